This is an optimization exercise on Yosys and OpenROAD, whose aim is small area and a short achievable clock period, not a production implementation.
Where RTL was checked, it was by simulation tests only, not by an equivalence proof against the original.
Order is by start time. A run may have started before the one above it ended, and the first run may already hold edits.
The series may have gaps, and a smaller design here may also do less where the tests do not look.
Only the layout flow was run in runs 2, 4, 5, 7 to 11, 16, 18, 22, 23, 26 to 34, 36, 41 to 43 and 53 to 57; the RTL was not checked for function there.

--- flow/design.v ---
`timescale 1ns / 1ps
module montgomery_kyber(clk,a,b,out);
input clk;
input [11:0] a,b;
output [11:0] out;
wire [23:0] res;
reg [23:0] res_t;
wire [35:0] restd;
wire [11:0] m;
wire [23:0] inter_n;
wire [24:0] resk;
wire [12:0] resu;
wire [12:0] modprime;
wire [11:0] prime;
assign prime=12'd3329;
assign res=a*b;
always@(posedge clk) begin
    res_t<=res;
end
assign restd=res_t*12'd3327;
assign m=restd[11:0];
assign inter_n=m*prime;
assign resk=res_t+inter_n;
assign resu=resk>>12;
assign modprime=resu-prime;
assign out=modprime[12]?resu[11:0]:modprime[11:0];
endmodule
--- flow/run.sh ---
#!/bin/bash
# synth_recipe.tcl (not shown) runs the flow's synth.tcl, then flattens the netlist and writes it again
# the make line also repeats each setting of config.mk as NAME=value (left out here)
make -C /OpenROAD-flow-scripts/flow DESIGN_CONFIG=/design/flow/config.mk WORK_HOME=/design/flow/orfs CLKGATE_MAP_FILE= SYNTH_SCRIPT=/design/flow/synth_recipe.tcl finish
--- flow/config.mk ---
export PLATFORM = sky130hd
export DESIGN_NAME = montgomery_kyber
export DESIGN_NICKNAME = montgomery_kyber
export VERILOG_FILES = /design/flow/design.v
export SDC_FILE = /design/flow/constraint.sdc
export NUM_CORES = 4
export LEC_CHECK = 0
export CAP_MARGIN = 20
export CORE_MARGIN = 2
export CORE_UTILIZATION = 40
export SLEW_MARGIN = 20
--- flow/constraint.sdc ---
create_clock -name core_clock -period 12.0 [get_ports {clk}]
set_input_delay 2.4000 -clock core_clock [delete_from_list [all_inputs] [get_ports {clk}]]
set_output_delay 2.4000 -clock core_clock [all_outputs]
set_load 0.01 [all_outputs]
==> flow_summary.toml, run 1 <==
[hold_path]
hold_start = "a[0]"
min_path_type = "in -> reg"
hold_end = "res_t[0]$_DFF_P_"
hold_depth = 2

[synth]
synth_cells = 1026
ys_ff_latch = 24
avgSynthCellArea_um2 = 8.955
netlist_top_cells_count = "221 x inv_1, 182 x ha_1, 148 x fa_1, 119 x nand2_1, 47 x and2_1"
synth_top_area_frac = 0.3225
synth_edf_count = 0
synth_top_cells_by_area = "fa_1 32%, ha_1 25%, inv_1 9.0%"
synth-main-ff-cell = "dfxtp_1"
synth_most_common_cell = "inv_1"
yosysSeqAreaShare = 0.05229
synthesis.nets = 1381
synth_top_area_cell = "fa_1"
async_reset_ff_frac = 0
synth_cell_types = 56
yosysWarnings = 1
synthesis.area_um2 = 9188

[final_layout]
finalNetCount = 1412
syn_to_final_growth_pct = 10.20
multi_input_area_um2 = 7840
fillers = 2223
top_regs = "res_t (24)"
stdcell_area_um2 = 10120
seq_area_um2 = 485.5
diodes = 0
largest_reg_flops = 24
top_register = "res_t"
drive_above_1_share = 0.04545

[critical_path]
cp_slowest_cell = "fa_1"
path_max_fanout = 6
path_buf_inv = 7
critPathCaptureType = "output port"
worst-endpoint-arrival_ns = 9.09
slowest_delay_ns = 0.57
cp_top_family = "adder cells"
start_kind = "register"
worstSetupPathType = "reg -> out"
crit_required_ns = 9.60

[detailed_routing]
ant_nets = 0
drc = 0
dr_wl_met3_um = 404
met1_length_um = 8984
via_per_inst = 4.903
routed_wl_um = 18300
firstDrtPassIters = 4
vias = 6575
first_iter_violations = 197
wl_met2_um = 8764
top_layer = "met4"
wl_per_cell_um = 13.65

[timing]
setup_tns_ns = 0
min_period_over_period = 0.9571
timing.fmax_ghz = 0.08707
hold_violations = 0
tightest_slew_ns = 0.6167
relSlewSlack = 0.5875
fin_crit_ns = 11.49
rsz0062_at_grt = "false"
slew_violations = 0
setup_viol = 0

[grt]
track_usage = 0.1584
grt_pass1_vias = 6727
grt_pass1_wl_um = 31620
grt_max_degree = 15
grt_antenna_before_repair = 0
overflow = 0

[cts]
root_buffer = "clkbuf_16"
path_clk_slew_ns = 0.06
htreeDepth = 1
numCtsBuffers = 3
cts_buffer_depth = 2
cts_tree = "done"
cts.sinks = 24
cts_hold_buf = 0

[die]
start_util = 0.4070
core_um2 = 22570
die_w_um = 155.6
die_area_um2 = 24200
rows = 55
ios = 37
die_y_um = 155.6

[run]
cap_violations = 0

[placed_design]
gp_congestion = 0.8374
dpl_cell_area_um2 = 9886
dp_hpwl_um = 16210
portBuffers = 36

[outcome]
status = "no timing/DRC/antenna violations"
==> timing repair <==
item,CTS,global route
resized for setup,8,19
endpoints found under the hold margin,0,0
setup endpoints to repair,9,12
pin swaps,4,5
setup buffers,4,2
==> layout by cell type, fill, tap and decap left out, drive strengths merged, types with 6 or more instances in the layout <==
| master | instances |
|---|---|
| buf | 17 |
| nand3 | 11 |
| a21o | 12 |
| nor2 | 31 |
| dfxtp | 24 |
| xor2 | 20 |
| o211ai | 6 |
| fa | 148 |
| a211oi | 6 |
| clkdlybuf4s50 | 25 |
| nor3 | 12 |
| o21a | 9 |
| inv | 221 |
| and2 | 48 |
| o21ai | 26 |
| ha | 182 |
| xnor2 | 43 |
| dlymetal6s2s | 10 |
| nand2 | 120 |
| a21oi | 27 |
==> how the worst max path moves through the flow <==
| stage | cells past startpoint | to | from |
|---|---|---|---|
| finish | 37 | out[3] | res_t[3]$_DFF_P_ |
| global route | 37 | out[3] | res_t[3]$_DFF_P_ |
| CTS | 37 | out[4] | res_t[3]$_DFF_P_ |
| detailed placement | 36 | out[5] | res_t[3]$_DFF_P_ |
| global placement | 37 | out[4] | res_t[3]$_DFF_P_ |
| floorplan | 35 | out[4] | res_t[1]$_DFF_P_ |
==> metal layers <==
layer | GRT usage | vias to the layer above
li1 | - | 3272
met1 | 0.2183 | 3205
met2 | 0.2819 | 89
met3 | 0.006667 | 9
met4 | 0.02534 | 0
met5 | 0 | -
==> stage by stage <==
stage / std cells / worst slack, ns / util / hold slack, ns
2_1_floorplan: 1026 / 0.9138 / - / 2.527
3_3_place_gp: 1331 / 0.2823 / 0.4380 / 3.381
3_5_place_dp: 1331 / 0.04715 / 0.4380 / 3.366
4_1_cts: 1339 / 0.0003784 / 0.4452 / 3.084
5_1_grt: 1341 / 0.09542 / 0.4486 / 3.137
6_report: 1341 / 0.5144 / 0.4486 / 3.077
==> final cells by class <==
type / instances / share of cell area
clock buffer: 3 / 0.007415
clock inverter: 1 / 0.002966
inverter: 221 / 0.08193
multi-input combinational: 754 / 0.7743
sequential: 24 / 0.04795
tap: 285 / 0.03522
timing repair buffer: 53 / 0.05017
==> kinds of logic after synthesis <==
family          synth area share
buf+inv                   0.1013
simple gates              0.1307
mux                     0.002179
fa+ha+maj                 0.5703
compound gates           0.08144
xor+xnor                 0.06169
flops                    0.05229
Power of run 1 is not shown: default switching activity piles up to over one toggle a cycle in this logic, so the estimate is an artifact.
## Run 2: large edit since run 1, in outline
flow/design.v: 27 -> 285 lines; modules unchanged: 0
  montgomery_kyber: edited, 26 -> 285 lines, shown in part
  code outside the modules changed too, not shown
==> module montgomery_kyber, changes in run 2, first 37 of 309 lines <==
@@ -1,26 +1,285 @@
-module montgomery_kyber(clk,a,b,out);
+module montgomery_kyber(clk, a, b, out);
 input clk;
-input [11:0] a,b;
+input [11:0] a, b;
 output [11:0] out;
-wire [23:0] res;
-reg [23:0] res_t;
-wire [35:0] restd;
-wire [11:0] m;
-wire [23:0] inter_n;
-wire [24:0] resk;
-wire [12:0] resu;
-wire [12:0] modprime;
-wire [11:0] prime;
-assign prime=12'd3329;
-assign res=a*b;
-always@(posedge clk) begin
-    res_t<=res;
-end
-assign restd=res_t*12'd3327;
-assign m=restd[11:0];
-assign inter_n=m*prime;
-assign resk=res_t+inter_n;
-assign resu=resk>>12;
-assign modprime=resu-prime;
-assign out=modprime[12]?resu[11:0]:modprime[11:0];
+wire s0 = (a[0] & b[2]) ^ (a[1] & b[1]);
+wire c1 = (a[0] & b[2]) & (a[1] & b[1]);
+wire s2 = (a[0] & b[3]) ^ (a[1] & b[2]) ^ (a[2] & b[1]);
+wire c3 = ((a[0] & b[3]) & (a[1] & b[2])) | ((a[0] & b[3]) & (a[2] & b[1])) | ((a[1] & b[2]) & (a[2] & b[1]));
+wire s4 = (a[3] & b[0]) ^ c1;
+wire c5 = (a[3] & b[0]) & c1;
+wire s6 = (a[0] & b[4]) ^ (a[1] & b[3]) ^ (a[2] & b[2]);
+wire c7 = ((a[0] & b[4]) & (a[1] & b[3])) | ((a[0] & b[4]) & (a[2] & b[2])) | ((a[1] & b[3]) & (a[2] & b[2]));
+wire s8 = (a[3] & b[1]) ^ (a[4] & b[0]) ^ c3;
==> flow_summary.toml, run 2 <==
[outcome]
status = "no timing/DRC/antenna violations"

[detailed_routing]
vias = 4904
firstDrtPassIters = 4
ant_nets = 0
drc = 0
via_per_inst = 5.061
routed_wl_um = 14270
wl_per_cell_um = 14.72
first_iter_violations = 124

[placed_design]
pre_cts_slack_ns = 2.971
dp_cells = 965
dpl_cell_area_um2 = 7077
dp_hpwl_um = 11940
portBuffers = 36
gp_congestion = 0.8564

[timing]
min_period_over_period = 0.7729
fin_crit_ns = 9.275
post-route-worst-setup-slack_ns = 2.725
tightest_slew_ns = 0.7021
relSlewSlack = 0.5284
setup_viol = 0
slew_violations = 0
hold_violations = 0
rsz0062_at_grt = "false"
holdWs_ns = 3.158
timing.fmax_ghz = 0.1078
setup_tns_ns = 0

[synth]
synth_top_area_cell = "fa_1"
async_reset_ff_frac = 0
synthesis.area_um2 = 6536
yosysWarnings = 1
yosysSeqAreaShare = 0.07351
synth_edf_count = 0
synth_cell_types = 51
synth_cells = 737
ys_ff_latch = 24
synth_most_common_cell = "inv_1"
synth-main-ff-cell = "dfxtp_1"
avgSynthCellArea_um2 = 8.869
synth_top_area_frac = 0.3798
synth_top_cells_by_area = "fa_1 38%, ha_1 11%, and2_1 8.4%"
netlist_top_cells_count = "134 x inv_1, 124 x fa_1, 88 x and2_1, 81 x nand2_1, 56 x ha_1"
synthesis.nets = 942

[cts]
cts_tree = "done"
cts_hold_buf = 0
cts-resized-gates = 0
post_cts_buffers = 0
root_buffer = "clkbuf_16"
htreeDepth = 1
numCtsBuffers = 3
cts.sinks = 24
path_clk_slew_ns = 0.05
cts_buffer_depth = 2

[hold_path]
min_path_type = "in -> reg"

[run]
cap_violations = 0

[final_layout]
top_register = "r"
final_cell_mix = "134 x inv_1, 124 x fa_1, 88 x and2_1, 81 x nand2_1, 56 x ha_1"
stdcell_area_um2 = 7166
finalNetCount = 959
final_common_cell = "inv_1"
syn_to_final_growth_pct = 9.629
top_regs = "r (24)"
layout.cells.non_filler = 969
drive_above_1_share = 0.02258
multi_input_area_um2 = 5463
finalCoreUtilization = 0.4495
largest_reg_flops = 24
diodes = 0
seq_area_um2 = 480.5
fillers = 1570

[critical_path]
cp_top_family = "adder cells"
worst-path-stages = 24
start_kind = "register"
cp-startpoint = "r[1]$_DFF_P_"
path_max_fanout = 7
critPathCaptureType = "output port"
slowest_delay_ns = 0.55
path_buf_inv = 5
worstSetupPathType = "reg -> out"
path_cells = "inv_1, fa_1, inv_1, ha_1, fa_1, xor2_1, xor2_1, inv_1, fa_1, fa_1, inv_1, ha_1, o211ai_1, a21o_1, a211oi_2, a21o_1, a31oi_1, xnor2_1, o31a_1, a21oi_2, nor3_4, nand4_1, xnor2_1, clkdlybuf4s50_1"
crit_required_ns = 9.60
worst-endpoint-arrival_ns = 6.88
cp-endpoint = "out[4]"
cp_slowest_cell = "clkdlybuf4s50_1"

[grt]
grt_max_degree = 14
overflow = 0
use_met3 = 0.01230
grt_antenna_before_repair = 0
grtUsageMet2 = 0.3185
grt_pass1_vias = 5455
grtUsageMet1 = 0.2227
grt_pass1_wl_um = 25420
track_usage = 0.1742
busiest_layer = "met2"

[die]
die_w_um = 131.8
die_area_um2 = 17380
ios = 37
rows = 46
core_um2 = 15940
die_y_um = 131.8
start_util = 0.4100
[run 2: changes by cell type in the layout (fill, tap and decap cells not counted), moves of 13 or more]
| cell | previous run | this run |
|---|---|---|
| and2_1 | 47 | 88 |
| buf_4 | 17 | 0 |
| fa_1 | 148 | 124 |
| ha_1 | 180 | 56 |
| inv_1 | 221 | 134 |
| nand2_1 | 119 | 81 |
| nor2_1 | 31 | 18 |
| o21ai_0 | 23 | 10 |
[run 2: worst min-delay path by stage]
stage / cells after the start / slack, ns / start / endpoint
after floorplan: 1 / 2.53 / a[0] / r[0]$_DFF_P_
after global placement: 2 / 3.40 / b[0] / r[0]$_DFF_P_
after detailed placement: 2 / 3.41 / b[0] / r[0]$_DFF_P_
after CTS: 2 / 3.14 / b[0] / r[0]$_DFF_P_
after global routing: 2 / 3.16 / b[0] / r[0]$_DFF_P_
final: 2 / 3.16 / b[0] / r[0]$_DFF_P_
[run 2: per-layer routing]
metal | vias to the layer above | wire length, um
li1 | 2321 | -
met1 | 2445 | 6333
met2 | 118 | 7156
met3 | 20 | 528
met4 | 0 | 248
met5 | - | 0
[run 2: logic make-up (layout without fill, tap and decap cells)]
family | Yosys count | in the layout | synth area share
buf+inv | 158 | 174 | 0.09074
fa+ha+maj | 180 | 180 | 0.4870
flops | 24 | 24 | 0.07351
xor+xnor | 43 | 43 | 0.05877
mux | 3 | 3 | 0.004594
simple gates | 239 | 239 | 0.1926
compound gates | 90 | 90 | 0.09284
[run 2: final cells by class]
cell class,instances,area share
Clock buffer,4,0.01240
Inverter,134,0.07019
Multi-Input combinational cell,555,0.7624
Sequential cell,24,0.06705
Tap cell,216,0.03772
Timing Repair Buffer,36,0.05029
Power of run 2 is left out for the same reason.
==> run 3: changes to the inputs <==
--- a/flow/design.v
+++ b/flow/design.v
@@ -224,10 +224,9 @@
 wire c219 = ((a[10] & b[11]) & (a[11] & b[10])) | ((a[10] & b[11]) & c215) | ((a[11] & b[10]) & c215);
 wire [23:0] p = {1'b0, (a[11] & b[11]), s218, s216, s212, s206, c189, c177, c163, s162, c129, c109, s106, c71, s68, s52, s38, s26, s16, s10, s2, (a[2] & b[0]), (a[0] & b[1]), (a[0] & b[0])} + {1'b0, c219, c217, c213, c207, c199, s198, s188, s176, c147, s146, s128, s108, s88, s70, s54, s40, s28, s18, s8, s4, s0, (a[1] & b[0]), 1'b0};
+wire [3:0] mh1 = p[11:8] + p[3:0] + {p[2:0], 1'b0};
 reg [23:0] r;
-always @(posedge clk) r <= p;
+always @(posedge clk) r <= {p[23:12], mh1, p[7:0]};
 wire [11:0] ph = r[23:12];
-wire [11:0] pl = r[11:0];
-wire [3:0] mh = pl[11:8] + pl[3:0] + {pl[2:0], 1'b0};
-wire [11:0] m = {mh, pl[7:0]};
+wire [11:0] m = r[11:0];
 wire s220 = ~m[0] ^ ~m[10];
 wire c221 = ~m[0] & ~m[10];
==> flow_summary.toml, run 3 <==
[synth]
synth_top_cells_by_area = "fa_1 34%, ha_1 9.3%, inv_1 7.9%"
synth_top_family_by_area = "adder cells"
synth_top_area_frac = 0.3366
netlist_top_cells_count = "156 x inv_1, 124 x fa_1, 88 x and2_1, 85 x nand2_1, 55 x ha_1"
synth_edf_count = 0
synth_xor_xnor_area_share = 0.05462
synth_fa_ha_area_frac = 0.4314
synth_top_area_cell = "fa_1"
synth_most_common_cell = "inv_1"
synthesis.area_um2 = 7376
synth_cell_types = 75
ys_ff_latch = 24
avgSynthCellArea_um2 = 8.577
yosysWarnings = 1
synth_cells = 860
async_reset_ff_frac = 0
synth-compound-area-share = 0.1410
synth_mux_area_frac = 0.002714
synthesis.nets = 1064
yosys.area_share.simple = 0.2017
yosysSeqAreaShare = 0.06514
synth-main-ff-cell = "dfxtp_1"

[run]
cap_violations = 0

[detailed_routing]
vias = 5674
first_iter_violations = 295
firstDrtPassIters = 4
drc = 0
wl_per_cell_um = 14.76
via_per_inst = 5.196
ant_nets = 0
routed_wl_um = 16120

[timing]
setup_viol = 0
fin_crit_ns = 7.809
hold_violations = 0
min_period_over_period = 0.6508
holdWs_ns = 3.189
tightest_slew_ns = 0.7063
slew_violations = 0
timing.fmax_ghz = 0.1281
rsz0062_at_grt = "false"
relSlewSlack = 0.5275
post-route-worst-setup-slack_ns = 4.191
setup_tns_ns = 0

[cts]
post_cts_buffers = 0
root_buffer = "clkbuf_16"
numCtsBuffers = 3
cts_hold_buf = 0
cts.sinks = 24
htreeDepth = 1
path_clk_slew_ns = 0.06
cts_buffer_depth = 2
cts_tree = "done"
cts-resized-gates = 0

[placed_design]
dpl_cell_area_um2 = 7875
gp_congestion = 0.8127
portBuffers = 36
dp_hpwl_um = 13230
pre_cts_slack_ns = 4.088

[grt]
overflow = 0
grt_pass1_wl_um = 28820
grt_pass1_vias = 5913
grt_antenna_before_repair = 0
track_usage = 0.1765
grt_max_degree = 23

[critical_path]
cp_top_family = "compound AO/OA/AOI/OAI gates"
worst-endpoint-arrival_ns = 5.41
crit_required_ns = 9.60
path_max_fanout = 19
start_kind = "register"
crit_top_cell = "inv_1"
worstSetupPathType = "reg -> out"
path_cells = "inv_1, fa_1, inv_1, fa_1, inv_1, ha_1, and3_1, a221oi_2, xnor2_1, nand2_2, nor3_4, a41oi_4, a21oi_4, a2111o_1, nand3_1, a2111oi_1, clkdlybuf4s50_1"
slowest_delay_ns = 0.61
cp_slowest_cell = "clkdlybuf4s50_1"
critPathCaptureType = "output port"
path_buf_inv = 4

[final_layout]
finalNetCount = 1068
multi_input_area_um2 = 6132
top_register = "r"
stdcell_area_um2 = 7980
final_common_cell = "inv_1"
fillers = 1819
diodes = 0
final_cell_mix = "156 x inv_1, 124 x fa_1, 88 x and2_1, 85 x nand2_1, 55 x ha_1"
seq_area_um2 = 480.5
top_regs = "r (24)"
syn_to_final_growth_pct = 8.193
largest_reg_flops = 24
drive_above_1_share = 0.03824

[hold_path]
min_path_type = "in -> reg"

[die]
ios = 37
core_um2 = 18020
die_y_um = 139.8
die_area_um2 = 19540
start_util = 0.4092
die_w_um = 139.8
rows = 49

[outcome]
status = "no timing/DRC/antenna violations"
==> run 3: changes by cell type after synthesis, moves of 5 or more <==
cell and change:
nand3_1 +13, a211oi_1 +9, a21o_1 +6, clkbuf_1 +7, inv_1 +22, nor2_1 +8
a2111oi_0 +5, xnor2_1 -9, a21oi_1 -5, nor3_1 +12, buf_2 +7
==> run 3: area by class of cell <==
class                           instances  share of cell area
Multi-Input combinational cell        639              0.7684
Inverter                              156             0.07338
Sequential cell                        24             0.06021
Timing Repair Buffer                   40             0.04892
Tap cell                              229             0.03590
Clock buffer                            3            0.009407
Clock inverter                          1            0.003763
==> run 3: path summary, 6_finish.rpt <==
kind | slack [ns] | cells after the start | start | end
max | 4.19 | 17 | r[2]$_DFF_P_ | out[7]
min | 3.19 | 2 | a[0] | r[0]$_DFF_P_
==> run 3: kinds of logic (layout without fill, tap and decap cells) <==
family                   Yosys count  in the layout
flip-flops                        24             24
buffers and inverters            197            200
AO/OA/AOI/OAI                    132            132
XOR/XNOR                          40             40
multiplexers                       2              2
AND/OR/NAND/NOR                  285            285
adder cells (fa/ha/maj)          180            180
==> run 3: stage by stage <==
stage                 util  cells
finish              0.4427   1092
global placement    0.4369   1088
CTS                 0.4427   1092
global route        0.4427   1092
detailed placement  0.4369   1088
floorplan                -    860
==> run 3: metal layers <==
metal | wire length [um] | global-route usage | vias up
li1 | - | - | 2779
met5 | 0 | 0 | -
met2 | 7839 | 0.3032 | 70
met3 | 377 | 0.01686 | 10
met4 | 136 | 0.02158 | 0
met1 | 7769 | 0.2497 | 2815
Power of run 3 is left out for the same reason.
==> run 4: too many edits to list; what changed since run 3 <==
flow/design.v: 284 -> 1647 lines; modules unchanged: 0
  montgomery_kyber: edited, 284 -> 1565 lines, not shown
  kfa: new, 6 lines, not shown
  kha: new, 6 lines, not shown
  k_a21bo: new, 5 lines, not shown
  k_a21oi: new, 5 lines, not shown
  k_and2: new, 5 lines
  k_andn2: new, 5 lines, not shown
  k_inv: new, 5 lines
  k_mux2i: new, 5 lines, not shown
  k_nand2: new, 5 lines, not shown
  k_nor2: new, 5 lines, not shown
  k_o21ai: new, 5 lines, not shown
  k_o21bai: new, 5 lines, not shown
  k_or2: new, 5 lines
  k_orn2: new, 5 lines, not shown
  k_xnor2: new, 5 lines, not shown
  k_xor2: new, 5 lines, not shown
==> module k_and2 as of run 4 <==
module k_and2(a, b, y);
input a, b;
output y;
assign y = a & b;
endmodule
==> module k_inv as of run 4 <==
module k_inv(a, y);
input a;
output y;
assign y = ~a;
endmodule
==> module k_or2 as of run 4 <==
module k_or2(a, b, y);
input a, b;
output y;
assign y = a | b;
endmodule
--- a/flow/config.mk
+++ b/flow/config.mk
@@ -10,2 +10,4 @@
 export CORE_UTILIZATION = 40
 export SLEW_MARGIN = 20
+export SYNTH_HIERARCHICAL = 1
+export SYNTH_MINIMUM_KEEP_SIZE = 0
==> flow_summary.toml, run 4 <==
[outcome]
status = "no timing/DRC/antenna violations"

[synth]
synth_edf_count = 0
avgSynthCellArea_um2 = 9.109
synth_top_area_cell = "fa_1"
ys_ff_latch = 24
synth_most_common_cell = "nand2_1"
synthesis.nets = 883
yosysWarnings = 7
synth_cells = 736
synth_top_cells_by_area = "fa_1 36%, xor2_1 15%, nand2_1 9.5%"
async_reset_ff_frac = 0
synth_cell_types = 17
yosysSeqAreaShare = 0.07167
synthesis.area_um2 = 6704
synth-main-ff-cell = "dfxtp_1"
netlist_top_cells_count = "170 x nand2_1, 121 x fa_1, 118 x xor2_1, 58 x inv_1, 53 x a21oi_2"
synth_top_area_frac = 0.3613

[timing]
min_period_over_period = 0.6215
slew_violations = 0
relSlewSlack = 0.5566
setup_viol = 0
hold_violations = 0
setup_tns_ns = 0
rsz0062_at_grt = "false"
tightest_slew_ns = 0.6606
timing.fmax_ghz = 0.1341
fin_crit_ns = 7.458

[grt]
overflow = 0
grt_pass1_vias = 4843
grt_pass1_wl_um = 23560
track_usage = 0.1605
grt_antenna_before_repair = 0
grt_max_degree = 14

[hold_path]
min_path_type = "in -> reg"
hold_start = "a[0]"

[detailed_routing]
via_per_inst = 4.723
wl_per_cell_um = 13.34
drc = 0
first_iter_violations = 198
vias = 4709
ant_nets = 0
firstDrtPassIters = 4
routed_wl_um = 13300

[critical_path]
worst-endpoint-arrival_ns = 7.59
crit_required_ns = 12.13
critPathCaptureType = "register"
path_max_fanout = 12
cp-startpoint = "b[11]"
start_kind = "primary input"
worstSetupPathType = "in -> reg"

[cts]
cts-resized-gates = 0
post_cts_buffers = 0
root_buffer = "clkbuf_16"
cts.sinks = 24
path_clk_slew_ns = 0.06
numCtsBuffers = 3
cts_tree = "done"
htreeDepth = 1
cts_buffer_depth = 2
cts_hold_buf = 0

[die]
core_um2 = 16470
ios = 37
rows = 47
die_w_um = 133.5
die_y_um = 133.5
start_util = 0.4071
die_area_um2 = 17810

[final_layout]
drive_above_1_share = 0.1158
top_regs = "r (24)"
multi_input_area_um2 = 6006
finalNetCount = 925
final_common_cell = "nand2_1"
syn_to_final_growth_pct = 10.92
largest_reg_flops = 24
fillers = 1630
diodes = 0
final_cell_mix = "170 x nand2_1, 121 x fa_1, 118 x xor2_1, 58 x inv_1, 53 x a21oi_2"
top_register = "r"
finalCoreUtilization = 0.4516
seq_area_um2 = 480.5

[placed_design]
gp_congestion = 0.8406
dp_hpwl_um = 11430
portBuffers = 36

[run]
cap_violations = 0
run 4: final timing paths:
check | end | cells after the start
worst max-delay path | r[18]$_DFF_P_ | 15
worst min-delay path | r[1]$_DFF_P_ | 3
run 4: logic make-up (layout without fill, tap and decap cells):
kind of cell	Yosys count	count (layout)	synth area share
simple gates	286	286	0.2228
xor+xnor	141	141	0.1842
fa+ha+maj	122	122	0.3632
compound gates	93	93	0.1077
buf+inv	58	99	0.03247
flops	24	24	0.07167
mux	12	12	0.01792
run 4: layer usage:
| layer | wire length (um) | share of wire | GRT usage | vias to the layer above |
|---|---|---|---|---|
| met4 | 79 | 0.0059 | 0.02837 | 0 |
| li1 | - | - | - | 2356 |
| met3 | 618 | 0.046 | 0.008371 | 4 |
| met1 | 6331 | 0.48 | 0.2344 | 2246 |
| met5 | 0 | 0 | 0 | - |
| met2 | 6266 | 0.47 | 0.2686 | 103 |
run 4: layout make-up:
class,count,area share
Clock buffer,4,0.01195
Inverter,58,0.02928
Multi-Input combinational cell,654,0.8077
Sequential cell,24,0.06461
Tap cell,220,0.03702
Timing Repair Buffer,37,0.04947
run 4: per-stage QoR:
step                      setup WS (ns)  std cells  hold slack (ns)  instance area [um^2]
final                             4.542        997            3.276                  7436
after global routing              4.182        997            3.335                  7436
after CTS                         4.504        997            3.295                  7436
after detailed placement          4.230        993            3.571                  7347
after global placement            4.397        993            3.554                  7347
after floorplan                   5.477        736            2.666                  6704
run 4: Yosys stat by module, one instance, submodules excluded, excerpt:
module	area, um^2	flops+latches	copies in the design	cells
kfa	20.02	0	121	1
k_inv	3.754	0	58	1
kha	12.51	0	1	1
k_xnor2	8.758	0	23	1
k_a21bo	10.01	0	9	1
k_xor2	8.758	0	118	1
k_nor2	3.754	0	44	1
k_a21oi	8.758	0	53	1
run 4: worst max-delay path, cell delays in order:
cell,delay [ns]
clkdlybuf4s50_1,0.79
nand2_1,0.16
fa_1,0.60
fa_1,0.44
fa_1,0.40
fa_1,0.46
fa_1,0.52
xor2_1,0.33
nand2_1,0.24
nor2_1,0.23
nand2_1,0.07
o21ai_1,0.54
inv_1,0.13
o21ai_1,0.19
xnor2_1,0.09
Power of run 4 is left out for the same reason.
--- run 5: outline of the changes from run 4 ---
flow/design.v: 1647 -> 1664 lines; modules unchanged: 15
  montgomery_kyber: edited, 1565 -> 1587 lines, not shown
  removed: k_andn2
--- a/flow/config.mk
+++ b/flow/config.mk
@@ -9,4 +9,5 @@
 export CORE_MARGIN = 2
 export CORE_UTILIZATION = 40
+export SETUP_SLACK_MARGIN = 5
 export SLEW_MARGIN = 20
 export SYNTH_HIERARCHICAL = 1
==> flow_summary.toml, run 5 <==
[cts]
root_buffer = "clkbuf_16"
cts_tree = "done"
numCtsBuffers = 3
htreeDepth = 1
cts_buffer_depth = 2
path_clk_slew_ns = 0.06
cts.sinks = 24

[die]
core_um2 = 15710
die_area_um2 = 16870
start_util = 0.4035
die_w_um = 129.9
die_y_um = 129.9
ios = 37
rows = 46

[detailed_routing]
ant_nets = 0
first_iter_violations = 172
via_per_inst = 4.803
vias = 4721
firstDrtPassIters = 4
drc = 0
routed_wl_um = 13130
wl_per_cell_um = 13.35

[synth]
netlist_top_cells_count = "176 x nand2_1, 121 x fa_1, 82 x xor2_1, 66 x nor2_1, 59 x xnor2_1"
ys_ff_latch = 24
yosysSeqAreaShare = 0.07578
async_reset_ff_frac = 0
yosysWarnings = 7
synth-main-ff-cell = "dfxtp_1"
synth_top_area_cell = "fa_1"
synth_edf_count = 0
avgSynthCellArea_um2 = 8.733
synthesis.area_um2 = 6340
synth_cells = 726
synth_top_cells_by_area = "fa_1 38%, xor2_1 11%, nand2_1 10%"
synthesis.nets = 873
synth_most_common_cell = "nand2_1"
synth_cell_types = 16
synth_top_area_frac = 0.3821

[critical_path]
path_max_fanout = 12
start_kind = "primary input"
path_cells = "clkdlybuf4s15_1, nand2_1, fa_1, fa_1, fa_1, fa_1, fa_1, xor2_1, nand2_1, nor2_1, nand2_1, o21ai_2, inv_1, o21ai_1, xnor2_1"
critPathCaptureType = "register"
cp_slowest_cell = "fa_1"
cp-startpoint = "a[6]"
worst-endpoint-arrival_ns = 6.85
cp_top_family = "adder cells"
crit_required_ns = 12.13
path_buf_inv = 2
cp-endpoint = "r[18]$_DFF_P_"
worstSetupPathType = "in -> reg"
slowest_delay_ns = 0.52
worst-path-stages = 15
crit_top_cell = "fa_1"

[final_layout]
top_regs = "r (24)"
drive_above_1_share = 0.1069
final_common_cell = "nand2_1"
largest_reg_flops = 24
final_cell_mix = "176 x nand2_1, 121 x fa_1, 81 x xor2_1, 66 x nor2_1, 59 x xnor2_1"
top_register = "r"
diodes = 0
finalNetCount = 915
syn_to_final_growth_pct = 10.74
fillers = 1524

[timing]
relSlewSlack = 0.6272
setup_tns_ns = 0
min_period_over_period = 0.5595
rsz0062_at_grt = "true"
slew_violations = 0
timing.fmax_ghz = 0.1489
holdWs_ns = 2.657
hold_violations = 0
tightest_slew_ns = 0.5582
setup_viol = 0
fin_crit_ns = 6.714

[placed_design]
portBuffers = 36
gp_congestion = 0.7900
dp_hpwl_um = 11100

[hold_path]
hold_depth = 2
min_path_type = "in -> reg"

[run]
cap_violations = 0

[outcome]
status = "no timing/DRC/antenna violations"

[grt]
track_usage = 0.1699
grt_max_degree = 15
grt_antenna_before_repair = 0
grt_pass1_vias = 5040
grt_pass1_wl_um = 23230
overflow = 0
-- run 5: routing by layer --
metal	part of all wire	up-vias	global-route usage
li1	-	2327	-
met1	0.42	2299	0.2138
met2	0.53	89	0.3274
met3	0.044	6	0.01640
met4	0.0048	0	0.01392
met5	0	-	0
-- run 5: repair_timing --
item                                    4_1_cts  5_1_grt
resized for setup                            20       44
buffers inserted                              0        0
hold buffers                                  0        0
endpoints found under the setup margin        9       21
hold endpoints to repair                      0        0
-- run 5: worst min-delay path by stage --
| stage | slack [ns] | to | startpoint |
|---|---|---|---|
| 2_1_floorplan | 2.58 | r[0]$_DFF_P_ | b[0] |
| 3_3_place_gp | 3.46 | r[0]$_DFF_P_ | a[0] |
| 3_5_place_dp | 3.46 | r[0]$_DFF_P_ | b[0] |
| 4_1_cts | 2.87 | r[0]$_DFF_P_ | a[0] |
| 5_1_grt | 2.70 | r[0]$_DFF_P_ | a[0] |
| 6_report | 2.66 | r[0]$_DFF_P_ | a[0] |
-- run 5: per-stage QoR --
step,utilization,area (um^2),setup slack [ns],instances
floorplan,-,6340,5.579,726
global placement,0.4441,6978,4.426,979
detailed placement,0.4441,6978,4.369,979
CTS,0.4495,7063,5.039,983
global route,0.4468,7020,4.967,983
finish,0.4468,7020,5.286,983
-- run 5: cell families after synthesis --
family / after synthesis / share of synthesized area
DFF: 24 / 0.07578
adders and majority gates: 122 / 0.3841
muxes: 12 / 0.01895
xor gates and xnor gates: 141 / 0.1948
AOI/OAI and AO/OA: 93 / 0.1113
and+or+nand+nor: 286 / 0.1867
buffers and inverters: 48 / 0.02842
-- run 5: cell type report --
| type | instances | area, um^2 | area share |
|---|---|---|---|
| repair buffers | 37 | 290.3 | 0.04135 |
| multi-input cells | 654 | 5694 | 0.8111 |
| clock buffers | 3 | 75.07 | 0.01069 |
| clock inverters | 1 | 30.03 | 0.004277 |
| well taps | 216 | 270.3 | 0.03850 |
| inverters | 48 | 180.2 | 0.02566 |
| flip-flops and latches | 24 | 480.5 | 0.06844 |
Power of run 5 is left out for the same reason.
==> run 6: changes to the inputs <==
==> flow/design.v: back to that of run 3 <==
--- a/flow/config.mk
+++ b/flow/config.mk
@@ -11,4 +11,2 @@
 export SETUP_SLACK_MARGIN = 5
 export SLEW_MARGIN = 20
-export SYNTH_HIERARCHICAL = 1
-export SYNTH_MINIMUM_KEEP_SIZE = 0
==> flow_summary.toml, run 6 <==
[placed_design]
portBuffers = 36
pre_cts_slack_ns = 4.143
dp_hpwl_um = 13400
dp_cells = 1088
gp_congestion = 0.8315

[synth]
synth_edf_count = 0
synthesis.nets = 1064
synth-main-ff-cell = "dfxtp_1"
synth_top_area_cell = "fa_1"
synth_most_common_cell = "inv_1"
ys_ff_latch = 24
synth_cells = 860
avgSynthCellArea_um2 = 8.577
yosysSeqAreaShare = 0.06514
synth_top_area_frac = 0.3366
yosysWarnings = 1
synth_cell_types = 75
netlist_top_cells_count = "156 x inv_1, 124 x fa_1, 88 x and2_1, 85 x nand2_1, 55 x ha_1"
async_reset_ff_frac = 0
synthesis.area_um2 = 7376
synth_top_cells_by_area = "fa_1 34%, ha_1 9.3%, inv_1 7.9%"

[cts]
cts_buffer_depth = 2
cts_tree = "done"
cts_hold_buf = 0
numCtsBuffers = 3
cts.sinks = 24
htreeDepth = 1
path_clk_slew_ns = 0.06
root_buffer = "clkbuf_16"

[timing]
post-route-worst-setup-slack_ns = 5.086
relSlewSlack = 0.5501
tightest_slew_ns = 0.6726
setup_viol = 0
hold_violations = 0
slew_violations = 0
fin_crit_ns = 6.914
min_period_over_period = 0.5762
setup_tns_ns = 0
timing.fmax_ghz = 0.1446
rsz0062_at_grt = "true"

[final_layout]
top_register = "r"
final_cell_mix = "152 x inv_1, 123 x fa_1, 88 x and2_1, 85 x nand2_1, 45 x ha_1"
finalNetCount = 1104
syn_to_final_growth_pct = 16.32
final_common_cell = "inv_1"
drive_above_1_share = 0.1769
seq_area_um2 = 481.7
largest_reg_flops = 24
diodes = 0
layout.cells.non_filler = 1128
multi_input_area_um2 = 6593
top_regs = "r (24)"
fillers = 1774

[critical_path]
critPathCaptureType = "output port"
crit_required_ns = 9.60
start_kind = "register"
worst-endpoint-arrival_ns = 4.51
worstSetupPathType = "reg -> out"
path_max_fanout = 7

[die]
start_util = 0.4092
die_w_um = 139.8
core_um2 = 18020
die_area_um2 = 19540
rows = 49
ios = 37
die_y_um = 139.8

[grt]
track_usage = 0.1812
grt_pass1_wl_um = 29640
grt_pass1_vias = 6127
overflow = 0
grt_antenna_before_repair = 0
grt_max_degree = 23

[detailed_routing]
first_iter_violations = 258
via_per_inst = 5.287
wl_per_cell_um = 15.85
routed_wl_um = 17870
drc = 0
vias = 5964
firstDrtPassIters = 5
ant_nets = 0

[hold_path]
min_path_type = "in -> reg"

[outcome]
status = "no timing/DRC/antenna violations"

[run]
cap_violations = 0
run 6: cell count changes after synthesis, moves of 54 or more:
cell	change
a21oi_2	-54
nand2_1	-91
inv_1	+108
and2_1	+83
ha_1	+54
xor2_1	-71
run 6: area by class of cell:
cell class | count | share of cell area
clock buffers | 3 | 0.008750
flip-flops and latches | 24 | 0.05615
multi-input cells | 640 | 0.7684
inverters | 156 | 0.06825
clock inverters | 1 | 0.003500
well taps | 229 | 0.03340
repair buffers | 75 | 0.06154
run 6: worst max-delay path, stage by stage (launching register included):
cell	delay, ns
dfxtp_1	0.33
inv_2	0.06
fa_1	0.50
inv_1	0.05
fa_1	0.47
inv_1	0.06
ha_4	0.30
inv_1	0.06
a221o_1	0.31
a211o_2	0.37
nand2_2	0.15
nor3_4	0.07
buf_4	0.15
a41oi_4	0.27
a21oi_4	0.11
buf_4	0.16
buf_4	0.13
a2111o_1	0.38
nand3_1	0.12
a2111oi_2	0.04
buf_2	0.16
run 6: routing by layer:
metal | up-vias | GRT usage | routed length (um)
met3 | 25 | 0.01376 | 605
li1 | 2850 | - | -
met2 | 124 | 0.3212 | 8745
met1 | 2965 | 0.2469 | 8239
met4 | 0 | 0.03000 | 284
met5 | - | 0 | 0
run 6: cells by family after synthesis:
group,after synthesis,share of synthesized area
AO/OA/AOI/OAI,132,0.1410
adder cells (fa/ha/maj),180,0.4314
XOR/XNOR,40,0.05462
flip-flops,24,0.06514
AND/OR/NAND/NOR,285,0.2017
buffers and inverters,197,0.1035
multiplexers,2,0.002714
run 6: timing repair:
action / CTS / global route
endpoints found under the setup margin: 23 / 21
cloned: 0 / 3
resized for setup: 140 / 105
buffers inserted: 15 / 18
pin swaps: 6 / 27
run 6: worst paths after layout:
kind / from / end / cells past startpoint
worst max-delay path: r[2]$_DFF_P_ / out[7] / 20
worst min-delay path: b[0] / r[0]$_DFF_P_ / 2
run 6: through the flow:
stage	hold slack, ns	instance area (um^2)	util
global placement	3.474	7875	0.4369
detailed placement	3.484	7875	0.4369
CTS	2.647	8205	0.4552
floorplan	2.615	7377	-
finish	2.635	8579	0.4760
global route	2.661	8579	0.4760
Power of run 6 is left out for the same reason.
==> run 7: changes to the inputs <==
==> flow/design.v: back to that of run 5 <==
==> flow/flow/run.sh (new file) <==
#!/bin/bash
set -euo pipefail
MARGIN=${MARGIN:-6.5}
bash standard.sh "SETUP_SLACK_MARGIN=$MARGIN" \
  "BUFFER_PORTS_ARGS=-buffer_cell sky130_fd_sc_hd__buf_1" finish > flow_make.log 2>&1
==> flow/standard.sh (new file) <==
#!/bin/bash
# synth_recipe.tcl (not shown) runs the flow's synth.tcl, then flattens the netlist and writes it again
# the make line also repeats each setting of config.mk as NAME=value (left out here)
make -C /OpenROAD-flow-scripts/flow DESIGN_CONFIG=/design/flow/config.mk WORK_HOME=/design/flow/orfs CLKGATE_MAP_FILE= SYNTH_SCRIPT=/design/flow/synth_recipe.tcl "${@:-finish}"
--- a/flow/config.mk
+++ b/flow/config.mk
@@ -11,2 +11,4 @@
 export SETUP_SLACK_MARGIN = 5
 export SLEW_MARGIN = 20
+export SYNTH_HIERARCHICAL = 1
+export SYNTH_MINIMUM_KEEP_SIZE = 0
removed: flow/run.sh
==> flow_summary.toml, run 7 <==
[outcome]
status = "no timing/DRC/antenna violations"

[grt]
overflow = 0
grt_pass1_vias = 5719
grt_max_degree = 15
track_usage = 0.1946
grt_pass1_wl_um = 26510
grt_antenna_before_repair = 0

[detailed_routing]
dr_wl_met3_um = 460
wl_per_cell_um = 14.37
routed_wl_um = 15610
met1_length_um = 6564
via_per_inst = 4.890
first_iter_violations = 194
firstDrtPassIters = 4
wl_met2_um = 8433
drc = 0
vias = 5311
top_layer = "met4"
ant_nets = 0

[die]
die_w_um = 129.9
die_y_um = 129.9
core_um2 = 15710
rows = 46
start_util = 0.4035
ios = 37
die_area_um2 = 16870

[final_layout]
diodes = 0
drive_above_1_share = 0.4034
seq_area_um2 = 499.2
syn_to_final_growth_pct = 39.53
top_register = "r"
final_common_cell = "nand2_1"
multi_input_area_um2 = 6477
final_cell_mix = "147 x nand2_1, 96 x buf_4, 89 x fa_1, 58 x nor2_1, 53 x xor2_1"
fillers = 1349
finalNetCount = 1018
largest_reg_flops = 24
top_regs = "r (24)"

[synth]
synth_cell_types = 16
synthesis.nets = 873
synth_top_cells_by_area = "fa_1 38%, xor2_1 11%, nand2_1 10%"
synth_edf_count = 0
synthesis.area_um2 = 6340
async_reset_ff_frac = 0
synth_most_common_cell = "nand2_1"
synth-main-ff-cell = "dfxtp_1"
synth_cells = 726
ys_ff_latch = 24
yosysWarnings = 7
synth_top_area_frac = 0.3821
avgSynthCellArea_um2 = 8.733
synth_top_area_cell = "fa_1"
netlist_top_cells_count = "176 x nand2_1, 121 x fa_1, 82 x xor2_1, 66 x nor2_1, 59 x xnor2_1"
yosysSeqAreaShare = 0.07578

[critical_path]
cp_slowest_cell = "fa_1"
cp_top_family = "adder cells"
path_buf_inv = 5
critPathCaptureType = "register"
crit_top_cell = "fa_2"
path_cells = "buf_12, buf_8, nand2_4, fa_2, fa_2, fa_1, fa_1, fa_2, xor2_2, buf_4, a21oi_2, o21ai_2, a21oi_2, o21ai_4, buf_4, buf_6, xnor2_2"
path_max_fanout = 7
worstSetupPathType = "in -> reg"
slowest_delay_ns = 0.56
start_kind = "primary input"
crit_required_ns = 12.13
worst-endpoint-arrival_ns = 6.28

[timing]
setup_tns_ns = 0
min_period_over_period = 0.5121
relSlewSlack = 0.6841
fin_crit_ns = 6.145
setup_viol = 0
rsz0062_at_grt = "true"
hold_violations = 0
tightest_slew_ns = 0.4706
slew_violations = 0
timing.fmax_ghz = 0.1627

[cts]
root_buffer = "clkbuf_16"
cts.sinks = 24
cts_tree = "done"
numCtsBuffers = 3
htreeDepth = 1
path_clk_slew_ns = 0.06
cts_buffer_depth = 2

[run]
cap_violations = 0

[placed_design]
dp_hpwl_um = 10980
portBuffers = 36
gp_congestion = 0.7857

[hold_path]
min_path_type = "in -> reg"
-- run 7: changes by cell type after synthesis, moves of 54 or more --
cell     previous run  this run
xor2_1             11        82
inv_1             156        48
a21oi_2             2        56
and2_1             88         5
nand2_1            85       176
ha_1               55         1
-- run 7: kinds of logic after synthesis --
family	after synthesis	synth area share
fa+ha+maj	122	0.3841
buf+inv	48	0.02842
simple gates	286	0.1867
mux	12	0.01895
xor+xnor	141	0.1948
flops	24	0.07578
compound gates	93	0.1113
-- run 7: timing repair --
| item | CTS | global route |
|---|---|---|
| endpoints found under the setup margin | 28 | 27 |
| resized for setup | 201 | 45 |
| cloned | 1 | 0 |
| hold buffers | 0 | 0 |
| setup buffers | 77 | 26 |
| pin swaps | 87 | 58 |
-- run 7: worst paths after layout --
path / depth (start not counted) / from / end / slack [ns]
max: 17 / a[5] / r[16]$_DFF_P_ / 5.86
min: 2 / b[0] / r[0]$_DFF_P_ / 2.55
-- run 7: per-layer routing --
| layer | vias to the layer above | GRT usage |
|---|---|---|
| met5 | - | 0 |
| met1 | 2672 | 0.2458 |
| met4 | 0 | 0.02214 |
| li1 | 2519 | - |
| met3 | 16 | 0.01845 |
| met2 | 104 | 0.3714 |
-- run 7: layout make-up --
type,count,area share
clock buffers,3,0.008487
clock inverters,1,0.003395
inverters,48,0.02037
multi-input cells,654,0.7322
flip-flops and latches,24,0.05644
well taps,216,0.03055
repair buffers,140,0.1485
-- run 7: through the flow --
| step | std cells | util | hold WS, ns | area, um^2 | worst slack (ns) |
|---|---|---|---|---|---|
| 6_report | 1086 | 0.5630 | 2.548 | 8846 | 5.855 |
| 5_1_grt | 1086 | 0.5630 | 2.557 | 8846 | 5.745 |
| 4_1_cts | 1060 | 0.5373 | 2.553 | 8443 | 5.938 |
| 3_5_place_dp | 978 | 0.4481 | 3.080 | 7041 | 4.903 |
| 3_3_place_gp | 978 | 0.4481 | 3.081 | 7041 | 4.972 |
| 2_1_floorplan | 726 | - | 2.575 | 6635 | 5.887 |
Power of run 7 is left out for the same reason.
==> run 8: changes to the inputs <==
==> flow/flow/run.sh (replaced) <==
#!/bin/bash
set -euo pipefail
MARGIN=${MARGIN:-5}
bash standard.sh "SETUP_SLACK_MARGIN=$MARGIN" \
  "BUFFER_PORTS_ARGS=-buffer_cell sky130_fd_sc_hd__buf_1" finish > flow_make.log 2>&1
==> flow_summary.toml, run 8 <==
[critical_path]
worstSetupPathType = "in -> reg"
critPathCaptureType = "register"
path_buf_inv = 2
cp-startpoint = "a[7]"
cp_top_family = "adder cells"
slowest_delay_ns = 0.53
start_kind = "primary input"
cp_slowest_cell = "fa_1"
crit_required_ns = 12.14
path_max_fanout = 12
path_cells = "buf_1, nand2_1, fa_1, fa_1, fa_1, fa_1, fa_1, xor2_1, nand2_1, nor2_1, nand2_1, o21ai_2, inv_1, o21ai_1, xnor2_1"
worst-endpoint-arrival_ns = 6.90
crit_top_cell = "fa_1"

[die]
start_util = 0.4035
ios = 37
rows = 46
die_area_um2 = 16870
die_w_um = 129.9
die_y_um = 129.9
core_um2 = 15710

[synth]
synth-main-ff-cell = "dfxtp_1"
async_reset_ff_frac = 0
yosysWarnings = 7
synth_cell_types = 16
synthesis.nets = 873
synthesis.area_um2 = 6340
synth-compound-area-share = 0.1113
ys_ff_latch = 24
yosysSeqAreaShare = 0.07578
synth_top_family_by_area = "adder cells"
netlist_top_cells_count = "176 x nand2_1, 121 x fa_1, 82 x xor2_1, 66 x nor2_1, 59 x xnor2_1"
synth_xor_xnor_area_share = 0.1948
yosys.area_share.simple = 0.1867
synth_top_area_cell = "fa_1"
synth_top_cells_by_area = "fa_1 38%, xor2_1 11%, nand2_1 10%"
avgSynthCellArea_um2 = 8.733
synth_edf_count = 0
synth_fa_ha_area_frac = 0.3841
synth_most_common_cell = "nand2_1"
synth_top_area_frac = 0.3821
synth_mux_area_frac = 0.01895
synth_cells = 726

[timing]
min_period_over_period = 0.5638
slew_violations = 0
timing.fmax_ghz = 0.1478
hold_violations = 0
rsz0062_at_grt = "false"
setup_viol = 0
setup_tns_ns = 0
fin_crit_ns = 6.766
relSlewSlack = 0.5265
holdWs_ns = 2.668
tightest_slew_ns = 0.7102

[final_layout]
syn_to_final_growth_pct = 8.565
finalNetCount = 915
top_register = "r"
largest_reg_flops = 24
stdcell_area_um2 = 6883
top_regs = "r (24)"
layout.cells.non_filler = 983
drive_above_1_share = 0.1030
final_common_cell = "nand2_1"
diodes = 0
final_cell_mix = "176 x nand2_1, 121 x fa_1, 82 x xor2_1, 66 x nor2_1, 59 x xnor2_1"

[detailed_routing]
drc = 0
first_iter_violations = 167
firstDrtPassIters = 5
wl_per_cell_um = 13.44
routed_wl_um = 13210
ant_nets = 0
via_per_inst = 4.891
vias = 4808

[placed_design]
dp_cells = 979
gp_congestion = 0.8287
dpl_cell_area_um2 = 6753
portBuffers = 36
dp_hpwl_um = 11100

[hold_path]
hold_start = "a[0]"
hold_end = "r[0]$_DFF_P_"
hold_depth = 2
min_path_type = "in -> reg"

[cts]
htreeDepth = 1
path_clk_slew_ns = 0.06
cts_buffer_depth = 2
cts_tree = "done"
cts_hold_buf = 0
cts.sinks = 24
numCtsBuffers = 3
root_buffer = "clkbuf_16"
post_cts_buffers = 0

[run]
cap_violations = 0

[outcome]
status = "no timing/DRC/antenna violations"

[grt]
grt_pass1_vias = 5172
grt_antenna_before_repair = 0
grt_max_degree = 15
grt_pass1_wl_um = 23600
overflow = 0
track_usage = 0.1724
[run 8: final cells by class]
type | count | area (um^2)
inverter | 48 | 180.2
clock buffer | 3 | 75.07
tap | 216 | 270.3
timing repair buffer | 37 | 163.9
clock inverter | 1 | 30.03
sequential | 24 | 480.5
multi-input combinational | 654 | 5683
fill | 1534 | 8830
[run 8: kinds of logic (layout without fill, tap and decap cells)]
| kind of cell | Yosys count | count (layout) |
|---|---|---|
| XOR/XNOR | 141 | 141 |
| buffers and inverters | 48 | 89 |
| adder cells (fa/ha/maj) | 122 | 122 |
| AO/OA/AOI/OAI | 93 | 93 |
| flip-flops | 24 | 24 |
| multiplexers | 12 | 12 |
| AND/OR/NAND/NOR | 286 | 286 |
[run 8: per-stage QoR]
stage	setup slack [ns]	util
floorplan	5.579	-
detailed placement	4.669	0.4298
global placement	4.751	0.4298
CTS	5.104	0.4367
global route	5.002	0.4380
finish	5.234	0.4380
[run 8: what timing repair did]
action	4_1_cts	5_1_grt
resized for setup	1	17
hold endpoints to repair	0	0
setup endpoints to repair	6	8
[run 8: worst max-delay path by stage]
stage                    end  slack (ns)  cells after the start
2_1_floorplan  r[18]$_DFF_P_        5.58                     14
3_3_place_gp   r[21]$_DFF_P_        4.75                     15
3_5_place_dp   r[18]$_DFF_P_        4.67                     15
4_1_cts        r[18]$_DFF_P_        5.10                     15
5_1_grt        r[11]$_DFF_P_        5.00                     15
6_report       r[18]$_DFF_P_        5.23                     15
[run 8: per-layer routing]
metal / global-route usage / up-vias / share of wire
met5: 0 / - / 0
met4: 0.03289 / 0 / 0.018
met3: 0.02132 / 20 / 0.035
met2: 0.3237 / 93 / 0.52
met1: 0.2133 / 2359 / 0.43
li1: - / 2336 / -
[run 8: per-module statistics from Yosys, one instance, submodules excluded, excerpt]
module    times used  area (um^2)
k_mux2i           12        10.01
k_or2             34        6.256
k_orn2             5        6.256
k_and2             5        6.256
k_nor2            66        3.754
k_a21bo            5        10.01
kfa              121        20.02
k_o21ai           30        5.005
k_inv             48        3.754
k_a21oi           56        8.758
k_o21bai           2        7.507
k_nand2          176        3.754
Power of run 8 is left out for the same reason.
==> run 9: changes to the inputs <==
==> flow/flow/run.sh (replaced) <==
#!/bin/bash
set -euo pipefail
MARGIN=${MARGIN:-5.5}
bash standard.sh "SETUP_SLACK_MARGIN=$MARGIN" \
  "BUFFER_PORTS_ARGS=-buffer_cell sky130_fd_sc_hd__buf_1" finish > flow_make.log 2>&1
==> flow_summary.toml, run 9 <==
[final_layout]
fillers = 1502
largest_reg_flops = 24
syn_to_final_growth_pct = 13.03
stdcell_area_um2 = 7166
layout.cells.non_filler = 990
final_common_cell = "nand2_1"
finalNetCount = 922
drive_above_1_share = 0.1499
diodes = 0
final_cell_mix = "174 x nand2_1, 118 x fa_1, 70 x xor2_1, 64 x nor2_1, 59 x xnor2_1"
top_register = "r"
top_regs = "r (24)"

[placed_design]
gp_congestion = 0.8287
portBuffers = 36
dpl_cell_area_um2 = 6753
dp_hpwl_um = 11100
dp_cells = 979

[critical_path]
crit_required_ns = 12.18
critPathCaptureType = "register"
crit_top_cell = "fa_2"
path_cells = "buf_4, nand2_1, fa_2, fa_1, fa_2, fa_2, xor2_4, nand2_2, o21ai_2, xor2_1, fa_1, xor2_2, inv_1, o21ai_2, xor2_1"
start_kind = "primary input"
slowest_delay_ns = 0.66
cp_slowest_cell = "fa_2"
worst-endpoint-arrival_ns = 6.56
worstSetupPathType = "in -> reg"
path_max_fanout = 12

[grt]
grtUsageMet1 = 0.2137
overflow = 0
grt_antenna_before_repair = 0
grt_pass1_vias = 5183
grtUsageMet2 = 0.3252
use_met3 = 0.02132
track_usage = 0.1730
grt_pass1_wl_um = 23670
grt_max_degree = 15
busiest_layer = "met2"

[synth]
ys_ff_latch = 24
synth_top_area_cell = "fa_1"
yosysWarnings = 7
synthesis.area_um2 = 6340
synth_cell_types = 16
netlist_top_cells_count = "176 x nand2_1, 121 x fa_1, 82 x xor2_1, 66 x nor2_1, 59 x xnor2_1"
synthesis.nets = 873
async_reset_ff_frac = 0
yosysSeqAreaShare = 0.07578
synth_most_common_cell = "nand2_1"
synth_edf_count = 0
synth_top_cells_by_area = "fa_1 38%, xor2_1 11%, nand2_1 10%"
synth_top_area_frac = 0.3821
avgSynthCellArea_um2 = 8.733
synth_cells = 726
synth-main-ff-cell = "dfxtp_1"

[die]
die_area_um2 = 16870
die_w_um = 129.9
start_util = 0.4035
core_um2 = 15710
rows = 46
ios = 37
die_y_um = 129.9

[timing]
fin_crit_ns = 6.384
hold_violations = 0
rsz0062_at_grt = "false"
tightest_slew_ns = 0.6042
timing.fmax_ghz = 0.1566
min_period_over_period = 0.5320
slew_violations = 0
relSlewSlack = 0.5972
setup_tns_ns = 0
setup_viol = 0

[hold_path]
min_path_type = "in -> reg"

[detailed_routing]
dr_wl_met3_um = 548
first_iter_violations = 173
ant_nets = 0
firstDrtPassIters = 5
routed_wl_um = 13490
drc = 0
vias = 4841
top_layer = "met4"
met1_length_um = 5651
via_per_inst = 4.890
wl_met2_um = 7064
wl_per_cell_um = 13.63

[run]
cap_violations = 0

[cts]
cts_tree = "done"
htreeDepth = 1
root_buffer = "clkbuf_16"
numCtsBuffers = 3
path_clk_slew_ns = 0.06
cts.sinks = 24
cts_buffer_depth = 2

[outcome]
status = "no timing/DRC/antenna violations"
## run 9: cell counts after synthesis
Identical to the previous run, type by type.
## run 9: final timing paths
path | slack (ns) | cells after the start | to | from
worst max-delay path | 5.62 | 15 | r[11]$_DFF_P_ | a[0]
worst min-delay path | 2.58 | 2 | r[0]$_DFF_P_ | a[0]
## run 9: cell families (layout without fill, tap and decap cells)
kind of cell,after synthesis,in the layout,share of synthesized area
simple gates,286,286,0.1867
xor+xnor,141,141,0.1948
fa+ha+maj,122,122,0.3841
compound gates,93,93,0.1113
buf+inv,48,96,0.02842
flops,24,24,0.07578
mux,12,12,0.01895
## run 9: worst max-delay path, delay by kind of cell
kind	cells	cell delay [ns]
compound gates	2	0.28
buf+inv	2	0.25
xor+xnor	4	0.69
fa+ha+maj	5	2.73
simple gates	2	0.22
## run 9: final cells by class
class	instances	area (um^2)	area share
Clock buffer	3	75.07	0.01048
Clock inverter	1	30.03	0.004191
Inverter	48	180.2	0.02514
Multi-Input combinational cell	654	5856	0.8172
Sequential cell	24	481.7	0.06723
Tap cell	216	270.3	0.03772
Timing Repair Buffer	44	272.8	0.03807
## run 9: stage by stage
stage | hold WS (ns) | utilization | worst slack (ns)
finish | 2.584 | 0.4560 | 5.616
global route | 2.593 | 0.4560 | 5.433
CTS | 2.599 | 0.4400 | 5.503
detailed placement | 3.007 | 0.4298 | 4.669
global placement | 3.026 | 0.4298 | 4.751
floorplan | 2.575 | - | 5.579
## run 9: what timing repair did
item                       4_1_cts  5_1_grt
setup endpoints to repair       12       23
resized for setup               26       55
pin swaps                        0        5
hold buffers                     0        0
buffers inserted                 0        7
## run 9: modules after synthesis, one instance, submodules excluded, excerpt
module,flops+latches,times used,cells,cell area [um^2]
montgomery_kyber,24,1,24,480.5
kha,0,1,1,12.51
k_xor2,0,82,1,8.758
k_mux2i,0,12,1,10.01
kfa,0,121,1,20.02
k_orn2,0,5,1,6.256
k_a21oi,0,56,1,8.758
k_o21bai,0,2,1,7.507
k_and2,0,5,1,6.256
k_nand2,0,176,1,3.754
k_inv,0,48,1,3.754
k_xnor2,0,59,1,8.758
k_o21ai,0,30,1,5.005
Power of run 9 is left out for the same reason.
==> run 10: too many edits to list; what changed since run 9 <==
flow/design.v: 1664 -> 1536 lines; modules unchanged: 14
  montgomery_kyber: edited, 1587 -> 1465 lines, shown in part
  removed: kha
==> module montgomery_kyber, changes in run 10, first 21 of 1566 lines <==
@@ -534,1054 +534,932 @@
 kfa ufs264 (.a(n131), .b(n142), .c(fc243), .s(fs264), .co(fc264));
 wire n265;
-k_nor2 un265 (.a(n1), .b(n12), .y(n265));
+k_xnor2 un265 (.a(n1), .b(n12), .y(n265));
 wire n266;
-k_xor2 un266 (.a(n1), .b(n12), .y(n266));
-wire n267;
-k_nor2 un267 (.a(n24), .b(n244), .y(n267));
-wire n268;
-k_xor2 un268 (.a(n24), .b(n244), .y(n268));
-wire n269;
-k_nor2 un269 (.a(fs246), .b(n245), .y(n269));
-wire n270;
-k_xor2 un270 (.a(fs246), .b(n245), .y(n270));
+k_or2 un266 (.a(n1), .b(n12), .y(n266));
+wire fs267, fc267;
+kfa ufs267 (.a(n24), .b(n244), .c(n266), .s(fs267), .co(fc267));
+wire fs268, fc268;
+kfa ufs268 (.a(fs246), .b(n245), .c(fc267), .s(fs268), .co(fc268));
+wire fs269, fc269;
removed: flow/flow/run.sh
removed: flow/standard.sh
==> flow/run.sh (new file) <==
#!/bin/bash
# synth_recipe.tcl (not shown) runs the flow's synth.tcl, then flattens the netlist and writes it again
# the make line also repeats each setting of config.mk as NAME=value (left out here)
make -C /OpenROAD-flow-scripts/flow DESIGN_CONFIG=/design/flow/config.mk WORK_HOME=/design/flow/orfs CLKGATE_MAP_FILE= SYNTH_SCRIPT=/design/flow/synth_recipe.tcl finish
--- a/flow/config.mk
+++ b/flow/config.mk
@@ -8,5 +8,5 @@
 export CAP_MARGIN = 20
 export CORE_MARGIN = 2
-export CORE_UTILIZATION = 40
+export CORE_UTILIZATION = 65
 export SETUP_SLACK_MARGIN = 5
 export SLEW_MARGIN = 20
==> flow_summary.toml, run 10 <==
[detailed_routing]
routed_wl_um = 12860
firstDrtPassIters = 4
drc = 0
wl_per_cell_um = 14.86
ant_nets = 0
vias = 4707
first_iter_violations = 192
via_per_inst = 5.442

[die]
core_um2 = 9240
die_area_um2 = 10320
die_y_um = 101.6
die_w_um = 101.6
ios = 37
rows = 35
start_util = 0.6699

[synth]
yosysSeqAreaShare = 0.07762
synth_top_area_frac = 0.4043
synth_top_cells_by_area = "fa_1 40%, nand2_1 10%, xor2_1 10%"
synth-compound-area-share = 0.09905
synth_cells = 695
yosysWarnings = 7
ys_ff_latch = 24
synth_most_common_cell = "nand2_1"
synth_fa_ha_area_frac = 0.4043
synthesis.nets = 845
synth_top_family_by_area = "adder cells"
avgSynthCellArea_um2 = 8.906
synth_cell_types = 15
yosys.area_share.simple = 0.1842
synth_edf_count = 0
synthesis.area_um2 = 6190
synth_xor_xnor_area_share = 0.1882
synth_mux_area_frac = 0.01941
synth_top_area_cell = "fa_1"
synth-main-ff-cell = "dfxtp_1"
netlist_top_cells_count = "171 x nand2_1, 125 x fa_1, 71 x xor2_1, 62 x xnor2_1, 61 x nor2_1"
async_reset_ff_frac = 0

[cts]
path_clk_slew_ns = 0.08
root_buffer = "clkbuf_8"
htreeDepth = 1
post_cts_buffers = 0
cts_tree = "done"
cts_buffer_depth = 2
cts_hold_buf = 0
cts.sinks = 24
numCtsBuffers = 3

[final_layout]
fillers = 732
finalNetCount = 887
diodes = 0
layout.cells.non_filler = 865
stdcell_area_um2 = 6804
seq_area_um2 = 480.5
syn_to_final_growth_pct = 9.925
top_regs = "r (24)"
drive_above_1_share = 0.08152
final_cell_mix = "171 x nand2_1, 125 x fa_1, 71 x xor2_1, 62 x xnor2_1, 61 x nor2_1"
top_register = "r"
final_common_cell = "nand2_1"
finalCoreUtilization = 0.7364
largest_reg_flops = 24
multi_input_area_um2 = 5548

[outcome]
status = "no timing/DRC/antenna violations"

[hold_path]
hold_end = "r[0]$_DFF_P_"
hold_start = "a[0]"
min_path_type = "in -> reg"
hold_depth = 3

[critical_path]
crit_top_cell = "fa_1"
crit_required_ns = 12.14
path_cells = "dlygate4sd2_1, nand2_1, fa_1, fa_1, fa_1, fa_1, fa_1, xor2_1, nand2_1, nor2_1, nand2_1, o21ai_1, a21oi_2, xor2_1"
cp-startpoint = "a[5]"
path_max_fanout = 12
worst-endpoint-arrival_ns = 6.96
worstSetupPathType = "in -> reg"
cp-endpoint = "r[22]$_DFF_P_"
start_kind = "primary input"
cp_slowest_cell = "fa_1"
critPathCaptureType = "register"
slowest_delay_ns = 0.59

[grt]
grt_antenna_before_repair = 0
track_usage = 0.2661
grt_pass1_wl_um = 21900
overflow = 0
grt_max_degree = 15
grt_pass1_vias = 5017

[timing]
hold_violations = 0
holdWs_ns = 2.686
setup_tns_ns = 0
relSlewSlack = 0.5812
rsz0062_at_grt = "true"
setup_viol = 0
min_period_over_period = 0.5686
post-route-worst-setup-slack_ns = 5.177
timing.fmax_ghz = 0.1466
tightest_slew_ns = 0.6271
fin_crit_ns = 6.823
slew_violations = 0

[placed_design]
gp_congestion = 0.8775
portBuffers = 36
dp_cells = 861
pre_cts_slack_ns = 4.554
dpl_cell_area_um2 = 6719
dp_hpwl_um = 10830

[run]
cap_violations = 0
-- run 10: changes by cell type after synthesis, moves of 4 or more --
cell      change
nand2b_1      -4
o21ai_1       -4
a21oi_2       -6
nor2_1        -5
xor2_1       -11
fa_1          +4
nand2_1       -5
-- run 10: per-module statistics from Yosys, one instance, submodules excluded --
module / flops+latches / times used
k_a21bo: 0 / 3
k_a21oi: 0 / 50
k_and2: 0 / 7
k_inv: 0 / 45
k_mux2i: 0 / 12
k_nand2: 0 / 171
k_nor2: 0 / 61
k_o21ai: 0 / 26
k_o21bai: 0 / 2
k_or2: 0 / 35
k_orn2: 0 / 1
k_xnor2: 0 / 62
k_xor2: 0 / 71
kfa: 0 / 125
montgomery_kyber: 24 / 1
-- run 10: routing by layer --
layer | part of all wire | track usage | up-vias
li1 | - | - | 2229
met1 | 0.40 | 0.3358 | 2269
met2 | 0.51 | 0.4909 | 190
met3 | 0.074 | 0.02001 | 19
met4 | 0.017 | 0.07484 | 0
met5 | 0 | 0 | -
-- run 10: logic make-up after synthesis --
group                      Yosys count
buffers and inverters               45
adders and majority gates          125
xor gates and xnor gates           133
and+or+nand+nor                    275
AOI/OAI and AO/OA                   81
DFF                                 24
muxes                               12
-- run 10: cell type report --
class | count | area share
sequential | 24 | 0.07061
tap | 129 | 0.02372
clock inverter | 1 | 0.004413
clock buffer | 3 | 0.006068
multi-input combinational | 626 | 0.8154
inverter | 45 | 0.02483
timing repair buffer | 37 | 0.05498
-- run 10: what timing repair did --
item | CTS | global route
endpoints found under the hold margin | 0 | 0
gates resized for setup | 12 | 22
cloned | 0 | 0
endpoints found under the setup margin | 3 | 20
-- run 10: critical path, delay by kind of cell --
kind / cells / cell delay [ns]
simple gates: 4 / 0.75
fa+ha+maj: 5 / 2.41
xor+xnor: 2 / 0.51
compound gates: 2 / 0.36
buf+inv: 1 / 0.53
Power of run 10 is left out for the same reason.
==> run 11: changes to the inputs <==
--- a/flow/config.mk
+++ b/flow/config.mk
@@ -8,5 +8,5 @@
 export CAP_MARGIN = 20
 export CORE_MARGIN = 2
-export CORE_UTILIZATION = 65
+export CORE_UTILIZATION = 40
 export SETUP_SLACK_MARGIN = 5
 export SLEW_MARGIN = 20
==> flow_summary.toml, run 11 <==
[grt]
track_usage = 0.1753
overflow = 0
grt_antenna_before_repair = 0
grtUsageMet2 = 0.3198
use_met3 = 0.009979
busiest_layer = "met2"
grt_pass1_vias = 4969
grtUsageMet1 = 0.2305
grt_max_degree = 15
grt_pass1_wl_um = 23450

[placed_design]
gp_congestion = 0.8423
portBuffers = 36
dp_hpwl_um = 11380
dpl_cell_area_um2 = 6793

[timing]
fin_crit_ns = 6.767
tightest_slew_ns = 0.5939
setup_tns_ns = 0
rsz0062_at_grt = "true"
setup_viol = 0
slew_violations = 0
hold_violations = 0
relSlewSlack = 0.6034
timing.fmax_ghz = 0.1478
min_period_over_period = 0.5639

[detailed_routing]
routed_wl_um = 13380
via_per_inst = 4.908
ant_nets = 0
wl_per_cell_um = 14.48
vias = 4535
drc = 0
firstDrtPassIters = 4
first_iter_violations = 186

[synth]
synth_top_area_frac = 0.4043
synth_top_cells_by_area = "fa_1 40%, nand2_1 10%, xor2_1 10%"
ys_ff_latch = 24
synthesis.area_um2 = 6190
synth_cells = 695
synth-main-ff-cell = "dfxtp_1"
synth_top_area_cell = "fa_1"
avgSynthCellArea_um2 = 8.906
synth_cell_types = 15
yosysSeqAreaShare = 0.07762
async_reset_ff_frac = 0
netlist_top_cells_count = "171 x nand2_1, 125 x fa_1, 71 x xor2_1, 62 x xnor2_1, 61 x nor2_1"
synthesis.nets = 845
yosysWarnings = 7
synth_most_common_cell = "nand2_1"
synth_edf_count = 0

[final_layout]
final_cell_mix = "171 x nand2_1, 125 x fa_1, 71 x xor2_1, 61 x xnor2_1, 61 x nor2_1"
diodes = 0
finalNetCount = 887
stdcell_area_um2 = 6909
top_regs = "r (24)"
largest_reg_flops = 24
drive_above_1_share = 0.09511
final_common_cell = "nand2_1"
syn_to_final_growth_pct = 11.62
top_register = "r"

[die]
die_w_um = 128.4
start_util = 0.4087
ios = 37
die_area_um2 = 16490
die_y_um = 128.4
core_um2 = 15150
rows = 45

[cts]
path_clk_slew_ns = 0.06
htreeDepth = 1
root_buffer = "clkbuf_16"
cts_buffer_depth = 2
cts.sinks = 24
cts_tree = "done"
numCtsBuffers = 3

[critical_path]
worst-endpoint-arrival_ns = 6.91
worstSetupPathType = "in -> reg"
crit_required_ns = 12.14
critPathCaptureType = "register"
start_kind = "primary input"
path_max_fanout = 12

[outcome]
status = "no timing/DRC/antenna violations"

[hold_path]
hold_depth = 3
hold_end = "r[0]$_DFF_P_"
hold_start = "a[0]"
min_path_type = "in -> reg"

[run]
cap_violations = 0
[run 11: cells by family after synthesis]
family | count (synthesis) | synth area share
AOI/OAI and AO/OA | 81 | 0.09905
xor gates and xnor gates | 133 | 0.1882
adders and majority gates | 125 | 0.4043
buffers and inverters | 45 | 0.02729
DFF | 24 | 0.07762
muxes | 12 | 0.01941
and+or+nand+nor | 275 | 0.1842
[run 11: how the worst max path moves through the flow]
stage,start,end,cells past startpoint
after floorplan,a[0],r[11]$_DFF_P_,15
after global placement,a[1],r[11]$_DFF_P_,16
after detailed placement,a[0],r[11]$_DFF_P_,16
after CTS,b[10],r[22]$_DFF_P_,14
after global routing,a[7],r[22]$_DFF_P_,14
final,b[7],r[11]$_DFF_P_,16
[run 11: final cells by class]
| type | instances | area, um^2 |
|---|---|---|
| Multi-Input combinational cell | 626 | 5574 |
| Clock inverter | 1 | 30.03 |
| Tap cell | 188 | 235.2 |
| Fill cell | 1465 | 8237 |
| Timing Repair Buffer | 37 | 344.1 |
| Clock buffer | 3 | 75.07 |
| Sequential cell | 24 | 481.7 |
| Inverter | 45 | 168.9 |
[run 11: repair_timing]
action,CTS,global route
endpoints found under the setup margin,15,23
pin swaps,0,1
buffers inserted,0,1
hold buffers,0,0
resized for setup,17,30
[run 11: metrics by stage]
step	cells	util	hold slack (ns)	setup slack [ns]
floorplan	695	-	2.589	5.692
global placement	919	0.4485	3.454	4.743
detailed placement	919	0.4485	3.519	4.550
CTS	923	0.4552	2.916	5.000
global route	924	0.4562	2.777	4.984
finish	924	0.4562	2.709	5.233
[run 11: worst max-delay path, stage by stage]
cell	delay, ns
clkdlybuf4s15_1	0.44
nand2_1	0.16
fa_1	0.52
fa_1	0.40
fa_1	0.46
fa_1	0.53
xor2_1	0.30
nand2_1	0.11
o21ai_2	0.24
a21oi_2	0.09
xnor2_1	0.17
inv_1	0.07
fa_1	0.52
xor2_1	0.28
a21oi_2	0.10
xnor2_1	0.13
[run 11: layer usage]
layer	vias up	wire length, um
li1	2227	-
met1	2222	6000
met2	82	6852
met3	4	434
met4	0	93
met5	-	0
Power of run 11 is left out for the same reason.
==> run 12: too many edits to list; what changed since run 11 <==
flow/design.v: 1536 -> 1549 lines; modules unchanged: 13
  montgomery_kyber: edited, 1465 -> 1483 lines, shown in part
  removed: k_orn2
==> module montgomery_kyber, changes in run 12, first 37 of 1083 lines <==
@@ -782,684 +782,702 @@
 k_xor2 un388 (.a(n304), .b(n369), .y(n388));
 wire n389;
-k_xnor2 un389 (.a(n0), .b(n265), .y(n389));
+k_nor2 un389 (.a(n265), .b(n0), .y(n389));
 wire n390;
-k_or2 un390 (.a(n0), .b(n265), .y(n390));
+k_xor2 un390 (.a(n265), .b(n0), .y(n390));
 wire n391;
-k_inv un391 (.a(n376), .y(n391));
-wire fs392, fc392;
-kfa ufs392 (.a(n265), .b(fs267), .c(n391), .s(fs392), .co(fc392));
+k_nor2 un391 (.a(fs267), .b(n265), .y(n391));
+wire n392;
+k_xor2 un392 (.a(fs267), .b(n265), .y(n392));
 wire n393;
-k_inv un393 (.a(n377), .y(n393));
-wire fs394, fc394;
-kfa ufs394 (.a(fs267), .b(fs268), .c(n393), .s(fs394), .co(fc394));
+k_nor2 un393 (.a(fs268), .b(fs267), .y(n393));
+wire n394;
+k_xor2 un394 (.a(fs268), .b(fs267), .y(n394));
 wire n395;
-k_inv un395 (.a(n374), .y(n395));
+k_inv un395 (.a(n0), .y(n395));
 wire n396;
-k_nor2 un396 (.a(n395), .b(n0), .y(n396));
+k_nand2 un396 (.a(n390), .b(n395), .y(n396));
 wire n397;
-k_xor2 un397 (.a(n374), .b(n0), .y(n397));
+k_a21oi un397 (.a(n394), .b(n391), .c(n393), .y(n397));
 wire n398;
-k_inv un398 (.a(n375), .y(n398));
+k_nand2 un398 (.a(n394), .b(n392), .y(n398));
 wire n399;
-k_nor2 un399 (.a(n398), .b(n389), .y(n399));
+k_a21oi un399 (.a(n392), .b(n389), .c(n391), .y(n399));
==> flow_summary.toml, run 12 <==
[final_layout]
top_regs = "r (24)"
drive_above_1_share = 0.07984
final_common_cell = "nand2_1"
final_cell_mix = "173 x nand2_1, 127 x fa_1, 75 x xor2_1, 62 x nor2_1, 58 x xnor2_1"
syn_to_final_growth_pct = 12.56
finalCoreUtilization = 0.4617
diodes = 0
layout.cells.non_filler = 927
top_register = "r"
finalNetCount = 892
stdcell_area_um2 = 7019
largest_reg_flops = 24

[timing]
holdWs_ns = 2.811
hold_violations = 0
post-route-worst-setup-slack_ns = 5.185
rsz0062_at_grt = "false"
slew_violations = 0
min_period_over_period = 0.5679
tightest_slew_ns = 0.5886
relSlewSlack = 0.6070
fin_crit_ns = 6.815
timing.fmax_ghz = 0.1467
setup_tns_ns = 0
setup_viol = 0

[placed_design]
portBuffers = 36
dp_cells = 922
pre_cts_slack_ns = 4.681
gp_congestion = 0.8869
dp_hpwl_um = 11520
dpl_cell_area_um2 = 6839

[detailed_routing]
routed_wl_um = 13460
firstDrtPassIters = 5
vias = 4638
via_per_inst = 5.003
drc = 0
wl_per_cell_um = 14.52
first_iter_violations = 191
ant_nets = 0

[cts]
numCtsBuffers = 3
root_buffer = "clkbuf_16"
path_clk_slew_ns = 0.06
cts_hold_buf = 0
htreeDepth = 1
cts.sinks = 24
cts_buffer_depth = 2
cts_tree = "done"

[die]
ios = 37
die_w_um = 128.9
core_um2 = 15200
start_util = 0.4102
die_y_um = 128.9
die_area_um2 = 16600
rows = 45

[synth]
netlist_top_cells_count = "173 x nand2_1, 127 x fa_1, 75 x xor2_1, 62 x nor2_1, 59 x xnor2_1"
yosysWarnings = 7
synth_top_cells_by_area = "fa_1 41%, xor2_1 11%, nand2_1 10%"
synthesis.nets = 850
ys_ff_latch = 24
synth_cells = 698
synth_cell_types = 14
synth_top_area_frac = 0.4077
avgSynthCellArea_um2 = 8.934
synth-main-ff-cell = "dfxtp_1"
async_reset_ff_frac = 0
synth_edf_count = 0
synth_top_area_cell = "fa_1"
synth_most_common_cell = "nand2_1"
synthesis.area_um2 = 6236
yosysSeqAreaShare = 0.07705

[run]
cap_violations = 0

[hold_path]
min_path_type = "in -> reg"
hold_depth = 3

[critical_path]
path_max_fanout = 12
crit_required_ns = 12.13
worstSetupPathType = "in -> reg"
start_kind = "primary input"
worst-endpoint-arrival_ns = 6.94
critPathCaptureType = "register"

[grt]
grt_pass1_wl_um = 23320
overflow = 0
grt_max_degree = 15
grt_pass1_vias = 5050
grt_antenna_before_repair = 0
track_usage = 0.1735

[outcome]
status = "no timing/DRC/antenna violations"
==> run 12: cells by family after synthesis <==
group / after synthesis / share of synthesized area
compound gates: 81 / 0.09831
xor+xnor: 134 / 0.1882
fa+ha+maj: 127 / 0.4077
buf+inv: 43 / 0.02588
flops: 24 / 0.07705
mux: 12 / 0.01926
simple gates: 277 / 0.1836
==> run 12: final timing paths <==
kind | slack [ns] | from | end
max | 5.19 | b[11] | r[22]$_DFF_P_
min | 2.81 | a[0] | r[0]$_DFF_P_
==> run 12: per-module statistics from Yosys (local to each module, per instance), excerpt <==
module	cell area, um^2	cells	flops+latches	copies in the design
k_xnor2	8.758	1	0	59
k_mux2i	10.01	1	0	12
montgomery_kyber	480.5	24	24	1
k_a21oi	8.758	1	0	50
k_a21bo	10.01	1	0	3
k_xor2	8.758	1	0	75
k_o21ai	5.005	1	0	26
k_o21bai	7.507	1	0	2
k_inv	3.754	1	0	43
k_and2	6.256	1	0	7
k_or2	6.256	1	0	35
==> run 12: final cells by class <==
| class | count | area [um^2] |
|---|---|---|
| clock buffer | 3 | 75.07 |
| timing repair buffer | 37 | 412.9 |
| sequential | 24 | 480.5 |
| tap | 188 | 235.2 |
| clock inverter | 1 | 30.03 |
| multi-input combinational | 631 | 5624 |
| inverter | 43 | 161.4 |
| fill | 1465 | 8183 |
==> run 12: per-layer routing <==
layer  track usage  share of wire  up-vias
met4       0.04412          0.018        0
met3       0.01040          0.045       18
met5             0              0        -
li1              -              -     2232
met2        0.3159           0.50      117
met1        0.2258           0.44     2271
==> run 12: critical path: stages <==
cell,delay [ns]
dlygate4sd2_1,0.52
nand2_1,0.15
fa_1,0.47
fa_1,0.47
fa_1,0.54
fa_1,0.43
fa_1,0.52
xor2_1,0.36
nand2_1,0.15
nor2_1,0.29
nand2_1,0.09
o21ai_1,0.28
a21oi_2,0.10
xor2_1,0.16
==> run 12: repair_timing <==
item / 4_1_cts / 5_1_grt
setup endpoints to repair: 13 / 17
setup buffers: 0 / 1
endpoints found under the hold margin: 0 / 0
pin swaps: 1 / 1
gates resized for setup: 5 / 17
Power of run 12 is left out for the same reason.
==> run 13: changes to the inputs <==
==> flow/flow/run.sh (new file) <==
#!/bin/bash
set -euo pipefail
MARGIN=${MARGIN:-6}
bash standard.sh "SETUP_SLACK_MARGIN=$MARGIN" \
  "BUFFER_PORTS_ARGS=-buffer_cell sky130_fd_sc_hd__buf_1" finish > flow_make.log 2>&1
==> flow/standard.sh (new file) <==
#!/bin/bash
# synth_recipe.tcl (not shown) runs the flow's synth.tcl, then flattens the netlist and writes it again
# the make line also repeats each setting of config.mk as NAME=value (left out here)
make -C /OpenROAD-flow-scripts/flow DESIGN_CONFIG=/design/flow/config.mk WORK_HOME=/design/flow/orfs CLKGATE_MAP_FILE= SYNTH_SCRIPT=/design/flow/synth_recipe.tcl "${@:-finish}"
removed: flow/run.sh
==> flow_summary.toml, run 13 <==
[outcome]
status = "no timing/DRC/antenna violations"

[synth]
synth-main-ff-cell = "dfxtp_1"
yosysSeqAreaShare = 0.07705
synth_top_area_frac = 0.4077
ys_ff_latch = 24
yosysWarnings = 7
synthesis.nets = 850
synth_edf_count = 0
netlist_top_cells_count = "173 x nand2_1, 127 x fa_1, 75 x xor2_1, 62 x nor2_1, 59 x xnor2_1"
avgSynthCellArea_um2 = 8.934
async_reset_ff_frac = 0
synth_cells = 698
synth_top_cells_by_area = "fa_1 41%, xor2_1 11%, nand2_1 10%"
synth_most_common_cell = "nand2_1"
synth_top_area_cell = "fa_1"
synthesis.area_um2 = 6236
synth_cell_types = 14

[detailed_routing]
routed_wl_um = 15040
top_layer = "met4"
dr_wl_met3_um = 637
ant_nets = 0
met1_length_um = 6377
first_iter_violations = 211
drc = 0
vias = 4934
wl_per_cell_um = 15.25
via_per_inst = 5.004
firstDrtPassIters = 5
wl_met2_um = 7803

[critical_path]
start_kind = "primary input"
worst-endpoint-arrival_ns = 6.07
path_cells = "buf_8, nand2_2, fa_1, fa_1, fa_2, fa_1, fa_2, xor2_2, nand2_2, o21ai_4, a21oi_4, o21ai_4, a21oi_2, xor2_1"
crit_top_cell = "fa_1"
crit_required_ns = 12.13
cp_slowest_cell = "fa_2"
slowest_delay_ns = 0.67
path_max_fanout = 12
worstSetupPathType = "in -> reg"
critPathCaptureType = "register"

[cts]
numCtsBuffers = 3
cts_tree = "done"
path_clk_slew_ns = 0.06
htreeDepth = 1
root_buffer = "clkbuf_16"
cts.sinks = 24
cts_buffer_depth = 2

[timing]
holdWs_ns = 2.567
timing.fmax_ghz = 0.1682
min_period_over_period = 0.4955
rsz0062_at_grt = "true"
hold_violations = 0
fin_crit_ns = 5.946
slew_violations = 0
setup_tns_ns = 0
setup_viol = 0
relSlewSlack = 0.6706
tightest_slew_ns = 0.4906
post-route-worst-setup-slack_ns = 6.054

[final_layout]
top_register = "r"
diodes = 0
drive_above_1_share = 0.3083
layout.cells.non_filler = 986
seq_area_um2 = 506.7
top_regs = "r (24)"
syn_to_final_growth_pct = 30.50
finalNetCount = 951
finalCoreUtilization = 0.5353
final_common_cell = "nand2_1"
fillers = 1315
multi_input_area_um2 = 6250
final_cell_mix = "157 x nand2_1, 112 x fa_1, 55 x buf_4, 52 x xnor2_1, 52 x nor2_1"
largest_reg_flops = 24
stdcell_area_um2 = 8138

[grt]
track_usage = 0.1771
grt_pass1_vias = 5103
grt_pass1_wl_um = 23920
overflow = 0
grt_max_degree = 15
grt_antenna_before_repair = 0

[placed_design]
gp_congestion = 0.8766
dp_hpwl_um = 11440
pre_cts_slack_ns = 5.218
dp_cells = 922
dpl_cell_area_um2 = 6646
portBuffers = 36

[die]
die_w_um = 128.9
die_y_um = 128.9
rows = 45
ios = 37
die_area_um2 = 16600
start_util = 0.4102
core_um2 = 15200

[hold_path]
min_path_type = "in -> reg"

[run]
cap_violations = 0
## run 13: metal layers
| layer | up-vias | GRT usage |
|---|---|---|
| met5 | - | 0 |
| met1 | 2446 | 0.2359 |
| met2 | 135 | 0.3221 |
| met4 | 0 | 0.03772 |
| met3 | 14 | 0.007484 |
| li1 | 2339 | - |
## run 13: critical path, delay by kind of cell
| kind | cells | cell delay (ns) |
|---|---|---|
| XOR/XNOR | 2 | 0.34 |
| AND/OR/NAND/NOR | 2 | 0.18 |
| adder cells (fa/ha/maj) | 5 | 2.51 |
| AO/OA/AOI/OAI | 4 | 0.51 |
| buffers and inverters | 1 | 0.12 |
## run 13: worst paths after layout
path / from / end / slack (ns) / depth (start not counted)
setup / recovery: a[0] / r[22]$_DFF_P_ / 6.05 / 14
hold / removal: a[0] / r[0]$_DFF_P_ / 2.57 / 3
## run 13: final cells by class
class / instances / area share
Sequential cell: 24 / 0.06227
Tap cell: 188 / 0.02891
Clock buffer: 3 / 0.009225
Clock inverter: 1 / 0.003690
Timing Repair Buffer: 96 / 0.1081
Multi-Input combinational cell: 631 / 0.7680
Inverter: 43 / 0.01983
## run 13: kinds of logic (layout without fill, tap and decap cells)
group | after synthesis | count (layout) | share of synthesized area
XOR/XNOR | 134 | 134 | 0.1882
multiplexers | 12 | 12 | 0.01926
flip-flops | 24 | 24 | 0.07705
AO/OA/AOI/OAI | 81 | 81 | 0.09831
AND/OR/NAND/NOR | 277 | 277 | 0.1836
adder cells (fa/ha/maj) | 127 | 127 | 0.4077
buffers and inverters | 43 | 143 | 0.02588
## run 13: what timing repair did
action | 4_1_cts | 5_1_grt
buffers inserted | 10 | 48
pin swaps | 15 | 56
cloned | 0 | 2
endpoints found under the setup margin | 24 | 24
hold buffers | 0 | 0
gates resized for setup | 86 | 137
## run 13: Yosys stat by module, one instance, submodules excluded, excerpt
module	cell area, um^2	cells inside	flops+latches
k_xor2	8.758	1	0
k_nand2	3.754	1	0
k_o21bai	7.507	1	0
k_xnor2	8.758	1	0
montgomery_kyber	480.5	24	24
k_and2	6.256	1	0
k_o21ai	5.005	1	0
k_mux2i	10.01	1	0
kfa	20.02	1	0
Power of run 13 is left out for the same reason.
==> run 14: changes to the inputs <==
==> flow/flow/run.sh (replaced) <==
#!/bin/bash
set -euo pipefail
MARGIN=${MARGIN:-5.5}
bash standard.sh "SETUP_SLACK_MARGIN=$MARGIN" \
  "BUFFER_PORTS_ARGS=-buffer_cell sky130_fd_sc_hd__buf_1" finish > flow_make.log 2>&1
==> flow_summary.toml, run 14 <==
[synth]
synthesis.nets = 850
synth-main-ff-cell = "dfxtp_1"
ys_ff_latch = 24
synth_top_area_cell = "fa_1"
synth_cell_types = 14
yosys.area_share.simple = 0.1836
synth-compound-area-share = 0.09831
synth_top_area_frac = 0.4077
synth_mux_area_frac = 0.01926
synth_xor_xnor_area_share = 0.1882
synthesis.area_um2 = 6236
synth_fa_ha_area_frac = 0.4077
synth_most_common_cell = "nand2_1"
synth_edf_count = 0
async_reset_ff_frac = 0
netlist_top_cells_count = "173 x nand2_1, 127 x fa_1, 75 x xor2_1, 62 x nor2_1, 59 x xnor2_1"
yosysWarnings = 7
synth_cells = 698
yosysSeqAreaShare = 0.07705
synth_top_family_by_area = "adder cells"
avgSynthCellArea_um2 = 8.934
synth_top_cells_by_area = "fa_1 41%, xor2_1 11%, nand2_1 10%"

[cts]
cts_tree = "done"
path_clk_slew_ns = 0.05
numCtsBuffers = 3
htreeDepth = 1
cts_hold_buf = 0
root_buffer = "clkbuf_16"
cts_buffer_depth = 2
cts.sinks = 24

[grt]
grt_max_degree = 13
grt_pass1_vias = 5044
grt_pass1_wl_um = 23490
grt_antenna_before_repair = 0
overflow = 0
track_usage = 0.1740

[critical_path]
path_max_fanout = 12
critPathCaptureType = "register"
start_kind = "primary input"
cp-startpoint = "b[10]"
cp-endpoint = "r[22]$_DFF_P_"
worstSetupPathType = "in -> reg"
crit_required_ns = 12.13
worst-endpoint-arrival_ns = 6.42

[timing]
timing.fmax_ghz = 0.1588
min_period_over_period = 0.5246
setup_viol = 0
rsz0062_at_grt = "false"
setup_tns_ns = 0
tightest_slew_ns = 0.6605
slew_violations = 0
fin_crit_ns = 6.296
post-route-worst-setup-slack_ns = 5.704
relSlewSlack = 0.5596
hold_violations = 0

[placed_design]
gp_congestion = 0.8574
dp_hpwl_um = 11460
portBuffers = 36
pre_cts_slack_ns = 5.034

[final_layout]
top_regs = "r (24)"
final_cell_mix = "173 x nand2_1, 127 x fa_1, 74 x xor2_1, 61 x nor2_1, 58 x xnor2_1"
syn_to_final_growth_pct = 8.587
diodes = 0
final_common_cell = "nand2_1"
drive_above_1_share = 0.1084
top_register = "r"
finalNetCount = 892
largest_reg_flops = 24

[die]
rows = 45
start_util = 0.4102
core_um2 = 15200
die_w_um = 128.9
die_y_um = 128.9
die_area_um2 = 16600
ios = 37

[detailed_routing]
routed_wl_um = 13440
dr_wl_met3_um = 644
vias = 4644
firstDrtPassIters = 5
ant_nets = 0
drc = 0
met1_length_um = 5847
top_layer = "met4"
first_iter_violations = 216
wl_met2_um = 6725
wl_per_cell_um = 14.51
via_per_inst = 5.015

[run]
cap_violations = 0

[outcome]
status = "no timing/DRC/antenna violations"

[hold_path]
min_path_type = "in -> reg"
[run 14: cell counts after synthesis]
Identical to the previous run, type by type.
[run 14: worst max-delay path, cell delays in order]
cell and delay (ns):
buf_2 0.24, nand2_1 0.12, fa_1 0.56, fa_1 0.44, fa_1 0.41, fa_1 0.48, fa_1 0.59, xor2_1 0.29
nand2_1 0.11, nor2_1 0.14, a21oi_2 0.14, o21ai_2 0.25, a21oi_2 0.08, xor2_1 0.16
[run 14: worst min path at each step]
| stage | end | slack [ns] | cells after the start | start |
|---|---|---|---|---|
| after detailed placement | r[0]$_DFF_P_ | 3.07 | 3 | a[0] |
| after CTS | r[0]$_DFF_P_ | 2.67 | 3 | a[0] |
| final | r[0]$_DFF_P_ | 2.68 | 3 | a[0] |
| after global routing | r[0]$_DFF_P_ | 2.72 | 3 | a[0] |
| after floorplan | r[0]$_DFF_P_ | 2.59 | 2 | b[0] |
| after global placement | r[0]$_DFF_P_ | 3.06 | 3 | b[0] |
[run 14: metrics by stage]
| step | utilization | hold WS [ns] | cell area (um^2) | cells |
|---|---|---|---|---|
| detailed placement | 0.4351 | 3.068 | 6614 | 922 |
| global route | 0.4454 | 2.716 | 6771 | 926 |
| CTS | 0.4437 | 2.667 | 6745 | 926 |
| floorplan | - | 2.594 | 6236 | 698 |
| global placement | 0.4351 | 3.055 | 6614 | 922 |
| finish | 0.4454 | 2.685 | 6771 | 926 |
[run 14: kinds of logic after synthesis]
kind of cell,count (synthesis)
adders and majority gates,127
DFF,24
muxes,12
buffers and inverters,43
and+or+nand+nor,277
AOI/OAI and AO/OA,81
xor gates and xnor gates,134
[run 14: layout make-up]
type,instances,area [um^2]
clock buffers,3,75.07
fillers,1504,8431
inverters,43,161.4
multi-input cells,631,5642
flip-flops and latches,24,481.7
well taps,188,235.2
repair buffers,37,176.4
[run 14: metal layers]
metal  vias to the layer above  GRT usage
met1                      2267     0.2269
li1                       2239          -
met4                         0    0.04604
met2                       126     0.3109
met3                        12    0.01622
met5                         -          0
[run 14: timing repair]
action	CTS	global route
setup buffers	1	0
gates resized for setup	19	7
endpoints found under the setup margin	17	17
pin swaps	1	0
Power of run 14 is left out for the same reason.
==> run 15: changes to the inputs <==
--- a/flow/config.mk
+++ b/flow/config.mk
@@ -8,5 +8,6 @@
 export CAP_MARGIN = 20
 export CORE_MARGIN = 2
-export CORE_UTILIZATION = 40
+export CORE_UTILIZATION = 60
+export PLACE_DENSITY = 0.75
 export SETUP_SLACK_MARGIN = 5
 export SLEW_MARGIN = 20
==> flow_summary.toml, run 15 <==
[outcome]
status = "no timing/DRC/antenna violations"

[final_layout]
top_register = "r"
syn_to_final_growth_pct = 7.404
layout.cells.non_filler = 875
top_regs = "r (24)"
final_cell_mix = "173 x nand2_1, 127 x fa_1, 71 x xor2_1, 61 x nor2_1, 59 x xnor2_1"
seq_area_um2 = 481.7
final_common_cell = "nand2_1"
drive_above_1_share = 0.1110
fillers = 876
largest_reg_flops = 24
finalNetCount = 892
diodes = 0
multi_input_area_um2 = 5649

[die]
die_w_um = 105.9
core_um2 = 10180
die_area_um2 = 11220
ios = 37
start_util = 0.6123
rows = 37
die_y_um = 105.9

[detailed_routing]
drc = 0
top_layer = "met4"
first_iter_violations = 242
dr_wl_met3_um = 836
wl_met2_um = 6981
ant_nets = 0
vias = 4783
firstDrtPassIters = 5
via_per_inst = 5.466
wl_per_cell_um = 15.12
met1_length_um = 5192
routed_wl_um = 13230

[placed_design]
dp_cells = 871
gp_congestion = 0.9314
portBuffers = 36
dp_hpwl_um = 11240

[timing]
rsz0062_at_grt = "true"
setup_tns_ns = 0
setup_viol = 0
timing.fmax_ghz = 0.1592
slew_violations = 0
hold_violations = 0
fin_crit_ns = 6.281
relSlewSlack = 0.5209
min_period_over_period = 0.5234
tightest_slew_ns = 0.7186

[grt]
grt_max_degree = 15
overflow = 0
grt_antenna_before_repair = 0
use_met3 = 0.02820
grt_pass1_vias = 5037
grt_pass1_wl_um = 23030
grtUsageMet1 = 0.3239
track_usage = 0.2553
busiest_layer = "met2"
grtUsageMet2 = 0.4696

[cts]
root_buffer = "clkbuf_8"
path_clk_slew_ns = 0.08
post_cts_buffers = 0
cts_hold_buf = 0
cts_buffer_depth = 2
cts.sinks = 24
numCtsBuffers = 3
htreeDepth = 1
cts_tree = "done"

[critical_path]
critPathCaptureType = "register"
path_max_fanout = 12
crit_required_ns = 12.14
worst-endpoint-arrival_ns = 6.42
worstSetupPathType = "in -> reg"
start_kind = "primary input"
cp-startpoint = "b[11]"

[synth]
synth_most_common_cell = "nand2_1"
synthesis.area_um2 = 6236
yosysWarnings = 7
synth_edf_count = 0
avgSynthCellArea_um2 = 8.934
async_reset_ff_frac = 0
ys_ff_latch = 24
synth_top_area_cell = "fa_1"
synth_cell_types = 14
netlist_top_cells_count = "173 x nand2_1, 127 x fa_1, 75 x xor2_1, 62 x nor2_1, 59 x xnor2_1"
synthesis.nets = 850
synth-main-ff-cell = "dfxtp_1"
synth_cells = 698
synth_top_area_frac = 0.4077
yosysSeqAreaShare = 0.07705
synth_top_cells_by_area = "fa_1 41%, xor2_1 11%, nand2_1 10%"

[hold_path]
hold_depth = 3
min_path_type = "in -> reg"
hold_end = "r[0]$_DFF_P_"
hold_start = "a[0]"

[run]
cap_violations = 0
## run 15: cell counts after synthesis
No cell type changed its count.
## run 15: critical path: stages
cell,delay [ns]
buf_2,0.23
nand2_1,0.13
fa_1,0.44
fa_1,0.46
fa_1,0.55
fa_1,0.43
fa_1,0.57
xor2_2,0.27
nand2_1,0.15
nor2_2,0.23
nand2_1,0.11
o21ai_2,0.21
a21oi_2,0.08
xor2_1,0.16
## run 15: stage by stage
step                hold WS [ns]  worst slack (ns)    util  instance area [um^2]
global route               2.656             5.497  0.6576                  6698
finish                     2.636             5.719  0.6576                  6698
floorplan                  2.594             5.741       -                  6236
CTS                        2.617             5.488  0.6522                  6643
detailed placement         3.043             5.024  0.6430                  6549
global placement           3.054             5.147  0.6430                  6549
## run 15: worst max-delay path by stage
| stage | endpoint | slack [ns] | cells past startpoint |
|---|---|---|---|
| final | r[22]$_DFF_P_ | 5.72 | 14 |
| after global placement | r[22]$_DFF_P_ | 5.15 | 14 |
| after global routing | r[22]$_DFF_P_ | 5.50 | 13 |
| after CTS | r[22]$_DFF_P_ | 5.49 | 14 |
| after detailed placement | r[22]$_DFF_P_ | 5.02 | 14 |
| after floorplan | out[0] | 5.74 | 10 |
## run 15: logic make-up (layout without fill, tap and decap cells)
logic type | after synthesis | in the layout | share of synthesized area
AOI/OAI and AO/OA | 81 | 81 | 0.09831
xor gates and xnor gates | 134 | 134 | 0.1882
adders and majority gates | 127 | 127 | 0.4077
buffers and inverters | 43 | 84 | 0.02588
DFF | 24 | 24 | 0.07705
muxes | 12 | 12 | 0.01926
and+or+nand+nor | 277 | 277 | 0.1836
## run 15: area by class of cell
cell class / count / area share
Multi-Input combinational cell: 631 / 0.8435
Sequential cell: 24 / 0.07192
Clock inverter: 1 / 0.004483
Clock buffer: 3 / 0.006165
Timing Repair Buffer: 37 / 0.02447
Inverter: 43 / 0.02410
Tap cell: 136 / 0.02541
## run 15: timing repair
action,CTS,global route
gates cloned,0,0
gates resized for setup,16,12
endpoints found under the setup margin,6,20
Power of run 15 is left out for the same reason.
==> run 16: too many edits to list; what changed since run 15 <==
flow/design.v: 1549 -> 1493 lines; modules unchanged: 13
  montgomery_kyber: edited, 1483 -> 1427 lines, shown in part
==> module montgomery_kyber, changes in run 16, first 21 of 459 lines <==
@@ -1146,145 +1146,145 @@
 k_nand2 un569 (.a(n567), .b(n555), .y(n569));
 wire n570;
-k_inv un570 (.a(n556), .y(n570));
+k_o21ai un570 (.a(n558), .b(n556), .c(n557), .y(n570));
 wire n571;
-k_a21oi un571 (.a(n535), .b(n570), .c(n534), .y(n571));
+k_o21ai un571 (.a(n562), .b(n559), .c(n561), .y(n571));
 wire n572;
-k_o21ai un572 (.a(n558), .b(n556), .c(n557), .y(n572));
+k_nor2 un572 (.a(n562), .b(n560), .y(n572));
 wire n573;
-k_inv un573 (.a(n559), .y(n573));
+k_o21ai un573 (.a(n566), .b(n563), .c(n565), .y(n573));
 wire n574;
-k_a21oi un574 (.a(n543), .b(n573), .c(n542), .y(n574));
+k_nor2 un574 (.a(n566), .b(n564), .y(n574));
 wire n575;
-k_inv un575 (.a(n543), .y(n575));
+k_a21oi un575 (.a(n572), .b(n570), .c(n571), .y(n575));
 wire n576;
==> flow/flow/run.sh (replaced) <==
#!/bin/bash
set -euo pipefail
MARGIN=${MARGIN:-5.5}
BUF=${BUF:-sky130_fd_sc_hd__buf_1}
bash standard.sh "SETUP_SLACK_MARGIN=$MARGIN" \
  "BUFFER_PORTS_ARGS=-buffer_cell $BUF" finish > flow_make.log 2>&1
--- a/flow/config.mk
+++ b/flow/config.mk
@@ -8,6 +8,5 @@
 export CAP_MARGIN = 20
 export CORE_MARGIN = 2
-export CORE_UTILIZATION = 60
-export PLACE_DENSITY = 0.75
+export CORE_UTILIZATION = 40
 export SETUP_SLACK_MARGIN = 5
 export SLEW_MARGIN = 20
==> flow_summary.toml, run 16 <==
[hold_path]
min_path_type = "in -> reg"

[cts]
cts_tree = "done"
path_clk_slew_ns = 0.05
numCtsBuffers = 3
cts.sinks = 24
root_buffer = "clkbuf_16"
htreeDepth = 1
cts_buffer_depth = 2

[synth]
async_reset_ff_frac = 0
synth_top_family_by_area = "adder cells"
avgSynthCellArea_um2 = 9.055
yosysWarnings = 7
synth_most_common_cell = "nand2_1"
synth_mux_area_frac = 0.01954
netlist_top_cells_count = "172 x nand2_1, 127 x fa_1, 80 x xor2_1, 58 x nor2_1, 54 x xnor2_1"
synth_cell_types = 14
ys_ff_latch = 24
yosysSeqAreaShare = 0.07814
synth-main-ff-cell = "dfxtp_1"
synth_edf_count = 0
synthesis.area_um2 = 6148
synth_top_area_frac = 0.4135
synth_top_area_cell = "fa_1"
synth_xor_xnor_area_share = 0.1909
synthesis.nets = 831
synth_top_cells_by_area = "fa_1 41%, xor2_1 11%, nand2_1 11%"
synth_fa_ha_area_frac = 0.4135
synth_cells = 679
yosys.area_share.simple = 0.1832
synth-compound-area-share = 0.09402

[detailed_routing]
via_per_inst = 4.989
wl_per_cell_um = 14.40
firstDrtPassIters = 6
vias = 4560
routed_wl_um = 13160
drc = 0
ant_nets = 0
first_iter_violations = 221

[placed_design]
portBuffers = 36
gp_congestion = 0.8648
pre_cts_slack_ns = 4.960
dp_hpwl_um = 11160

[critical_path]
path_cells = "buf_2, nand2_1, fa_1, fa_1, fa_1, fa_1, fa_1, xor2_1, nand2_1, nor2_1, a21oi_2, o21ai_2, a21oi_2, xor2_1"
worst-endpoint-arrival_ns = 6.45
cp_top_family = "adder cells"
cp_slowest_cell = "fa_1"
critPathCaptureType = "register"
crit_required_ns = 12.12
path_buf_inv = 1
crit_top_cell = "fa_1"
slowest_delay_ns = 0.58
start_kind = "primary input"
worstSetupPathType = "in -> reg"
path_max_fanout = 12

[final_layout]
fillers = 1479
finalNetCount = 879
drive_above_1_share = 0.1322
multi_input_area_um2 = 5608
final_cell_mix = "172 x nand2_1, 125 x fa_1, 74 x xor2_1, 57 x nor2_1, 54 x xnor2_1"
top_regs = "r (24)"
top_register = "r"
syn_to_final_growth_pct = 9.971
final_common_cell = "nand2_1"
diodes = 0
largest_reg_flops = 24
seq_area_um2 = 486.7

[timing]
setup_tns_ns = 0
min_period_over_period = 0.5269
fin_crit_ns = 6.323
slew_violations = 0
setup_viol = 0
relSlewSlack = 0.5440
tightest_slew_ns = 0.6841
holdWs_ns = 2.678
hold_violations = 0
timing.fmax_ghz = 0.1581
post-route-worst-setup-slack_ns = 5.677
rsz0062_at_grt = "true"

[grt]
grt_antenna_before_repair = 0
overflow = 0
busiest_layer = "met2"
grt_max_degree = 14
grt_pass1_vias = 4938
use_met3 = 0.01169
grtUsageMet2 = 0.3073
track_usage = 0.1717
grtUsageMet1 = 0.2282
grt_pass1_wl_um = 22890

[die]
die_area_um2 = 16380
die_y_um = 128.0
die_w_um = 128.0
ios = 37
rows = 45
core_um2 = 15090
start_util = 0.4075

[run]
cap_violations = 0

[outcome]
status = "no timing/DRC/antenna violations"
[run 16: cells by family after synthesis]
family / after synthesis
AND/OR/NAND/NOR: 272
adder cells (fa/ha/maj): 127
buffers and inverters: 34
AO/OA/AOI/OAI: 76
flip-flops: 24
multiplexers: 12
XOR/XNOR: 134
[run 16: Yosys stat by module (local to each module, per instance)]
module	flip-flops and latches	cells inside	times used	cell area (um^2)
k_nand2	0	1	172	3.754
kfa	0	1	127	20.02
k_o21ai	0	1	23	5.005
k_xor2	0	1	80	8.758
k_inv	0	1	34	3.754
montgomery_kyber	24	24	1	480.5
k_nor2	0	1	58	3.754
k_mux2i	0	1	12	10.01
k_o21bai	0	1	2	7.507
k_a21oi	0	1	50	8.758
k_and2	0	1	7	6.256
k_xnor2	0	1	54	8.758
k_a21bo	0	1	1	10.01
k_or2	0	1	35	6.256
[run 16: timing repair]
action | in CTS | in global routing
endpoints found under the setup margin | 18 | 15
buffers inserted | 1 | 4
hold buffers | 0 | 0
pin swaps | 1 | 6
cloned | 0 | 1
resized for setup | 20 | 18
[run 16: layout make-up]
class	count	share of cell area
sequential	24	0.07198
inverter	34	0.01887
clock buffer	4	0.01314
timing repair buffer	43	0.03183
tap	188	0.03479
multi-input combinational	621	0.8294
[run 16: worst paths after layout]
path	start	end	slack, ns	cells after the start
max	a[0]	r[22]$_DFF_P_	5.68	14
min	a[0]	r[0]$_DFF_P_	2.68	3
[run 16: per-layer routing]
metal  routed length, um  up-vias
met4                 155        0
met5                   0        -
met1                6009     2225
met3                 599       12
met2                6394      129
li1                    -     2194
[run 16: through the flow]
stage | utilization | cells | cell area (um^2)
2_1_floorplan | - | 679 | 6148
3_3_place_gp | 0.4325 | 904 | 6526
3_5_place_dp | 0.4325 | 904 | 6526
4_1_cts | 0.4410 | 909 | 6655
5_1_grt | 0.4481 | 914 | 6761
6_report | 0.4481 | 914 | 6761
Power of run 16 is left out for the same reason.
==> run 17: changes to the inputs <==
==> flow/design.v: back to that of run 12 <==
==> flow/flow/run.sh (replaced) <==
#!/bin/bash
set -euo pipefail
MARGIN=${MARGIN:-5.75}
BUF=${BUF:-sky130_fd_sc_hd__buf_1}
bash standard.sh "SETUP_SLACK_MARGIN=$MARGIN" \
  "BUFFER_PORTS_ARGS=-buffer_cell $BUF" finish > flow_make.log 2>&1
==> flow_summary.toml, run 17 <==
[outcome]
status = "no timing/DRC/antenna violations"

[critical_path]
slowest_delay_ns = 0.58
path_max_fanout = 12
worstSetupPathType = "in -> reg"
critPathCaptureType = "register"
crit_required_ns = 12.13
cp_slowest_cell = "fa_2"
crit_top_cell = "fa_1"
worst-endpoint-arrival_ns = 6.28
path_cells = "clkbuf_4, nand2_1, fa_1, fa_2, fa_1, fa_1, fa_2, xor2_2, nand2_2, nor2_4, nand2_1, o21ai_4, a21oi_2, xor2_1"
start_kind = "primary input"

[final_layout]
top_register = "r"
fillers = 1461
final_common_cell = "nand2_1"
syn_to_final_growth_pct = 16.09
diodes = 0
top_regs = "r (24)"
final_cell_mix = "171 x nand2_1, 116 x fa_1, 60 x nor2_1, 57 x xor2_1, 53 x xnor2_1"
drive_above_1_share = 0.1854
finalNetCount = 908
stdcell_area_um2 = 7239
largest_reg_flops = 24

[hold_path]
min_path_type = "in -> reg"
hold_depth = 3

[placed_design]
dpl_cell_area_um2 = 6614
gp_congestion = 0.8555
portBuffers = 36
dp_hpwl_um = 11410
pre_cts_slack_ns = 5.029

[synth]
synth_top_area_cell = "fa_1"
synth_edf_count = 0
synth_top_area_frac = 0.4077
yosysSeqAreaShare = 0.07705
yosysWarnings = 7
avgSynthCellArea_um2 = 8.934
synth_cell_types = 14
synthesis.nets = 850
ys_ff_latch = 24
async_reset_ff_frac = 0
netlist_top_cells_count = "173 x nand2_1, 127 x fa_1, 75 x xor2_1, 62 x nor2_1, 59 x xnor2_1"
synth_top_cells_by_area = "fa_1 41%, xor2_1 11%, nand2_1 10%"
synth_most_common_cell = "nand2_1"
synthesis.area_um2 = 6236
synth_cells = 698
synth-main-ff-cell = "dfxtp_1"

[detailed_routing]
via_per_inst = 5.015
drc = 0
vias = 4729
first_iter_violations = 221
wl_per_cell_um = 14.66
firstDrtPassIters = 4
routed_wl_um = 13820
ant_nets = 0

[die]
die_w_um = 128.9
start_util = 0.4102
core_um2 = 15200
rows = 45
die_area_um2 = 16600
ios = 37
die_y_um = 128.9

[run]
cap_violations = 0

[grt]
grt_pass1_wl_um = 23800
grt_antenna_before_repair = 0
track_usage = 0.1759
grt_pass1_vias = 5044
grt_max_degree = 14
overflow = 0

[cts]
cts_hold_buf = 0
htreeDepth = 1
cts_tree = "done"
cts_buffer_depth = 2
path_clk_slew_ns = 0.06
root_buffer = "clkbuf_16"
numCtsBuffers = 3
cts.sinks = 24

[timing]
tightest_slew_ns = 0.6218
setup_viol = 0
holdWs_ns = 2.628
hold_violations = 0
min_period_over_period = 0.5124
setup_tns_ns = 0
post-route-worst-setup-slack_ns = 5.851
timing.fmax_ghz = 0.1626
rsz0062_at_grt = "false"
relSlewSlack = 0.5855
slew_violations = 0
fin_crit_ns = 6.149
## run 17: layer usage
| layer | track usage | part of all wire |
|---|---|---|
| met4 | 0.04923 | 0.021 |
| met5 | 0 | 0 |
| met3 | 0.01954 | 0.044 |
| met1 | 0.2334 | 0.44 |
| met2 | 0.3063 | 0.50 |
## run 17: timing repair
item,in CTS,in global routing
resized for setup,29,70
setup endpoints to repair,22,23
setup buffers,1,16
pin swaps,1,16
## run 17: area by class of cell
| type | count | area, um^2 | share of cell area |
|---|---|---|---|
| clock buffers | 4 | 88.84 | 0.01227 |
| inverters | 43 | 161.4 | 0.02230 |
| multi-input cells | 631 | 5937 | 0.8201 |
| flip-flops and latches | 24 | 483.0 | 0.06671 |
| well taps | 188 | 235.2 | 0.03249 |
| repair buffers | 53 | 334.1 | 0.04615 |
## run 17: worst paths after layout
path                  start             to  slack, ns
worst max-delay path   a[3]  r[22]$_DFF_P_       5.85
worst min-delay path   a[0]   r[0]$_DFF_P_       2.63
## run 17: cell families after synthesis
kind of cell / after synthesis / synth area share
and+or+nand+nor: 277 / 0.1836
adders and majority gates: 127 / 0.4077
muxes: 12 / 0.01926
buffers and inverters: 43 / 0.02588
AOI/OAI and AO/OA: 81 / 0.09831
DFF: 24 / 0.07705
xor gates and xnor gates: 134 / 0.1882
## run 17: stage by stage
step | cells | util
after floorplan | 698 | -
after global placement | 922 | 0.4351
after detailed placement | 922 | 0.4351
after CTS | 927 | 0.4482
after global routing | 943 | 0.4762
final | 943 | 0.4762
## run 17: critical path: cells and delay by family
family / cells / cell delay (ns)
compound gates: 2 / 0.28
xor+xnor: 2 / 0.38
fa+ha+maj: 5 / 2.48
buf+inv: 1 / 0.20
simple gates: 4 / 0.53
## run 17: modules after synthesis, one instance, submodules excluded, excerpt
module / copies in the design / cells inside
montgomery_kyber: 1 / 24
kfa: 127 / 1
k_mux2i: 12 / 1
k_a21bo: 3 / 1
k_xnor2: 59 / 1
k_xor2: 75 / 1
k_o21bai: 2 / 1
k_and2: 7 / 1
k_or2: 35 / 1
k_o21ai: 26 / 1
k_nand2: 173 / 1
k_nor2: 62 / 1
Power of run 17 is left out for the same reason.
==> run 18: changes to the inputs <==
--- a/flow/design.v
+++ b/flow/design.v
@@ -1214,271 +1214,181 @@
 k_o21bai un603 (.a(n595), .b(n589), .c(n593), .y(n603));
 wire n604;
-k_xnor2 un604 (.a(n533), .b(n520), .y(n604));
+k_xor2 un604 (.a(n533), .b(n520), .y(n604));
 wire n605;
-k_xor2 un605 (.a(n535), .b(n556), .y(n605));
+k_xnor2 un605 (.a(n535), .b(n556), .y(n605));
 wire n606;
-k_xor2 un606 (.a(n537), .b(n571), .y(n606));
+k_xnor2 un606 (.a(n537), .b(n571), .y(n606));
 wire n607;
-k_xnor2 un607 (.a(n539), .b(n572), .y(n607));
+k_xor2 un607 (.a(n539), .b(n572), .y(n607));
 wire n608;
-k_xor2 un608 (.a(n541), .b(n585), .y(n608));
+k_xnor2 un608 (.a(n541), .b(n585), .y(n608));
 wire n609;
-k_xnor2 un609 (.a(n543), .b(n587), .y(n609));
+k_xor2 un609 (.a(n543), .b(n587), .y(n609));
 wire n610;
-k_xnor2 un610 (.a(n545), .b(n588), .y(n610));
+k_xor2 un610 (.a(n545), .b(n588), .y(n610));
 wire n611;
-k_xor2 un611 (.a(n547), .b(n589), .y(n611));
+k_xnor2 un611 (.a(n547), .b(n589), .y(n611));
 wire n612;
-k_xor2 un612 (.a(n549), .b(n597), .y(n612));
+k_xnor2 un612 (.a(n549), .b(n597), .y(n612));
 wire n613;
-k_xnor2 un613 (.a(n551), .b(n598), .y(n613));
+k_xor2 un613 (.a(n551), .b(n598), .y(n613));
 wire n614;
-k_xnor2 un614 (.a(n553), .b(n600), .y(n614));
+k_xor2 un614 (.a(n553), .b(n600), .y(n614));
 wire n615;
-k_xor2 un615 (.a(n555), .b(n601), .y(n615));
+k_xnor2 un615 (.a(n555), .b(n601), .y(n615));
 wire n616;
 k_xnor2 un616 (.a(n496), .b(n602), .y(n616));
 wire n617;
-k_xor2 un617 (.a(n480), .b(fs481), .y(n617));
+k_nand2 un617 (.a(n604), .b(n616), .y(n617));
 wire n618;
-k_and2 un618 (.a(n480), .b(fs481), .y(n618));
+k_xor2 un618 (.a(n604), .b(n616), .y(n618));
 wire n619;
-k_xnor2 un619 (.a(fc481), .b(fs482), .y(n619));
+k_nand2 un619 (.a(n612), .b(n616), .y(n619));
 wire n620;
-k_or2 un620 (.a(fc481), .b(fs482), .y(n620));
+k_xor2 un620 (.a(n612), .b(n616), .y(n620));
 wire n621;
-k_xnor2 un621 (.a(fc482), .b(fs483), .y(n621));
+k_nand2 un621 (.a(n614), .b(n616), .y(n621));
 wire n622;
-k_or2 un622 (.a(fc482), .b(fs483), .y(n622));
+k_xor2 un622 (.a(n614), .b(n616), .y(n622));
 wire n623;
-k_xnor2 un623 (.a(fc483), .b(fs484), .y(n623));
+k_nand2 un623 (.a(n615), .b(n616), .y(n623));
 wire n624;
-k_or2 un624 (.a(fc483), .b(fs484), .y(n624));
+k_xor2 un624 (.a(n615), .b(n616), .y(n624));
 wire n625;
-k_xnor2 un625 (.a(fc484), .b(fs485), .y(n625));
+k_inv un625 (.a(n605), .y(n625));
 wire n626;
-k_or2 un626 (.a(fc484), .b(fs485), .y(n626));
+k_nor2 un626 (.a(n625), .b(n617), .y(n626));
 wire n627;
-k_xnor2 un627 (.a(fc485), .b(fs486), .y(n627));
+k_nand2 un627 (.a(n605), .b(n618), .y(n627));
 wire n628;
-k_or2 un628 (.a(fc485), .b(fs486), .y(n628));
+k_nand2 un628 (.a(n607), .b(n606), .y(n628));
 wire n629;
-k_xnor2 un629 (.a(fc486), .b(fs487), .y(n629));
+k_nand2 un629 (.a(n609), .b(n608), .y(n629));
 wire n630;
-k_or2 un630 (.a(fc486), .b(fs487), .y(n630));
+k_nand2 un630 (.a(n611), .b(n610), .y(n630));
 wire n631;
-k_xnor2 un631 (.a(fc487), .b(fs488), .y(n631));
+k_inv un631 (.a(n613), .y(n631));
 wire n632;
-k_or2 un632 (.a(fc487), .b(fs488), .y(n632));
+k_nor2 un632 (.a(n631), .b(n619), .y(n632));
 wire n633;
-k_xor2 un633 (.a(n489), .b(fc488), .y(n633));
+k_nand2 un633 (.a(n613), .b(n620), .y(n633));
 wire n634;
-k_and2 un634 (.a(n489), .b(fc488), .y(n634));
+k_inv un634 (.a(n624), .y(n634));
 wire n635;
-k_xnor2 un635 (.a(n490), .b(n491), .y(n635));
+k_o21ai un635 (.a(n634), .b(n621), .c(n623), .y(n635));
 wire n636;
-k_or2 un636 (.a(n490), .b(n491), .y(n636));
+k_nand2 un636 (.a(n624), .b(n622), .y(n636));
 wire n637;
-k_xor2 un637 (.a(n492), .b(fs493), .y(n637));
+k_nand2 un637 (.a(n606), .b(n626), .y(n637));
 wire n638;
-k_and2 un638 (.a(n492), .b(fs493), .y(n638));
+k_inv un638 (.a(n606), .y(n638));
 wire n639;
-k_xor2 un639 (.a(n494), .b(fc493), .y(n639));
+k_nor2 un639 (.a(n638), .b(n627), .y(n639));
 wire n640;
-k_and2 un640 (.a(n494), .b(fc493), .y(n640));
+k_inv un640 (.a(n628), .y(n640));
 wire n641;
-k_nor2 un641 (.a(n619), .b(n618), .y(n641));
+k_nand2 un641 (.a(n640), .b(n626), .y(n641));
 wire n642;
-k_xor2 un642 (.a(n619), .b(n618), .y(n642));
+k_nor2 un642 (.a(n628), .b(n627), .y(n642));
 wire n643;
-k_nor2 un643 (.a(n621), .b(n620), .y(n643));
+k_inv un643 (.a(n610), .y(n643));
 wire n644;
-k_xor2 un644 (.a(n621), .b(n620), .y(n644));
+k_nor2 un644 (.a(n643), .b(n629), .y(n644));
 wire n645;
-k_nor2 un645 (.a(n623), .b(n622), .y(n645));
+k_nor2 un645 (.a(n630), .b(n629), .y(n645));
 wire n646;
-k_xor2 un646 (.a(n623), .b(n622), .y(n646));
+k_a21bo un646 (.a(n622), .b(n632), .c(n621), .y(n646));
 wire n647;
-k_nor2 un647 (.a(n625), .b(n624), .y(n647));
+k_inv un647 (.a(n622), .y(n647));
 wire n648;
-k_xor2 un648 (.a(n625), .b(n624), .y(n648));
+k_nor2 un648 (.a(n647), .b(n633), .y(n648));
 wire n649;
-k_nor2 un649 (.a(n627), .b(n626), .y(n649));
+k_inv un649 (.a(n636), .y(n649));
 wire n650;
-k_xor2 un650 (.a(n627), .b(n626), .y(n650));
+k_a21oi un650 (.a(n649), .b(n632), .c(n635), .y(n650));
 wire n651;
-k_nor2 un651 (.a(n629), .b(n628), .y(n651));
+k_nor2 un651 (.a(n636), .b(n633), .y(n651));
 wire n652;
-k_xor2 un652 (.a(n629), .b(n628), .y(n652));
+k_inv un652 (.a(n608), .y(n652));
 wire n653;
-k_nor2 un653 (.a(n631), .b(n630), .y(n653));
+k_nor2 un653 (.a(n652), .b(n641), .y(n653));
 wire n654;
-k_xor2 un654 (.a(n631), .b(n630), .y(n654));
+k_nand2 un654 (.a(n608), .b(n642), .y(n654));
 wire n655;
-k_nor2 un655 (.a(n633), .b(n632), .y(n655));
+k_nor2 un655 (.a(n629), .b(n641), .y(n655));
 wire n656;
-k_xor2 un656 (.a(n633), .b(n632), .y(n656));
+k_inv un656 (.a(n629), .y(n656));
 wire n657;
-k_nor2 un657 (.a(n635), .b(n634), .y(n657));
+k_nand2 un657 (.a(n656), .b(n642), .y(n657));
 wire n658;
-k_xor2 un658 (.a(n635), .b(n634), .y(n658));
+k_inv un658 (.a(n644), .y(n658));
 wire n659;
-k_nor2 un659 (.a(n637), .b(n636), .y(n659));
+k_nor2 un659 (.a(n658), .b(n641), .y(n659));
 wire n660;
-k_xor2 un660 (.a(n637), .b(n636), .y(n660));
+k_nand2 un660 (.a(n644), .b(n642), .y(n660));
 wire n661;
-k_nor2 un661 (.a(n639), .b(n638), .y(n661));
+k_inv un661 (.a(n645), .y(n661));
 wire n662;
-k_xor2 un662 (.a(n639), .b(n638), .y(n662));
+k_nor2 un662 (.a(n661), .b(n641), .y(n662));
 wire n663;
-k_nor2 un663 (.a(n496), .b(n640), .y(n663));
+k_nand2 un663 (.a(n645), .b(n642), .y(n663));
 wire n664;
-k_xor2 un664 (.a(n496), .b(n640), .y(n664));
+k_a21bo un664 (.a(n620), .b(n662), .c(n619), .y(n664));
 wire n665;
-k_inv un665 (.a(n520), .y(n665));
+k_inv un665 (.a(n620), .y(n665));
 wire n666;
-k_nor2 un666 (.a(n617), .b(n665), .y(n666));
+k_nor2 un666 (.a(n665), .b(n663), .y(n666));
 wire n667;
-k_a21oi un667 (.a(n644), .b(n641), .c(n643), .y(n667));
+k_inv un667 (.a(n633), .y(n667));
 wire n668;
-k_nand2 un668 (.a(n644), .b(n642), .y(n668));
+k_a21oi un668 (.a(n667), .b(n662), .c(n632), .y(n668));
 wire n669;
-k_a21oi un669 (.a(n648), .b(n645), .c(n647), .y(n669));
+k_nor2 un669 (.a(n633), .b(n663), .y(n669));
 wire n670;
-k_nand2 un670 (.a(n648), .b(n646), .y(n670));
+k_a21oi un670 (.a(n648), .b(n662), .c(n646), .y(n670));
 wire n671;
-k_a21oi un671 (.a(n652), .b(n649), .c(n651), .y(n671));
+k_inv un671 (.a(n648), .y(n671));
 wire n672;
-k_nand2 un672 (.a(n652), .b(n650), .y(n672));
+k_nor2 un672 (.a(n671), .b(n663), .y(n672));
 wire n673;
-k_a21oi un673 (.a(n656), .b(n653), .c(n655), .y(n673));
+k_a21bo un673 (.a(n651), .b(n662), .c(n650), .y(n673));
 wire n674;
-k_nand2 un674 (.a(n656), .b(n654), .y(n674));
+k_inv un674 (.a(n651), .y(n674));
 wire n675;
-k_a21oi un675 (.a(n660), .b(n657), .c(n659), .y(n675));
+k_nor2 un675 (.a(n674), .b(n663), .y(n675));
 wire n676;
-k_nand2 un676 (.a(n660), .b(n658), .y(n676));
+k_xnor2 un676 (.a(n605), .b(n617), .y(n676));
 wire n677;
-k_a21oi un677 (.a(n664), .b(n661), .c(n663), .y(n677));
+k_xor2 un677 (.a(n606), .b(n626), .y(n677));
 wire n678;
-k_nand2 un678 (.a(n664), .b(n662), .y(n678));
+k_xnor2 un678 (.a(n607), .b(n637), .y(n678));
 wire n679;
-k_a21oi un679 (.a(n642), .b(n666), .c(n641), .y(n679));
+k_xnor2 un679 (.a(n608), .b(n641), .y(n679));
 wire n680;
-k_inv un680 (.a(n666), .y(n680));
+k_xor2 un680 (.a(n609), .b(n653), .y(n680));
 wire n681;
-k_o21ai un681 (.a(n668), .b(n680), .c(n667), .y(n681));
+k_xor2 un681 (.a(n610), .b(n655), .y(n681));
 wire n682;
-k_inv un682 (.a(n669), .y(n682));
+k_xor2 un682 (.a(n611), .b(n659), .y(n682));
 wire n683;
-k_a21oi un683 (.a(n650), .b(n682), .c(n649), .y(n683));
+k_xor2 un683 (.a(n620), .b(n662), .y(n683));
 wire n684;
-k_inv un684 (.a(n650), .y(n684));
+k_xor2 un684 (.a(n613), .b(n664), .y(n684));
 wire n685;
-k_nor2 un685 (.a(n684), .b(n670), .y(n685));
+k_xnor2 un685 (.a(n622), .b(n668), .y(n685));
 wire n686;
-k_o21ai un686 (.a(n672), .b(n669), .c(n671), .y(n686));
-wire n687;
-k_nor2 un687 (.a(n672), .b(n670), .y(n687));
-wire n688;
-k_inv un688 (.a(n673), .y(n688));
-wire n689;
-k_a21oi un689 (.a(n658), .b(n688), .c(n657), .y(n689));
-wire n690;
-k_inv un690 (.a(n658), .y(n690));
-wire n691;
-k_nor2 un691 (.a(n690), .b(n674), .y(n691));
-wire n692;
-k_o21ai un692 (.a(n676), .b(n673), .c(n675), .y(n692));
-wire n693;
-k_nor2 un693 (.a(n676), .b(n674), .y(n693));
-wire n694;
-k_a21oi un694 (.a(n646), .b(n681), .c(n645), .y(n694));
-wire n695;
-k_inv un695 (.a(n681), .y(n695));
-wire n696;
-k_o21ai un696 (.a(n670), .b(n695), .c(n669), .y(n696));
-wire n697;
-k_a21bo un697 (.a(n685), .b(n681), .c(n683), .y(n697));
-wire n698;
-k_a21oi un698 (.a(n687), .b(n681), .c(n686), .y(n698));
-wire n699;
-k_a21oi un699 (.a(n662), .b(n692), .c(n661), .y(n699));
-wire n700;
-k_nand2 un700 (.a(n662), .b(n693), .y(n700));
-wire n701;
-k_inv un701 (.a(n692), .y(n701));
-wire n702;
-k_o21ai un702 (.a(n678), .b(n701), .c(n677), .y(n702));
-wire n703;
-k_inv un703 (.a(n678), .y(n703));
-wire n704;
-k_nand2 un704 (.a(n703), .b(n693), .y(n704));
-wire n705;
-k_inv un705 (.a(n698), .y(n705));
-wire n706;
-k_a21oi un706 (.a(n654), .b(n705), .c(n653), .y(n706));
-wire n707;
-k_o21ai un707 (.a(n674), .b(n698), .c(n673), .y(n707));
-wire n708;
-k_inv un708 (.a(n691), .y(n708));
-wire n709;
-k_o21ai un709 (.a(n708), .b(n698), .c(n689), .y(n709));
-wire n710;
-k_a21oi un710 (.a(n693), .b(n705), .c(n692), .y(n710));
-wire n711;
-k_o21ai un711 (.a(n700), .b(n698), .c(n699), .y(n711));
-wire n712;
-k_o21bai un712 (.a(n704), .b(n698), .c(n702), .y(n712));
-wire n713;
-k_xor2 un713 (.a(n617), .b(n520), .y(n713));
-wire n714;
-k_xnor2 un714 (.a(n642), .b(n666), .y(n714));
-wire n715;
-k_xor2 un715 (.a(n644), .b(n679), .y(n715));
-wire n716;
-k_xnor2 un716 (.a(n646), .b(n681), .y(n716));
-wire n717;
-k_xor2 un717 (.a(n648), .b(n694), .y(n717));
-wire n718;
-k_xnor2 un718 (.a(n650), .b(n696), .y(n718));
-wire n719;
-k_xnor2 un719 (.a(n652), .b(n697), .y(n719));
-wire n720;
-k_xor2 un720 (.a(n654), .b(n698), .y(n720));
-wire n721;
-k_xor2 un721 (.a(n656), .b(n706), .y(n721));
-wire n722;
-k_xnor2 un722 (.a(n658), .b(n707), .y(n722));
-wire n723;
-k_xnor2 un723 (.a(n660), .b(n709), .y(n723));
-wire n724;
-k_xor2 un724 (.a(n662), .b(n710), .y(n724));
-wire n725;
-k_xnor2 un725 (.a(n664), .b(n711), .y(n725));
-wire o0;
-k_mux2i uo0 (.s(n616), .a(n604), .b(n713), .y(out[0]));
-wire o1;
-k_mux2i uo1 (.s(n616), .a(n605), .b(n714), .y(out[1]));
-wire o2;
-k_mux2i uo2 (.s(n616), .a(n606), .b(n715), .y(out[2]));
-wire o3;
-k_mux2i uo3 (.s(n616), .a(n607), .b(n716), .y(out[3]));
-wire o4;
-k_mux2i uo4 (.s(n616), .a(n608), .b(n717), .y(out[4]));
-wire o5;
-k_mux2i uo5 (.s(n616), .a(n609), .b(n718), .y(out[5]));
-wire o6;
-k_mux2i uo6 (.s(n616), .a(n610), .b(n719), .y(out[6]));
-wire o7;
-k_mux2i uo7 (.s(n616), .a(n611), .b(n720), .y(out[7]));
-wire o8;
-k_mux2i uo8 (.s(n616), .a(n612), .b(n721), .y(out[8]));
-wire o9;
-k_mux2i uo9 (.s(n616), .a(n613), .b(n722), .y(out[9]));
-wire o10;
-k_mux2i uo10 (.s(n616), .a(n614), .b(n723), .y(out[10]));
-wire o11;
-k_mux2i uo11 (.s(n616), .a(n615), .b(n724), .y(out[11]));
+k_xnor2 un686 (.a(n624), .b(n670), .y(n686));
+assign out[0] = n618;
+assign out[1] = n676;
+assign out[2] = n677;
+assign out[3] = n678;
+assign out[4] = n679;
+assign out[5] = n680;
+assign out[6] = n681;
+assign out[7] = n682;
+assign out[8] = n683;
+assign out[9] = n684;
+assign out[10] = n685;
+assign out[11] = n686;
 endmodule
 module kfa(a, b, c, s, co);
@@ -1508,9 +1418,4 @@
 assign y = ~a;
 endmodule
-module k_mux2i(s, a, b, y);
-input s, a, b;
-output y;
-assign y = ~(s ? b : a);
-endmodule
 module k_nand2(a, b, y);
 input a, b;
==> flow/flow/run.sh (replaced) <==
#!/bin/bash
set -euo pipefail
MARGIN=${MARGIN:-5.5}
BUF=${BUF:-sky130_fd_sc_hd__buf_1}
bash standard.sh "SETUP_SLACK_MARGIN=$MARGIN" \
  "BUFFER_PORTS_ARGS=-buffer_cell $BUF" finish > flow_make.log 2>&1
==> flow_summary.toml, run 18 <==
[synth]
synth-main-ff-cell = "dfxtp_1"
netlist_top_cells_count = "177 x nand2_1, 127 x fa_1, 64 x xor2_1, 56 x nor2_1, 50 x xnor2_1"
ys_ff_latch = 24
synth_most_common_cell = "nand2_1"
synth_edf_count = 0
synth_cell_types = 14
yosysWarnings = 7
synth_cells = 650
synth_top_cells_by_area = "fa_1 43%, nand2_1 11%, xor2_1 9.6%"
async_reset_ff_frac = 0
yosysSeqAreaShare = 0.08217
synth_top_area_cell = "fa_1"
avgSynthCellArea_um2 = 8.995
synth_top_area_frac = 0.4348
synthesis.nets = 802
synthesis.area_um2 = 5847

[final_layout]
top_register = "r"
final_common_cell = "nand2_1"
finalCoreUtilization = 0.4555
largest_reg_flops = 24
stdcell_area_um2 = 6570
layout.cells.non_filler = 875
drive_above_1_share = 0.1679
finalNetCount = 845
top_regs = "r (24)"
diodes = 0
syn_to_final_growth_pct = 12.37
final_cell_mix = "175 x nand2_1, 126 x fa_1, 50 x nor2_1, 47 x xnor2_1, 47 x xor2_1"

[detailed_routing]
ant_nets = 0
drc = 0
met1_length_um = 5395
vias = 4236
first_iter_violations = 175
firstDrtPassIters = 4
wl_per_cell_um = 14.49
via_per_inst = 4.841
dr_wl_met3_um = 513
wl_met2_um = 6542
top_layer = "met4"
routed_wl_um = 12680

[timing]
setup_viol = 0
holdWs_ns = 2.682
relSlewSlack = 0.5539
fin_crit_ns = 6.284
rsz0062_at_grt = "false"
slew_violations = 0
post-route-worst-setup-slack_ns = 5.716
tightest_slew_ns = 0.6692
setup_tns_ns = 0
hold_violations = 0
timing.fmax_ghz = 0.1591
min_period_over_period = 0.5236

[run]
cap_violations = 0

[placed_design]
portBuffers = 36
dpl_cell_area_um2 = 6130
gp_congestion = 0.8347
dp_cells = 858
dp_hpwl_um = 10630
pre_cts_slack_ns = 5.027

[grt]
overflow = 0
grt_pass1_wl_um = 21740
grt_pass1_vias = 4685
track_usage = 0.1687
grt_max_degree = 13
grt_antenna_before_repair = 0

[cts]
cts.sinks = 24
numCtsBuffers = 3
cts_tree = "done"
path_clk_slew_ns = 0.05
cts_buffer_depth = 2
root_buffer = "clkbuf_16"
htreeDepth = 1

[hold_path]
hold_start = "a[0]"
min_path_type = "in -> reg"

[die]
die_y_um = 124.9
die_area_um2 = 15600
core_um2 = 14420
ios = 37
start_util = 0.4054
rows = 44
die_w_um = 124.9

[critical_path]
path_max_fanout = 8
critPathCaptureType = "output port"
start_kind = "register"
worst-endpoint-arrival_ns = 3.88
worstSetupPathType = "reg -> out"
crit_required_ns = 9.60
cp-startpoint = "r[11]$_DFF_P_"

[outcome]
status = "no timing/DRC/antenna violations"
## run 18: cell type report
class | instances | area (um^2)
fillers | 1411 | 7854
multi-input cells | 571 | 5348
flip-flops and latches | 24 | 486.7
repair buffers | 50 | 269.0
well taps | 184 | 230.2
inverters | 43 | 161.4
clock buffers | 3 | 75.07
## run 18: critical path, cell delays in order (launching register included)
cell and delay [ns]:
dfxtp_2 0.37, or2_1 0.24, fa_1 0.50, fa_2 0.47, xor2_2 0.20, a21oi_2 0.22
o21ai_4 0.09, a21oi_4 0.22, o21ai_2 0.10, xnor2_2 0.26, buf_6 0.19, xor2_4 0.17
nand2_1 0.10, nor2_2 0.13, a21oi_2 0.07, xnor2_1 0.15, clkbuf_2 0.15
## run 18: kinds of logic (layout without fill, tap and decap cells)
| family | count (synthesis) | in the layout | share of synthesized area |
|---|---|---|---|
| simple gates | 264 | 264 | 0.1828 |
| flops | 24 | 24 | 0.08217 |
| compound gates | 66 | 66 | 0.08645 |
| fa+ha+maj | 127 | 127 | 0.4348 |
| xor+xnor | 114 | 114 | 0.1708 |
| buf+inv | 55 | 96 | 0.04301 |
## run 18: final timing paths
path      endpoint  cells past startpoint
max        out[11]                     16
min   r[0]$_DFF_P_                      3
## run 18: routing by layer
| metal | vias to the layer above | GRT usage |
|---|---|---|
| met5 | - | 0 |
| met4 | 0 | 0.04837 |
| met3 | 17 | 0.01503 |
| met2 | 93 | 0.3044 |
| met1 | 2083 | 0.2173 |
| li1 | 2043 | - |
## run 18: what timing repair did
item / in CTS / in global routing
pin swaps: 3 / 13
gates resized for setup: 33 / 32
hold endpoints to repair: 0 / 0
endpoints found under the setup margin: 15 / 14
buffers inserted: 3 / 11
hold buffers: 0 / 0
## run 18: Yosys stat by module (local to each module, per instance), excerpt
module,cells,times used,area [um^2],flops+latches
k_or2,1,27,6.256,0
k_o21ai,1,20,5.005,0
k_nand2,1,177,3.754,0
k_xor2,1,64,8.758,0
kfa,1,127,20.02,0
k_nor2,1,56,3.754,0
k_xnor2,1,50,8.758,0
Power of run 18 is left out for the same reason.
==> run 19: changes to the inputs <==
==> flow/design.v: back to that of run 12 <==
==> flow/flow/run.sh (replaced) <==
#!/bin/bash
set -euo pipefail
MARGIN=${MARGIN:-5.25}
BUF=${BUF:-sky130_fd_sc_hd__buf_1}
bash standard.sh "SETUP_SLACK_MARGIN=$MARGIN" \
  "BUFFER_PORTS_ARGS=-buffer_cell $BUF" finish > flow_make.log 2>&1
==> flow_summary.toml, run 19 <==
[timing]
hold_violations = 0
slew_violations = 0
fin_crit_ns = 6.484
setup_viol = 0
rsz0062_at_grt = "false"
setup_tns_ns = 0
relSlewSlack = 0.5498
post-route-worst-setup-slack_ns = 5.516
holdWs_ns = 2.723
min_period_over_period = 0.5403
timing.fmax_ghz = 0.1542
tightest_slew_ns = 0.6753

[synth]
yosys.area_share.simple = 0.1836
avgSynthCellArea_um2 = 8.934
yosysSeqAreaShare = 0.07705
synth_edf_count = 0
netlist_top_cells_count = "173 x nand2_1, 127 x fa_1, 75 x xor2_1, 62 x nor2_1, 59 x xnor2_1"
synth_xor_xnor_area_share = 0.1882
synth_top_family_by_area = "adder cells"
synth-main-ff-cell = "dfxtp_1"
ys_ff_latch = 24
synthesis.area_um2 = 6236
synthesis.nets = 850
synth_cell_types = 14
synth_most_common_cell = "nand2_1"
synth_fa_ha_area_frac = 0.4077
synth_cells = 698
synth_top_cells_by_area = "fa_1 41%, xor2_1 11%, nand2_1 10%"
synth_mux_area_frac = 0.01926
yosysWarnings = 7
async_reset_ff_frac = 0
synth_top_area_frac = 0.4077
synth-compound-area-share = 0.09831
synth_top_area_cell = "fa_1"

[final_layout]
syn_to_final_growth_pct = 8.226
diodes = 0
top_regs = "r (24)"
layout.cells.non_filler = 926
final_cell_mix = "173 x nand2_1, 127 x fa_1, 75 x xor2_1, 62 x nor2_1, 58 x xnor2_1"
finalCoreUtilization = 0.4440
finalNetCount = 892
top_register = "r"
final_common_cell = "nand2_1"
drive_above_1_share = 0.1003
stdcell_area_um2 = 6749
largest_reg_flops = 24
fillers = 1509

[critical_path]
cp_top_family = "adder cells"
start_kind = "primary input"
crit_required_ns = 12.13
critPathCaptureType = "register"
worstSetupPathType = "in -> reg"
cp_slowest_cell = "fa_1"
path_max_fanout = 12
slowest_delay_ns = 0.55
path_buf_inv = 1
worst-endpoint-arrival_ns = 6.61
crit_top_cell = "fa_1"
path_cells = "clkbuf_2, nand2_1, fa_1, fa_1, fa_1, fa_1, fa_1, xor2_1, nand2_1, nor2_1, nand2_1, o21ai_1, a21oi_2, xor2_1"

[die]
ios = 37
core_um2 = 15200
die_y_um = 128.9
die_area_um2 = 16600
rows = 45
start_util = 0.4102
die_w_um = 128.9

[cts]
cts.sinks = 24
cts_hold_buf = 0
htreeDepth = 1
cts_buffer_depth = 2
root_buffer = "clkbuf_16"
numCtsBuffers = 3
cts_tree = "done"
path_clk_slew_ns = 0.05

[grt]
grt_antenna_before_repair = 0
grt_max_degree = 13
grt_pass1_vias = 5043
overflow = 0
grt_pass1_wl_um = 23450
track_usage = 0.1736

[hold_path]
min_path_type = "in -> reg"
hold_depth = 3
hold_start = "a[0]"
hold_end = "r[0]$_DFF_P_"

[detailed_routing]
first_iter_violations = 210
via_per_inst = 5.018
routed_wl_um = 13360
wl_per_cell_um = 14.43
firstDrtPassIters = 5
vias = 4647
drc = 0
ant_nets = 0

[placed_design]
dp_hpwl_um = 11460
dpl_cell_area_um2 = 6614
pre_cts_slack_ns = 5.034
gp_congestion = 0.8574
portBuffers = 36
dp_cells = 922

[outcome]
status = "no timing/DRC/antenna violations"

[run]
cap_violations = 0
[run 19: final cells by class]
cell class	count	area, um^2	area share
Clock buffer	3	75.07	0.01112
Inverter	43	161.4	0.02392
Multi-Input combinational cell	631	5620	0.8328
Sequential cell	24	480.5	0.07119
Tap cell	188	235.2	0.03485
Timing Repair Buffer	37	176.4	0.02614
[run 19: what timing repair did]
| action | in CTS | in global routing |
|---|---|---|
| resized for setup | 1 | 19 |
| pin swaps | 0 | 1 |
| buffers inserted | 0 | 1 |
| endpoints found under the hold margin | 0 | 0 |
| setup endpoints to repair | 12 | 17 |
[run 19: worst min-delay path: stages]
cell and delay (ns):
clkbuf_2 0.20, nand2_1 0.26, inv_1 0.06
[run 19: worst max path at each step]
stage,start,slack (ns),depth (start not counted),end
after floorplan,r[11]$_DFF_P_,5.74,10,out[0]
after global placement,b[11],5.13,14,r[22]$_DFF_P_
after detailed placement,b[11],5.03,14,r[22]$_DFF_P_
after CTS,b[11],5.29,14,r[22]$_DFF_P_
after global routing,b[11],5.25,14,r[22]$_DFF_P_
final,a[3],5.52,14,r[22]$_DFF_P_
[run 19: kinds of logic (layout without fill, tap and decap cells)]
kind of cell | Yosys count | count (layout)
AOI/OAI and AO/OA | 81 | 81
xor gates and xnor gates | 134 | 134
adders and majority gates | 127 | 127
buffers and inverters | 43 | 83
DFF | 24 | 24
muxes | 12 | 12
and+or+nand+nor | 277 | 277
[run 19: routing by layer]
metal / up-vias / global-route usage / wire, um
met5: - / 0 / 0
met4: 0 / 0.04540 / 236
met3: 14 / 0.01622 / 637
met2: 116 / 0.3081 / 6665
met1: 2274 / 0.2285 / 5819
li1: 2243 / - / -
[run 19: per-module statistics from Yosys, one instance, submodules excluded, a selection]
module | cells | flip-flops and latches
k_and2 | 1 | 0
k_xnor2 | 1 | 0
k_o21ai | 1 | 0
k_o21bai | 1 | 0
montgomery_kyber | 24 | 24
k_or2 | 1 | 0
k_a21bo | 1 | 0
k_nor2 | 1 | 0
kfa | 1 | 0
Power of run 19 is left out for the same reason.
==> run 20: changes to the inputs <==
==> flow/flow/run.sh (replaced) <==
#!/bin/bash
set -euo pipefail
MARGIN=${MARGIN:-5.5}
BUF=${BUF:-sky130_fd_sc_hd__buf_2}
bash standard.sh "SETUP_SLACK_MARGIN=$MARGIN" \
  "BUFFER_PORTS_ARGS=-buffer_cell $BUF" finish > flow_make.log 2>&1
==> flow_summary.toml, run 20 <==
[timing]
timing.fmax_ghz = 0.1591
rsz0062_at_grt = "false"
hold_violations = 0
min_period_over_period = 0.5238
setup_viol = 0
fin_crit_ns = 6.286
setup_tns_ns = 0
slew_violations = 0
relSlewSlack = 0.6512
tightest_slew_ns = 0.5194

[critical_path]
worst-path-stages = 14
slowest_delay_ns = 0.58
path_max_fanout = 12
cp_slowest_cell = "fa_1"
worst-endpoint-arrival_ns = 6.41
start_kind = "primary input"
path_buf_inv = 1
cp-endpoint = "r[22]$_DFF_P_"
worstSetupPathType = "in -> reg"
crit_top_cell = "fa_1"
critPathCaptureType = "register"
path_cells = "buf_2, nand2_1, fa_1, fa_1, fa_1, fa_1, fa_1, xor2_1, nand2_1, nor2_2, nand2_1, o21ai_2, a21oi_2, xor2_1"
cp-startpoint = "a[1]"
cp_top_family = "adder cells"
crit_required_ns = 12.13

[final_layout]
stdcell_area_um2 = 6815
top_regs = "r (24)"
layout.cells.non_filler = 927
syn_to_final_growth_pct = 9.290
finalNetCount = 892
final_cell_mix = "173 x nand2_1, 127 x fa_1, 73 x xor2_1, 61 x nor2_1, 58 x xnor2_1"
drive_above_1_share = 0.1353
largest_reg_flops = 24
finalCoreUtilization = 0.4483
top_register = "r"
diodes = 0
final_common_cell = "nand2_1"

[die]
rows = 45
die_y_um = 128.9
core_um2 = 15200
die_area_um2 = 16600
die_w_um = 128.9
ios = 37
start_util = 0.4102

[placed_design]
dpl_cell_area_um2 = 6659
dp_hpwl_um = 11050
dp_cells = 922
portBuffers = 36
gp_congestion = 0.8476

[synth]
ys_ff_latch = 24
yosysWarnings = 7
synthesis.area_um2 = 6236
avgSynthCellArea_um2 = 8.934
yosysSeqAreaShare = 0.07705
netlist_top_cells_count = "173 x nand2_1, 127 x fa_1, 75 x xor2_1, 62 x nor2_1, 59 x xnor2_1"
synth_cell_types = 14
synth_top_area_frac = 0.4077
synth-main-ff-cell = "dfxtp_1"
synthesis.nets = 850
async_reset_ff_frac = 0
synth_top_cells_by_area = "fa_1 41%, xor2_1 11%, nand2_1 10%"
synth_cells = 698
synth_edf_count = 0
synth_top_area_cell = "fa_1"
synth_most_common_cell = "nand2_1"

[hold_path]
hold_depth = 3
hold_start = "b[0]"
min_path_type = "in -> reg"

[grt]
grt_antenna_before_repair = 0
grt_pass1_wl_um = 22940
grt_max_degree = 14
grt_pass1_vias = 4949
overflow = 0
track_usage = 0.1690

[detailed_routing]
first_iter_violations = 156
vias = 4608
routed_wl_um = 13060
drc = 0
ant_nets = 0
via_per_inst = 4.971
wl_per_cell_um = 14.08
firstDrtPassIters = 4

[cts]
htreeDepth = 1
cts.sinks = 24
numCtsBuffers = 3
cts_tree = "done"
cts_buffer_depth = 2
path_clk_slew_ns = 0.06
root_buffer = "clkbuf_16"

[outcome]
status = "no timing/DRC/antenna violations"

[run]
cap_violations = 0
run 20: cell counts after synthesis:
No cell type changed its count.
run 20: layout make-up:
class                           instances  area, um^2
Tap cell                              188       235.2
Clock buffer                            4       88.84
Sequential cell                        24       480.5
Timing Repair Buffer                   37       200.2
Multi-Input combinational cell        631        5649
Fill cell                            1483        8387
Inverter                               43       161.4
run 20: per-module statistics from Yosys, one instance, submodules excluded, a selection:
module | flip-flops and latches | cell area [um^2]
montgomery_kyber | 24 | 480.5
k_or2 | 0 | 6.256
k_a21oi | 0 | 8.758
k_mux2i | 0 | 10.01
k_xor2 | 0 | 8.758
k_xnor2 | 0 | 8.758
k_o21bai | 0 | 7.507
run 20: cell families after synthesis:
group	synth area share
and+or+nand+nor	0.1836
xor gates and xnor gates	0.1882
adders and majority gates	0.4077
AOI/OAI and AO/OA	0.09831
buffers and inverters	0.02588
DFF	0.07705
muxes	0.01926
run 20: repair_timing:
item,4_1_cts,5_1_grt
pin swaps,1,1
hold buffers,0,0
endpoints found under the setup margin,12,17
buffers inserted,0,1
gates cloned,0,0
resized for setup,2,7
run 20: routing by layer:
metal	routed length, um	vias up	part of all wire	track usage
met4	125	0	0.0096	0.03389
met2	6650	99	0.51	0.3125
met3	521	10	0.040	0.01247
li1	-	2231	-	-
met1	5758	2268	0.44	0.2182
met5	0	-	0	0
run 20: metrics by stage:
stage                     setup slack, ns  hold slack [ns]
after floorplan                     5.741            2.594
after global placement              5.365            2.921
after detailed placement            5.293            2.929
after CTS                           5.516            2.668
after global routing                5.532            2.709
final                               5.714            2.661
run 20: how the worst min path moves through the flow:
stage / end / slack, ns
CTS: r[0]$_DFF_P_ / 2.67
global route: r[0]$_DFF_P_ / 2.71
finish: r[0]$_DFF_P_ / 2.66
floorplan: r[0]$_DFF_P_ / 2.59
detailed placement: r[0]$_DFF_P_ / 2.93
global placement: r[0]$_DFF_P_ / 2.92
Power of run 20 is left out for the same reason.
==> run 21: changes to the inputs <==
==> flow/flow/run.sh (replaced) <==
#!/bin/bash
set -euo pipefail
MARGIN=${MARGIN:-5.5}
BUF=${BUF:-sky130_fd_sc_hd__buf_1}
RECOVER=${RECOVER:-100}
bash standard.sh "SETUP_SLACK_MARGIN=$MARGIN" \
  "BUFFER_PORTS_ARGS=-buffer_cell $BUF" "RECOVER_POWER=$RECOVER" finish > flow_make.log 2>&1
==> flow_summary.toml, run 21 <==
[final_layout]
largest_reg_flops = 24
syn_to_final_growth_pct = 7.725
drive_above_1_share = 0.09350
diodes = 0
final_cell_mix = "173 x nand2_1, 127 x fa_1, 74 x xor2_1, 61 x nor2_1, 58 x xnor2_1"
finalNetCount = 892
fillers = 1523
top_register = "r"
multi_input_area_um2 = 5604
finalCoreUtilization = 0.4419
final_common_cell = "nand2_1"
top_regs = "r (24)"
seq_area_um2 = 481.7

[critical_path]
cp-endpoint = "out[8]"
cp_top_family = "compound AO/OA/AOI/OAI gates"
slowest_delay_ns = 0.69
cp-startpoint = "r[5]$_DFF_P_"
start_kind = "register"
worstSetupPathType = "reg -> out"
worst-endpoint-arrival_ns = 5.26
cp_slowest_cell = "clkbuf_1"
path_buf_inv = 2
crit_required_ns = 9.60
path_cells = "or2_1, fa_1, fa_1, xor2_1, nand2_1, o21ai_0, a21oi_1, o21ai_0, xnor2_4, clkbuf_1, mux2i_1, buf_1"
worst-path-stages = 12
path_max_fanout = 12
critPathCaptureType = "output port"

[synth]
synth_top_area_cell = "fa_1"
synthesis.area_um2 = 6236
yosysWarnings = 7
yosysSeqAreaShare = 0.07705
async_reset_ff_frac = 0
netlist_top_cells_count = "173 x nand2_1, 127 x fa_1, 75 x xor2_1, 62 x nor2_1, 59 x xnor2_1"
synth_most_common_cell = "nand2_1"
avgSynthCellArea_um2 = 8.934
synth_top_area_frac = 0.4077
synthesis.nets = 850
synth_top_cells_by_area = "fa_1 41%, xor2_1 11%, nand2_1 10%"
synth_edf_count = 0
ys_ff_latch = 24
synth-main-ff-cell = "dfxtp_1"
synth_cell_types = 14
synth_cells = 698

[timing]
slew_violations = 0
fin_crit_ns = 7.655
tightest_slew_ns = 0.8957
post-route-worst-setup-slack_ns = 4.345
setup_tns_ns = 0
rsz0062_at_grt = "false"
timing.fmax_ghz = 0.1306
min_period_over_period = 0.6380
setup_viol = 0
relSlewSlack = 0.4029
hold_violations = 0

[grt]
grt_max_degree = 13
grt_antenna_before_repair = 0
overflow = 0
grt_pass1_wl_um = 23490
track_usage = 0.1740
grt_pass1_vias = 5044

[cts]
cts_tree = "done"
cts_buffer_depth = 2
root_buffer = "clkbuf_16"
htreeDepth = 1
path_clk_slew_ns = 0.05
cts.sinks = 24
numCtsBuffers = 3

[placed_design]
pre_cts_slack_ns = 5.034
portBuffers = 36
gp_congestion = 0.8574
dp_hpwl_um = 11460

[detailed_routing]
vias = 4684
wl_per_cell_um = 14.49
ant_nets = 0
first_iter_violations = 246
via_per_inst = 5.058
routed_wl_um = 13420
drc = 0
firstDrtPassIters = 6

[hold_path]
min_path_type = "in -> reg"
hold_end = "r[0]$_DFF_P_"
hold_start = "a[0]"
hold_depth = 3

[die]
start_util = 0.4102
die_y_um = 128.9
ios = 37
core_um2 = 15200
die_area_um2 = 16600
die_w_um = 128.9
rows = 45

[outcome]
status = "no timing/DRC/antenna violations"

[run]
cap_violations = 0
run 21: cell counts after synthesis:
Identical to the previous run, type by type.
run 21: per-module statistics from Yosys, one instance, submodules excluded, a selection:
module    cells  cell area [um^2]  times used  flip-flops and latches
k_and2        1             6.256           7                       0
k_nor2        1             3.754          62                       0
k_nand2       1             3.754         173                       0
k_o21bai      1             7.507           2                       0
k_xnor2       1             8.758          59                       0
k_o21ai       1             5.005          26                       0
k_inv         1             3.754          43                       0
k_mux2i       1             10.01          12                       0
k_or2         1             6.256          35                       0
run 21: cells by family after synthesis:
group,synth area share
fa+ha+maj,0.4077
flops,0.07705
mux,0.01926
simple gates,0.1836
buf+inv,0.02588
xor+xnor,0.1882
compound gates,0.09831
run 21: per-stage QoR:
| step | instance area, um^2 | cells | hold WS [ns] |
|---|---|---|---|
| 2_1_floorplan | 6236 | 698 | 2.594 |
| 6_report | 6718 | 926 | 2.680 |
| 5_1_grt | 6718 | 926 | 2.716 |
| 3_5_place_dp | 6614 | 922 | 3.068 |
| 4_1_cts | 6745 | 926 | 2.667 |
| 3_3_place_gp | 6614 | 922 | 3.055 |
run 21: repair_timing:
| item | 4_1_cts | 5_1_grt |
|---|---|---|
| gates resized for setup | 19 | 7 |
| pin swaps | 1 | 0 |
| setup buffers | 1 | 0 |
| hold buffers | 0 | 0 |
| endpoints found under the setup margin | 17 | 17 |
run 21: routing by layer:
layer / wire length [um] / vias to the layer above / global-route usage / part of all wire
met2: 6706 / 125 / 0.3109 / 0.50
met3: 575 / 16 / 0.01622 / 0.043
met5: 0 / - / 0 / 0
li1: - / 2237 / - / -
met4: 243 / 0 / 0.04604 / 0.018
met1: 5894 / 2306 / 0.2269 / 0.44
run 21: area by class of cell:
| class | count | area share |
|---|---|---|
| flip-flops and latches | 24 | 0.07171 |
| multi-input cells | 631 | 0.8342 |
| clock buffers | 3 | 0.01118 |
| inverters | 43 | 0.02403 |
| well taps | 188 | 0.03502 |
| repair buffers | 37 | 0.02384 |
Power of run 21 is left out for the same reason.
==> run 22: changes to the inputs <==
==> flow/design.v: back to that of run 18 <==
==> flow/flow/run.sh (replaced) <==
#!/bin/bash
set -euo pipefail
MARGIN=${MARGIN:-5.5}
BUF=${BUF:-sky130_fd_sc_hd__buf_1}
RECOVER=${RECOVER:-0}
bash standard.sh "SETUP_SLACK_MARGIN=$MARGIN" \
  "BUFFER_PORTS_ARGS=-buffer_cell $BUF" "RECOVER_POWER=$RECOVER" finish > flow_make.log 2>&1
==> flow_summary.toml, run 22 <==
[die]
die_w_um = 124.9
core_um2 = 14420
start_util = 0.4054
die_y_um = 124.9
ios = 37
die_area_um2 = 15600
rows = 44

[synth]
ys_ff_latch = 24
synthesis.nets = 802
synth_top_cells_by_area = "fa_1 43%, nand2_1 11%, xor2_1 9.6%"
synth_cell_types = 14
synth_most_common_cell = "nand2_1"
netlist_top_cells_count = "177 x nand2_1, 127 x fa_1, 64 x xor2_1, 56 x nor2_1, 50 x xnor2_1"
yosysWarnings = 7
synth_top_area_cell = "fa_1"
yosysSeqAreaShare = 0.08217
synthesis.area_um2 = 5847
async_reset_ff_frac = 0
synth_top_area_frac = 0.4348
synth_edf_count = 0
avgSynthCellArea_um2 = 8.995
synth_cells = 650
synth-main-ff-cell = "dfxtp_1"

[critical_path]
path_max_fanout = 8
worst-endpoint-arrival_ns = 3.88
crit_required_ns = 9.60
start_kind = "register"
worstSetupPathType = "reg -> out"
critPathCaptureType = "output port"

[timing]
slew_violations = 0
setup_tns_ns = 0
fin_crit_ns = 6.284
rsz0062_at_grt = "false"
relSlewSlack = 0.5539
timing.fmax_ghz = 0.1591
setup_viol = 0
holdWs_ns = 2.682
tightest_slew_ns = 0.6692
min_period_over_period = 0.5236
hold_violations = 0

[cts]
cts.sinks = 24
root_buffer = "clkbuf_16"
htreeDepth = 1
path_clk_slew_ns = 0.05
numCtsBuffers = 3
cts_tree = "done"
cts_buffer_depth = 2

[grt]
overflow = 0
grt_antenna_before_repair = 0
track_usage = 0.1687
grt_pass1_wl_um = 21740
grt_pass1_vias = 4685
grt_max_degree = 13

[placed_design]
dp_hpwl_um = 10630
gp_congestion = 0.8347
portBuffers = 36

[final_layout]
final_cell_mix = "175 x nand2_1, 126 x fa_1, 50 x nor2_1, 47 x xnor2_1, 47 x xor2_1"
diodes = 0
finalNetCount = 845
top_register = "r"
syn_to_final_growth_pct = 12.37
final_common_cell = "nand2_1"
largest_reg_flops = 24
top_regs = "r (24)"
drive_above_1_share = 0.1679

[detailed_routing]
first_iter_violations = 175
ant_nets = 0
wl_met2_um = 6542
drc = 0
via_per_inst = 4.841
top_layer = "met4"
vias = 4236
wl_per_cell_um = 14.49
met1_length_um = 5395
dr_wl_met3_um = 513
routed_wl_um = 12680
firstDrtPassIters = 4

[hold_path]
min_path_type = "in -> reg"

[outcome]
status = "no timing/DRC/antenna violations"

[run]
cap_violations = 0
==> run 22: per-module statistics from Yosys, one instance, submodules excluded, a selection <==
module   times used  cells
k_xnor2          50      1
k_nor2           56      1
kfa             127      1
k_a21oi          40      1
k_nand2         177      1
k_and2            4      1
k_a21bo           4      1
k_or2            27      1
k_inv            43      1
==> run 22: final timing paths <==
kind                       from           end  slack (ns)  cells after the start
setup / recovery  r[11]$_DFF_P_       out[11]        5.72                     16
hold / removal             a[0]  r[0]$_DFF_P_        2.68                      3
==> run 22: layout make-up <==
class,instances,area [um^2]
multi-input combinational,571,5348
fill,1411,7854
tap,184,230.2
sequential,24,486.7
clock buffer,3,75.07
timing repair buffer,50,269.0
inverter,43,161.4
==> run 22: kinds of logic (layout without fill, tap and decap cells) <==
group,Yosys count,after routing,share of synthesized area
buffers and inverters,55,96,0.04301
and+or+nand+nor,264,264,0.1828
AOI/OAI and AO/OA,66,66,0.08645
xor gates and xnor gates,114,114,0.1708
DFF,24,24,0.08217
adders and majority gates,127,127,0.4348
==> run 22: per-layer routing <==
metal / GRT usage / up-vias
met3: 0.01503 / 17
met2: 0.3044 / 93
met1: 0.2173 / 2083
li1: - / 2043
met5: 0 / -
met4: 0.04837 / 0
==> run 22: critical path, cell delays in order (launching register included) <==
cell	delay, ns
dfxtp_2	0.37
or2_1	0.24
fa_1	0.50
fa_2	0.47
xor2_2	0.20
a21oi_2	0.22
o21ai_4	0.09
a21oi_4	0.22
o21ai_2	0.10
xnor2_2	0.26
buf_6	0.19
xor2_4	0.17
nand2_1	0.10
nor2_2	0.13
a21oi_2	0.07
xnor2_1	0.15
clkbuf_2	0.15
==> run 22: repair_timing <==
action	4_1_cts	5_1_grt
gates resized for setup	33	32
buffers inserted	3	11
endpoints found under the hold margin	0	0
hold buffers	0	0
endpoints found under the setup margin	15	14
pin swaps	3	13
==> run 22: through the flow <==
stage	instances	utilization	setup slack, ns	area (um^2)
CTS	864	0.4401	5.487	6347
global placement	858	0.4250	5.107	6130
floorplan	650	-	5.556	5854
global route	875	0.4555	5.467	6570
detailed placement	858	0.4250	5.027	6130
finish	875	0.4555	5.716	6570
Power of run 22 is left out for the same reason.
==> run 23: changes to the inputs <==
==> flow/design.v: back to that of run 16 <==
==> flow_summary.toml, run 23 <==
[cts]
cts_tree = "done"
cts_buffer_depth = 2
cts.sinks = 24
numCtsBuffers = 3
htreeDepth = 1
path_clk_slew_ns = 0.05
root_buffer = "clkbuf_16"

[timing]
slew_violations = 0
setup_tns_ns = 0
hold_violations = 0
setup_viol = 0
min_period_over_period = 0.5269
tightest_slew_ns = 0.6841
fin_crit_ns = 6.323
relSlewSlack = 0.5440
timing.fmax_ghz = 0.1581
rsz0062_at_grt = "true"

[final_layout]
drive_above_1_share = 0.1322
diodes = 0
stdcell_area_um2 = 6761
layout.cells.non_filler = 914
syn_to_final_growth_pct = 9.971
top_regs = "r (24)"
finalNetCount = 879
final_cell_mix = "172 x nand2_1, 125 x fa_1, 74 x xor2_1, 57 x nor2_1, 54 x xnor2_1"
final_common_cell = "nand2_1"
largest_reg_flops = 24
top_register = "r"

[synth]
synth_fa_ha_area_frac = 0.4135
synth_top_cells_by_area = "fa_1 41%, xor2_1 11%, nand2_1 11%"
ys_ff_latch = 24
synth_edf_count = 0
synth_top_area_cell = "fa_1"
yosysSeqAreaShare = 0.07814
synth-main-ff-cell = "dfxtp_1"
synth_top_family_by_area = "adder cells"
synth-compound-area-share = 0.09402
synth_top_area_frac = 0.4135
yosysWarnings = 7
synth_cell_types = 14
yosys.area_share.simple = 0.1832
synth_most_common_cell = "nand2_1"
synthesis.nets = 831
synth_xor_xnor_area_share = 0.1909
synth_mux_area_frac = 0.01954
async_reset_ff_frac = 0
synthesis.area_um2 = 6148
avgSynthCellArea_um2 = 9.055
synth_cells = 679
netlist_top_cells_count = "172 x nand2_1, 127 x fa_1, 80 x xor2_1, 58 x nor2_1, 54 x xnor2_1"

[outcome]
status = "no timing/DRC/antenna violations"

[detailed_routing]
drc = 0
firstDrtPassIters = 6
dr_wl_met3_um = 599
wl_met2_um = 6394
routed_wl_um = 13160
met1_length_um = 6009
ant_nets = 0
top_layer = "met4"
wl_per_cell_um = 14.40
vias = 4560
via_per_inst = 4.989
first_iter_violations = 221

[grt]
overflow = 0
grt_antenna_before_repair = 0
track_usage = 0.1717
grt_max_degree = 14
grt_pass1_vias = 4938
grt_pass1_wl_um = 22890

[die]
core_um2 = 15090
rows = 45
ios = 37
die_y_um = 128.0
start_util = 0.4075
die_area_um2 = 16380
die_w_um = 128.0

[placed_design]
gp_congestion = 0.8648
dp_hpwl_um = 11160
portBuffers = 36
dp_cells = 904
dpl_cell_area_um2 = 6526

[critical_path]
crit_top_cell = "fa_1"
critPathCaptureType = "register"
path_max_fanout = 12
cp_slowest_cell = "fa_1"
worstSetupPathType = "in -> reg"
path_cells = "buf_2, nand2_1, fa_1, fa_1, fa_1, fa_1, fa_1, xor2_1, nand2_1, nor2_1, a21oi_2, o21ai_2, a21oi_2, xor2_1"
slowest_delay_ns = 0.58
path_buf_inv = 1
start_kind = "primary input"
crit_required_ns = 12.12
worst-endpoint-arrival_ns = 6.45
cp_top_family = "adder cells"

[run]
cap_violations = 0

[hold_path]
min_path_type = "in -> reg"
run 23: cell types whose count changed after synthesis, sizes merged:
cell / change
a21bo: -3
a21oi: +10
and2: +3
buf: -12
inv: -9
mux2i: +12
nand2: -5
nor2: +2
o21ai: +3
or2: +8
xnor2: +4
xor2: +16
run 23: per-layer routing:
metal	track usage	up-vias
li1	-	2194
met1	0.2282	2225
met2	0.3073	129
met3	0.01169	12
met4	0.04072	0
met5	0	-
run 23: worst paths after layout:
check,from,endpoint,slack [ns],cells past startpoint
max,a[0],r[22]$_DFF_P_,5.68,14
min,a[0],r[0]$_DFF_P_,2.68,3
run 23: cell families after synthesis:
family          count (synthesis)
simple gates                  272
mux                            12
buf+inv                        34
xor+xnor                      134
compound gates                 76
fa+ha+maj                     127
flops                          24
run 23: modules after synthesis (local to each module, per instance), a selection:
module	area [um^2]	cells
k_and2	6.256	1
montgomery_kyber	480.5	24
k_nand2	3.754	1
k_mux2i	10.01	1
k_a21oi	8.758	1
k_inv	3.754	1
k_o21ai	5.005	1
k_or2	6.256	1
k_a21bo	10.01	1
k_xor2	8.758	1
k_o21bai	7.507	1
run 23: layout make-up:
type,count,area [um^2]
Fill cell,1479,8328
Multi-Input combinational cell,621,5608
Clock buffer,4,88.84
Tap cell,188,235.2
Timing Repair Buffer,43,215.2
Sequential cell,24,486.7
Inverter,34,127.6
run 23: worst min-delay path, stage by stage:
cell     delay [ns]
buf_2          0.19
nand2_1        0.22
inv_1          0.06
run 23: timing repair:
item                       in CTS  in global routing
pin swaps                       1                  6
setup endpoints to repair      18                 15
buffers inserted                1                  4
gates resized for setup        20                 18
hold buffers                    0                  0
gates cloned                    0                  1
run 23: per-stage QoR:
| step | util | hold WS [ns] | worst slack, ns |
|---|---|---|---|
| final | 0.4481 | 2.678 | 5.677 |
| after global routing | 0.4481 | 2.706 | 5.480 |
| after CTS | 0.4410 | 2.669 | 5.521 |
| after detailed placement | 0.4325 | 3.095 | 4.960 |
| after global placement | 0.4325 | 3.083 | 5.081 |
| after floorplan | - | 2.594 | 5.586 |
Power of run 23 is left out for the same reason.
==> run 24: changes to the inputs <==
==> flow/design.v: back to that of run 12 <==
--- a/flow/flow/run.sh
+++ b/flow/flow/run.sh
@@ -1,5 +1,5 @@
 #!/bin/bash
 set -euo pipefail
-MARGIN=${MARGIN:-5.5}
+MARGIN=${MARGIN:-5.25}
 BUF=${BUF:-sky130_fd_sc_hd__buf_1}
 RECOVER=${RECOVER:-0}
==> flow_summary.toml, run 24 <==
[run]
cap_violations = 0

[detailed_routing]
wl_per_cell_um = 14.43
dr_wl_met3_um = 637
first_iter_violations = 210
via_per_inst = 5.018
drc = 0
met1_length_um = 5819
ant_nets = 0
routed_wl_um = 13360
firstDrtPassIters = 5
wl_met2_um = 6665
vias = 4647
top_layer = "met4"

[grt]
busiest_layer = "met2"
track_usage = 0.1736
grtUsageMet2 = 0.3081
grt_pass1_wl_um = 23450
overflow = 0
grt_pass1_vias = 5043
use_met3 = 0.01622
grtUsageMet1 = 0.2285
grt_max_degree = 13
grt_antenna_before_repair = 0

[cts]
htreeDepth = 1
cts_hold_buf = 0
numCtsBuffers = 3
cts_tree = "done"
cts_buffer_depth = 2
cts.sinks = 24
root_buffer = "clkbuf_16"
path_clk_slew_ns = 0.05

[synth]
avgSynthCellArea_um2 = 8.934
synth_most_common_cell = "nand2_1"
yosysWarnings = 7
netlist_top_cells_count = "173 x nand2_1, 127 x fa_1, 75 x xor2_1, 62 x nor2_1, 59 x xnor2_1"
yosysSeqAreaShare = 0.07705
ys_ff_latch = 24
synth_cells = 698
synth_top_area_frac = 0.4077
synth-main-ff-cell = "dfxtp_1"
synthesis.area_um2 = 6236
synth_top_cells_by_area = "fa_1 41%, xor2_1 11%, nand2_1 10%"
synth_edf_count = 0
synth_top_area_cell = "fa_1"
synthesis.nets = 850
async_reset_ff_frac = 0
synth_cell_types = 14

[critical_path]
cp_slowest_cell = "fa_1"
worst-endpoint-arrival_ns = 6.61
path_max_fanout = 12
slowest_delay_ns = 0.55
worstSetupPathType = "in -> reg"
crit_required_ns = 12.13
path_buf_inv = 1
critPathCaptureType = "register"
crit_top_cell = "fa_1"
start_kind = "primary input"
path_cells = "clkbuf_2, nand2_1, fa_1, fa_1, fa_1, fa_1, fa_1, xor2_1, nand2_1, nor2_1, nand2_1, o21ai_1, a21oi_2, xor2_1"
cp_top_family = "adder cells"

[timing]
setup_viol = 0
hold_violations = 0
rsz0062_at_grt = "false"
post-route-worst-setup-slack_ns = 5.516
fin_crit_ns = 6.484
min_period_over_period = 0.5403
slew_violations = 0
relSlewSlack = 0.5498
setup_tns_ns = 0
holdWs_ns = 2.723
timing.fmax_ghz = 0.1542
tightest_slew_ns = 0.6753

[placed_design]
gp_congestion = 0.8574
portBuffers = 36
dpl_cell_area_um2 = 6614
pre_cts_slack_ns = 5.034
dp_hpwl_um = 11460

[final_layout]
largest_reg_flops = 24
top_register = "r"
finalNetCount = 892
fillers = 1509
final_common_cell = "nand2_1"
final_cell_mix = "173 x nand2_1, 127 x fa_1, 75 x xor2_1, 62 x nor2_1, 58 x xnor2_1"
drive_above_1_share = 0.1003
stdcell_area_um2 = 6749
top_regs = "r (24)"
syn_to_final_growth_pct = 8.226
diodes = 0

[die]
rows = 45
die_area_um2 = 16600
core_um2 = 15200
ios = 37
die_w_um = 128.9
start_util = 0.4102
die_y_um = 128.9

[hold_path]
min_path_type = "in -> reg"

[outcome]
status = "no timing/DRC/antenna violations"
==> run 24: worst paths after layout <==
check | from | endpoint | slack [ns] | cells after the start
min | a[0] | r[0]$_DFF_P_ | 2.72 | 3
max | a[3] | r[22]$_DFF_P_ | 5.52 | 14
==> run 24: metrics by stage <==
step | std cells | util
2_1_floorplan | 698 | -
3_3_place_gp | 922 | 0.4351
3_5_place_dp | 922 | 0.4351
4_1_cts | 925 | 0.4407
5_1_grt | 926 | 0.4440
6_report | 926 | 0.4440
==> run 24: layout make-up <==
class	count	area (um^2)	area share
Sequential cell	24	480.5	0.07119
Inverter	43	161.4	0.02392
Tap cell	188	235.2	0.03485
Multi-Input combinational cell	631	5620	0.8328
Timing Repair Buffer	37	176.4	0.02614
Clock buffer	3	75.07	0.01112
==> run 24: Yosys stat by module (local to each module, per instance), a selection <==
| module | copies in the design | cell area (um^2) |
|---|---|---|
| k_a21oi | 50 | 8.758 |
| montgomery_kyber | 1 | 480.5 |
| k_inv | 43 | 3.754 |
| k_o21ai | 26 | 5.005 |
| k_or2 | 35 | 6.256 |
| k_mux2i | 12 | 10.01 |
| k_nand2 | 173 | 3.754 |
| k_xnor2 | 59 | 8.758 |
| k_nor2 | 62 | 3.754 |
| kfa | 127 | 20.02 |
| k_xor2 | 75 | 8.758 |
==> run 24: kinds of logic (layout without fill, tap and decap cells) <==
| group | after synthesis | count (layout) | synth area share |
|---|---|---|---|
| and+or+nand+nor | 277 | 277 | 0.1836 |
| buffers and inverters | 43 | 83 | 0.02588 |
| DFF | 24 | 24 | 0.07705 |
| xor gates and xnor gates | 134 | 134 | 0.1882 |
| muxes | 12 | 12 | 0.01926 |
| AOI/OAI and AO/OA | 81 | 81 | 0.09831 |
| adders and majority gates | 127 | 127 | 0.4077 |
==> run 24: repair_timing <==
item	4_1_cts	5_1_grt
endpoints found under the setup margin	12	17
buffers inserted	0	1
resized for setup	1	19
pin swaps	0	1
Power of run 24 is left out for the same reason.
==> run 25: changes to the inputs <==
==> flow/flow/run.sh (replaced) <==
#!/bin/bash
set -euo pipefail
MARGIN=${MARGIN:-5.5}
BUF=${BUF:-sky130_fd_sc_hd__buf_2}
RECOVER=${RECOVER:-0}
bash standard.sh "SETUP_SLACK_MARGIN=$MARGIN" \
  "BUFFER_PORTS_ARGS=-buffer_cell $BUF" "RECOVER_POWER=$RECOVER" finish > flow_make.log 2>&1
==> flow_summary.toml, run 25 <==
[outcome]
status = "no timing/DRC/antenna violations"

[synth]
synth_edf_count = 0
synth_top_area_cell = "fa_1"
synth-main-ff-cell = "dfxtp_1"
synth_cell_types = 14
synth_top_cells_by_area = "fa_1 41%, xor2_1 11%, nand2_1 10%"
synthesis.nets = 850
synth_cells = 698
yosysSeqAreaShare = 0.07705
synthesis.area_um2 = 6236
synth_most_common_cell = "nand2_1"
synth_top_area_frac = 0.4077
avgSynthCellArea_um2 = 8.934
netlist_top_cells_count = "173 x nand2_1, 127 x fa_1, 75 x xor2_1, 62 x nor2_1, 59 x xnor2_1"
async_reset_ff_frac = 0
ys_ff_latch = 24
yosysWarnings = 7

[timing]
min_period_over_period = 0.5238
relSlewSlack = 0.6512
hold_violations = 0
slew_violations = 0
tightest_slew_ns = 0.5194
holdWs_ns = 2.661
fin_crit_ns = 6.286
post-route-worst-setup-slack_ns = 5.714
timing.fmax_ghz = 0.1591
rsz0062_at_grt = "false"
setup_viol = 0
setup_tns_ns = 0

[hold_path]
min_path_type = "in -> reg"

[final_layout]
top_register = "r"
stdcell_area_um2 = 6815
syn_to_final_growth_pct = 9.290
final_cell_mix = "173 x nand2_1, 127 x fa_1, 73 x xor2_1, 61 x nor2_1, 58 x xnor2_1"
top_regs = "r (24)"
final_common_cell = "nand2_1"
fillers = 1483
drive_above_1_share = 0.1353
finalNetCount = 892
diodes = 0
largest_reg_flops = 24

[critical_path]
cp_slowest_cell = "fa_1"
start_kind = "primary input"
slowest_delay_ns = 0.58
path_buf_inv = 1
worstSetupPathType = "in -> reg"
path_max_fanout = 12
path_cells = "buf_2, nand2_1, fa_1, fa_1, fa_1, fa_1, fa_1, xor2_1, nand2_1, nor2_2, nand2_1, o21ai_2, a21oi_2, xor2_1"
worst-endpoint-arrival_ns = 6.41
critPathCaptureType = "register"
crit_required_ns = 12.13
crit_top_cell = "fa_1"
cp_top_family = "adder cells"

[detailed_routing]
via_per_inst = 4.971
first_iter_violations = 156
routed_wl_um = 13060
wl_per_cell_um = 14.08
drc = 0
vias = 4608
firstDrtPassIters = 4
ant_nets = 0

[cts]
cts_buffer_depth = 2
root_buffer = "clkbuf_16"
numCtsBuffers = 3
cts_tree = "done"
htreeDepth = 1
path_clk_slew_ns = 0.06
cts.sinks = 24

[grt]
grt_max_degree = 14
grt_pass1_wl_um = 22940
grt_antenna_before_repair = 0
overflow = 0
track_usage = 0.1690
grt_pass1_vias = 4949

[die]
die_w_um = 128.9
rows = 45
ios = 37
die_area_um2 = 16600
core_um2 = 15200
die_y_um = 128.9
start_util = 0.4102

[placed_design]
dp_hpwl_um = 11050
pre_cts_slack_ns = 5.293
dpl_cell_area_um2 = 6659
portBuffers = 36
gp_congestion = 0.8476

[run]
cap_violations = 0
[run 25: metal layers]
metal  vias to the layer above  wire (um)  track usage
met2                        99       6650       0.3125
met4                         0        125      0.03389
met5                         -          0            0
li1                       2231          -            -
met1                      2268       5758       0.2182
met3                        10        521      0.01247
[run 25: cells by family after synthesis]
| kind of cell | count (synthesis) | share of synthesized area |
|---|---|---|
| adders and majority gates | 127 | 0.4077 |
| muxes | 12 | 0.01926 |
| buffers and inverters | 43 | 0.02588 |
| and+or+nand+nor | 277 | 0.1836 |
| AOI/OAI and AO/OA | 81 | 0.09831 |
| xor gates and xnor gates | 134 | 0.1882 |
| DFF | 24 | 0.07705 |
[run 25: final timing paths]
path              from       endpoint  slack (ns)  cells past startpoint
hold / removal    b[0]   r[0]$_DFF_P_        2.66                      3
setup / recovery  a[1]  r[22]$_DFF_P_        5.71                     14
[run 25: per-module statistics from Yosys, one instance, submodules excluded, a selection]
module,flops+latches,times used,cells inside,area [um^2]
k_xnor2,0,59,1,8.758
k_o21bai,0,2,1,7.507
montgomery_kyber,24,1,24,480.5
k_mux2i,0,12,1,10.01
k_and2,0,7,1,6.256
k_o21ai,0,26,1,5.005
[run 25: what timing repair did]
item                       in CTS  in global routing
setup buffers                   0                  1
hold buffers                    0                  0
gates resized for setup         2                  7
setup endpoints to repair      12                 17
pin swaps                       1                  1
[run 25: tightest hold or removal path, stage by stage]
cell and delay (ns):
buf_2 0.18, nand2_1 0.20, inv_1 0.07
[run 25: area by class of cell]
| cell class | count | area (um^2) | share of cell area |
|---|---|---|---|
| clock buffer | 4 | 88.84 | 0.01303 |
| inverter | 43 | 161.4 | 0.02368 |
| multi-input combinational | 631 | 5649 | 0.8289 |
| sequential | 24 | 480.5 | 0.07050 |
| tap | 188 | 235.2 | 0.03451 |
| timing repair buffer | 37 | 200.2 | 0.02937 |
[run 25: through the flow]
| step | util | cells |
|---|---|---|
| 2_1_floorplan | - | 698 |
| 3_3_place_gp | 0.4380 | 922 |
| 3_5_place_dp | 0.4380 | 922 |
| 4_1_cts | 0.4449 | 926 |
| 5_1_grt | 0.4483 | 927 |
| 6_report | 0.4483 | 927 |
Power of run 25 is left out for the same reason.
==> run 26: changes to the inputs <==
==> flow/design.v: back to that of run 18 <==
==> flow/flow/run.sh (replaced) <==
#!/bin/bash
set -euo pipefail
MARGIN=${MARGIN:-5.75}
BUF=${BUF:-sky130_fd_sc_hd__buf_1}
RECOVER=${RECOVER:-0}
bash standard.sh "SETUP_SLACK_MARGIN=$MARGIN" \
  "BUFFER_PORTS_ARGS=-buffer_cell $BUF" "RECOVER_POWER=$RECOVER" finish > flow_make.log 2>&1
==> flow_summary.toml, run 26 <==
[die]
die_w_um = 124.9
ios = 37
rows = 44
die_y_um = 124.9
core_um2 = 14420
die_area_um2 = 15600
start_util = 0.4054

[timing]
setup_viol = 0
setup_tns_ns = 0
fin_crit_ns = 6.180
min_period_over_period = 0.5150
hold_violations = 0
timing.fmax_ghz = 0.1618
tightest_slew_ns = 0.5063
slew_violations = 0
relSlewSlack = 0.6600
holdWs_ns = 2.586
rsz0062_at_grt = "true"

[grt]
grt_antenna_before_repair = 0
overflow = 0
track_usage = 0.1730
grt_pass1_wl_um = 22350
grt_pass1_vias = 4745
grt_max_degree = 15

[detailed_routing]
ant_nets = 0
wl_per_cell_um = 14.96
first_iter_violations = 235
drc = 0
firstDrtPassIters = 5
via_per_inst = 4.891
routed_wl_um = 13400
vias = 4382

[synth]
avgSynthCellArea_um2 = 8.995
synth_top_cells_by_area = "fa_1 43%, nand2_1 11%, xor2_1 9.6%"
synth_top_area_cell = "fa_1"
synthesis.area_um2 = 5847
ys_ff_latch = 24
synthesis.nets = 802
synth-main-ff-cell = "dfxtp_1"
synth_cells = 650
async_reset_ff_frac = 0
synth_cell_types = 14
synth_most_common_cell = "nand2_1"
synth_top_area_frac = 0.4348
yosysSeqAreaShare = 0.08217
synth_edf_count = 0
netlist_top_cells_count = "177 x nand2_1, 127 x fa_1, 64 x xor2_1, 56 x nor2_1, 50 x xnor2_1"
yosysWarnings = 7

[cts]
cts_hold_buf = 0
cts_tree = "done"
cts_buffer_depth = 2
numCtsBuffers = 3
path_clk_slew_ns = 0.06
root_buffer = "clkbuf_16"
htreeDepth = 1
cts.sinks = 24

[run]
cap_violations = 0

[critical_path]
cp_slowest_cell = "fa_1"
slowest_delay_ns = 0.58
worst-path-stages = 16
crit_required_ns = 9.60
start_kind = "register"
cp-endpoint = "out[9]"
path_buf_inv = 1
path_max_fanout = 5
cp-startpoint = "r[6]$_DFF_P_"
critPathCaptureType = "output port"
worst-endpoint-arrival_ns = 3.78
path_cells = "or2_1, fa_1, fa_1, xor2_2, nand2_2, nor2_4, a21oi_4, o21ai_2, xnor2_2, nand2_1, nor2_2, nand2_2, nor2_4, a21bo_1, xor2_1, buf_2"
cp_top_family = "simple AND/OR/NAND/NOR gates"
worstSetupPathType = "reg -> out"

[final_layout]
finalCoreUtilization = 0.4801
finalNetCount = 865
syn_to_final_growth_pct = 18.45
layout.cells.non_filler = 896
diodes = 0
final_cell_mix = "170 x nand2_1, 123 x fa_1, 48 x nor2_1, 46 x xnor2_1"
top_register = "r"
top_regs = "r (24)"
largest_reg_flops = 24
seq_area_um2 = 496.7
final_common_cell = "nand2_1"
fillers = 1384
drive_above_1_share = 0.2388
multi_input_area_um2 = 5451

[placed_design]
dp_hpwl_um = 10640
gp_congestion = 0.8644
portBuffers = 36
dp_cells = 858

[hold_path]
min_path_type = "in -> reg"

[outcome]
status = "no timing/DRC/antenna violations"
==> run 26: what timing repair did <==
item	in CTS	in global routing
buffers inserted	17	17
pin swaps	16	34
endpoints found under the setup margin	22	20
gates resized for setup	58	69
==> run 26: cells by family after synthesis <==
family	Yosys count	synth area share
simple gates	264	0.1828
fa+ha+maj	127	0.4348
xor+xnor	114	0.1708
compound gates	66	0.08645
buf+inv	55	0.04301
flops	24	0.08217
==> run 26: metrics by stage <==
step / instance area, um^2 / setup slack, ns
3_3_place_gp: 6141 / 5.086
3_5_place_dp: 6141 / 5.001
2_1_floorplan: 5866 / 5.772
4_1_cts: 6608 / 5.754
6_report: 6925 / 5.820
5_1_grt: 6925 / 5.573
==> run 26: cell type report <==
cell class | count | share of cell area
well taps | 184 | 0.03324
clock inverters | 1 | 0.004336
repair buffers | 70 | 0.06938
multi-input cells | 571 | 0.7872
clock buffers | 3 | 0.01084
flip-flops and latches | 24 | 0.07173
inverters | 43 | 0.02331
==> run 26: how the worst min path moves through the flow <==
| stage | start | endpoint | cells past startpoint |
|---|---|---|---|
| 3_3_place_gp | a[0] | r[0]$_DFF_P_ | 3 |
| 2_1_floorplan | b[0] | r[0]$_DFF_P_ | 2 |
| 4_1_cts | a[0] | r[0]$_DFF_P_ | 3 |
| 3_5_place_dp | b[0] | r[0]$_DFF_P_ | 3 |
| 6_report | a[0] | r[0]$_DFF_P_ | 3 |
| 5_1_grt | a[0] | r[0]$_DFF_P_ | 3 |
==> run 26: metal layers <==
layer	vias to the layer above	part of all wire	track usage
li1	2078	-	-
met1	2178	0.42	0.2282
met2	118	0.53	0.3173
met3	8	0.045	0.008591
met4	0	0.010	0.03725
met5	-	0	0
==> run 26: Yosys stat by module, one instance, submodules excluded <==
module	times used	flip-flops and latches
k_xnor2	50	0
k_and2	4	0
montgomery_kyber	1	24
k_xor2	64	0
k_o21ai	20	0
k_a21bo	4	0
k_nor2	56	0
k_a21oi	40	0
k_nand2	177	0
k_o21bai	2	0
k_or2	27	0
k_inv	43	0
kfa	127	0
Power of run 26 is left out for the same reason.
--- run 27: outline of the changes from run 26 ---
flow/design.v: 1454 -> 1450 lines; modules unchanged: 12
  montgomery_kyber: edited, 1393 -> 1389 lines, shown in part
==> module montgomery_kyber, changes in run 27, first 30 of 553 lines <==
@@ -1028,366 +1028,362 @@
 k_nand2 un510 (.a(n502), .b(n500), .y(n510));
 wire n511;
-k_inv un511 (.a(r[2]), .y(n511));
+k_nand2 un511 (.a(n504), .b(n503), .y(n511));
 wire n512;
-k_nand2 un512 (.a(n511), .b(n503), .y(n512));
+k_nand2 un512 (.a(n506), .b(n505), .y(n512));
 wire n513;
-k_nand2 un513 (.a(n504), .b(n503), .y(n513));
+k_o21ai un513 (.a(n510), .b(n508), .c(n509), .y(n513));
 wire n514;
-k_inv un514 (.a(r[6]), .y(n514));
+k_inv un514 (.a(n498), .y(n514));
 wire n515;
-k_nand2 un515 (.a(n514), .b(n505), .y(n515));
+k_nor2 un515 (.a(n510), .b(n514), .y(n515));
 wire n516;
-k_nand2 un516 (.a(n506), .b(n505), .y(n516));
+k_nor2 un516 (.a(n512), .b(n511), .y(n516));
 wire n517;
-k_inv un517 (.a(n508), .y(n517));
+k_nand2 un517 (.a(n515), .b(n516), .y(n517));
 wire n518;
-k_a21oi un518 (.a(n500), .b(n517), .c(n499), .y(n518));
+k_inv un518 (.a(n505), .y(n518));
 wire n519;
-k_nand2 un519 (.a(n500), .b(n498), .y(n519));
+k_nor2 un519 (.a(n518), .b(n511), .y(n519));
 wire n520;
--- a/flow/flow/run.sh
+++ b/flow/flow/run.sh
@@ -1,5 +1,5 @@
 #!/bin/bash
 set -euo pipefail
-MARGIN=${MARGIN:-5.75}
+MARGIN=${MARGIN:-5.5}
 BUF=${BUF:-sky130_fd_sc_hd__buf_1}
 RECOVER=${RECOVER:-0}
==> flow_summary.toml, run 27 <==
[cts]
root_buffer = "clkbuf_16"
path_clk_slew_ns = 0.06
cts_buffer_depth = 2
numCtsBuffers = 3
htreeDepth = 1
cts.sinks = 24
cts_tree = "done"

[final_layout]
final_cell_mix = "172 x nand2_1, 125 x fa_1, 50 x nor2_1, 50 x xor2_1, 47 x xnor2_1"
finalNetCount = 845
fillers = 1396
syn_to_final_growth_pct = 12.58
largest_reg_flops = 24
top_regs = "r (24)"
diodes = 0
final_common_cell = "nand2_1"
drive_above_1_share = 0.1720
top_register = "r"

[detailed_routing]
wl_per_cell_um = 14.18
drc = 0
firstDrtPassIters = 4
vias = 4274
via_per_inst = 4.879
first_iter_violations = 157
ant_nets = 0
routed_wl_um = 12420

[synth]
synth_edf_count = 0
synth_xor_xnor_area_share = 0.1708
async_reset_ff_frac = 0
synth_cells = 650
synth_cell_types = 14
synth-main-ff-cell = "dfxtp_1"
synth_top_cells_by_area = "fa_1 43%, nand2_1 11%, xor2_1 9.6%"
avgSynthCellArea_um2 = 8.995
synth_top_area_cell = "fa_1"
synth_top_area_frac = 0.4348
synth_top_family_by_area = "adder cells"
synth_most_common_cell = "nand2_1"
synth-compound-area-share = 0.08645
ys_ff_latch = 24
yosysSeqAreaShare = 0.08217
synth_fa_ha_area_frac = 0.4348
synth_mux_area_frac = 0
yosysWarnings = 7
synthesis.nets = 802
netlist_top_cells_count = "177 x nand2_1, 127 x fa_1, 64 x xor2_1, 56 x nor2_1, 50 x xnor2_1"
yosys.area_share.simple = 0.1828
synthesis.area_um2 = 5847

[run]
cap_violations = 0

[die]
die_y_um = 124.9
die_w_um = 124.9
start_util = 0.4054
rows = 44
core_um2 = 14420
ios = 37
die_area_um2 = 15600

[placed_design]
gp_congestion = 0.8418
portBuffers = 36
dp_hpwl_um = 10640

[critical_path]
path_max_fanout = 12
start_kind = "primary input"
slowest_delay_ns = 0.54
critPathCaptureType = "register"
cp_slowest_cell = "fa_1"
crit_required_ns = 12.12
path_cells = "buf_2, nand2_1, fa_1, fa_1, fa_1, fa_1, fa_1, xor2_1, nand2_1, nor2_2, nand2_1, o21ai_2, a21oi_2, xor2_1"
crit_top_cell = "fa_1"
worstSetupPathType = "in -> reg"
worst-endpoint-arrival_ns = 6.42

[timing]
holdWs_ns = 2.669
setup_tns_ns = 0
min_period_over_period = 0.5245
fin_crit_ns = 6.294
hold_violations = 0
slew_violations = 0
timing.fmax_ghz = 0.1589
relSlewSlack = 0.5665
rsz0062_at_grt = "true"
tightest_slew_ns = 0.6503
setup_viol = 0

[grt]
grt_max_degree = 14
grt_pass1_vias = 4501
overflow = 0
track_usage = 0.1656
grt_pass1_wl_um = 21180
grt_antenna_before_repair = 0

[hold_path]
min_path_type = "in -> reg"

[outcome]
status = "no timing/DRC/antenna violations"
==> run 27: final timing paths <==
kind,from,endpoint,slack (ns),cells past startpoint
min,a[0],r[0]$_DFF_P_,2.67,3
max,b[11],r[22]$_DFF_P_,5.71,14
==> run 27: metal layers <==
layer	global-route usage	wire length (um)	vias to the layer above
li1	-	-	2043
met1	0.2098	5220	2098
met3	0.01289	621	18
met2	0.3047	6310	115
met5	0	0	-
met4	0.04641	269	0
==> run 27: logic make-up (layout without fill, tap and decap cells) <==
kind of cell               after synthesis  in the layout
adders and majority gates              127            127
AOI/OAI and AO/OA                       66             66
buffers and inverters                   55             97
DFF                                     24             24
and+or+nand+nor                        264            264
xor gates and xnor gates               114            114
==> run 27: stage by stage <==
step	area [um^2]	cells	setup WS, ns	utilization
after floorplan	5854	650	5.556	-
after global placement	6130	858	5.101	0.4250
after detailed placement	6130	858	4.992	0.4250
after CTS	6375	865	5.501	0.4420
after global routing	6583	876	5.456	0.4564
final	6583	876	5.706	0.4564
==> run 27: critical path, delay by kind of cell <==
kind	cells	cell delay, ns
compound gates	2	0.29
buf+inv	1	0.24
fa+ha+maj	5	2.42
simple gates	4	0.58
xor+xnor	2	0.48
==> run 27: final cells by class <==
class | instances | area, um^2 | area share
clock buffers | 4 | 88.84 | 0.01350
flip-flops and latches | 24 | 491.7 | 0.07470
multi-input cells | 571 | 5343 | 0.8116
inverters | 43 | 161.4 | 0.02452
repair buffers | 50 | 267.8 | 0.04068
well taps | 184 | 230.2 | 0.03497
==> run 27: repair_timing <==
| item | CTS | global route |
|---|---|---|
| resized for setup | 37 | 34 |
| cloned | 0 | 0 |
| hold buffers | 0 | 0 |
| setup endpoints to repair | 15 | 11 |
| pin swaps | 3 | 19 |
| endpoints found under the hold margin | 0 | 0 |
| setup buffers | 3 | 11 |
==> run 27: modules after synthesis, one instance, submodules excluded, excerpt <==
module	times used	cells inside	cell area (um^2)
k_nand2	177	1	3.754
k_a21bo	4	1	10.01
k_or2	27	1	6.256
k_o21bai	2	1	7.507
k_a21oi	40	1	8.758
montgomery_kyber	1	36	570.5
Power of run 27 is left out for the same reason.
## Run 28: large edit since run 27, in outline
flow/design.v: 1450 -> 1416 lines; modules unchanged: 12
  montgomery_kyber: edited, 1389 -> 1355 lines, shown in part
==> module montgomery_kyber, changes in run 28, first 37 of 532 lines <==
@@ -1028,362 +1028,328 @@
 k_nand2 un510 (.a(n502), .b(n500), .y(n510));
 wire n511;
-k_nand2 un511 (.a(n504), .b(n503), .y(n511));
+k_inv un511 (.a(r[2]), .y(n511));
 wire n512;
-k_nand2 un512 (.a(n506), .b(n505), .y(n512));
+k_nand2 un512 (.a(n511), .b(n503), .y(n512));
 wire n513;
-k_o21ai un513 (.a(n510), .b(n508), .c(n509), .y(n513));
+k_nand2 un513 (.a(n504), .b(n503), .y(n513));
 wire n514;
-k_inv un514 (.a(n498), .y(n514));
+k_inv un514 (.a(r[6]), .y(n514));
 wire n515;
-k_nor2 un515 (.a(n510), .b(n514), .y(n515));
+k_nand2 un515 (.a(n514), .b(n505), .y(n515));
 wire n516;
-k_nor2 un516 (.a(n512), .b(n511), .y(n516));
+k_nand2 un516 (.a(n506), .b(n505), .y(n516));
 wire n517;
-k_nand2 un517 (.a(n515), .b(n516), .y(n517));
+k_inv un517 (.a(n508), .y(n517));
 wire n518;
-k_inv un518 (.a(n505), .y(n518));
+k_a21oi un518 (.a(n500), .b(n517), .c(n499), .y(n518));
 wire n519;
-k_nor2 un519 (.a(n518), .b(n511), .y(n519));
+k_nand2 un519 (.a(n500), .b(n498), .y(n519));
 wire n520;
-k_nand2 un520 (.a(n498), .b(n516), .y(n520));
+k_o21ai un520 (.a(n510), .b(n508), .c(n509), .y(n520));
 wire n521;
-k_inv un521 (.a(r[2]), .y(n521));
+k_inv un521 (.a(n498), .y(n521));
 wire n522;
-k_nand2 un522 (.a(n521), .b(n503), .y(n522));
==> flow_summary.toml, run 28 <==
[timing]
holdWs_ns = 2.666
tightest_slew_ns = 0.7159
fin_crit_ns = 6.539
timing.fmax_ghz = 0.1529
post-route-worst-setup-slack_ns = 5.461
relSlewSlack = 0.5227
setup_viol = 0
min_period_over_period = 0.5449
setup_tns_ns = 0
slew_violations = 0
hold_violations = 0
rsz0062_at_grt = "true"

[synth]
netlist_top_cells_count = "177 x nand2_1, 127 x fa_1, 63 x xor2_1, 51 x nor2_1, 51 x xnor2_1"
synth_top_area_cell = "fa_1"
synthesis.nets = 787
synth_top_cells_by_area = "fa_1 44%, nand2_1 12%, xor2_1 9.6%"
synth_top_area_frac = 0.4405
synth_cells = 635
yosysWarnings = 7
ys_ff_latch = 24
yosysSeqAreaShare = 0.08324
avgSynthCellArea_um2 = 9.089
synth_most_common_cell = "nand2_1"
async_reset_ff_frac = 0
synth_edf_count = 0
synth_cell_types = 14
synthesis.area_um2 = 5772
synth-main-ff-cell = "dfxtp_1"

[die]
die_y_um = 124.1
die_area_um2 = 15410
ios = 37
rows = 43
die_w_um = 124.1
core_um2 = 13990
start_util = 0.4126

[grt]
busiest_layer = "met2"
grt_pass1_wl_um = 21870
grt_pass1_vias = 4722
use_met3 = 0.01786
grt_antenna_before_repair = 0
overflow = 0
track_usage = 0.1809
grtUsageMet1 = 0.2342
grtUsageMet2 = 0.3241
grt_max_degree = 14

[cts]
cts.sinks = 24
path_clk_slew_ns = 0.05
htreeDepth = 1
numCtsBuffers = 3
root_buffer = "clkbuf_16"
cts_tree = "done"
cts_buffer_depth = 2

[critical_path]
cp-startpoint = "r[3]$_DFF_P_"
start_kind = "register"
path_cells = "or2_1, fa_1, fa_1, xor2_2, a21oi_2, o21ai_2, a21oi_2, inv_2, a21oi_4, inv_2, a21oi_4, xor2_4, nand2_2, nor2_4, nand2_4, nor2_4, a21oi_2, o21ai_2, xor2_1, buf_2"
worst-path-stages = 20
slowest_delay_ns = 0.52
worstSetupPathType = "reg -> out"
path_max_fanout = 3
worst-endpoint-arrival_ns = 4.14
cp_slowest_cell = "fa_1"
crit_required_ns = 9.60
cp-endpoint = "out[11]"
crit_top_cell = "a21oi_2"
cp_top_family = "compound AO/OA/AOI/OAI gates"
critPathCaptureType = "output port"
path_buf_inv = 3

[final_layout]
finalCoreUtilization = 0.4735
diodes = 0
final_common_cell = "nand2_1"
largest_reg_flops = 24
finalNetCount = 839
syn_to_final_growth_pct = 14.76
top_register = "r"
drive_above_1_share = 0.1924
layout.cells.non_filler = 866
top_regs = "r (24)"
stdcell_area_um2 = 6624
final_cell_mix = "174 x nand2_1, 126 x fa_1, 48 x xnor2_1, 48 x xor2_1, 46 x nor2_1"

[placed_design]
pre_cts_slack_ns = 4.962
portBuffers = 36
dpl_cell_area_um2 = 6058
gp_congestion = 0.8562
dp_cells = 839
dp_hpwl_um = 10700

[detailed_routing]
wl_per_cell_um = 14.94
ant_nets = 0
drc = 0
routed_wl_um = 12940
via_per_inst = 4.948
first_iter_violations = 225
firstDrtPassIters = 4
vias = 4285

[hold_path]
min_path_type = "in -> reg"

[outcome]
status = "no timing/DRC/antenna violations"

[run]
cap_violations = 0
-- run 28: cell count changes after synthesis, sizes merged --
| cell | change |
|---|---|
| inv | -6 |
| nor2 | -5 |
| a21bo | -2 |
| a21oi | -1 |
| o21ai | -1 |
| xnor2 | +1 |
| xor2 | -1 |
-- run 28: layout make-up --
type	count	area [um^2]
clock buffers	4	88.84
fillers	1314	7365
inverters	37	138.9
multi-input cells	562	5318
flip-flops and latches	24	499.2
well taps	180	225.2
repair buffers	59	354.1
-- run 28: worst min-delay path by stage --
stage	from	end	slack [ns]	cells past startpoint
6_report	a[0]	r[0]$_DFF_P_	2.67	3
3_3_place_gp	a[0]	r[0]$_DFF_P_	3.07	3
2_1_floorplan	b[0]	r[0]$_DFF_P_	2.59	2
4_1_cts	a[0]	r[0]$_DFF_P_	2.67	3
3_5_place_dp	a[0]	r[0]$_DFF_P_	3.08	3
5_1_grt	a[0]	r[0]$_DFF_P_	2.71	3
-- run 28: layer usage --
layer / wire length, um / vias to the layer above / part of all wire
li1: - / 2021 / -
met1: 5489 / 2144 / 0.42
met2: 6604 / 104 / 0.51
met3: 649 / 16 / 0.050
met4: 198 / 0 / 0.015
met5: 0 / - / 0
-- run 28: modules after synthesis, one instance, submodules excluded --
module,flip-flops and latches,copies in the design
k_and2,0,4
k_nor2,0,51
k_a21oi,0,39
k_a21bo,0,2
k_o21ai,0,19
k_xor2,0,63
k_inv,0,37
k_or2,0,27
kfa,0,127
k_o21bai,0,2
k_xnor2,0,51
montgomery_kyber,24,1
k_nand2,0,177
-- run 28: timing repair --
item	CTS	global route
hold buffers	0	0
buffers inserted	16	7
setup endpoints to repair	17	13
hold endpoints to repair	0	0
resized for setup	45	42
pin swaps	17	15
-- run 28: logic make-up (layout without fill, tap and decap cells) --
kind of cell	Yosys count	in the layout	synth area share
and+or+nand+nor	259	259	0.1819
adders and majority gates	127	127	0.4405
xor gates and xnor gates	114	114	0.1730
AOI/OAI and AO/OA	62	62	0.08173
buffers and inverters	49	100	0.03967
DFF	24	24	0.08324
-- run 28: worst min-delay path: stages --
cell     delay [ns]
buf_2          0.19
nand2_1        0.22
inv_1          0.06
Power of run 28 is left out for the same reason.
==> run 29: changes to the inputs <==
==> flow/design.v: back to that of run 18 <==
--- a/flow/config.mk
+++ b/flow/config.mk
@@ -9,4 +9,5 @@
 export CORE_MARGIN = 2
 export CORE_UTILIZATION = 40
+export CTS_BUF_LIST = sky130_fd_sc_hd__clkbuf_4 sky130_fd_sc_hd__clkbuf_8
 export SETUP_SLACK_MARGIN = 5
 export SLEW_MARGIN = 20
==> flow_summary.toml, run 29 <==
[detailed_routing]
first_iter_violations = 193
vias = 4237
routed_wl_um = 12580
firstDrtPassIters = 4
wl_per_cell_um = 14.42
via_per_inst = 4.859
drc = 0
ant_nets = 0

[final_layout]
drive_above_1_share = 0.1672
top_register = "r"
seq_area_um2 = 489.2
largest_reg_flops = 24
final_cell_mix = "175 x nand2_1, 126 x fa_1, 50 x nor2_1, 47 x xnor2_1, 47 x xor2_1"
syn_to_final_growth_pct = 11.45
top_regs = "r (24)"
multi_input_area_um2 = 5348
stdcell_area_um2 = 6516
diodes = 0
layout.cells.non_filler = 872
finalCoreUtilization = 0.4518
final_common_cell = "nand2_1"
finalNetCount = 842
fillers = 1419

[cts]
numCtsBuffers = 3
cts_hold_buf = 0
htreeDepth = 1
cts.sinks = 24
cts_buffer_depth = 2
path_clk_slew_ns = 0.07
root_buffer = "clkbuf_8"
cts_tree = "done"

[die]
ios = 37
core_um2 = 14420
rows = 44
die_w_um = 124.9
start_util = 0.4054
die_y_um = 124.9
die_area_um2 = 15600

[synth]
synthesis.area_um2 = 5847
synth_top_area_frac = 0.4348
synth-main-ff-cell = "dfxtp_1"
avgSynthCellArea_um2 = 8.995
synth_top_area_cell = "fa_1"
async_reset_ff_frac = 0
ys_ff_latch = 24
synth_most_common_cell = "nand2_1"
synth_edf_count = 0
netlist_top_cells_count = "177 x nand2_1, 127 x fa_1, 64 x xor2_1, 56 x nor2_1, 50 x xnor2_1"
synthesis.nets = 802
synth_cells = 650
yosysWarnings = 7
yosysSeqAreaShare = 0.08217
synth_cell_types = 14
synth_top_cells_by_area = "fa_1 43%, nand2_1 11%, xor2_1 9.6%"

[critical_path]
worstSetupPathType = "reg -> out"
slowest_delay_ns = 0.50
critPathCaptureType = "output port"
crit_required_ns = 9.60
worst-endpoint-arrival_ns = 3.88
cp-startpoint = "r[11]$_DFF_P_"
path_cells = "or2_1, fa_1, fa_2, xor2_2, a21oi_2, o21ai_4, a21oi_4, o21ai_2, xnor2_2, buf_6, xor2_4, nand2_1, nor2_2, a21oi_2, xnor2_1, clkbuf_2"
cp_slowest_cell = "fa_1"
start_kind = "register"
crit_top_cell = "a21oi_2"
path_max_fanout = 8

[grt]
grt_antenna_before_repair = 0
track_usage = 0.1676
grt_pass1_vias = 4684
grt_pass1_wl_um = 21640
overflow = 0
grt_max_degree = 13

[hold_path]
min_path_type = "in -> reg"
hold_end = "r[0]$_DFF_P_"
hold_depth = 3
hold_start = "a[0]"

[placed_design]
dpl_cell_area_um2 = 6130
portBuffers = 36
pre_cts_slack_ns = 5.027
dp_hpwl_um = 10630
gp_congestion = 0.8347
dp_cells = 858

[timing]
rsz0062_at_grt = "true"
min_period_over_period = 0.5232
setup_tns_ns = 0
timing.fmax_ghz = 0.1593
post-route-worst-setup-slack_ns = 5.722
setup_viol = 0
fin_crit_ns = 6.278
slew_violations = 0
tightest_slew_ns = 0.6660
hold_violations = 0
holdWs_ns = 2.667
relSlewSlack = 0.5560

[run]
cap_violations = 0

[outcome]
status = "no timing/DRC/antenna violations"
## run 29: changes by cell type after synthesis
cell     previous run  this run
o21ai_1            19        20
nor2_1             51        56
xnor2_1            51        50
inv_1              37        43
a21bo_1             2         4
xor2_1             63        64
a21oi_2            39        40
## run 29: worst max-delay path by stage
stage	to	slack (ns)	cells past startpoint
after floorplan	out[9]	5.56	16
after global placement	out[9]	5.11	16
after detailed placement	r[22]$_DFF_P_	5.03	14
after CTS	out[9]	5.51	16
after global routing	out[11]	5.48	16
final	out[11]	5.72	16
## run 29: layout make-up
type	instances	share of cell area
multi-input cells	571	0.8207
well taps	184	0.03533
repair buffers	47	0.03783
inverters	43	0.02477
clock buffers	3	0.006336
flip-flops and latches	24	0.07508
## run 29: critical path: cells and delay by family, from the launching register on
family | cells | cell delay, ns
AOI/OAI and AO/OA | 5 | 0.70
xor gates and xnor gates | 4 | 0.77
and+or+nand+nor | 3 | 0.46
buffers and inverters | 2 | 0.34
adders and majority gates | 2 | 0.97
DFF | 1 | 0.38
## run 29: per-layer routing
metal	wire (um)	global-route usage	share of wire
met3	589	0.01589	0.047
met5	0	0	0
met4	193	0.04902	0.015
met2	6475	0.3028	0.51
met1	5317	0.2144	0.42
## run 29: modules after synthesis (local to each module, per instance), excerpt
module | times used | flip-flops and latches
k_or2 | 27 | 0
k_a21oi | 40 | 0
k_a21bo | 4 | 0
k_xnor2 | 50 | 0
k_o21bai | 2 | 0
kfa | 127 | 0
k_inv | 43 | 0
k_nand2 | 177 | 0
## run 29: cells by family after synthesis
| family | Yosys count | synth area share |
|---|---|---|
| simple gates | 264 | 0.1828 |
| fa+ha+maj | 127 | 0.4348 |
| xor+xnor | 114 | 0.1708 |
| compound gates | 66 | 0.08645 |
| buf+inv | 55 | 0.04301 |
| flops | 24 | 0.08217 |
## run 29: what timing repair did
action | 4_1_cts | 5_1_grt
gates resized for setup | 33 | 34
endpoints found under the hold margin | 0 | 0
cloned | 0 | 0
setup endpoints to repair | 15 | 12
pin swaps | 3 | 11
buffers inserted | 3 | 8
Power of run 29 is left out for the same reason.
## Run 30: large edit since run 29, in outline
flow/design.v: 1454 -> 1518 lines; modules unchanged: 12
  montgomery_kyber: edited, 1393 -> 1457 lines, shown in part
==> module montgomery_kyber, changes in run 30, first 28 of 1374 lines <==
@@ -548,846 +548,910 @@
 k_nor2 un271 (.a(fs249), .b(fc248), .y(n271));
 wire n272;
-k_xor2 un272 (.a(fs249), .b(fc248), .y(n272));
+k_nand2 un272 (.a(fs249), .b(fc248), .y(n272));
 wire n273;
-k_nor2 un273 (.a(fs250), .b(fc249), .y(n273));
+k_xor2 un273 (.a(fs249), .b(fc248), .y(n273));
 wire n274;
-k_xor2 un274 (.a(fs250), .b(fc249), .y(n274));
+k_nor2 un274 (.a(fs250), .b(fc249), .y(n274));
 wire n275;
-k_nor2 un275 (.a(fs251), .b(fc250), .y(n275));
+k_nand2 un275 (.a(fs250), .b(fc249), .y(n275));
 wire n276;
-k_xor2 un276 (.a(fs251), .b(fc250), .y(n276));
+k_xor2 un276 (.a(fs250), .b(fc249), .y(n276));
 wire n277;
-k_nor2 un277 (.a(fs252), .b(fc251), .y(n277));
+k_nor2 un277 (.a(fs251), .b(fc250), .y(n277));
 wire n278;
-k_xor2 un278 (.a(fs252), .b(fc251), .y(n278));
+k_nand2 un278 (.a(fs251), .b(fc250), .y(n278));
 wire n279;
-k_nor2 un279 (.a(fs253), .b(fc252), .y(n279));
+k_xor2 un279 (.a(fs251), .b(fc250), .y(n279));
 wire n280;
-k_xor2 un280 (.a(fs253), .b(fc252), .y(n280));
--- a/flow/flow/run.sh
+++ b/flow/flow/run.sh
@@ -1,5 +1,5 @@
 #!/bin/bash
 set -euo pipefail
-MARGIN=${MARGIN:-5.5}
+MARGIN=${MARGIN:-5.75}
 BUF=${BUF:-sky130_fd_sc_hd__buf_1}
 RECOVER=${RECOVER:-0}
==> flow_summary.toml, run 30 <==
[critical_path]
cp_slowest_cell = "fa_1"
cp_top_family = "adder cells"
path_max_fanout = 6
path_buf_inv = 6
path_cells = "or2_1, fa_1, fa_1, nand2_2, a21oi_4, o21ai_4, a21oi_4, buf_4, o21ai_4, xnor2_4, buf_6, buf_4, nor2_4, inv_1, nand2_1, inv_1, a21oi_2, xnor2_1, buf_2"
critPathCaptureType = "output port"
slowest_delay_ns = 0.59
worst-endpoint-arrival_ns = 3.83
worstSetupPathType = "reg -> out"
crit_required_ns = 9.60
start_kind = "register"

[detailed_routing]
vias = 4469
routed_wl_um = 13010
ant_nets = 0
first_iter_violations = 208
wl_per_cell_um = 14.23
via_per_inst = 4.889
firstDrtPassIters = 5
drc = 0

[synth]
ys_ff_latch = 24
synth_top_family_by_area = "adder cells"
synth_mux_area_frac = 0
synth_xor_xnor_area_share = 0.1623
synth_edf_count = 0
netlist_top_cells_count = "209 x nand2_1, 127 x fa_1, 60 x xor2_1, 58 x nor2_1, 50 x xnor2_1"
yosysWarnings = 7
synth_cells = 682
synth_cell_types = 14
async_reset_ff_frac = 0
yosys.area_share.simple = 0.2015
synth_fa_ha_area_frac = 0.4282
synth-main-ff-cell = "dfxtp_1"
synth_top_area_frac = 0.4282
synth_top_area_cell = "fa_1"
synth_most_common_cell = "nand2_1"
synth_top_cells_by_area = "fa_1 43%, nand2_1 13%, xor2_1 8.9%"
synthesis.nets = 834
avgSynthCellArea_um2 = 8.705
synth-compound-area-share = 0.08346
synthesis.area_um2 = 5937
yosysSeqAreaShare = 0.08093

[final_layout]
syn_to_final_growth_pct = 12.52
clock_buffers = 4
inv_count = 45
multi_input_area_share = 0.8069
drive_above_1_share = 0.1726
seq_area_um2 = 493.0
final_common_cell = "nand2_1"
multi_input_area_um2 = 5390
buffers_excl_clock = 56
sh_seq_area = 0.07380
largest_reg_flops = 24
diodes = 0
clkCellAreaFrac = 0.008241
final_cell_mix = "205 x nand2_1, 127 x fa_1, 58 x xor2_1, 46 x xnor2_1, 45 x inv_1"
multi_input_gates = 601
top_register = "r"
top_regs = "r (24)"
dominant_cells = "multi-input gates"
finalNetCount = 883
fillers = 1420
seq_cell_count = 24
buf_share = 0.05132

[cts]
cts.sinks = 24
cts_hold_buf = 0
numCtsBuffers = 3
path_clk_slew_ns = 0.07
cts_tree = "done"
htreeDepth = 1
root_buffer = "clkbuf_8"
cts_buffer_depth = 2

[placed_design]
dp_hpwl_um = 10860
gp_congestion = 0.9176
portBuffers = 36

[grt]
grt_pass1_vias = 4734
grt_pass1_wl_um = 22340
grt_antenna_before_repair = 0
track_usage = 0.1705
grt_max_degree = 14
overflow = 0

[timing]
timing.fmax_ghz = 0.1605
slew_violations = 0
min_period_over_period = 0.5193
setup_tns_ns = 0
relSlewSlack = 0.5771
rsz0062_at_grt = "true"
fin_crit_ns = 6.232
setup_viol = 0
tightest_slew_ns = 0.6343
hold_violations = 0

[die]
ios = 37
die_y_um = 125.8
rows = 44
taps = 184
die_area_um2 = 15830
start_util = 0.4085
die_w_um = 125.8
core_um2 = 14530

[hold_path]
min_path_type = "in -> reg"
hold_start = "a[0]"
hold_depth = 3
hold_end = "r[0]$_DFF_P_"

[outcome]
status = "no timing/DRC/antenna violations"

[run]
cap_violations = 0
==> run 30: changes by cell type after synthesis <==
cell     before  now
o21ai_1      20   22
xor2_1       64   60
nor2_1       56   58
nand2_1     177  209
inv_1        43   45
a21bo_1       4    2
==> run 30: through the flow <==
step           hold slack (ns)    util  cell area (um^2)  cells  setup WS [ns]
2_1_floorplan            2.594       -              5961    682          5.773
3_3_place_gp             3.068  0.4291              6236    890          5.286
3_5_place_dp             3.059  0.4291              6236    890          5.187
4_1_cts                  2.668  0.4485              6519    907          5.746
5_1_grt                  2.660  0.4596              6680    914          5.527
6_report                 2.649  0.4596              6680    914          5.768
==> run 30: what timing repair did <==
action / in CTS / in global routing
pin swaps: 10 / 17
buffers inserted: 13 / 7
resized for setup: 41 / 36
setup endpoints to repair: 21 / 13
==> run 30: worst max path at each step <==
| stage | startpoint | to | slack, ns | cells after the start |
|---|---|---|---|---|
| after floorplan | r[11]$_DFF_P_ | out[9] | 5.77 | 17 |
| after global placement | a[0] | r[22]$_DFF_P_ | 5.29 | 14 |
| after detailed placement | b[11] | r[22]$_DFF_P_ | 5.19 | 14 |
| after CTS | r[10]$_DFF_P_ | out[9] | 5.75 | 17 |
| after global routing | r[3]$_DFF_P_ | out[11] | 5.53 | 18 |
| final | r[3]$_DFF_P_ | out[11] | 5.77 | 19 |
==> run 30: per-layer routing <==
| metal | vias up | share of wire | GRT usage |
|---|---|---|---|
| li1 | 2161 | - | - |
| met1 | 2179 | 0.44 | 0.2292 |
| met2 | 117 | 0.50 | 0.3056 |
| met3 | 12 | 0.046 | 0.008071 |
| met4 | 0 | 0.012 | 0.04137 |
| met5 | - | 0 | 0 |
==> run 30: logic make-up (layout without fill, tap and decap cells) <==
kind of cell / after synthesis / in the layout
buf+inv: 57 / 105
compound gates: 66 / 66
xor+xnor: 110 / 110
simple gates: 298 / 298
fa+ha+maj: 127 / 127
flops: 24 / 24
==> run 30: Yosys stat by module, one instance, submodules excluded, a selection <==
module / cells / times used
k_a21bo: 1 / 2
k_a21oi: 1 / 40
k_and2: 1 / 4
k_xor2: 1 / 60
kfa: 1 / 127
montgomery_kyber: 36 / 1
Power of run 30 is left out for the same reason.
==> run 31: changes to the inputs <==
==> flow/design.v: back to that of run 18 <==
--- a/flow/flow/run.sh
+++ b/flow/flow/run.sh
@@ -1,5 +1,5 @@
 #!/bin/bash
 set -euo pipefail
-MARGIN=${MARGIN:-5.75}
+MARGIN=${MARGIN:-5.5}
 BUF=${BUF:-sky130_fd_sc_hd__buf_1}
 RECOVER=${RECOVER:-0}
--- a/flow/config.mk
+++ b/flow/config.mk
@@ -9,5 +9,5 @@
 export CORE_MARGIN = 2
 export CORE_UTILIZATION = 40
-export CTS_BUF_LIST = sky130_fd_sc_hd__clkbuf_4 sky130_fd_sc_hd__clkbuf_8
+export CTS_BUF_LIST = sky130_fd_sc_hd__clkbuf_2 sky130_fd_sc_hd__clkbuf_4
 export SETUP_SLACK_MARGIN = 5
 export SLEW_MARGIN = 20
==> flow_summary.toml, run 31 <==
[final_layout]
drive_above_1_share = 0.1848
final_cell_mix = "174 x nand2_1, 125 x fa_1, 49 x nor2_1, 48 x xor2_1, 47 x xnor2_1"
top_register = "r"
finalNetCount = 852
syn_to_final_growth_pct = 12.93
diodes = 0
final_common_cell = "nand2_1"
largest_reg_flops = 24
top_regs = "r (24)"

[detailed_routing]
first_iter_violations = 171
drc = 0
ant_nets = 0
routed_wl_um = 12730
wl_per_cell_um = 14.43
firstDrtPassIters = 4
vias = 4284
via_per_inst = 4.857

[synth]
synth_most_common_cell = "nand2_1"
ys_ff_latch = 24
synth_cells = 650
yosysSeqAreaShare = 0.08217
yosys.area_share.simple = 0.1828
synth_xor_xnor_area_share = 0.1708
netlist_top_cells_count = "177 x nand2_1, 127 x fa_1, 64 x xor2_1, 56 x nor2_1, 50 x xnor2_1"
synth_mux_area_frac = 0
synth-main-ff-cell = "dfxtp_1"
synth_top_cells_by_area = "fa_1 43%, nand2_1 11%, xor2_1 9.6%"
synth_top_area_frac = 0.4348
synth_top_family_by_area = "adder cells"
synthesis.area_um2 = 5847
synth-compound-area-share = 0.08645
synth_cell_types = 14
async_reset_ff_frac = 0
avgSynthCellArea_um2 = 8.995
synth_top_area_cell = "fa_1"
synth_fa_ha_area_frac = 0.4348
synth_edf_count = 0
synthesis.nets = 802
yosysWarnings = 7

[placed_design]
portBuffers = 36
gp_congestion = 0.8347
dp_hpwl_um = 10630

[cts]
cts_hold_buf = 0
htreeDepth = 1
cts.sinks = 24
path_clk_slew_ns = 0.11
cts_buffer_depth = 2
cts_tree = "done"
numCtsBuffers = 3
root_buffer = "clkbuf_4"

[critical_path]
start_kind = "register"
critPathCaptureType = "output port"
path_cells = "or2_1, fa_1, fa_2, xor2_2, a21oi_2, o21ai_4, a21oi_4, o21ai_2, xnor2_2, buf_6, xor2_4, inv_1, nor2_2, a21oi_2, xnor2_1, buf_2"
path_max_fanout = 6
cp_slowest_cell = "fa_1"
slowest_delay_ns = 0.56
crit_required_ns = 9.60
path_buf_inv = 3
crit_top_cell = "a21oi_2"
worstSetupPathType = "reg -> out"
cp_top_family = "adder cells"
worst-endpoint-arrival_ns = 3.91

[grt]
grt_max_degree = 13
grtUsageMet1 = 0.2148
grt_antenna_before_repair = 0
grtUsageMet2 = 0.3028
track_usage = 0.1674
grt_pass1_wl_um = 21640
grt_pass1_vias = 4681
use_met3 = 0.01589
busiest_layer = "met2"
overflow = 0

[die]
core_um2 = 14420
start_util = 0.4054
die_w_um = 124.9
die_area_um2 = 15600
rows = 44
die_y_um = 124.9
ios = 37

[timing]
setup_tns_ns = 0
slew_violations = 0
tightest_slew_ns = 0.6596
min_period_over_period = 0.5262
timing.fmax_ghz = 0.1584
rsz0062_at_grt = "true"
relSlewSlack = 0.5602
fin_crit_ns = 6.315
setup_viol = 0
hold_violations = 0

[run]
cap_violations = 0

[outcome]
status = "no timing/DRC/antenna violations"

[hold_path]
min_path_type = "in -> reg"
## run 31: cells by family (layout without fill, tap and decap cells)
family | Yosys count | count (layout)
and+or+nand+nor | 264 | 264
adders and majority gates | 127 | 127
xor gates and xnor gates | 114 | 114
AOI/OAI and AO/OA | 66 | 66
buffers and inverters | 55 | 103
DFF | 24 | 24
## run 31: layout make-up
class,count,area (um^2)
multi-input cells,571,5364
well taps,184,230.2
repair buffers,57,325.3
flip-flops and latches,24,499.2
inverters,43,161.4
fillers,1413,7821
clock buffers,3,22.52
## run 31: timing repair
| action | in CTS | in global routing |
|---|---|---|
| setup endpoints to repair | 13 | 13 |
| setup buffers | 3 | 18 |
| pin swaps | 5 | 23 |
| resized for setup | 36 | 44 |
## run 31: through the flow
step                      instance area [um^2]  hold slack [ns]  setup WS, ns  std cells    util
after detailed placement                  6130            3.073         5.027        858  0.4250
after global routing                      6603            2.647         5.426        882  0.4578
after CTS                                 6305            2.619         5.496        864  0.4371
after global placement                    6130            3.083         5.107        858  0.4250
after floorplan                           5854            2.594         5.556        650       -
final                                     6603            2.631         5.685        882  0.4578
## run 31: routing by layer
layer / vias to the layer above / part of all wire
li1: 2059 / -
met1: 2118 / 0.42
met2: 95 / 0.52
met3: 12 / 0.044
met4: 0 / 0.013
met5: - / 0
## run 31: tightest hold or removal path: stages
cell and delay, ns:
buf_2 0.19, nand2_1 0.23, inv_1 0.06
## run 31: path summary, 6_finish.rpt
kind / startpoint / to / slack, ns / cells past startpoint
hold / removal: a[0] / r[0]$_DFF_P_ / 2.63 / 3
setup / recovery: r[3]$_DFF_P_ / out[11] / 5.69 / 16
## run 31: Yosys stat by module, one instance, submodules excluded
module | cell area, um^2 | flip-flops and latches
montgomery_kyber | 570.5 | 24
kfa | 20.02 | 0
k_a21bo | 10.01 | 0
k_a21oi | 8.758 | 0
k_xnor2 | 8.758 | 0
k_xor2 | 8.758 | 0
k_o21bai | 7.507 | 0
k_and2 | 6.256 | 0
k_or2 | 6.256 | 0
k_o21ai | 5.005 | 0
k_inv | 3.754 | 0
k_nand2 | 3.754 | 0
k_nor2 | 3.754 | 0
Power of run 31 is left out for the same reason.
==> run 32: changes to the inputs <==
==> flow/design.v: back to that of run 30 <==
--- a/flow/config.mk
+++ b/flow/config.mk
@@ -9,5 +9,5 @@
 export CORE_MARGIN = 2
 export CORE_UTILIZATION = 40
-export CTS_BUF_LIST = sky130_fd_sc_hd__clkbuf_2 sky130_fd_sc_hd__clkbuf_4
+export CTS_BUF_LIST = sky130_fd_sc_hd__clkbuf_4 sky130_fd_sc_hd__clkbuf_8
 export SETUP_SLACK_MARGIN = 5
 export SLEW_MARGIN = 20
==> flow_summary.toml, run 32 <==
[die]
core_um2 = 14530
die_area_um2 = 15830
die_w_um = 125.8
start_util = 0.4085
rows = 44
ios = 37
die_y_um = 125.8

[grt]
grt_pass1_wl_um = 21510
track_usage = 0.1634
grt_pass1_vias = 4607
overflow = 0
grtUsageMet2 = 0.2909
grt_antenna_before_repair = 0
grtUsageMet1 = 0.2220
use_met3 = 0.007647
grt_max_degree = 15
busiest_layer = "met2"

[cts]
htreeDepth = 1
numCtsBuffers = 3
cts_tree = "done"
cts_buffer_depth = 2
cts_hold_buf = 0
path_clk_slew_ns = 0.07
root_buffer = "clkbuf_8"
cts.sinks = 24

[critical_path]
crit_top_cell = "o21ai_1"
cp_top_family = "adder cells"
worstSetupPathType = "reg -> out"
path_buf_inv = 2
path_max_fanout = 5
cp_slowest_cell = "fa_1"
crit_required_ns = 9.60
slowest_delay_ns = 0.58
path_cells = "or2_1, fa_1, fa_1, nand2_1, a21oi_2, o21ai_1, a21oi_4, o21ai_1, xnor2_2, nand2_2, nor2_4, nand2_4, nor2_4, inv_1, o21ai_1, xor2_1, clkbuf_2"
critPathCaptureType = "output port"
worst-endpoint-arrival_ns = 3.90
start_kind = "register"

[detailed_routing]
wl_per_cell_um = 14.00
dr_wl_met3_um = 463
met1_length_um = 5823
vias = 4380
ant_nets = 0
firstDrtPassIters = 4
drc = 0
via_per_inst = 4.856
routed_wl_um = 12630
wl_met2_um = 6193
first_iter_violations = 179
top_layer = "met4"

[hold_path]
min_path_type = "in -> reg"

[synth]
yosys.area_share.simple = 0.2015
synthesis.area_um2 = 5937
avgSynthCellArea_um2 = 8.705
synth_most_common_cell = "nand2_1"
synthesis.nets = 834
synth-main-ff-cell = "dfxtp_1"
netlist_top_cells_count = "209 x nand2_1, 127 x fa_1, 60 x xor2_1, 58 x nor2_1, 50 x xnor2_1"
synth_xor_xnor_area_share = 0.1623
synth_cell_types = 14
async_reset_ff_frac = 0
synth-compound-area-share = 0.08346
yosysWarnings = 7
synth_mux_area_frac = 0
synth_top_cells_by_area = "fa_1 43%, nand2_1 13%, xor2_1 8.9%"
synth_top_area_cell = "fa_1"
synth_top_family_by_area = "adder cells"
synth_cells = 682
synth_edf_count = 0
yosysSeqAreaShare = 0.08093
ys_ff_latch = 24
synth_fa_ha_area_frac = 0.4282
synth_top_area_frac = 0.4282

[timing]
setup_viol = 0
setup_tns_ns = 0
min_period_over_period = 0.5250
tightest_slew_ns = 0.6673
timing.fmax_ghz = 0.1587
hold_violations = 0
fin_crit_ns = 6.301
rsz0062_at_grt = "true"
relSlewSlack = 0.5551
slew_violations = 0

[final_layout]
diodes = 0
drive_above_1_share = 0.1281
top_regs = "r (24)"
final_common_cell = "nand2_1"
fillers = 1437
syn_to_final_growth_pct = 8.936
top_register = "r"
finalNetCount = 871
final_cell_mix = "207 x nand2_1, 126 x fa_1, 60 x xor2_1, 51 x nor2_1, 48 x xnor2_1"
largest_reg_flops = 24

[placed_design]
dp_hpwl_um = 10790
gp_congestion = 0.8824
portBuffers = 36

[run]
cap_violations = 0

[outcome]
status = "no timing/DRC/antenna violations"
run 32: changes by cell type after synthesis, sizes merged:
| cell | delta |
|---|---|
| nor2 | +2 |
| xor2 | -4 |
| nand2 | +32 |
| a21bo | -2 |
| o21ai | +2 |
| inv | +2 |
run 32: repair_timing:
item	in CTS	in global routing
resized for setup	11	35
buffers inserted	2	6
pin swaps	2	6
setup endpoints to repair	12	13
run 32: metrics by stage:
stage	setup WS (ns)	util	hold WS [ns]	area [um^2]	instances
final	5.699	0.4450	2.725	6467	902
after global routing	5.464	0.4450	2.746	6467	902
after CTS	5.491	0.4368	2.758	6349	896
after detailed placement	4.970	0.4279	3.090	6220	890
after global placement	5.219	0.4279	3.063	6220	890
after floorplan	5.535	-	2.594	5944	682
run 32: layout make-up:
| class | count | area [um^2] | share of cell area |
|---|---|---|---|
| multi-input cells | 601 | 5286 | 0.8174 |
| flip-flops and latches | 24 | 488.0 | 0.07545 |
| well taps | 184 | 230.2 | 0.03560 |
| repair buffers | 44 | 222.7 | 0.03444 |
| inverters | 45 | 168.9 | 0.02612 |
| clock buffers | 3 | 41.29 | 0.006384 |
| clock inverters | 1 | 30.03 | 0.004643 |
run 32: modules after synthesis, one instance, submodules excluded:
module | cell area [um^2] | flops+latches
k_a21bo | 10.01 | 0
k_and2 | 6.256 | 0
k_o21bai | 7.507 | 0
k_o21ai | 5.005 | 0
k_nand2 | 3.754 | 0
montgomery_kyber | 570.5 | 24
k_xnor2 | 8.758 | 0
k_inv | 3.754 | 0
k_nor2 | 3.754 | 0
kfa | 20.02 | 0
k_a21oi | 8.758 | 0
k_or2 | 6.256 | 0
k_xor2 | 8.758 | 0
run 32: path summary, 6_finish.rpt:
kind / from / depth (start not counted) / slack (ns) / endpoint
max: r[7]$_DFF_P_ / 17 / 5.70 / out[9]
min: a[0] / 3 / 2.72 / r[0]$_DFF_P_
Power of run 32 is left out for the same reason.
==> run 33: too many edits to list; what changed since run 32 <==
flow/design.v: 1518 -> 1592 lines; modules unchanged: 11
  montgomery_kyber: edited, 1457 -> 1531 lines, shown in part
  k_orn2: new, 5 lines
  removed: k_o21bai
==> module montgomery_kyber, changes in run 33, first 29 of 1338 lines <==
@@ -652,806 +652,880 @@
 k_a21oi un323 (.a(n272), .b(n322), .c(n271), .y(n323));
 wire n324;
-k_a21oi un324 (.a(n278), .b(n274), .c(n277), .y(n324));
+k_a21oi un324 (.a(n275), .b(n271), .c(n274), .y(n324));
 wire n325;
-k_nand2 un325 (.a(n278), .b(n275), .y(n325));
+k_nand2 un325 (.a(n275), .b(n272), .y(n325));
 wire n326;
-k_a21oi un326 (.a(n284), .b(n280), .c(n283), .y(n326));
+k_a21oi un326 (.a(n278), .b(n274), .c(n277), .y(n326));
 wire n327;
-k_nand2 un327 (.a(n284), .b(n281), .y(n327));
+k_nand2 un327 (.a(n278), .b(n275), .y(n327));
 wire n328;
-k_a21oi un328 (.a(n290), .b(n286), .c(n289), .y(n328));
+k_a21oi un328 (.a(n281), .b(n277), .c(n280), .y(n328));
 wire n329;
-k_nand2 un329 (.a(n290), .b(n287), .y(n329));
+k_nand2 un329 (.a(n281), .b(n278), .y(n329));
 wire n330;
-k_a21oi un330 (.a(n296), .b(n292), .c(n295), .y(n330));
+k_a21oi un330 (.a(n284), .b(n280), .c(n283), .y(n330));
 wire n331;
-k_nand2 un331 (.a(n296), .b(n293), .y(n331));
+k_nand2 un331 (.a(n284), .b(n281), .y(n331));
 wire n332;
-k_a21oi un332 (.a(n302), .b(n298), .c(n301), .y(n332));
+k_a21oi un332 (.a(n287), .b(n283), .c(n286), .y(n332));
==> module k_orn2 as of run 33 <==
module k_orn2(a, b, y);
input a, b;
output y;
assign y = a | ~b;
endmodule
==> flow_summary.toml, run 33 <==
[outcome]
status = "no timing/DRC/antenna violations"

[synth]
synth_edf_count = 0
synthesis.area_um2 = 6161
synth_cells = 721
synthesis.nets = 873
yosysSeqAreaShare = 0.07799
avgSynthCellArea_um2 = 8.545
synth_cell_types = 13
synth_top_area_cell = "fa_1"
yosysWarnings = 7
netlist_top_cells_count = "222 x nand2_1, 127 x fa_1, 68 x nor2_1, 58 x xor2_1, 54 x a21oi_2"
ys_ff_latch = 24
synth_top_area_frac = 0.4127
synth_most_common_cell = "nand2_1"
synth-main-ff-cell = "dfxtp_1"
synth_top_cells_by_area = "fa_1 41%, nand2_1 14%, xor2_1 8.2%"
async_reset_ff_frac = 0

[final_layout]
largest_reg_flops = 24
finalNetCount = 906
drive_above_1_share = 0.1248
top_register = "r"
diodes = 0
syn_to_final_growth_pct = 8.022
final_common_cell = "nand2_1"
layout.cells.non_filler = 941
top_regs = "r (24)"
stdcell_area_um2 = 6655
finalCoreUtilization = 0.4394
final_cell_mix = "220 x nand2_1, 127 x fa_1, 63 x nor2_1, 57 x xor2_1, 52 x a21oi_2"

[placed_design]
gp_congestion = 0.8675
dp_cells = 933
dpl_cell_area_um2 = 6449
portBuffers = 36
pre_cts_slack_ns = 4.993
dp_hpwl_um = 11480

[die]
die_y_um = 128.1
start_util = 0.4068
die_area_um2 = 16410
core_um2 = 15150
rows = 45
die_w_um = 128.1
ios = 37

[timing]
setup_tns_ns = 0
post-route-worst-setup-slack_ns = 5.733
slew_violations = 0
tightest_slew_ns = 0.7162
relSlewSlack = 0.5225
rsz0062_at_grt = "true"
timing.fmax_ghz = 0.1596
setup_viol = 0
holdWs_ns = 2.711
min_period_over_period = 0.5223
fin_crit_ns = 6.267
hold_violations = 0

[cts]
numCtsBuffers = 3
htreeDepth = 1
path_clk_slew_ns = 0.08
cts_hold_buf = 0
cts-resized-gates = 11
root_buffer = "clkbuf_8"
cts_buffer_depth = 2
cts.sinks = 24
cts_tree = "done"
post_cts_buffers = 2

[critical_path]
start_kind = "register"
worst-endpoint-arrival_ns = 3.87
cp_slowest_cell = "fa_1"
worstSetupPathType = "reg -> out"
path_cells = "or2_1, fa_1, fa_1, nor2_2, a21oi_2, o21ai_2, a21oi_4, o21ai_2, xor2_2, nand2_2, nor2_4, nand2_2, nor2_4, buf_4, a21oi_2, xnor2_1, buf_1"
slowest_delay_ns = 0.57
critPathCaptureType = "output port"
crit_required_ns = 9.60
path_max_fanout = 5

[detailed_routing]
routed_wl_um = 13630
ant_nets = 0
firstDrtPassIters = 4
first_iter_violations = 212
top_layer = "met4"
via_per_inst = 4.984
met1_length_um = 5927
vias = 4690
wl_per_cell_um = 14.49
wl_met2_um = 7067
dr_wl_met3_um = 427
drc = 0

[grt]
grt_max_degree = 15
overflow = 0
track_usage = 0.1814
grt_antenna_before_repair = 0
grt_pass1_vias = 5113
grt_pass1_wl_um = 24050

[hold_path]
min_path_type = "in -> reg"

[run]
cap_violations = 0
==> run 33: cell types whose count changed in the layout (fill, tap and decap cells not counted), moves of 4 or more <==
cell and delta:
a21oi_2 +14, nand2_1 +13, o21ai_1 +13, nor2_1 +12, inv_1 -11, buf_1 +6, buf_4 -4
==> run 33: cells by family after synthesis <==
| logic type | share of synthesized area |
|---|---|
| XOR/XNOR | 0.1564 |
| buffers and inverters | 0.03534 |
| flip-flops | 0.07799 |
| AO/OA/AOI/OAI | 0.1084 |
| AND/OR/NAND/NOR | 0.2092 |
| adder cells (fa/ha/maj) | 0.4127 |
==> run 33: worst max-delay path, delay by kind of cell (launching register included) <==
family	cells	cell delay [ns]
compound gates	5	0.65
xor+xnor	2	0.41
fa+ha+maj	2	1.03
buf+inv	2	0.30
flops	1	0.38
simple gates	6	0.85
==> run 33: cell type report <==
type                            count  area [um^2]
Clock buffer                        3        41.29
Clock inverter                      1        30.03
Fill cell                        1524         8491
Inverter                           34        127.6
Multi-Input combinational cell    651         5547
Sequential cell                    24        489.2
Tap cell                          188        235.2
Timing Repair Buffer               40        185.2
==> run 33: worst paths after layout <==
path                  cells past startpoint  slack, ns         start           end
worst max-delay path                     17       5.73  r[6]$_DFF_P_       out[11]
worst min-delay path                      3       2.71          a[0]  r[0]$_DFF_P_
==> run 33: routing by layer <==
metal | up-vias | GRT usage
li1 | 2296 | -
met1 | 2300 | 0.2327
met3 | 19 | 0.01377
met5 | - | 0
met2 | 75 | 0.3397
met4 | 0 | 0.02973
==> run 33: modules after synthesis (local to each module, per instance), a selection <==
| module | cell area, um^2 | flip-flops and latches | cells |
|---|---|---|---|
| k_a21oi | 8.758 | 0 | 1 |
| k_nand2 | 3.754 | 0 | 1 |
| k_or2 | 6.256 | 0 | 1 |
| kfa | 20.02 | 0 | 1 |
| k_inv | 3.754 | 0 | 1 |
| k_xnor2 | 8.758 | 0 | 1 |
| k_nor2 | 3.754 | 0 | 1 |
| montgomery_kyber | 570.5 | 24 | 36 |
Power of run 33 is left out for the same reason.
==> run 34: too many edits to list; what changed since run 33 <==
flow/design.v: 1592 -> 1442 lines; modules unchanged: 11
  montgomery_kyber: edited, 1531 -> 1381 lines, shown in part
  k_o21bai: new, 5 lines
  removed: k_orn2
==> module montgomery_kyber, changes in run 34, first 29 of 1775 lines <==
@@ -313,62 +313,62 @@
 wire fs154, fc154;
 kfa ufs154 (.a(n56), .b(n67), .c(n78), .s(fs154), .co(fc154));
-wire n155;
-k_xnor2 un155 (.a(n89), .b(n100), .y(n155));
-wire n156;
-k_or2 un156 (.a(n89), .b(n100), .y(n156));
+wire fs155, fc155;
+kfa ufs155 (.a(n89), .b(n100), .c(n111), .s(fs155), .co(fc155));
+wire fs156, fc156;
+kfa ufs156 (.a(n35), .b(n46), .c(n57), .s(fs156), .co(fc156));
 wire fs157, fc157;
-kfa ufs157 (.a(n35), .b(n46), .c(n57), .s(fs157), .co(fc157));
+kfa ufs157 (.a(n68), .b(n79), .c(n90), .s(fs157), .co(fc157));
 wire fs158, fc158;
-kfa ufs158 (.a(n68), .b(n79), .c(n90), .s(fs158), .co(fc158));
-wire fs159, fc159;
-kfa ufs159 (.a(n47), .b(n58), .c(n69), .s(fs159), .co(fc159));
+kfa ufs158 (.a(n47), .b(n58), .c(n69), .s(fs158), .co(fc158));
+wire n159;
+k_xnor2 un159 (.a(n6), .b(n17), .y(n159));
 wire n160;
-k_xnor2 un160 (.a(n6), .b(n17), .y(n160));
-wire n161;
-k_or2 un161 (.a(n6), .b(n17), .y(n161));
-wire fs162, fc162;
-kfa ufs162 (.a(n7), .b(n18), .c(n29), .s(fs162), .co(fc162));
+k_or2 un160 (.a(n6), .b(n17), .y(n160));
+wire fs161, fc161;
==> module k_o21bai as of run 34 <==
module k_o21bai(a, b, c, y);
input a, b, c;
output y;
assign y = ~((a | b) & ~c);
endmodule
==> flow_summary.toml, run 34 <==
[final_layout]
top_register = "r"
final_common_cell = "nand2_1"
largest_reg_flops = 25
syn_to_final_growth_pct = 9.374
fillers = 1401
stdcell_area_um2 = 6321
diodes = 0
drive_above_1_share = 0.1414
top_regs = "r (25)"
multi_input_area_um2 = 5134
seq_area_um2 = 513.0
finalNetCount = 831
finalCoreUtilization = 0.4519
final_cell_mix = "175 x nand2_1, 126 x fa_1, 55 x inv_1, 53 x xor2_1, 53 x nor2_1"

[timing]
timing.fmax_ghz = 0.1586
relSlewSlack = 0.5806
slew_violations = 0
min_period_over_period = 0.5254
setup_tns_ns = 0
setup_viol = 0
hold_violations = 0
fin_crit_ns = 6.305
rsz0062_at_grt = "true"
tightest_slew_ns = 0.6291

[detailed_routing]
first_iter_violations = 167
drc = 0
vias = 4193
via_per_inst = 4.881
firstDrtPassIters = 4
wl_per_cell_um = 14.52
routed_wl_um = 12470
ant_nets = 0

[die]
core_um2 = 13990
die_area_um2 = 15430
die_w_um = 124.2
die_y_um = 124.2
start_util = 0.4131
rows = 43
ios = 37

[synth]
synth_most_common_cell = "nand2_1"
synth-main-ff-cell = "dfxtp_1"
synth_top_area_cell = "fa_1"
synth_top_area_frac = 0.4365
yosysWarnings = 7
async_reset_ff_frac = 0
netlist_top_cells_count = "177 x nand2_1, 126 x fa_1, 65 x xor2_1, 56 x nor2_1, 55 x inv_1"
synthesis.nets = 798
synth_top_cells_by_area = "fa_1 44%, nand2_1 11%, xor2_1 9.9%"
ys_ff_latch = 25
yosysSeqAreaShare = 0.08660
avgSynthCellArea_um2 = 8.932
synth_cells = 647
synth_cell_types = 14
synth_edf_count = 0
synthesis.area_um2 = 5779

[critical_path]
cp_slowest_cell = "fa_1"
path_max_fanout = 7
start_kind = "register"
worstSetupPathType = "reg -> out"
path_buf_inv = 2
slowest_delay_ns = 0.58
critPathCaptureType = "output port"
worst-endpoint-arrival_ns = 3.90
worst-path-stages = 16
path_cells = "fa_1, fa_1, xor2_2, nand2_1, o21ai_4, a21oi_2, o21ai_1, xor2_1, buf_4, nand2_1, nor2_4, nand2_2, nor2_4, a21bo_1, xor2_1, buf_1"
cp_top_family = "adder cells"
crit_required_ns = 9.60

[placed_design]
dpl_cell_area_um2 = 6057
dp_hpwl_um = 10600
portBuffers = 36
gp_congestion = 0.8571

[cts]
htreeDepth = 1
cts_buffer_depth = 2
cts_hold_buf = 0
cts.sinks = 25
root_buffer = "clkbuf_8"
cts_tree = "done"
path_clk_slew_ns = 0.08
numCtsBuffers = 3

[grt]
grt_antenna_before_repair = 0
grt_max_degree = 15
grt_pass1_vias = 4672
overflow = 0
track_usage = 0.1672
grt_pass1_wl_um = 21740

[hold_path]
hold_depth = 3
min_path_type = "in -> reg"

[outcome]
status = "no timing/DRC/antenna violations"

[run]
cap_violations = 0
run 34: cell count changes after synthesis, sizes merged:
cell,delta
a21bo,+3
a21oi,-13
dfxtp,+1
fa,-1
inv,+21
nand2,-45
nor2,-12
o21ai,-16
o21bai,+2
or2,-10
xnor2,-11
xor2,+7
run 34: stage by stage:
stage	setup slack, ns	std cells	hold WS [ns]
6_report	5.695	859	2.652
4_1_cts	5.506	856	2.655
3_5_place_dp	4.821	852	3.070
3_3_place_gp	4.914	852	3.061
2_1_floorplan	5.623	647	2.594
5_1_grt	5.473	859	2.670
run 34: timing repair:
action                                  4_1_cts  5_1_grt
buffers inserted                              0        3
resized for setup                            34       23
pin swaps                                     0        3
endpoints found under the setup margin       15       11
cloned                                        0        0
run 34: kinds of logic after synthesis:
logic type / count (synthesis) / share of synthesized area
adders and majority gates: 126 / 0.4365
AOI/OAI and AO/OA: 68 / 0.08984
xor gates and xnor gates: 106 / 0.1606
DFF: 25 / 0.08660
buffers and inverters: 67 / 0.05131
and+or+nand+nor: 255 / 0.1751
run 34: path summary, 6_finish.rpt:
check                     from            to  slack, ns
setup / recovery  r[6]$_DFF_P_        out[9]       5.70
hold / removal            a[0]  r[0]$_DFF_P_       2.65
run 34: metal layers:
layer / vias to the layer above / wire length, um / GRT usage / share of wire
li1: 2000 / - / - / -
met1: 2060 / 5336 / 0.2175 / 0.43
met2: 121 / 6375 / 0.3044 / 0.51
met3: 12 / 650 / 0.01635 / 0.052
met4: 0 / 112 / 0.03106 / 0.0090
met5: - / 0 / 0 / 0
run 34: area by class of cell:
| cell class | count | share of cell area |
|---|---|---|
| multi-input combinational | 555 | 0.8122 |
| clock inverter | 1 | 0.0007918 |
| tap | 180 | 0.03563 |
| sequential | 25 | 0.08116 |
| inverter | 55 | 0.03266 |
| timing repair buffer | 40 | 0.03108 |
| clock buffer | 3 | 0.006532 |
Power of run 34 is left out for the same reason.
==> run 35: too many edits to list; what changed since run 34 <==
flow/design.v: 1442 -> 1514 lines; modules unchanged: 12
  montgomery_kyber: edited, 1381 -> 1453 lines, not shown
==> flow_summary.toml, run 35 <==
[timing]
hold_violations = 0
rsz0062_at_grt = "false"
setup_viol = 0
post-route-worst-setup-slack_ns = 5.745
timing.fmax_ghz = 0.1599
tightest_slew_ns = 0.6691
fin_crit_ns = 6.255
relSlewSlack = 0.5540
setup_tns_ns = 0
min_period_over_period = 0.5212
slew_violations = 0

[placed_design]
dp_hpwl_um = 11110
pre_cts_slack_ns = 5.035
portBuffers = 36
gp_congestion = 0.9082

[synth]
async_reset_ff_frac = 0
synthesis.area_um2 = 5864
synth_edf_count = 0
ys_ff_latch = 25
yosysSeqAreaShare = 0.08534
synth_top_area_cell = "fa_1"
synth_top_family_by_area = "adder cells"
synth_top_cells_by_area = "fa_1 43%, nand2_1 13%, xor2_1 9.1%"
synth-main-ff-cell = "dfxtp_1"
yosysWarnings = 7
synth_mux_area_frac = 0
synth_fa_ha_area_frac = 0.4301
synth_xor_xnor_area_share = 0.1523
synth_cell_types = 14
synth-compound-area-share = 0.08598
synthesis.nets = 829
synth_cells = 678
yosys.area_share.simple = 0.1944
netlist_top_cells_count = "210 x nand2_1, 126 x fa_1, 61 x xor2_1, 57 x inv_1, 57 x nor2_1"
synth_top_area_frac = 0.4301
synth_most_common_cell = "nand2_1"
avgSynthCellArea_um2 = 8.650

[final_layout]
final_common_cell = "nand2_1"
final_cell_mix = "209 x nand2_1, 126 x fa_1, 60 x xor2_1, 57 x inv_1, 53 x nor2_1"
fillers = 1443
top_regs = "r (25)"
drive_above_1_share = 0.1132
syn_to_final_growth_pct = 7.019
diodes = 0
largest_reg_flops = 25
multi_input_area_um2 = 5111
seq_area_um2 = 508.0
finalNetCount = 859
top_register = "r"

[critical_path]
cp_slowest_cell = "fa_1"
path_max_fanout = 5
worstSetupPathType = "reg -> out"
path_buf_inv = 2
crit_top_cell = "o21ai_1"
path_cells = "fa_1, fa_1, nor2_2, a21oi_2, o21ai_1, a21oi_4, o21ai_1, xor2_2, nand2_1, nor2_2, nand2_2, nor2_4, inv_1, o21ai_1, xor2_1, buf_1"
slowest_delay_ns = 0.51
cp-startpoint = "r[3]$_DFF_P_"
critPathCaptureType = "output port"
start_kind = "register"
cp_top_family = "adder cells"
worst-endpoint-arrival_ns = 3.85
crit_required_ns = 9.60

[die]
start_util = 0.4066
ios = 37
die_y_um = 125.1
die_w_um = 125.1
rows = 44
die_area_um2 = 15650
core_um2 = 14420

[detailed_routing]
firstDrtPassIters = 4
via_per_inst = 4.838
drc = 0
ant_nets = 0
wl_per_cell_um = 14.51
vias = 4311
routed_wl_um = 12930
first_iter_violations = 187

[grt]
grt_max_degree = 15
overflow = 0
grt_pass1_wl_um = 21870
grt_antenna_before_repair = 0
grt_pass1_vias = 4655
track_usage = 0.1685

[hold_path]
hold_start = "a[0]"
hold_depth = 3
min_path_type = "in -> reg"
hold_end = "r[0]$_DFF_P_"

[cts]
cts_tree = "done"
cts.sinks = 25
path_clk_slew_ns = 0.08
numCtsBuffers = 3
root_buffer = "clkbuf_8"
cts_buffer_depth = 2
htreeDepth = 1

[run]
cap_violations = 0

[outcome]
status = "no timing/DRC/antenna violations"
-- run 35: cell count changes after synthesis, sizes merged --
cell / delta
nor2: +1
inv: +2
xor2: -4
nand2: +33
a21bo: -2
o21ai: +1
-- run 35: modules after synthesis (local to each module, per instance), a selection --
module    cell area, um^2  flip-flops and latches
k_a21oi             8.758                       0
k_o21bai            7.507                       0
k_xnor2             8.758                       0
kfa                 20.02                       0
k_nand2             3.754                       0
k_and2              6.256                       0
-- run 35: layer usage --
layer / vias up / global-route usage / share of wire / routed length (um)
li1: 2093 / - / - / -
met4: 0 / 0.04902 / 0.020 / 255
met1: 2106 / 0.2247 / 0.44 / 5646
met5: - / 0 / 0 / 0
met3: 13 / 0.008130 / 0.039 / 506
met2: 99 / 0.2992 / 0.50 / 6516
-- run 35: stage by stage --
step                hold WS (ns)  std cells    util  area [um^2]
finish                     2.650        891  0.4351         6276
global placement           3.069        886  0.4257         6140
floorplan                  2.594        678       -         5864
global route               2.701        891  0.4351         6276
CTS                        2.644        891  0.4323         6236
detailed placement         3.051        886  0.4257         6140
-- run 35: worst max path at each step --
stage                          to  slack (ns)  cells after the start
floorplan                  out[9]        5.70                     16
global placement           out[9]        5.15                     16
detailed placement         out[9]        5.03                     16
CTS                 r[23]$_DFF_P_        5.51                     15
global route        r[23]$_DFF_P_        5.51                     15
finish                     out[9]        5.75                     16
-- run 35: cell type report --
class | instances | share of cell area
sequential | 25 | 0.08094
clock buffer | 3 | 0.006579
clock inverter | 1 | 0.0007974
tap | 184 | 0.03668
multi-input combinational | 584 | 0.8144
inverter | 57 | 0.03409
timing repair buffer | 37 | 0.02652
-- run 35: logic make-up (layout without fill, tap and decap cells) --
group,Yosys count,count (layout)
AND/OR/NAND/NOR,289,289
adder cells (fa/ha/maj),126,126
XOR/XNOR,102,102
buffers and inverters,69,98
AO/OA/AOI/OAI,67,67
flip-flops,25,25
-- run 35: timing repair --
item / CTS / global route
buffers inserted: 1 / 0
endpoints found under the setup margin: 12 / 10
pin swaps: 1 / 0
resized for setup: 23 / 14
hold buffers: 0 / 0
Power of run 35 is left out for the same reason.
==> run 36: changes to the inputs <==
--- a/flow/design.v
+++ b/flow/design.v
@@ -1272,183 +1272,299 @@
 k_o21bai un632 (.a(n624), .b(n618), .c(n622), .y(n632));
 wire n633;
-k_xor2 un633 (.a(n549), .b(n535), .y(n633));
+k_xnor2 un633 (.a(n549), .b(n535), .y(n633));
 wire n634;
-k_xnor2 un634 (.a(n552), .b(n586), .y(n634));
+k_xor2 un634 (.a(n552), .b(n586), .y(n634));
 wire n635;
-k_xnor2 un635 (.a(n555), .b(n600), .y(n635));
+k_xor2 un635 (.a(n555), .b(n600), .y(n635));
 wire n636;
-k_xor2 un636 (.a(n558), .b(n601), .y(n636));
+k_xnor2 un636 (.a(n558), .b(n601), .y(n636));
 wire n637;
-k_xnor2 un637 (.a(n561), .b(n614), .y(n637));
+k_xor2 un637 (.a(n561), .b(n614), .y(n637));
 wire n638;
-k_xor2 un638 (.a(n564), .b(n616), .y(n638));
+k_xnor2 un638 (.a(n564), .b(n616), .y(n638));
 wire n639;
-k_xor2 un639 (.a(n567), .b(n617), .y(n639));
+k_xnor2 un639 (.a(n567), .b(n617), .y(n639));
 wire n640;
-k_xnor2 un640 (.a(n570), .b(n618), .y(n640));
+k_xor2 un640 (.a(n570), .b(n618), .y(n640));
 wire n641;
-k_xnor2 un641 (.a(n573), .b(n626), .y(n641));
+k_xor2 un641 (.a(n573), .b(n626), .y(n641));
 wire n642;
-k_xor2 un642 (.a(n576), .b(n627), .y(n642));
+k_xnor2 un642 (.a(n576), .b(n627), .y(n642));
 wire n643;
-k_xor2 un643 (.a(n579), .b(n629), .y(n643));
+k_xnor2 un643 (.a(n579), .b(n629), .y(n643));
 wire n644;
-k_xnor2 un644 (.a(n582), .b(n630), .y(n644));
+k_xor2 un644 (.a(n582), .b(n630), .y(n644));
 wire n645;
 k_xor2 un645 (.a(n585), .b(n631), .y(n645));
 wire n646;
-k_nand2 un646 (.a(n633), .b(n645), .y(n646));
+k_xor2 un646 (.a(fc490), .b(fs492), .y(n646));
 wire n647;
-k_nor2 un647 (.a(n633), .b(n645), .y(n647));
+k_and2 un647 (.a(fc490), .b(fs492), .y(n647));
 wire n648;
-k_xor2 un648 (.a(n633), .b(n645), .y(n648));
+k_xnor2 un648 (.a(fc492), .b(fs494), .y(n648));
 wire n649;
-k_nand2 un649 (.a(n641), .b(n645), .y(n649));
+k_or2 un649 (.a(fc492), .b(fs494), .y(n649));
 wire n650;
-k_nor2 un650 (.a(n641), .b(n645), .y(n650));
+k_xnor2 un650 (.a(fc494), .b(fs496), .y(n650));
 wire n651;
-k_xor2 un651 (.a(n641), .b(n645), .y(n651));
+k_or2 un651 (.a(fc494), .b(fs496), .y(n651));
 wire n652;
-k_nand2 un652 (.a(n643), .b(n645), .y(n652));
+k_xnor2 un652 (.a(fc496), .b(fs498), .y(n652));
 wire n653;
-k_nor2 un653 (.a(n643), .b(n645), .y(n653));
+k_or2 un653 (.a(fc496), .b(fs498), .y(n653));
 wire n654;
-k_xor2 un654 (.a(n643), .b(n645), .y(n654));
+k_xnor2 un654 (.a(fc498), .b(fs500), .y(n654));
 wire n655;
-k_nand2 un655 (.a(n644), .b(n645), .y(n655));
+k_or2 un655 (.a(fc498), .b(fs500), .y(n655));
 wire n656;
-k_nor2 un656 (.a(n644), .b(n645), .y(n656));
+k_xnor2 un656 (.a(fc500), .b(fs502), .y(n656));
 wire n657;
-k_xor2 un657 (.a(n644), .b(n645), .y(n657));
+k_or2 un657 (.a(fc500), .b(fs502), .y(n657));
 wire n658;
-k_inv un658 (.a(n634), .y(n658));
+k_xnor2 un658 (.a(fc502), .b(fs504), .y(n658));
 wire n659;
-k_nor2 un659 (.a(n658), .b(n646), .y(n659));
+k_or2 un659 (.a(fc502), .b(fs504), .y(n659));
 wire n660;
-k_nor2 un660 (.a(n658), .b(n647), .y(n660));
+k_xnor2 un660 (.a(fc504), .b(fs506), .y(n660));
 wire n661;
-k_nand2 un661 (.a(n636), .b(n635), .y(n661));
+k_or2 un661 (.a(fc504), .b(fs506), .y(n661));
 wire n662;
-k_nand2 un662 (.a(n638), .b(n637), .y(n662));
+k_xor2 un662 (.a(fs508), .b(fc506), .y(n662));
 wire n663;
-k_nand2 un663 (.a(n640), .b(n639), .y(n663));
+k_and2 un663 (.a(fs508), .b(fc506), .y(n663));
 wire n664;
-k_inv un664 (.a(n642), .y(n664));
+k_xnor2 un664 (.a(fs510), .b(fc508), .y(n664));
 wire n665;
-k_nor2 un665 (.a(n664), .b(n649), .y(n665));
+k_or2 un665 (.a(fs510), .b(fc508), .y(n665));
 wire n666;
-k_nor2 un666 (.a(n664), .b(n650), .y(n666));
+k_xor2 un666 (.a(fs511), .b(fc510), .y(n666));
 wire n667;
-k_o21ai un667 (.a(n656), .b(n652), .c(n655), .y(n667));
+k_and2 un667 (.a(fs511), .b(fc510), .y(n667));
 wire n668;
-k_nor2 un668 (.a(n656), .b(n653), .y(n668));
+k_xor2 un668 (.a(n512), .b(fc511), .y(n668));
 wire n669;
-k_nand2 un669 (.a(n635), .b(n659), .y(n669));
+k_and2 un669 (.a(n512), .b(fc511), .y(n669));
 wire n670;
-k_nand2 un670 (.a(n635), .b(n660), .y(n670));
+k_xnor2 un670 (.a(r[24]), .b(n513), .y(n670));
 wire n671;
-k_inv un671 (.a(n661), .y(n671));
+k_or2 un671 (.a(r[24]), .b(n513), .y(n671));
 wire n672;
-k_nand2 un672 (.a(n671), .b(n659), .y(n672));
+k_nor2 un672 (.a(n648), .b(n647), .y(n672));
 wire n673;
-k_nand2 un673 (.a(n671), .b(n660), .y(n673));
+k_nand2 un673 (.a(n648), .b(n647), .y(n673));
 wire n674;
-k_inv un674 (.a(n639), .y(n674));
+k_xor2 un674 (.a(n648), .b(n647), .y(n674));
 wire n675;
-k_nor2 un675 (.a(n674), .b(n662), .y(n675));
+k_nor2 un675 (.a(n650), .b(n649), .y(n675));
 wire n676;
-k_nor2 un676 (.a(n663), .b(n662), .y(n676));
+k_nand2 un676 (.a(n650), .b(n649), .y(n676));
 wire n677;
-k_inv un677 (.a(n665), .y(n677));
+k_xor2 un677 (.a(n650), .b(n649), .y(n677));
 wire n678;
-k_o21ai un678 (.a(n653), .b(n677), .c(n652), .y(n678));
+k_nor2 un678 (.a(n652), .b(n651), .y(n678));
 wire n679;
-k_inv un679 (.a(n653), .y(n679));
+k_nand2 un679 (.a(n652), .b(n651), .y(n679));
 wire n680;
-k_nand2 un680 (.a(n679), .b(n666), .y(n680));
+k_xor2 un680 (.a(n652), .b(n651), .y(n680));
 wire n681;
-k_a21oi un681 (.a(n668), .b(n665), .c(n667), .y(n681));
+k_nor2 un681 (.a(n654), .b(n653), .y(n681));
 wire n682;
-k_nand2 un682 (.a(n668), .b(n666), .y(n682));
+k_nand2 un682 (.a(n654), .b(n653), .y(n682));
 wire n683;
-k_inv un683 (.a(n637), .y(n683));
+k_xor2 un683 (.a(n654), .b(n653), .y(n683));
 wire n684;
-k_nor2 un684 (.a(n683), .b(n672), .y(n684));
+k_nor2 un684 (.a(n656), .b(n655), .y(n684));
 wire n685;
-k_nor2 un685 (.a(n683), .b(n673), .y(n685));
+k_nand2 un685 (.a(n656), .b(n655), .y(n685));
 wire n686;
-k_nor2 un686 (.a(n662), .b(n672), .y(n686));
+k_xor2 un686 (.a(n656), .b(n655), .y(n686));
 wire n687;
-k_nor2 un687 (.a(n662), .b(n673), .y(n687));
+k_nor2 un687 (.a(n658), .b(n657), .y(n687));
 wire n688;
-k_inv un688 (.a(n675), .y(n688));
+k_nand2 un688 (.a(n658), .b(n657), .y(n688));
 wire n689;
-k_nor2 un689 (.a(n688), .b(n672), .y(n689));
+k_xor2 un689 (.a(n658), .b(n657), .y(n689));
 wire n690;
-k_nor2 un690 (.a(n688), .b(n673), .y(n690));
+k_nor2 un690 (.a(n660), .b(n659), .y(n690));
 wire n691;
-k_inv un691 (.a(n676), .y(n691));
+k_nand2 un691 (.a(n660), .b(n659), .y(n691));
 wire n692;
-k_nor2 un692 (.a(n691), .b(n672), .y(n692));
+k_xor2 un692 (.a(n660), .b(n659), .y(n692));
 wire n693;
-k_nor2 un693 (.a(n691), .b(n673), .y(n693));
+k_nor2 un693 (.a(n662), .b(n661), .y(n693));
 wire n694;
-k_inv un694 (.a(n692), .y(n694));
+k_nand2 un694 (.a(n662), .b(n661), .y(n694));
 wire n695;
-k_o21ai un695 (.a(n650), .b(n694), .c(n649), .y(n695));
+k_xor2 un695 (.a(n662), .b(n661), .y(n695));
 wire n696;
-k_inv un696 (.a(n650), .y(n696));
+k_nor2 un696 (.a(n664), .b(n663), .y(n696));
 wire n697;
-k_nand2 un697 (.a(n696), .b(n693), .y(n697));
+k_nand2 un697 (.a(n664), .b(n663), .y(n697));
 wire n698;
-k_a21oi un698 (.a(n666), .b(n692), .c(n665), .y(n698));
+k_xor2 un698 (.a(n664), .b(n663), .y(n698));
 wire n699;
-k_nand2 un699 (.a(n666), .b(n693), .y(n699));
+k_nor2 un699 (.a(n666), .b(n665), .y(n699));
 wire n700;
-k_inv un700 (.a(n680), .y(n700));
+k_nand2 un700 (.a(n666), .b(n665), .y(n700));
 wire n701;
-k_a21oi un701 (.a(n700), .b(n692), .c(n678), .y(n701));
+k_xor2 un701 (.a(n666), .b(n665), .y(n701));
 wire n702;
-k_nand2 un702 (.a(n700), .b(n693), .y(n702));
+k_nor2 un702 (.a(n668), .b(n667), .y(n702));
 wire n703;
-k_o21ai un703 (.a(n682), .b(n694), .c(n681), .y(n703));
+k_nand2 un703 (.a(n668), .b(n667), .y(n703));
 wire n704;
-k_inv un704 (.a(n682), .y(n704));
+k_xor2 un704 (.a(n668), .b(n667), .y(n704));
 wire n705;
-k_nand2 un705 (.a(n704), .b(n693), .y(n705));
+k_nor2 un705 (.a(n670), .b(n669), .y(n705));
 wire n706;
-k_xnor2 un706 (.a(n634), .b(n646), .y(n706));
+k_nand2 un706 (.a(n670), .b(n669), .y(n706));
 wire n707;
-k_xor2 un707 (.a(n635), .b(n659), .y(n707));
+k_xor2 un707 (.a(n670), .b(n669), .y(n707));
 wire n708;
-k_xnor2 un708 (.a(n636), .b(n669), .y(n708));
+k_inv un708 (.a(n646), .y(n708));
 wire n709;
-k_xnor2 un709 (.a(n637), .b(n672), .y(n709));
+k_nand2 un709 (.a(n708), .b(n535), .y(n709));
 wire n710;
-k_xor2 un710 (.a(n638), .b(n684), .y(n710));
+k_a21oi un710 (.a(n676), .b(n672), .c(n675), .y(n710));
 wire n711;
-k_xor2 un711 (.a(n639), .b(n686), .y(n711));
+k_nand2 un711 (.a(n676), .b(n673), .y(n711));
 wire n712;
-k_xor2 un712 (.a(n640), .b(n689), .y(n712));
+k_a21oi un712 (.a(n682), .b(n678), .c(n681), .y(n712));
 wire n713;
-k_xor2 un713 (.a(n651), .b(n692), .y(n713));
+k_nand2 un713 (.a(n682), .b(n679), .y(n713));
 wire n714;
-k_xor2 un714 (.a(n642), .b(n695), .y(n714));
+k_a21oi un714 (.a(n688), .b(n684), .c(n687), .y(n714));
 wire n715;
-k_xnor2 un715 (.a(n654), .b(n698), .y(n715));
+k_nand2 un715 (.a(n688), .b(n685), .y(n715));
 wire n716;
-k_xnor2 un716 (.a(n657), .b(n701), .y(n716));
-assign out[0] = n648;
-assign out[1] = n706;
-assign out[2] = n707;
-assign out[3] = n708;
-assign out[4] = n709;
-assign out[5] = n710;
-assign out[6] = n711;
-assign out[7] = n712;
-assign out[8] = n713;
-assign out[9] = n714;
-assign out[10] = n715;
-assign out[11] = n716;
+k_a21oi un716 (.a(n694), .b(n690), .c(n693), .y(n716));
+wire n717;
+k_nand2 un717 (.a(n694), .b(n691), .y(n717));
+wire n718;
+k_a21oi un718 (.a(n700), .b(n696), .c(n699), .y(n718));
+wire n719;
+k_nand2 un719 (.a(n700), .b(n697), .y(n719));
+wire n720;
+k_a21oi un720 (.a(n706), .b(n702), .c(n705), .y(n720));
+wire n721;
+k_nand2 un721 (.a(n706), .b(n703), .y(n721));
+wire n722;
+k_inv un722 (.a(n709), .y(n722));
+wire n723;
+k_a21oi un723 (.a(n673), .b(n722), .c(n672), .y(n723));
+wire n724;
+k_o21ai un724 (.a(n711), .b(n709), .c(n710), .y(n724));
+wire n725;
+k_inv un725 (.a(n712), .y(n725));
+wire n726;
+k_a21oi un726 (.a(n685), .b(n725), .c(n684), .y(n726));
+wire n727;
+k_inv un727 (.a(n685), .y(n727));
+wire n728;
+k_nor2 un728 (.a(n727), .b(n713), .y(n728));
+wire n729;
+k_o21ai un729 (.a(n715), .b(n712), .c(n714), .y(n729));
+wire n730;
+k_nor2 un730 (.a(n715), .b(n713), .y(n730));
+wire n731;
+k_inv un731 (.a(n716), .y(n731));
+wire n732;
+k_a21oi un732 (.a(n697), .b(n731), .c(n696), .y(n732));
+wire n733;
+k_inv un733 (.a(n697), .y(n733));
+wire n734;
+k_nor2 un734 (.a(n733), .b(n717), .y(n734));
+wire n735;
+k_o21ai un735 (.a(n719), .b(n716), .c(n718), .y(n735));
+wire n736;
+k_nor2 un736 (.a(n719), .b(n717), .y(n736));
+wire n737;
+k_a21oi un737 (.a(n679), .b(n724), .c(n678), .y(n737));
+wire n738;
+k_inv un738 (.a(n724), .y(n738));
+wire n739;
+k_o21ai un739 (.a(n713), .b(n738), .c(n712), .y(n739));
+wire n740;
+k_a21bo un740 (.a(n728), .b(n724), .c(n726), .y(n740));
+wire n741;
+k_a21oi un741 (.a(n730), .b(n724), .c(n729), .y(n741));
+wire n742;
+k_a21oi un742 (.a(n703), .b(n735), .c(n702), .y(n742));
+wire n743;
+k_nand2 un743 (.a(n703), .b(n736), .y(n743));
+wire n744;
+k_inv un744 (.a(n735), .y(n744));
+wire n745;
+k_o21ai un745 (.a(n721), .b(n744), .c(n720), .y(n745));
+wire n746;
+k_inv un746 (.a(n721), .y(n746));
+wire n747;
+k_nand2 un747 (.a(n746), .b(n736), .y(n747));
+wire n748;
+k_inv un748 (.a(n741), .y(n748));
+wire n749;
+k_a21oi un749 (.a(n691), .b(n748), .c(n690), .y(n749));
+wire n750;
+k_o21ai un750 (.a(n717), .b(n741), .c(n716), .y(n750));
+wire n751;
+k_inv un751 (.a(n734), .y(n751));
+wire n752;
+k_o21ai un752 (.a(n751), .b(n741), .c(n732), .y(n752));
+wire n753;
+k_a21oi un753 (.a(n736), .b(n748), .c(n735), .y(n753));
+wire n754;
+k_o21ai un754 (.a(n743), .b(n741), .c(n742), .y(n754));
+wire n755;
+k_o21bai un755 (.a(n747), .b(n741), .c(n745), .y(n755));
+wire n756;
+k_xor2 un756 (.a(n646), .b(n535), .y(n756));
+wire n757;
+k_xor2 un757 (.a(n674), .b(n709), .y(n757));
+wire n758;
+k_xor2 un758 (.a(n677), .b(n723), .y(n758));
+wire n759;
+k_xnor2 un759 (.a(n680), .b(n724), .y(n759));
+wire n760;
+k_xor2 un760 (.a(n683), .b(n737), .y(n760));
+wire n761;
+k_xnor2 un761 (.a(n686), .b(n739), .y(n761));
+wire n762;
+k_xnor2 un762 (.a(n689), .b(n740), .y(n762));
+wire n763;
+k_xor2 un763 (.a(n692), .b(n741), .y(n763));
+wire n764;
+k_xor2 un764 (.a(n695), .b(n749), .y(n764));
+wire n765;
+k_xnor2 un765 (.a(n698), .b(n750), .y(n765));
+wire n766;
+k_xnor2 un766 (.a(n701), .b(n752), .y(n766));
+wire n767;
+k_xor2 un767 (.a(n704), .b(n753), .y(n767));
+wire n768;
+k_xnor2 un768 (.a(n707), .b(n754), .y(n768));
+wire o0;
+k_mux2i uo0 (.s(n645), .a(n633), .b(n756), .y(out[0]));
+wire o1;
+k_mux2i uo1 (.s(n645), .a(n634), .b(n757), .y(out[1]));
+wire o2;
+k_mux2i uo2 (.s(n645), .a(n635), .b(n758), .y(out[2]));
+wire o3;
+k_mux2i uo3 (.s(n645), .a(n636), .b(n759), .y(out[3]));
+wire o4;
+k_mux2i uo4 (.s(n645), .a(n637), .b(n760), .y(out[4]));
+wire o5;
+k_mux2i uo5 (.s(n645), .a(n638), .b(n761), .y(out[5]));
+wire o6;
+k_mux2i uo6 (.s(n645), .a(n639), .b(n762), .y(out[6]));
+wire o7;
+k_mux2i uo7 (.s(n645), .a(n640), .b(n763), .y(out[7]));
+wire o8;
+k_mux2i uo8 (.s(n645), .a(n641), .b(n764), .y(out[8]));
+wire o9;
+k_mux2i uo9 (.s(n645), .a(n642), .b(n765), .y(out[9]));
+wire o10;
+k_mux2i uo10 (.s(n645), .a(n643), .b(n766), .y(out[10]));
+wire o11;
+k_mux2i uo11 (.s(n645), .a(n644), .b(n767), .y(out[11]));
 endmodule
 module kfa(a, b, c, s, co);
@@ -1478,4 +1594,9 @@
 assign y = ~a;
 endmodule
+module k_mux2i(s, a, b, y);
+input s, a, b;
+output y;
+assign y = ~(s ? b : a);
+endmodule
 module k_nand2(a, b, y);
 input a, b;
==> flow_summary.toml, run 36 <==
[final_layout]
top_register = "r"
largest_reg_flops = 25
final_cell_mix = "217 x nand2_1, 126 x fa_1, 73 x xor2_1, 59 x nor2_1, 55 x inv_1"
finalCoreUtilization = 0.4436
final_common_cell = "nand2_1"
seq_area_um2 = 500.5
top_regs = "r (25)"
diodes = 0
multi_input_area_um2 = 5585
drive_above_1_share = 0.09961
fillers = 1533
finalNetCount = 925
syn_to_final_growth_pct = 7.683

[placed_design]
portBuffers = 36
dp_hpwl_um = 11080
gp_congestion = 0.7930

[critical_path]
worst-endpoint-arrival_ns = 6.44
crit_required_ns = 12.20
worstSetupPathType = "in -> reg"
critPathCaptureType = "register"
cp-startpoint = "b[11]"
cp-endpoint = "r[23]$_DFF_P_"
path_max_fanout = 12
start_kind = "primary input"

[detailed_routing]
top_layer = "met4"
drc = 0
wl_met2_um = 6160
routed_wl_um = 12960
dr_wl_met3_um = 501
vias = 4684
wl_per_cell_um = 13.17
met1_length_um = 6182
via_per_inst = 4.760
firstDrtPassIters = 5
ant_nets = 0
first_iter_violations = 240

[synth]
synth_top_area_frac = 0.4013
yosysWarnings = 7
netlist_top_cells_count = "217 x nand2_1, 126 x fa_1, 73 x xor2_1, 60 x nor2_1, 55 x inv_1"
async_reset_ff_frac = 0
synth_cell_types = 14
avgSynthCellArea_um2 = 8.587
synthesis.nets = 883
synthesis.area_um2 = 6286
synth_cells = 732
synth-main-ff-cell = "dfxtp_1"
synth_most_common_cell = "nand2_1"
synth_top_cells_by_area = "fa_1 40%, nand2_1 13%, xor2_1 10%"
ys_ff_latch = 25
synth_top_area_cell = "fa_1"
yosysSeqAreaShare = 0.07962
synth_edf_count = 0

[grt]
grt_antenna_before_repair = 0
grt_pass1_wl_um = 22500
grt_max_degree = 15
overflow = 0
track_usage = 0.1669
grt_pass1_vias = 4675

[timing]
fin_crit_ns = 6.247
min_period_over_period = 0.5206
slew_violations = 0
timing.fmax_ghz = 0.1601
hold_violations = 0
setup_tns_ns = 0
tightest_slew_ns = 0.6729
rsz0062_at_grt = "false"
relSlewSlack = 0.5514
holdWs_ns = 2.661
setup_viol = 0

[hold_path]
min_path_type = "in -> reg"
hold_depth = 3
hold_start = "a[0]"
hold_end = "r[0]$_DFF_P_"

[cts]
cts_hold_buf = 0
htreeDepth = 1
numCtsBuffers = 3
post_cts_buffers = 0
cts.sinks = 25
cts_buffer_depth = 2
cts_tree = "done"
root_buffer = "clkbuf_8"
path_clk_slew_ns = 0.08

[die]
die_w_um = 129.4
core_um2 = 15260
die_area_um2 = 16730
die_y_um = 129.4
start_util = 0.4120
rows = 45
ios = 37

[outcome]
status = "no timing/DRC/antenna violations"

[run]
cap_violations = 0
-- run 36: cell type report --
type                            instances  share of cell area
Tap cell                              211             0.03900
Sequential cell                        25             0.07394
Multi-Input combinational cell        652              0.8251
Timing Repair Buffer                   37             0.02458
Clock buffer                            3            0.006100
Inverter                               55             0.03050
Clock inverter                          1           0.0007394
-- run 36: layer usage --
metal  global-route usage  up-vias
li1                     -     2332
met1               0.2374     2244
met2               0.2889      101
met3             0.003716        7
met4              0.03453        0
met5                    0        -
-- run 36: kinds of logic (layout without fill, tap and decap cells) --
group / Yosys count / after routing / share of synthesized area
buffers and inverters: 55 / 96 / 0.03284
adder cells (fa/ha/maj): 126 / 126 / 0.4013
AO/OA/AOI/OAI: 82 / 82 / 0.09892
XOR/XNOR: 122 / 122 / 0.1700
AND/OR/NAND/NOR: 310 / 310 / 0.1982
flip-flops: 25 / 25 / 0.07962
multiplexers: 12 / 12 / 0.01911
-- run 36: per-module statistics from Yosys, one instance, submodules excluded, excerpt --
module   cell area, um^2  cells inside  flops+latches  times used
k_a21oi            8.758             1              0          51
k_mux2i            10.01             1              0          12
k_o21ai            5.005             1              0          26
k_xnor2            8.758             1              0          49
k_xor2             8.758             1              0          73
kfa                20.02             1              0         126
-- run 36: repair_timing --
action,4_1_cts,5_1_grt
setup endpoints to repair,2,5
gates resized for setup,15,6
pin swaps,0,0
hold endpoints to repair,0,0
-- run 36: critical path, cell delays in order --
cell and delay, ns:
buf_2 0.24, nand2_1 0.12, fa_1 0.57, fa_1 0.44, fa_1 0.41, fa_1 0.52, fa_1 0.46, nor2_1 0.20
a21oi_2 0.11, o21ai_2 0.29, a21oi_2 0.08, o21ai_1 0.22, inv_1 0.08, o21ai_1 0.16, xnor2_1 0.13
-- run 36: per-stage QoR --
step / area (um^2) / instances / worst slack [ns]
2_1_floorplan: 6286 / 732 / 5.939
3_3_place_gp: 6693 / 980 / 5.119
3_5_place_dp: 6693 / 980 / 5.066
4_1_cts: 6758 / 984 / 5.512
5_1_grt: 6769 / 984 / 5.540
6_report: 6769 / 984 / 5.753
Power of run 36 is left out for the same reason.
==> run 37: changes to the inputs <==
==> flow/design.v: back to that of run 35 <==
--- a/flow/flow/run.sh
+++ b/flow/flow/run.sh
@@ -1,5 +1,5 @@
 #!/bin/bash
 set -euo pipefail
-MARGIN=${MARGIN:-5.5}
+MARGIN=${MARGIN:-5.75}
 BUF=${BUF:-sky130_fd_sc_hd__buf_1}
 RECOVER=${RECOVER:-0}
==> flow_summary.toml, run 37 <==
[timing]
fin_crit_ns = 6.064
holdWs_ns = 2.664
tightest_slew_ns = 0.6895
min_period_over_period = 0.5053
setup_tns_ns = 0
rsz0062_at_grt = "true"
slew_violations = 0
setup_viol = 0
relSlewSlack = 0.5403
timing.fmax_ghz = 0.1649
hold_violations = 0

[detailed_routing]
via_per_inst = 4.923
routed_wl_um = 12770
vias = 4401
first_iter_violations = 184
drc = 0
wl_per_cell_um = 14.28
firstDrtPassIters = 4
ant_nets = 0

[cts]
root_buffer = "clkbuf_8"
cts_hold_buf = 0
cts-resized-gates = 30
post_cts_buffers = 2
cts_buffer_depth = 2
numCtsBuffers = 3
cts_tree = "done"
path_clk_slew_ns = 0.07
htreeDepth = 1
cts.sinks = 25

[final_layout]
fillers = 1445
top_regs = "r (25)"
drive_above_1_share = 0.1451
multi_input_area_um2 = 5181
syn_to_final_growth_pct = 9.004
final_cell_mix = "208 x nand2_1, 126 x fa_1, 60 x xor2_1, 57 x inv_1, 48 x nor2_1"
finalCoreUtilization = 0.4432
stdcell_area_um2 = 6392
diodes = 0
finalNetCount = 862
top_register = "r"
final_common_cell = "nand2_1"
seq_area_um2 = 516.7
largest_reg_flops = 25

[grt]
grt_max_degree = 15
overflow = 0
grt_pass1_wl_um = 21670
track_usage = 0.1676
grt_pass1_vias = 4678
grt_antenna_before_repair = 0

[synth]
avgSynthCellArea_um2 = 8.650
synth_xor_xnor_area_share = 0.1523
synthesis.nets = 829
synth-compound-area-share = 0.08598
synth-main-ff-cell = "dfxtp_1"
synth_top_area_cell = "fa_1"
synthesis.area_um2 = 5864
yosysWarnings = 7
synth_top_cells_by_area = "fa_1 43%, nand2_1 13%, xor2_1 9.1%"
yosys.area_share.simple = 0.1944
synth_cells = 678
synth_top_family_by_area = "adder cells"
synth_most_common_cell = "nand2_1"
synth_mux_area_frac = 0
synth_fa_ha_area_frac = 0.4301
synth_edf_count = 0
synth_cell_types = 14
yosysSeqAreaShare = 0.08534
async_reset_ff_frac = 0
ys_ff_latch = 25
synth_top_area_frac = 0.4301
netlist_top_cells_count = "210 x nand2_1, 126 x fa_1, 61 x xor2_1, 57 x inv_1, 57 x nor2_1"

[hold_path]
hold_depth = 3
hold_end = "r[0]$_DFF_P_"
hold_start = "a[0]"
min_path_type = "in -> reg"

[critical_path]
critPathCaptureType = "register"
worstSetupPathType = "in -> reg"
cp-endpoint = "r[14]$_DFF_P_"
worst-endpoint-arrival_ns = 6.25
cp-startpoint = "a[0]"
start_kind = "primary input"
crit_required_ns = 12.19
path_max_fanout = 12

[die]
die_w_um = 125.1
ios = 37
rows = 44
die_area_um2 = 15650
core_um2 = 14420
start_util = 0.4066
die_y_um = 125.1

[placed_design]
portBuffers = 36
dpl_cell_area_um2 = 6147
gp_congestion = 0.8790
dp_hpwl_um = 10810

[outcome]
status = "no timing/DRC/antenna violations"

[run]
cap_violations = 0
run 37: changes by cell type after synthesis, sizes merged:
| cell | before | now |
|---|---|---|
| buf | 0 | 12 |
| mux2i | 12 | 0 |
| xor2 | 73 | 61 |
| a21oi | 51 | 41 |
| or2 | 26 | 18 |
| xnor2 | 49 | 41 |
| nand2 | 217 | 210 |
| o21ai | 26 | 22 |
| and2 | 7 | 4 |
| nor2 | 60 | 57 |
| inv | 55 | 57 |
| a21bo | 3 | 2 |
run 37: logic make-up (layout without fill, tap and decap cells):
group                      count (synthesis)  after routing
buffers and inverters                     69            101
and+or+nand+nor                          289            289
adders and majority gates                126            126
xor gates and xnor gates                 102            102
DFF                                       25             25
AOI/OAI and AO/OA                         67             67
run 37: modules after synthesis, one instance, submodules excluded, excerpt:
module	cells	area [um^2]	copies in the design	flops+latches
montgomery_kyber	37	590.6	1	25
k_a21bo	1	10.01	2	0
k_xor2	1	8.758	61	0
k_a21oi	1	8.758	41	0
k_and2	1	6.256	4	0
k_o21ai	1	5.005	22	0
k_nand2	1	3.754	210	0
k_nor2	1	3.754	57	0
run 37: final cells by class:
cell class / count / area share
inverter: 57 / 0.03347
tap: 184 / 0.03601
sequential: 25 / 0.08084
multi-input combinational: 584 / 0.8105
clock inverter: 1 / 0.0007829
timing repair buffer: 40 / 0.03190
clock buffer: 3 / 0.006459
run 37: per-layer routing:
metal  up-vias  track usage  share of wire
li1       2111            -              -
met1      2161       0.2182           0.42
met2       120       0.3066           0.51
met3         9      0.01155          0.060
met4         0      0.03856          0.010
met5         -            0              0
run 37: critical path: stages:
cell,delay (ns)
buf_2,0.24
nand2_1,0.12
fa_1,0.58
fa_1,0.44
fa_1,0.41
fa_1,0.46
fa_1,0.55
nand2_1,0.10
a21oi_2,0.16
o21ai_2,0.09
a21oi_4,0.26
inv_1,0.13
a21oi_2,0.14
xor2_1,0.15
run 37: through the flow:
step,instances,setup WS (ns)
finish,894,5.937
CTS,892,5.699
detailed placement,886,5.088
floorplan,678,5.836
global placement,886,5.174
global route,894,5.745
Power of run 37 is left out for the same reason.
==> run 38: changes to the inputs <==
--- a/flow/config.mk
+++ b/flow/config.mk
@@ -8,5 +8,5 @@
 export CAP_MARGIN = 20
 export CORE_MARGIN = 2
-export CORE_UTILIZATION = 40
+export CORE_UTILIZATION = 55
 export CTS_BUF_LIST = sky130_fd_sc_hd__clkbuf_4 sky130_fd_sc_hd__clkbuf_8
 export SETUP_SLACK_MARGIN = 5
==> flow_summary.toml, run 38 <==
[outcome]
status = "no timing/DRC/antenna violations"

[synth]
synth_mux_area_frac = 0
synth_fa_ha_area_frac = 0.4301
synthesis.nets = 829
async_reset_ff_frac = 0
yosysWarnings = 7
avgSynthCellArea_um2 = 8.650
synth_top_area_cell = "fa_1"
synthesis.area_um2 = 5864
synth_edf_count = 0
synth_top_area_frac = 0.4301
synth_most_common_cell = "nand2_1"
synth_top_family_by_area = "adder cells"
synth-compound-area-share = 0.08598
synth-main-ff-cell = "dfxtp_1"
synth_cells = 678
yosys.area_share.simple = 0.1944
ys_ff_latch = 25
synth_xor_xnor_area_share = 0.1523
synth_cell_types = 14
synth_top_cells_by_area = "fa_1 43%, nand2_1 13%, xor2_1 9.1%"
netlist_top_cells_count = "210 x nand2_1, 126 x fa_1, 61 x xor2_1, 57 x inv_1, 57 x nor2_1"
yosysSeqAreaShare = 0.08534

[die]
die_w_um = 107.3
core_um2 = 10320
start_util = 0.5681
rows = 37
ios = 37
die_area_um2 = 11500
die_y_um = 107.3

[critical_path]
start_kind = "register"
path_cells = "fa_1, fa_1, nand2_1, nand2_1, o21ai_4, a21oi_4, o21ai_4, xor2_4, nand2_1, nor2_4, nand2_2, nor2_4, inv_1, o21ai_1, xor2_1, buf_1"
critPathCaptureType = "output port"
path_buf_inv = 2
cp_top_family = "adder cells"
crit_required_ns = 9.60
worst-path-stages = 16
worstSetupPathType = "reg -> out"
slowest_delay_ns = 0.56
cp_slowest_cell = "fa_1"
crit_top_cell = "nand2_1"
worst-endpoint-arrival_ns = 3.71
path_max_fanout = 5

[cts]
post_cts_buffers = 1
cts.sinks = 25
cts_tree = "done"
cts-resized-gates = 36
cts_buffer_depth = 2
htreeDepth = 1
root_buffer = "clkbuf_8"
cts_hold_buf = 0
path_clk_slew_ns = 0.08
numCtsBuffers = 3

[final_layout]
fillers = 939
finalCoreUtilization = 0.6170
largest_reg_flops = 25
syn_to_final_growth_pct = 8.620
top_register = "r"
finalNetCount = 863
final_cell_mix = "209 x nand2_1, 126 x fa_1, 60 x xor2_1, 57 x inv_1, 49 x nor2_1"
diodes = 0
top_regs = "r (25)"
final_common_cell = "nand2_1"
layout.cells.non_filler = 847
drive_above_1_share = 0.1392

[timing]
hold_violations = 0
rsz0062_at_grt = "true"
tightest_slew_ns = 0.6474
relSlewSlack = 0.5684
setup_viol = 0
slew_violations = 0
min_period_over_period = 0.5094
timing.fmax_ghz = 0.1636
setup_tns_ns = 0
fin_crit_ns = 6.112

[grt]
grt_max_degree = 15
grt_antenna_before_repair = 0
overflow = 0
track_usage = 0.2400
grt_pass1_vias = 4717
grt_pass1_wl_um = 21870

[placed_design]
gp_congestion = 0.8807
portBuffers = 36
dp_hpwl_um = 10580
dp_cells = 838

[hold_path]
min_path_type = "in -> reg"
hold_start = "a[0]"
hold_end = "r[0]$_DFF_P_"
hold_depth = 3

[detailed_routing]
first_iter_violations = 150
firstDrtPassIters = 7
routed_wl_um = 12660
ant_nets = 0
drc = 0
wl_per_cell_um = 14.94
via_per_inst = 5.253
vias = 4449

[run]
cap_violations = 0
==> run 38: metrics by stage <==
step	hold slack [ns]	setup slack (ns)	instance area, um^2
finish	2.647	5.888	6370
global route	2.682	5.662	6370
CTS	2.652	5.706	6230
detailed placement	3.110	5.028	6087
global placement	3.108	5.124	6087
floorplan	2.594	5.836	5872
==> run 38: area by class of cell <==
| class | instances | area (um^2) | area share |
|---|---|---|---|
| tap | 136 | 170.2 | 0.02671 |
| timing repair buffer | 41 | 219.0 | 0.03437 |
| multi-input combinational | 584 | 5199 | 0.8161 |
| sequential | 25 | 521.8 | 0.08191 |
| clock inverter | 1 | 5.005 | 0.0007857 |
| clock buffer | 3 | 41.29 | 0.006482 |
| inverter | 57 | 214.0 | 0.03359 |
==> run 38: per-layer routing <==
| layer | routed length [um] | GRT usage | up-vias |
|---|---|---|---|
| met5 | 0 | 0 | - |
| met4 | 183 | 0.05751 | 0 |
| met3 | 641 | 0.02058 | 12 |
| met2 | 6441 | 0.4381 | 133 |
| met1 | 5391 | 0.3090 | 2190 |
| li1 | - | - | 2114 |
==> run 38: how the worst max path moves through the flow <==
| stage | startpoint | endpoint | slack [ns] |
|---|---|---|---|
| after floorplan | r[14]$_DFF_P_ | out[9] | 5.84 |
| after global placement | b[8] | r[23]$_DFF_P_ | 5.12 |
| after global routing | a[4] | r[23]$_DFF_P_ | 5.66 |
| final | r[13]$_DFF_P_ | out[9] | 5.89 |
| after CTS | r[1]$_DFF_P_ | out[9] | 5.71 |
| after detailed placement | b[8] | r[23]$_DFF_P_ | 5.03 |
==> run 38: per-module statistics from Yosys (local to each module, per instance), excerpt <==
module / copies in the design / area [um^2] / cells inside
k_xor2: 61 / 8.758 / 1
k_xnor2: 41 / 8.758 / 1
k_nand2: 210 / 3.754 / 1
k_a21bo: 2 / 10.01 / 1
kfa: 126 / 20.02 / 1
montgomery_kyber: 1 / 590.6 / 37
k_o21bai: 2 / 7.507 / 1
k_and2: 4 / 6.256 / 1
k_or2: 18 / 6.256 / 1
k_nor2: 57 / 3.754 / 1
Power of run 38 is left out for the same reason.
==> run 39: changes to the inputs <==
--- a/flow/flow/run.sh
+++ b/flow/flow/run.sh
@@ -1,5 +1,5 @@
 #!/bin/bash
 set -euo pipefail
-MARGIN=${MARGIN:-5.75}
+MARGIN=${MARGIN:-6.0}
 BUF=${BUF:-sky130_fd_sc_hd__buf_1}
 RECOVER=${RECOVER:-0}
--- a/flow/config.mk
+++ b/flow/config.mk
@@ -8,5 +8,5 @@
 export CAP_MARGIN = 20
 export CORE_MARGIN = 2
-export CORE_UTILIZATION = 55
+export CORE_UTILIZATION = 40
 export CTS_BUF_LIST = sky130_fd_sc_hd__clkbuf_4 sky130_fd_sc_hd__clkbuf_8
 export SETUP_SLACK_MARGIN = 5
==> flow_summary.toml, run 39 <==
[critical_path]
critPathCaptureType = "output port"
cp_slowest_cell = "fa_1"
path_buf_inv = 4
start_kind = "register"
slowest_delay_ns = 0.63
crit_top_cell = "o21ai_2"
worstSetupPathType = "reg -> out"
crit_required_ns = 9.60
path_max_fanout = 8
worst-endpoint-arrival_ns = 3.59
cp_top_family = "adder cells"
path_cells = "fa_1, fa_1, nand2_2, a21oi_4, o21ai_2, a21oi_4, o21ai_2, xor2_2, buf_4, buf_6, nand2_2, nor2_2, inv_1, o21ai_2, a21oi_2, xnor2_1, buf_2"

[grt]
grt_max_degree = 14
overflow = 0
grt_pass1_wl_um = 22590
grt_antenna_before_repair = 0
track_usage = 0.1731
grt_pass1_vias = 4825

[die]
start_util = 0.4066
rows = 44
die_area_um2 = 15650
core_um2 = 14420
ios = 37
die_y_um = 125.1
die_w_um = 125.1

[cts]
cts_buffer_depth = 2
numCtsBuffers = 3
cts_tree = "done"
cts.sinks = 25
path_clk_slew_ns = 0.07
htreeDepth = 1
cts_hold_buf = 0
root_buffer = "clkbuf_8"

[synth]
ys_ff_latch = 25
synth_xor_xnor_area_share = 0.1523
synth_top_family_by_area = "adder cells"
synth_top_area_frac = 0.4301
synth_most_common_cell = "nand2_1"
async_reset_ff_frac = 0
synth_top_area_cell = "fa_1"
avgSynthCellArea_um2 = 8.650
synth-main-ff-cell = "dfxtp_1"
yosys.area_share.simple = 0.1944
synth_top_cells_by_area = "fa_1 43%, nand2_1 13%, xor2_1 9.1%"
yosysSeqAreaShare = 0.08534
synth_fa_ha_area_frac = 0.4301
netlist_top_cells_count = "210 x nand2_1, 126 x fa_1, 61 x xor2_1, 57 x inv_1, 57 x nor2_1"
synth_cell_types = 14
synth-compound-area-share = 0.08598
synthesis.area_um2 = 5864
synthesis.nets = 829
yosysWarnings = 7
synth_edf_count = 0
synth_cells = 678
synth_mux_area_frac = 0

[final_layout]
final_common_cell = "nand2_1"
final_cell_mix = "193 x nand2_1, 112 x fa_1, 59 x xor2_1, 56 x inv_1, 41 x xnor2_1"
syn_to_final_growth_pct = 16.32
top_register = "r"
largest_reg_flops = 25
top_regs = "r (25)"
layout.cells.non_filler = 918
diodes = 0
finalNetCount = 886
drive_above_1_share = 0.2425
finalCoreUtilization = 0.4729

[timing]
slew_violations = 0
timing.fmax_ghz = 0.1670
setup_tns_ns = 0
setup_viol = 0
hold_violations = 0
tightest_slew_ns = 0.5484
fin_crit_ns = 5.988
min_period_over_period = 0.4990
rsz0062_at_grt = "true"
relSlewSlack = 0.6318

[detailed_routing]
via_per_inst = 4.841
wl_per_cell_um = 14.28
first_iter_violations = 195
drc = 0
routed_wl_um = 13110
vias = 4444
firstDrtPassIters = 4
ant_nets = 0

[placed_design]
portBuffers = 36
dp_cells = 886
dp_hpwl_um = 10900
gp_congestion = 0.8695

[outcome]
status = "no timing/DRC/antenna violations"

[run]
cap_violations = 0

[hold_path]
min_path_type = "in -> reg"
run 39: cell count changes in the layout (fill, tap and decap cells not counted), sizes merged:
cell,change
clkbuf,-1
buf,+25
clkinv,-1
run 39: cells by family (layout without fill, tap and decap cells):
logic type	Yosys count	count (layout)
compound gates	67	67
xor+xnor	102	102
fa+ha+maj	126	126
buf+inv	69	125
flops	25	25
simple gates	289	289
run 39: worst paths after layout:
kind | start | endpoint | slack [ns] | depth (start not counted)
setup / recovery | r[8]$_DFF_P_ | out[11] | 6.01 | 17
hold / removal | a[0] | r[0]$_DFF_P_ | 2.60 | 3
run 39: per-module statistics from Yosys (local to each module, per instance):
module            cells inside  flip-flops and latches  cell area [um^2]  times used
k_a21bo                      1                       0             10.01           2
k_inv                        1                       0             3.754          57
k_o21ai                      1                       0             5.005          22
kfa                          1                       0             20.02         126
k_xnor2                      1                       0             8.758          41
k_and2                       1                       0             6.256           4
k_xor2                       1                       0             8.758          61
k_or2                        1                       0             6.256          18
k_o21bai                     1                       0             7.507           2
montgomery_kyber            37                      25             590.6           1
k_a21oi                      1                       0             8.758          41
k_nand2                      1                       0             3.754         210
k_nor2                       1                       0             3.754          57
run 39: layout make-up:
cell class	count	area, um^2
clock buffer	4	48.80
fill	1425	7602
inverter	57	214.0
multi-input combinational	584	5319
sequential	25	524.3
tap	184	230.2
timing repair buffer	64	485.5
run 39: timing repair:
| action | CTS | global route |
|---|---|---|
| endpoints found under the setup margin | 23 | 19 |
| resized for setup | 72 | 85 |
| pin swaps | 10 | 33 |
| buffers inserted | 10 | 18 |
run 39: per-layer routing:
layer	share of wire	GRT usage
met1	0.44	0.2326
met2	0.51	0.3069
met3	0.043	0.008558
met4	0.0099	0.04706
met5	0	0
run 39: worst min-delay path: cells and delay by family:
family / cells / cell delay, ns
simple gates: 1 / 0.17
buf+inv: 2 / 0.26
run 39: per-stage QoR:
step	instance area, um^2	hold WS [ns]	worst slack (ns)
2_1_floorplan	5886	2.594	5.996
3_3_place_gp	6161	3.065	5.305
3_5_place_dp	6161	3.077	5.217
4_1_cts	6461	2.591	5.998
5_1_grt	6822	2.649	5.809
6_report	6822	2.597	6.012
Power of run 39 is left out for the same reason.
==> run 40: changes to the inputs <==
--- a/flow/flow/run.sh
+++ b/flow/flow/run.sh
@@ -1,5 +1,5 @@
 #!/bin/bash
 set -euo pipefail
-MARGIN=${MARGIN:-6.0}
+MARGIN=${MARGIN:-5.65}
 BUF=${BUF:-sky130_fd_sc_hd__buf_1}
 RECOVER=${RECOVER:-0}
==> flow_summary.toml, run 40 <==
[final_layout]
finalCoreUtilization = 0.4383
layout.cells.non_filler = 892
syn_to_final_growth_pct = 7.809
finalNetCount = 860
top_register = "r"
largest_reg_flops = 25
drive_above_1_share = 0.1243
fillers = 1433
top_regs = "r (25)"
final_common_cell = "nand2_1"
final_cell_mix = "209 x nand2_1, 125 x fa_1, 60 x xor2_1, 57 x inv_1, 52 x nor2_1"
diodes = 0

[synth]
synth_cells = 678
ys_ff_latch = 25
synth_top_area_frac = 0.4301
netlist_top_cells_count = "210 x nand2_1, 126 x fa_1, 61 x xor2_1, 57 x inv_1, 57 x nor2_1"
synth_edf_count = 0
synth_most_common_cell = "nand2_1"
synth_top_area_cell = "fa_1"
synthesis.nets = 829
synth_top_cells_by_area = "fa_1 43%, nand2_1 13%, xor2_1 9.1%"
async_reset_ff_frac = 0
synth_cell_types = 14
avgSynthCellArea_um2 = 8.650
synthesis.area_um2 = 5864
yosysWarnings = 7
yosysSeqAreaShare = 0.08534
synth-main-ff-cell = "dfxtp_1"

[hold_path]
min_path_type = "in -> reg"

[die]
core_um2 = 14420
die_w_um = 125.1
start_util = 0.4066
die_area_um2 = 15650
rows = 44
die_y_um = 125.1
ios = 37

[critical_path]
slowest_delay_ns = 0.55
path_buf_inv = 2
worst-endpoint-arrival_ns = 3.74
path_max_fanout = 5
worstSetupPathType = "reg -> out"
start_kind = "register"
cp_top_family = "adder cells"
cp_slowest_cell = "fa_1"
critPathCaptureType = "output port"
crit_required_ns = 9.60
path_cells = "fa_1, fa_1, nand2_1, a21oi_2, o21ai_1, a21oi_4, o21ai_2, xor2_2, nand2_1, nor2_4, nand2_2, nor2_4, inv_1, o21ai_1, xor2_1, buf_1"

[grt]
grt_pass1_wl_um = 21850
grt_max_degree = 15
busiest_layer = "met2"
grt_antenna_before_repair = 0
grt_pass1_vias = 4650
grtUsageMet1 = 0.2247
grtUsageMet2 = 0.2989
track_usage = 0.1683
overflow = 0
use_met3 = 0.008558

[timing]
setup_tns_ns = 0
hold_violations = 0
holdWs_ns = 2.652
rsz0062_at_grt = "true"
relSlewSlack = 0.5574
tightest_slew_ns = 0.6639
slew_violations = 0
timing.fmax_ghz = 0.1630
min_period_over_period = 0.5113
setup_viol = 0
fin_crit_ns = 6.135

[cts]
numCtsBuffers = 3
root_buffer = "clkbuf_8"
htreeDepth = 1
cts_tree = "done"
cts_buffer_depth = 2
cts.sinks = 25
path_clk_slew_ns = 0.08

[detailed_routing]
vias = 4350
firstDrtPassIters = 4
wl_per_cell_um = 14.52
via_per_inst = 4.877
first_iter_violations = 217
drc = 0
routed_wl_um = 12950
ant_nets = 0

[placed_design]
dp_cells = 886
dp_hpwl_um = 11110
portBuffers = 36
gp_congestion = 0.9082

[run]
cap_violations = 0

[outcome]
status = "no timing/DRC/antenna violations"
==> run 40: cell types whose count changed in the layout (fill, tap and decap cells not counted), sizes merged <==
cell / change
buf: -20
clkbuf: -7
clkinv: +1
==> run 40: stage by stage <==
stage,setup WS (ns),cell area (um^2)
2_1_floorplan,5.699,5864
3_3_place_gp,5.153,6140
3_5_place_dp,5.035,6140
4_1_cts,5.607,6262
5_1_grt,5.627,6322
6_report,5.865,6322
==> run 40: timing repair <==
| item | in CTS | in global routing |
|---|---|---|
| pin swaps | 1 | 3 |
| buffers inserted | 1 | 1 |
| endpoints found under the setup margin | 18 | 13 |
| resized for setup | 31 | 18 |
| hold buffers | 0 | 0 |
==> run 40: final timing paths <==
| path | start | end | slack [ns] | cells after the start |
|---|---|---|---|---|
| setup / recovery | r[4]$_DFF_P_ | out[9] | 5.86 | 16 |
| hold / removal | a[0] | r[0]$_DFF_P_ | 2.65 | 3 |
==> run 40: area by class of cell <==
class | count | area [um^2] | share of cell area
Clock inverter | 1 | 5.005 | 0.0007916
Sequential cell | 25 | 515.5 | 0.08154
Inverter | 57 | 214.0 | 0.03384
Timing Repair Buffer | 38 | 176.4 | 0.02790
Clock buffer | 3 | 41.29 | 0.006531
Tap cell | 184 | 230.2 | 0.03641
Multi-Input combinational cell | 584 | 5140 | 0.8130
==> run 40: cells by family after synthesis <==
| group | after synthesis | synth area share |
|---|---|---|
| buffers and inverters | 69 | 0.05185 |
| xor gates and xnor gates | 102 | 0.1523 |
| adders and majority gates | 126 | 0.4301 |
| DFF | 25 | 0.08534 |
| AOI/OAI and AO/OA | 67 | 0.08598 |
| and+or+nand+nor | 289 | 0.1944 |
==> run 40: per-layer routing <==
| metal | wire, um | up-vias |
|---|---|---|
| li1 | - | 2096 |
| met1 | 5611 | 2128 |
| met5 | 0 | - |
| met2 | 6525 | 108 |
| met3 | 536 | 18 |
| met4 | 277 | 0 |
Power of run 40 is left out for the same reason.
==> run 41: too many edits to list; what changed since run 40 <==
flow/design.v: 1514 -> 1509 lines; modules unchanged: 12
  montgomery_kyber: edited, 1453 -> 1437 lines, not shown
  kha: new, 6 lines
  k_orn2: new, 5 lines
==> module kha as of run 41 <==
module kha(a, b, s, co);
input a, b;
output s, co;
assign s = a ^ b;
assign co = a & b;
endmodule
==> module k_orn2 as of run 41 <==
module k_orn2(a, b, y);
input a, b;
output y;
assign y = a | ~b;
endmodule
--- a/flow/flow/run.sh
+++ b/flow/flow/run.sh
@@ -1,5 +1,5 @@
 #!/bin/bash
 set -euo pipefail
-MARGIN=${MARGIN:-5.65}
+MARGIN=${MARGIN:-5.75}
 BUF=${BUF:-sky130_fd_sc_hd__buf_1}
 RECOVER=${RECOVER:-0}
==> flow_summary.toml, run 41 <==
[synth]
avgSynthCellArea_um2 = 8.633
synth_cell_types = 16
synth_edf_count = 0
async_reset_ff_frac = 0
ys_ff_latch = 25
synthesis.nets = 830
synthesis.area_um2 = 5871
synth_top_area_frac = 0.4228
netlist_top_cells_count = "202 x nand2_1, 124 x fa_1, 62 x inv_1, 57 x xor2_1, 56 x nor2_1"
synth_most_common_cell = "nand2_1"
synth_top_area_cell = "fa_1"
synth_top_cells_by_area = "fa_1 42%, nand2_1 13%, dfxtp_1 8.5%"
synth-main-ff-cell = "dfxtp_1"
yosysWarnings = 7
synth_cells = 680
yosysSeqAreaShare = 0.08525

[final_layout]
diodes = 0
top_register = "r"
multi_input_area_um2 = 5199
final_cell_mix = "197 x nand2_1, 123 x fa_1, 62 x inv_1, 56 x xor2_1, 48 x nor2_1"
largest_reg_flops = 25
syn_to_final_growth_pct = 11.15
drive_above_1_share = 0.1578
finalNetCount = 867
top_regs = "r (25)"
fillers = 1441
final_common_cell = "nand2_1"
seq_area_um2 = 511.7

[detailed_routing]
ant_nets = 0
firstDrtPassIters = 4
via_per_inst = 4.828
routed_wl_um = 12840
wl_per_cell_um = 14.27
drc = 0
first_iter_violations = 183
vias = 4345

[cts]
numCtsBuffers = 3
path_clk_slew_ns = 0.08
htreeDepth = 1
root_buffer = "clkbuf_8"
cts_hold_buf = 0
cts.sinks = 25
cts_buffer_depth = 2
cts_tree = "done"

[placed_design]
portBuffers = 36
gp_congestion = 0.8845
dp_hpwl_um = 10740

[outcome]
status = "no timing/DRC/antenna violations"

[grt]
grt_pass1_wl_um = 21780
track_usage = 0.1677
grt_antenna_before_repair = 0
overflow = 0
grt_max_degree = 16
grt_pass1_vias = 4633

[hold_path]
hold_depth = 3
hold_end = "r[0]$_DFF_P_"
min_path_type = "in -> reg"
hold_start = "a[0]"

[critical_path]
worst-endpoint-arrival_ns = 6.28
path_cells = "buf_6, nand2_2, fa_1, fa_1, fa_2, fa_1, fa_1, xor2_1, xor2_1, inv_1, fa_1, xor2_1, xnor2_1"
start_kind = "primary input"
path_buf_inv = 2
worstSetupPathType = "in -> reg"
cp_slowest_cell = "fa_1"
critPathCaptureType = "register"
path_max_fanout = 12
worst-path-stages = 13
crit_top_cell = "fa_1"
cp-endpoint = "r[11]$_DFF_P_"
slowest_delay_ns = 0.61
cp_top_family = "adder cells"
crit_required_ns = 12.19
cp-startpoint = "a[2]"

[timing]
setup_viol = 0
rsz0062_at_grt = "true"
tightest_slew_ns = 0.5063
relSlewSlack = 0.6600
timing.fmax_ghz = 0.1642
hold_violations = 0
setup_tns_ns = 0
min_period_over_period = 0.5076
fin_crit_ns = 6.091
slew_violations = 0

[run]
cap_violations = 0

[die]
ios = 37
rows = 44
die_w_um = 125.1
die_area_um2 = 15660
start_util = 0.4070
core_um2 = 14420
die_y_um = 125.1
[run 41: changes by cell type after synthesis]
cell | before | now
nand2_1 | 210 | 202
inv_1 | 57 | 62
xnor2_1 | 41 | 47
nor2_1 | 57 | 56
nand2b_1 | 0 | 6
or2_1 | 18 | 17
ha_1 | 0 | 1
xor2_1 | 61 | 57
fa_1 | 126 | 124
[run 41: through the flow]
step | hold WS, ns | area [um^2] | utilization | cells | setup WS [ns]
after CTS | 2.638 | 6284 | 0.4356 | 895 | 5.677
after detailed placement | 3.080 | 6153 | 0.4266 | 888 | 5.052
after global placement | 3.050 | 6153 | 0.4266 | 888 | 5.160
final | 2.544 | 6525 | 0.4524 | 900 | 5.909
after global routing | 2.553 | 6525 | 0.4524 | 900 | 5.686
after floorplan | 2.589 | 5878 | - | 680 | 5.801
[run 41: cell families (layout without fill, tap and decap cells)]
kind of cell	after synthesis	count (layout)	share of synthesized area
xor gates and xnor gates	104	104	0.1552
and+or+nand+nor	285	285	0.1937
DFF	25	25	0.08525
AOI/OAI and AO/OA	67	67	0.08589
buffers and inverters	74	110	0.05499
adders and majority gates	125	125	0.4250
[run 41: final cells by class]
class                      count  area share
clock buffer                   3    0.006328
clock inverter                 1    0.001151
inverter                      62     0.03567
multi-input combinational    581      0.7967
sequential                    25     0.07843
tap                          184     0.03528
timing repair buffer          44     0.04640
[run 41: Yosys stat by module, one instance, submodules excluded, excerpt]
module,flip-flops and latches,copies in the design,cells inside
kha,0,1,1
montgomery_kyber,25,1,37
k_inv,0,62,1
k_nor2,0,56,1
kfa,0,124,1
k_xnor2,0,47,1
k_o21bai,0,2,1
[run 41: layer usage]
layer / track usage / vias to the layer above / wire [um]
li1: - / 2124 / -
met1: 0.2218 / 2106 / 5613
met2: 0.2996 / 100 / 6426
met3: 0.01326 / 15 / 604
met4: 0.04118 / 0 / 195
met5: 0 / - / 0
[run 41: repair_timing]
action	4_1_cts	5_1_grt
endpoints found under the setup margin	23	14
pin swaps	1	15
gates resized for setup	33	71
buffers inserted	3	5
Power of run 41 is left out for the same reason.
--- run 42: outline of the changes from run 41 ---
flow/design.v: 1509 -> 1505 lines; modules unchanged: 13
  montgomery_kyber: edited, 1437 -> 1439 lines, not shown
  removed: kha
==> flow_summary.toml, run 42 <==
[outcome]
status = "no timing/DRC/antenna violations"

[synth]
synth_cells = 670
yosysWarnings = 7
synth-main-ff-cell = "dfxtp_1"
synth_most_common_cell = "nand2_1"
yosysSeqAreaShare = 0.08573
synth_cell_types = 15
synth_top_cells_by_area = "fa_1 44%, nand2_1 13%, xor2_1 9.0%"
synth-compound-area-share = 0.08423
yosys.area_share.simple = 0.1937
synth_fa_ha_area_frac = 0.4355
ys_ff_latch = 25
synthesis.nets = 822
synth_edf_count = 0
synth_top_area_frac = 0.4355
synth_xor_xnor_area_share = 0.1500
synth_mux_area_frac = 0
synthesis.area_um2 = 5838
synth_top_family_by_area = "adder cells"
avgSynthCellArea_um2 = 8.714
netlist_top_cells_count = "206 x nand2_1, 127 x fa_1, 60 x xor2_1, 57 x nor2_1, 55 x inv_1"
async_reset_ff_frac = 0
synth_top_area_cell = "fa_1"

[timing]
setup_tns_ns = 0
relSlewSlack = 0.5487
timing.fmax_ghz = 0.1646
hold_violations = 0
rsz0062_at_grt = "true"
slew_violations = 0
setup_viol = 0
holdWs_ns = 2.648
min_period_over_period = 0.5064
tightest_slew_ns = 0.6770
fin_crit_ns = 6.076
post-route-worst-setup-slack_ns = 5.924

[critical_path]
worst-endpoint-arrival_ns = 6.22
cp-endpoint = "r[23]$_DFF_P_"
critPathCaptureType = "register"
path_buf_inv = 1
worst-path-stages = 14
path_max_fanout = 12
path_cells = "buf_2, nand2_1, fa_1, fa_1, fa_1, fa_1, fa_1, nand2_1, nand2_1, nor2_4, nand2_1, o21ai_2, a21oi_2, xor2_1"
worstSetupPathType = "in -> reg"
crit_top_cell = "fa_1"
cp-startpoint = "b[11]"
start_kind = "primary input"
crit_required_ns = 12.15
cp_slowest_cell = "fa_1"
slowest_delay_ns = 0.56
cp_top_family = "adder cells"

[detailed_routing]
ant_nets = 0
routed_wl_um = 12770
via_per_inst = 4.897
drc = 0
vias = 4368
wl_per_cell_um = 14.31
firstDrtPassIters = 5
first_iter_violations = 175

[final_layout]
drive_above_1_share = 0.1497
syn_to_final_growth_pct = 9.966
finalCoreUtilization = 0.4468
top_regs = "r (25)"
diodes = 0
stdcell_area_um2 = 6420
top_register = "r"
largest_reg_flops = 25
finalNetCount = 861
final_common_cell = "nand2_1"
layout.cells.non_filler = 892
final_cell_mix = "204 x nand2_1, 127 x fa_1, 59 x xor2_1, 55 x inv_1, 48 x nor2_1"

[placed_design]
pre_cts_slack_ns = 5.058
portBuffers = 36
dpl_cell_area_um2 = 6121
dp_hpwl_um = 10710
gp_congestion = 0.8522
dp_cells = 878

[die]
ios = 37
start_util = 0.4063
core_um2 = 14370
rows = 44
die_area_um2 = 15580
die_y_um = 124.8
die_w_um = 124.8

[cts]
cts.sinks = 25
numCtsBuffers = 3
cts_hold_buf = 0
cts_tree = "done"
htreeDepth = 1
root_buffer = "clkbuf_8"
path_clk_slew_ns = 0.07
cts_buffer_depth = 2

[grt]
overflow = 0
grt_pass1_vias = 4696
grt_pass1_wl_um = 21870
track_usage = 0.1683
grt_max_degree = 15
grt_antenna_before_repair = 0

[run]
cap_violations = 0

[hold_path]
min_path_type = "in -> reg"
## run 42: cell types whose count changed after synthesis, sizes merged, moves of 2 or more
cell and change:
inv -7, xnor2 -7, nand2b -5, nand2 +4, fa +3, xor2 +3
a21oi -2
## run 42: kinds of logic after synthesis
| group | count (synthesis) |
|---|---|
| AO/OA/AOI/OAI | 65 |
| XOR/XNOR | 100 |
| adder cells (fa/ha/maj) | 127 |
| buffers and inverters | 67 |
| flip-flops | 25 |
| AND/OR/NAND/NOR | 286 |
## run 42: modules after synthesis (local to each module, per instance)
module	cell area, um^2	copies in the design
k_a21bo	10.01	3
kfa	20.02	127
k_or2	6.256	18
k_orn2	6.256	1
montgomery_kyber	590.6	1
k_xnor2	8.758	40
k_and2	6.256	4
k_xor2	8.758	60
k_inv	3.754	55
k_nor2	3.754	57
k_o21bai	7.507	2
k_o21ai	5.005	21
k_nand2	3.754	206
k_a21oi	8.758	39
## run 42: layout make-up
class	instances	area, um^2
multi-input combinational	578	5164
fill	1403	7949
inverter	55	206.4
sequential	25	514.2
clock buffer	3	41.29
timing repair buffer	46	259.0
clock inverter	1	5.005
tap	184	230.2
## run 42: repair_timing
| action | in CTS | in global routing |
|---|---|---|
| buffers inserted | 1 | 9 |
| resized for setup | 34 | 36 |
| hold endpoints to repair | 0 | 0 |
| gates cloned | 0 | 0 |
| pin swaps | 1 | 7 |
| setup endpoints to repair | 20 | 16 |
## run 42: how the worst min path moves through the flow
stage,start,endpoint,slack (ns),depth (start not counted)
5_1_grt,a[0],r[0]$_DFF_P_,2.70,3
6_report,a[0],r[0]$_DFF_P_,2.65,3
3_3_place_gp,a[0],r[0]$_DFF_P_,3.08,3
4_1_cts,a[0],r[0]$_DFF_P_,2.66,3
3_5_place_dp,a[0],r[0]$_DFF_P_,3.08,3
2_1_floorplan,b[0],r[0]$_DFF_P_,2.59,2
## run 42: metal layers
metal  up-vias  share of wire  global-route usage
met5         -              0                   0
met4         0          0.010             0.03203
met3        12          0.060            0.007732
met2       158           0.50              0.3070
met1      2109           0.43              0.2246
li1       2089              -                   -
Power of run 42 is left out for the same reason.
--- run 43: outline of the changes from run 42 ---
flow/design.v: 1505 -> 1537 lines; modules unchanged: 13
  montgomery_kyber: edited, 1439 -> 1471 lines, shown in part
==> module montgomery_kyber, changes in run 43, first 34 of 1393 lines <==
@@ -557,164 +557,164 @@
 wire fs276, fc276;
 kfa ufs276 (.a(fs250), .b(fc249), .c(fc275), .s(fs276), .co(fc276));
-wire fs277, fc277;
-kfa ufs277 (.a(fs251), .b(fc250), .c(fc276), .s(fs277), .co(fc277));
-wire fs278, fc278;
-kfa ufs278 (.a(fs252), .b(fc251), .c(fc277), .s(fs278), .co(fc278));
+wire n277;
+k_nor2 un277 (.a(fs251), .b(fc250), .y(n277));
+wire n278;
+k_nand2 un278 (.a(fs251), .b(fc250), .y(n278));
 wire n279;
-k_nor2 un279 (.a(fs253), .b(fc252), .y(n279));
+k_xor2 un279 (.a(fs251), .b(fc250), .y(n279));
 wire n280;
-k_nand2 un280 (.a(fs253), .b(fc252), .y(n280));
+k_nor2 un280 (.a(fs252), .b(fc251), .y(n280));
 wire n281;
-k_xor2 un281 (.a(fs253), .b(fc252), .y(n281));
+k_nand2 un281 (.a(fs252), .b(fc251), .y(n281));
 wire n282;
-k_nor2 un282 (.a(fs254), .b(fc253), .y(n282));
+k_xor2 un282 (.a(fs252), .b(fc251), .y(n282));
 wire n283;
-k_nand2 un283 (.a(fs254), .b(fc253), .y(n283));
+k_nor2 un283 (.a(fs253), .b(fc252), .y(n283));
 wire n284;
-k_xor2 un284 (.a(fs254), .b(fc253), .y(n284));
+k_nand2 un284 (.a(fs253), .b(fc252), .y(n284));
 wire n285;
-k_nor2 un285 (.a(fs255), .b(fc254), .y(n285));
+k_xor2 un285 (.a(fs253), .b(fc252), .y(n285));
 wire n286;
-k_nand2 un286 (.a(fs255), .b(fc254), .y(n286));
==> flow_summary.toml, run 43 <==
[synth]
netlist_top_cells_count = "209 x nand2_1, 125 x fa_1, 60 x nor2_1, 60 x xor2_1, 55 x inv_1"
synth_top_cells_by_area = "fa_1 43%, nand2_1 13%, xor2_1 8.9%"
synth_cell_types = 15
synth_mux_area_frac = 0
synth-main-ff-cell = "dfxtp_1"
synth_top_area_frac = 0.4254
synth_most_common_cell = "nand2_1"
ys_ff_latch = 25
synth_cells = 681
async_reset_ff_frac = 0
avgSynthCellArea_um2 = 8.639
synth_edf_count = 0
synthesis.nets = 831
synth-compound-area-share = 0.08826
synth_xor_xnor_area_share = 0.1548
synth_top_area_cell = "fa_1"
yosys.area_share.simple = 0.1961
yosysSeqAreaShare = 0.08507
synthesis.area_um2 = 5883
yosysWarnings = 7
synth_top_family_by_area = "adder cells"
synth_fa_ha_area_frac = 0.4254

[grt]
track_usage = 0.1732
grtUsageMet2 = 0.3069
busiest_layer = "met2"
grtUsageMet1 = 0.2252
grt_max_degree = 15
overflow = 0
grt_antenna_before_repair = 0
grt_pass1_vias = 4834
grt_pass1_wl_um = 22700
use_met3 = 0.01583

[final_layout]
layout.cells.non_filler = 902
finalCoreUtilization = 0.4473
top_regs = "r (25)"
syn_to_final_growth_pct = 9.677
drive_above_1_share = 0.1421
diodes = 0
final_cell_mix = "206 x nand2_1, 124 x fa_1, 60 x xor2_1, 55 x inv_1, 53 x nor2_1"
top_register = "r"
fillers = 1434
stdcell_area_um2 = 6452
final_common_cell = "nand2_1"
largest_reg_flops = 25
finalNetCount = 869

[cts]
cts_buffer_depth = 2
path_clk_slew_ns = 0.07
root_buffer = "clkbuf_8"
cts_hold_buf = 0
cts.sinks = 25
htreeDepth = 1
cts_tree = "done"
numCtsBuffers = 3

[outcome]
status = "no timing/DRC/antenna violations"

[timing]
setup_viol = 0
fin_crit_ns = 6.061
setup_tns_ns = 0
min_period_over_period = 0.5051
relSlewSlack = 0.5684
rsz0062_at_grt = "true"
hold_violations = 0
slew_violations = 0
holdWs_ns = 2.680
tightest_slew_ns = 0.6475
timing.fmax_ghz = 0.1650
post-route-worst-setup-slack_ns = 5.939

[detailed_routing]
firstDrtPassIters = 4
first_iter_violations = 143
wl_per_cell_um = 14.26
ant_nets = 0
routed_wl_um = 12860
drc = 0
vias = 4407
via_per_inst = 4.886

[hold_path]
hold_start = "a[0]"
min_path_type = "in -> reg"

[die]
ios = 37
start_util = 0.4079
die_area_um2 = 15690
die_w_um = 125.3
rows = 44
core_um2 = 14420
die_y_um = 125.3

[critical_path]
cp_top_family = "adder cells"
crit_required_ns = 12.19
path_buf_inv = 2
cp_slowest_cell = "fa_1"
critPathCaptureType = "register"
slowest_delay_ns = 0.57
path_max_fanout = 12
start_kind = "primary input"
worstSetupPathType = "in -> reg"
crit_top_cell = "fa_1"
path_cells = "buf_2, nand2_1, fa_1, fa_1, fa_1, fa_1, fa_1, nand2_1, nand2_1, nor2_1, a21oi_4, o21ai_4, inv_1, o21ai_1, xnor2_1"
worst-endpoint-arrival_ns = 6.25
cp-startpoint = "a[0]"

[placed_design]
gp_congestion = 0.8494
pre_cts_slack_ns = 5.067
dp_cells = 889
portBuffers = 36
dpl_cell_area_um2 = 6166
dp_hpwl_um = 10830

[run]
cap_violations = 0
run 43: changes by cell type after synthesis, sizes merged:
| cell | change |
|---|---|
| xnor2 | +4 |
| nand2 | +3 |
| nor2 | +3 |
| a21oi | +2 |
| fa | -2 |
| a21bo | +1 |
run 43: modules after synthesis (local to each module, per instance):
module,flops+latches,cells inside,copies in the design
k_a21bo,0,1,4
k_a21oi,0,1,41
k_and2,0,1,4
k_inv,0,1,55
k_nand2,0,1,209
k_nor2,0,1,60
k_o21ai,0,1,21
k_o21bai,0,1,2
k_or2,0,1,18
k_orn2,0,1,1
k_xnor2,0,1,44
k_xor2,0,1,60
kfa,0,1,125
montgomery_kyber,25,37,1
run 43: layer usage:
| metal | vias up | wire length (um) | part of all wire |
|---|---|---|---|
| li1 | 2133 | - | - |
| met1 | 2144 | 5560 | 0.43 |
| met2 | 121 | 6423 | 0.50 |
| met3 | 9 | 688 | 0.053 |
| met4 | 0 | 189 | 0.015 |
| met5 | - | 0 | 0 |
run 43: logic make-up after synthesis:
logic type / Yosys count
simple gates: 292
fa+ha+maj: 125
xor+xnor: 104
compound gates: 68
buf+inv: 67
flops: 25
run 43: timing repair:
item                       in CTS  in global routing
setup endpoints to repair      19                 16
pin swaps                       1                  8
buffers inserted                1                  8
resized for setup              31                 36
run 43: final timing paths:
path	to	slack, ns	cells after the start
max	r[22]$_DFF_P_	5.94	15
min	r[0]$_DFF_P_	2.68	3
run 43: tightest hold or removal path, cell delays in order:
cell	delay [ns]
buf_2	0.19
nand2_1	0.23
inv_1	0.06
run 43: area by class of cell:
type	count	area [um^2]	share of cell area
clock inverters	1	5.005	0.0007756
clock buffers	3	41.29	0.006399
flip-flops and latches	25	516.7	0.08009
multi-input cells	589	5197	0.8055
inverters	55	206.4	0.03200
well taps	184	230.2	0.03568
repair buffers	45	255.2	0.03956
Power of run 43 is left out for the same reason.
--- run 44: outline of the changes from run 43 ---
flow/design.v: 1537 -> 1478 lines; modules unchanged: 13
  montgomery_kyber: edited, 1471 -> 1407 lines, shown in part
  k_mux2i: new, 5 lines
==> module montgomery_kyber, changes in run 44, first 30 of 1380 lines <==
@@ -557,915 +557,851 @@
 wire fs276, fc276;
 kfa ufs276 (.a(fs250), .b(fc249), .c(fc275), .s(fs276), .co(fc276));
-wire n277;
-k_nor2 un277 (.a(fs251), .b(fc250), .y(n277));
+wire fs277, fc277;
+kfa ufs277 (.a(fs251), .b(fc250), .c(fc276), .s(fs277), .co(fc277));
 wire n278;
-k_nand2 un278 (.a(fs251), .b(fc250), .y(n278));
+k_nor2 un278 (.a(fs252), .b(fc251), .y(n278));
 wire n279;
-k_xor2 un279 (.a(fs251), .b(fc250), .y(n279));
+k_nand2 un279 (.a(fs252), .b(fc251), .y(n279));
 wire n280;
-k_nor2 un280 (.a(fs252), .b(fc251), .y(n280));
+k_xor2 un280 (.a(fs252), .b(fc251), .y(n280));
 wire n281;
-k_nand2 un281 (.a(fs252), .b(fc251), .y(n281));
+k_nor2 un281 (.a(fs253), .b(fc252), .y(n281));
 wire n282;
-k_xor2 un282 (.a(fs252), .b(fc251), .y(n282));
+k_nand2 un282 (.a(fs253), .b(fc252), .y(n282));
 wire n283;
-k_nor2 un283 (.a(fs253), .b(fc252), .y(n283));
+k_xor2 un283 (.a(fs253), .b(fc252), .y(n283));
 wire n284;
-k_nand2 un284 (.a(fs253), .b(fc252), .y(n284));
+k_nor2 un284 (.a(fs254), .b(fc253), .y(n284));
 wire n285;
-k_xor2 un285 (.a(fs253), .b(fc252), .y(n285));
==> module k_mux2i as of run 44 <==
module k_mux2i(s, a, b, y);
input s, a, b;
output y;
assign y = ~(s ? b : a);
endmodule
==> flow_summary.toml, run 44 <==
[synth]
yosys.area_share.simple = 0.1937
synth_top_area_cell = "fa_1"
synth-compound-area-share = 0.08502
synth_cell_types = 15
synth_fa_ha_area_frac = 0.4339
synth_most_common_cell = "nand2_1"
ys_ff_latch = 25
yosysSeqAreaShare = 0.08610
synth_mux_area_frac = 0.02066
synth_top_family_by_area = "adder cells"
synth_cells = 661
synthesis.nets = 812
yosysWarnings = 7
synth_top_area_frac = 0.4339
synth-main-ff-cell = "dfxtp_1"
synth_xor_xnor_area_share = 0.1477
synth_top_cells_by_area = "fa_1 43%, nand2_1 13%, dfxtp_1 8.6%"
avgSynthCellArea_um2 = 8.794
synth_edf_count = 0
async_reset_ff_frac = 0
synthesis.area_um2 = 5813
netlist_top_cells_count = "206 x nand2_1, 126 x fa_1, 57 x xor2_1, 54 x nor2_1, 51 x inv_1"

[grt]
grt_pass1_vias = 4741
track_usage = 0.1707
overflow = 0
grt_max_degree = 15
grt_pass1_wl_um = 22050
grt_antenna_before_repair = 0

[die]
start_util = 0.4046
die_y_um = 124.6
rows = 44
die_area_um2 = 15510
core_um2 = 14370
ios = 37
die_w_um = 124.6

[outcome]
status = "no timing/DRC/antenna violations"

[run]
cap_violations = 0

[critical_path]
path_max_fanout = 12
worstSetupPathType = "in -> reg"
crit_required_ns = 12.15
slowest_delay_ns = 0.52
crit_top_cell = "fa_1"
path_cells = "clkbuf_4, nand2_1, fa_1, fa_1, fa_1, fa_1, fa_1, nand2_1, nand2_1, nor2_4, nand2_1, o21ai_4, inv_1, o21ai_1, xnor2_1"
start_kind = "primary input"
path_buf_inv = 2
cp_top_family = "adder cells"
worst-endpoint-arrival_ns = 6.21
cp_slowest_cell = "fa_1"
critPathCaptureType = "register"

[cts]
root_buffer = "clkbuf_8"
cts_buffer_depth = 2
cts_tree = "done"
numCtsBuffers = 3
path_clk_slew_ns = 0.08
cts.sinks = 25
cts_hold_buf = 0
htreeDepth = 1

[final_layout]
largest_reg_flops = 25
stdcell_area_um2 = 6377
drive_above_1_share = 0.1209
diodes = 0
finalNetCount = 855
final_common_cell = "nand2_1"
top_register = "r"
top_regs = "r (25)"
syn_to_final_growth_pct = 9.707
final_cell_mix = "206 x nand2_1, 126 x fa_1, 56 x xor2_1, 51 x inv_1, 48 x nor2_1"

[timing]
min_period_over_period = 0.5048
slew_violations = 0
hold_violations = 0
timing.fmax_ghz = 0.1651
setup_viol = 0
tightest_slew_ns = 0.6803
fin_crit_ns = 6.058
setup_tns_ns = 0
rsz0062_at_grt = "false"
relSlewSlack = 0.5465
holdWs_ns = 2.625

[placed_design]
dp_hpwl_um = 10900
portBuffers = 36
gp_congestion = 0.8821
dpl_cell_area_um2 = 6186

[detailed_routing]
drc = 0
vias = 4369
first_iter_violations = 188
via_per_inst = 4.926
routed_wl_um = 12760
ant_nets = 0
wl_per_cell_um = 14.39
firstDrtPassIters = 4

[hold_path]
min_path_type = "in -> reg"
hold_start = "a[0]"
hold_end = "r[0]$_DFF_P_"
hold_depth = 3
run 44: modules after synthesis, one instance, submodules excluded:
module	area, um^2	cells
k_nand2	3.754	1
k_and2	6.256	1
k_a21bo	10.01	1
k_a21oi	8.758	1
k_o21bai	7.507	1
k_inv	3.754	1
kfa	20.02	1
k_or2	6.256	1
k_o21ai	5.005	1
k_nor2	3.754	1
k_xor2	8.758	1
montgomery_kyber	500.5	25
k_mux2i	10.01	1
k_orn2	6.256	1
k_xnor2	8.758	1
run 44: metrics by stage:
step,instances,util,setup slack (ns)
final,887,0.4438,5.942
after global placement,882,0.4305,5.189
after floorplan,661,-,5.939
after global routing,887,0.4438,5.737
after CTS,886,0.4359,5.782
after detailed placement,882,0.4305,5.105
run 44: layout make-up:
class / instances / area [um^2]
clock inverter: 1 / 5.005
inverter: 51 / 191.4
fill: 1388 / 7991
clock buffer: 3 / 41.29
multi-input combinational: 585 / 5201
tap: 184 / 230.2
sequential: 25 / 504.2
timing repair buffer: 38 / 203.9
run 44: worst max path at each step:
stage | startpoint | endpoint | slack, ns | depth (start not counted)
after floorplan | a[1] | r[23]$_DFF_P_ | 5.94 | 14
after global placement | b[8] | r[23]$_DFF_P_ | 5.19 | 15
after detailed placement | a[2] | r[23]$_DFF_P_ | 5.10 | 15
after CTS | r[8]$_DFF_P_ | out[11] | 5.78 | 15
after global routing | a[6] | r[23]$_DFF_P_ | 5.74 | 15
final | a[3] | r[23]$_DFF_P_ | 5.94 | 15
run 44: metal layers:
metal	GRT usage	wire length (um)	vias to the layer above
met4	0.04957	231	0
met3	0.006443	657	21
met5	0	0	-
met2	0.3057	6304	123
li1	-	-	2103
met1	0.2261	5567	2122
run 44: timing repair:
action                     CTS  global route
buffers inserted             0             1
pin swaps                    0             0
gates resized for setup     21            32
setup endpoints to repair   11            14
cloned                       0             0
Power of run 44 is left out for the same reason.
==> run 45: changes to the inputs <==
==> flow/design.v: back to that of run 35 <==
==> flow/flow/run.sh (replaced) <==
#!/bin/bash
set -euo pipefail
MARGIN=${MARGIN:-5.75}
BUF=${BUF:-sky130_fd_sc_hd__buf_1}
HERE=$(cd "$(dirname "$0")" && pwd)
bash standard.sh "SETUP_SLACK_MARGIN=$MARGIN" \
  "BUFFER_PORTS_ARGS=-buffer_cell $BUF" \
  "PRE_FLOORPLAN_TCL=$HERE/downsize.tcl" finish > flow_make.log 2>&1
==> flow/flow/downsize.tcl (new file) <==
# Before floorplanning: set every combinational cell to its smallest drive
# strength (x1) so that repair_timing sizes up only the cells that need it.
# Flip-flops are left as synthesis made them.
set db [ord::get_db]
set n 0
foreach inst [[ord::get_db_block] getInsts] {
  set m [[$inst getMaster] getName]
  if {[regexp {^(sky130_fd_sc_hd__[a-z0-9]+)_([0-9]+)$} $m -> base sz] && $sz > 1 && ![string match "*__df*" $base] && ![string match "*__dl*" $base]} {
    set new [$db findMaster ${base}_1]
    if {$new ne "NULL"} {
      $inst swapMaster $new
      incr n
    }
  }
}
puts "downsize: $n cells set to x1"
==> flow_summary.toml, run 45 <==
[die]
die_w_um = 123.0
ios = 37
die_y_um = 123.0
core_um2 = 13880
die_area_um2 = 15130
start_util = 0.4081
rows = 43

[final_layout]
drive_above_1_share = 0.08310
seq_area_um2 = 518.0
final_common_cell = "nand2_1"
top_regs = "r (25)"
largest_reg_flops = 25
top_register = "r"
multi_input_area_um2 = 5002
fillers = 1388
final_cell_mix = "208 x nand2_1, 126 x fa_1, 60 x xor2_1, 57 x inv_1, 52 x nor2_1"
finalNetCount = 862
diodes = 0

[detailed_routing]
met1_length_um = 5628
ant_nets = 0
firstDrtPassIters = 4
first_iter_violations = 199
routed_wl_um = 12360
dr_wl_met3_um = 546
drc = 0
wl_met2_um = 5975
vias = 4277
via_per_inst = 4.806
wl_per_cell_um = 13.89
top_layer = "met4"

[critical_path]
critPathCaptureType = "register"
start_kind = "primary input"
worstSetupPathType = "in -> reg"
crit_required_ns = 12.19
worst-endpoint-arrival_ns = 6.23
path_max_fanout = 12

[hold_path]
min_path_type = "in -> reg"

[synth]
synthesis.nets = 829
yosysWarnings = 7
synth_cells = 678

[grt]
track_usage = 0.1750
grt_max_degree = 15
overflow = 0
grt_pass1_wl_um = 20950
grt_antenna_before_repair = 0
grt_pass1_vias = 4469

[cts]
path_clk_slew_ns = 0.08
cts.sinks = 25
root_buffer = "clkbuf_8"
numCtsBuffers = 3
htreeDepth = 1
cts_hold_buf = 0
cts_tree = "done"
cts_buffer_depth = 2

[placed_design]
portBuffers = 36
dp_hpwl_um = 10460
pre_cts_slack_ns = 4.954
gp_congestion = 0.8630

[timing]
hold_violations = 0
min_period_over_period = 0.5034
post-route-worst-setup-slack_ns = 5.960
rsz0062_at_grt = "true"
fin_crit_ns = 6.040
slew_violations = 0
tightest_slew_ns = 0.6577
relSlewSlack = 0.5616
setup_viol = 0
timing.fmax_ghz = 0.1656
holdWs_ns = 2.646
setup_tns_ns = 0

[run]
cap_violations = 0

[outcome]
status = "no timing/DRC/antenna violations"
-- run 45: cell types whose count changed in the layout (fill, tap and decap cells not counted), sizes merged --
cell,delta
mux2i,-12
buf,+8
clkbuf,-6
nand2b,-2
nor2,+3
nand2,+4
o21ai,+2
xor2,+4
inv,+6
-- run 45: per-stage QoR --
| step | util | area [um^2] | std cells |
|---|---|---|---|
| after floorplan | - | 5673 | 678 |
| after global placement | 0.4314 | 5988 | 882 |
| after detailed placement | 0.4314 | 5988 | 882 |
| after CTS | 0.4411 | 6123 | 890 |
| after global routing | 0.4479 | 6217 | 890 |
| final | 0.4479 | 6217 | 890 |
-- run 45: path summary, 6_finish.rpt --
kind	slack (ns)	start	end	depth (start not counted)
hold / removal	2.65	a[0]	r[0]$_DFF_P_	3
setup / recovery	5.96	a[2]	r[22]$_DFF_P_	14
-- run 45: repair_timing --
item                                    in CTS  in global routing
endpoints found under the setup margin      22                  9
setup buffers                                4                  0
resized for setup                           32                 32
gates cloned                                 0                  0
pin swaps                                    1                  1
-- run 45: metal layers --
metal | global-route usage | vias to the layer above
li1 | - | 2110
met1 | 0.2422 | 2041
met2 | 0.3070 | 112
met3 | 0.007841 | 14
met4 | 0.03764 | 0
met5 | 0 | -
-- run 45: layout make-up --
type,instances,share of cell area
clock buffer,3,0.006641
clock inverter,1,0.0008050
inverter,57,0.03441
multi-input combinational,584,0.8046
sequential,25,0.08332
tap,180,0.03622
timing repair buffer,40,0.03401
-- run 45: critical path, cell delays in order --
cell and delay, ns:
clkbuf_4 0.19, nand2_1 0.10, fa_1 0.60, fa_1 0.45, fa_1 0.44, fa_1 0.46
fa_1 0.54, nand2_1 0.09, a21oi_2 0.21, o21ai_2 0.12, a21oi_1 0.18, o21ai_2 0.11
a21oi_1 0.18, xor2_1 0.15
Power of run 45 is left out for the same reason.
==> run 46: changes to the inputs <==
==> flow/design.v: back to that of run 44 <==
==> flow/flow/run.sh (replaced) <==
#!/bin/bash
set -euo pipefail
MARGIN=${MARGIN:-5.75}
BUF=${BUF:-sky130_fd_sc_hd__buf_2}
RECOVER=${RECOVER:-0}
bash standard.sh "SETUP_SLACK_MARGIN=$MARGIN" \
  "BUFFER_PORTS_ARGS=-buffer_cell $BUF" "RECOVER_POWER=$RECOVER" finish > flow_make.log 2>&1
removed: flow/flow/downsize.tcl
==> flow_summary.toml, run 46 <==
[outcome]
status = "no timing/DRC/antenna violations"

[timing]
rsz0062_at_grt = "true"
setup_viol = 0
setup_tns_ns = 0
min_period_over_period = 0.5041
hold_violations = 0
holdWs_ns = 2.635
relSlewSlack = 0.5823
slew_violations = 0
fin_crit_ns = 6.050
post-route-worst-setup-slack_ns = 5.950
tightest_slew_ns = 0.6221
timing.fmax_ghz = 0.1653

[detailed_routing]
via_per_inst = 4.923
vias = 4367
firstDrtPassIters = 5
top_layer = "met4"
wl_per_cell_um = 14.38
routed_wl_um = 12760
first_iter_violations = 197
dr_wl_met3_um = 676
drc = 0
ant_nets = 0
met1_length_um = 5637
wl_met2_um = 6153

[placed_design]
dp_hpwl_um = 10850
portBuffers = 36
pre_cts_slack_ns = 5.384
dp_cells = 882
gp_congestion = 0.9076
dpl_cell_area_um2 = 6231

[hold_path]
hold_start = "a[0]"
min_path_type = "in -> reg"

[grt]
overflow = 0
grt_pass1_wl_um = 22040
grtUsageMet2 = 0.2948
use_met3 = 0.009880
grt_max_degree = 14
grtUsageMet1 = 0.2302
grt_pass1_vias = 4670
grt_antenna_before_repair = 0
track_usage = 0.1701
busiest_layer = "met2"

[cts]
cts_buffer_depth = 2
cts_tree = "done"
path_clk_slew_ns = 0.07
cts_hold_buf = 0
numCtsBuffers = 3
cts.sinks = 25
root_buffer = "clkbuf_8"
htreeDepth = 1

[critical_path]
cp-endpoint = "r[23]$_DFF_P_"
worst-endpoint-arrival_ns = 6.23
worstSetupPathType = "in -> reg"
start_kind = "primary input"
critPathCaptureType = "register"
path_max_fanout = 12
cp-startpoint = "a[2]"
crit_required_ns = 12.18

[die]
ios = 37
core_um2 = 14370
die_y_um = 124.6
die_w_um = 124.6
start_util = 0.4046
rows = 44
die_area_um2 = 15510

[final_layout]
final_common_cell = "nand2_1"
drive_above_1_share = 0.1366
diodes = 0
top_register = "r"
layout.cells.non_filler = 887
finalCoreUtilization = 0.4448
final_cell_mix = "206 x nand2_1, 126 x fa_1, 56 x xor2_1, 51 x inv_1, 49 x nor2_1"
finalNetCount = 855
stdcell_area_um2 = 6391
syn_to_final_growth_pct = 9.944
top_regs = "r (25)"
largest_reg_flops = 25

[synth]
synth_top_cells_by_area = "fa_1 43%, nand2_1 13%, dfxtp_1 8.6%"
synth_cell_types = 15
synth-main-ff-cell = "dfxtp_1"
async_reset_ff_frac = 0
synth_top_area_frac = 0.4339
synth_cells = 661
yosysSeqAreaShare = 0.08610
ys_ff_latch = 25
synth_top_area_cell = "fa_1"
synthesis.nets = 812
netlist_top_cells_count = "206 x nand2_1, 126 x fa_1, 57 x xor2_1, 54 x nor2_1, 51 x inv_1"
synth_edf_count = 0
synthesis.area_um2 = 5813
synth_most_common_cell = "nand2_1"
avgSynthCellArea_um2 = 8.794
yosysWarnings = 7

[run]
cap_violations = 0
[run 46: Yosys stat by module (local to each module, per instance), excerpt]
module,copies in the design,cell area [um^2]
montgomery_kyber,1,500.5
kfa,126,20.02
k_a21oi,41,8.758
k_xnor2,41,8.758
k_o21bai,2,7.507
k_orn2,2,6.256
k_or2,18,6.256
k_and2,4,6.256
k_inv,51,3.754
k_nor2,54,3.754
k_nand2,206,3.754
[run 46: cell type report]
type	count	area, um^2
Multi-Input combinational cell	585	5199
Timing Repair Buffer	38	217.7
Fill cell	1412	7978
Inverter	51	191.4
Sequential cell	25	504.2
Tap cell	184	230.2
Clock buffer	4	48.80
[run 46: what timing repair did]
item | in CTS | in global routing
gates cloned | 0 | 0
gates resized for setup | 3 | 25
endpoints found under the setup margin | 3 | 10
buffers inserted | 0 | 1
pin swaps | 0 | 1
[run 46: cells by family (layout without fill, tap and decap cells)]
kind of cell               Yosys count  count (layout)  synth area share
AOI/OAI and AO/OA                   65              65           0.08502
xor gates and xnor gates            98              98            0.1477
adders and majority gates          126             126            0.4339
buffers and inverters               51              93           0.03293
DFF                                 25              25           0.08610
muxes                               12              12           0.02066
and+or+nand+nor                    284             284            0.1937
[run 46: worst min path at each step]
stage / depth (start not counted) / to / slack [ns]
floorplan: 2 / r[0]$_DFF_P_ / 2.59
global placement: 3 / r[0]$_DFF_P_ / 2.92
detailed placement: 3 / r[0]$_DFF_P_ / 2.92
CTS: 3 / r[0]$_DFF_P_ / 2.64
global route: 3 / r[0]$_DFF_P_ / 2.67
finish: 3 / r[0]$_DFF_P_ / 2.63
[run 46: critical path, stage by stage]
cell and delay (ns):
buf_2 0.23, nand2_1 0.12, fa_1 0.46, fa_1 0.45
fa_1 0.51, fa_1 0.43, fa_1 0.49, nand2_1 0.14
nand2_1 0.15, nor2_4 0.17, nand2_1 0.11, o21ai_4 0.19
inv_1 0.06, o21ai_1 0.16, xnor2_1 0.13
Power of run 46 is left out for the same reason.
==> run 47: changes to the inputs <==
==> flow/flow/run.sh (replaced) <==
#!/bin/bash
set -euo pipefail
MARGIN=${MARGIN:-5.9}
BUF=${BUF:-sky130_fd_sc_hd__buf_1}
RECOVER=${RECOVER:-0}
bash standard.sh "SETUP_SLACK_MARGIN=$MARGIN" \
  "BUFFER_PORTS_ARGS=-buffer_cell $BUF" "RECOVER_POWER=$RECOVER" finish > flow_make.log 2>&1
==> flow_summary.toml, run 47 <==
[cts]
cts_tree = "done"
root_buffer = "clkbuf_8"
cts.sinks = 25
cts-resized-gates = 28
post_cts_buffers = 0
path_clk_slew_ns = 0.08
cts_hold_buf = 0
cts_buffer_depth = 2
numCtsBuffers = 3
htreeDepth = 1

[synth]
synth-main-ff-cell = "dfxtp_1"
synth_top_cells_by_area = "fa_1 43%, nand2_1 13%, dfxtp_1 8.6%"
synth_edf_count = 0
yosysWarnings = 7
ys_ff_latch = 25
async_reset_ff_frac = 0
synth_cell_types = 15
synth_top_area_frac = 0.4339
synth_cells = 661
yosysSeqAreaShare = 0.08610
synthesis.area_um2 = 5813
netlist_top_cells_count = "206 x nand2_1, 126 x fa_1, 57 x xor2_1, 54 x nor2_1, 51 x inv_1"
synthesis.nets = 812
synth_top_area_cell = "fa_1"
synth_most_common_cell = "nand2_1"
avgSynthCellArea_um2 = 8.794

[timing]
relSlewSlack = 0.6215
tightest_slew_ns = 0.5637
hold_violations = 0
setup_tns_ns = 0
fin_crit_ns = 5.969
timing.fmax_ghz = 0.1675
setup_viol = 0
rsz0062_at_grt = "true"
slew_violations = 0
post-route-worst-setup-slack_ns = 6.031
min_period_over_period = 0.4974
holdWs_ns = 2.591

[die]
die_y_um = 124.6
start_util = 0.4046
die_area_um2 = 15510
core_um2 = 14370
rows = 44
die_w_um = 124.6
ios = 37

[critical_path]
worst-path-stages = 14
cp-startpoint = "b[7]"
path_max_fanout = 12
crit_top_cell = "fa_1"
crit_required_ns = 12.15
worst-endpoint-arrival_ns = 6.12
cp_slowest_cell = "fa_2"
cp-endpoint = "r[15]$_DFF_P_"
path_buf_inv = 2
cp_top_family = "adder cells"
worstSetupPathType = "in -> reg"
path_cells = "clkbuf_4, nand2_1, fa_1, fa_1, fa_1, fa_1, fa_2, nand2_1, a21oi_2, o21ai_2, a21oi_4, buf_4, o21ai_1, xnor2_1"
slowest_delay_ns = 0.58
start_kind = "primary input"
critPathCaptureType = "register"

[grt]
grt_pass1_wl_um = 22110
busiest_layer = "met2"
track_usage = 0.1712
grtUsageMet1 = 0.2255
grt_max_degree = 15
overflow = 0
grt_pass1_vias = 4758
use_met3 = 0.006443
grtUsageMet2 = 0.3079
grt_antenna_before_repair = 0

[detailed_routing]
wl_per_cell_um = 14.55
ant_nets = 0
firstDrtPassIters = 5
dr_wl_met3_um = 441
met1_length_um = 5806
routed_wl_um = 13050
vias = 4436
wl_met2_um = 6525
top_layer = "met4"
via_per_inst = 4.945
drc = 0
first_iter_violations = 170

[outcome]
status = "no timing/DRC/antenna violations"

[final_layout]
top_register = "r"
final_cell_mix = "203 x nand2_1, 122 x fa_1, 55 x xor2_1, 49 x inv_1, 47 x nor2_1"
syn_to_final_growth_pct = 12.98
diodes = 0
finalNetCount = 865
final_common_cell = "nand2_1"
finalCoreUtilization = 0.4571
largest_reg_flops = 25
stdcell_area_um2 = 6568
drive_above_1_share = 0.1641
top_regs = "r (25)"
layout.cells.non_filler = 897

[placed_design]
portBuffers = 36
gp_congestion = 0.8821
pre_cts_slack_ns = 5.105
dp_hpwl_um = 10900
dpl_cell_area_um2 = 6186
dp_cells = 882

[hold_path]
hold_depth = 3
min_path_type = "in -> reg"

[run]
cap_violations = 0
==> run 47: cell count changes in the layout (fill, tap and decap cells not counted), sizes merged <==
cell    delta
clkbuf     +5
buf        +4
clkinv     +1
==> run 47: cell families (layout without fill, tap and decap cells) <==
logic type | count (synthesis) | after routing | share of synthesized area
multiplexers | 12 | 12 | 0.02066
AND/OR/NAND/NOR | 284 | 284 | 0.1937
XOR/XNOR | 98 | 98 | 0.1477
AO/OA/AOI/OAI | 65 | 65 | 0.08502
flip-flops | 25 | 25 | 0.08610
adder cells (fa/ha/maj) | 126 | 126 | 0.4339
buffers and inverters | 51 | 103 | 0.03293
==> run 47: per-module statistics from Yosys (local to each module, per instance), excerpt <==
| module | cells | cell area (um^2) | flops+latches | times used |
|---|---|---|---|---|
| k_a21bo | 1 | 10.01 | 0 | 2 |
| montgomery_kyber | 25 | 500.5 | 25 | 1 |
| k_and2 | 1 | 6.256 | 0 | 4 |
| k_o21bai | 1 | 7.507 | 0 | 2 |
| k_nand2 | 1 | 3.754 | 0 | 206 |
| k_o21ai | 1 | 5.005 | 0 | 20 |
| k_a21oi | 1 | 8.758 | 0 | 41 |
| kfa | 1 | 20.02 | 0 | 126 |
| k_nor2 | 1 | 3.754 | 0 | 54 |
| k_orn2 | 1 | 6.256 | 0 | 2 |
==> run 47: area by class of cell <==
cell class              count  area (um^2)
clock buffers               3        41.29
clock inverters             1        5.005
fillers                  1372         7801
inverters                  51        191.4
multi-input cells         585         5273
flip-flops and latches     25        520.5
well taps                 184        230.2
repair buffers             48        306.5
==> run 47: how the worst min path moves through the flow <==
| stage | start | end | slack (ns) |
|---|---|---|---|
| 2_1_floorplan | b[0] | r[0]$_DFF_P_ | 2.59 |
| 6_report | a[0] | r[0]$_DFF_P_ | 2.59 |
| 3_5_place_dp | a[0] | r[0]$_DFF_P_ | 3.06 |
| 4_1_cts | a[0] | r[0]$_DFF_P_ | 2.64 |
| 3_3_place_gp | a[0] | r[0]$_DFF_P_ | 3.07 |
| 5_1_grt | a[0] | r[0]$_DFF_P_ | 2.64 |
Power of run 47 is left out for the same reason.
==> run 48: changes to the inputs <==
==> flow/design.v: back to that of run 35 <==
==> flow/flow/run.sh (replaced) <==
#!/bin/bash
set -euo pipefail
MARGIN=${MARGIN:-5.9}
BUF=${BUF:-sky130_fd_sc_hd__buf_1}
HERE=$(cd "$(dirname "$0")" && pwd)
bash standard.sh "SETUP_SLACK_MARGIN=$MARGIN" \
  "BUFFER_PORTS_ARGS=-buffer_cell $BUF" \
  "PRE_FLOORPLAN_TCL=$HERE/downsize.tcl" finish > flow_make.log 2>&1
==> flow/flow/downsize.tcl (new file) <==
# Before floorplanning: set every combinational cell to its smallest drive
# strength (x1) so that repair_timing sizes up only the cells that need it.
# Flip-flops are left as synthesis made them.
set db [ord::get_db]
set n 0
foreach inst [[ord::get_db_block] getInsts] {
  set m [[$inst getMaster] getName]
  if {[regexp {^(sky130_fd_sc_hd__[a-z0-9]+)_([0-9]+)$} $m -> base sz] && $sz > 1 && ![string match "*__df*" $base] && ![string match "*__dl*" $base]} {
    set new [$db findMaster ${base}_1]
    if {$new ne "NULL"} {
      $inst swapMaster $new
      incr n
    }
  }
}
puts "downsize: $n cells set to x1"
==> flow_summary.toml, run 48 <==
[outcome]
status = "no timing/DRC/antenna violations"

[final_layout]
final_common_cell = "nand2_1"
largest_reg_flops = 25
finalCoreUtilization = 0.4697
top_register = "r"
drive_above_1_share = 0.1474
stdcell_area_um2 = 6520
final_cell_mix = "203 x nand2_1, 119 x fa_1, 58 x xor2_1, 57 x inv_1, 48 x nor2_1"
finalNetCount = 878
top_regs = "r (25)"
fillers = 1356
diodes = 0

[timing]
setup_viol = 0
relSlewSlack = 0.5872
min_period_over_period = 0.4994
timing.fmax_ghz = 0.1669
holdWs_ns = 2.635
setup_tns_ns = 0
fin_crit_ns = 5.992
hold_violations = 0
slew_violations = 0
tightest_slew_ns = 0.6192
rsz0062_at_grt = "true"

[cts]
cts_tree = "done"
cts.sinks = 25
htreeDepth = 1
root_buffer = "clkbuf_8"
numCtsBuffers = 3
cts_buffer_depth = 2
cts_hold_buf = 0
path_clk_slew_ns = 0.07

[synth]
yosysWarnings = 7
synthesis.nets = 829
synth_cells = 678

[grt]
track_usage = 0.1757
grt_antenna_before_repair = 0
grt_max_degree = 14
grt_pass1_wl_um = 21220
grt_pass1_vias = 4511
overflow = 0

[detailed_routing]
via_per_inst = 4.827
ant_nets = 0
firstDrtPassIters = 4
first_iter_violations = 160
routed_wl_um = 12550
wl_per_cell_um = 13.85
drc = 0
vias = 4373

[placed_design]
portBuffers = 36
dp_hpwl_um = 10380
gp_congestion = 0.8656
dpl_cell_area_um2 = 5992

[die]
die_area_um2 = 15130
die_y_um = 123.0
core_um2 = 13880
rows = 43
ios = 37
die_w_um = 123.0
start_util = 0.4081

[critical_path]
critPathCaptureType = "register"
crit_top_cell = "fa_1"
start_kind = "primary input"
slowest_delay_ns = 0.58
path_cells = "buf_4, nand2_1, fa_1, fa_1, fa_2, fa_1, fa_1, nand2_1, a21oi_2, o21ai_2, a21oi_4, inv_1, a21oi_1, xor2_1"
worstSetupPathType = "in -> reg"
cp_slowest_cell = "fa_1"
path_buf_inv = 2
crit_required_ns = 12.18
worst-endpoint-arrival_ns = 6.17
cp_top_family = "adder cells"
path_max_fanout = 12
cp-startpoint = "b[8]"

[hold_path]
min_path_type = "in -> reg"
hold_end = "r[0]$_DFF_P_"
hold_depth = 3
hold_start = "a[0]"

[run]
cap_violations = 0
[run 48: cell types whose count changed in the layout (fill, tap and decap cells not counted), moves of 4 or more]
| cell | before | now |
|---|---|---|
| a21oi_2 | 37 | 9 |
| inv_1 | 49 | 57 |
| clkbuf_4 | 10 | 14 |
| buf_4 | 17 | 22 |
| a21oi_1 | 0 | 28 |
| mux2i_1 | 12 | 0 |
[run 48: through the flow]
step	instances	setup slack (ns)
after global placement	882	5.202
after detailed placement	882	5.009
after floorplan	678	5.943
after CTS	887	5.833
final	906	6.008
after global routing	906	5.832
[run 48: cell type report]
cell class / count / area [um^2] / share of cell area
clock buffers: 4 / 48.80 / 0.007484
inverters: 57 / 214.0 / 0.03282
multi-input cells: 584 / 5145 / 0.7891
flip-flops and latches: 25 / 521.8 / 0.08002
well taps: 180 / 225.2 / 0.03454
repair buffers: 56 / 365.4 / 0.05604
[run 48: routing by layer]
layer	routed length [um]	GRT usage
met5	0	0
met4	158	0.03835
met3	582	0.01799
met2	6213	0.3056
met1	5593	0.2385
[run 48: what timing repair did]
item	CTS	global route
setup endpoints to repair	22	18
pin swaps	0	22
setup buffers	1	19
gates resized for setup	43	77
[run 48: worst max-delay path by stage]
stage / to / depth (start not counted) / slack (ns)
floorplan: out[9] / 16 / 5.94
global placement: r[23]$_DFF_P_ / 15 / 5.20
detailed placement: r[22]$_DFF_P_ / 14 / 5.01
CTS: out[9] / 16 / 5.83
global route: out[11] / 16 / 5.83
finish: r[17]$_DFF_P_ / 14 / 6.01
[run 48: tightest hold or removal path: stages]
cell and delay, ns:
clkbuf_4 0.19, nand2_1 0.17, inv_1 0.09
Power of run 48 is left out for the same reason.
==> run 49: changes to the inputs <==
==> flow/design.v: back to that of run 44 <==
==> flow_summary.toml, run 49 <==
[run]
cap_violations = 0

[timing]
min_period_over_period = 0.5028
fin_crit_ns = 6.034
timing.fmax_ghz = 0.1657
hold_violations = 0
setup_tns_ns = 0
tightest_slew_ns = 0.6285
setup_viol = 0
slew_violations = 0
relSlewSlack = 0.5780
rsz0062_at_grt = "true"

[final_layout]
fillers = 1328
finalNetCount = 860
final_cell_mix = "204 x nand2_1, 125 x fa_1, 57 x xor2_1, 51 x nor2_1, 51 x inv_1"
drive_above_1_share = 0.09322
top_register = "r"
diodes = 0
top_regs = "r (25)"
largest_reg_flops = 25
final_common_cell = "nand2_1"

[synth]
yosysWarnings = 7
synthesis.nets = 812
synth_cells = 661

[critical_path]
critPathCaptureType = "register"
path_buf_inv = 2
path_max_fanout = 12
worstSetupPathType = "in -> reg"
crit_top_cell = "fa_1"
cp_top_family = "adder cells"
worst-path-stages = 15
cp-startpoint = "b[11]"
crit_required_ns = 12.19
slowest_delay_ns = 0.56
worst-endpoint-arrival_ns = 6.22
cp_slowest_cell = "fa_1"
start_kind = "primary input"
path_cells = "clkbuf_4, nand2_1, fa_1, fa_1, fa_1, fa_1, fa_1, nor2_1, a21oi_4, o21ai_4, a21oi_2, o21ai_4, inv_1, o21ai_1, xnor2_1"

[detailed_routing]
vias = 4311
wl_per_cell_um = 13.80
routed_wl_um = 12260
drc = 0
via_per_inst = 4.855
firstDrtPassIters = 4
ant_nets = 0
first_iter_violations = 202

[grt]
overflow = 0
grt_pass1_wl_um = 20620
grt_pass1_vias = 4372
track_usage = 0.1710
grt_max_degree = 14
grt_antenna_before_repair = 0

[cts]
root_buffer = "clkbuf_8"
numCtsBuffers = 3
cts_buffer_depth = 2
cts_tree = "done"
path_clk_slew_ns = 0.07
cts.sinks = 25
htreeDepth = 1

[die]
core_um2 = 13830
start_util = 0.4093
die_area_um2 = 15120
ios = 37
die_y_um = 122.9
rows = 43
die_w_um = 122.9

[placed_design]
dp_hpwl_um = 10360
portBuffers = 36
gp_congestion = 0.8569

[hold_path]
min_path_type = "in -> reg"
hold_depth = 3
hold_start = "a[0]"

[outcome]
status = "no timing/DRC/antenna violations"
-- run 49: path summary, 6_finish.rpt --
path | end | slack (ns)
max | r[23]$_DFF_P_ | 5.97
min | r[0]$_DFF_P_ | 2.65
-- run 49: final cells by class --
cell class              count  area (um^2)  area share
flip-flops and latches     25        515.5     0.08171
clock buffers               4        48.80    0.007735
multi-input cells         585         5074      0.8042
inverters                  51        191.4     0.03035
well taps                 180        225.2     0.03570
repair buffers             43        254.0     0.04026
-- run 49: timing repair --
item	in CTS	in global routing
hold buffers	0	0
endpoints found under the setup margin	15	13
buffers inserted	1	5
resized for setup	28	47
hold endpoints to repair	0	0
pin swaps	1	5
-- run 49: tightest hold or removal path, delay by kind of cell --
family	cells	cell delay [ns]
buf+inv	2	0.28
simple gates	1	0.19
-- run 49: through the flow --
step	cell area, um^2	util	instances	worst slack, ns	hold WS, ns
3_3_place_gp	6027	0.4359	878	5.193	3.036
5_1_grt	6309	0.4562	888	5.847	2.699
3_5_place_dp	6027	0.4359	878	5.075	3.065
2_1_floorplan	5659	-	661	5.948	2.594
4_1_cts	6138	0.4439	883	5.915	2.660
6_report	6309	0.4562	888	5.966	2.649
-- run 49: per-layer routing --
metal,track usage,routed length [um],vias up
met2,0.2970,5863,97
li1,-,-,2121
met4,0.03520,165,0
met3,0.008303,443,10
met5,0,0,-
met1,0.2389,5784,2083
Power of run 49 is left out for the same reason.
==> run 50: changes to the inputs <==
--- a/flow/flow/run.sh
+++ b/flow/flow/run.sh
@@ -1,5 +1,5 @@
 #!/bin/bash
 set -euo pipefail
-MARGIN=${MARGIN:-5.9}
+MARGIN=${MARGIN:-5.75}
 BUF=${BUF:-sky130_fd_sc_hd__buf_1}
 HERE=$(cd "$(dirname "$0")" && pwd)
==> flow_summary.toml, run 50 <==
[final_layout]
top_register = "r"
finalCoreUtilization = 0.4492
diodes = 0
final_common_cell = "nand2_1"
final_cell_mix = "206 x nand2_1, 126 x fa_1, 56 x xor2_1, 52 x nor2_1, 51 x inv_1"
drive_above_1_share = 0.06215
top_regs = "r (25)"
largest_reg_flops = 25
finalNetCount = 860

[critical_path]
slowest_delay_ns = 0.57
worstSetupPathType = "in -> reg"
start_kind = "primary input"
worst-endpoint-arrival_ns = 6.23
critPathCaptureType = "register"
path_cells = "buf_2, nand2_1, fa_1, fa_1, fa_1, fa_1, fa_1, nand2_1, nand2_1, nor2_1, a21oi_4, o21ai_2, inv_1, o21ai_1, xnor2_1"
cp_slowest_cell = "fa_1"
crit_required_ns = 12.19
path_max_fanout = 12
crit_top_cell = "fa_1"

[placed_design]
portBuffers = 36
pre_cts_slack_ns = 5.075
dp_hpwl_um = 10360
gp_congestion = 0.8569

[timing]
setup_viol = 0
fin_crit_ns = 6.047
post-route-worst-setup-slack_ns = 5.953
setup_tns_ns = 0
min_period_over_period = 0.5039
tightest_slew_ns = 0.6286
relSlewSlack = 0.5780
slew_violations = 0
timing.fmax_ghz = 0.1654
rsz0062_at_grt = "false"
hold_violations = 0

[cts]
cts_hold_buf = 0
htreeDepth = 1
root_buffer = "clkbuf_8"
numCtsBuffers = 3
cts.sinks = 25
cts_buffer_depth = 2
cts_tree = "done"
path_clk_slew_ns = 0.07

[detailed_routing]
via_per_inst = 4.822
routed_wl_um = 11970
ant_nets = 0
drc = 0
wl_per_cell_um = 13.48
first_iter_violations = 208
firstDrtPassIters = 5
vias = 4282

[synth]
synth_cells = 661
yosysWarnings = 7
synthesis.nets = 812

[hold_path]
min_path_type = "in -> reg"
hold_depth = 3
hold_start = "a[0]"
hold_end = "r[0]$_DFF_P_"

[die]
start_util = 0.4093
die_y_um = 122.9
die_area_um2 = 15120
die_w_um = 122.9
rows = 43
ios = 37
core_um2 = 13830

[outcome]
status = "no timing/DRC/antenna violations"

[grt]
grt_max_degree = 14
grt_pass1_wl_um = 20520
grt_antenna_before_repair = 0
track_usage = 0.1702
overflow = 0
grt_pass1_vias = 4354

[run]
cap_violations = 0
-- run 50: cell type report --
cell class	count	area, um^2
clock buffer	4	48.80
fill	1339	7616
timing repair buffer	43	225.2
multi-input combinational	585	5017
sequential	25	503.0
tap	180	225.2
inverter	51	191.4
-- run 50: worst max-delay path by stage --
stage / from / depth (start not counted) / end
4_1_cts: r[4]$_DFF_P_ / 15 / out[11]
3_3_place_gp: b[8] / 15 / r[23]$_DFF_P_
3_5_place_dp: b[11] / 14 / r[22]$_DFF_P_
2_1_floorplan: a[0] / 14 / r[23]$_DFF_P_
6_report: b[10] / 15 / r[23]$_DFF_P_
5_1_grt: a[7] / 14 / r[22]$_DFF_P_
-- run 50: per-layer routing --
| metal | vias up | track usage | routed length, um |
|---|---|---|---|
| met5 | - | 0 | 0 |
| met4 | 0 | 0.03520 | 140 |
| met3 | 8 | 0.008303 | 444 |
| met2 | 99 | 0.2942 | 5614 |
| met1 | 2059 | 0.2389 | 5769 |
| li1 | 2116 | - | - |
-- run 50: metrics by stage --
step	instance area (um^2)	hold slack, ns	instances
5_1_grt	6211	2.717	888
6_report	6211	2.668	888
3_3_place_gp	6027	3.036	878
2_1_floorplan	5659	2.594	661
4_1_cts	6108	2.660	882
3_5_place_dp	6027	3.065	878
-- run 50: critical path, delay by kind of cell --
kind / cells / cell delay, ns
adders and majority gates: 5 / 2.40
and+or+nand+nor: 4 / 0.51
xor gates and xnor gates: 1 / 0.13
AOI/OAI and AO/OA: 3 / 0.52
buffers and inverters: 2 / 0.29
-- run 50: what timing repair did --
item	4_1_cts	5_1_grt
endpoints found under the setup margin	13	11
pin swaps	0	2
buffers inserted	0	6
cloned	0	0
resized for setup	22	17
Power of run 50 is left out for the same reason.
==> run 51: changes to the inputs <==
--- a/flow/flow/run.sh
+++ b/flow/flow/run.sh
@@ -1,5 +1,5 @@
 #!/bin/bash
 set -euo pipefail
-MARGIN=${MARGIN:-5.75}
+MARGIN=${MARGIN:-5.82}
 BUF=${BUF:-sky130_fd_sc_hd__buf_1}
 HERE=$(cd "$(dirname "$0")" && pwd)
==> flow_summary.toml, run 51 <==
[grt]
grt_pass1_wl_um = 20580
grtUsageMet2 = 0.2956
grt_antenna_before_repair = 0
overflow = 0
grt_pass1_vias = 4372
grt_max_degree = 14
track_usage = 0.1707
grtUsageMet1 = 0.2392
busiest_layer = "met2"
use_met3 = 0.008303

[detailed_routing]
first_iter_violations = 180
ant_nets = 0
wl_per_cell_um = 13.45
drc = 0
routed_wl_um = 11940
firstDrtPassIters = 4
vias = 4293
via_per_inst = 4.834

[critical_path]
start_kind = "primary input"
critPathCaptureType = "register"
worstSetupPathType = "in -> reg"
crit_required_ns = 12.19
worst-endpoint-arrival_ns = 6.21
path_max_fanout = 12

[timing]
fin_crit_ns = 6.018
tightest_slew_ns = 0.6398
hold_violations = 0
holdWs_ns = 2.650
min_period_over_period = 0.5015
setup_tns_ns = 0
slew_violations = 0
setup_viol = 0
timing.fmax_ghz = 0.1662
rsz0062_at_grt = "true"
relSlewSlack = 0.5735

[die]
die_y_um = 122.9
die_area_um2 = 15120
start_util = 0.4093
die_w_um = 122.9
core_um2 = 13830
ios = 37
rows = 43

[hold_path]
min_path_type = "in -> reg"

[cts]
htreeDepth = 1
path_clk_slew_ns = 0.07
cts_buffer_depth = 2
cts.sinks = 25
cts_tree = "done"
root_buffer = "clkbuf_8"
cts_hold_buf = 0
numCtsBuffers = 3

[placed_design]
gp_congestion = 0.8569
portBuffers = 36
dp_hpwl_um = 10360

[outcome]
status = "no timing/DRC/antenna violations"

[final_layout]
top_regs = "r (25)"
largest_reg_flops = 25
fillers = 1335
drive_above_1_share = 0.06638
final_common_cell = "nand2_1"
top_register = "r"
final_cell_mix = "206 x nand2_1, 126 x fa_1, 57 x xor2_1, 52 x nor2_1, 51 x inv_1"
diodes = 0
finalNetCount = 860

[run]
cap_violations = 0

[synth]
synthesis.nets = 812
yosysWarnings = 7
synth_cells = 661
## run 51: repair_timing
action                                  4_1_cts  5_1_grt
resized for setup                            24       24
setup buffers                                 1        5
cloned                                        0        0
pin swaps                                     1        3
endpoints found under the setup margin       15       13
## run 51: layout make-up
cell class	count	area, um^2	area share
well taps	180	225.2	0.03614
multi-input cells	585	5022	0.8059
inverters	51	191.4	0.03072
clock buffers	4	48.80	0.007830
flip-flops and latches	25	506.7	0.08131
repair buffers	43	237.7	0.03814
## run 51: worst paths after layout
check	start	depth (start not counted)	slack (ns)	to
worst min-delay path	a[0]	3	2.65	r[0]$_DFF_P_
worst max-delay path	b[9]	15	5.98	r[23]$_DFF_P_
## run 51: per-stage QoR
step	instances	util	setup WS, ns	instance area (um^2)
global route	888	0.4507	5.790	6232
global placement	878	0.4359	5.193	6027
CTS	883	0.4428	5.832	6122
finish	888	0.4507	5.982	6232
detailed placement	878	0.4359	5.075	6027
floorplan	661	-	5.948	5659
## run 51: worst max-delay path, cell delays in order
cell	delay (ns)
buf_2	0.23
nand2_1	0.11
fa_1	0.54
fa_1	0.44
fa_1	0.40
fa_1	0.52
fa_1	0.47
nand2_1	0.13
nand2_1	0.08
nor2_1	0.18
a21oi_4	0.12
o21ai_2	0.24
inv_1	0.06
o21ai_1	0.16
xnor2_1	0.13
## run 51: routing by layer
metal	routed length (um)	up-vias	share of wire
met4	140	0	0.012
li1	-	2118	-
met5	0	-	0
met3	446	8	0.037
met1	5740	2073	0.48
met2	5617	94	0.47
Power of run 51 is left out for the same reason.
==> run 52: changes to the inputs <==
--- a/flow/flow/run.sh
+++ b/flow/flow/run.sh
@@ -1,5 +1,5 @@
 #!/bin/bash
 set -euo pipefail
-MARGIN=${MARGIN:-5.82}
+MARGIN=${MARGIN:-5.6}
 BUF=${BUF:-sky130_fd_sc_hd__buf_1}
 HERE=$(cd "$(dirname "$0")" && pwd)
==> flow_summary.toml, run 52 <==
[die]
die_y_um = 122.9
start_util = 0.4093
rows = 43
die_w_um = 122.9
core_um2 = 13830
die_area_um2 = 15120
ios = 37

[grt]
grt_max_degree = 14
grt_pass1_wl_um = 20520
overflow = 0
track_usage = 0.1702
grt_antenna_before_repair = 0
grt_pass1_vias = 4354

[critical_path]
crit_required_ns = 12.19
cp_slowest_cell = "fa_1"
start_kind = "primary input"
cp_top_family = "adder cells"
crit_top_cell = "fa_1"
path_cells = "buf_2, nand2_1, fa_1, fa_1, fa_1, fa_1, fa_1, nor2_1, a21oi_2, o21ai_1, a21oi_1, o21ai_1, inv_1, o21ai_1, xnor2_1"
worst-endpoint-arrival_ns = 6.38
worstSetupPathType = "in -> reg"
slowest_delay_ns = 0.59
path_max_fanout = 12
critPathCaptureType = "register"
worst-path-stages = 15
path_buf_inv = 2

[synth]
synth_cells = 661
yosysWarnings = 7
synthesis.nets = 812

[detailed_routing]
firstDrtPassIters = 5
drc = 0
routed_wl_um = 11890
via_per_inst = 4.809
first_iter_violations = 212
ant_nets = 0
wl_per_cell_um = 13.45
vias = 4251

[final_layout]
diodes = 0
largest_reg_flops = 25
top_register = "r"
final_common_cell = "nand2_1"
final_cell_mix = "206 x nand2_1, 126 x fa_1, 56 x xor2_1, 53 x nor2_1, 51 x inv_1"
stdcell_area_um2 = 6141
top_regs = "r (25)"
drive_above_1_share = 0.04688
finalNetCount = 856

[timing]
hold_violations = 0
rsz0062_at_grt = "true"
tightest_slew_ns = 0.6538
min_period_over_period = 0.5161
setup_viol = 0
fin_crit_ns = 6.194
timing.fmax_ghz = 0.1615
slew_violations = 0
relSlewSlack = 0.5641
post-route-worst-setup-slack_ns = 5.806
setup_tns_ns = 0

[cts]
cts_tree = "done"
path_clk_slew_ns = 0.07
root_buffer = "clkbuf_8"
cts_buffer_depth = 2
numCtsBuffers = 3
htreeDepth = 1
cts.sinks = 25

[outcome]
status = "no timing/DRC/antenna violations"

[run]
cap_violations = 0

[placed_design]
dp_hpwl_um = 10360
dpl_cell_area_um2 = 6027
gp_congestion = 0.8569
pre_cts_slack_ns = 5.075
portBuffers = 36

[hold_path]
min_path_type = "in -> reg"
hold_depth = 3
run 52: layer usage:
| layer | global-route usage | part of all wire | routed length (um) | vias to the layer above |
|---|---|---|---|---|
| met5 | 0 | 0 | 0 | - |
| met4 | 0.03520 | 0.013 | 153 | 0 |
| met3 | 0.008303 | 0.040 | 471 | 10 |
| met2 | 0.2942 | 0.47 | 5530 | 105 |
| met1 | 0.2389 | 0.48 | 5737 | 2030 |
| li1 | - | - | - | 2106 |
run 52: through the flow:
step / hold slack, ns / util / std cells
2_1_floorplan: 2.594 / - / 661
3_3_place_gp: 3.036 / 0.4359 / 878
6_report: 2.716 / 0.4441 / 884
3_5_place_dp: 3.065 / 0.4359 / 878
4_1_cts: 2.748 / 0.4410 / 882
5_1_grt: 2.769 / 0.4441 / 884
run 52: repair_timing:
action,in CTS,in global routing
gates resized for setup,14,12
setup buffers,0,2
hold buffers,0,0
pin swaps,0,2
endpoints found under the setup margin,7,14
run 52: cell type report:
type                       count  area (um^2)
clock buffer                   4        48.80
fill                        1339         7686
inverter                      51        191.4
multi-input combinational    585         4992
sequential                    25        501.7
tap                          180        225.2
timing repair buffer          39        181.4
run 52: path summary, 6_finish.rpt:
kind / start / endpoint
worst min-delay path: a[0] / r[0]$_DFF_P_
worst max-delay path: b[11] / r[23]$_DFF_P_
Power of run 52 is left out for the same reason.
==> run 53: changes to the inputs <==
--- a/flow/design.v
+++ b/flow/design.v
@@ -1204,205 +1204,169 @@
 k_nand2 un598 (.a(n584), .b(n581), .y(n598));
 wire n599;
-k_inv un599 (.a(n586), .y(n599));
+k_o21ai un599 (.a(n588), .b(n586), .c(n587), .y(n599));
 wire n600;
-k_a21oi un600 (.a(n551), .b(n599), .c(n550), .y(n600));
+k_o21ai un600 (.a(n592), .b(n589), .c(n591), .y(n600));
 wire n601;
-k_o21ai un601 (.a(n588), .b(n586), .c(n587), .y(n601));
+k_nor2 un601 (.a(n592), .b(n590), .y(n601));
 wire n602;
-k_inv un602 (.a(n589), .y(n602));
+k_o21ai un602 (.a(n596), .b(n593), .c(n595), .y(n602));
 wire n603;
-k_a21oi un603 (.a(n563), .b(n602), .c(n562), .y(n603));
+k_nor2 un603 (.a(n596), .b(n594), .y(n603));
 wire n604;
-k_inv un604 (.a(n563), .y(n604));
+k_a21oi un604 (.a(n601), .b(n599), .c(n600), .y(n604));
 wire n605;
-k_nor2 un605 (.a(n604), .b(n590), .y(n605));
+k_inv un605 (.a(n604), .y(n605));
 wire n606;
-k_o21ai un606 (.a(n592), .b(n589), .c(n591), .y(n606));
+k_a21oi un606 (.a(n603), .b(n605), .c(n602), .y(n606));
 wire n607;
-k_nor2 un607 (.a(n592), .b(n590), .y(n607));
+k_inv un607 (.a(n599), .y(n607));
 wire n608;
-k_inv un608 (.a(n593), .y(n608));
+k_o21ai un608 (.a(n590), .b(n607), .c(n589), .y(n608));
 wire n609;
-k_a21oi un609 (.a(n575), .b(n608), .c(n574), .y(n609));
+k_o21ai un609 (.a(n594), .b(n604), .c(n593), .y(n609));
 wire n610;
-k_inv un610 (.a(n575), .y(n610));
+k_o21ai un610 (.a(n598), .b(n606), .c(n597), .y(n610));
 wire n611;
-k_nor2 un611 (.a(n610), .b(n594), .y(n611));
+k_inv un611 (.a(n586), .y(n611));
 wire n612;
-k_o21ai un612 (.a(n596), .b(n593), .c(n595), .y(n612));
+k_a21oi un612 (.a(n551), .b(n611), .c(n550), .y(n612));
 wire n613;
-k_nor2 un613 (.a(n596), .b(n594), .y(n613));
+k_a21oi un613 (.a(n557), .b(n599), .c(n556), .y(n613));
 wire n614;
-k_a21oi un614 (.a(n557), .b(n601), .c(n556), .y(n614));
+k_a21oi un614 (.a(n563), .b(n608), .c(n562), .y(n614));
 wire n615;
-k_inv un615 (.a(n601), .y(n615));
+k_a21oi un615 (.a(n569), .b(n605), .c(n568), .y(n615));
 wire n616;
-k_o21ai un616 (.a(n590), .b(n615), .c(n589), .y(n616));
+k_a21oi un616 (.a(n575), .b(n609), .c(n574), .y(n616));
 wire n617;
-k_a21bo un617 (.a(n605), .b(n601), .c(n603), .y(n617));
+k_inv un617 (.a(n606), .y(n617));
 wire n618;
-k_a21oi un618 (.a(n607), .b(n601), .c(n606), .y(n618));
+k_a21oi un618 (.a(n581), .b(n617), .c(n580), .y(n618));
 wire n619;
-k_a21oi un619 (.a(n581), .b(n612), .c(n580), .y(n619));
+k_xnor2 un619 (.a(n549), .b(n535), .y(n619));
 wire n620;
-k_nand2 un620 (.a(n581), .b(n613), .y(n620));
+k_xor2 un620 (.a(n552), .b(n586), .y(n620));
 wire n621;
-k_inv un621 (.a(n612), .y(n621));
+k_xor2 un621 (.a(n555), .b(n612), .y(n621));
 wire n622;
-k_o21ai un622 (.a(n598), .b(n621), .c(n597), .y(n622));
+k_xnor2 un622 (.a(n558), .b(n599), .y(n622));
 wire n623;
-k_inv un623 (.a(n598), .y(n623));
+k_xor2 un623 (.a(n561), .b(n613), .y(n623));
 wire n624;
-k_nand2 un624 (.a(n623), .b(n613), .y(n624));
+k_xnor2 un624 (.a(n564), .b(n608), .y(n624));
 wire n625;
-k_inv un625 (.a(n618), .y(n625));
+k_xor2 un625 (.a(n567), .b(n614), .y(n625));
 wire n626;
-k_a21oi un626 (.a(n569), .b(n625), .c(n568), .y(n626));
+k_xor2 un626 (.a(n570), .b(n604), .y(n626));
 wire n627;
-k_o21ai un627 (.a(n594), .b(n618), .c(n593), .y(n627));
+k_xor2 un627 (.a(n573), .b(n615), .y(n627));
 wire n628;
-k_inv un628 (.a(n611), .y(n628));
+k_xnor2 un628 (.a(n576), .b(n609), .y(n628));
 wire n629;
-k_o21ai un629 (.a(n628), .b(n618), .c(n609), .y(n629));
+k_xor2 un629 (.a(n579), .b(n616), .y(n629));
 wire n630;
-k_a21oi un630 (.a(n613), .b(n625), .c(n612), .y(n630));
+k_xor2 un630 (.a(n582), .b(n606), .y(n630));
 wire n631;
-k_o21ai un631 (.a(n620), .b(n618), .c(n619), .y(n631));
+k_xnor2 un631 (.a(n585), .b(n618), .y(n631));
 wire n632;
-k_o21bai un632 (.a(n624), .b(n618), .c(n622), .y(n632));
+k_nor2 un632 (.a(n620), .b(n619), .y(n632));
 wire n633;
-k_xnor2 un633 (.a(n549), .b(n535), .y(n633));
+k_nor2 un633 (.a(n622), .b(n621), .y(n633));
 wire n634;
-k_xor2 un634 (.a(n552), .b(n586), .y(n634));
+k_nor2 un634 (.a(n624), .b(n623), .y(n634));
 wire n635;
-k_xor2 un635 (.a(n555), .b(n600), .y(n635));
+k_nor2 un635 (.a(n626), .b(n625), .y(n635));
 wire n636;
-k_xnor2 un636 (.a(n558), .b(n601), .y(n636));
+k_nor2 un636 (.a(n628), .b(n627), .y(n636));
 wire n637;
-k_xor2 un637 (.a(n561), .b(n614), .y(n637));
+k_nand2 un637 (.a(n630), .b(n629), .y(n637));
 wire n638;
-k_xnor2 un638 (.a(n564), .b(n616), .y(n638));
+k_nand2 un638 (.a(n633), .b(n632), .y(n638));
 wire n639;
-k_xnor2 un639 (.a(n567), .b(n617), .y(n639));
+k_inv un639 (.a(n620), .y(n639));
 wire n640;
-k_xor2 un640 (.a(n570), .b(n618), .y(n640));
+k_nand2 un640 (.a(n633), .b(n639), .y(n640));
 wire n641;
-k_xor2 un641 (.a(n573), .b(n626), .y(n641));
+k_nand2 un641 (.a(n635), .b(n634), .y(n641));
 wire n642;
-k_xnor2 un642 (.a(n576), .b(n627), .y(n642));
+k_nor2 un642 (.a(n637), .b(n636), .y(n642));
 wire n643;
-k_xnor2 un643 (.a(n579), .b(n629), .y(n643));
+k_nor2 un643 (.a(n641), .b(n638), .y(n643));
 wire n644;
-k_xor2 un644 (.a(n582), .b(n630), .y(n644));
+k_nor2 un644 (.a(n641), .b(n640), .y(n644));
 wire n645;
-k_xor2 un645 (.a(n585), .b(n631), .y(n645));
+k_inv un645 (.a(n643), .y(n645));
 wire n646;
-k_nor2 un646 (.a(n634), .b(n633), .y(n646));
+k_o21ai un646 (.a(n628), .b(n645), .c(n642), .y(n646));
 wire n647;
-k_nor2 un647 (.a(n636), .b(n635), .y(n647));
+k_inv un647 (.a(n628), .y(n647));
 wire n648;
-k_nor2 un648 (.a(n638), .b(n637), .y(n648));
+k_nand2 un648 (.a(n647), .b(n644), .y(n648));
 wire n649;
-k_nor2 un649 (.a(n640), .b(n639), .y(n649));
+k_inv un649 (.a(n638), .y(n649));
 wire n650;
-k_nor2 un650 (.a(n642), .b(n641), .y(n650));
+k_nand2 un650 (.a(n634), .b(n649), .y(n650));
 wire n651;
-k_nand2 un651 (.a(n644), .b(n643), .y(n651));
+k_inv un651 (.a(n640), .y(n651));
 wire n652;
-k_inv un652 (.a(n635), .y(n652));
+k_nand2 un652 (.a(n634), .b(n651), .y(n652));
 wire n653;
-k_nand2 un653 (.a(n652), .b(n646), .y(n653));
+k_a21oi un653 (.a(n647), .b(n643), .c(n636), .y(n653));
 wire n654;
-k_nor2 un654 (.a(n635), .b(n634), .y(n654));
+k_nand2 un654 (.a(n647), .b(n644), .y(n654));
 wire n655;
-k_nand2 un655 (.a(n647), .b(n646), .y(n655));
+k_inv un655 (.a(n621), .y(n655));
 wire n656;
-k_inv un656 (.a(n634), .y(n656));
+k_nand2 un656 (.a(n655), .b(n632), .y(n656));
 wire n657;
-k_nand2 un657 (.a(n647), .b(n656), .y(n657));
+k_nor2 un657 (.a(n621), .b(n620), .y(n657));
 wire n658;
-k_inv un658 (.a(n639), .y(n658));
+k_nor2 un658 (.a(n623), .b(n638), .y(n658));
 wire n659;
-k_nand2 un659 (.a(n658), .b(n648), .y(n659));
+k_nor2 un659 (.a(n623), .b(n640), .y(n659));
 wire n660;
-k_nand2 un660 (.a(n649), .b(n648), .y(n660));
+k_nor2 un660 (.a(n625), .b(n650), .y(n660));
 wire n661;
-k_orn2 un661 (.a(n650), .b(n643), .y(n661));
+k_nor2 un661 (.a(n625), .b(n652), .y(n661));
 wire n662;
-k_nor2 un662 (.a(n651), .b(n650), .y(n662));
+k_orn2 un662 (.a(n643), .b(n627), .y(n662));
 wire n663;
-k_nor2 un663 (.a(n637), .b(n655), .y(n663));
+k_nand2 un663 (.a(n629), .b(n653), .y(n663));
 wire n664;
-k_nor2 un664 (.a(n637), .b(n657), .y(n664));
+k_xnor2 un664 (.a(n620), .b(n619), .y(n664));
 wire n665;
-k_inv un665 (.a(n655), .y(n665));
+k_xor2 un665 (.a(n621), .b(n632), .y(n665));
 wire n666;
-k_nand2 un666 (.a(n648), .b(n665), .y(n666));
+k_xnor2 un666 (.a(n622), .b(n656), .y(n666));
 wire n667;
-k_inv un667 (.a(n657), .y(n667));
+k_xnor2 un667 (.a(n623), .b(n638), .y(n667));
 wire n668;
-k_nand2 un668 (.a(n648), .b(n667), .y(n668));
+k_xor2 un668 (.a(n624), .b(n658), .y(n668));
 wire n669;
-k_nor2 un669 (.a(n659), .b(n655), .y(n669));
+k_xnor2 un669 (.a(n625), .b(n650), .y(n669));
 wire n670;
-k_nor2 un670 (.a(n659), .b(n657), .y(n670));
+k_xor2 un670 (.a(n626), .b(n660), .y(n670));
 wire n671;
-k_nor2 un671 (.a(n660), .b(n655), .y(n671));
+k_xnor2 un671 (.a(n627), .b(n643), .y(n671));
 wire n672;
-k_nor2 un672 (.a(n660), .b(n657), .y(n672));
+k_xor2 un672 (.a(n628), .b(n662), .y(n672));
 wire n673;
-k_orn2 un673 (.a(n671), .b(n641), .y(n673));
+k_xor2 un673 (.a(n629), .b(n653), .y(n673));
 wire n674;
-k_inv un674 (.a(n642), .y(n674));
+k_xnor2 un674 (.a(n630), .b(n663), .y(n674));
 wire n675;
-k_a21oi un675 (.a(n674), .b(n671), .c(n650), .y(n675));
-wire n676;
-k_nand2 un676 (.a(n674), .b(n672), .y(n676));
-wire n677;
-k_a21oi un677 (.a(n674), .b(n671), .c(n661), .y(n677));
-wire n678;
-k_nand2 un678 (.a(n674), .b(n672), .y(n678));
-wire n679;
-k_inv un679 (.a(n671), .y(n679));
-wire n680;
-k_o21ai un680 (.a(n642), .b(n679), .c(n662), .y(n680));
-wire n681;
-k_nand2 un681 (.a(n674), .b(n672), .y(n681));
-wire n682;
-k_xnor2 un682 (.a(n634), .b(n633), .y(n682));
-wire n683;
-k_xor2 un683 (.a(n635), .b(n646), .y(n683));
-wire n684;
-k_xnor2 un684 (.a(n636), .b(n653), .y(n684));
-wire n685;
-k_xnor2 un685 (.a(n637), .b(n655), .y(n685));
-wire n686;
-k_xor2 un686 (.a(n638), .b(n663), .y(n686));
-wire n687;
-k_xnor2 un687 (.a(n639), .b(n666), .y(n687));
-wire n688;
-k_xor2 un688 (.a(n640), .b(n669), .y(n688));
-wire n689;
-k_xnor2 un689 (.a(n641), .b(n671), .y(n689));
-wire n690;
-k_xor2 un690 (.a(n642), .b(n673), .y(n690));
-wire n691;
-k_xor2 un691 (.a(n643), .b(n675), .y(n691));
-wire n692;
-k_xor2 un692 (.a(n644), .b(n677), .y(n692));
-wire n693;
-k_inv un693 (.a(n633), .y(n693));
-k_mux2i uo0 (.s(n645), .a(n633), .b(n693), .y(out[0]));
-k_mux2i uo1 (.s(n645), .a(n634), .b(n682), .y(out[1]));
-k_mux2i uo2 (.s(n645), .a(n635), .b(n683), .y(out[2]));
-k_mux2i uo3 (.s(n645), .a(n636), .b(n684), .y(out[3]));
-k_mux2i uo4 (.s(n645), .a(n637), .b(n685), .y(out[4]));
-k_mux2i uo5 (.s(n645), .a(n638), .b(n686), .y(out[5]));
-k_mux2i uo6 (.s(n645), .a(n639), .b(n687), .y(out[6]));
-k_mux2i uo7 (.s(n645), .a(n640), .b(n688), .y(out[7]));
-k_mux2i uo8 (.s(n645), .a(n641), .b(n689), .y(out[8]));
-k_mux2i uo9 (.s(n645), .a(n642), .b(n690), .y(out[9]));
-k_mux2i uo10 (.s(n645), .a(n643), .b(n691), .y(out[10]));
-k_mux2i uo11 (.s(n645), .a(n644), .b(n692), .y(out[11]));
+k_inv un675 (.a(n619), .y(n675));
+k_mux2i uo0 (.s(n631), .a(n619), .b(n675), .y(out[0]));
+k_mux2i uo1 (.s(n631), .a(n620), .b(n664), .y(out[1]));
+k_mux2i uo2 (.s(n631), .a(n621), .b(n665), .y(out[2]));
+k_mux2i uo3 (.s(n631), .a(n622), .b(n666), .y(out[3]));
+k_mux2i uo4 (.s(n631), .a(n623), .b(n667), .y(out[4]));
+k_mux2i uo5 (.s(n631), .a(n624), .b(n668), .y(out[5]));
+k_mux2i uo6 (.s(n631), .a(n625), .b(n669), .y(out[6]));
+k_mux2i uo7 (.s(n631), .a(n626), .b(n670), .y(out[7]));
+k_mux2i uo8 (.s(n631), .a(n627), .b(n671), .y(out[8]));
+k_mux2i uo9 (.s(n631), .a(n628), .b(n672), .y(out[9]));
+k_mux2i uo10 (.s(n631), .a(n629), .b(n673), .y(out[10]));
+k_mux2i uo11 (.s(n631), .a(n630), .b(n674), .y(out[11]));
 endmodule
 module kfa(a, b, c, s, co);
--- a/flow/flow/run.sh
+++ b/flow/flow/run.sh
@@ -1,5 +1,5 @@
 #!/bin/bash
 set -euo pipefail
-MARGIN=${MARGIN:-5.6}
+MARGIN=${MARGIN:-5.75}
 BUF=${BUF:-sky130_fd_sc_hd__buf_1}
 HERE=$(cd "$(dirname "$0")" && pwd)
==> flow_summary.toml, run 53 <==
[outcome]
status = "no timing/DRC/antenna violations"

[grt]
track_usage = 0.1716
grt_pass1_wl_um = 20510
grt_antenna_before_repair = 0
grt_pass1_vias = 4346
overflow = 0
grt_max_degree = 14

[cts]
cts_buffer_depth = 2
cts_hold_buf = 0
htreeDepth = 1
cts_tree = "done"
path_clk_slew_ns = 0.07
cts.sinks = 25
root_buffer = "clkbuf_8"
numCtsBuffers = 3

[critical_path]
worstSetupPathType = "in -> reg"
cp_top_family = "adder cells"
crit_required_ns = 12.19
slowest_delay_ns = 0.51
path_buf_inv = 2
path_max_fanout = 12
path_cells = "buf_2, nand2_1, fa_1, fa_1, fa_1, fa_1, fa_1, nand2_1, nand2_1, nor2_2, nand2_1, o21ai_2, inv_1, o21ai_1, xnor2_1"
cp_slowest_cell = "fa_1"
crit_top_cell = "fa_1"
critPathCaptureType = "register"
worst-endpoint-arrival_ns = 6.24
start_kind = "primary input"
worst-path-stages = 15

[final_layout]
fillers = 1414
top_register = "r"
finalCoreUtilization = 0.4479
final_cell_mix = "205 x nand2_1, 126 x fa_1, 55 x xor2_1, 50 x nor2_1, 46 x inv_1"
diodes = 0
final_common_cell = "nand2_1"
stdcell_area_um2 = 6168
largest_reg_flops = 25
top_regs = "r (25)"
drive_above_1_share = 0.06647
multi_input_area_um2 = 5001
seq_area_um2 = 504.2
finalNetCount = 844

[timing]
timing.fmax_ghz = 0.1653
min_period_over_period = 0.5042
tightest_slew_ns = 0.6006
relSlewSlack = 0.5996
fin_crit_ns = 6.051
slew_violations = 0
setup_tns_ns = 0
setup_viol = 0
hold_violations = 0
rsz0062_at_grt = "true"

[placed_design]
dpl_cell_area_um2 = 5966
gp_congestion = 0.8905
portBuffers = 36
dp_hpwl_um = 10400

[hold_path]
min_path_type = "in -> reg"
hold_depth = 3

[synth]
yosysWarnings = 7
synthesis.nets = 799
synth_cells = 648

[detailed_routing]
vias = 4182
wl_per_cell_um = 13.75
ant_nets = 0
routed_wl_um = 11990
firstDrtPassIters = 4
via_per_inst = 4.796
first_iter_violations = 167
drc = 0

[die]
rows = 43
die_area_um2 = 14960
die_y_um = 122.3
die_w_um = 122.3
start_util = 0.4064
ios = 37
core_um2 = 13770

[run]
cap_violations = 0
run 53: cell count changes in the layout (fill, tap and decap cells not counted), sizes merged:
cell / before / now
a21bo: 2 / 1
a21oi: 41 / 40
buf: 32 / 30
clkbuf: 11 / 14
inv: 51 / 46
nand2: 206 / 205
nand2b: 2 / 1
nor2: 54 / 52
o21ai: 20 / 18
run 53: what timing repair did:
action	CTS	global route
resized for setup	20	30
pin swaps	0	3
setup endpoints to repair	12	21
setup buffers	0	3
run 53: final timing paths:
check / slack, ns / from / endpoint
max: 5.95 / a[4] / r[23]$_DFF_P_
min: 2.64 / a[0] / r[0]$_DFF_P_
run 53: layer usage:
metal	part of all wire	up-vias	global-route usage
li1	-	2066	-
met1	0.46	2019	0.2394
met2	0.50	90	0.2990
met3	0.037	7	0.007435
met4	0.0085	0	0.03592
met5	0	-	0
run 53: per-stage QoR:
step	worst slack [ns]	std cells	hold WS (ns)
CTS	5.760	869	2.646
global placement	5.183	865	3.015
global route	5.728	872	2.677
finish	5.949	872	2.637
floorplan	5.948	648	2.594
detailed placement	5.031	865	3.040
run 53: tightest hold or removal path, cell delays in order:
cell and delay, ns:
clkbuf_4 0.19, nand2_1 0.18, inv_1 0.08
run 53: area by class of cell:
class | count | share of cell area
repair buffers | 40 | 0.03509
flip-flops and latches | 25 | 0.08174
inverters | 46 | 0.02799
well taps | 180 | 0.03651
clock buffers | 4 | 0.007911
multi-input cells | 577 | 0.8108
Power of run 53 is left out for the same reason.
--- run 54: outline of the changes from run 53 ---
flow/design.v: 1442 -> 1436 lines; modules unchanged: 14
  montgomery_kyber: edited, 1371 -> 1365 lines, shown in part
==> module montgomery_kyber, changes in run 54, first 34 of 1053 lines <==
@@ -698,674 +698,668 @@
 k_nand2 un346 (.a(n327), .b(n324), .y(n346));
 wire n347;
-k_inv un347 (.a(n330), .y(n347));
+k_o21ai un347 (.a(n332), .b(n330), .c(n331), .y(n347));
 wire n348;
-k_a21oi un348 (.a(n282), .b(n347), .c(n281), .y(n348));
+k_o21ai un348 (.a(n336), .b(n333), .c(n335), .y(n348));
 wire n349;
-k_o21ai un349 (.a(n332), .b(n330), .c(n331), .y(n349));
+k_nor2 un349 (.a(n336), .b(n334), .y(n349));
 wire n350;
-k_inv un350 (.a(n333), .y(n350));
+k_o21ai un350 (.a(n340), .b(n337), .c(n339), .y(n350));
 wire n351;
-k_a21oi un351 (.a(n294), .b(n350), .c(n293), .y(n351));
+k_nor2 un351 (.a(n340), .b(n338), .y(n351));
 wire n352;
-k_inv un352 (.a(n334), .y(n352));
+k_o21ai un352 (.a(n344), .b(n341), .c(n343), .y(n352));
 wire n353;
-k_nand2 un353 (.a(n294), .b(n352), .y(n353));
+k_nor2 un353 (.a(n344), .b(n342), .y(n353));
 wire n354;
-k_o21ai un354 (.a(n336), .b(n333), .c(n335), .y(n354));
+k_a21oi un354 (.a(n349), .b(n347), .c(n348), .y(n354));
 wire n355;
-k_nor2 un355 (.a(n336), .b(n334), .y(n355));
+k_a21oi un355 (.a(n353), .b(n350), .c(n352), .y(n355));
 wire n356;
-k_inv un356 (.a(n337), .y(n356));
+k_nand2 un356 (.a(n353), .b(n351), .y(n356));
 wire n357;
-k_a21oi un357 (.a(n306), .b(n356), .c(n305), .y(n357));
==> flow_summary.toml, run 54 <==
[outcome]
status = "no timing/DRC/antenna violations"

[critical_path]
path_max_fanout = 12
path_buf_inv = 3
worstSetupPathType = "in -> reg"
crit_top_cell = "fa_1"
slowest_delay_ns = 0.59
worst-endpoint-arrival_ns = 6.32
critPathCaptureType = "register"
start_kind = "primary input"
crit_required_ns = 12.19
path_cells = "buf_8, nand2_2, fa_1, fa_1, fa_2, fa_1, fa_1, nand2_2, a21oi_2, o21ai_1, a21oi_2, inv_2, a21oi_4, inv_1, a21oi_1, xor2_1"
cp_slowest_cell = "fa_1"
cp_top_family = "adder cells"

[cts]
cts_tree = "done"
root_buffer = "clkbuf_8"
numCtsBuffers = 3
htreeDepth = 1
cts_buffer_depth = 2
path_clk_slew_ns = 0.07
cts.sinks = 25

[timing]
setup_tns_ns = 0
tightest_slew_ns = 0.5751
slew_violations = 0
setup_viol = 0
hold_violations = 0
timing.fmax_ghz = 0.1632
rsz0062_at_grt = "true"
min_period_over_period = 0.5106
relSlewSlack = 0.6138
fin_crit_ns = 6.127

[die]
core_um2 = 13720
start_util = 0.4057
rows = 43
die_w_um = 122.0
ios = 37
die_area_um2 = 14870
die_y_um = 122.0

[placed_design]
portBuffers = 36
dp_hpwl_um = 10410
gp_congestion = 0.8433

[grt]
track_usage = 0.1713
grt_max_degree = 14
grt_antenna_before_repair = 0
grt_pass1_vias = 4379
overflow = 0
grt_pass1_wl_um = 20470

[detailed_routing]
firstDrtPassIters = 5
vias = 4208
via_per_inst = 4.854
wl_per_cell_um = 14.07
ant_nets = 0
routed_wl_um = 12200
first_iter_violations = 197
drc = 0

[final_layout]
drive_above_1_share = 0.08588
diodes = 0
final_common_cell = "nand2_1"
fillers = 1347
multi_input_area_um2 = 4994
final_cell_mix = "198 x nand2_1, 122 x fa_1, 60 x xor2_1, 50 x nor2_1, 41 x inv_1"
seq_area_um2 = 501.7
top_regs = "r (25)"
top_register = "r"
finalNetCount = 839
largest_reg_flops = 25

[hold_path]
min_path_type = "in -> reg"

[run]
cap_violations = 0

[synth]
yosysWarnings = 7
synth_cells = 640
synthesis.nets = 791
==> run 54: metal layers <==
layer  vias up  track usage  share of wire
li1       2055            -              -
met1      2028       0.2384           0.45
met2       117       0.2957           0.48
met3         8     0.008895          0.054
met4         0      0.04095         0.0093
met5         -            0              0
==> run 54: per-stage QoR <==
stage	hold slack (ns)	setup slack (ns)	area, um^2	utilization	std cells
after floorplan	2.594	5.881	5565	-	640
after global placement	3.040	5.184	5933	0.4325	857
after detailed placement	3.058	5.025	5933	0.4325	857
after CTS	2.646	5.741	6017	0.4386	861
after global routing	2.598	5.686	6230	0.4541	867
final	2.547	5.873	6230	0.4541	867
==> run 54: final cells by class <==
cell class,instances,share of cell area
Multi-Input combinational cell,573,0.8016
Sequential cell,25,0.08054
Timing Repair Buffer,43,0.04860
Tap cell,180,0.03615
Inverter,42,0.02531
Clock buffer,4,0.007833
==> run 54: final timing paths <==
| path | cells past startpoint | end | start |
|---|---|---|---|
| worst max-delay path | 16 | r[18]$_DFF_P_ | a[5] |
| worst min-delay path | 3 | r[0]$_DFF_P_ | a[0] |
==> run 54: repair_timing <==
action,CTS,global route
hold buffers,0,0
pin swaps,0,10
gates resized for setup,22,67
cloned,0,0
endpoints found under the setup margin,12,12
setup buffers,0,6
Power of run 54 is left out for the same reason.
--- run 55: outline of the changes from run 54 ---
flow/design.v: 1436 -> 1458 lines; modules unchanged: 14
  montgomery_kyber: edited, 1365 -> 1387 lines, shown in part
==> module montgomery_kyber, changes in run 55, first 34 of 1285 lines <==
@@ -559,807 +559,829 @@
 wire fs277, fc277;
 kfa ufs277 (.a(fs251), .b(fc250), .c(fc276), .s(fs277), .co(fc277));
-wire n278;
-k_nor2 un278 (.a(fs252), .b(fc251), .y(n278));
-wire n279;
-k_nand2 un279 (.a(fs252), .b(fc251), .y(n279));
+wire fs278, fc278;
+kfa ufs278 (.a(fs252), .b(fc251), .c(fc277), .s(fs278), .co(fc278));
+wire fs279, fc279;
+kfa ufs279 (.a(fs253), .b(fc252), .c(fc278), .s(fs279), .co(fc279));
 wire n280;
-k_xor2 un280 (.a(fs252), .b(fc251), .y(n280));
+k_nor2 un280 (.a(fs254), .b(fc253), .y(n280));
 wire n281;
-k_nor2 un281 (.a(fs253), .b(fc252), .y(n281));
+k_nand2 un281 (.a(fs254), .b(fc253), .y(n281));
 wire n282;
-k_nand2 un282 (.a(fs253), .b(fc252), .y(n282));
+k_xor2 un282 (.a(fs254), .b(fc253), .y(n282));
 wire n283;
-k_xor2 un283 (.a(fs253), .b(fc252), .y(n283));
+k_nor2 un283 (.a(fs255), .b(fc254), .y(n283));
 wire n284;
-k_nor2 un284 (.a(fs254), .b(fc253), .y(n284));
+k_nand2 un284 (.a(fs255), .b(fc254), .y(n284));
 wire n285;
-k_nand2 un285 (.a(fs254), .b(fc253), .y(n285));
+k_xor2 un285 (.a(fs255), .b(fc254), .y(n285));
 wire n286;
-k_xor2 un286 (.a(fs254), .b(fc253), .y(n286));
+k_nor2 un286 (.a(fs256), .b(fc255), .y(n286));
 wire n287;
-k_nor2 un287 (.a(fs255), .b(fc254), .y(n287));
==> flow_summary.toml, run 55 <==
[outcome]
status = "no timing/DRC/antenna violations"

[critical_path]
path_max_fanout = 12
worst-endpoint-arrival_ns = 6.25
critPathCaptureType = "register"
crit_required_ns = 12.15
start_kind = "primary input"
worstSetupPathType = "in -> reg"

[timing]
hold_violations = 0
rsz0062_at_grt = "true"
fin_crit_ns = 6.102
timing.fmax_ghz = 0.1639
tightest_slew_ns = 0.6419
setup_viol = 0
min_period_over_period = 0.5085
relSlewSlack = 0.5721
slew_violations = 0
setup_tns_ns = 0

[die]
die_y_um = 122.7
ios = 37
start_util = 0.4075
core_um2 = 13830
die_area_um2 = 15050
die_w_um = 122.7
rows = 43

[final_layout]
drive_above_1_share = 0.07296
final_cell_mix = "200 x nand2_1, 126 x fa_1, 53 x xor2_1, 52 x nor2_1, 50 x inv_1"
multi_input_area_um2 = 5016
fillers = 1355
seq_area_um2 = 503.0
finalNetCount = 853
top_regs = "r (25)"
top_register = "r"
final_common_cell = "nand2_1"
diodes = 0
largest_reg_flops = 25

[cts]
cts_tree = "done"
root_buffer = "clkbuf_8"
htreeDepth = 1
cts_buffer_depth = 2
numCtsBuffers = 3
path_clk_slew_ns = 0.07
cts.sinks = 25

[detailed_routing]
routed_wl_um = 12360
via_per_inst = 4.840
firstDrtPassIters = 4
vias = 4254
drc = 0
wl_met2_um = 6138
first_iter_violations = 177
wl_per_cell_um = 14.06
top_layer = "met4"
met1_length_um = 5607
dr_wl_met3_um = 541
ant_nets = 0

[synth]
synth_cells = 650
synthesis.nets = 803
yosysWarnings = 7

[grt]
grt_antenna_before_repair = 0
grt_pass1_wl_um = 21250
grt_pass1_vias = 4566
track_usage = 0.1768
overflow = 0
grt_max_degree = 14

[hold_path]
min_path_type = "in -> reg"
hold_depth = 3

[placed_design]
dp_hpwl_um = 10560
portBuffers = 36
gp_congestion = 0.8457

[run]
cap_violations = 0
[run 55: path summary, 6_finish.rpt]
check             startpoint            end  slack [ns]
hold / removal          a[0]   r[0]$_DFF_P_        2.61
setup / recovery        b[2]  r[22]$_DFF_P_        5.90
[run 55: what timing repair did]
item | 4_1_cts | 5_1_grt
pin swaps | 1 | 6
hold buffers | 0 | 0
resized for setup | 25 | 31
buffers inserted | 1 | 7
endpoints found under the setup margin | 15 | 13
[run 55: per-stage QoR]
step                  util  hold slack [ns]  setup WS [ns]  instance area [um^2]  std cells
floorplan                -            2.594          5.936                  5634        650
global placement    0.4341            3.056          5.102                  6002        867
CTS                 0.4410            2.655          5.794                  6097        872
global route        0.4514            2.659          5.699                  6241        879
detailed placement  0.4341            3.063          4.935                  6002        867
finish              0.4514            2.611          5.898                  6241        879
[run 55: area by class of cell]
type,instances,share of cell area
timing repair buffer,45,0.04170
multi-input combinational,575,0.8037
sequential,25,0.08059
inverter,50,0.03007
clock buffer,4,0.007819
tap,180,0.03609
[run 55: worst max-delay path, stage by stage]
cell	delay (ns)
buf_4	0.17
nand2_1	0.12
xnor2_2	0.15
fa_1	0.49
fa_1	0.45
fa_1	0.39
fa_1	0.40
fa_2	0.36
fa_2	0.40
inv_1	0.07
a21oi_1	0.07
o21ai_2	0.25
a21oi_4	0.12
buf_4	0.15
o21bai_1	0.18
xnor2_1	0.09
[run 55: layer usage]
layer  vias to the layer above  global-route usage
li1                       2080                   -
met1                      2059              0.2420
met2                       111              0.3184
met3                         4            0.002323
met4                         0             0.03376
met5                         -                   0
Power of run 55 is left out for the same reason.
--- run 56: outline of the changes from run 55 ---
flow/design.v: 1458 -> 1432 lines; modules unchanged: 14
  montgomery_kyber: edited, 1387 -> 1355 lines, not shown
  kha: new, 6 lines
==> module kha as of run 56 <==
module kha(a, b, s, co);
input a, b;
output s, co;
assign s = a ^ b;
assign co = a & b;
endmodule
==> flow_summary.toml, run 56 <==
[outcome]
status = "no timing/DRC/antenna violations"

[detailed_routing]
firstDrtPassIters = 4
drc = 0
routed_wl_um = 12590
first_iter_violations = 190
ant_nets = 0
via_per_inst = 4.829
vias = 4322
wl_per_cell_um = 14.06

[timing]
relSlewSlack = 0.5769
timing.fmax_ghz = 0.1636
setup_viol = 0
slew_violations = 0
fin_crit_ns = 6.112
setup_tns_ns = 0
hold_violations = 0
min_period_over_period = 0.5093
rsz0062_at_grt = "true"
tightest_slew_ns = 0.6347

[cts]
htreeDepth = 1
path_clk_slew_ns = 0.07
cts.sinks = 25
cts_buffer_depth = 2
cts_tree = "done"
root_buffer = "clkbuf_8"
numCtsBuffers = 3

[synth]
yosysWarnings = 7
synthesis.nets = 800
synth_cells = 650

[critical_path]
start_kind = "primary input"
worst-endpoint-arrival_ns = 6.30
critPathCaptureType = "register"
crit_required_ns = 12.19
worstSetupPathType = "in -> reg"
path_max_fanout = 8

[hold_path]
min_path_type = "in -> reg"
hold_depth = 3

[die]
start_util = 0.4069
ios = 37
core_um2 = 13770
rows = 43
die_y_um = 122.4
die_w_um = 122.4
die_area_um2 = 14970

[grt]
grt_max_degree = 14
overflow = 0
grt_antenna_before_repair = 0
track_usage = 0.1781
grt_pass1_wl_um = 21350
grt_pass1_vias = 4573

[placed_design]
portBuffers = 36
dp_hpwl_um = 10380
gp_congestion = 0.8559

[final_layout]
final_cell_mix = "194 x nand2_1, 120 x fa_1, 56 x xor2_1, 51 x inv_1, 50 x nor2_1"
seq_area_um2 = 506.7
multi_input_area_um2 = 5040
diodes = 0
finalNetCount = 866
largest_reg_flops = 25
drive_above_1_share = 0.1147
final_common_cell = "nand2_1"
top_regs = "r (25)"
fillers = 1378
top_register = "r"

[run]
cap_violations = 0
-- run 56: worst max-delay path, stage by stage --
cell,delay [ns]
buf_12,0.10
nand2_4,0.04
fa_1,0.50
fa_1,0.53
fa_2,0.38
fa_1,0.49
fa_2,0.63
xor2_2,0.17
xor2_1,0.15
inv_1,0.07
fa_1,0.52
xor2_1,0.18
xnor2_1,0.13
-- run 56: final cells by class --
type / instances / share of cell area
Sequential cell: 25 / 0.07800
Multi-Input combinational cell: 574 / 0.7758
Tap cell: 180 / 0.03467
Clock buffer: 4 / 0.007512
Inverter: 51 / 0.02947
Timing Repair Buffer: 61 / 0.07454
-- run 56: worst paths after layout --
kind	start	endpoint	slack, ns
worst max-delay path	b[8]	r[11]$_DFF_P_	5.89
worst min-delay path	a[0]	r[0]$_DFF_P_	2.54
-- run 56: stage by stage --
step / hold slack, ns / setup WS, ns / util / instance area, um^2 / instances
3_5_place_dp: 3.112 / 4.921 / 0.4336 / 5972 / 867
2_1_floorplan: 2.589 / 5.947 / - / 5604 / 650
5_1_grt: 2.545 / 5.722 / 0.4717 / 6496 / 895
4_1_cts: 2.679 / 5.731 / 0.4400 / 6060 / 871
6_report: 2.543 / 5.888 / 0.4717 / 6496 / 895
3_3_place_gp: 3.086 / 5.053 / 0.4336 / 5972 / 867
-- run 56: per-layer routing --
layer | track usage | routed length [um]
met5 | 0 | 0
met4 | 0.04382 | 127
met1 | 0.2423 | 5553
met3 | 0.006970 | 663
met2 | 0.3146 | 6241
-- run 56: timing repair --
item	CTS	global route
buffers inserted	0	24
hold buffers	0	0
resized for setup	25	82
gates cloned	0	0
setup endpoints to repair	15	25
pin swaps	0	13
Power of run 56 is left out for the same reason.
==> run 57: changes to the inputs <==
==> flow/design.v: back to that of run 53 <==
--- a/flow/flow/run.sh
+++ b/flow/flow/run.sh
@@ -1,5 +1,5 @@
 #!/bin/bash
 set -euo pipefail
-MARGIN=${MARGIN:-5.75}
+MARGIN=${MARGIN:-5.82}
 BUF=${BUF:-sky130_fd_sc_hd__buf_1}
 HERE=$(cd "$(dirname "$0")" && pwd)
==> flow_summary.toml, run 57 <==
[outcome]
status = "no timing/DRC/antenna violations"

[hold_path]
hold_end = "r[0]$_DFF_P_"
min_path_type = "in -> reg"
hold_start = "a[0]"
hold_depth = 3

[synth]
synth_cells = 648
yosysWarnings = 7
synthesis.nets = 799

[final_layout]
diodes = 0
largest_reg_flops = 25
fillers = 1402
top_regs = "r (25)"
top_register = "r"
finalNetCount = 847
final_cell_mix = "205 x nand2_1, 126 x fa_1, 54 x xor2_1, 50 x nor2_1, 46 x inv_1"
final_common_cell = "nand2_1"
drive_above_1_share = 0.08633

[critical_path]
cp_slowest_cell = "fa_1"
path_cells = "clkbuf_4, nand2_1, fa_1, fa_1, fa_1, fa_1, fa_1, nand2_1, a21oi_1, o21ai_2, a21oi_4, inv_1, a21oi_1, xor2_1"
critPathCaptureType = "register"
crit_required_ns = 12.19
worst-endpoint-arrival_ns = 6.22
worstSetupPathType = "in -> reg"
cp_top_family = "adder cells"
slowest_delay_ns = 0.57
worst-path-stages = 14
crit_top_cell = "fa_1"
path_buf_inv = 2
start_kind = "primary input"
path_max_fanout = 12

[placed_design]
gp_congestion = 0.8905
dp_hpwl_um = 10400
portBuffers = 36

[detailed_routing]
via_per_inst = 4.819
firstDrtPassIters = 4
vias = 4217
drc = 0
wl_per_cell_um = 13.91
ant_nets = 0
first_iter_violations = 145
routed_wl_um = 12170

[die]
start_util = 0.4064
die_w_um = 122.3
rows = 43
die_y_um = 122.3
die_area_um2 = 14960
ios = 37
core_um2 = 13770

[timing]
rsz0062_at_grt = "true"
min_period_over_period = 0.5024
tightest_slew_ns = 0.6088
setup_tns_ns = 0
hold_violations = 0
timing.fmax_ghz = 0.1659
fin_crit_ns = 6.029
setup_viol = 0
relSlewSlack = 0.5942
slew_violations = 0

[cts]
cts_buffer_depth = 2
cts.sinks = 25
root_buffer = "clkbuf_8"
numCtsBuffers = 3
path_clk_slew_ns = 0.07
htreeDepth = 1
cts_tree = "done"
cts_hold_buf = 0

[grt]
grt_pass1_wl_um = 20530
overflow = 0
grt_antenna_before_repair = 0
grt_pass1_vias = 4346
track_usage = 0.1717
grt_max_degree = 14

[run]
cap_violations = 0
==> run 57: cell types whose count changed in the layout (fill, tap and decap cells not counted), moves of 3 or more <==
cell	change
buf_4	-19
fa_1	+6
nand2b_1	-6
inv_1	-5
fa_2	-4
nand2_1	+11
buf_2	+5
buf_1	+3
buf_12	-6
==> run 57: how the worst max path moves through the flow <==
stage,start,slack (ns),end
after floorplan,a[0],5.95,r[23]$_DFF_P_
after global placement,b[11],5.18,r[23]$_DFF_P_
after detailed placement,a[4],5.03,r[22]$_DFF_P_
after CTS,a[5],5.80,r[22]$_DFF_P_
after global routing,a[3],5.79,r[22]$_DFF_P_
final,b[8],5.97,r[14]$_DFF_P_
==> run 57: area by class of cell <==
cell class              instances  area, um^2  share of cell area
repair buffers                 43       246.5             0.03939
flip-flops and latches         25       509.2             0.08138
clock buffers                   4       48.80            0.007798
multi-input cells             577        5055              0.8078
well taps                     180       225.2             0.03599
inverters                      46       172.7             0.02759
==> run 57: metal layers <==
metal	track usage	vias up	wire (um)
li1	-	2076	-
met1	0.2397	2033	5475
met2	0.2990	106	6157
met3	0.007435	2	480
met4	0.03592	0	53
met5	0	-	0
==> run 57: timing repair <==
action / 4_1_cts / 5_1_grt
gates resized for setup: 24 / 43
pin swaps: 0 / 5
endpoints found under the setup margin: 19 / 21
setup buffers: 0 / 6
==> run 57: metrics by stage <==
| step | instance area (um^2) | utilization | hold slack (ns) | setup slack, ns | std cells |
|---|---|---|---|---|---|
| after floorplan | 5598 | - | 2.594 | 5.948 | 648 |
| after global routing | 6257 | 0.4543 | 2.677 | 5.792 | 875 |
| after CTS | 6053 | 0.4395 | 2.646 | 5.796 | 869 |
| final | 6257 | 0.4543 | 2.637 | 5.971 | 875 |
| after global placement | 5966 | 0.4331 | 3.015 | 5.183 | 865 |
| after detailed placement | 5966 | 0.4331 | 3.040 | 5.031 | 865 |
Power of run 57 is left out for the same reason.
==> run 58: too many edits to list; what changed since run 57 <==
flow/design.v: 1442 -> 1438 lines; modules unchanged: 14
  montgomery_kyber: edited, 1371 -> 1367 lines, shown in part
==> module montgomery_kyber, changes in run 58, first 30 of 466 lines <==
@@ -1062,310 +1062,306 @@
 k_nand2 un527 (.a(n519), .b(n517), .y(n527));
 wire n528;
-k_nand2 un528 (.a(n491), .b(n520), .y(n528));
+k_nand2 un528 (.a(n521), .b(n520), .y(n528));
 wire n529;
-k_nand2 un529 (.a(n521), .b(n520), .y(n529));
+k_nand2 un529 (.a(n523), .b(n522), .y(n529));
 wire n530;
-k_nand2 un530 (.a(n499), .b(n522), .y(n530));
+k_o21ai un530 (.a(n527), .b(n525), .c(n526), .y(n530));
 wire n531;
-k_nand2 un531 (.a(n523), .b(n522), .y(n531));
+k_inv un531 (.a(n515), .y(n531));
 wire n532;
-k_inv un532 (.a(n525), .y(n532));
+k_nor2 un532 (.a(n527), .b(n531), .y(n532));
 wire n533;
-k_a21oi un533 (.a(n517), .b(n532), .c(n516), .y(n533));
+k_nor2 un533 (.a(n529), .b(n528), .y(n533));
 wire n534;
-k_nand2 un534 (.a(n517), .b(n515), .y(n534));
+k_nand2 un534 (.a(n532), .b(n533), .y(n534));
 wire n535;
-k_o21ai un535 (.a(n527), .b(n525), .c(n526), .y(n535));
+k_inv un535 (.a(n522), .y(n535));
 wire n536;
-k_inv un536 (.a(n515), .y(n536));
+k_nor2 un536 (.a(n535), .b(n528), .y(n536));
 wire n537;
--- a/flow/flow/run.sh
+++ b/flow/flow/run.sh
@@ -1,5 +1,5 @@
 #!/bin/bash
 set -euo pipefail
-MARGIN=${MARGIN:-5.82}
+MARGIN=${MARGIN:-5.75}
 BUF=${BUF:-sky130_fd_sc_hd__buf_1}
 HERE=$(cd "$(dirname "$0")" && pwd)
==> flow_summary.toml, run 58 <==
[outcome]
status = "no timing/DRC/antenna violations"

[final_layout]
layout.cells.non_filler = 871
finalNetCount = 843
fillers = 1385
final_common_cell = "nand2_1"
final_cell_mix = "205 x nand2_1, 126 x fa_1, 57 x xor2_1, 51 x nor2_1, 46 x inv_1"
drive_above_1_share = 0.05499
top_regs = "r (25)"
largest_reg_flops = 25
top_register = "r"
diodes = 0

[detailed_routing]
via_per_inst = 4.825
ant_nets = 0
firstDrtPassIters = 6
drc = 0
routed_wl_um = 12180
first_iter_violations = 221
vias = 4203
wl_per_cell_um = 13.98

[hold_path]
hold_start = "a[0]"
min_path_type = "in -> reg"
hold_end = "r[0]$_DFF_P_"
hold_depth = 3

[die]
die_area_um2 = 14960
die_y_um = 122.3
die_w_um = 122.3
rows = 43
ios = 37
core_um2 = 13770
start_util = 0.4064

[placed_design]
portBuffers = 36
dp_hpwl_um = 10480
dp_cells = 865
gp_congestion = 0.8727

[synth]
synthesis.nets = 799
yosysWarnings = 7
synth_cells = 648

[cts]
htreeDepth = 1
root_buffer = "clkbuf_8"
cts.sinks = 25
cts_buffer_depth = 2
cts_tree = "done"
path_clk_slew_ns = 0.08
cts_hold_buf = 0
numCtsBuffers = 3

[grt]
grt_max_degree = 15
grtUsageMet1 = 0.2388
grt_antenna_before_repair = 0
track_usage = 0.1720
overflow = 0
grt_pass1_vias = 4440
busiest_layer = "met2"
use_met3 = 0.006506
grtUsageMet2 = 0.2990
grt_pass1_wl_um = 20600

[critical_path]
path_max_fanout = 12
crit_required_ns = 12.20
slowest_delay_ns = 0.57
cp_slowest_cell = "fa_1"
crit_top_cell = "fa_1"
worstSetupPathType = "in -> reg"
worst-endpoint-arrival_ns = 6.26
critPathCaptureType = "register"
path_cells = "buf_2, nand2_1, fa_1, fa_1, fa_1, fa_1, fa_1, nand2_1, nand2_1, nor2_1, a21oi_4, o21ai_2, inv_1, o21ai_1, xnor2_1"
start_kind = "primary input"

[timing]
holdWs_ns = 2.651
tightest_slew_ns = 0.5979
slew_violations = 0
relSlewSlack = 0.6014
setup_viol = 0
fin_crit_ns = 6.057
timing.fmax_ghz = 0.1651
min_period_over_period = 0.5047
hold_violations = 0
setup_tns_ns = 0
rsz0062_at_grt = "true"

[run]
cap_violations = 0
==> run 58: changes by cell type in the layout (fill, tap and decap cells not counted), sizes merged <==
cell / before / now
buf: 31 / 30
clkinv: 0 / 1
clkbuf: 16 / 12
==> run 58: final cells by class <==
class / instances / area [um^2] / area share
Multi-Input combinational cell: 577 / 4961 / 0.8117
Sequential cell: 25 / 504.2 / 0.08250
Tap cell: 180 / 225.2 / 0.03685
Timing Repair Buffer: 39 / 202.7 / 0.03316
Inverter: 46 / 172.7 / 0.02825
Clock buffer: 3 / 41.29 / 0.006755
Clock inverter: 1 / 5.005 / 0.0008188
==> run 58: worst max-delay path by stage <==
stage | start | to | slack, ns
global route | a[0] | r[23]$_DFF_P_ | 5.70
CTS | r[6]$_DFF_P_ | out[11] | 5.77
global placement | b[11] | r[23]$_DFF_P_ | 5.18
floorplan | a[0] | r[23]$_DFF_P_ | 5.95
detailed placement | b[11] | r[22]$_DFF_P_ | 5.06
finish | a[0] | r[23]$_DFF_P_ | 5.94
==> run 58: critical path: cells and delay by family <==
kind,cells,cell delay (ns)
xor+xnor,1,0.13
buf+inv,2,0.28
compound gates,3,0.53
fa+ha+maj,5,2.39
simple gates,4,0.54
==> run 58: routing by layer <==
layer / part of all wire / up-vias
met5: 0 / -
met4: 0.013 / 0
met3: 0.032 / 11
met2: 0.49 / 85
met1: 0.47 / 2041
li1: - / 2066
==> run 58: timing repair <==
action	CTS	global route
pin swaps	0	1
endpoints found under the setup margin	12	20
buffers inserted	1	1
gates cloned	0	0
gates resized for setup	21	19
==> run 58: per-stage QoR <==
step	worst slack, ns	area, um^2	util
after floorplan	5.948	5598	-
after detailed placement	5.062	5966	0.4331
after CTS	5.769	6048	0.4391
final	5.943	6112	0.4438
after global routing	5.704	6112	0.4438
after global placement	5.184	5966	0.4331
Power of run 58 is left out for the same reason.
==> run 59: changes to the inputs <==
--- a/flow/config.mk
+++ b/flow/config.mk
@@ -8,5 +8,5 @@
 export CAP_MARGIN = 20
 export CORE_MARGIN = 2
-export CORE_UTILIZATION = 40
+export CORE_UTILIZATION = 30
 export CTS_BUF_LIST = sky130_fd_sc_hd__clkbuf_4 sky130_fd_sc_hd__clkbuf_8
 export SETUP_SLACK_MARGIN = 5
==> flow_summary.toml, run 59 <==
[detailed_routing]
ant_nets = 0
routed_wl_um = 12110
firstDrtPassIters = 4
first_iter_violations = 187
via_per_inst = 4.450
vias = 4103
drc = 0
wl_per_cell_um = 13.13

[die]
start_util = 0.3085
die_w_um = 140.6
core_um2 = 18150
rows = 49
die_y_um = 140.6
ios = 37
die_area_um2 = 19770

[synth]
synth_cells = 648
synthesis.nets = 799
yosysWarnings = 7

[final_layout]
top_regs = "r (25)"
fillers = 1923
largest_reg_flops = 25
top_register = "r"
final_common_cell = "nand2_1"
finalNetCount = 845
final_cell_mix = "205 x nand2_1, 126 x fa_1, 56 x xor2_1, 51 x nor2_1, 46 x inv_1"
diodes = 0
drive_above_1_share = 0.06494

[grt]
grt_antenna_before_repair = 0
grt_max_degree = 14
track_usage = 0.1292
grt_pass1_wl_um = 20850
overflow = 0
grt_pass1_vias = 4209

[cts]
cts_buffer_depth = 2
numCtsBuffers = 3
path_clk_slew_ns = 0.08
cts.sinks = 25
htreeDepth = 1
cts_tree = "done"
root_buffer = "clkbuf_8"

[timing]
slew_violations = 0
post-route-worst-setup-slack_ns = 5.926
relSlewSlack = 0.5705
min_period_over_period = 0.5062
setup_tns_ns = 0
setup_viol = 0
hold_violations = 0
rsz0062_at_grt = "true"
timing.fmax_ghz = 0.1646
fin_crit_ns = 6.074
tightest_slew_ns = 0.6443

[critical_path]
crit_top_cell = "fa_1"
path_buf_inv = 1
worstSetupPathType = "in -> reg"
cp_slowest_cell = "fa_1"
path_max_fanout = 12
critPathCaptureType = "register"
slowest_delay_ns = 0.56
crit_required_ns = 12.19
path_cells = "buf_2, nand2_1, fa_1, fa_1, fa_1, fa_1, fa_1, nand2_1, a21oi_2, o21ai_2, a21oi_2, o21ai_4, a21oi_1, xor2_1"
cp_top_family = "adder cells"
worst-endpoint-arrival_ns = 6.26
start_kind = "primary input"

[hold_path]
min_path_type = "in -> reg"

[placed_design]
pre_cts_slack_ns = 5.019
gp_congestion = 0.8115
dp_hpwl_um = 10220
portBuffers = 36

[outcome]
status = "no timing/DRC/antenna violations"

[run]
cap_violations = 0
-- run 59: final cells by class --
class,instances,area (um^2),share of cell area
multi-input combinational,577,4984,0.8001
timing repair buffer,41,230.2,0.03696
tap,229,286.5,0.04600
clock buffer,4,48.80,0.007834
sequential,25,506.7,0.08136
inverter,46,172.7,0.02772
-- run 59: path summary, 6_finish.rpt --
check / end / depth (start not counted) / slack (ns) / from
worst min-delay path: r[0]$_DFF_P_ / 3 / 2.65 / a[0]
worst max-delay path: r[22]$_DFF_P_ / 14 / 5.93 / a[5]
-- run 59: routing by layer --
metal  vias up  part of all wire  global-route usage
met5         -                 0                   0
met4         0            0.0082             0.02632
met3         4             0.033             0.01019
met2        72              0.45              0.2008
met1      1956              0.51              0.1983
li1       2071                 -                   -
-- run 59: repair_timing --
| item | in CTS | in global routing |
|---|---|---|
| endpoints found under the setup margin | 12 | 21 |
| buffers inserted | 0 | 4 |
| gates cloned | 0 | 0 |
| hold buffers | 0 | 0 |
| gates resized for setup | 20 | 31 |
| pin swaps | 0 | 1 |
-- run 59: per-stage QoR --
stage                     area [um^2]  utilization  cells  hold WS [ns]
after floorplan                  5598            -    648         2.594
after global placement           6027       0.3321    914         3.064
after detailed placement         6027       0.3321    914         3.070
after CTS                        6103       0.3363    918         2.647
after global routing             6228       0.3432    922         2.706
final                            6228       0.3432    922         2.653
Power of run 59 is left out for the same reason.
==> run 60: changes to the inputs <==
--- a/flow/config.mk
+++ b/flow/config.mk
@@ -8,5 +8,5 @@
 export CAP_MARGIN = 20
 export CORE_MARGIN = 2
-export CORE_UTILIZATION = 30
+export CORE_UTILIZATION = 55
 export CTS_BUF_LIST = sky130_fd_sc_hd__clkbuf_4 sky130_fd_sc_hd__clkbuf_8
 export SETUP_SLACK_MARGIN = 5
==> flow_summary.toml, run 60 <==
[outcome]
status = "no timing/DRC/antenna violations"

[die]
core_um2 = 9819
die_w_um = 104.9
start_util = 0.5701
die_y_um = 104.9
rows = 36
ios = 37
die_area_um2 = 11000

[final_layout]
final_common_cell = "nand2_1"
top_register = "r"
finalNetCount = 847
largest_reg_flops = 25
diodes = 0
final_cell_mix = "205 x nand2_1, 125 x fa_1, 55 x xor2_1, 51 x nor2_1, 46 x inv_1"
top_regs = "r (25)"
drive_above_1_share = 0.08058

[detailed_routing]
ant_nets = 0
vias = 4338
first_iter_violations = 180
drc = 0
wl_per_cell_um = 14.92
routed_wl_um = 12350
via_per_inst = 5.239
firstDrtPassIters = 5

[grt]
overflow = 0
grt_pass1_wl_um = 21000
track_usage = 0.2375
grt_max_degree = 17
grt_antenna_before_repair = 0
grt_pass1_vias = 4505

[critical_path]
crit_top_cell = "fa_1"
path_buf_inv = 3
cp_slowest_cell = "buf_1"
path_max_fanout = 12
critPathCaptureType = "register"
path_cells = "buf_1, nand2_1, xnor2_1, fa_1, fa_1, fa_1, fa_1, inv_1, a21oi_1, o21ai_1, a21oi_4, o21ai_2, inv_1, o21ai_1, xnor2_1"
start_kind = "primary input"
cp_top_family = "adder cells"
worstSetupPathType = "in -> reg"
crit_required_ns = 12.19
worst-endpoint-arrival_ns = 6.29
slowest_delay_ns = 0.51

[cts]
path_clk_slew_ns = 0.09
cts_hold_buf = 0
cts.sinks = 25
numCtsBuffers = 3
cts_buffer_depth = 2
cts_tree = "done"
root_buffer = "clkbuf_8"
htreeDepth = 1

[timing]
rsz0062_at_grt = "true"
slew_violations = 0
setup_viol = 0
relSlewSlack = 0.5394
fin_crit_ns = 6.098
hold_violations = 0
setup_tns_ns = 0
tightest_slew_ns = 0.6909
timing.fmax_ghz = 0.1640
min_period_over_period = 0.5082

[hold_path]
min_path_type = "in -> reg"

[synth]
synth_cells = 648
synthesis.nets = 799
yosysWarnings = 7

[placed_design]
portBuffers = 36
gp_congestion = 0.8770
dp_hpwl_um = 10460

[run]
cap_violations = 0
-- run 60: stage by stage --
stage / utilization / setup slack, ns / std cells / hold slack (ns) / cell area, um^2
after floorplan: - / 5.948 / 648 / 2.594 / 5598
after global placement: 0.6016 / 5.169 / 818 / 3.028 / 5907
after detailed placement: 0.6016 / 5.001 / 818 / 3.054 / 5907
after CTS: 0.6115 / 5.788 / 823 / 2.643 / 6005
after global routing: 0.6256 / 5.712 / 828 / 2.671 / 6143
final: 0.6256 / 5.902 / 828 / 2.635 / 6143
-- run 60: repair_timing --
item                                    4_1_cts  5_1_grt
pin swaps                                     0        3
endpoints found under the setup margin       24       23
resized for setup                            24       33
setup buffers                                 1        5
-- run 60: cell type report --
| type | count | area [um^2] |
|---|---|---|
| Timing Repair Buffer | 43 | 237.7 |
| Fill cell | 913 | 3676 |
| Tap cell | 133 | 166.4 |
| Sequential cell | 25 | 515.5 |
| Inverter | 46 | 172.7 |
| Multi-Input combinational cell | 577 | 5001 |
| Clock buffer | 3 | 41.29 |
| Clock inverter | 1 | 8.758 |
-- run 60: path summary, 6_finish.rpt --
path,cells past startpoint,startpoint,end,slack (ns)
min,3,a[0],r[0]$_DFF_P_,2.64
max,15,b[2],r[23]$_DFF_P_,5.90
-- run 60: metal layers --
metal  up-vias  share of wire  track usage
met4         0          0.013      0.04857
met5         -              0            0
li1       2079              -            -
met2       127           0.48       0.4123
met1      2120           0.44       0.3231
met3        12          0.058      0.02807
Power of run 60 is left out for the same reason.

## afterwards: timing with drivers on the ports
In the flow no input, the clock included, has a driving cell. The finished layouts below were timed again as built, in two steps. Step 1 (the two cells are an assumption about what drives the block):
set clk [get_ports {clk}]
set_driving_cell -lib_cell sky130_fd_sc_hd__clkbuf_16 $clk
set_driving_cell -lib_cell sky130_fd_sc_hd__buf_2 [delete_from_list [all_inputs] $clk]
Step 2, shift: input delay + t, output delay - t, t = (earliest + latest rising clock arrival at the registers) / 2. This alone moves slack from input paths to output paths. Slacks: ideal / step 1 / step 2; pairs: ideal / step 1.
| run | t (ns) | setup WS [ns] | worst slew at a driven data input, ns |
|---|---|---|---|
| run 1 | 0.293 | 0.514 / 0.478 / 0.771 | 0.04 |
| run 2 | 0.287 | 2.725 / 2.690 / 2.977 | 0.03 |
| run 3 | 0.288 | 4.191 / 4.153 / 4.083 | 0.03 |
| run 4 | 0.287 | 4.542 / 4.551 / 4.264 | 0.03 |
| run 5 | 0.287 | 5.286 / 5.297 / 5.012 | 0.03 |
| run 6 | 0.289 | 5.086 / 5.052 / 4.873 | 0.03 |
| run 7 | 0.283 | 5.855 / 5.814 / 5.531 | 0.07 |
| run 8 | 0.288 | 5.234 / 5.244 / 4.956 | 0.03 |
| run 9 | 0.290 | 5.616 / 5.623 / 5.333 | 0.04 |
| run 10 | 0.284 | 5.177 / 5.182 / 4.898 | 0.03 |
| run 11 | 0.285 | 5.233 / 5.242 / 4.957 | 0.03 |
| run 12 | 0.284 | 5.185 / 5.199 / 4.915 | 0.03 |
| run 13 | 0.284 | 6.054 / 6.005 / 5.720 | 0.10 |
| run 14 | 0.284 | 5.704 / 5.699 / 5.435 | 0.03 |
| run 15 | 0.288 | 5.719 / 5.724 / 5.436 | 0.03 |
| run 16 | 0.281 | 5.677 / 5.683 / 5.409 | 0.03 |
| run 17 | 0.285 | 5.851 / 5.865 / 5.580 | 0.03 |
| run 18 | 0.285 | 5.716 / 5.682 / 5.450 | 0.03 |
| run 19 | 0.284 | 5.516 / 5.527 / 5.243 | 0.03 |
| run 20 | 0.285 | 5.714 / 5.688 / 5.444 | 0.03 |
| run 21 | 0.285 | 4.345 / 4.310 / 4.595 | 0.03 |
| run 22 | 0.285 | 5.716 / 5.682 / 5.450 | 0.03 |
| run 23 | 0.281 | 5.677 / 5.683 / 5.409 | 0.03 |
| run 24 | 0.284 | 5.516 / 5.527 / 5.243 | 0.03 |
| run 25 | 0.285 | 5.714 / 5.688 / 5.444 | 0.03 |
| run 26 | 0.283 | 5.820 / 5.787 / 5.612 | 0.04 |
| run 27 | 0.284 | 5.706 / 5.688 / 5.432 | 0.03 |
| run 28 | 0.281 | 5.461 / 5.428 / 5.465 | 0.03 |
| run 29 | 0.282 | 5.722 / 5.692 / 5.459 | 0.03 |
| run 30 | 0.283 | 5.768 / 5.739 / 5.669 | 0.03 |
| run 31 | 0.317 | 5.685 / 5.655 / 5.390 | 0.03 |
| run 32 | 0.283 | 5.699 / 5.673 / 5.495 | 0.03 |
| run 33 | 0.283 | 5.733 / 5.702 / 5.468 | 0.03 |
| run 34 | 0.284 | 5.695 / 5.669 / 5.434 | 0.03 |
| run 35 | 0.281 | 5.745 / 5.717 / 5.490 | 0.03 |
| run 36 | 0.292 | 5.753 / 5.758 / 5.466 | 0.03 |
| run 37 | 0.281 | 5.936 / 5.939 / 5.658 | 0.03 |
| run 38 | 0.288 | 5.888 / 5.858 / 5.623 | 0.03 |
| run 39 | 0.293 | 6.012 / 5.984 / 5.821 | 0.05 |
| run 40 | 0.281 | 5.865 / 5.837 / 5.602 | 0.03 |
| run 41 | 0.293 | 5.909 / 5.893 / 5.600 | 0.04 |
| run 42 | 0.281 | 5.924 / 5.928 / 5.647 | 0.03 |
| run 43 | 0.285 | 5.939 / 5.919 / 5.661 | 0.03 |
| run 44 | 0.281 | 5.942 / 5.949 / 5.668 | 0.03 |
| run 45 | 0.281 | 5.960 / 5.956 / 5.680 | 0.03 |
| run 46 | 0.280 | 5.950 / 5.959 / 5.679 | 0.03 |
| run 47 | 0.280 | 6.031 / 6.036 / 5.755 | 0.04 |
| run 48 | 0.277 | 6.008 / 6.011 / 5.734 | 0.04 |
| run 49 | 0.281 | 5.966 / 5.973 / 5.692 | 0.03 |
| run 50 | 0.281 | 5.953 / 5.958 / 5.677 | 0.03 |
| run 51 | 0.281 | 5.982 / 5.987 / 5.705 | 0.03 |
| run 52 | 0.281 | 5.806 / 5.815 / 5.534 | 0.03 |
| run 53 | 0.279 | 5.949 / 5.957 / 5.678 | 0.04 |
| run 54 | 0.281 | 5.873 / 5.852 / 5.570 | 0.05 |
| run 55 | 0.281 | 5.898 / 5.900 / 5.619 | 0.03 |
| run 56 | 0.282 | 5.888 / 5.843 / 5.561 | 0.07 |
| run 57 | 0.280 | 5.971 / 5.974 / 5.694 | 0.04 |
| run 58 | 0.293 | 5.943 / 5.932 / 5.643 | 0.04 |
| run 59 | 0.286 | 5.926 / 5.934 / 5.648 | 0.04 |
| run 60 | 0.291 | 5.902 / 5.908 / 5.616 | 0.03 |
After both steps every run listed still meets setup and hold. For run 13, which loses most, drivers alone change the setup slack by -0.049 ns; drivers and shift together by -0.334 ns.
